Background: an optimization exercise with open tools, aiming at a short achievable clock period and few clock cycles. Do not read the settings as production practice.
Only simulation tests tie the RTL to the original design; equivalence was not proved.
The runs stand in the order in which they began. Some may have run side by side, so a run need not build on the results above it, and the first need not be the original design.
The series may have gaps, and a smaller design here may also do less where the tests do not look.

### design.v
`timescale 10 ns / 1 ns
module alu(
	input  [32 - 1:0]  A,
	input  [32 - 1:0]  B,
	input  [              2:0]  ALUop,
	output                      Overflow,
	output                      CarryOut,
	output                      Zero,
	output [32 - 1:0]  Result
);
	localparam AND = 3'b111, OR = 3'b110, ADD = 3'b000, SUB = 3'b001, SLT = 3'b010, XOR = 3'b100, NOR = 3'b101, SLTU = 3'b011;
	wire [32 - 1:0] A_switched, B_switched, res_sum, res_and, res_or, res_xor, res_nor;
	wire cin, cout;
	wire A_sign, B_sign, sum_sign;   
	wire opAND, opOR, opADD, opSUB, opSLT, opXOR, opNOR, opSLTU;
	assign { cout,res_sum } = A_switched + B_switched + cin;
	assign { opAND,opOR,opADD,opSUB,opSLT,opXOR,opNOR,opSLTU } = { ALUop == AND,ALUop == OR,ALUop == ADD,ALUop == SUB,ALUop == SLT,ALUop == XOR,ALUop == NOR,ALUop == SLTU };
	assign Zero = ~|Result;
	assign A_switched = (opSLT ? { ~A_sign,A[32 - 2:0] } : A);   
	assign B_switched = (opSUB || opSLTU ? ~B : (opSLT ? ~{ ~B_sign,B[32 - 2:0] } : B));
	assign cin = (opSUB || opSLT || opSLTU ? 1'b1 : 1'b0);
	assign res_and = A & B;
	assign res_or = A | B;
	assign res_xor = A ^ B;
	assign res_nor = ~res_or;
	assign A_sign = A[32 - 1];
	assign B_sign = B[32 - 1];
	assign sum_sign = res_sum[32 - 1];
	assign Overflow = (A_sign == B_switched[32 - 1] && A_sign != sum_sign);
	assign CarryOut = (opADD && cout) || (opSUB && ~cout);
	assign Result = (
		{32{opAND}} & res_and |
		{32{opOR}} & res_or |
		{32{opXOR}} & res_xor |
		{32{opNOR}} & res_nor |
		{32{opADD || opSUB}} & res_sum |
		{32{opSLT || opSLTU}} & { 31'd0,~cout }
	);
endmodule
`timescale 10 ns / 1 ns
module shifter (
	input  signed [32 - 1:0] A,
	input  [              4:0] B,
	input  [              1:0] Shiftop,
	output [32 - 1:0] Result
);
	parameter LL = 2'b00, RL = 2'b10, RA = 2'b11;
	assign Result = (
		$signed({32{Shiftop == LL}}) & (A << B) |
		$signed({32{Shiftop == RL}}) & (A >> B) |
		$signed({32{Shiftop == RA}}) & (A >>> B)
	);
endmodule
`timescale 10 ns / 1 ns
module reg_file(
	input                       clk,
	input  [5 - 1:0]  waddr,
	input  [5 - 1:0]  raddr1,
	input  [5 - 1:0]  raddr2,
	input                       wen,
	input  [32 - 1:0]  wdata,
	output [32 - 1:0]  rdata1,
	output [32 - 1:0]  rdata2
);
	reg [32 - 1:0] rf [31:0];
	always @ (posedge clk) begin
		if (wen != 0 && waddr != 0)
			rf[waddr] <= wdata;
	end
	assign rdata1 = (raddr1 == 0 ? 32'd0 : rf[raddr1]);
	assign rdata2 = (raddr2 == 0 ? 32'd0 : rf[raddr2]);
endmodule
module multiplier(
	input [31:0] A,
	input [31:0] B,
	output [2 * 31 + 1:0] P,
	input clk,
	input rst,
	output done
);
	localparam s_ADD = 3'b001,
		s_SFT = 3'b010,
		s_DNE = 3'b100;
	localparam DW = 5'd31,    
		ZEROy = 5'd0,
		ZEROd = 33'd0;
	reg [4:0] ymr;
	reg [31 + 1:0] ACC, AX, Q;
	reg [2:0] current_state, next_state;
	always @ (posedge clk) begin
		if (rst)
			if (B[0] == 1'b0)
				current_state <= s_SFT;
			else
				current_state <= s_ADD;
		else
			current_state <= next_state;
	end
	always @ (*) begin
		case (current_state)
		s_ADD:
			if (ymr == ZEROy)
				next_state = s_DNE;
			else
				next_state = s_SFT;
		s_SFT:
			if (ymr == ZEROy)
				next_state = s_DNE;
			else if (Q[2] == Q[1])
				next_state = s_SFT;
			else	 
				next_state = s_ADD;
		default:	 
			next_state = s_DNE;
		endcase
	end
	always @ (posedge clk) begin
		if (rst)
			ymr <= DW;
		else if (current_state == s_SFT)  
			ymr <= ymr - 1;
	end
	always @ (posedge clk) begin
		if (rst)
			AX <= { A[31],A };
	end
	always @ (posedge clk) begin
		if (rst)
			ACC <= ZEROd;
		else if (current_state == s_ADD)
			ACC <= ACC + (Q[1] ? ~AX : AX) + Q[1];
		else if (current_state == s_SFT && ymr != ZEROy)
			ACC <= { ACC[31 + 1],ACC[31 + 1:1] };
	end
	always @ (posedge clk) begin
		if (rst)
			Q <= { B,1'd0 };
		else if (current_state == s_SFT && ymr != ZEROy)
			Q <= { ACC[0],Q[31 + 1:1] };
	end
	assign done = !rst && (current_state == s_DNE);
	assign P = { ACC,Q[31 + 1:2] };
endmodule
`timescale 10ns / 1ns
module custom_cpu(
	input         clk,
	input         rst,
	output reg [31:0] PC,
	output        Inst_Req_Valid,
	input         Inst_Req_Ready,
	input  [31:0] Instruction,
	input         Inst_Valid,
	output        Inst_Ready,
	output [31:0] Address,
	output        MemWrite,
	output [31:0] Write_data,
	output [ 3:0] Write_strb,
	output        MemRead,
	input         Mem_Req_Ready,
	input  [31:0] Read_data,
	input         Read_data_Valid,
	output        Read_data_Ready
);
	wire RF_wen;
	wire [31:0] RF_rdata1, RF_rdata2, RF_wdata;
	wire [4:0] RF_raddr1, RF_raddr2, RF_waddr;
	reg [31:0] RR1, RR2;
	reg [31:0] IR, PCs4;
	wire Rtype, Itype_CS, Itype_L, Itype_J, Stype, Utype, Btype, Jtype, Itype, MUL;
	wire SFTtype;	 
	wire [31:0] Imm;
	wire [6:0] Opcode, Funct7;
	wire [2:0] Funct3;
	wire [31:0] ALU_A, ALU_B, ALU_res;
	wire [2:0] ALUop;
	wire ALU_ZF, ALU_CF, ALU_OF;
	wire [31:0] SFT_A, SFT_B, SFT_res;
	wire [1:0] SFTop;
	wire [31:0] MULT_A, MULT_B;
	wire [63:0] MULT_res;
	wire MULT_rst, MULT_done;
	reg [31:0] ASR;	 
	reg [8:0] current_state, next_state;
	reg [31:0] MDR;	 
	wire [7:0] LoadB;
	wire [15:0] LoadH;
	localparam s_INIT = 9'h1, s_IF = 9'h2, s_IW = 9'h4,
		s_ID = 9'h8, s_EX = 9'h10, s_LD = 9'h20, s_RDW = 9'h40,
		s_ST = 9'h80, s_WB = 9'h100;
	localparam OC_auipc = 7'b0010111,
		OC_jal = 7'b1101111, OC_jalr = 7'b1100111;
	localparam ALU_ADD = 3'b000, ALU_SLT = 3'b010,
		ALU_SLTU = 3'b011, ALU_SUB = 3'b001;
	assign Rtype = (Opcode == 7'b0110011),
		Itype_CS = (Opcode == 7'b0010011),
		Itype_L = (Opcode == 7'b0000011),
		Itype_J = (Opcode == OC_jalr),
		Stype = (Opcode == 7'b0100011),
		Utype = ({ Opcode[6],Opcode[4:0] } == 6'b010111),
		Btype = (Opcode == 7'b1100011),
		Jtype = (Opcode == OC_jal);
	assign MUL = (Rtype && Funct3 == 3'd0 && Funct7 == 7'd1);
	assign Itype = Itype_CS || Itype_J || Itype_L;
	assign SFTtype = (Itype_CS || Rtype) && (Funct3[1:0] == 2'b01);
	assign Imm = {
 	IR[31],
 	(Utype ? IR[30:20] : {11{IR[31]}}),
 	(Utype || Jtype ? IR[19:12] : {8{IR[31]}}),
 	(Itype || Stype) & IR[31] |
			Btype & IR[7] |	Jtype & IR[20],
 	~{6{Utype}} & IR[30:25],
 	{4{Itype  || Jtype}} & IR[24:21] |
			{4{Stype || Btype}} & IR[11:8],
 		Itype & IR[20] | Stype & IR[7]
	};
	assign Opcode = IR[6:0];
	assign Funct3 = IR[14:12], Funct7 = IR[31:25];
	reg_file RF (
		.clk(clk), .waddr(RF_waddr), .wen(RF_wen), .wdata(RF_wdata),
		.raddr1(RF_raddr1), .raddr2(RF_raddr2), .rdata1(RF_rdata1), .rdata2(RF_rdata2)
	);
	alu ALU (
		.A(ALU_A), .B(ALU_B), .ALUop(ALUop), .Overflow(ALU_OF),
		.CarryOut(ALU_CF), .Zero(ALU_ZF), .Result(ALU_res)
	);
	shifter SFT (
		.A(SFT_A), .B(SFT_B), .Shiftop(SFTop), .Result(SFT_res)
	);
	multiplier MULT(
		.A(MULT_A), .B(MULT_B), .P(MULT_res),
		.clk(clk), .rst(MULT_rst), .done(MULT_done)
	);
	always @ (posedge clk)
		if (rst)
			current_state <= s_INIT;
		else
			current_state <= next_state;
	always @ (*) begin
		case (current_state)
		s_INIT:	 
			if (rst == 0)
				next_state = s_IF;
			else
				next_state = s_INIT;
		s_IF:	 
			if (Inst_Req_Ready)
				next_state = s_IW;
			else
				next_state = s_IF;
		s_IW:	 
			if (Inst_Valid)
				next_state = s_ID;
			else
				next_state = s_IW;
		s_ID:	 
			next_state = s_EX;
		s_EX:	 
			if (MUL && !MULT_done)
				next_state = s_EX;
			else if (Btype)
				next_state = s_IF;
			else if (Rtype || Itype_CS || Utype || Jtype || Itype_J)
				next_state = s_WB;
			else if (Itype_L)
				next_state = s_LD;
			else	 
				next_state = s_ST;
		s_ST:	 
			if (Mem_Req_Ready)
				next_state = s_IF;
			else
				next_state = s_ST;
		s_LD:	 
			if (Mem_Req_Ready)
				next_state = s_RDW;
			else
				next_state = s_LD;
		s_RDW:	 
			if (Read_data_Valid)
				next_state = s_WB;
			else
				next_state = s_RDW;
		s_WB:	 
			next_state = s_IF;
		default:
			next_state = s_INIT;
		endcase
	end
	always @ (posedge clk) begin
		if (rst)
			PC <= 32'd0;
		else if (current_state == s_IF && Inst_Req_Ready)
			PC <= ALU_res;	 
		else if (current_state == s_EX) begin
			if (Btype && (Funct3[2] ^ Funct3[0] ^ ALU_ZF)
				|| Jtype || Itype_J)
				PC <= { ASR[31:1],1'd0 };
		end
	end
	always @ (posedge clk) begin
		if (current_state == s_IF && Inst_Req_Ready)
			PCs4 <= PC;
	end
	always @ (posedge clk) begin
		if (current_state == s_IW && Inst_Valid)
			IR <= Instruction;
	end
	always @ (posedge clk) begin
		if (current_state == s_ID)
			RR1 <= RF_rdata1;
	end
	always @ (posedge clk) begin
		if (current_state == s_ID)
			RR2 <= RF_rdata2;
	end
	always @ (posedge clk) begin
		if (current_state == s_EX && SFTtype)
			ASR <= SFT_res;
		else if (current_state == s_EX && Utype)
			ASR <= (Opcode == OC_auipc ?
				ALU_res : Imm
			);	 
		else if (current_state == s_EX && MUL && MULT_done)
			ASR <= MULT_res[31:0];	 
		else if (current_state == s_EX ||
			current_state == s_ID && (Btype || Jtype || Itype_J))
			ASR <= ALU_res;
	end
	always @ (posedge clk) begin
		if (current_state == s_RDW && Read_data_Valid)
			MDR <= Read_data;
		else if (current_state == s_EX && Stype)
			MDR <= (
				{32{Funct3[1:0] == 2'b00}} & (RR2 << { ALU_res[1:0],3'd0 }) |
				{32{Funct3[1:0] == 2'b01}} & (RR2 << { ALU_res[1],4'd0 }) |
				{32{Funct3[1:0] == 2'b10}} & RR2
			);
	end
	assign ALU_A = (
		{32{current_state == s_IF}} & PC |
		{32{current_state == s_ID}} &
			(Itype_J ? RF_rdata1 : PCs4) |
		{32{current_state == s_EX}} & (Jtype || Itype_J || Utype ? PCs4 : RR1)
	);
	assign ALU_B = (
		{32{current_state == s_IF}} & 32'd4 |
		{32{current_state == s_ID}} & Imm |
		{32{current_state == s_EX}} & (
			{32{Rtype || Btype}} & RR2 |
			{32{Itype_CS || Itype_L || Stype || Utype}} & Imm |
			{32{Jtype || Itype_J}} & 32'd4
		)
	);
	assign ALUop = (
		{3{current_state == s_IF || current_state == s_ID}} & ALU_ADD |
		{3{current_state == s_EX}} & (
			{3{Rtype}} & (Funct3 | { 2'd0,Funct7[5] }) |
			{3{Itype_CS}} & Funct3 |
			{3{Itype_L || Stype || Utype || Jtype || Itype_J}} & ALU_ADD |
			{3{Btype}} & { 1'd0,Funct3[2],~(Funct3[2] ^ Funct3[1]) }
		)
	);
	assign SFT_A = {32{current_state == s_EX}} & RR1,
		SFT_B = {5{current_state == s_EX}} & (
		{5{Rtype}} & RR2[4:0] |
		{5{Itype_CS}} & Imm[4:0]
	);
	assign SFTop = { Funct3[2],Funct7[5] };
	assign MULT_A = {32{current_state == s_ID}} & RF_rdata1,
		MULT_B = {32{current_state == s_ID}} & RF_rdata2;
	assign MULT_rst = (current_state == s_ID && MUL);
	assign RF_raddr1 = IR[19:15],
		RF_raddr2 = IR[24:20],
		RF_waddr = IR[11:7];
	assign RF_wen = (
		current_state == s_WB && 
			(Rtype || Itype || Utype || Jtype)
	);
	assign RF_wdata = (
		{32{Rtype || Itype_CS || Utype || Jtype || Itype_J}} & ASR |
		{32{Itype_L}} & (
			{32{Funct3[1:0] == 2'b00}} &
				{ (Funct3[2] ? 24'd0 : {24{LoadB[7]}}),LoadB } |
			{32{Funct3[1:0] == 2'b01}} &
				{ (Funct3[2] ? 16'd0 : {24{LoadH[15]}}),LoadH } |
			{32{Funct3[1:0] == 2'b10}} & MDR
		)
	);
	assign LoadB = MDR[{ ASR[1:0],3'd0 } +: 8],
		LoadH = MDR[{ ASR[1],4'd0 } +: 16];
	assign MemRead = (current_state == s_LD),
		MemWrite = (current_state == s_ST);
	assign Inst_Req_Valid = (current_state == s_IF),
		Inst_Ready = (current_state == s_IW || current_state == s_INIT),
		Read_data_Ready = (current_state == s_RDW || current_state == s_INIT);
	assign Address = { ASR[31:2],2'd0 };
	assign Write_data = MDR,
		Write_strb = (
			{4{Funct3[1:0] == 2'b00}} & (4'd1 << ASR[1:0]) |
			{4{Funct3[1:0] == 2'b01}} & (4'd3 << { ASR[1],1'd0 }) |
			{4{Funct3[1:0] == 2'b10}} & 4'd15
		);
endmodule
### run.sh
#!/bin/bash
# synth_recipe.tcl (not shown) runs the flow's synth.tcl, then flattens the netlist and writes it again
# the make line also repeats each setting of config.mk as NAME=value (left out here)
make -C /OpenROAD-flow-scripts/flow DESIGN_CONFIG=/design/flow/config.mk WORK_HOME=/design/flow/orfs CLKGATE_MAP_FILE= SYNTH_SCRIPT=/design/flow/synth_recipe.tcl finish
### config.mk
export PLATFORM = sky130hd
export DESIGN_NAME = custom_cpu
export DESIGN_NICKNAME = custom_cpu
export VERILOG_FILES = /design/flow/design.v
export SDC_FILE = /design/flow/constraint.sdc
export NUM_CORES = 4
export LEC_CHECK = 0
export CAP_MARGIN = 20
export CORE_MARGIN = 2
export CORE_UTILIZATION = 30
export PLACE_DENSITY = 0.5
export SLEW_MARGIN = 20
### constraint.sdc
create_clock -name core_clock -period 10.0 [get_ports {clk}]
set_input_delay 2.0000 -clock core_clock [delete_from_list [all_inputs] [get_ports {clk}]]
set_output_delay 2.0000 -clock core_clock [all_outputs]
set_load 0.01 [all_outputs]
==> out/results.env, run 1 <==
FP.DIEAREA_SQ_UM=255000
FLOORPLAN.CORE_AREA_SQ_UM=249000
GRT-OVFL-TOTAL=0
CTS.REPAIR.RESIZED=0
SYNTH_ENABLE_FLOP_CELLS=1280
ASYNC_FLOP_SHARE=0
BUFFER_PORTS.INSERTED=172
CLOCK-SINKS=1372
WORST-PATH-MAX-FANOUT=49
SYNTH.CELL_AREA_SQ_UM=75200
YOSYS-TOP-CELLS-COUNT='1280 x edfxtp_1, 659 x mux4_2, 392 x nor2_1'
POST_SYNTH_MAIN_AREA_CONTRIBUTORS='edfxtp_1 51%, mux4_2 20%, dfxtp_1 2.4%'
SYNTH-SEQ-CELLS=1372
TIMING_WORST_SLEW_PIN_VALUE_NS=1.38
NUM-NETS-FINAL=5662
STATUS='finished clean'
PERIOD_MINUS_SLACK_NS=9.03
CLK_TRANSITION_REPORTED_PATHS_NS=0.06
WORST_EP_REQUIRED_TIME_NS=10.64
PIN_COUNT=175
HOLDBUFCOUNTCTS=0
TIMING.CRITICAL_PATH.FROM_TYPE='flip-flop'
YOSYS.CELL_COUNT.TOP_TYPE='edfxtp_1'
NETLIST.TOP_CELL.BY_AREA='edfxtp_1'
CRITICAL_PATH.ENDPOINT='PC[1]'
HOLD_PATH_DEPTH=2
SETUP_TOTAL_NEGATIVE_SLACK_NS=0
LARGEST_NET_DEGREE_AT_THE_START_OF_GLOBAL_ROUTING=87
DP_HPWL_MM=209
MAXSLEWVIOLCOUNT=0
CTS-BUFFERS-INSERTED=154
INSERTION_DELAY_NS=0.85
MOST_COMMON_FLOP_CELL_MAPPED_BY_YOSYS='edfxtp_1'
DRT_WL_TOTAL_MM=315
SYNTH_WARNINGS=4
R2R-END='PC[1]'
CTSHTREEMAXLEVEL=4
FMAX_MHz=111
CAP_VIOL_MAX_COUNT=0
SLOWEST_DELAY_NS=0.82
WORSTHOLDPATHTYPE='reg -> reg'
CTS_MAX_PATH_BUFFERS=3
SETUP_VIOL=0
CRIT_CELLS=24
DIE-HEIGHT_MICRONS=505
PART_OF_THE_YOSYS_AREA_USED_FOR_SEQUENTIAL_ELEMENTS=0.536
FINAL_WORST_PATH_CYCLE_SHARE=0.903
SYNTH.DISTINCT_CELLS=95
DRIVE_GT1_FRAC=0.234
ROUTED_VIA_DENSITY=6.00
DIE_W_MICRONS=505
CP_CELL_SEQUENCE='buf_12 -> buf_4 -> buf_4 -> mux4_2 -> mux4_2 -> mux2i_1 -> nor2_1 -> mux2_2 -> a221o_1 -> ha_1 -> and2_1 -> nand3_1 -> o211ai_1 -> nor2_1 -> a21oi_1 -> a311oi_1 -> nor3_1 -> nand3_1 -> or4_1 -> or3_1 -> o211ai_4 -> buf_12 -> nor3b_1 -> nor4_2'
CLOCKROOTBUFFER='clkbuf_16'
HOLD_VIOL=0
TIMING.REG2REG.SETUP_SLACK_NS=0.97
WIRE_LENGTH_OF_THE_FIRST_GLOBAL_ROUTING_PASS_MM=431
POST_CTS_BUFFERS=0
VIA_COUNT=53500
CRITICAL_PATH.ENDPOINT_TYPE='flip-flop'
DRT-PASS1-ITER-COUNT=9
DRT_FIRST_ITER_VIOLATIONS=7767
POST_DRT_WL_PER_CELL_MICRONS=35.3
RSZ0062_AT_GRT='false'
CRIT_FAMILY='simple AND/OR/NAND/NOR gates'
POST_SYNTH_INST_COUNT=5342
CRITICAL_PATH_SLOWEST_STAGE_CELL='nor3_1'
FLOORPLAN.INITIALDENSITY=0.302
GLOBALROUTETOTALUTIL=0.241
FINALCLOCKSKEW_NS=0.0660
REMAINING_DRC_ERRORS=0
SYN-MEAN-INSTANCE-AREA_SQ_UM=14.1
TIMING.SLEW.HEADROOM=0.0793
SYNTH_LARGEST_TYPE_AREA_FRACTION=0.511
FP-ROW-COUNT=183
RR_WORST_DEPTH=24
FINAL_ANTENNA_NET_COUNT=0
ARRIVAL_NS=9.67
GRT_PASS1_VIAS=51600
CP.BUFFERS_INVERTERS=4
TIMING.SETUP.CRITICAL_PATH_CLASS='reg -> reg'
CTS_TREE='done'
PLACE.GP.CONGESTION=0.997
GRT_ANTENNA_BEFORE_REPAIR=21
AREA_GROWTH_SYN_TO_LAYOUT_PCT=15.5
-- per-stage QoR --
stage | cells | utilization | hold WS (ns) | cell area, sq um | setup WS, ns
3_5_place_dp | 8630 | 0.328 | 0.479 | 81600 | 1.30
3_3_place_gp | 8630 | 0.328 | 0.475 | 81600 | 1.21
6_report | 8921 | 0.349 | 0.487 | 86900 | 0.973
4_1_cts | 8909 | 0.349 | 0.488 | 86700 | 1.22
5_1_grt | 8915 | 0.349 | 0.508 | 86800 | 0.647
2_1_floorplan | 5375 | - | 0.457 | 75300 | 2.59
-- cells in the final DEF, fill, tap and decap left out, types with 127 or more instances in the layout --
master	count
edfxtp_1	1280
mux4_2	659
nand2_1	356
nor2_1	352
a21oi_1	270
buf_4	195
o21ai_0	172
clkdlybuf4s50_1	171
clkbuf_16	156
ha_1	127
-- worst min-delay path by stage --
stage / from / endpoint / slack (ns)
after floorplan: MULT.ymr[3] / MULT.ymr[3] / 0.46
after global placement: MULT.ymr[3] / MULT.ymr[3] / 0.47
after detailed placement: MULT.ACC[32] / MULT.ACC[32] / 0.48
after CTS: MULT.ACC[32] / MULT.ACC[32] / 0.49
after global routing: MULT.ACC[32] / MULT.ACC[32] / 0.51
final: MULT.ACC[32] / MULT.ACC[32] / 0.49
-- cell type report --
class	instances	area, sq um
Multi-Input combinational cell	3447	33400
Clock inverter	93	1080
Clock buffer	186	4060
Sequential cell	1372	40300
Antenna cell	6	15.0
Tap cell	3330	4170
Timing Repair Buffer	382	3440
Fill cell	23900	162000
Inverter	105	398
-- cells by family (layout without fill, tap and decap cells) --
| family | after synthesis | count (layout) | synth area share |
|---|---|---|---|
| muxes | 829 | 829 | 0.221 |
| adders and majority gates | 130 | 130 | 0.0219 |
| AOI/OAI and AO/OA | 1094 | 1094 | 0.0994 |
| buffers and inverters | 556 | 766 | 0.0306 |
| xor gates and xnor gates | 113 | 113 | 0.0133 |
| other | 1 | 40 | 0.0000499 |
| DFF | 1372 | 1372 | 0.536 |
| and+or+nand+nor | 1247 | 1247 | 0.0783 |
-- registers in the layout, indices dropped and copies added (netlist names), named ones only --
signal	cells
MULT.ymr	5
RR1	32
PCs4	32
MULT.ACC	33
PC	32
MDR	32
MULT.AX	32
ASR	32
MULT.Q	32
RF.rf	1024
current_state	9
MULT.current_state	3
RR2	32
IR	32
-- routing by layer --
| metal | wire length, microns | GRT usage |
|---|---|---|
| met1 | 119000 | 0.300 |
| met2 | 148000 | 0.389 |
| met3 | 26200 | 0.0498 |
| met4 | 21400 | 0.138 |
| met5 | 91 | 0 |
-- tightest hold or removal path, cell delays in order, from the launching register on --
cell and delay [ns]:
dfxtp_1 0.32, nand3_1 0.06, a21oi_1 0.06
Testbench counts, summed over its fixed seeds: cycles 505,439.
Power of run 1 is not shown: the default activity estimate is doubtful for this run.
==> inputs of run 2 (changes only) <==
==> design.v (replaced) <==
`timescale 10 ns / 1 ns
module alu(
	input  [31:0] A,
	input  [31:0] B,         
	input  [31:0] Imm,
	input         use_imm,
	input         op_add,    
	input         op_sub,
	input         op_slt,
	input         op_sltu,
	input         op_xor,
	input         op_or,
	input         op_and,
	input         op_sll,
	input         op_srl,
	input         op_sra,
	input         op_pre,    
	input  [31:0] Pre,
	input  [2:0]  br_f3,
	output [31:0] Sum,
	output        Cond,
	output [31:0] Result
);
	wire [31:0] ob = use_imm ? Imm : B;
	assign Sum = A + (op_sub ? ~ob : ob) + {31'd0, op_sub};
	wire eq  = (A == ob);
	wire lts = ($signed(A) < $signed(ob));
	wire ltu = (A < ob);
	assign Cond = (br_f3[2] ? (br_f3[1] ? ltu : lts) : eq) ^ br_f3[0];
	wire [31:0] sft;
	shifter SFT (.A(A), .B(ob[4:0]), .op_sll(op_sll), .op_srl(op_srl), .op_sra(op_sra), .Result(sft));
	assign Result = ({32{op_add | op_sub}} & Sum) |
		{31'd0, op_slt & lts} | {31'd0, op_sltu & ltu} |
		({32{op_xor}} & (A ^ ob)) |
		({32{op_or}} & (A | ob)) |
		({32{op_and}} & (A & ob)) |
		sft |
		({32{op_pre}} & Pre);
endmodule
`timescale 10 ns / 1 ns
module shifter (
	input  [31:0] A,
	input  [4:0]  B,
	input         op_sll,
	input         op_srl,
	input         op_sra,
	output [31:0] Result
);
	wire [31:0] sll = A << B;
	wire [31:0] srl = A >> B;
	wire [31:0] sra = $signed(A) >>> B;
	assign Result = ({32{op_sll}} & sll) | ({32{op_srl}} & srl) | ({32{op_sra}} & sra);
endmodule
`timescale 10 ns / 1 ns
module reg_file(
	input         clk,
	input  [4:0]  waddr,
	input  [4:0]  raddr1,
	input  [4:0]  raddr2,
	input         wen,
	input  [31:0] wdata,
	output [31:0] rdata1,
	output [31:0] rdata2
);
	reg [31:0] rf [31:1];
	always @ (posedge clk) begin
		if (wen && waddr != 5'd0)
			rf[waddr] <= wdata;
	end
	assign rdata1 = (raddr1 == 5'd0) ? 32'd0 : rf[raddr1];
	assign rdata2 = (raddr2 == 5'd0) ? 32'd0 : rf[raddr2];
endmodule
module mul_pipe(
	input         clk,
	input         en,
	input  [31:0] a,
	input  [31:0] b,
	output [31:0] p
);
	wire [32:0] bx = {b, 1'b0};
	wire neg0 = bx[2] & ~(bx[1] & bx[0]);
	wire one0 = bx[1] ^ bx[0];
	wire two0 = (bx[2] & ~bx[1] & ~bx[0]) | (~bx[2] & bx[1] & bx[0]);
	wire pp0_0 = ((one0 & a[0]) | (two0 & 1'b0)) ^ neg0;
	wire pp0_1 = ((one0 & a[1]) | (two0 & a[0])) ^ neg0;
	wire pp0_2 = ((one0 & a[2]) | (two0 & a[1])) ^ neg0;
	wire pp0_3 = ((one0 & a[3]) | (two0 & a[2])) ^ neg0;
	wire pp0_4 = ((one0 & a[4]) | (two0 & a[3])) ^ neg0;
	wire pp0_5 = ((one0 & a[5]) | (two0 & a[4])) ^ neg0;
	wire pp0_6 = ((one0 & a[6]) | (two0 & a[5])) ^ neg0;
	wire pp0_7 = ((one0 & a[7]) | (two0 & a[6])) ^ neg0;
	wire pp0_8 = ((one0 & a[8]) | (two0 & a[7])) ^ neg0;
	wire pp0_9 = ((one0 & a[9]) | (two0 & a[8])) ^ neg0;
	wire pp0_10 = ((one0 & a[10]) | (two0 & a[9])) ^ neg0;
	wire pp0_11 = ((one0 & a[11]) | (two0 & a[10])) ^ neg0;
	wire pp0_12 = ((one0 & a[12]) | (two0 & a[11])) ^ neg0;
	wire pp0_13 = ((one0 & a[13]) | (two0 & a[12])) ^ neg0;
	wire pp0_14 = ((one0 & a[14]) | (two0 & a[13])) ^ neg0;
	wire pp0_15 = ((one0 & a[15]) | (two0 & a[14])) ^ neg0;
	wire pp0_16 = ((one0 & a[16]) | (two0 & a[15])) ^ neg0;
	wire pp0_17 = ((one0 & a[17]) | (two0 & a[16])) ^ neg0;
	wire pp0_18 = ((one0 & a[18]) | (two0 & a[17])) ^ neg0;
	wire pp0_19 = ((one0 & a[19]) | (two0 & a[18])) ^ neg0;
	wire pp0_20 = ((one0 & a[20]) | (two0 & a[19])) ^ neg0;
	wire pp0_21 = ((one0 & a[21]) | (two0 & a[20])) ^ neg0;
	wire pp0_22 = ((one0 & a[22]) | (two0 & a[21])) ^ neg0;
	wire pp0_23 = ((one0 & a[23]) | (two0 & a[22])) ^ neg0;
	wire pp0_24 = ((one0 & a[24]) | (two0 & a[23])) ^ neg0;
	wire pp0_25 = ((one0 & a[25]) | (two0 & a[24])) ^ neg0;
	wire pp0_26 = ((one0 & a[26]) | (two0 & a[25])) ^ neg0;
	wire pp0_27 = ((one0 & a[27]) | (two0 & a[26])) ^ neg0;
	wire pp0_28 = ((one0 & a[28]) | (two0 & a[27])) ^ neg0;
	wire pp0_29 = ((one0 & a[29]) | (two0 & a[28])) ^ neg0;
	wire pp0_30 = ((one0 & a[30]) | (two0 & a[29])) ^ neg0;
	wire pp0_31 = ((one0 & a[31]) | (two0 & a[30])) ^ neg0;
	wire neg1 = bx[4] & ~(bx[3] & bx[2]);
	wire one1 = bx[3] ^ bx[2];
	wire two1 = (bx[4] & ~bx[3] & ~bx[2]) | (~bx[4] & bx[3] & bx[2]);
	wire pp1_0 = ((one1 & a[0]) | (two1 & 1'b0)) ^ neg1;
	wire pp1_1 = ((one1 & a[1]) | (two1 & a[0])) ^ neg1;
	wire pp1_2 = ((one1 & a[2]) | (two1 & a[1])) ^ neg1;
	wire pp1_3 = ((one1 & a[3]) | (two1 & a[2])) ^ neg1;
	wire pp1_4 = ((one1 & a[4]) | (two1 & a[3])) ^ neg1;
	wire pp1_5 = ((one1 & a[5]) | (two1 & a[4])) ^ neg1;
	wire pp1_6 = ((one1 & a[6]) | (two1 & a[5])) ^ neg1;
	wire pp1_7 = ((one1 & a[7]) | (two1 & a[6])) ^ neg1;
	wire pp1_8 = ((one1 & a[8]) | (two1 & a[7])) ^ neg1;
	wire pp1_9 = ((one1 & a[9]) | (two1 & a[8])) ^ neg1;
	wire pp1_10 = ((one1 & a[10]) | (two1 & a[9])) ^ neg1;
	wire pp1_11 = ((one1 & a[11]) | (two1 & a[10])) ^ neg1;
	wire pp1_12 = ((one1 & a[12]) | (two1 & a[11])) ^ neg1;
	wire pp1_13 = ((one1 & a[13]) | (two1 & a[12])) ^ neg1;
	wire pp1_14 = ((one1 & a[14]) | (two1 & a[13])) ^ neg1;
	wire pp1_15 = ((one1 & a[15]) | (two1 & a[14])) ^ neg1;
	wire pp1_16 = ((one1 & a[16]) | (two1 & a[15])) ^ neg1;
	wire pp1_17 = ((one1 & a[17]) | (two1 & a[16])) ^ neg1;
	wire pp1_18 = ((one1 & a[18]) | (two1 & a[17])) ^ neg1;
	wire pp1_19 = ((one1 & a[19]) | (two1 & a[18])) ^ neg1;
	wire pp1_20 = ((one1 & a[20]) | (two1 & a[19])) ^ neg1;
	wire pp1_21 = ((one1 & a[21]) | (two1 & a[20])) ^ neg1;
	wire pp1_22 = ((one1 & a[22]) | (two1 & a[21])) ^ neg1;
	wire pp1_23 = ((one1 & a[23]) | (two1 & a[22])) ^ neg1;
	wire pp1_24 = ((one1 & a[24]) | (two1 & a[23])) ^ neg1;
	wire pp1_25 = ((one1 & a[25]) | (two1 & a[24])) ^ neg1;
	wire pp1_26 = ((one1 & a[26]) | (two1 & a[25])) ^ neg1;
	wire pp1_27 = ((one1 & a[27]) | (two1 & a[26])) ^ neg1;
	wire pp1_28 = ((one1 & a[28]) | (two1 & a[27])) ^ neg1;
	wire pp1_29 = ((one1 & a[29]) | (two1 & a[28])) ^ neg1;
	wire neg2 = bx[6] & ~(bx[5] & bx[4]);
	wire one2 = bx[5] ^ bx[4];
	wire two2 = (bx[6] & ~bx[5] & ~bx[4]) | (~bx[6] & bx[5] & bx[4]);
	wire pp2_0 = ((one2 & a[0]) | (two2 & 1'b0)) ^ neg2;
	wire pp2_1 = ((one2 & a[1]) | (two2 & a[0])) ^ neg2;
	wire pp2_2 = ((one2 & a[2]) | (two2 & a[1])) ^ neg2;
	wire pp2_3 = ((one2 & a[3]) | (two2 & a[2])) ^ neg2;
	wire pp2_4 = ((one2 & a[4]) | (two2 & a[3])) ^ neg2;
	wire pp2_5 = ((one2 & a[5]) | (two2 & a[4])) ^ neg2;
	wire pp2_6 = ((one2 & a[6]) | (two2 & a[5])) ^ neg2;
	wire pp2_7 = ((one2 & a[7]) | (two2 & a[6])) ^ neg2;
	wire pp2_8 = ((one2 & a[8]) | (two2 & a[7])) ^ neg2;
	wire pp2_9 = ((one2 & a[9]) | (two2 & a[8])) ^ neg2;
	wire pp2_10 = ((one2 & a[10]) | (two2 & a[9])) ^ neg2;
	wire pp2_11 = ((one2 & a[11]) | (two2 & a[10])) ^ neg2;
	wire pp2_12 = ((one2 & a[12]) | (two2 & a[11])) ^ neg2;
	wire pp2_13 = ((one2 & a[13]) | (two2 & a[12])) ^ neg2;
	wire pp2_14 = ((one2 & a[14]) | (two2 & a[13])) ^ neg2;
	wire pp2_15 = ((one2 & a[15]) | (two2 & a[14])) ^ neg2;
	wire pp2_16 = ((one2 & a[16]) | (two2 & a[15])) ^ neg2;
	wire pp2_17 = ((one2 & a[17]) | (two2 & a[16])) ^ neg2;
	wire pp2_18 = ((one2 & a[18]) | (two2 & a[17])) ^ neg2;
	wire pp2_19 = ((one2 & a[19]) | (two2 & a[18])) ^ neg2;
	wire pp2_20 = ((one2 & a[20]) | (two2 & a[19])) ^ neg2;
	wire pp2_21 = ((one2 & a[21]) | (two2 & a[20])) ^ neg2;
	wire pp2_22 = ((one2 & a[22]) | (two2 & a[21])) ^ neg2;
	wire pp2_23 = ((one2 & a[23]) | (two2 & a[22])) ^ neg2;
	wire pp2_24 = ((one2 & a[24]) | (two2 & a[23])) ^ neg2;
	wire pp2_25 = ((one2 & a[25]) | (two2 & a[24])) ^ neg2;
	wire pp2_26 = ((one2 & a[26]) | (two2 & a[25])) ^ neg2;
	wire pp2_27 = ((one2 & a[27]) | (two2 & a[26])) ^ neg2;
	wire neg3 = bx[8] & ~(bx[7] & bx[6]);
	wire one3 = bx[7] ^ bx[6];
	wire two3 = (bx[8] & ~bx[7] & ~bx[6]) | (~bx[8] & bx[7] & bx[6]);
	wire pp3_0 = ((one3 & a[0]) | (two3 & 1'b0)) ^ neg3;
	wire pp3_1 = ((one3 & a[1]) | (two3 & a[0])) ^ neg3;
	wire pp3_2 = ((one3 & a[2]) | (two3 & a[1])) ^ neg3;
	wire pp3_3 = ((one3 & a[3]) | (two3 & a[2])) ^ neg3;
	wire pp3_4 = ((one3 & a[4]) | (two3 & a[3])) ^ neg3;
	wire pp3_5 = ((one3 & a[5]) | (two3 & a[4])) ^ neg3;
	wire pp3_6 = ((one3 & a[6]) | (two3 & a[5])) ^ neg3;
	wire pp3_7 = ((one3 & a[7]) | (two3 & a[6])) ^ neg3;
	wire pp3_8 = ((one3 & a[8]) | (two3 & a[7])) ^ neg3;
	wire pp3_9 = ((one3 & a[9]) | (two3 & a[8])) ^ neg3;
	wire pp3_10 = ((one3 & a[10]) | (two3 & a[9])) ^ neg3;
	wire pp3_11 = ((one3 & a[11]) | (two3 & a[10])) ^ neg3;
	wire pp3_12 = ((one3 & a[12]) | (two3 & a[11])) ^ neg3;
	wire pp3_13 = ((one3 & a[13]) | (two3 & a[12])) ^ neg3;
	wire pp3_14 = ((one3 & a[14]) | (two3 & a[13])) ^ neg3;
	wire pp3_15 = ((one3 & a[15]) | (two3 & a[14])) ^ neg3;
	wire pp3_16 = ((one3 & a[16]) | (two3 & a[15])) ^ neg3;
	wire pp3_17 = ((one3 & a[17]) | (two3 & a[16])) ^ neg3;
	wire pp3_18 = ((one3 & a[18]) | (two3 & a[17])) ^ neg3;
	wire pp3_19 = ((one3 & a[19]) | (two3 & a[18])) ^ neg3;
	wire pp3_20 = ((one3 & a[20]) | (two3 & a[19])) ^ neg3;
	wire pp3_21 = ((one3 & a[21]) | (two3 & a[20])) ^ neg3;
	wire pp3_22 = ((one3 & a[22]) | (two3 & a[21])) ^ neg3;
	wire pp3_23 = ((one3 & a[23]) | (two3 & a[22])) ^ neg3;
	wire pp3_24 = ((one3 & a[24]) | (two3 & a[23])) ^ neg3;
	wire pp3_25 = ((one3 & a[25]) | (two3 & a[24])) ^ neg3;
	wire neg4 = bx[10] & ~(bx[9] & bx[8]);
	wire one4 = bx[9] ^ bx[8];
	wire two4 = (bx[10] & ~bx[9] & ~bx[8]) | (~bx[10] & bx[9] & bx[8]);
	wire pp4_0 = ((one4 & a[0]) | (two4 & 1'b0)) ^ neg4;
	wire pp4_1 = ((one4 & a[1]) | (two4 & a[0])) ^ neg4;
	wire pp4_2 = ((one4 & a[2]) | (two4 & a[1])) ^ neg4;
	wire pp4_3 = ((one4 & a[3]) | (two4 & a[2])) ^ neg4;
	wire pp4_4 = ((one4 & a[4]) | (two4 & a[3])) ^ neg4;
	wire pp4_5 = ((one4 & a[5]) | (two4 & a[4])) ^ neg4;
	wire pp4_6 = ((one4 & a[6]) | (two4 & a[5])) ^ neg4;
	wire pp4_7 = ((one4 & a[7]) | (two4 & a[6])) ^ neg4;
	wire pp4_8 = ((one4 & a[8]) | (two4 & a[7])) ^ neg4;
	wire pp4_9 = ((one4 & a[9]) | (two4 & a[8])) ^ neg4;
	wire pp4_10 = ((one4 & a[10]) | (two4 & a[9])) ^ neg4;
	wire pp4_11 = ((one4 & a[11]) | (two4 & a[10])) ^ neg4;
	wire pp4_12 = ((one4 & a[12]) | (two4 & a[11])) ^ neg4;
	wire pp4_13 = ((one4 & a[13]) | (two4 & a[12])) ^ neg4;
	wire pp4_14 = ((one4 & a[14]) | (two4 & a[13])) ^ neg4;
	wire pp4_15 = ((one4 & a[15]) | (two4 & a[14])) ^ neg4;
	wire pp4_16 = ((one4 & a[16]) | (two4 & a[15])) ^ neg4;
	wire pp4_17 = ((one4 & a[17]) | (two4 & a[16])) ^ neg4;
	wire pp4_18 = ((one4 & a[18]) | (two4 & a[17])) ^ neg4;
	wire pp4_19 = ((one4 & a[19]) | (two4 & a[18])) ^ neg4;
	wire pp4_20 = ((one4 & a[20]) | (two4 & a[19])) ^ neg4;
	wire pp4_21 = ((one4 & a[21]) | (two4 & a[20])) ^ neg4;
	wire pp4_22 = ((one4 & a[22]) | (two4 & a[21])) ^ neg4;
	wire pp4_23 = ((one4 & a[23]) | (two4 & a[22])) ^ neg4;
	wire neg5 = bx[12] & ~(bx[11] & bx[10]);
	wire one5 = bx[11] ^ bx[10];
	wire two5 = (bx[12] & ~bx[11] & ~bx[10]) | (~bx[12] & bx[11] & bx[10]);
	wire pp5_0 = ((one5 & a[0]) | (two5 & 1'b0)) ^ neg5;
	wire pp5_1 = ((one5 & a[1]) | (two5 & a[0])) ^ neg5;
	wire pp5_2 = ((one5 & a[2]) | (two5 & a[1])) ^ neg5;
	wire pp5_3 = ((one5 & a[3]) | (two5 & a[2])) ^ neg5;
	wire pp5_4 = ((one5 & a[4]) | (two5 & a[3])) ^ neg5;
	wire pp5_5 = ((one5 & a[5]) | (two5 & a[4])) ^ neg5;
	wire pp5_6 = ((one5 & a[6]) | (two5 & a[5])) ^ neg5;
	wire pp5_7 = ((one5 & a[7]) | (two5 & a[6])) ^ neg5;
	wire pp5_8 = ((one5 & a[8]) | (two5 & a[7])) ^ neg5;
	wire pp5_9 = ((one5 & a[9]) | (two5 & a[8])) ^ neg5;
	wire pp5_10 = ((one5 & a[10]) | (two5 & a[9])) ^ neg5;
	wire pp5_11 = ((one5 & a[11]) | (two5 & a[10])) ^ neg5;
	wire pp5_12 = ((one5 & a[12]) | (two5 & a[11])) ^ neg5;
	wire pp5_13 = ((one5 & a[13]) | (two5 & a[12])) ^ neg5;
	wire pp5_14 = ((one5 & a[14]) | (two5 & a[13])) ^ neg5;
	wire pp5_15 = ((one5 & a[15]) | (two5 & a[14])) ^ neg5;
	wire pp5_16 = ((one5 & a[16]) | (two5 & a[15])) ^ neg5;
	wire pp5_17 = ((one5 & a[17]) | (two5 & a[16])) ^ neg5;
	wire pp5_18 = ((one5 & a[18]) | (two5 & a[17])) ^ neg5;
	wire pp5_19 = ((one5 & a[19]) | (two5 & a[18])) ^ neg5;
	wire pp5_20 = ((one5 & a[20]) | (two5 & a[19])) ^ neg5;
	wire pp5_21 = ((one5 & a[21]) | (two5 & a[20])) ^ neg5;
	wire neg6 = bx[14] & ~(bx[13] & bx[12]);
	wire one6 = bx[13] ^ bx[12];
	wire two6 = (bx[14] & ~bx[13] & ~bx[12]) | (~bx[14] & bx[13] & bx[12]);
	wire pp6_0 = ((one6 & a[0]) | (two6 & 1'b0)) ^ neg6;
	wire pp6_1 = ((one6 & a[1]) | (two6 & a[0])) ^ neg6;
	wire pp6_2 = ((one6 & a[2]) | (two6 & a[1])) ^ neg6;
	wire pp6_3 = ((one6 & a[3]) | (two6 & a[2])) ^ neg6;
	wire pp6_4 = ((one6 & a[4]) | (two6 & a[3])) ^ neg6;
	wire pp6_5 = ((one6 & a[5]) | (two6 & a[4])) ^ neg6;
	wire pp6_6 = ((one6 & a[6]) | (two6 & a[5])) ^ neg6;
	wire pp6_7 = ((one6 & a[7]) | (two6 & a[6])) ^ neg6;
	wire pp6_8 = ((one6 & a[8]) | (two6 & a[7])) ^ neg6;
	wire pp6_9 = ((one6 & a[9]) | (two6 & a[8])) ^ neg6;
	wire pp6_10 = ((one6 & a[10]) | (two6 & a[9])) ^ neg6;
	wire pp6_11 = ((one6 & a[11]) | (two6 & a[10])) ^ neg6;
	wire pp6_12 = ((one6 & a[12]) | (two6 & a[11])) ^ neg6;
	wire pp6_13 = ((one6 & a[13]) | (two6 & a[12])) ^ neg6;
	wire pp6_14 = ((one6 & a[14]) | (two6 & a[13])) ^ neg6;
	wire pp6_15 = ((one6 & a[15]) | (two6 & a[14])) ^ neg6;
	wire pp6_16 = ((one6 & a[16]) | (two6 & a[15])) ^ neg6;
	wire pp6_17 = ((one6 & a[17]) | (two6 & a[16])) ^ neg6;
	wire pp6_18 = ((one6 & a[18]) | (two6 & a[17])) ^ neg6;
	wire pp6_19 = ((one6 & a[19]) | (two6 & a[18])) ^ neg6;
	wire neg7 = bx[16] & ~(bx[15] & bx[14]);
	wire one7 = bx[15] ^ bx[14];
	wire two7 = (bx[16] & ~bx[15] & ~bx[14]) | (~bx[16] & bx[15] & bx[14]);
	wire pp7_0 = ((one7 & a[0]) | (two7 & 1'b0)) ^ neg7;
	wire pp7_1 = ((one7 & a[1]) | (two7 & a[0])) ^ neg7;
	wire pp7_2 = ((one7 & a[2]) | (two7 & a[1])) ^ neg7;
	wire pp7_3 = ((one7 & a[3]) | (two7 & a[2])) ^ neg7;
	wire pp7_4 = ((one7 & a[4]) | (two7 & a[3])) ^ neg7;
	wire pp7_5 = ((one7 & a[5]) | (two7 & a[4])) ^ neg7;
	wire pp7_6 = ((one7 & a[6]) | (two7 & a[5])) ^ neg7;
	wire pp7_7 = ((one7 & a[7]) | (two7 & a[6])) ^ neg7;
	wire pp7_8 = ((one7 & a[8]) | (two7 & a[7])) ^ neg7;
	wire pp7_9 = ((one7 & a[9]) | (two7 & a[8])) ^ neg7;
	wire pp7_10 = ((one7 & a[10]) | (two7 & a[9])) ^ neg7;
	wire pp7_11 = ((one7 & a[11]) | (two7 & a[10])) ^ neg7;
	wire pp7_12 = ((one7 & a[12]) | (two7 & a[11])) ^ neg7;
	wire pp7_13 = ((one7 & a[13]) | (two7 & a[12])) ^ neg7;
	wire pp7_14 = ((one7 & a[14]) | (two7 & a[13])) ^ neg7;
	wire pp7_15 = ((one7 & a[15]) | (two7 & a[14])) ^ neg7;
	wire pp7_16 = ((one7 & a[16]) | (two7 & a[15])) ^ neg7;
	wire pp7_17 = ((one7 & a[17]) | (two7 & a[16])) ^ neg7;
	wire neg8 = bx[18] & ~(bx[17] & bx[16]);
	wire one8 = bx[17] ^ bx[16];
	wire two8 = (bx[18] & ~bx[17] & ~bx[16]) | (~bx[18] & bx[17] & bx[16]);
	wire pp8_0 = ((one8 & a[0]) | (two8 & 1'b0)) ^ neg8;
	wire pp8_1 = ((one8 & a[1]) | (two8 & a[0])) ^ neg8;
	wire pp8_2 = ((one8 & a[2]) | (two8 & a[1])) ^ neg8;
	wire pp8_3 = ((one8 & a[3]) | (two8 & a[2])) ^ neg8;
	wire pp8_4 = ((one8 & a[4]) | (two8 & a[3])) ^ neg8;
	wire pp8_5 = ((one8 & a[5]) | (two8 & a[4])) ^ neg8;
	wire pp8_6 = ((one8 & a[6]) | (two8 & a[5])) ^ neg8;
	wire pp8_7 = ((one8 & a[7]) | (two8 & a[6])) ^ neg8;
	wire pp8_8 = ((one8 & a[8]) | (two8 & a[7])) ^ neg8;
	wire pp8_9 = ((one8 & a[9]) | (two8 & a[8])) ^ neg8;
	wire pp8_10 = ((one8 & a[10]) | (two8 & a[9])) ^ neg8;
	wire pp8_11 = ((one8 & a[11]) | (two8 & a[10])) ^ neg8;
	wire pp8_12 = ((one8 & a[12]) | (two8 & a[11])) ^ neg8;
	wire pp8_13 = ((one8 & a[13]) | (two8 & a[12])) ^ neg8;
	wire pp8_14 = ((one8 & a[14]) | (two8 & a[13])) ^ neg8;
	wire pp8_15 = ((one8 & a[15]) | (two8 & a[14])) ^ neg8;
	wire neg9 = bx[20] & ~(bx[19] & bx[18]);
	wire one9 = bx[19] ^ bx[18];
	wire two9 = (bx[20] & ~bx[19] & ~bx[18]) | (~bx[20] & bx[19] & bx[18]);
	wire pp9_0 = ((one9 & a[0]) | (two9 & 1'b0)) ^ neg9;
	wire pp9_1 = ((one9 & a[1]) | (two9 & a[0])) ^ neg9;
	wire pp9_2 = ((one9 & a[2]) | (two9 & a[1])) ^ neg9;
	wire pp9_3 = ((one9 & a[3]) | (two9 & a[2])) ^ neg9;
	wire pp9_4 = ((one9 & a[4]) | (two9 & a[3])) ^ neg9;
	wire pp9_5 = ((one9 & a[5]) | (two9 & a[4])) ^ neg9;
	wire pp9_6 = ((one9 & a[6]) | (two9 & a[5])) ^ neg9;
	wire pp9_7 = ((one9 & a[7]) | (two9 & a[6])) ^ neg9;
	wire pp9_8 = ((one9 & a[8]) | (two9 & a[7])) ^ neg9;
	wire pp9_9 = ((one9 & a[9]) | (two9 & a[8])) ^ neg9;
	wire pp9_10 = ((one9 & a[10]) | (two9 & a[9])) ^ neg9;
	wire pp9_11 = ((one9 & a[11]) | (two9 & a[10])) ^ neg9;
	wire pp9_12 = ((one9 & a[12]) | (two9 & a[11])) ^ neg9;
	wire pp9_13 = ((one9 & a[13]) | (two9 & a[12])) ^ neg9;
	wire neg10 = bx[22] & ~(bx[21] & bx[20]);
	wire one10 = bx[21] ^ bx[20];
	wire two10 = (bx[22] & ~bx[21] & ~bx[20]) | (~bx[22] & bx[21] & bx[20]);
	wire pp10_0 = ((one10 & a[0]) | (two10 & 1'b0)) ^ neg10;
	wire pp10_1 = ((one10 & a[1]) | (two10 & a[0])) ^ neg10;
	wire pp10_2 = ((one10 & a[2]) | (two10 & a[1])) ^ neg10;
	wire pp10_3 = ((one10 & a[3]) | (two10 & a[2])) ^ neg10;
	wire pp10_4 = ((one10 & a[4]) | (two10 & a[3])) ^ neg10;
	wire pp10_5 = ((one10 & a[5]) | (two10 & a[4])) ^ neg10;
	wire pp10_6 = ((one10 & a[6]) | (two10 & a[5])) ^ neg10;
	wire pp10_7 = ((one10 & a[7]) | (two10 & a[6])) ^ neg10;
	wire pp10_8 = ((one10 & a[8]) | (two10 & a[7])) ^ neg10;
	wire pp10_9 = ((one10 & a[9]) | (two10 & a[8])) ^ neg10;
	wire pp10_10 = ((one10 & a[10]) | (two10 & a[9])) ^ neg10;
	wire pp10_11 = ((one10 & a[11]) | (two10 & a[10])) ^ neg10;
	wire neg11 = bx[24] & ~(bx[23] & bx[22]);
	wire one11 = bx[23] ^ bx[22];
	wire two11 = (bx[24] & ~bx[23] & ~bx[22]) | (~bx[24] & bx[23] & bx[22]);
	wire pp11_0 = ((one11 & a[0]) | (two11 & 1'b0)) ^ neg11;
	wire pp11_1 = ((one11 & a[1]) | (two11 & a[0])) ^ neg11;
	wire pp11_2 = ((one11 & a[2]) | (two11 & a[1])) ^ neg11;
	wire pp11_3 = ((one11 & a[3]) | (two11 & a[2])) ^ neg11;
	wire pp11_4 = ((one11 & a[4]) | (two11 & a[3])) ^ neg11;
	wire pp11_5 = ((one11 & a[5]) | (two11 & a[4])) ^ neg11;
	wire pp11_6 = ((one11 & a[6]) | (two11 & a[5])) ^ neg11;
	wire pp11_7 = ((one11 & a[7]) | (two11 & a[6])) ^ neg11;
	wire pp11_8 = ((one11 & a[8]) | (two11 & a[7])) ^ neg11;
	wire pp11_9 = ((one11 & a[9]) | (two11 & a[8])) ^ neg11;
	wire neg12 = bx[26] & ~(bx[25] & bx[24]);
	wire one12 = bx[25] ^ bx[24];
	wire two12 = (bx[26] & ~bx[25] & ~bx[24]) | (~bx[26] & bx[25] & bx[24]);
	wire pp12_0 = ((one12 & a[0]) | (two12 & 1'b0)) ^ neg12;
	wire pp12_1 = ((one12 & a[1]) | (two12 & a[0])) ^ neg12;
	wire pp12_2 = ((one12 & a[2]) | (two12 & a[1])) ^ neg12;
	wire pp12_3 = ((one12 & a[3]) | (two12 & a[2])) ^ neg12;
	wire pp12_4 = ((one12 & a[4]) | (two12 & a[3])) ^ neg12;
	wire pp12_5 = ((one12 & a[5]) | (two12 & a[4])) ^ neg12;
	wire pp12_6 = ((one12 & a[6]) | (two12 & a[5])) ^ neg12;
	wire pp12_7 = ((one12 & a[7]) | (two12 & a[6])) ^ neg12;
	wire neg13 = bx[28] & ~(bx[27] & bx[26]);
	wire one13 = bx[27] ^ bx[26];
	wire two13 = (bx[28] & ~bx[27] & ~bx[26]) | (~bx[28] & bx[27] & bx[26]);
	wire pp13_0 = ((one13 & a[0]) | (two13 & 1'b0)) ^ neg13;
	wire pp13_1 = ((one13 & a[1]) | (two13 & a[0])) ^ neg13;
	wire pp13_2 = ((one13 & a[2]) | (two13 & a[1])) ^ neg13;
	wire pp13_3 = ((one13 & a[3]) | (two13 & a[2])) ^ neg13;
	wire pp13_4 = ((one13 & a[4]) | (two13 & a[3])) ^ neg13;
	wire pp13_5 = ((one13 & a[5]) | (two13 & a[4])) ^ neg13;
	wire neg14 = bx[30] & ~(bx[29] & bx[28]);
	wire one14 = bx[29] ^ bx[28];
	wire two14 = (bx[30] & ~bx[29] & ~bx[28]) | (~bx[30] & bx[29] & bx[28]);
	wire pp14_0 = ((one14 & a[0]) | (two14 & 1'b0)) ^ neg14;
	wire pp14_1 = ((one14 & a[1]) | (two14 & a[0])) ^ neg14;
	wire pp14_2 = ((one14 & a[2]) | (two14 & a[1])) ^ neg14;
	wire pp14_3 = ((one14 & a[3]) | (two14 & a[2])) ^ neg14;
	wire neg15 = bx[32] & ~(bx[31] & bx[30]);
	wire one15 = bx[31] ^ bx[30];
	wire two15 = (bx[32] & ~bx[31] & ~bx[30]) | (~bx[32] & bx[31] & bx[30]);
	wire pp15_0 = ((one15 & a[0]) | (two15 & 1'b0)) ^ neg15;
	wire pp15_1 = ((one15 & a[1]) | (two15 & a[0])) ^ neg15;
	wire s1 = pp0_24 ^ pp1_22;
	wire c2 = pp0_24 & pp1_22;
	wire s3 = pp0_25 ^ pp1_23;
	wire c4 = pp0_25 & pp1_23;
	wire s5 = pp0_26 ^ pp1_24 ^ pp2_22;
	wire c6 = (pp0_26 & pp1_24) | (pp0_26 & pp2_22) | (pp1_24 & pp2_22);
	wire s7 = pp3_20 ^ pp4_18;
	wire c8 = pp3_20 & pp4_18;
	wire s9 = pp0_27 ^ pp1_25 ^ pp2_23;
	wire c10 = (pp0_27 & pp1_25) | (pp0_27 & pp2_23) | (pp1_25 & pp2_23);
	wire s11 = pp3_21 ^ pp4_19;
	wire c12 = pp3_21 & pp4_19;
	wire s13 = pp0_28 ^ pp1_26 ^ pp2_24;
	wire c14 = (pp0_28 & pp1_26) | (pp0_28 & pp2_24) | (pp1_26 & pp2_24);
	wire s15 = pp3_22 ^ pp4_20 ^ pp5_18;
	wire c16 = (pp3_22 & pp4_20) | (pp3_22 & pp5_18) | (pp4_20 & pp5_18);
	wire s17 = pp6_16 ^ pp7_14;
	wire c18 = pp6_16 & pp7_14;
	wire s19 = pp0_29 ^ pp1_27 ^ pp2_25;
	wire c20 = (pp0_29 & pp1_27) | (pp0_29 & pp2_25) | (pp1_27 & pp2_25);
	wire s21 = pp3_23 ^ pp4_21 ^ pp5_19;
	wire c22 = (pp3_23 & pp4_21) | (pp3_23 & pp5_19) | (pp4_21 & pp5_19);
	wire s23 = pp6_17 ^ pp7_15;
	wire c24 = pp6_17 & pp7_15;
	wire s25 = pp0_30 ^ pp1_28 ^ pp2_26;
	wire c26 = (pp0_30 & pp1_28) | (pp0_30 & pp2_26) | (pp1_28 & pp2_26);
	wire s27 = pp3_24 ^ pp4_22 ^ pp5_20;
	wire c28 = (pp3_24 & pp4_22) | (pp3_24 & pp5_20) | (pp4_22 & pp5_20);
	wire s29 = pp6_18 ^ pp7_16 ^ pp8_14;
	wire c30 = (pp6_18 & pp7_16) | (pp6_18 & pp8_14) | (pp7_16 & pp8_14);
	wire s31 = pp9_12 ^ pp10_10;
	wire c32 = pp9_12 & pp10_10;
	wire s33 = pp0_31 ^ pp1_29 ^ pp2_27;
	wire s35 = pp3_25 ^ pp4_23 ^ pp5_21;
	wire s37 = pp6_19 ^ pp7_17 ^ pp8_15;
	wire s39 = pp9_13 ^ pp10_11;
	wire s41 = pp0_16 ^ pp1_14;
	wire c42 = pp0_16 & pp1_14;
	wire s43 = pp0_17 ^ pp1_15;
	wire c44 = pp0_17 & pp1_15;
	wire s45 = pp0_18 ^ pp1_16 ^ pp2_14;
	wire c46 = (pp0_18 & pp1_16) | (pp0_18 & pp2_14) | (pp1_16 & pp2_14);
	wire s47 = pp3_12 ^ pp4_10;
	wire c48 = pp3_12 & pp4_10;
	wire s49 = pp0_19 ^ pp1_17 ^ pp2_15;
	wire c50 = (pp0_19 & pp1_17) | (pp0_19 & pp2_15) | (pp1_17 & pp2_15);
	wire s51 = pp3_13 ^ pp4_11;
	wire c52 = pp3_13 & pp4_11;
	wire s53 = pp0_20 ^ pp1_18 ^ pp2_16;
	wire c54 = (pp0_20 & pp1_18) | (pp0_20 & pp2_16) | (pp1_18 & pp2_16);
	wire s55 = pp3_14 ^ pp4_12 ^ pp5_10;
	wire c56 = (pp3_14 & pp4_12) | (pp3_14 & pp5_10) | (pp4_12 & pp5_10);
	wire s57 = pp6_8 ^ pp7_6;
	wire c58 = pp6_8 & pp7_6;
	wire s59 = pp0_21 ^ pp1_19 ^ pp2_17;
	wire c60 = (pp0_21 & pp1_19) | (pp0_21 & pp2_17) | (pp1_19 & pp2_17);
	wire s61 = pp3_15 ^ pp4_13 ^ pp5_11;
	wire c62 = (pp3_15 & pp4_13) | (pp3_15 & pp5_11) | (pp4_13 & pp5_11);
	wire s63 = pp6_9 ^ pp7_7;
	wire c64 = pp6_9 & pp7_7;
	wire s65 = pp0_22 ^ pp1_20 ^ pp2_18;
	wire c66 = (pp0_22 & pp1_20) | (pp0_22 & pp2_18) | (pp1_20 & pp2_18);
	wire s67 = pp3_16 ^ pp4_14 ^ pp5_12;
	wire c68 = (pp3_16 & pp4_14) | (pp3_16 & pp5_12) | (pp4_14 & pp5_12);
	wire s69 = pp6_10 ^ pp7_8 ^ pp8_6;
	wire c70 = (pp6_10 & pp7_8) | (pp6_10 & pp8_6) | (pp7_8 & pp8_6);
	wire s71 = pp9_4 ^ pp10_2;
	wire c72 = pp9_4 & pp10_2;
	wire s73 = pp0_23 ^ pp1_21 ^ pp2_19;
	wire c74 = (pp0_23 & pp1_21) | (pp0_23 & pp2_19) | (pp1_21 & pp2_19);
	wire s75 = pp3_17 ^ pp4_15 ^ pp5_13;
	wire c76 = (pp3_17 & pp4_15) | (pp3_17 & pp5_13) | (pp4_15 & pp5_13);
	wire s77 = pp6_11 ^ pp7_9 ^ pp8_7;
	wire c78 = (pp6_11 & pp7_9) | (pp6_11 & pp8_7) | (pp7_9 & pp8_7);
	wire s79 = pp9_5 ^ pp10_3;
	wire c80 = pp9_5 & pp10_3;
	wire s81 = s1 ^ pp2_20 ^ pp3_18;
	wire c82 = (s1 & pp2_20) | (s1 & pp3_18) | (pp2_20 & pp3_18);
	wire s83 = pp4_16 ^ pp5_14 ^ pp6_12;
	wire c84 = (pp4_16 & pp5_14) | (pp4_16 & pp6_12) | (pp5_14 & pp6_12);
	wire s85 = pp7_10 ^ pp8_8 ^ pp9_6;
	wire c86 = (pp7_10 & pp8_8) | (pp7_10 & pp9_6) | (pp8_8 & pp9_6);
	wire s87 = pp10_4 ^ pp11_2 ^ pp12_0;
	wire c88 = (pp10_4 & pp11_2) | (pp10_4 & pp12_0) | (pp11_2 & pp12_0);
	wire s89 = c2 ^ s3 ^ pp2_21;
	wire c90 = (c2 & s3) | (c2 & pp2_21) | (s3 & pp2_21);
	wire s91 = pp3_19 ^ pp4_17 ^ pp5_15;
	wire c92 = (pp3_19 & pp4_17) | (pp3_19 & pp5_15) | (pp4_17 & pp5_15);
	wire s93 = pp6_13 ^ pp7_11 ^ pp8_9;
	wire c94 = (pp6_13 & pp7_11) | (pp6_13 & pp8_9) | (pp7_11 & pp8_9);
	wire s95 = pp9_7 ^ pp10_5 ^ pp11_3;
	wire c96 = (pp9_7 & pp10_5) | (pp9_7 & pp11_3) | (pp10_5 & pp11_3);
	wire s97 = c4 ^ s5 ^ s7;
	wire c98 = (c4 & s5) | (c4 & s7) | (s5 & s7);
	wire s99 = pp5_16 ^ pp6_14 ^ pp7_12;
	wire c100 = (pp5_16 & pp6_14) | (pp5_16 & pp7_12) | (pp6_14 & pp7_12);
	wire s101 = pp8_10 ^ pp9_8 ^ pp10_6;
	wire c102 = (pp8_10 & pp9_8) | (pp8_10 & pp10_6) | (pp9_8 & pp10_6);
	wire s103 = pp11_4 ^ pp12_2 ^ pp13_0;
	wire c104 = (pp11_4 & pp12_2) | (pp11_4 & pp13_0) | (pp12_2 & pp13_0);
	wire s105 = c6 ^ c8 ^ s9;
	wire c106 = (c6 & c8) | (c6 & s9) | (c8 & s9);
	wire s107 = s11 ^ pp5_17 ^ pp6_15;
	wire c108 = (s11 & pp5_17) | (s11 & pp6_15) | (pp5_17 & pp6_15);
	wire s109 = pp7_13 ^ pp8_11 ^ pp9_9;
	wire c110 = (pp7_13 & pp8_11) | (pp7_13 & pp9_9) | (pp8_11 & pp9_9);
	wire s111 = pp10_7 ^ pp11_5 ^ pp12_3;
	wire c112 = (pp10_7 & pp11_5) | (pp10_7 & pp12_3) | (pp11_5 & pp12_3);
	wire s113 = c10 ^ c12 ^ s13;
	wire c114 = (c10 & c12) | (c10 & s13) | (c12 & s13);
	wire s115 = s15 ^ s17 ^ pp8_12;
	wire c116 = (s15 & s17) | (s15 & pp8_12) | (s17 & pp8_12);
	wire s117 = pp9_10 ^ pp10_8 ^ pp11_6;
	wire c118 = (pp9_10 & pp10_8) | (pp9_10 & pp11_6) | (pp10_8 & pp11_6);
	wire s119 = pp12_4 ^ pp13_2 ^ pp14_0;
	wire c120 = (pp12_4 & pp13_2) | (pp12_4 & pp14_0) | (pp13_2 & pp14_0);
	wire s121 = c14 ^ c16 ^ c18;
	wire c122 = (c14 & c16) | (c14 & c18) | (c16 & c18);
	wire s123 = s19 ^ s21 ^ s23;
	wire c124 = (s19 & s21) | (s19 & s23) | (s21 & s23);
	wire s125 = pp8_13 ^ pp9_11 ^ pp10_9;
	wire c126 = (pp8_13 & pp9_11) | (pp8_13 & pp10_9) | (pp9_11 & pp10_9);
	wire s127 = pp11_7 ^ pp12_5 ^ pp13_3;
	wire c128 = (pp11_7 & pp12_5) | (pp11_7 & pp13_3) | (pp12_5 & pp13_3);
	wire s129 = c20 ^ c22 ^ c24;
	wire c130 = (c20 & c22) | (c20 & c24) | (c22 & c24);
	wire s131 = s25 ^ s27 ^ s29;
	wire c132 = (s25 & s27) | (s25 & s29) | (s27 & s29);
	wire s133 = s31 ^ pp11_8 ^ pp12_6;
	wire c134 = (s31 & pp11_8) | (s31 & pp12_6) | (pp11_8 & pp12_6);
	wire s135 = pp13_4 ^ pp14_2 ^ pp15_0;
	wire c136 = (pp13_4 & pp14_2) | (pp13_4 & pp15_0) | (pp14_2 & pp15_0);
	wire s137 = c26 ^ c28 ^ c30;
	wire s139 = c32 ^ s33 ^ s35;
	wire s141 = s37 ^ s39 ^ pp11_9;
	wire s143 = pp12_7 ^ pp13_5 ^ pp14_3;
	wire s145 = pp0_10 ^ pp1_8;
	wire c146 = pp0_10 & pp1_8;
	wire s147 = pp0_11 ^ pp1_9;
	wire c148 = pp0_11 & pp1_9;
	wire s149 = pp0_12 ^ pp1_10 ^ pp2_8;
	wire c150 = (pp0_12 & pp1_10) | (pp0_12 & pp2_8) | (pp1_10 & pp2_8);
	wire s151 = pp3_6 ^ pp4_4;
	wire c152 = pp3_6 & pp4_4;
	wire s153 = pp0_13 ^ pp1_11 ^ pp2_9;
	wire c154 = (pp0_13 & pp1_11) | (pp0_13 & pp2_9) | (pp1_11 & pp2_9);
	wire s155 = pp3_7 ^ pp4_5;
	wire c156 = pp3_7 & pp4_5;
	wire s157 = pp0_14 ^ pp1_12 ^ pp2_10;
	wire c158 = (pp0_14 & pp1_12) | (pp0_14 & pp2_10) | (pp1_12 & pp2_10);
	wire s159 = pp3_8 ^ pp4_6 ^ pp5_4;
	wire c160 = (pp3_8 & pp4_6) | (pp3_8 & pp5_4) | (pp4_6 & pp5_4);
	wire s161 = pp6_2 ^ pp7_0;
	wire c162 = pp6_2 & pp7_0;
	wire s163 = pp0_15 ^ pp1_13 ^ pp2_11;
	wire c164 = (pp0_15 & pp1_13) | (pp0_15 & pp2_11) | (pp1_13 & pp2_11);
	wire s165 = pp3_9 ^ pp4_7 ^ pp5_5;
	wire c166 = (pp3_9 & pp4_7) | (pp3_9 & pp5_5) | (pp4_7 & pp5_5);
	wire s167 = pp6_3 ^ pp7_1;
	wire c168 = pp6_3 & pp7_1;
	wire s169 = s41 ^ pp2_12 ^ pp3_10;
	wire c170 = (s41 & pp2_12) | (s41 & pp3_10) | (pp2_12 & pp3_10);
	wire s171 = pp4_8 ^ pp5_6 ^ pp6_4;
	wire c172 = (pp4_8 & pp5_6) | (pp4_8 & pp6_4) | (pp5_6 & pp6_4);
	wire s173 = pp7_2 ^ pp8_0 ^ neg8;
	wire c174 = (pp7_2 & pp8_0) | (pp7_2 & neg8) | (pp8_0 & neg8);
	wire s175 = c42 ^ s43 ^ pp2_13;
	wire c176 = (c42 & s43) | (c42 & pp2_13) | (s43 & pp2_13);
	wire s177 = pp3_11 ^ pp4_9 ^ pp5_7;
	wire c178 = (pp3_11 & pp4_9) | (pp3_11 & pp5_7) | (pp4_9 & pp5_7);
	wire s179 = pp6_5 ^ pp7_3 ^ pp8_1;
	wire c180 = (pp6_5 & pp7_3) | (pp6_5 & pp8_1) | (pp7_3 & pp8_1);
	wire s181 = c44 ^ s45 ^ s47;
	wire c182 = (c44 & s45) | (c44 & s47) | (s45 & s47);
	wire s183 = pp5_8 ^ pp6_6 ^ pp7_4;
	wire c184 = (pp5_8 & pp6_6) | (pp5_8 & pp7_4) | (pp6_6 & pp7_4);
	wire s185 = pp8_2 ^ pp9_0 ^ neg9;
	wire c186 = (pp8_2 & pp9_0) | (pp8_2 & neg9) | (pp9_0 & neg9);
	wire s187 = c46 ^ c48 ^ s49;
	wire c188 = (c46 & c48) | (c46 & s49) | (c48 & s49);
	wire s189 = s51 ^ pp5_9 ^ pp6_7;
	wire c190 = (s51 & pp5_9) | (s51 & pp6_7) | (pp5_9 & pp6_7);
	wire s191 = pp7_5 ^ pp8_3 ^ pp9_1;
	wire c192 = (pp7_5 & pp8_3) | (pp7_5 & pp9_1) | (pp8_3 & pp9_1);
	wire s193 = c50 ^ c52 ^ s53;
	wire c194 = (c50 & c52) | (c50 & s53) | (c52 & s53);
	wire s195 = s55 ^ s57 ^ pp8_4;
	wire c196 = (s55 & s57) | (s55 & pp8_4) | (s57 & pp8_4);
	wire s197 = pp9_2 ^ pp10_0 ^ neg10;
	wire c198 = (pp9_2 & pp10_0) | (pp9_2 & neg10) | (pp10_0 & neg10);
	wire s199 = c54 ^ c56 ^ c58;
	wire c200 = (c54 & c56) | (c54 & c58) | (c56 & c58);
	wire s201 = s59 ^ s61 ^ s63;
	wire c202 = (s59 & s61) | (s59 & s63) | (s61 & s63);
	wire s203 = pp8_5 ^ pp9_3 ^ pp10_1;
	wire c204 = (pp8_5 & pp9_3) | (pp8_5 & pp10_1) | (pp9_3 & pp10_1);
	wire s205 = c60 ^ c62 ^ c64;
	wire c206 = (c60 & c62) | (c60 & c64) | (c62 & c64);
	wire s207 = s65 ^ s67 ^ s69;
	wire c208 = (s65 & s67) | (s65 & s69) | (s67 & s69);
	wire s209 = s71 ^ pp11_0 ^ neg11;
	wire c210 = (s71 & pp11_0) | (s71 & neg11) | (pp11_0 & neg11);
	wire s211 = c66 ^ c68 ^ c70;
	wire c212 = (c66 & c68) | (c66 & c70) | (c68 & c70);
	wire s213 = c72 ^ s73 ^ s75;
	wire c214 = (c72 & s73) | (c72 & s75) | (s73 & s75);
	wire s215 = s77 ^ s79 ^ pp11_1;
	wire c216 = (s77 & s79) | (s77 & pp11_1) | (s79 & pp11_1);
	wire s217 = c74 ^ c76 ^ c78;
	wire c218 = (c74 & c76) | (c74 & c78) | (c76 & c78);
	wire s219 = c80 ^ s81 ^ s83;
	wire c220 = (c80 & s81) | (c80 & s83) | (s81 & s83);
	wire s221 = s85 ^ s87 ^ neg12;
	wire c222 = (s85 & s87) | (s85 & neg12) | (s87 & neg12);
	wire s223 = c82 ^ c84 ^ c86;
	wire c224 = (c82 & c84) | (c82 & c86) | (c84 & c86);
	wire s225 = c88 ^ s89 ^ s91;
	wire c226 = (c88 & s89) | (c88 & s91) | (s89 & s91);
	wire s227 = s93 ^ s95 ^ pp12_1;
	wire c228 = (s93 & s95) | (s93 & pp12_1) | (s95 & pp12_1);
	wire s229 = c90 ^ c92 ^ c94;
	wire c230 = (c90 & c92) | (c90 & c94) | (c92 & c94);
	wire s231 = c96 ^ s97 ^ s99;
	wire c232 = (c96 & s97) | (c96 & s99) | (s97 & s99);
	wire s233 = s101 ^ s103 ^ neg13;
	wire c234 = (s101 & s103) | (s101 & neg13) | (s103 & neg13);
	wire s235 = c98 ^ c100 ^ c102;
	wire c236 = (c98 & c100) | (c98 & c102) | (c100 & c102);
	wire s237 = c104 ^ s105 ^ s107;
	wire c238 = (c104 & s105) | (c104 & s107) | (s105 & s107);
	wire s239 = s109 ^ s111 ^ pp13_1;
	wire c240 = (s109 & s111) | (s109 & pp13_1) | (s111 & pp13_1);
	wire s241 = c106 ^ c108 ^ c110;
	wire c242 = (c106 & c108) | (c106 & c110) | (c108 & c110);
	wire s243 = c112 ^ s113 ^ s115;
	wire c244 = (c112 & s113) | (c112 & s115) | (s113 & s115);
	wire s245 = s117 ^ s119 ^ neg14;
	wire c246 = (s117 & s119) | (s117 & neg14) | (s119 & neg14);
	wire s247 = c114 ^ c116 ^ c118;
	wire c248 = (c114 & c116) | (c114 & c118) | (c116 & c118);
	wire s249 = c120 ^ s121 ^ s123;
	wire c250 = (c120 & s121) | (c120 & s123) | (s121 & s123);
	wire s251 = s125 ^ s127 ^ pp14_1;
	wire c252 = (s125 & s127) | (s125 & pp14_1) | (s127 & pp14_1);
	wire s253 = c122 ^ c124 ^ c126;
	wire c254 = (c122 & c124) | (c122 & c126) | (c124 & c126);
	wire s255 = c128 ^ s129 ^ s131;
	wire c256 = (c128 & s129) | (c128 & s131) | (s129 & s131);
	wire s257 = s133 ^ s135 ^ neg15;
	wire c258 = (s133 & s135) | (s133 & neg15) | (s135 & neg15);
	wire s259 = c130 ^ c132 ^ c134;
	wire s261 = c136 ^ s137 ^ s139;
	wire s263 = s141 ^ s143 ^ pp15_1;
	reg r265;
	reg r266;
	reg r267;
	reg r268;
	reg r269;
	reg r270;
	reg r271;
	reg r272;
	reg r273;
	reg r274;
	reg r275;
	reg r276;
	reg r277;
	reg r278;
	reg r279;
	reg r280;
	reg r281;
	reg r282;
	reg r283;
	reg r284;
	reg r285;
	reg r286;
	reg r287;
	reg r288;
	reg r289;
	reg r290;
	reg r291;
	reg r292;
	reg r293;
	reg r294;
	reg r295;
	reg r296;
	reg r297;
	reg r298;
	reg r299;
	reg r300;
	reg r301;
	reg r302;
	reg r303;
	reg r304;
	reg r305;
	reg r306;
	reg r307;
	reg r308;
	reg r309;
	reg r310;
	reg r311;
	reg r312;
	reg r313;
	reg r314;
	reg r315;
	reg r316;
	reg r317;
	reg r318;
	reg r319;
	reg r320;
	reg r321;
	reg r322;
	reg r323;
	reg r324;
	reg r325;
	reg r326;
	reg r327;
	reg r328;
	reg r329;
	reg r330;
	reg r331;
	reg r332;
	reg r333;
	reg r334;
	reg r335;
	reg r336;
	reg r337;
	reg r338;
	reg r339;
	reg r340;
	reg r341;
	reg r342;
	reg r343;
	reg r344;
	reg r345;
	reg r346;
	reg r347;
	reg r348;
	reg r349;
	reg r350;
	reg r351;
	reg r352;
	reg r353;
	reg r354;
	reg r355;
	reg r356;
	reg r357;
	reg r358;
	reg r359;
	reg r360;
	reg r361;
	reg r362;
	reg r363;
	reg r364;
	reg r365;
	reg r366;
	reg r367;
	reg r368;
	reg r369;
	reg r370;
	reg r371;
	reg r372;
	reg r373;
	reg r374;
	reg r375;
	reg r376;
	reg r377;
	reg r378;
	reg r379;
	reg r380;
	reg r381;
	reg r382;
	reg r383;
	reg r384;
	reg r385;
	reg r386;
	reg r387;
	reg r388;
	reg r389;
	reg r390;
	reg r391;
	reg r392;
	reg r393;
	reg r394;
	reg r395;
	reg r396;
	reg r397;
	reg r398;
	reg r399;
	reg r400;
	reg r401;
	reg r402;
	reg r403;
	reg r404;
	reg r405;
	reg r406;
	reg r407;
	reg r408;
	reg r409;
	reg r410;
	reg r411;
	reg r412;
	reg r413;
	reg r414;
	reg r415;
	reg r416;
	reg r417;
	reg r418;
	reg r419;
	reg r420;
	reg r421;
	reg r422;
	reg r423;
	reg r424;
	reg r425;
	reg r426;
	reg r427;
	reg r428;
	reg r429;
	reg r430;
	reg r431;
	always @(posedge clk) if (en) begin
		r265 <= pp0_0;
		r266 <= neg0;
		r267 <= pp0_1;
		r268 <= pp0_2;
		r269 <= pp1_0;
		r270 <= neg1;
		r271 <= pp0_3;
		r272 <= pp1_1;
		r273 <= pp0_4;
		r274 <= pp1_2;
		r275 <= pp2_0;
		r276 <= neg2;
		r277 <= pp0_5;
		r278 <= pp1_3;
		r279 <= pp2_1;
		r280 <= pp0_6;
		r281 <= pp1_4;
		r282 <= pp2_2;
		r283 <= pp3_0;
		r284 <= neg3;
		r285 <= pp0_7;
		r286 <= pp1_5;
		r287 <= pp2_3;
		r288 <= pp3_1;
		r289 <= pp0_8;
		r290 <= pp1_6;
		r291 <= pp2_4;
		r292 <= pp3_2;
		r293 <= pp4_0;
		r294 <= neg4;
		r295 <= pp0_9;
		r296 <= pp1_7;
		r297 <= pp2_5;
		r298 <= pp3_3;
		r299 <= pp4_1;
		r300 <= s145;
		r301 <= pp2_6;
		r302 <= pp3_4;
		r303 <= pp4_2;
		r304 <= pp5_0;
		r305 <= neg5;
		r306 <= c146;
		r307 <= s147;
		r308 <= pp2_7;
		r309 <= pp3_5;
		r310 <= pp4_3;
		r311 <= pp5_1;
		r312 <= c148;
		r313 <= s149;
		r314 <= s151;
		r315 <= pp5_2;
		r316 <= pp6_0;
		r317 <= neg6;
		r318 <= c150;
		r319 <= c152;
		r320 <= s153;
		r321 <= s155;
		r322 <= pp5_3;
		r323 <= pp6_1;
		r324 <= c154;
		r325 <= c156;
		r326 <= s157;
		r327 <= s159;
		r328 <= s161;
		r329 <= neg7;
		r330 <= c158;
		r331 <= c160;
		r332 <= c162;
		r333 <= s163;
		r334 <= s165;
		r335 <= s167;
		r336 <= c164;
		r337 <= c166;
		r338 <= c168;
		r339 <= s169;
		r340 <= s171;
		r341 <= s173;
		r342 <= c170;
		r343 <= c172;
		r344 <= c174;
		r345 <= s175;
		r346 <= s177;
		r347 <= s179;
		r348 <= c176;
		r349 <= c178;
		r350 <= c180;
		r351 <= s181;
		r352 <= s183;
		r353 <= s185;
		r354 <= c182;
		r355 <= c184;
		r356 <= c186;
		r357 <= s187;
		r358 <= s189;
		r359 <= s191;
		r360 <= c188;
		r361 <= c190;
		r362 <= c192;
		r363 <= s193;
		r364 <= s195;
		r365 <= s197;
		r366 <= c194;
		r367 <= c196;
		r368 <= c198;
		r369 <= s199;
		r370 <= s201;
		r371 <= s203;
		r372 <= c200;
		r373 <= c202;
		r374 <= c204;
		r375 <= s205;
		r376 <= s207;
		r377 <= s209;
		r378 <= c206;
		r379 <= c208;
		r380 <= c210;
		r381 <= s211;
		r382 <= s213;
		r383 <= s215;
		r384 <= c212;
		r385 <= c214;
		r386 <= c216;
		r387 <= s217;
		r388 <= s219;
		r389 <= s221;
		r390 <= c218;
		r391 <= c220;
		r392 <= c222;
		r393 <= s223;
		r394 <= s225;
		r395 <= s227;
		r396 <= c224;
		r397 <= c226;
		r398 <= c228;
		r399 <= s229;
		r400 <= s231;
		r401 <= s233;
		r402 <= c230;
		r403 <= c232;
		r404 <= c234;
		r405 <= s235;
		r406 <= s237;
		r407 <= s239;
		r408 <= c236;
		r409 <= c238;
		r410 <= c240;
		r411 <= s241;
		r412 <= s243;
		r413 <= s245;
		r414 <= c242;
		r415 <= c244;
		r416 <= c246;
		r417 <= s247;
		r418 <= s249;
		r419 <= s251;
		r420 <= c248;
		r421 <= c250;
		r422 <= c252;
		r423 <= s253;
		r424 <= s255;
		r425 <= s257;
		r426 <= c254;
		r427 <= c256;
		r428 <= c258;
		r429 <= s259;
		r430 <= s261;
		r431 <= s263;
	end
	wire s432 = r280 ^ r281;
	wire c433 = r280 & r281;
	wire s434 = r285 ^ r286;
	wire c435 = r285 & r286;
	wire s436 = r289 ^ r290 ^ r291;
	wire c437 = (r289 & r290) | (r289 & r291) | (r290 & r291);
	wire s438 = r292 ^ r293;
	wire c439 = r292 & r293;
	wire s440 = r295 ^ r296 ^ r297;
	wire c441 = (r295 & r296) | (r295 & r297) | (r296 & r297);
	wire s442 = r298 ^ r299;
	wire c443 = r298 & r299;
	wire s444 = r300 ^ r301 ^ r302;
	wire c445 = (r300 & r301) | (r300 & r302) | (r301 & r302);
	wire s446 = r303 ^ r304 ^ r305;
	wire c447 = (r303 & r304) | (r303 & r305) | (r304 & r305);
	wire s448 = r306 ^ r307 ^ r308;
	wire c449 = (r306 & r307) | (r306 & r308) | (r307 & r308);
	wire s450 = r309 ^ r310 ^ r311;
	wire c451 = (r309 & r310) | (r309 & r311) | (r310 & r311);
	wire s452 = r312 ^ r313 ^ r314;
	wire c453 = (r312 & r313) | (r312 & r314) | (r313 & r314);
	wire s454 = r315 ^ r316 ^ r317;
	wire c455 = (r315 & r316) | (r315 & r317) | (r316 & r317);
	wire s456 = r318 ^ r319 ^ r320;
	wire c457 = (r318 & r319) | (r318 & r320) | (r319 & r320);
	wire s458 = r321 ^ r322 ^ r323;
	wire c459 = (r321 & r322) | (r321 & r323) | (r322 & r323);
	wire s460 = r324 ^ r325 ^ r326;
	wire c461 = (r324 & r325) | (r324 & r326) | (r325 & r326);
	wire s462 = r327 ^ r328 ^ r329;
	wire c463 = (r327 & r328) | (r327 & r329) | (r328 & r329);
	wire s464 = r330 ^ r331 ^ r332;
	wire c465 = (r330 & r331) | (r330 & r332) | (r331 & r332);
	wire s466 = r333 ^ r334 ^ r335;
	wire c467 = (r333 & r334) | (r333 & r335) | (r334 & r335);
	wire s468 = r336 ^ r337 ^ r338;
	wire c469 = (r336 & r337) | (r336 & r338) | (r337 & r338);
	wire s470 = r339 ^ r340 ^ r341;
	wire c471 = (r339 & r340) | (r339 & r341) | (r340 & r341);
	wire s472 = r342 ^ r343 ^ r344;
	wire c473 = (r342 & r343) | (r342 & r344) | (r343 & r344);
	wire s474 = r345 ^ r346 ^ r347;
	wire c475 = (r345 & r346) | (r345 & r347) | (r346 & r347);
	wire s476 = r348 ^ r349 ^ r350;
	wire c477 = (r348 & r349) | (r348 & r350) | (r349 & r350);
	wire s478 = r351 ^ r352 ^ r353;
	wire c479 = (r351 & r352) | (r351 & r353) | (r352 & r353);
	wire s480 = r354 ^ r355 ^ r356;
	wire c481 = (r354 & r355) | (r354 & r356) | (r355 & r356);
	wire s482 = r357 ^ r358 ^ r359;
	wire c483 = (r357 & r358) | (r357 & r359) | (r358 & r359);
	wire s484 = r360 ^ r361 ^ r362;
	wire c485 = (r360 & r361) | (r360 & r362) | (r361 & r362);
	wire s486 = r363 ^ r364 ^ r365;
	wire c487 = (r363 & r364) | (r363 & r365) | (r364 & r365);
	wire s488 = r366 ^ r367 ^ r368;
	wire c489 = (r366 & r367) | (r366 & r368) | (r367 & r368);
	wire s490 = r369 ^ r370 ^ r371;
	wire c491 = (r369 & r370) | (r369 & r371) | (r370 & r371);
	wire s492 = r372 ^ r373 ^ r374;
	wire c493 = (r372 & r373) | (r372 & r374) | (r373 & r374);
	wire s494 = r375 ^ r376 ^ r377;
	wire c495 = (r375 & r376) | (r375 & r377) | (r376 & r377);
	wire s496 = r378 ^ r379 ^ r380;
	wire c497 = (r378 & r379) | (r378 & r380) | (r379 & r380);
	wire s498 = r381 ^ r382 ^ r383;
	wire c499 = (r381 & r382) | (r381 & r383) | (r382 & r383);
	wire s500 = r384 ^ r385 ^ r386;
	wire c501 = (r384 & r385) | (r384 & r386) | (r385 & r386);
	wire s502 = r387 ^ r388 ^ r389;
	wire c503 = (r387 & r388) | (r387 & r389) | (r388 & r389);
	wire s504 = r390 ^ r391 ^ r392;
	wire c505 = (r390 & r391) | (r390 & r392) | (r391 & r392);
	wire s506 = r393 ^ r394 ^ r395;
	wire c507 = (r393 & r394) | (r393 & r395) | (r394 & r395);
	wire s508 = r396 ^ r397 ^ r398;
	wire c509 = (r396 & r397) | (r396 & r398) | (r397 & r398);
	wire s510 = r399 ^ r400 ^ r401;
	wire c511 = (r399 & r400) | (r399 & r401) | (r400 & r401);
	wire s512 = r402 ^ r403 ^ r404;
	wire c513 = (r402 & r403) | (r402 & r404) | (r403 & r404);
	wire s514 = r405 ^ r406 ^ r407;
	wire c515 = (r405 & r406) | (r405 & r407) | (r406 & r407);
	wire s516 = r408 ^ r409 ^ r410;
	wire c517 = (r408 & r409) | (r408 & r410) | (r409 & r410);
	wire s518 = r411 ^ r412 ^ r413;
	wire c519 = (r411 & r412) | (r411 & r413) | (r412 & r413);
	wire s520 = r414 ^ r415 ^ r416;
	wire c521 = (r414 & r415) | (r414 & r416) | (r415 & r416);
	wire s522 = r417 ^ r418 ^ r419;
	wire c523 = (r417 & r418) | (r417 & r419) | (r418 & r419);
	wire s524 = r420 ^ r421 ^ r422;
	wire c525 = (r420 & r421) | (r420 & r422) | (r421 & r422);
	wire s526 = r423 ^ r424 ^ r425;
	wire c527 = (r423 & r424) | (r423 & r425) | (r424 & r425);
	wire s528 = r426 ^ r427 ^ r428;
	wire s530 = r429 ^ r430 ^ r431;
	wire s532 = r273 ^ r274;
	wire c533 = r273 & r274;
	wire s534 = r277 ^ r278;
	wire c535 = r277 & r278;
	wire s536 = s432 ^ r282 ^ r283;
	wire c537 = (s432 & r282) | (s432 & r283) | (r282 & r283);
	wire s538 = c433 ^ s434 ^ r287;
	wire c539 = (c433 & s434) | (c433 & r287) | (s434 & r287);
	wire s540 = c435 ^ s436 ^ s438;
	wire c541 = (c435 & s436) | (c435 & s438) | (s436 & s438);
	wire s542 = c437 ^ c439 ^ s440;
	wire c543 = (c437 & c439) | (c437 & s440) | (c439 & s440);
	wire s544 = c441 ^ c443 ^ s444;
	wire c545 = (c441 & c443) | (c441 & s444) | (c443 & s444);
	wire s546 = c445 ^ c447 ^ s448;
	wire c547 = (c445 & c447) | (c445 & s448) | (c447 & s448);
	wire s548 = c449 ^ c451 ^ s452;
	wire c549 = (c449 & c451) | (c449 & s452) | (c451 & s452);
	wire s550 = c453 ^ c455 ^ s456;
	wire c551 = (c453 & c455) | (c453 & s456) | (c455 & s456);
	wire s552 = c457 ^ c459 ^ s460;
	wire c553 = (c457 & c459) | (c457 & s460) | (c459 & s460);
	wire s554 = c461 ^ c463 ^ s464;
	wire c555 = (c461 & c463) | (c461 & s464) | (c463 & s464);
	wire s556 = c465 ^ c467 ^ s468;
	wire c557 = (c465 & c467) | (c465 & s468) | (c467 & s468);
	wire s558 = c469 ^ c471 ^ s472;
	wire c559 = (c469 & c471) | (c469 & s472) | (c471 & s472);
	wire s560 = c473 ^ c475 ^ s476;
	wire c561 = (c473 & c475) | (c473 & s476) | (c475 & s476);
	wire s562 = c477 ^ c479 ^ s480;
	wire c563 = (c477 & c479) | (c477 & s480) | (c479 & s480);
	wire s564 = c481 ^ c483 ^ s484;
	wire c565 = (c481 & c483) | (c481 & s484) | (c483 & s484);
	wire s566 = c485 ^ c487 ^ s488;
	wire c567 = (c485 & c487) | (c485 & s488) | (c487 & s488);
	wire s568 = c489 ^ c491 ^ s492;
	wire c569 = (c489 & c491) | (c489 & s492) | (c491 & s492);
	wire s570 = c493 ^ c495 ^ s496;
	wire c571 = (c493 & c495) | (c493 & s496) | (c495 & s496);
	wire s572 = c497 ^ c499 ^ s500;
	wire c573 = (c497 & c499) | (c497 & s500) | (c499 & s500);
	wire s574 = c501 ^ c503 ^ s504;
	wire c575 = (c501 & c503) | (c501 & s504) | (c503 & s504);
	wire s576 = c505 ^ c507 ^ s508;
	wire c577 = (c505 & c507) | (c505 & s508) | (c507 & s508);
	wire s578 = c509 ^ c511 ^ s512;
	wire c579 = (c509 & c511) | (c509 & s512) | (c511 & s512);
	wire s580 = c513 ^ c515 ^ s516;
	wire c581 = (c513 & c515) | (c513 & s516) | (c515 & s516);
	wire s582 = c517 ^ c519 ^ s520;
	wire c583 = (c517 & c519) | (c517 & s520) | (c519 & s520);
	wire s584 = c521 ^ c523 ^ s524;
	wire c585 = (c521 & c523) | (c521 & s524) | (c523 & s524);
	wire s586 = c525 ^ c527 ^ s528;
	wire s588 = r268 ^ r269;
	wire c589 = r268 & r269;
	wire s590 = r271 ^ r272;
	wire c591 = r271 & r272;
	wire s592 = s532 ^ r275 ^ r276;
	wire c593 = (s532 & r275) | (s532 & r276) | (r275 & r276);
	wire s594 = c533 ^ s534 ^ r279;
	wire c595 = (c533 & s534) | (c533 & r279) | (s534 & r279);
	wire s596 = c535 ^ s536 ^ r284;
	wire c597 = (c535 & s536) | (c535 & r284) | (s536 & r284);
	wire s598 = c537 ^ s538 ^ r288;
	wire c599 = (c537 & s538) | (c537 & r288) | (s538 & r288);
	wire s600 = c539 ^ s540 ^ r294;
	wire c601 = (c539 & s540) | (c539 & r294) | (s540 & r294);
	wire s602 = c541 ^ s542 ^ s442;
	wire c603 = (c541 & s542) | (c541 & s442) | (s542 & s442);
	wire s604 = c543 ^ s544 ^ s446;
	wire c605 = (c543 & s544) | (c543 & s446) | (s544 & s446);
	wire s606 = c545 ^ s546 ^ s450;
	wire c607 = (c545 & s546) | (c545 & s450) | (s546 & s450);
	wire s608 = c547 ^ s548 ^ s454;
	wire c609 = (c547 & s548) | (c547 & s454) | (s548 & s454);
	wire s610 = c549 ^ s550 ^ s458;
	wire c611 = (c549 & s550) | (c549 & s458) | (s550 & s458);
	wire s612 = c551 ^ s552 ^ s462;
	wire c613 = (c551 & s552) | (c551 & s462) | (s552 & s462);
	wire s614 = c553 ^ s554 ^ s466;
	wire c615 = (c553 & s554) | (c553 & s466) | (s554 & s466);
	wire s616 = c555 ^ s556 ^ s470;
	wire c617 = (c555 & s556) | (c555 & s470) | (s556 & s470);
	wire s618 = c557 ^ s558 ^ s474;
	wire c619 = (c557 & s558) | (c557 & s474) | (s558 & s474);
	wire s620 = c559 ^ s560 ^ s478;
	wire c621 = (c559 & s560) | (c559 & s478) | (s560 & s478);
	wire s622 = c561 ^ s562 ^ s482;
	wire c623 = (c561 & s562) | (c561 & s482) | (s562 & s482);
	wire s624 = c563 ^ s564 ^ s486;
	wire c625 = (c563 & s564) | (c563 & s486) | (s564 & s486);
	wire s626 = c565 ^ s566 ^ s490;
	wire c627 = (c565 & s566) | (c565 & s490) | (s566 & s490);
	wire s628 = c567 ^ s568 ^ s494;
	wire c629 = (c567 & s568) | (c567 & s494) | (s568 & s494);
	wire s630 = c569 ^ s570 ^ s498;
	wire c631 = (c569 & s570) | (c569 & s498) | (s570 & s498);
	wire s632 = c571 ^ s572 ^ s502;
	wire c633 = (c571 & s572) | (c571 & s502) | (s572 & s502);
	wire s634 = c573 ^ s574 ^ s506;
	wire c635 = (c573 & s574) | (c573 & s506) | (s574 & s506);
	wire s636 = c575 ^ s576 ^ s510;
	wire c637 = (c575 & s576) | (c575 & s510) | (s576 & s510);
	wire s638 = c577 ^ s578 ^ s514;
	wire c639 = (c577 & s578) | (c577 & s514) | (s578 & s514);
	wire s640 = c579 ^ s580 ^ s518;
	wire c641 = (c579 & s580) | (c579 & s518) | (s580 & s518);
	wire s642 = c581 ^ s582 ^ s522;
	wire c643 = (c581 & s582) | (c581 & s522) | (s582 & s522);
	wire s644 = c583 ^ s584 ^ s526;
	wire c645 = (c583 & s584) | (c583 & s526) | (s584 & s526);
	wire s646 = c585 ^ s586 ^ s530;
	wire [31:0] x0 = {c645, c643, c641, c639, c637, c635, c633, c631, c629, c627, c625, c623, c621, c619, c617, c615, c613, c611, c609, c607, c605, c603, c601, c599, c597, c595, c593, c591, c589, s588, r267, r265};
	wire [31:0] x1 = {s646, s644, s642, s640, s638, s636, s634, s632, s630, s628, s626, s624, s622, s620, s618, s616, s614, s612, s610, s608, s606, s604, s602, s600, s598, s596, s594, s592, s590, r270, 1'b0, r266};
	assign p = x0 + x1;
endmodule
`timescale 10ns / 1ns
module custom_cpu(
	input         clk,
	input         rst,
	output reg [31:0] PC,
	output        Inst_Req_Valid,
	input         Inst_Req_Ready,
	input  [31:0] Instruction,
	input         Inst_Valid,
	output        Inst_Ready,
	output [31:0] Address,
	output        MemWrite,
	output [31:0] Write_data,
	output [ 3:0] Write_strb,
	output        MemRead,
	input         Mem_Req_Ready,
	input  [31:0] Read_data,
	input         Read_data_Valid,
	output        Read_data_Ready
);
	reg         run_r, ird_r, rdr_r;
	reg         pend, pend_kill;
	reg  [31:0] pend_pc, pend_ptgt;
	reg         pend_pt;
	reg         sk_v, sk_pt;
	reg  [31:0] sk_inst, sk_pc, sk_ptgt;
	reg         d_v, d_pt;
	reg  [31:0] d_inst, d_pc, d_ptgt;
	reg         e_v, e_pt, e_tok;
	reg  [31:0] e_pc4, e_tgt, e_rv1, e_rv2, e_imm, e_pre;
	reg  [3:0]  e_s1, e_s2;      
	reg         e_useimm;
	reg         e_add, e_sub, e_slt, e_sltu, e_xor, e_or, e_and, e_sll, e_srl, e_sra, e_pres;
	reg         e_ld, e_st, e_mul, e_br, e_jal, e_jalr, e_wen;
	reg  [2:0]  e_f3;
	reg  [4:0]  e_rd;
	reg  [31:0] e_pc;
	reg         m_v, m_ld, m_mul, m_wen, mrd_q, mwr_q;
	reg  [31:0] m_res, m_sdata;
	reg  [3:0]  m_strb;
	reg  [2:0]  m_f3;
	reg  [4:0]  m_rd;
	reg         w_v, w_ld, w_wen;
	reg  [31:0] w_res;
	reg  [2:0]  w_f3;
	reg  [4:0]  w_rd;
	reg         x_v, x_wen;
	reg  [31:0] x_res;
	reg  [4:0]  x_rd;
	wire stall_ldw = w_v & w_ld & ~Read_data_Valid;      
	wire stall_mem = (mrd_q | mwr_q) & ~Mem_Req_Ready;   
	wire frz_W = stall_ldw;
	wire frz_M = stall_ldw | stall_mem;                  
	reg  [15:0] btb_v;
	reg  [7:0]  btb_tag [0:15];
	reg  [31:0] btb_tgt [0:15];
	reg  [1:0]  btb_cnt [0:15];
	wire [3:0]  f_idx = PC[5:2];
	wire        f_hit = btb_v[f_idx] && (btb_tag[f_idx] == PC[13:6]);
	wire        f_pt = f_hit && btb_cnt[f_idx][1];
	wire [31:0] f_pnext = f_pt ? btb_tgt[f_idx] : PC + 32'd4;
	wire [6:0] d_op = d_inst[6:0];
	wire [2:0] d_f3 = d_inst[14:12];
	wire [4:0] d_rs1 = d_inst[19:15], d_rs2 = d_inst[24:20], d_rdn = d_inst[11:7];
	wire d_lui   = (d_op[6:2] == 5'b01101);
	wire d_auipc = (d_op[6:2] == 5'b00101);
	wire d_jal   = (d_op[6:2] == 5'b11011);
	wire d_jalr  = (d_op[6:2] == 5'b11001);
	wire d_br    = (d_op[6:2] == 5'b11000);
	wire d_ld    = (d_op[6:2] == 5'b00000);
	wire d_st    = (d_op[6:2] == 5'b01000);
	wire d_opi   = (d_op[6:2] == 5'b00100);
	wire d_opr   = (d_op[6:2] == 5'b01100);
	wire d_mul   = d_opr & d_inst[25];
	wire d_alu   = d_opi | (d_opr & ~d_inst[25]);
	wire [31:0] immI = {{20{d_inst[31]}}, d_inst[31:20]};
	wire [31:0] immS = {{20{d_inst[31]}}, d_inst[31:25], d_inst[11:7]};
	wire [31:0] immB = {{19{d_inst[31]}}, d_inst[31], d_inst[7], d_inst[30:25], d_inst[11:8], 1'b0};
	wire [31:0] immU = {d_inst[31:12], 12'd0};
	wire [31:0] immJ = {{11{d_inst[31]}}, d_inst[31], d_inst[19:12], d_inst[20], d_inst[30:21], 1'b0};
	wire [31:0] d_padd = d_pc + (d_jal ? immJ : (d_auipc ? immU : immB));
	wire [31:0] d_pc4 = d_pc + 32'd4;
	wire [31:0] d_pre = d_lui ? immU : (d_auipc ? d_padd : d_pc4);
	wire        d_use1 = ~(d_lui | d_auipc | d_jal);
	wire        d_use2 = d_opr | d_st | d_br;
	wire        d_wen = (d_lui | d_auipc | d_jal | d_jalr | d_ld | d_opi | d_opr) & (d_rdn != 5'd0);
	wire d_sttaken = d_jal | (d_br & (d_inst[31] | (d_f3 == 3'b001)));
	wire [31:0] rf_r1, rf_r2;
	reg_file RF (
		.clk(clk), .waddr(x_rd), .wen(x_v & x_wen), .wdata(x_res),
		.raddr1(d_rs1), .raddr2(d_rs2), .rdata1(rf_r1), .rdata2(rf_r2)
	);
	wire [31:0] d_rv1 = (x_v & x_wen & (x_rd == d_rs1)) ? x_res : rf_r1;
	wire [31:0] d_rv2 = (x_v & x_wen & (x_rd == d_rs2)) ? x_res : rf_r2;
	wire d1M = e_v & e_wen & (e_rd == d_rs1);
	wire d1W = m_v & m_wen & (m_rd == d_rs1);
	wire d1X = w_v & w_wen & (w_rd == d_rs1);
	wire d2M = e_v & e_wen & (e_rd == d_rs2);
	wire d2W = m_v & m_wen & (m_rd == d_rs2);
	wire d2X = w_v & w_wen & (w_rd == d_rs2);
	wire [3:0] d_s1 = d1M ? 4'b0001 : d1W ? 4'b0010 : d1X ? 4'b0100 : 4'b1000;
	wire [3:0] d_s2 = d2M ? 4'b0001 : d2W ? 4'b0010 : d2X ? 4'b0100 : 4'b1000;
	wire hz = d_v & (
		((e_ld | e_mul) & ((d_use1 & d1M) | (d_use2 & d2M))) |
		(m_ld & ((d_use1 & d1W) | (d_use2 & d2W))));
	wire [31:0] fa = ({32{e_s1[0]}} & m_res) | ({32{e_s1[1]}} & w_res) |
		({32{e_s1[2]}} & x_res) | ({32{e_s1[3]}} & e_rv1);
	wire [31:0] fb = ({32{e_s2[0]}} & m_res) | ({32{e_s2[1]}} & w_res) |
		({32{e_s2[2]}} & x_res) | ({32{e_s2[3]}} & e_rv2);
	wire [31:0] e_sum, e_res;
	wire        e_cond;
	alu ALU (
		.A(fa), .B(fb), .Imm(e_imm), .use_imm(e_useimm),
		.op_add(e_add), .op_sub(e_sub), .op_slt(e_slt), .op_sltu(e_sltu),
		.op_xor(e_xor), .op_or(e_or), .op_and(e_and),
		.op_sll(e_sll), .op_srl(e_srl), .op_sra(e_sra),
		.op_pre(e_pres), .Pre(e_pre), .br_f3(e_f3),
		.Sum(e_sum), .Cond(e_cond), .Result(e_res)
	);
	wire        e_taken = e_jal | (e_br & e_cond);
	wire        e_mis = e_v & (e_jalr |
		((e_br | e_jal) ? ((e_taken ^ e_pt) | (e_taken & ~e_tok)) : e_pt));
	wire [31:0] e_npc = e_jalr ? {e_sum[31:1], 1'b0} : (e_taken ? e_tgt : e_pc4);
	wire [31:0] mul_p;
	mul_pipe MULT (.clk(clk), .en(~frz_M), .a(fa), .b(fb), .p(mul_p));
	wire d_redir = d_v & ~d_pt & d_sttaken & ~e_mis;
	wire redir = e_mis | d_redir;
	wire [31:0] redir_pc = e_mis ? e_npc : d_padd;
	wire req_fire  = run_r & Inst_Req_Ready;
	wire resp_fire = pend & Inst_Valid & ird_r;
	wire resp_ok   = resp_fire & ~pend_kill & ~redir;
	wire d_adv  = ~frz_M & ~hz;           
	wire d_take = ~d_v | d_adv;           
	wire sk_v_n = rst ? 1'b0 :
		redir ? 1'b0 :
		sk_v ? ~d_take :
		(resp_ok & ~d_take);
	always @ (posedge clk) begin
		if (rst) begin
			run_r <= 1'b0;
			rdr_r <= 1'b0;
			ird_r <= 1'b0;
			pend <= 1'b0;
			pend_kill <= 1'b0;
			PC <= 32'd0;
		end else begin
			run_r <= 1'b1;
			rdr_r <= 1'b1;
			ird_r <= ~sk_v_n;
			if (redir)
				PC <= redir_pc;
			else if (req_fire)
				PC <= f_pnext;
			if (req_fire) begin
				pend <= 1'b1;
				pend_kill <= redir;
			end else if (resp_fire)
				pend <= 1'b0;
			else if (redir)
				pend_kill <= 1'b1;
		end
		if (req_fire) begin
			pend_pc <= PC;
			pend_pt <= f_pt;
			pend_ptgt <= f_pnext;
		end
	end
	always @ (posedge clk) begin
		sk_v <= sk_v_n;
		if (~sk_v) begin
			sk_inst <= Instruction;
			sk_pc <= pend_pc;
			sk_pt <= pend_pt;
			sk_ptgt <= pend_ptgt;
		end
	end
	always @ (posedge clk) begin
		if (rst)
			d_v <= 1'b0;
		else if (e_mis)
			d_v <= 1'b0;
		else if (d_take)
			d_v <= ~d_redir & (sk_v | resp_ok);
		if (d_take) begin
			d_inst <= sk_v ? sk_inst : Instruction;
			d_pc <= sk_v ? sk_pc : pend_pc;
			d_pt <= sk_v ? sk_pt : pend_pt;
			d_ptgt <= sk_v ? sk_ptgt : pend_ptgt;
		end else if (d_redir) begin
			d_pt <= 1'b1;
			d_ptgt <= d_padd;
		end
	end
	always @ (posedge clk) begin
		if (rst)
			e_v <= 1'b0;
		else if (~frz_M)
			e_v <= d_v & ~hz & ~e_mis;
		if (frz_M) begin
			e_rv1 <= fa;
			e_rv2 <= fb;
			e_s1 <= 4'b1000;
			e_s2 <= 4'b1000;
		end else begin
			e_rv1 <= d_rv1;
			e_rv2 <= d_rv2;
			e_s1 <= d_s1;
			e_s2 <= d_s2;
			e_pc <= d_pc;
			e_pc4 <= d_pc4;
			e_tgt <= d_padd;
			e_pt <= d_pt | d_redir;
			e_tok <= d_redir | (d_ptgt == d_padd);
			e_imm <= d_st ? immS : immI;
			e_useimm <= ~d_opr & ~d_br;
			e_pre <= d_pre;
			e_add <= (d_alu & (d_f3 == 3'b000) & ~(d_opr & d_inst[30])) | d_ld | d_st;
			e_sub <= d_opr & ~d_inst[25] & (d_f3 == 3'b000) & d_inst[30];
			e_slt <= d_alu & (d_f3 == 3'b010);
			e_sltu <= d_alu & (d_f3 == 3'b011);
			e_xor <= d_alu & (d_f3 == 3'b100);
			e_or <= d_alu & (d_f3 == 3'b110);
			e_and <= d_alu & (d_f3 == 3'b111);
			e_sll <= d_alu & (d_f3 == 3'b001);
			e_srl <= d_alu & (d_f3 == 3'b101) & ~d_inst[30];
			e_sra <= d_alu & (d_f3 == 3'b101) & d_inst[30];
			e_pres <= d_lui | d_auipc | d_jal | d_jalr;
			e_ld <= d_ld;
			e_st <= d_st;
			e_mul <= d_mul;
			e_br <= d_br;
			e_jal <= d_jal;
			e_jalr <= d_jalr;
			e_wen <= d_wen;
			e_f3 <= d_f3;
			e_rd <= d_rdn;
		end
	end
	wire [3:0] u_idx = e_pc[5:2];
	wire       u_hit = btb_v[u_idx] && (btb_tag[u_idx] == e_pc[13:6]);
	wire [1:0] u_cnt = btb_cnt[u_idx];
	always @ (posedge clk) begin
		if (rst)
			btb_v <= 16'd0;
		else if (e_v & (e_br | e_jal) & ~frz_M & e_taken)
			btb_v[u_idx] <= 1'b1;
		if (e_v & (e_br | e_jal) & ~frz_M) begin
			if (e_taken) begin
				btb_tag[u_idx] <= e_pc[13:6];
				btb_tgt[u_idx] <= e_tgt;
				btb_cnt[u_idx] <= ~u_hit ? 2'b10 : (u_cnt == 2'b11 ? 2'b11 : u_cnt + 2'b01);
			end else if (u_hit)
				btb_cnt[u_idx] <= (u_cnt == 2'b00) ? 2'b00 : u_cnt - 2'b01;
		end
	end
	always @ (posedge clk) begin
		if (rst) begin
			m_v <= 1'b0;
			mrd_q <= 1'b0;
			mwr_q <= 1'b0;
		end else if (~frz_M) begin
			m_v <= e_v;
			mrd_q <= e_v & e_ld;
			mwr_q <= e_v & e_st;
		end
		if (~frz_M) begin
			m_res <= e_res;
			m_ld <= e_ld;
			m_mul <= e_mul;
			m_wen <= e_wen;
			m_rd <= e_rd;
			m_f3 <= e_f3;
			m_sdata <= e_f3[1] ? fb : (e_f3[0] ? {2{fb[15:0]}} : {4{fb[7:0]}});
			m_strb <= e_f3[1] ? 4'b1111 :
				(e_f3[0] ? (e_sum[1] ? 4'b1100 : 4'b0011) : (4'b0001 << e_sum[1:0]));
		end
	end
	assign MemRead = mrd_q;
	assign MemWrite = mwr_q;
	assign Address = m_res;
	assign Write_data = m_sdata;
	assign Write_strb = m_strb;
	always @ (posedge clk) begin
		if (rst)
			w_v <= 1'b0;
		else if (~frz_W)
			w_v <= m_v & ~frz_M;
		if (~frz_W) begin
			w_res <= m_mul ? mul_p : m_res;
			w_ld <= m_ld;
			w_wen <= m_wen;
			w_rd <= m_rd;
			w_f3 <= m_f3;
		end
	end
	wire [31:0] ld_sh = Read_data >> {w_res[1:0], 3'b000};
	wire [31:0] ld_al = w_f3[1] ? Read_data :
		(w_f3[0] ? {{16{ld_sh[15] & ~w_f3[2]}}, ld_sh[15:0]} :
		           {{24{ld_sh[7] & ~w_f3[2]}}, ld_sh[7:0]});
	always @ (posedge clk) begin
		if (rst)
			x_v <= 1'b0;
		else
			x_v <= w_v & ~frz_W;
		x_res <= w_ld ? ld_al : w_res;
		x_wen <= w_wen;
		x_rd <= w_rd;
	end
	assign Inst_Req_Valid = run_r;
	assign Inst_Ready = ird_r;
	assign Read_data_Ready = rdr_r;
endmodule
--- a/config.mk
+++ b/config.mk
@@ -9,4 +9,5 @@
 export CORE_MARGIN = 2
 export CORE_UTILIZATION = 30
 export PLACE_DENSITY = 0.5
+export SETUP_SLACK_MARGIN = 5
 export SLEW_MARGIN = 20
==> run 2 against run 1 <==
  * Final cell count is 71% higher
  * Final area is 79% higher
  * Synthesized cell count is 68% higher
  * Worst setup slack better by 3.9 ns
  * Via count is 61% higher
  * Utilization is 1.1 points higher
  * Sequential share of layout area is 1.0 points higher
  * Largest cell class unchanged
  * Highest routed layer unchanged
==> out/results.env, run 2 <==
DRT_FIRST_ITER_VIOLATIONS=10700  # +38%
CTS_TREE='done'
PIN_COUNT=175  # unchanged
TIMING.CRITICAL_PATH.FROM='e_s1[1]'
GRT.MET2_USAGE=0.347  # -0.0427
NUM-NETS-FINAL=9832  # +74%
ROUTED_VIA_DENSITY=5.64  # -5.9%
FMAX_MHz=195  # +76%
FLOORPLAN.CORE_AREA_SQ_UM=431000  # +73%
TIMING.CRITICAL_PATH.FROM_TYPE='flip-flop'
WORST-PATH-MAX-FANOUT=32  # -35%
LAYOUT.CELLS.MOST_COMMON='edfxtp_1'
DRIVE_GT1_FRAC=0.255  # +0.0210
ARRIVAL_NS=5.74  # -3.93 ns
MULTI_INPUT_COMB_AREA_SQ_UM=55100  # +65%
SYNTH_WARNINGS=3  # -1
LARGEST_NET_DEGREE_AT_THE_START_OF_GLOBAL_ROUTING=139  # +60%
CTSHTREEMAXLEVEL=5  # +1
FINALCLOCKSKEW_NS=0.119  # +0.0535 ns
CAP_VIOL_MAX_COUNT=0  # unchanged
WORSTHOLDPATHTYPE='reg -> reg'
WIRE_LENGTH_OF_THE_FIRST_GLOBAL_ROUTING_PASS_MM=676  # +57%
PLACE.GP.CONGESTION=0.929  # -6.9%
GRT-OVFL-TOTAL=0  # unchanged
INSERTION_DELAY_NS=0.95  # +0.10 ns
YOSYS-TOP-CELLS-COUNT='2259 x edfxtp_1, 805 x mux4_2, 485 x clkbuf_1'
MAXSLEWVIOLCOUNT=0  # unchanged
SETUP_VIOL=0  # unchanged
CTS_MAX_PATH_BUFFERS=4  # +1
STATUS='finished clean'
DIE-HEIGHT_MICRONS=662  # +31%
POST_SYNTH_MAIN_AREA_CONTRIBUTORS='edfxtp_1 52%, mux4_2 14%, dfxtp_1 4.4%'
GROUTE.LAYER.MET1.USAGE=0.291  # -0.00979
REGAREA_SQ_UM=73600  # +83%
RR_STARTPOINT='e_s1[1]'
NUMPLACEDINSTANCES=14500  # +68%
SLOWEST_DELAY_NS=0.59  # -0.23 ns
REG.LARGEST.LIST='RF.rf: 992 flops, btb_tgt: 512 flops, btb_tag: 128 flops'
FP.DIEAREA_SQ_UM=439000  # +72%
CLOCKROOTBUFFER='clkbuf_16'
TIMING.SLEW.HEADROOM=0.134  # +0.0544
GLOBALROUTETOTALUTIL=0.217  # -0.0247
FINAL_ANTENNA_NET_COUNT=0  # unchanged
BUFFER_PORTS.INSERTED=172  # unchanged
CRITICAL_PATH.ENDPOINT_TYPE='flip-flop'
MOST_COMMON_FLOP_CELL_MAPPED_BY_YOSYS='edfxtp_1'
HOLDBUFCOUNTCTS=0  # unchanged
REMAINING_DRC_ERRORS=0  # unchanged
HOLD_VIOL=0  # unchanged
VIA_COUNT=86200  # +61%
SYNTH.DISTINCT_CELLS=94  # -1.1%
HOLD_PATH_STARTPOINT='w_rd[0]'
CP_CELL_SEQUENCE='buf_4 -> a22o_1 -> a221oi_2 -> buf_6 -> clkinvlp_4 -> ha_4 -> or4_4 -> a31oi_4 -> o31ai_4 -> a21boi_2 -> a32oi_2 -> buf_4 -> mux2_4 -> nor2_4 -> nor2_4 -> nand2_4 -> buf_6 -> nor2_4 -> buf_12 -> clkbuf_16'
SYNTH-SEQ-CELLS=2542  # +85%
SETUP_TOTAL_NEGATIVE_SLACK_NS=0  # unchanged
FILLERINSTANCES=40900  # +71%
FINISH.CELL_COUNT_WITHOUT_FILLERS=15300  # +71%
REGISTER_RANKED_FIRST_BY_FLIP_FLOP_COUNT='RF.rf'
POST_SYNTH_INST_COUNT=8958  # +68%
SYNTH_ENABLE_FLOP_CELLS=2259  # +76%
DRT_WL_TOTAL_MM=497  # +58%
WORST_EP_REQUIRED_TIME_NS=10.60  # -0.04 ns
GLOBAL_ROUTE.USAGE.MET3=0.0405  # -0.00922
CLOCK-SINKS=2542  # +85%
SYNTH_LARGEST_TYPE_AREA_FRACTION=0.522  # +0.0108
FLOORPLAN.INITIALDENSITY=0.301  # -0.000703
AREA_GROWTH_SYN_TO_LAYOUT_PCT=19.4
CLK_TRANSITION_REPORTED_PATHS_NS=0.06  # about the same
DRT-PASS1-ITER-COUNT=6  # -3
TIMING.CRITICAL_PATH.MODE_CELL='nor2_4'
BUSIEST_LAYER='met2'
TIMING_WORST_SLEW_PIN_VALUE_NS=1.30  # -0.0816 ns
GRT_PASS1_VIAS=85600  # +66%
MOST_USED_CELLS_IN_THE_LAYOUT_EXCLUDING_FILL_AND_TAP_CELLS='2259 x edfxtp_1, 805 x mux4_2, 435 x inv_1, 428 x nand2_1, 406 x a21oi_1'
SYNTH.CELL_AREA_SQ_UM=130000  # +73%
CRITICAL_PATH_SLOWEST_STAGE_CELL='or4_4'
SYN-MEAN-INSTANCE-AREA_SQ_UM=14.5  # +3.1%
PART_OF_THE_YOSYS_AREA_USED_FOR_SEQUENTIAL_ELEMENTS=0.565  # +0.0298
FP-ROW-COUNT=241  # +32%
CTS-BUFFERS-INSERTED=296  # +92%
ASYNC_FLOP_SHARE=0  # unchanged
RSZ0062_AT_GRT='true'
DIE_W_MICRONS=662  # +31%
DP_HPWL_MM=311  # +49%
GRT_ANTENNA_BEFORE_REPAIR=41  # +95%
POST_DRT_WL_PER_CELL_MICRONS=32.5  # -7.8%
FINAL_WORST_PATH_CYCLE_SHARE=0.514  # -0.389
PERIOD_MINUS_SLACK_NS=5.14  # -3.89 ns
LARGEST_REG_FLOPS=992  # -3.1%
TIMING.SETUP.CRITICAL_PATH_CLASS='reg -> reg'
YOSYS.CELL_COUNT.TOP_TYPE='edfxtp_1'
NETLIST.TOP_CELL.BY_AREA='edfxtp_1'
run 2: critical path, delay by kind of cell, from the launching register on:
family / cells / cell delay (ns)
flip-flops: 1 / 0.30
AO/OA/AOI/OAI: 6 / 1.18
multiplexers: 1 / 0.26
adder cells (fa/ha/maj): 1 / 0.29
AND/OR/NAND/NOR: 5 / 1.38
buffers and inverters: 7 / 1.37
run 2: per-stage QoR:
step           hold slack [ns]  setup slack, ns   util  cell area (sq um)
3_3_place_gp             0.361             2.27  0.323             139000
2_1_floorplan            0.348             4.82      -             130000
4_1_cts                  0.370             4.71  0.351             151000
5_1_grt                  0.390             4.74  0.360             155000
6_report                 0.379             4.86  0.360             155000
3_5_place_dp             0.356             2.34  0.323             139000
run 2: final cells by class:
type,instances,area share
Sequential cell,2542,0.474
Multi-Input combinational cell,5311,0.355
Timing Repair Buffer,708,0.0525
Clock buffer,377,0.0508
Tap cell,5710,0.0460
Inverter,470,0.0117
Clock inverter,159,0.00968
Antenna cell,15,0.000242
run 2: layer usage:
| metal | wire length, microns | share of wire |
|---|---|---|
| met1 | 202000 | 0.41 |
| met2 | 231000 | 0.46 |
| met3 | 41200 | 0.083 |
| met4 | 22900 | 0.046 |
| met5 | 31 | 0.000062 |
run 2: cells by family after synthesis:
kind of cell / Yosys count / share of synthesized area
DFF: 2542 / 0.565
AOI/OAI and AO/OA: 1745 / 0.0901
and+or+nand+nor: 1352 / 0.0468
muxes: 1217 / 0.174
buffers and inverters: 1112 / 0.0328
xor gates and xnor gates: 556 / 0.0383
adders and majority gates: 434 / 0.0530
run 2: worst paths after layout:
kind	to	slack (ns)	depth (start not counted)
hold reg to reg	x_rd[0]	0.38	0
setup / recovery	btb_tgt[13][15]	4.86	20
hold / removal	x_rd[0]	0.38	0
setup reg to reg	btb_tgt[13][15]	4.86	20
run 2: timing repair:
action,4_1_cts,5_1_grt
gates cloned,15,57
buffers inserted,103,100
hold endpoints to repair,0,0
pin swaps,63,123
endpoints found under the setup margin,1103,870
gates resized for setup,363,351
Testbench counts for the RTL of run 2, summed over its fixed seeds: cycles 81,442.
Power of run 2 is not shown: the default activity estimate is doubtful for this run.
==> inputs of run 3 (changes only) <==
==> design.v (replaced) <==
`timescale 10 ns / 1 ns
module alu(
	input  [31:0] A,
	input  [31:0] B,         
	input  [31:0] Imm,
	input         use_imm,
	input         op_add,    
	input         op_sub,
	input         op_slt,
	input         op_sltu,
	input         op_xor,
	input         op_or,
	input         op_and,
	input         op_sll,
	input         op_srl,
	input         op_sra,
	input         op_pre,    
	input  [31:0] Pre,
	input  [2:0]  br_f3,
	output [31:0] Sum,
	output        Cond,
	output [31:0] Result
);
	wire [31:0] ob = use_imm ? Imm : B;
	wire [31:0] add_rr = A + B;
	wire [31:0] add_ri = A + Imm;
	wire [31:0] sub_rr = A - B;
	assign Sum = use_imm ? add_ri : add_rr;
	wire eq    = (A == B);
	wire lts_r = ($signed(A) < $signed(B));
	wire ltu_r = (A < B);
	wire lts_i = ($signed(A) < $signed(Imm));
	wire ltu_i = (A < Imm);
	wire lts = use_imm ? lts_i : lts_r;
	wire ltu = use_imm ? ltu_i : ltu_r;
	assign Cond = (br_f3[2] ? (br_f3[1] ? ltu_r : lts_r) : eq) ^ br_f3[0];
	wire [31:0] sft;
	shifter SFT (.A(A), .B(ob[4:0]), .op_sll(op_sll), .op_srl(op_srl), .op_sra(op_sra), .Result(sft));
	assign Result = ({32{op_add & use_imm}} & add_ri) |
		({32{op_add & ~use_imm}} & add_rr) |
		({32{op_sub}} & sub_rr) |
		{31'd0, op_slt & lts} | {31'd0, op_sltu & ltu} |
		({32{op_xor}} & (A ^ ob)) |
		({32{op_or}} & (A | ob)) |
		({32{op_and}} & (A & ob)) |
		sft |
		({32{op_pre}} & Pre);
endmodule
`timescale 10 ns / 1 ns
module shifter (
	input  [31:0] A,
	input  [4:0]  B,
	input         op_sll,
	input         op_srl,
	input         op_sra,
	output [31:0] Result
);
	wire [31:0] sll = A << B;
	wire [31:0] srl = A >> B;
	wire [31:0] sra = $signed(A) >>> B;
	assign Result = ({32{op_sll}} & sll) | ({32{op_srl}} & srl) | ({32{op_sra}} & sra);
endmodule
`timescale 10 ns / 1 ns
module reg_file(
	input         clk,
	input  [4:0]  waddr,
	input  [4:0]  raddr1,
	input  [4:0]  raddr2,
	input         wen,
	input  [31:0] wdata,
	output [31:0] rdata1,
	output [31:0] rdata2
);
	reg [31:0] rf [31:1];
	always @ (posedge clk) begin
		if (wen && waddr != 5'd0)
			rf[waddr] <= wdata;
	end
	assign rdata1 = (raddr1 == 5'd0) ? 32'd0 : rf[raddr1];
	assign rdata2 = (raddr2 == 5'd0) ? 32'd0 : rf[raddr2];
endmodule
module mul_pipe(
	input         clk,
	input         en,
	input  [31:0] a,
	input  [31:0] b,
	output [31:0] p
);
	wire [32:0] bx = {b, 1'b0};
	reg [31:0] ar;
	reg [15:0] nr, or_, tr;
	wire eneg0 = bx[2] & ~(bx[1] & bx[0]);
	wire eone0 = bx[1] ^ bx[0];
	wire etwo0 = (bx[2] & ~bx[1] & ~bx[0]) | (~bx[2] & bx[1] & bx[0]);
	wire eneg1 = bx[4] & ~(bx[3] & bx[2]);
	wire eone1 = bx[3] ^ bx[2];
	wire etwo1 = (bx[4] & ~bx[3] & ~bx[2]) | (~bx[4] & bx[3] & bx[2]);
	wire eneg2 = bx[6] & ~(bx[5] & bx[4]);
	wire eone2 = bx[5] ^ bx[4];
	wire etwo2 = (bx[6] & ~bx[5] & ~bx[4]) | (~bx[6] & bx[5] & bx[4]);
	wire eneg3 = bx[8] & ~(bx[7] & bx[6]);
	wire eone3 = bx[7] ^ bx[6];
	wire etwo3 = (bx[8] & ~bx[7] & ~bx[6]) | (~bx[8] & bx[7] & bx[6]);
	wire eneg4 = bx[10] & ~(bx[9] & bx[8]);
	wire eone4 = bx[9] ^ bx[8];
	wire etwo4 = (bx[10] & ~bx[9] & ~bx[8]) | (~bx[10] & bx[9] & bx[8]);
	wire eneg5 = bx[12] & ~(bx[11] & bx[10]);
	wire eone5 = bx[11] ^ bx[10];
	wire etwo5 = (bx[12] & ~bx[11] & ~bx[10]) | (~bx[12] & bx[11] & bx[10]);
	wire eneg6 = bx[14] & ~(bx[13] & bx[12]);
	wire eone6 = bx[13] ^ bx[12];
	wire etwo6 = (bx[14] & ~bx[13] & ~bx[12]) | (~bx[14] & bx[13] & bx[12]);
	wire eneg7 = bx[16] & ~(bx[15] & bx[14]);
	wire eone7 = bx[15] ^ bx[14];
	wire etwo7 = (bx[16] & ~bx[15] & ~bx[14]) | (~bx[16] & bx[15] & bx[14]);
	wire eneg8 = bx[18] & ~(bx[17] & bx[16]);
	wire eone8 = bx[17] ^ bx[16];
	wire etwo8 = (bx[18] & ~bx[17] & ~bx[16]) | (~bx[18] & bx[17] & bx[16]);
	wire eneg9 = bx[20] & ~(bx[19] & bx[18]);
	wire eone9 = bx[19] ^ bx[18];
	wire etwo9 = (bx[20] & ~bx[19] & ~bx[18]) | (~bx[20] & bx[19] & bx[18]);
	wire eneg10 = bx[22] & ~(bx[21] & bx[20]);
	wire eone10 = bx[21] ^ bx[20];
	wire etwo10 = (bx[22] & ~bx[21] & ~bx[20]) | (~bx[22] & bx[21] & bx[20]);
	wire eneg11 = bx[24] & ~(bx[23] & bx[22]);
	wire eone11 = bx[23] ^ bx[22];
	wire etwo11 = (bx[24] & ~bx[23] & ~bx[22]) | (~bx[24] & bx[23] & bx[22]);
	wire eneg12 = bx[26] & ~(bx[25] & bx[24]);
	wire eone12 = bx[25] ^ bx[24];
	wire etwo12 = (bx[26] & ~bx[25] & ~bx[24]) | (~bx[26] & bx[25] & bx[24]);
	wire eneg13 = bx[28] & ~(bx[27] & bx[26]);
	wire eone13 = bx[27] ^ bx[26];
	wire etwo13 = (bx[28] & ~bx[27] & ~bx[26]) | (~bx[28] & bx[27] & bx[26]);
	wire eneg14 = bx[30] & ~(bx[29] & bx[28]);
	wire eone14 = bx[29] ^ bx[28];
	wire etwo14 = (bx[30] & ~bx[29] & ~bx[28]) | (~bx[30] & bx[29] & bx[28]);
	wire eneg15 = bx[32] & ~(bx[31] & bx[30]);
	wire eone15 = bx[31] ^ bx[30];
	wire etwo15 = (bx[32] & ~bx[31] & ~bx[30]) | (~bx[32] & bx[31] & bx[30]);
	always @(posedge clk) if (en) begin
		ar <= a;
		nr <= {eneg15, eneg14, eneg13, eneg12, eneg11, eneg10, eneg9, eneg8, eneg7, eneg6, eneg5, eneg4, eneg3, eneg2, eneg1, eneg0};
		or_ <= {eone15, eone14, eone13, eone12, eone11, eone10, eone9, eone8, eone7, eone6, eone5, eone4, eone3, eone2, eone1, eone0};
		tr <= {etwo15, etwo14, etwo13, etwo12, etwo11, etwo10, etwo9, etwo8, etwo7, etwo6, etwo5, etwo4, etwo3, etwo2, etwo1, etwo0};
	end
	wire neg0 = nr[0], one0 = or_[0], two0 = tr[0];
	wire pp0_0 = ((one0 & ar[0]) | (two0 & 1'b0)) ^ neg0;
	wire pp0_1 = ((one0 & ar[1]) | (two0 & ar[0])) ^ neg0;
	wire pp0_2 = ((one0 & ar[2]) | (two0 & ar[1])) ^ neg0;
	wire pp0_3 = ((one0 & ar[3]) | (two0 & ar[2])) ^ neg0;
	wire pp0_4 = ((one0 & ar[4]) | (two0 & ar[3])) ^ neg0;
	wire pp0_5 = ((one0 & ar[5]) | (two0 & ar[4])) ^ neg0;
	wire pp0_6 = ((one0 & ar[6]) | (two0 & ar[5])) ^ neg0;
	wire pp0_7 = ((one0 & ar[7]) | (two0 & ar[6])) ^ neg0;
	wire pp0_8 = ((one0 & ar[8]) | (two0 & ar[7])) ^ neg0;
	wire pp0_9 = ((one0 & ar[9]) | (two0 & ar[8])) ^ neg0;
	wire pp0_10 = ((one0 & ar[10]) | (two0 & ar[9])) ^ neg0;
	wire pp0_11 = ((one0 & ar[11]) | (two0 & ar[10])) ^ neg0;
	wire pp0_12 = ((one0 & ar[12]) | (two0 & ar[11])) ^ neg0;
	wire pp0_13 = ((one0 & ar[13]) | (two0 & ar[12])) ^ neg0;
	wire pp0_14 = ((one0 & ar[14]) | (two0 & ar[13])) ^ neg0;
	wire pp0_15 = ((one0 & ar[15]) | (two0 & ar[14])) ^ neg0;
	wire pp0_16 = ((one0 & ar[16]) | (two0 & ar[15])) ^ neg0;
	wire pp0_17 = ((one0 & ar[17]) | (two0 & ar[16])) ^ neg0;
	wire pp0_18 = ((one0 & ar[18]) | (two0 & ar[17])) ^ neg0;
	wire pp0_19 = ((one0 & ar[19]) | (two0 & ar[18])) ^ neg0;
	wire pp0_20 = ((one0 & ar[20]) | (two0 & ar[19])) ^ neg0;
	wire pp0_21 = ((one0 & ar[21]) | (two0 & ar[20])) ^ neg0;
	wire pp0_22 = ((one0 & ar[22]) | (two0 & ar[21])) ^ neg0;
	wire pp0_23 = ((one0 & ar[23]) | (two0 & ar[22])) ^ neg0;
	wire pp0_24 = ((one0 & ar[24]) | (two0 & ar[23])) ^ neg0;
	wire pp0_25 = ((one0 & ar[25]) | (two0 & ar[24])) ^ neg0;
	wire pp0_26 = ((one0 & ar[26]) | (two0 & ar[25])) ^ neg0;
	wire pp0_27 = ((one0 & ar[27]) | (two0 & ar[26])) ^ neg0;
	wire pp0_28 = ((one0 & ar[28]) | (two0 & ar[27])) ^ neg0;
	wire pp0_29 = ((one0 & ar[29]) | (two0 & ar[28])) ^ neg0;
	wire pp0_30 = ((one0 & ar[30]) | (two0 & ar[29])) ^ neg0;
	wire pp0_31 = ((one0 & ar[31]) | (two0 & ar[30])) ^ neg0;
	wire neg1 = nr[1], one1 = or_[1], two1 = tr[1];
	wire pp1_0 = ((one1 & ar[0]) | (two1 & 1'b0)) ^ neg1;
	wire pp1_1 = ((one1 & ar[1]) | (two1 & ar[0])) ^ neg1;
	wire pp1_2 = ((one1 & ar[2]) | (two1 & ar[1])) ^ neg1;
	wire pp1_3 = ((one1 & ar[3]) | (two1 & ar[2])) ^ neg1;
	wire pp1_4 = ((one1 & ar[4]) | (two1 & ar[3])) ^ neg1;
	wire pp1_5 = ((one1 & ar[5]) | (two1 & ar[4])) ^ neg1;
	wire pp1_6 = ((one1 & ar[6]) | (two1 & ar[5])) ^ neg1;
	wire pp1_7 = ((one1 & ar[7]) | (two1 & ar[6])) ^ neg1;
	wire pp1_8 = ((one1 & ar[8]) | (two1 & ar[7])) ^ neg1;
	wire pp1_9 = ((one1 & ar[9]) | (two1 & ar[8])) ^ neg1;
	wire pp1_10 = ((one1 & ar[10]) | (two1 & ar[9])) ^ neg1;
	wire pp1_11 = ((one1 & ar[11]) | (two1 & ar[10])) ^ neg1;
	wire pp1_12 = ((one1 & ar[12]) | (two1 & ar[11])) ^ neg1;
	wire pp1_13 = ((one1 & ar[13]) | (two1 & ar[12])) ^ neg1;
	wire pp1_14 = ((one1 & ar[14]) | (two1 & ar[13])) ^ neg1;
	wire pp1_15 = ((one1 & ar[15]) | (two1 & ar[14])) ^ neg1;
	wire pp1_16 = ((one1 & ar[16]) | (two1 & ar[15])) ^ neg1;
	wire pp1_17 = ((one1 & ar[17]) | (two1 & ar[16])) ^ neg1;
	wire pp1_18 = ((one1 & ar[18]) | (two1 & ar[17])) ^ neg1;
	wire pp1_19 = ((one1 & ar[19]) | (two1 & ar[18])) ^ neg1;
	wire pp1_20 = ((one1 & ar[20]) | (two1 & ar[19])) ^ neg1;
	wire pp1_21 = ((one1 & ar[21]) | (two1 & ar[20])) ^ neg1;
	wire pp1_22 = ((one1 & ar[22]) | (two1 & ar[21])) ^ neg1;
	wire pp1_23 = ((one1 & ar[23]) | (two1 & ar[22])) ^ neg1;
	wire pp1_24 = ((one1 & ar[24]) | (two1 & ar[23])) ^ neg1;
	wire pp1_25 = ((one1 & ar[25]) | (two1 & ar[24])) ^ neg1;
	wire pp1_26 = ((one1 & ar[26]) | (two1 & ar[25])) ^ neg1;
	wire pp1_27 = ((one1 & ar[27]) | (two1 & ar[26])) ^ neg1;
	wire pp1_28 = ((one1 & ar[28]) | (two1 & ar[27])) ^ neg1;
	wire pp1_29 = ((one1 & ar[29]) | (two1 & ar[28])) ^ neg1;
	wire neg2 = nr[2], one2 = or_[2], two2 = tr[2];
	wire pp2_0 = ((one2 & ar[0]) | (two2 & 1'b0)) ^ neg2;
	wire pp2_1 = ((one2 & ar[1]) | (two2 & ar[0])) ^ neg2;
	wire pp2_2 = ((one2 & ar[2]) | (two2 & ar[1])) ^ neg2;
	wire pp2_3 = ((one2 & ar[3]) | (two2 & ar[2])) ^ neg2;
	wire pp2_4 = ((one2 & ar[4]) | (two2 & ar[3])) ^ neg2;
	wire pp2_5 = ((one2 & ar[5]) | (two2 & ar[4])) ^ neg2;
	wire pp2_6 = ((one2 & ar[6]) | (two2 & ar[5])) ^ neg2;
	wire pp2_7 = ((one2 & ar[7]) | (two2 & ar[6])) ^ neg2;
	wire pp2_8 = ((one2 & ar[8]) | (two2 & ar[7])) ^ neg2;
	wire pp2_9 = ((one2 & ar[9]) | (two2 & ar[8])) ^ neg2;
	wire pp2_10 = ((one2 & ar[10]) | (two2 & ar[9])) ^ neg2;
	wire pp2_11 = ((one2 & ar[11]) | (two2 & ar[10])) ^ neg2;
	wire pp2_12 = ((one2 & ar[12]) | (two2 & ar[11])) ^ neg2;
	wire pp2_13 = ((one2 & ar[13]) | (two2 & ar[12])) ^ neg2;
	wire pp2_14 = ((one2 & ar[14]) | (two2 & ar[13])) ^ neg2;
	wire pp2_15 = ((one2 & ar[15]) | (two2 & ar[14])) ^ neg2;
	wire pp2_16 = ((one2 & ar[16]) | (two2 & ar[15])) ^ neg2;
	wire pp2_17 = ((one2 & ar[17]) | (two2 & ar[16])) ^ neg2;
	wire pp2_18 = ((one2 & ar[18]) | (two2 & ar[17])) ^ neg2;
	wire pp2_19 = ((one2 & ar[19]) | (two2 & ar[18])) ^ neg2;
	wire pp2_20 = ((one2 & ar[20]) | (two2 & ar[19])) ^ neg2;
	wire pp2_21 = ((one2 & ar[21]) | (two2 & ar[20])) ^ neg2;
	wire pp2_22 = ((one2 & ar[22]) | (two2 & ar[21])) ^ neg2;
	wire pp2_23 = ((one2 & ar[23]) | (two2 & ar[22])) ^ neg2;
	wire pp2_24 = ((one2 & ar[24]) | (two2 & ar[23])) ^ neg2;
	wire pp2_25 = ((one2 & ar[25]) | (two2 & ar[24])) ^ neg2;
	wire pp2_26 = ((one2 & ar[26]) | (two2 & ar[25])) ^ neg2;
	wire pp2_27 = ((one2 & ar[27]) | (two2 & ar[26])) ^ neg2;
	wire neg3 = nr[3], one3 = or_[3], two3 = tr[3];
	wire pp3_0 = ((one3 & ar[0]) | (two3 & 1'b0)) ^ neg3;
	wire pp3_1 = ((one3 & ar[1]) | (two3 & ar[0])) ^ neg3;
	wire pp3_2 = ((one3 & ar[2]) | (two3 & ar[1])) ^ neg3;
	wire pp3_3 = ((one3 & ar[3]) | (two3 & ar[2])) ^ neg3;
	wire pp3_4 = ((one3 & ar[4]) | (two3 & ar[3])) ^ neg3;
	wire pp3_5 = ((one3 & ar[5]) | (two3 & ar[4])) ^ neg3;
	wire pp3_6 = ((one3 & ar[6]) | (two3 & ar[5])) ^ neg3;
	wire pp3_7 = ((one3 & ar[7]) | (two3 & ar[6])) ^ neg3;
	wire pp3_8 = ((one3 & ar[8]) | (two3 & ar[7])) ^ neg3;
	wire pp3_9 = ((one3 & ar[9]) | (two3 & ar[8])) ^ neg3;
	wire pp3_10 = ((one3 & ar[10]) | (two3 & ar[9])) ^ neg3;
	wire pp3_11 = ((one3 & ar[11]) | (two3 & ar[10])) ^ neg3;
	wire pp3_12 = ((one3 & ar[12]) | (two3 & ar[11])) ^ neg3;
	wire pp3_13 = ((one3 & ar[13]) | (two3 & ar[12])) ^ neg3;
	wire pp3_14 = ((one3 & ar[14]) | (two3 & ar[13])) ^ neg3;
	wire pp3_15 = ((one3 & ar[15]) | (two3 & ar[14])) ^ neg3;
	wire pp3_16 = ((one3 & ar[16]) | (two3 & ar[15])) ^ neg3;
	wire pp3_17 = ((one3 & ar[17]) | (two3 & ar[16])) ^ neg3;
	wire pp3_18 = ((one3 & ar[18]) | (two3 & ar[17])) ^ neg3;
	wire pp3_19 = ((one3 & ar[19]) | (two3 & ar[18])) ^ neg3;
	wire pp3_20 = ((one3 & ar[20]) | (two3 & ar[19])) ^ neg3;
	wire pp3_21 = ((one3 & ar[21]) | (two3 & ar[20])) ^ neg3;
	wire pp3_22 = ((one3 & ar[22]) | (two3 & ar[21])) ^ neg3;
	wire pp3_23 = ((one3 & ar[23]) | (two3 & ar[22])) ^ neg3;
	wire pp3_24 = ((one3 & ar[24]) | (two3 & ar[23])) ^ neg3;
	wire pp3_25 = ((one3 & ar[25]) | (two3 & ar[24])) ^ neg3;
	wire neg4 = nr[4], one4 = or_[4], two4 = tr[4];
	wire pp4_0 = ((one4 & ar[0]) | (two4 & 1'b0)) ^ neg4;
	wire pp4_1 = ((one4 & ar[1]) | (two4 & ar[0])) ^ neg4;
	wire pp4_2 = ((one4 & ar[2]) | (two4 & ar[1])) ^ neg4;
	wire pp4_3 = ((one4 & ar[3]) | (two4 & ar[2])) ^ neg4;
	wire pp4_4 = ((one4 & ar[4]) | (two4 & ar[3])) ^ neg4;
	wire pp4_5 = ((one4 & ar[5]) | (two4 & ar[4])) ^ neg4;
	wire pp4_6 = ((one4 & ar[6]) | (two4 & ar[5])) ^ neg4;
	wire pp4_7 = ((one4 & ar[7]) | (two4 & ar[6])) ^ neg4;
	wire pp4_8 = ((one4 & ar[8]) | (two4 & ar[7])) ^ neg4;
	wire pp4_9 = ((one4 & ar[9]) | (two4 & ar[8])) ^ neg4;
	wire pp4_10 = ((one4 & ar[10]) | (two4 & ar[9])) ^ neg4;
	wire pp4_11 = ((one4 & ar[11]) | (two4 & ar[10])) ^ neg4;
	wire pp4_12 = ((one4 & ar[12]) | (two4 & ar[11])) ^ neg4;
	wire pp4_13 = ((one4 & ar[13]) | (two4 & ar[12])) ^ neg4;
	wire pp4_14 = ((one4 & ar[14]) | (two4 & ar[13])) ^ neg4;
	wire pp4_15 = ((one4 & ar[15]) | (two4 & ar[14])) ^ neg4;
	wire pp4_16 = ((one4 & ar[16]) | (two4 & ar[15])) ^ neg4;
	wire pp4_17 = ((one4 & ar[17]) | (two4 & ar[16])) ^ neg4;
	wire pp4_18 = ((one4 & ar[18]) | (two4 & ar[17])) ^ neg4;
	wire pp4_19 = ((one4 & ar[19]) | (two4 & ar[18])) ^ neg4;
	wire pp4_20 = ((one4 & ar[20]) | (two4 & ar[19])) ^ neg4;
	wire pp4_21 = ((one4 & ar[21]) | (two4 & ar[20])) ^ neg4;
	wire pp4_22 = ((one4 & ar[22]) | (two4 & ar[21])) ^ neg4;
	wire pp4_23 = ((one4 & ar[23]) | (two4 & ar[22])) ^ neg4;
	wire neg5 = nr[5], one5 = or_[5], two5 = tr[5];
	wire pp5_0 = ((one5 & ar[0]) | (two5 & 1'b0)) ^ neg5;
	wire pp5_1 = ((one5 & ar[1]) | (two5 & ar[0])) ^ neg5;
	wire pp5_2 = ((one5 & ar[2]) | (two5 & ar[1])) ^ neg5;
	wire pp5_3 = ((one5 & ar[3]) | (two5 & ar[2])) ^ neg5;
	wire pp5_4 = ((one5 & ar[4]) | (two5 & ar[3])) ^ neg5;
	wire pp5_5 = ((one5 & ar[5]) | (two5 & ar[4])) ^ neg5;
	wire pp5_6 = ((one5 & ar[6]) | (two5 & ar[5])) ^ neg5;
	wire pp5_7 = ((one5 & ar[7]) | (two5 & ar[6])) ^ neg5;
	wire pp5_8 = ((one5 & ar[8]) | (two5 & ar[7])) ^ neg5;
	wire pp5_9 = ((one5 & ar[9]) | (two5 & ar[8])) ^ neg5;
	wire pp5_10 = ((one5 & ar[10]) | (two5 & ar[9])) ^ neg5;
	wire pp5_11 = ((one5 & ar[11]) | (two5 & ar[10])) ^ neg5;
	wire pp5_12 = ((one5 & ar[12]) | (two5 & ar[11])) ^ neg5;
	wire pp5_13 = ((one5 & ar[13]) | (two5 & ar[12])) ^ neg5;
	wire pp5_14 = ((one5 & ar[14]) | (two5 & ar[13])) ^ neg5;
	wire pp5_15 = ((one5 & ar[15]) | (two5 & ar[14])) ^ neg5;
	wire pp5_16 = ((one5 & ar[16]) | (two5 & ar[15])) ^ neg5;
	wire pp5_17 = ((one5 & ar[17]) | (two5 & ar[16])) ^ neg5;
	wire pp5_18 = ((one5 & ar[18]) | (two5 & ar[17])) ^ neg5;
	wire pp5_19 = ((one5 & ar[19]) | (two5 & ar[18])) ^ neg5;
	wire pp5_20 = ((one5 & ar[20]) | (two5 & ar[19])) ^ neg5;
	wire pp5_21 = ((one5 & ar[21]) | (two5 & ar[20])) ^ neg5;
	wire neg6 = nr[6], one6 = or_[6], two6 = tr[6];
	wire pp6_0 = ((one6 & ar[0]) | (two6 & 1'b0)) ^ neg6;
	wire pp6_1 = ((one6 & ar[1]) | (two6 & ar[0])) ^ neg6;
	wire pp6_2 = ((one6 & ar[2]) | (two6 & ar[1])) ^ neg6;
	wire pp6_3 = ((one6 & ar[3]) | (two6 & ar[2])) ^ neg6;
	wire pp6_4 = ((one6 & ar[4]) | (two6 & ar[3])) ^ neg6;
	wire pp6_5 = ((one6 & ar[5]) | (two6 & ar[4])) ^ neg6;
	wire pp6_6 = ((one6 & ar[6]) | (two6 & ar[5])) ^ neg6;
	wire pp6_7 = ((one6 & ar[7]) | (two6 & ar[6])) ^ neg6;
	wire pp6_8 = ((one6 & ar[8]) | (two6 & ar[7])) ^ neg6;
	wire pp6_9 = ((one6 & ar[9]) | (two6 & ar[8])) ^ neg6;
	wire pp6_10 = ((one6 & ar[10]) | (two6 & ar[9])) ^ neg6;
	wire pp6_11 = ((one6 & ar[11]) | (two6 & ar[10])) ^ neg6;
	wire pp6_12 = ((one6 & ar[12]) | (two6 & ar[11])) ^ neg6;
	wire pp6_13 = ((one6 & ar[13]) | (two6 & ar[12])) ^ neg6;
	wire pp6_14 = ((one6 & ar[14]) | (two6 & ar[13])) ^ neg6;
	wire pp6_15 = ((one6 & ar[15]) | (two6 & ar[14])) ^ neg6;
	wire pp6_16 = ((one6 & ar[16]) | (two6 & ar[15])) ^ neg6;
	wire pp6_17 = ((one6 & ar[17]) | (two6 & ar[16])) ^ neg6;
	wire pp6_18 = ((one6 & ar[18]) | (two6 & ar[17])) ^ neg6;
	wire pp6_19 = ((one6 & ar[19]) | (two6 & ar[18])) ^ neg6;
	wire neg7 = nr[7], one7 = or_[7], two7 = tr[7];
	wire pp7_0 = ((one7 & ar[0]) | (two7 & 1'b0)) ^ neg7;
	wire pp7_1 = ((one7 & ar[1]) | (two7 & ar[0])) ^ neg7;
	wire pp7_2 = ((one7 & ar[2]) | (two7 & ar[1])) ^ neg7;
	wire pp7_3 = ((one7 & ar[3]) | (two7 & ar[2])) ^ neg7;
	wire pp7_4 = ((one7 & ar[4]) | (two7 & ar[3])) ^ neg7;
	wire pp7_5 = ((one7 & ar[5]) | (two7 & ar[4])) ^ neg7;
	wire pp7_6 = ((one7 & ar[6]) | (two7 & ar[5])) ^ neg7;
	wire pp7_7 = ((one7 & ar[7]) | (two7 & ar[6])) ^ neg7;
	wire pp7_8 = ((one7 & ar[8]) | (two7 & ar[7])) ^ neg7;
	wire pp7_9 = ((one7 & ar[9]) | (two7 & ar[8])) ^ neg7;
	wire pp7_10 = ((one7 & ar[10]) | (two7 & ar[9])) ^ neg7;
	wire pp7_11 = ((one7 & ar[11]) | (two7 & ar[10])) ^ neg7;
	wire pp7_12 = ((one7 & ar[12]) | (two7 & ar[11])) ^ neg7;
	wire pp7_13 = ((one7 & ar[13]) | (two7 & ar[12])) ^ neg7;
	wire pp7_14 = ((one7 & ar[14]) | (two7 & ar[13])) ^ neg7;
	wire pp7_15 = ((one7 & ar[15]) | (two7 & ar[14])) ^ neg7;
	wire pp7_16 = ((one7 & ar[16]) | (two7 & ar[15])) ^ neg7;
	wire pp7_17 = ((one7 & ar[17]) | (two7 & ar[16])) ^ neg7;
	wire neg8 = nr[8], one8 = or_[8], two8 = tr[8];
	wire pp8_0 = ((one8 & ar[0]) | (two8 & 1'b0)) ^ neg8;
	wire pp8_1 = ((one8 & ar[1]) | (two8 & ar[0])) ^ neg8;
	wire pp8_2 = ((one8 & ar[2]) | (two8 & ar[1])) ^ neg8;
	wire pp8_3 = ((one8 & ar[3]) | (two8 & ar[2])) ^ neg8;
	wire pp8_4 = ((one8 & ar[4]) | (two8 & ar[3])) ^ neg8;
	wire pp8_5 = ((one8 & ar[5]) | (two8 & ar[4])) ^ neg8;
	wire pp8_6 = ((one8 & ar[6]) | (two8 & ar[5])) ^ neg8;
	wire pp8_7 = ((one8 & ar[7]) | (two8 & ar[6])) ^ neg8;
	wire pp8_8 = ((one8 & ar[8]) | (two8 & ar[7])) ^ neg8;
	wire pp8_9 = ((one8 & ar[9]) | (two8 & ar[8])) ^ neg8;
	wire pp8_10 = ((one8 & ar[10]) | (two8 & ar[9])) ^ neg8;
	wire pp8_11 = ((one8 & ar[11]) | (two8 & ar[10])) ^ neg8;
	wire pp8_12 = ((one8 & ar[12]) | (two8 & ar[11])) ^ neg8;
	wire pp8_13 = ((one8 & ar[13]) | (two8 & ar[12])) ^ neg8;
	wire pp8_14 = ((one8 & ar[14]) | (two8 & ar[13])) ^ neg8;
	wire pp8_15 = ((one8 & ar[15]) | (two8 & ar[14])) ^ neg8;
	wire neg9 = nr[9], one9 = or_[9], two9 = tr[9];
	wire pp9_0 = ((one9 & ar[0]) | (two9 & 1'b0)) ^ neg9;
	wire pp9_1 = ((one9 & ar[1]) | (two9 & ar[0])) ^ neg9;
	wire pp9_2 = ((one9 & ar[2]) | (two9 & ar[1])) ^ neg9;
	wire pp9_3 = ((one9 & ar[3]) | (two9 & ar[2])) ^ neg9;
	wire pp9_4 = ((one9 & ar[4]) | (two9 & ar[3])) ^ neg9;
	wire pp9_5 = ((one9 & ar[5]) | (two9 & ar[4])) ^ neg9;
	wire pp9_6 = ((one9 & ar[6]) | (two9 & ar[5])) ^ neg9;
	wire pp9_7 = ((one9 & ar[7]) | (two9 & ar[6])) ^ neg9;
	wire pp9_8 = ((one9 & ar[8]) | (two9 & ar[7])) ^ neg9;
	wire pp9_9 = ((one9 & ar[9]) | (two9 & ar[8])) ^ neg9;
	wire pp9_10 = ((one9 & ar[10]) | (two9 & ar[9])) ^ neg9;
	wire pp9_11 = ((one9 & ar[11]) | (two9 & ar[10])) ^ neg9;
	wire pp9_12 = ((one9 & ar[12]) | (two9 & ar[11])) ^ neg9;
	wire pp9_13 = ((one9 & ar[13]) | (two9 & ar[12])) ^ neg9;
	wire neg10 = nr[10], one10 = or_[10], two10 = tr[10];
	wire pp10_0 = ((one10 & ar[0]) | (two10 & 1'b0)) ^ neg10;
	wire pp10_1 = ((one10 & ar[1]) | (two10 & ar[0])) ^ neg10;
	wire pp10_2 = ((one10 & ar[2]) | (two10 & ar[1])) ^ neg10;
	wire pp10_3 = ((one10 & ar[3]) | (two10 & ar[2])) ^ neg10;
	wire pp10_4 = ((one10 & ar[4]) | (two10 & ar[3])) ^ neg10;
	wire pp10_5 = ((one10 & ar[5]) | (two10 & ar[4])) ^ neg10;
	wire pp10_6 = ((one10 & ar[6]) | (two10 & ar[5])) ^ neg10;
	wire pp10_7 = ((one10 & ar[7]) | (two10 & ar[6])) ^ neg10;
	wire pp10_8 = ((one10 & ar[8]) | (two10 & ar[7])) ^ neg10;
	wire pp10_9 = ((one10 & ar[9]) | (two10 & ar[8])) ^ neg10;
	wire pp10_10 = ((one10 & ar[10]) | (two10 & ar[9])) ^ neg10;
	wire pp10_11 = ((one10 & ar[11]) | (two10 & ar[10])) ^ neg10;
	wire neg11 = nr[11], one11 = or_[11], two11 = tr[11];
	wire pp11_0 = ((one11 & ar[0]) | (two11 & 1'b0)) ^ neg11;
	wire pp11_1 = ((one11 & ar[1]) | (two11 & ar[0])) ^ neg11;
	wire pp11_2 = ((one11 & ar[2]) | (two11 & ar[1])) ^ neg11;
	wire pp11_3 = ((one11 & ar[3]) | (two11 & ar[2])) ^ neg11;
	wire pp11_4 = ((one11 & ar[4]) | (two11 & ar[3])) ^ neg11;
	wire pp11_5 = ((one11 & ar[5]) | (two11 & ar[4])) ^ neg11;
	wire pp11_6 = ((one11 & ar[6]) | (two11 & ar[5])) ^ neg11;
	wire pp11_7 = ((one11 & ar[7]) | (two11 & ar[6])) ^ neg11;
	wire pp11_8 = ((one11 & ar[8]) | (two11 & ar[7])) ^ neg11;
	wire pp11_9 = ((one11 & ar[9]) | (two11 & ar[8])) ^ neg11;
	wire neg12 = nr[12], one12 = or_[12], two12 = tr[12];
	wire pp12_0 = ((one12 & ar[0]) | (two12 & 1'b0)) ^ neg12;
	wire pp12_1 = ((one12 & ar[1]) | (two12 & ar[0])) ^ neg12;
	wire pp12_2 = ((one12 & ar[2]) | (two12 & ar[1])) ^ neg12;
	wire pp12_3 = ((one12 & ar[3]) | (two12 & ar[2])) ^ neg12;
	wire pp12_4 = ((one12 & ar[4]) | (two12 & ar[3])) ^ neg12;
	wire pp12_5 = ((one12 & ar[5]) | (two12 & ar[4])) ^ neg12;
	wire pp12_6 = ((one12 & ar[6]) | (two12 & ar[5])) ^ neg12;
	wire pp12_7 = ((one12 & ar[7]) | (two12 & ar[6])) ^ neg12;
	wire neg13 = nr[13], one13 = or_[13], two13 = tr[13];
	wire pp13_0 = ((one13 & ar[0]) | (two13 & 1'b0)) ^ neg13;
	wire pp13_1 = ((one13 & ar[1]) | (two13 & ar[0])) ^ neg13;
	wire pp13_2 = ((one13 & ar[2]) | (two13 & ar[1])) ^ neg13;
	wire pp13_3 = ((one13 & ar[3]) | (two13 & ar[2])) ^ neg13;
	wire pp13_4 = ((one13 & ar[4]) | (two13 & ar[3])) ^ neg13;
	wire pp13_5 = ((one13 & ar[5]) | (two13 & ar[4])) ^ neg13;
	wire neg14 = nr[14], one14 = or_[14], two14 = tr[14];
	wire pp14_0 = ((one14 & ar[0]) | (two14 & 1'b0)) ^ neg14;
	wire pp14_1 = ((one14 & ar[1]) | (two14 & ar[0])) ^ neg14;
	wire pp14_2 = ((one14 & ar[2]) | (two14 & ar[1])) ^ neg14;
	wire pp14_3 = ((one14 & ar[3]) | (two14 & ar[2])) ^ neg14;
	wire neg15 = nr[15], one15 = or_[15], two15 = tr[15];
	wire pp15_0 = ((one15 & ar[0]) | (two15 & 1'b0)) ^ neg15;
	wire pp15_1 = ((one15 & ar[1]) | (two15 & ar[0])) ^ neg15;
	wire s1 = pp0_24 ^ pp1_22;
	wire c2 = pp0_24 & pp1_22;
	wire s3 = pp0_25 ^ pp1_23;
	wire c4 = pp0_25 & pp1_23;
	wire s5 = pp0_26 ^ pp1_24 ^ pp2_22;
	wire c6 = (pp0_26 & pp1_24) | (pp0_26 & pp2_22) | (pp1_24 & pp2_22);
	wire s7 = pp3_20 ^ pp4_18;
	wire c8 = pp3_20 & pp4_18;
	wire s9 = pp0_27 ^ pp1_25 ^ pp2_23;
	wire c10 = (pp0_27 & pp1_25) | (pp0_27 & pp2_23) | (pp1_25 & pp2_23);
	wire s11 = pp3_21 ^ pp4_19;
	wire c12 = pp3_21 & pp4_19;
	wire s13 = pp0_28 ^ pp1_26 ^ pp2_24;
	wire c14 = (pp0_28 & pp1_26) | (pp0_28 & pp2_24) | (pp1_26 & pp2_24);
	wire s15 = pp3_22 ^ pp4_20 ^ pp5_18;
	wire c16 = (pp3_22 & pp4_20) | (pp3_22 & pp5_18) | (pp4_20 & pp5_18);
	wire s17 = pp6_16 ^ pp7_14;
	wire c18 = pp6_16 & pp7_14;
	wire s19 = pp0_29 ^ pp1_27 ^ pp2_25;
	wire c20 = (pp0_29 & pp1_27) | (pp0_29 & pp2_25) | (pp1_27 & pp2_25);
	wire s21 = pp3_23 ^ pp4_21 ^ pp5_19;
	wire c22 = (pp3_23 & pp4_21) | (pp3_23 & pp5_19) | (pp4_21 & pp5_19);
	wire s23 = pp6_17 ^ pp7_15;
	wire c24 = pp6_17 & pp7_15;
	wire s25 = pp0_30 ^ pp1_28 ^ pp2_26;
	wire c26 = (pp0_30 & pp1_28) | (pp0_30 & pp2_26) | (pp1_28 & pp2_26);
	wire s27 = pp3_24 ^ pp4_22 ^ pp5_20;
	wire c28 = (pp3_24 & pp4_22) | (pp3_24 & pp5_20) | (pp4_22 & pp5_20);
	wire s29 = pp6_18 ^ pp7_16 ^ pp8_14;
	wire c30 = (pp6_18 & pp7_16) | (pp6_18 & pp8_14) | (pp7_16 & pp8_14);
	wire s31 = pp9_12 ^ pp10_10;
	wire c32 = pp9_12 & pp10_10;
	wire s33 = pp0_31 ^ pp1_29 ^ pp2_27;
	wire s35 = pp3_25 ^ pp4_23 ^ pp5_21;
	wire s37 = pp6_19 ^ pp7_17 ^ pp8_15;
	wire s39 = pp9_13 ^ pp10_11;
	wire s41 = pp0_16 ^ pp1_14;
	wire c42 = pp0_16 & pp1_14;
	wire s43 = pp0_17 ^ pp1_15;
	wire c44 = pp0_17 & pp1_15;
	wire s45 = pp0_18 ^ pp1_16 ^ pp2_14;
	wire c46 = (pp0_18 & pp1_16) | (pp0_18 & pp2_14) | (pp1_16 & pp2_14);
	wire s47 = pp3_12 ^ pp4_10;
	wire c48 = pp3_12 & pp4_10;
	wire s49 = pp0_19 ^ pp1_17 ^ pp2_15;
	wire c50 = (pp0_19 & pp1_17) | (pp0_19 & pp2_15) | (pp1_17 & pp2_15);
	wire s51 = pp3_13 ^ pp4_11;
	wire c52 = pp3_13 & pp4_11;
	wire s53 = pp0_20 ^ pp1_18 ^ pp2_16;
	wire c54 = (pp0_20 & pp1_18) | (pp0_20 & pp2_16) | (pp1_18 & pp2_16);
	wire s55 = pp3_14 ^ pp4_12 ^ pp5_10;
	wire c56 = (pp3_14 & pp4_12) | (pp3_14 & pp5_10) | (pp4_12 & pp5_10);
	wire s57 = pp6_8 ^ pp7_6;
	wire c58 = pp6_8 & pp7_6;
	wire s59 = pp0_21 ^ pp1_19 ^ pp2_17;
	wire c60 = (pp0_21 & pp1_19) | (pp0_21 & pp2_17) | (pp1_19 & pp2_17);
	wire s61 = pp3_15 ^ pp4_13 ^ pp5_11;
	wire c62 = (pp3_15 & pp4_13) | (pp3_15 & pp5_11) | (pp4_13 & pp5_11);
	wire s63 = pp6_9 ^ pp7_7;
	wire c64 = pp6_9 & pp7_7;
	wire s65 = pp0_22 ^ pp1_20 ^ pp2_18;
	wire c66 = (pp0_22 & pp1_20) | (pp0_22 & pp2_18) | (pp1_20 & pp2_18);
	wire s67 = pp3_16 ^ pp4_14 ^ pp5_12;
	wire c68 = (pp3_16 & pp4_14) | (pp3_16 & pp5_12) | (pp4_14 & pp5_12);
	wire s69 = pp6_10 ^ pp7_8 ^ pp8_6;
	wire c70 = (pp6_10 & pp7_8) | (pp6_10 & pp8_6) | (pp7_8 & pp8_6);
	wire s71 = pp9_4 ^ pp10_2;
	wire c72 = pp9_4 & pp10_2;
	wire s73 = pp0_23 ^ pp1_21 ^ pp2_19;
	wire c74 = (pp0_23 & pp1_21) | (pp0_23 & pp2_19) | (pp1_21 & pp2_19);
	wire s75 = pp3_17 ^ pp4_15 ^ pp5_13;
	wire c76 = (pp3_17 & pp4_15) | (pp3_17 & pp5_13) | (pp4_15 & pp5_13);
	wire s77 = pp6_11 ^ pp7_9 ^ pp8_7;
	wire c78 = (pp6_11 & pp7_9) | (pp6_11 & pp8_7) | (pp7_9 & pp8_7);
	wire s79 = pp9_5 ^ pp10_3;
	wire c80 = pp9_5 & pp10_3;
	wire s81 = s1 ^ pp2_20 ^ pp3_18;
	wire c82 = (s1 & pp2_20) | (s1 & pp3_18) | (pp2_20 & pp3_18);
	wire s83 = pp4_16 ^ pp5_14 ^ pp6_12;
	wire c84 = (pp4_16 & pp5_14) | (pp4_16 & pp6_12) | (pp5_14 & pp6_12);
	wire s85 = pp7_10 ^ pp8_8 ^ pp9_6;
	wire c86 = (pp7_10 & pp8_8) | (pp7_10 & pp9_6) | (pp8_8 & pp9_6);
	wire s87 = pp10_4 ^ pp11_2 ^ pp12_0;
	wire c88 = (pp10_4 & pp11_2) | (pp10_4 & pp12_0) | (pp11_2 & pp12_0);
	wire s89 = c2 ^ s3 ^ pp2_21;
	wire c90 = (c2 & s3) | (c2 & pp2_21) | (s3 & pp2_21);
	wire s91 = pp3_19 ^ pp4_17 ^ pp5_15;
	wire c92 = (pp3_19 & pp4_17) | (pp3_19 & pp5_15) | (pp4_17 & pp5_15);
	wire s93 = pp6_13 ^ pp7_11 ^ pp8_9;
	wire c94 = (pp6_13 & pp7_11) | (pp6_13 & pp8_9) | (pp7_11 & pp8_9);
	wire s95 = pp9_7 ^ pp10_5 ^ pp11_3;
	wire c96 = (pp9_7 & pp10_5) | (pp9_7 & pp11_3) | (pp10_5 & pp11_3);
	wire s97 = c4 ^ s5 ^ s7;
	wire c98 = (c4 & s5) | (c4 & s7) | (s5 & s7);
	wire s99 = pp5_16 ^ pp6_14 ^ pp7_12;
	wire c100 = (pp5_16 & pp6_14) | (pp5_16 & pp7_12) | (pp6_14 & pp7_12);
	wire s101 = pp8_10 ^ pp9_8 ^ pp10_6;
	wire c102 = (pp8_10 & pp9_8) | (pp8_10 & pp10_6) | (pp9_8 & pp10_6);
	wire s103 = pp11_4 ^ pp12_2 ^ pp13_0;
	wire c104 = (pp11_4 & pp12_2) | (pp11_4 & pp13_0) | (pp12_2 & pp13_0);
	wire s105 = c6 ^ c8 ^ s9;
	wire c106 = (c6 & c8) | (c6 & s9) | (c8 & s9);
	wire s107 = s11 ^ pp5_17 ^ pp6_15;
	wire c108 = (s11 & pp5_17) | (s11 & pp6_15) | (pp5_17 & pp6_15);
	wire s109 = pp7_13 ^ pp8_11 ^ pp9_9;
	wire c110 = (pp7_13 & pp8_11) | (pp7_13 & pp9_9) | (pp8_11 & pp9_9);
	wire s111 = pp10_7 ^ pp11_5 ^ pp12_3;
	wire c112 = (pp10_7 & pp11_5) | (pp10_7 & pp12_3) | (pp11_5 & pp12_3);
	wire s113 = c10 ^ c12 ^ s13;
	wire c114 = (c10 & c12) | (c10 & s13) | (c12 & s13);
	wire s115 = s15 ^ s17 ^ pp8_12;
	wire c116 = (s15 & s17) | (s15 & pp8_12) | (s17 & pp8_12);
	wire s117 = pp9_10 ^ pp10_8 ^ pp11_6;
	wire c118 = (pp9_10 & pp10_8) | (pp9_10 & pp11_6) | (pp10_8 & pp11_6);
	wire s119 = pp12_4 ^ pp13_2 ^ pp14_0;
	wire c120 = (pp12_4 & pp13_2) | (pp12_4 & pp14_0) | (pp13_2 & pp14_0);
	wire s121 = c14 ^ c16 ^ c18;
	wire c122 = (c14 & c16) | (c14 & c18) | (c16 & c18);
	wire s123 = s19 ^ s21 ^ s23;
	wire c124 = (s19 & s21) | (s19 & s23) | (s21 & s23);
	wire s125 = pp8_13 ^ pp9_11 ^ pp10_9;
	wire c126 = (pp8_13 & pp9_11) | (pp8_13 & pp10_9) | (pp9_11 & pp10_9);
	wire s127 = pp11_7 ^ pp12_5 ^ pp13_3;
	wire c128 = (pp11_7 & pp12_5) | (pp11_7 & pp13_3) | (pp12_5 & pp13_3);
	wire s129 = c20 ^ c22 ^ c24;
	wire c130 = (c20 & c22) | (c20 & c24) | (c22 & c24);
	wire s131 = s25 ^ s27 ^ s29;
	wire c132 = (s25 & s27) | (s25 & s29) | (s27 & s29);
	wire s133 = s31 ^ pp11_8 ^ pp12_6;
	wire c134 = (s31 & pp11_8) | (s31 & pp12_6) | (pp11_8 & pp12_6);
	wire s135 = pp13_4 ^ pp14_2 ^ pp15_0;
	wire c136 = (pp13_4 & pp14_2) | (pp13_4 & pp15_0) | (pp14_2 & pp15_0);
	wire s137 = c26 ^ c28 ^ c30;
	wire s139 = c32 ^ s33 ^ s35;
	wire s141 = s37 ^ s39 ^ pp11_9;
	wire s143 = pp12_7 ^ pp13_5 ^ pp14_3;
	wire s145 = pp0_10 ^ pp1_8;
	wire c146 = pp0_10 & pp1_8;
	wire s147 = pp0_11 ^ pp1_9;
	wire c148 = pp0_11 & pp1_9;
	wire s149 = pp0_12 ^ pp1_10 ^ pp2_8;
	wire c150 = (pp0_12 & pp1_10) | (pp0_12 & pp2_8) | (pp1_10 & pp2_8);
	wire s151 = pp3_6 ^ pp4_4;
	wire c152 = pp3_6 & pp4_4;
	wire s153 = pp0_13 ^ pp1_11 ^ pp2_9;
	wire c154 = (pp0_13 & pp1_11) | (pp0_13 & pp2_9) | (pp1_11 & pp2_9);
	wire s155 = pp3_7 ^ pp4_5;
	wire c156 = pp3_7 & pp4_5;
	wire s157 = pp0_14 ^ pp1_12 ^ pp2_10;
	wire c158 = (pp0_14 & pp1_12) | (pp0_14 & pp2_10) | (pp1_12 & pp2_10);
	wire s159 = pp3_8 ^ pp4_6 ^ pp5_4;
	wire c160 = (pp3_8 & pp4_6) | (pp3_8 & pp5_4) | (pp4_6 & pp5_4);
	wire s161 = pp6_2 ^ pp7_0;
	wire c162 = pp6_2 & pp7_0;
	wire s163 = pp0_15 ^ pp1_13 ^ pp2_11;
	wire c164 = (pp0_15 & pp1_13) | (pp0_15 & pp2_11) | (pp1_13 & pp2_11);
	wire s165 = pp3_9 ^ pp4_7 ^ pp5_5;
	wire c166 = (pp3_9 & pp4_7) | (pp3_9 & pp5_5) | (pp4_7 & pp5_5);
	wire s167 = pp6_3 ^ pp7_1;
	wire c168 = pp6_3 & pp7_1;
	wire s169 = s41 ^ pp2_12 ^ pp3_10;
	wire c170 = (s41 & pp2_12) | (s41 & pp3_10) | (pp2_12 & pp3_10);
	wire s171 = pp4_8 ^ pp5_6 ^ pp6_4;
	wire c172 = (pp4_8 & pp5_6) | (pp4_8 & pp6_4) | (pp5_6 & pp6_4);
	wire s173 = pp7_2 ^ pp8_0 ^ neg8;
	wire c174 = (pp7_2 & pp8_0) | (pp7_2 & neg8) | (pp8_0 & neg8);
	wire s175 = c42 ^ s43 ^ pp2_13;
	wire c176 = (c42 & s43) | (c42 & pp2_13) | (s43 & pp2_13);
	wire s177 = pp3_11 ^ pp4_9 ^ pp5_7;
	wire c178 = (pp3_11 & pp4_9) | (pp3_11 & pp5_7) | (pp4_9 & pp5_7);
	wire s179 = pp6_5 ^ pp7_3 ^ pp8_1;
	wire c180 = (pp6_5 & pp7_3) | (pp6_5 & pp8_1) | (pp7_3 & pp8_1);
	wire s181 = c44 ^ s45 ^ s47;
	wire c182 = (c44 & s45) | (c44 & s47) | (s45 & s47);
	wire s183 = pp5_8 ^ pp6_6 ^ pp7_4;
	wire c184 = (pp5_8 & pp6_6) | (pp5_8 & pp7_4) | (pp6_6 & pp7_4);
	wire s185 = pp8_2 ^ pp9_0 ^ neg9;
	wire c186 = (pp8_2 & pp9_0) | (pp8_2 & neg9) | (pp9_0 & neg9);
	wire s187 = c46 ^ c48 ^ s49;
	wire c188 = (c46 & c48) | (c46 & s49) | (c48 & s49);
	wire s189 = s51 ^ pp5_9 ^ pp6_7;
	wire c190 = (s51 & pp5_9) | (s51 & pp6_7) | (pp5_9 & pp6_7);
	wire s191 = pp7_5 ^ pp8_3 ^ pp9_1;
	wire c192 = (pp7_5 & pp8_3) | (pp7_5 & pp9_1) | (pp8_3 & pp9_1);
	wire s193 = c50 ^ c52 ^ s53;
	wire c194 = (c50 & c52) | (c50 & s53) | (c52 & s53);
	wire s195 = s55 ^ s57 ^ pp8_4;
	wire c196 = (s55 & s57) | (s55 & pp8_4) | (s57 & pp8_4);
	wire s197 = pp9_2 ^ pp10_0 ^ neg10;
	wire c198 = (pp9_2 & pp10_0) | (pp9_2 & neg10) | (pp10_0 & neg10);
	wire s199 = c54 ^ c56 ^ c58;
	wire c200 = (c54 & c56) | (c54 & c58) | (c56 & c58);
	wire s201 = s59 ^ s61 ^ s63;
	wire c202 = (s59 & s61) | (s59 & s63) | (s61 & s63);
	wire s203 = pp8_5 ^ pp9_3 ^ pp10_1;
	wire c204 = (pp8_5 & pp9_3) | (pp8_5 & pp10_1) | (pp9_3 & pp10_1);
	wire s205 = c60 ^ c62 ^ c64;
	wire c206 = (c60 & c62) | (c60 & c64) | (c62 & c64);
	wire s207 = s65 ^ s67 ^ s69;
	wire c208 = (s65 & s67) | (s65 & s69) | (s67 & s69);
	wire s209 = s71 ^ pp11_0 ^ neg11;
	wire c210 = (s71 & pp11_0) | (s71 & neg11) | (pp11_0 & neg11);
	wire s211 = c66 ^ c68 ^ c70;
	wire c212 = (c66 & c68) | (c66 & c70) | (c68 & c70);
	wire s213 = c72 ^ s73 ^ s75;
	wire c214 = (c72 & s73) | (c72 & s75) | (s73 & s75);
	wire s215 = s77 ^ s79 ^ pp11_1;
	wire c216 = (s77 & s79) | (s77 & pp11_1) | (s79 & pp11_1);
	wire s217 = c74 ^ c76 ^ c78;
	wire c218 = (c74 & c76) | (c74 & c78) | (c76 & c78);
	wire s219 = c80 ^ s81 ^ s83;
	wire c220 = (c80 & s81) | (c80 & s83) | (s81 & s83);
	wire s221 = s85 ^ s87 ^ neg12;
	wire c222 = (s85 & s87) | (s85 & neg12) | (s87 & neg12);
	wire s223 = c82 ^ c84 ^ c86;
	wire c224 = (c82 & c84) | (c82 & c86) | (c84 & c86);
	wire s225 = c88 ^ s89 ^ s91;
	wire c226 = (c88 & s89) | (c88 & s91) | (s89 & s91);
	wire s227 = s93 ^ s95 ^ pp12_1;
	wire c228 = (s93 & s95) | (s93 & pp12_1) | (s95 & pp12_1);
	wire s229 = c90 ^ c92 ^ c94;
	wire c230 = (c90 & c92) | (c90 & c94) | (c92 & c94);
	wire s231 = c96 ^ s97 ^ s99;
	wire c232 = (c96 & s97) | (c96 & s99) | (s97 & s99);
	wire s233 = s101 ^ s103 ^ neg13;
	wire c234 = (s101 & s103) | (s101 & neg13) | (s103 & neg13);
	wire s235 = c98 ^ c100 ^ c102;
	wire c236 = (c98 & c100) | (c98 & c102) | (c100 & c102);
	wire s237 = c104 ^ s105 ^ s107;
	wire c238 = (c104 & s105) | (c104 & s107) | (s105 & s107);
	wire s239 = s109 ^ s111 ^ pp13_1;
	wire c240 = (s109 & s111) | (s109 & pp13_1) | (s111 & pp13_1);
	wire s241 = c106 ^ c108 ^ c110;
	wire c242 = (c106 & c108) | (c106 & c110) | (c108 & c110);
	wire s243 = c112 ^ s113 ^ s115;
	wire c244 = (c112 & s113) | (c112 & s115) | (s113 & s115);
	wire s245 = s117 ^ s119 ^ neg14;
	wire c246 = (s117 & s119) | (s117 & neg14) | (s119 & neg14);
	wire s247 = c114 ^ c116 ^ c118;
	wire c248 = (c114 & c116) | (c114 & c118) | (c116 & c118);
	wire s249 = c120 ^ s121 ^ s123;
	wire c250 = (c120 & s121) | (c120 & s123) | (s121 & s123);
	wire s251 = s125 ^ s127 ^ pp14_1;
	wire c252 = (s125 & s127) | (s125 & pp14_1) | (s127 & pp14_1);
	wire s253 = c122 ^ c124 ^ c126;
	wire c254 = (c122 & c124) | (c122 & c126) | (c124 & c126);
	wire s255 = c128 ^ s129 ^ s131;
	wire c256 = (c128 & s129) | (c128 & s131) | (s129 & s131);
	wire s257 = s133 ^ s135 ^ neg15;
	wire c258 = (s133 & s135) | (s133 & neg15) | (s135 & neg15);
	wire s259 = c130 ^ c132 ^ c134;
	wire s261 = c136 ^ s137 ^ s139;
	wire s263 = s141 ^ s143 ^ pp15_1;
	wire s265 = pp0_6 ^ pp1_4;
	wire c266 = pp0_6 & pp1_4;
	wire s267 = pp0_7 ^ pp1_5;
	wire c268 = pp0_7 & pp1_5;
	wire s269 = pp0_8 ^ pp1_6 ^ pp2_4;
	wire c270 = (pp0_8 & pp1_6) | (pp0_8 & pp2_4) | (pp1_6 & pp2_4);
	wire s271 = pp3_2 ^ pp4_0;
	wire c272 = pp3_2 & pp4_0;
	wire s273 = pp0_9 ^ pp1_7 ^ pp2_5;
	wire c274 = (pp0_9 & pp1_7) | (pp0_9 & pp2_5) | (pp1_7 & pp2_5);
	wire s275 = pp3_3 ^ pp4_1;
	wire c276 = pp3_3 & pp4_1;
	wire s277 = s145 ^ pp2_6 ^ pp3_4;
	wire c278 = (s145 & pp2_6) | (s145 & pp3_4) | (pp2_6 & pp3_4);
	wire s279 = pp4_2 ^ pp5_0 ^ neg5;
	wire c280 = (pp4_2 & pp5_0) | (pp4_2 & neg5) | (pp5_0 & neg5);
	wire s281 = c146 ^ s147 ^ pp2_7;
	wire c282 = (c146 & s147) | (c146 & pp2_7) | (s147 & pp2_7);
	wire s283 = pp3_5 ^ pp4_3 ^ pp5_1;
	wire c284 = (pp3_5 & pp4_3) | (pp3_5 & pp5_1) | (pp4_3 & pp5_1);
	wire s285 = c148 ^ s149 ^ s151;
	wire c286 = (c148 & s149) | (c148 & s151) | (s149 & s151);
	wire s287 = pp5_2 ^ pp6_0 ^ neg6;
	wire c288 = (pp5_2 & pp6_0) | (pp5_2 & neg6) | (pp6_0 & neg6);
	wire s289 = c150 ^ c152 ^ s153;
	wire c290 = (c150 & c152) | (c150 & s153) | (c152 & s153);
	wire s291 = s155 ^ pp5_3 ^ pp6_1;
	wire c292 = (s155 & pp5_3) | (s155 & pp6_1) | (pp5_3 & pp6_1);
	wire s293 = c154 ^ c156 ^ s157;
	wire c294 = (c154 & c156) | (c154 & s157) | (c156 & s157);
	wire s295 = s159 ^ s161 ^ neg7;
	wire c296 = (s159 & s161) | (s159 & neg7) | (s161 & neg7);
	wire s297 = c158 ^ c160 ^ c162;
	wire c298 = (c158 & c160) | (c158 & c162) | (c160 & c162);
	wire s299 = s163 ^ s165 ^ s167;
	wire c300 = (s163 & s165) | (s163 & s167) | (s165 & s167);
	wire s301 = c164 ^ c166 ^ c168;
	wire c302 = (c164 & c166) | (c164 & c168) | (c166 & c168);
	wire s303 = s169 ^ s171 ^ s173;
	wire c304 = (s169 & s171) | (s169 & s173) | (s171 & s173);
	wire s305 = c170 ^ c172 ^ c174;
	wire c306 = (c170 & c172) | (c170 & c174) | (c172 & c174);
	wire s307 = s175 ^ s177 ^ s179;
	wire c308 = (s175 & s177) | (s175 & s179) | (s177 & s179);
	wire s309 = c176 ^ c178 ^ c180;
	wire c310 = (c176 & c178) | (c176 & c180) | (c178 & c180);
	wire s311 = s181 ^ s183 ^ s185;
	wire c312 = (s181 & s183) | (s181 & s185) | (s183 & s185);
	wire s313 = c182 ^ c184 ^ c186;
	wire c314 = (c182 & c184) | (c182 & c186) | (c184 & c186);
	wire s315 = s187 ^ s189 ^ s191;
	wire c316 = (s187 & s189) | (s187 & s191) | (s189 & s191);
	wire s317 = c188 ^ c190 ^ c192;
	wire c318 = (c188 & c190) | (c188 & c192) | (c190 & c192);
	wire s319 = s193 ^ s195 ^ s197;
	wire c320 = (s193 & s195) | (s193 & s197) | (s195 & s197);
	wire s321 = c194 ^ c196 ^ c198;
	wire c322 = (c194 & c196) | (c194 & c198) | (c196 & c198);
	wire s323 = s199 ^ s201 ^ s203;
	wire c324 = (s199 & s201) | (s199 & s203) | (s201 & s203);
	wire s325 = c200 ^ c202 ^ c204;
	wire c326 = (c200 & c202) | (c200 & c204) | (c202 & c204);
	wire s327 = s205 ^ s207 ^ s209;
	wire c328 = (s205 & s207) | (s205 & s209) | (s207 & s209);
	wire s329 = c206 ^ c208 ^ c210;
	wire c330 = (c206 & c208) | (c206 & c210) | (c208 & c210);
	wire s331 = s211 ^ s213 ^ s215;
	wire c332 = (s211 & s213) | (s211 & s215) | (s213 & s215);
	wire s333 = c212 ^ c214 ^ c216;
	wire c334 = (c212 & c214) | (c212 & c216) | (c214 & c216);
	wire s335 = s217 ^ s219 ^ s221;
	wire c336 = (s217 & s219) | (s217 & s221) | (s219 & s221);
	wire s337 = c218 ^ c220 ^ c222;
	wire c338 = (c218 & c220) | (c218 & c222) | (c220 & c222);
	wire s339 = s223 ^ s225 ^ s227;
	wire c340 = (s223 & s225) | (s223 & s227) | (s225 & s227);
	wire s341 = c224 ^ c226 ^ c228;
	wire c342 = (c224 & c226) | (c224 & c228) | (c226 & c228);
	wire s343 = s229 ^ s231 ^ s233;
	wire c344 = (s229 & s231) | (s229 & s233) | (s231 & s233);
	wire s345 = c230 ^ c232 ^ c234;
	wire c346 = (c230 & c232) | (c230 & c234) | (c232 & c234);
	wire s347 = s235 ^ s237 ^ s239;
	wire c348 = (s235 & s237) | (s235 & s239) | (s237 & s239);
	wire s349 = c236 ^ c238 ^ c240;
	wire c350 = (c236 & c238) | (c236 & c240) | (c238 & c240);
	wire s351 = s241 ^ s243 ^ s245;
	wire c352 = (s241 & s243) | (s241 & s245) | (s243 & s245);
	wire s353 = c242 ^ c244 ^ c246;
	wire c354 = (c242 & c244) | (c242 & c246) | (c244 & c246);
	wire s355 = s247 ^ s249 ^ s251;
	wire c356 = (s247 & s249) | (s247 & s251) | (s249 & s251);
	wire s357 = c248 ^ c250 ^ c252;
	wire c358 = (c248 & c250) | (c248 & c252) | (c250 & c252);
	wire s359 = s253 ^ s255 ^ s257;
	wire c360 = (s253 & s255) | (s253 & s257) | (s255 & s257);
	wire s361 = c254 ^ c256 ^ c258;
	wire s363 = s259 ^ s261 ^ s263;
	wire s365 = pp0_4 ^ pp1_2;
	wire c366 = pp0_4 & pp1_2;
	wire s367 = pp0_5 ^ pp1_3;
	wire c368 = pp0_5 & pp1_3;
	wire s369 = s265 ^ pp2_2 ^ pp3_0;
	wire c370 = (s265 & pp2_2) | (s265 & pp3_0) | (pp2_2 & pp3_0);
	wire s371 = c266 ^ s267 ^ pp2_3;
	wire c372 = (c266 & s267) | (c266 & pp2_3) | (s267 & pp2_3);
	wire s373 = c268 ^ s269 ^ s271;
	wire c374 = (c268 & s269) | (c268 & s271) | (s269 & s271);
	wire s375 = c270 ^ c272 ^ s273;
	wire c376 = (c270 & c272) | (c270 & s273) | (c272 & s273);
	wire s377 = c274 ^ c276 ^ s277;
	wire c378 = (c274 & c276) | (c274 & s277) | (c276 & s277);
	wire s379 = c278 ^ c280 ^ s281;
	wire c380 = (c278 & c280) | (c278 & s281) | (c280 & s281);
	wire s381 = c282 ^ c284 ^ s285;
	wire c382 = (c282 & c284) | (c282 & s285) | (c284 & s285);
	wire s383 = c286 ^ c288 ^ s289;
	wire c384 = (c286 & c288) | (c286 & s289) | (c288 & s289);
	wire s385 = c290 ^ c292 ^ s293;
	wire c386 = (c290 & c292) | (c290 & s293) | (c292 & s293);
	wire s387 = c294 ^ c296 ^ s297;
	wire c388 = (c294 & c296) | (c294 & s297) | (c296 & s297);
	wire s389 = c298 ^ c300 ^ s301;
	wire c390 = (c298 & c300) | (c298 & s301) | (c300 & s301);
	wire s391 = c302 ^ c304 ^ s305;
	wire c392 = (c302 & c304) | (c302 & s305) | (c304 & s305);
	wire s393 = c306 ^ c308 ^ s309;
	wire c394 = (c306 & c308) | (c306 & s309) | (c308 & s309);
	wire s395 = c310 ^ c312 ^ s313;
	wire c396 = (c310 & c312) | (c310 & s313) | (c312 & s313);
	wire s397 = c314 ^ c316 ^ s317;
	wire c398 = (c314 & c316) | (c314 & s317) | (c316 & s317);
	wire s399 = c318 ^ c320 ^ s321;
	wire c400 = (c318 & c320) | (c318 & s321) | (c320 & s321);
	wire s401 = c322 ^ c324 ^ s325;
	wire c402 = (c322 & c324) | (c322 & s325) | (c324 & s325);
	wire s403 = c326 ^ c328 ^ s329;
	wire c404 = (c326 & c328) | (c326 & s329) | (c328 & s329);
	wire s405 = c330 ^ c332 ^ s333;
	wire c406 = (c330 & c332) | (c330 & s333) | (c332 & s333);
	wire s407 = c334 ^ c336 ^ s337;
	wire c408 = (c334 & c336) | (c334 & s337) | (c336 & s337);
	wire s409 = c338 ^ c340 ^ s341;
	wire c410 = (c338 & c340) | (c338 & s341) | (c340 & s341);
	wire s411 = c342 ^ c344 ^ s345;
	wire c412 = (c342 & c344) | (c342 & s345) | (c344 & s345);
	wire s413 = c346 ^ c348 ^ s349;
	wire c414 = (c346 & c348) | (c346 & s349) | (c348 & s349);
	wire s415 = c350 ^ c352 ^ s353;
	wire c416 = (c350 & c352) | (c350 & s353) | (c352 & s353);
	wire s417 = c354 ^ c356 ^ s357;
	wire c418 = (c354 & c356) | (c354 & s357) | (c356 & s357);
	wire s419 = c358 ^ c360 ^ s361;
	reg r421;
	reg r422;
	reg r423;
	reg r424;
	reg r425;
	reg r426;
	reg r427;
	reg r428;
	reg r429;
	reg r430;
	reg r431;
	reg r432;
	reg r433;
	reg r434;
	reg r435;
	reg r436;
	reg r437;
	reg r438;
	reg r439;
	reg r440;
	reg r441;
	reg r442;
	reg r443;
	reg r444;
	reg r445;
	reg r446;
	reg r447;
	reg r448;
	reg r449;
	reg r450;
	reg r451;
	reg r452;
	reg r453;
	reg r454;
	reg r455;
	reg r456;
	reg r457;
	reg r458;
	reg r459;
	reg r460;
	reg r461;
	reg r462;
	reg r463;
	reg r464;
	reg r465;
	reg r466;
	reg r467;
	reg r468;
	reg r469;
	reg r470;
	reg r471;
	reg r472;
	reg r473;
	reg r474;
	reg r475;
	reg r476;
	reg r477;
	reg r478;
	reg r479;
	reg r480;
	reg r481;
	reg r482;
	reg r483;
	reg r484;
	reg r485;
	reg r486;
	reg r487;
	reg r488;
	reg r489;
	reg r490;
	reg r491;
	reg r492;
	reg r493;
	reg r494;
	reg r495;
	reg r496;
	reg r497;
	reg r498;
	reg r499;
	reg r500;
	reg r501;
	reg r502;
	reg r503;
	reg r504;
	reg r505;
	reg r506;
	reg r507;
	reg r508;
	reg r509;
	reg r510;
	reg r511;
	reg r512;
	always @(posedge clk) begin
		r421 <= pp0_0;
		r422 <= neg0;
		r423 <= pp0_1;
		r424 <= pp0_2;
		r425 <= pp1_0;
		r426 <= neg1;
		r427 <= pp0_3;
		r428 <= pp1_1;
		r429 <= s365;
		r430 <= pp2_0;
		r431 <= neg2;
		r432 <= c366;
		r433 <= s367;
		r434 <= pp2_1;
		r435 <= c368;
		r436 <= s369;
		r437 <= neg3;
		r438 <= c370;
		r439 <= s371;
		r440 <= pp3_1;
		r441 <= c372;
		r442 <= s373;
		r443 <= neg4;
		r444 <= c374;
		r445 <= s375;
		r446 <= s275;
		r447 <= c376;
		r448 <= s377;
		r449 <= s279;
		r450 <= c378;
		r451 <= s379;
		r452 <= s283;
		r453 <= c380;
		r454 <= s381;
		r455 <= s287;
		r456 <= c382;
		r457 <= s383;
		r458 <= s291;
		r459 <= c384;
		r460 <= s385;
		r461 <= s295;
		r462 <= c386;
		r463 <= s387;
		r464 <= s299;
		r465 <= c388;
		r466 <= s389;
		r467 <= s303;
		r468 <= c390;
		r469 <= s391;
		r470 <= s307;
		r471 <= c392;
		r472 <= s393;
		r473 <= s311;
		r474 <= c394;
		r475 <= s395;
		r476 <= s315;
		r477 <= c396;
		r478 <= s397;
		r479 <= s319;
		r480 <= c398;
		r481 <= s399;
		r482 <= s323;
		r483 <= c400;
		r484 <= s401;
		r485 <= s327;
		r486 <= c402;
		r487 <= s403;
		r488 <= s331;
		r489 <= c404;
		r490 <= s405;
		r491 <= s335;
		r492 <= c406;
		r493 <= s407;
		r494 <= s339;
		r495 <= c408;
		r496 <= s409;
		r497 <= s343;
		r498 <= c410;
		r499 <= s411;
		r500 <= s347;
		r501 <= c412;
		r502 <= s413;
		r503 <= s351;
		r504 <= c414;
		r505 <= s415;
		r506 <= s355;
		r507 <= c416;
		r508 <= s417;
		r509 <= s359;
		r510 <= c418;
		r511 <= s419;
		r512 <= s363;
	end
	wire s513 = r424 ^ r425;
	wire c514 = r424 & r425;
	wire s515 = r427 ^ r428;
	wire c516 = r427 & r428;
	wire s517 = r429 ^ r430 ^ r431;
	wire c518 = (r429 & r430) | (r429 & r431) | (r430 & r431);
	wire s519 = r432 ^ r433 ^ r434;
	wire c520 = (r432 & r433) | (r432 & r434) | (r433 & r434);
	wire s521 = r435 ^ r436 ^ r437;
	wire c522 = (r435 & r436) | (r435 & r437) | (r436 & r437);
	wire s523 = r438 ^ r439 ^ r440;
	wire c524 = (r438 & r439) | (r438 & r440) | (r439 & r440);
	wire s525 = r441 ^ r442 ^ r443;
	wire c526 = (r441 & r442) | (r441 & r443) | (r442 & r443);
	wire s527 = r444 ^ r445 ^ r446;
	wire c528 = (r444 & r445) | (r444 & r446) | (r445 & r446);
	wire s529 = r447 ^ r448 ^ r449;
	wire c530 = (r447 & r448) | (r447 & r449) | (r448 & r449);
	wire s531 = r450 ^ r451 ^ r452;
	wire c532 = (r450 & r451) | (r450 & r452) | (r451 & r452);
	wire s533 = r453 ^ r454 ^ r455;
	wire c534 = (r453 & r454) | (r453 & r455) | (r454 & r455);
	wire s535 = r456 ^ r457 ^ r458;
	wire c536 = (r456 & r457) | (r456 & r458) | (r457 & r458);
	wire s537 = r459 ^ r460 ^ r461;
	wire c538 = (r459 & r460) | (r459 & r461) | (r460 & r461);
	wire s539 = r462 ^ r463 ^ r464;
	wire c540 = (r462 & r463) | (r462 & r464) | (r463 & r464);
	wire s541 = r465 ^ r466 ^ r467;
	wire c542 = (r465 & r466) | (r465 & r467) | (r466 & r467);
	wire s543 = r468 ^ r469 ^ r470;
	wire c544 = (r468 & r469) | (r468 & r470) | (r469 & r470);
	wire s545 = r471 ^ r472 ^ r473;
	wire c546 = (r471 & r472) | (r471 & r473) | (r472 & r473);
	wire s547 = r474 ^ r475 ^ r476;
	wire c548 = (r474 & r475) | (r474 & r476) | (r475 & r476);
	wire s549 = r477 ^ r478 ^ r479;
	wire c550 = (r477 & r478) | (r477 & r479) | (r478 & r479);
	wire s551 = r480 ^ r481 ^ r482;
	wire c552 = (r480 & r481) | (r480 & r482) | (r481 & r482);
	wire s553 = r483 ^ r484 ^ r485;
	wire c554 = (r483 & r484) | (r483 & r485) | (r484 & r485);
	wire s555 = r486 ^ r487 ^ r488;
	wire c556 = (r486 & r487) | (r486 & r488) | (r487 & r488);
	wire s557 = r489 ^ r490 ^ r491;
	wire c558 = (r489 & r490) | (r489 & r491) | (r490 & r491);
	wire s559 = r492 ^ r493 ^ r494;
	wire c560 = (r492 & r493) | (r492 & r494) | (r493 & r494);
	wire s561 = r495 ^ r496 ^ r497;
	wire c562 = (r495 & r496) | (r495 & r497) | (r496 & r497);
	wire s563 = r498 ^ r499 ^ r500;
	wire c564 = (r498 & r499) | (r498 & r500) | (r499 & r500);
	wire s565 = r501 ^ r502 ^ r503;
	wire c566 = (r501 & r502) | (r501 & r503) | (r502 & r503);
	wire s567 = r504 ^ r505 ^ r506;
	wire c568 = (r504 & r505) | (r504 & r506) | (r505 & r506);
	wire s569 = r507 ^ r508 ^ r509;
	wire c570 = (r507 & r508) | (r507 & r509) | (r508 & r509);
	wire s571 = r510 ^ r511 ^ r512;
	wire [31:0] x0 = {c570, c568, c566, c564, c562, c560, c558, c556, c554, c552, c550, c548, c546, c544, c542, c540, c538, c536, c534, c532, c530, c528, c526, c524, c522, c520, c518, c516, c514, s513, r423, r421};
	wire [31:0] x1 = {s571, s569, s567, s565, s563, s561, s559, s557, s555, s553, s551, s549, s547, s545, s543, s541, s539, s537, s535, s533, s531, s529, s527, s525, s523, s521, s519, s517, s515, r426, 1'b0, r422};
	assign p = x0 + x1;
endmodule
`timescale 10ns / 1ns
module custom_cpu(
	input         clk,
	input         rst,
	output reg [31:0] PC,
	output        Inst_Req_Valid,
	input         Inst_Req_Ready,
	input  [31:0] Instruction,
	input         Inst_Valid,
	output        Inst_Ready,
	output [31:0] Address,
	output        MemWrite,
	output [31:0] Write_data,
	output [ 3:0] Write_strb,
	output        MemRead,
	input         Mem_Req_Ready,
	input  [31:0] Read_data,
	input         Read_data_Valid,
	output        Read_data_Ready
);
	reg         run_r, ird_r, rdr_r;
	reg         pend, pend_kill;
	reg  [31:0] pend_pc, pend_ptgt;
	reg         pend_pt;
	reg         sk_v, sk_pt;
	reg  [31:0] sk_inst, sk_pc, sk_ptgt;
	reg         d_v, d_pt;
	reg  [31:0] d_inst, d_pc, d_ptgt;
	reg         e_v, e_pt, e_tokf;
	reg  [31:0] e_ptgt;
	reg  [31:0] e_pc4, e_tgt, e_rv1, e_rv2, e_imm, e_pre;
	reg  [3:0]  e_s1, e_s2;      
	reg         e_useimm;
	reg         e_add, e_sub, e_slt, e_sltu, e_xor, e_or, e_and, e_sll, e_srl, e_sra, e_pres;
	reg         e_ld, e_st, e_mul, e_br, e_jal, e_jalr, e_wen;
	reg  [2:0]  e_f3;
	reg  [4:0]  e_rd;
	reg  [31:0] e_pc;
	reg         m_v, m_ld, m_mul, m_wen, mrd_q, mwr_q;
	reg  [31:0] m_res, m_sdata;
	reg  [3:0]  m_strb;
	reg  [2:0]  m_f3;
	reg  [4:0]  m_rd;
	reg         w_v, w_ld, w_mul, w_wen;
	reg  [31:0] w_res;
	reg  [2:0]  w_f3;
	reg  [4:0]  w_rd;
	reg         x_v, x_wen;
	reg  [31:0] x_res;
	reg  [4:0]  x_rd;
	wire stall_ldw = w_v & w_ld & ~Read_data_Valid;      
	wire stall_mem = (mrd_q | mwr_q) & ~Mem_Req_Ready;   
	wire frz_W = stall_ldw;
	wire frz_M = stall_ldw | stall_mem;                  
	reg  [15:0] btb_v;
	reg  [7:0]  btb_tag [0:15];
	reg  [31:0] btb_tgt [0:15];
	reg  [1:0]  btb_cnt [0:15];
	wire [3:0]  f_idx = PC[5:2];
	wire        f_hit = btb_v[f_idx] && (btb_tag[f_idx] == PC[13:6]);
	wire        f_pt = f_hit && btb_cnt[f_idx][1];
	wire [31:0] f_pnext = f_pt ? btb_tgt[f_idx] : PC + 32'd4;
	wire [6:0] d_op = d_inst[6:0];
	wire [2:0] d_f3 = d_inst[14:12];
	wire [4:0] d_rs1 = d_inst[19:15], d_rs2 = d_inst[24:20], d_rdn = d_inst[11:7];
	wire d_lui   = (d_op[6:2] == 5'b01101);
	wire d_auipc = (d_op[6:2] == 5'b00101);
	wire d_jal   = (d_op[6:2] == 5'b11011);
	wire d_jalr  = (d_op[6:2] == 5'b11001);
	wire d_br    = (d_op[6:2] == 5'b11000);
	wire d_ld    = (d_op[6:2] == 5'b00000);
	wire d_st    = (d_op[6:2] == 5'b01000);
	wire d_opi   = (d_op[6:2] == 5'b00100);
	wire d_opr   = (d_op[6:2] == 5'b01100);
	wire d_mul   = d_opr & d_inst[25];
	wire d_alu   = d_opi | (d_opr & ~d_inst[25]);
	wire [31:0] immI = {{20{d_inst[31]}}, d_inst[31:20]};
	wire [31:0] immS = {{20{d_inst[31]}}, d_inst[31:25], d_inst[11:7]};
	wire [31:0] immB = {{19{d_inst[31]}}, d_inst[31], d_inst[7], d_inst[30:25], d_inst[11:8], 1'b0};
	wire [31:0] immU = {d_inst[31:12], 12'd0};
	wire [31:0] immJ = {{11{d_inst[31]}}, d_inst[31], d_inst[19:12], d_inst[20], d_inst[30:21], 1'b0};
	wire [31:0] d_tgtB = d_pc + immB;
	wire [31:0] d_tgtJ = d_pc + immJ;
	wire [31:0] d_padd = d_jal ? d_tgtJ : d_tgtB;      
	wire [31:0] d_pc4 = d_pc + 32'd4;
	wire [31:0] d_pre = d_lui ? immU : (d_auipc ? (d_pc + immU) : d_pc4);
	wire        d_use1 = ~(d_lui | d_auipc | d_jal);
	wire        d_use2 = d_opr | d_st | d_br;
	wire        d_wen = (d_lui | d_auipc | d_jal | d_jalr | d_ld | d_opi | d_opr) & (d_rdn != 5'd0);
	wire d_sttaken = d_jal | (d_br & (d_inst[31] | (d_f3 == 3'b001)));
	wire [31:0] rf_r1, rf_r2;
	reg_file RF (
		.clk(clk), .waddr(x_rd), .wen(x_v & x_wen), .wdata(x_res),
		.raddr1(d_rs1), .raddr2(d_rs2), .rdata1(rf_r1), .rdata2(rf_r2)
	);
	wire [31:0] d_rv1 = (x_v & x_wen & (x_rd == d_rs1)) ? x_res : rf_r1;
	wire [31:0] d_rv2 = (x_v & x_wen & (x_rd == d_rs2)) ? x_res : rf_r2;
	wire d1M = e_v & e_wen & (e_rd == d_rs1);
	wire d1W = m_v & m_wen & (m_rd == d_rs1);
	wire d1X = w_v & w_wen & (w_rd == d_rs1);
	wire d2M = e_v & e_wen & (e_rd == d_rs2);
	wire d2W = m_v & m_wen & (m_rd == d_rs2);
	wire d2X = w_v & w_wen & (w_rd == d_rs2);
	wire [3:0] d_s1 = d1M ? 4'b0001 : d1W ? 4'b0010 : d1X ? 4'b0100 : 4'b1000;
	wire [3:0] d_s2 = d2M ? 4'b0001 : d2W ? 4'b0010 : d2X ? 4'b0100 : 4'b1000;
	wire hz = d_v & (
		((e_ld | e_mul) & ((d_use1 & d1M) | (d_use2 & d2M))) |
		((m_ld | m_mul) & ((d_use1 & d1W) | (d_use2 & d2W))));
	wire [31:0] fa = ({32{e_s1[0]}} & m_res) | ({32{e_s1[1]}} & w_res) |
		({32{e_s1[2]}} & x_res) | ({32{e_s1[3]}} & e_rv1);
	wire [31:0] fb = ({32{e_s2[0]}} & m_res) | ({32{e_s2[1]}} & w_res) |
		({32{e_s2[2]}} & x_res) | ({32{e_s2[3]}} & e_rv2);
	wire [31:0] e_sum, e_res;
	wire        e_cond;
	alu ALU (
		.A(fa), .B(fb), .Imm(e_imm), .use_imm(e_useimm),
		.op_add(e_add), .op_sub(e_sub), .op_slt(e_slt), .op_sltu(e_sltu),
		.op_xor(e_xor), .op_or(e_or), .op_and(e_and),
		.op_sll(e_sll), .op_srl(e_srl), .op_sra(e_sra),
		.op_pre(e_pres), .Pre(e_pre), .br_f3(e_f3),
		.Sum(e_sum), .Cond(e_cond), .Result(e_res)
	);
	wire        e_tok = e_tokf | (e_ptgt == e_tgt);
	wire        e_taken = e_jal | (e_br & e_cond);
	wire        e_mis = e_v & (e_jalr |
		((e_br | e_jal) ? ((e_taken ^ e_pt) | (e_taken & ~e_tok)) : e_pt));
	wire [31:0] e_npc = e_jalr ? {e_sum[31:1], 1'b0} : (e_taken ? e_tgt : e_pc4);
	wire [31:0] mul_p;
	mul_pipe MULT (.clk(clk), .en(~frz_M), .a(fa), .b(fb), .p(mul_p));
	wire d_redir_raw = d_v & ~d_pt & d_sttaken;
	wire d_redir = d_redir_raw & ~e_mis;
	wire redir = e_mis | d_redir;
	wire [31:0] redir_pc = e_mis ? e_npc : d_padd;
	wire req_fire  = run_r & Inst_Req_Ready;
	wire resp_fire = pend & Inst_Valid & ird_r;
	wire resp_ok   = resp_fire & ~pend_kill & ~redir;
	wire d_adv  = ~frz_M & ~hz;           
	wire d_take = ~d_v | d_adv;           
	wire sk_v_n = rst ? 1'b0 :
		redir ? 1'b0 :
		sk_v ? ~d_take :
		(resp_ok & ~d_take);
	always @ (posedge clk) begin
		if (rst) begin
			run_r <= 1'b0;
			rdr_r <= 1'b0;
			ird_r <= 1'b0;
			pend <= 1'b0;
			pend_kill <= 1'b0;
			PC <= 32'd0;
		end else begin
			run_r <= 1'b1;
			rdr_r <= 1'b1;
			ird_r <= ~sk_v_n;
			if (redir)
				PC <= redir_pc;
			else if (req_fire)
				PC <= f_pnext;
			if (req_fire) begin
				pend <= 1'b1;
				pend_kill <= redir;
			end else if (resp_fire)
				pend <= 1'b0;
			else if (redir)
				pend_kill <= 1'b1;
		end
		if (req_fire) begin
			pend_pc <= PC;
			pend_pt <= f_pt;
			pend_ptgt <= f_pnext;
		end
	end
	always @ (posedge clk) begin
		sk_v <= sk_v_n;
		if (~sk_v) begin
			sk_inst <= Instruction;
			sk_pc <= pend_pc;
			sk_pt <= pend_pt;
			sk_ptgt <= pend_ptgt;
		end
	end
	always @ (posedge clk) begin
		if (rst)
			d_v <= 1'b0;
		else if (e_mis)
			d_v <= 1'b0;
		else if (d_take)
			d_v <= ~d_redir & (sk_v | resp_ok);
		if (d_take) begin
			d_inst <= sk_v ? sk_inst : Instruction;
			d_pc <= sk_v ? sk_pc : pend_pc;
			d_pt <= sk_v ? sk_pt : pend_pt;
			d_ptgt <= sk_v ? sk_ptgt : pend_ptgt;
		end else if (d_redir_raw) begin
			d_pt <= 1'b1;
			d_ptgt <= d_padd;
		end
	end
	always @ (posedge clk) begin
		if (rst)
			e_v <= 1'b0;
		else if (~frz_M)
			e_v <= d_v & ~hz & ~e_mis;
		if (frz_M) begin
			e_rv1 <= fa;
			e_rv2 <= fb;
			e_s1 <= 4'b1000;
			e_s2 <= 4'b1000;
		end else begin
			e_rv1 <= d_rv1;
			e_rv2 <= d_rv2;
			e_s1 <= d_s1;
			e_s2 <= d_s2;
			e_pc <= d_pc;
			e_pc4 <= d_pc4;
			e_tgt <= d_padd;
			e_pt <= d_pt | d_redir_raw;
			e_tokf <= d_redir_raw;
			e_ptgt <= d_ptgt;
			e_imm <= d_st ? immS : immI;
			e_useimm <= ~d_opr & ~d_br;
			e_pre <= d_pre;
			e_add <= (d_alu & (d_f3 == 3'b000) & ~(d_opr & d_inst[30])) | d_ld | d_st;
			e_sub <= d_opr & ~d_inst[25] & (d_f3 == 3'b000) & d_inst[30];
			e_slt <= d_alu & (d_f3 == 3'b010);
			e_sltu <= d_alu & (d_f3 == 3'b011);
			e_xor <= d_alu & (d_f3 == 3'b100);
			e_or <= d_alu & (d_f3 == 3'b110);
			e_and <= d_alu & (d_f3 == 3'b111);
			e_sll <= d_alu & (d_f3 == 3'b001);
			e_srl <= d_alu & (d_f3 == 3'b101) & ~d_inst[30];
			e_sra <= d_alu & (d_f3 == 3'b101) & d_inst[30];
			e_pres <= d_lui | d_auipc | d_jal | d_jalr;
			e_ld <= d_ld;
			e_st <= d_st;
			e_mul <= d_mul;
			e_br <= d_br;
			e_jal <= d_jal;
			e_jalr <= d_jalr;
			e_wen <= d_wen;
			e_f3 <= d_f3;
			e_rd <= d_rdn;
		end
	end
	reg        u_v, u_taken;
	reg [31:0] u_pc, u_tgt;
	always @ (posedge clk) begin
		if (rst)
			u_v <= 1'b0;
		else
			u_v <= e_v & (e_br | e_jal) & ~frz_M;
		u_taken <= e_taken;
		u_pc <= e_pc;
		u_tgt <= e_tgt;
	end
	wire [3:0] u_idx = u_pc[5:2];
	wire       u_hit = btb_v[u_idx] && (btb_tag[u_idx] == u_pc[13:6]);
	wire [1:0] u_cnt = btb_cnt[u_idx];
	always @ (posedge clk) begin
		if (rst)
			btb_v <= 16'd0;
		else if (u_v & u_taken)
			btb_v[u_idx] <= 1'b1;
		if (u_v) begin
			if (u_taken) begin
				btb_tag[u_idx] <= u_pc[13:6];
				btb_tgt[u_idx] <= u_tgt;
				btb_cnt[u_idx] <= ~u_hit ? 2'b10 : (u_cnt == 2'b11 ? 2'b11 : u_cnt + 2'b01);
			end else if (u_hit)
				btb_cnt[u_idx] <= (u_cnt == 2'b00) ? 2'b00 : u_cnt - 2'b01;
		end
	end
	always @ (posedge clk) begin
		if (rst) begin
			m_v <= 1'b0;
			mrd_q <= 1'b0;
			mwr_q <= 1'b0;
		end else if (~frz_M) begin
			m_v <= e_v;
			mrd_q <= e_v & e_ld;
			mwr_q <= e_v & e_st;
		end
		if (~frz_M) begin
			m_res <= e_res;
			m_ld <= e_ld;
			m_mul <= e_mul;
			m_wen <= e_wen;
			m_rd <= e_rd;
			m_f3 <= e_f3;
			m_sdata <= e_f3[1] ? fb : (e_f3[0] ? {2{fb[15:0]}} : {4{fb[7:0]}});
			m_strb <= e_f3[1] ? 4'b1111 :
				(e_f3[0] ? (e_sum[1] ? 4'b1100 : 4'b0011) : (4'b0001 << e_sum[1:0]));
		end
	end
	assign MemRead = mrd_q;
	assign MemWrite = mwr_q;
	assign Address = m_res;
	assign Write_data = m_sdata;
	assign Write_strb = m_strb;
	always @ (posedge clk) begin
		if (rst)
			w_v <= 1'b0;
		else if (~frz_W)
			w_v <= m_v & ~frz_M;
		if (~frz_W) begin
			w_res <= m_res;
			w_ld <= m_ld;
			w_mul <= m_mul;
			w_wen <= m_wen;
			w_rd <= m_rd;
			w_f3 <= m_f3;
		end
	end
	wire [31:0] ld_sh = Read_data >> {w_res[1:0], 3'b000};
	wire [31:0] ld_al = w_f3[1] ? Read_data :
		(w_f3[0] ? {{16{ld_sh[15] & ~w_f3[2]}}, ld_sh[15:0]} :
		           {{24{ld_sh[7] & ~w_f3[2]}}, ld_sh[7:0]});
	always @ (posedge clk) begin
		if (rst)
			x_v <= 1'b0;
		else
			x_v <= w_v & ~frz_W;
		x_res <= w_ld ? ld_al : (w_mul ? mul_p : w_res);
		x_wen <= w_wen;
		x_rd <= w_rd;
	end
	assign Inst_Req_Valid = run_r;
	assign Inst_Ready = ird_r;
	assign Read_data_Ready = rdr_r;
endmodule
==> flow/run.sh (new file) <==
#!/bin/bash
set -euo pipefail
MARGIN=6.5
bash standard.sh SETUP_SLACK_MARGIN=$MARGIN finish > standard_make.log 2>&1
==> standard.sh (new file) <==
#!/bin/bash
# synth_recipe.tcl (not shown) runs the flow's synth.tcl, then flattens the netlist and writes it again
# the make line also repeats each setting of config.mk as NAME=value (left out here)
make -C /OpenROAD-flow-scripts/flow DESIGN_CONFIG=/design/flow/config.mk WORK_HOME=/design/flow/orfs CLKGATE_MAP_FILE= SYNTH_SCRIPT=/design/flow/synth_recipe.tcl "${@:-finish}"
--- a/config.mk
+++ b/config.mk
@@ -9,5 +9,4 @@
 export CORE_MARGIN = 2
 export CORE_UTILIZATION = 30
 export PLACE_DENSITY = 0.5
-export SETUP_SLACK_MARGIN = 5
 export SLEW_MARGIN = 20
removed: run.sh
==> run 3 against run 2 <==
  * Non-clock buffer count rose by 364
  * Utilization rose by 1.6 points
  * Global-route usage grew 0.65 points
  * Synthesized cell count grew 6.1%
  * Critical endpoint is now PC[13]
  * Highest routed layer unchanged
==> out/results.env, run 3 <==
VIA_COUNT=91900  # +6.5%
PIN_COUNT=175  # unchanged
FLOORPLAN.CORE_AREA_SQ_UM=446000  # +3.4%
REGAREA_SQ_UM=74800  # +1.6%
BUFFER_PORTS.INSERTED=172  # unchanged
WORST-PATH-MAX-FANOUT=7  # -78%
DRT_FIRST_ITER_VIOLATIONS=10500  # -1.8%
DIE_W_MICRONS=674  # +1.7%
GLOBALROUTETOTALUTIL=0.223  # +0.00652
GRT_PASS1_VIAS=91000  # +6.4%
PLACE.GP.CONGESTION=0.917  # -1.3%
SYNTH_MUX_AREA_FRAC=0.171  # -0.00235
CP_CELL_SEQUENCE='buf_12 -> a22o_4 -> a221oi_4 -> buf_6 -> clkinv_8 -> ha_4 -> or3_4 -> or3_4 -> a311oi_4 -> nor3_2 -> o31ai_4 -> nor3_4 -> buf_12 -> or3_4 -> a311oi_4 -> nor2_4 -> buf_12 -> buf_16 -> or3_1 -> o2111a_1'
WORST_EP_REQUIRED_TIME_NS=10.76  # +0.16 ns
CRITICAL_PATH_SLOWEST_STAGE_CELL='dfxtp_4'
WIRE_LENGTH_OF_THE_FIRST_GLOBAL_ROUTING_PASS_MM=720  # +6.5%
CTS_TREE='done'
ROUTED_VIA_DENSITY=5.61  # -0.49%
NUM-NETS-FINAL=10800  # +9.7%
FP-ROW-COUNT=245  # +1.7%
SYNTH-COMPOUND-AREA-SHARE=0.0940  # +0.00394
SYNTH_WARNINGS=3  # unchanged
NUMPLACEDINSTANCES=15200  # +4.9%
MULTI_INPUT_COMB_AREA_SQ_UM=62400  # +13%
SYNTH-SEQ-CELLS=2621  # +3.1%
MOST_COMMON_FLOP_CELL_MAPPED_BY_YOSYS='edfxtp_1'
DRIVE_GT1_FRAC=0.331  # +0.0756
GRT_ANTENNA_BEFORE_REPAIR=48  # +17%
TIMING.CRITICAL_PATH.FROM_TYPE='flip-flop'
LARGEST_REG_FLOPS=992  # unchanged
DRT-PASS1-ITER-COUNT=6  # unchanged
FINALCLOCKSKEW_NS=0.0961  # -0.0234 ns
POST_SYNTH_INST_COUNT=9503  # +6.1%
LAYOUT.CELLS.MOST_COMMON='edfxtp_1'
HOLD_VIOL=0  # unchanged
YOSYS-TOP-CELLS-COUNT='2204 x edfxtp_1, 806 x mux4_2, 602 x nor2_1'
NETLIST.TOP_CELL.BY_AREA='edfxtp_1'
POST_SYNTH_MAIN_AREA_CONTRIBUTORS='edfxtp_1 49%, mux4_2 13%, dfxtp_1 6.2%'
SETUP_VIOL=0  # unchanged
MAXSLEWVIOLCOUNT=0  # unchanged
LARGEST_NET_DEGREE_AT_THE_START_OF_GLOBAL_ROUTING=88  # -37%
POST_SYNTHESIS_SIMPLE_GATE_AREA_FRACTION=0.0527  # +0.00582
RSZ0062_AT_GRT='true'
SYNTH_ENABLE_FLOP_CELLS=2204  # -2.4%
WORSTHOLDPATHTYPE='reg -> reg'
DRT_WL_TOTAL_MM=524  # +5.4%
TIMING_WORST_SLEW_PIN_VALUE_NS=1.20  # -0.103 ns
REMAINING_DRC_ERRORS=0  # unchanged
ASYNC_FLOP_SHARE=0  # unchanged
CAP_VIOL_MAX_COUNT=0  # unchanged
FILLERINSTANCES=41800  # +2.2%
STATUS='finished clean'
FLOORPLAN.INITIALDENSITY=0.302  # about the same
SYNTH_TOP_FAMILY_BY_AREA='multiplexers'
REGISTER_RANKED_FIRST_BY_FLIP_FLOP_COUNT='RF.rf'
TIMING.SETUP.CRITICAL_PATH_CLASS='reg -> reg'
SETUP_TOTAL_NEGATIVE_SLACK_NS=0  # unchanged
SYN-MEAN-INSTANCE-AREA_SQ_UM=14.2  # -2.5%
MOST_USED_CELLS_IN_THE_LAYOUT_EXCLUDING_FILL_AND_TAP_CELLS='2204 x edfxtp_1, 806 x mux4_2, 599 x buf_4, 516 x nor2_1, 438 x nand2_1'
DP_HPWL_MM=325  # +4.4%
FINAL_ANTENNA_NET_COUNT=0  # unchanged
SLOWEST_DELAY_NS=0.41  # -0.18 ns
CLOCKROOTBUFFER='clkbuf_16'
INSERTION_DELAY_NS=0.95  # about the same
FINISH.CELL_COUNT_WITHOUT_FILLERS=16400  # +7.1%
PERIOD_MINUS_SLACK_NS=4.84  # -0.293 ns
FP.DIEAREA_SQ_UM=454000  # +3.4%
POST_DRT_WL_PER_CELL_MICRONS=32.0  # -1.6%
CRITICAL_PATH.ENDPOINT_TYPE='flip-flop'
HOLDBUFCOUNTCTS=0  # unchanged
DIE-HEIGHT_MICRONS=674  # +1.7%
TIMING.SLEW.HEADROOM=0.191  # +0.0576
CTS-BUFFERS-INSERTED=300  # +1.4%
FINAL_WORST_PATH_CYCLE_SHARE=0.484  # -0.0293
YOSYS.CELL_COUNT.TOP_TYPE='edfxtp_1'
REG.LARGEST.LIST='RF.rf: 992 flops, btb_tgt: 512 flops, btb_tag: 128 flops'
SYNTH_LARGEST_TYPE_AREA_FRACTION=0.492  # -0.0298
GRT-OVFL-TOTAL=0  # unchanged
FMAX_MHz=206  # +6.0%
SYNTH.CELL_AREA_SQ_UM=134000  # +3.5%
CLK_TRANSITION_REPORTED_PATHS_NS=0.06  # about the same
YOSYS.AREA_SHARE.ADDER=0.0591  # +0.00619
AREA_GROWTH_SYN_TO_LAYOUT_PCT=24.4
CLOCK-SINKS=2621  # +3.1%
ARRIVAL_NS=5.61  # -0.13 ns
SYNTH.DISTINCT_CELLS=101  # +7.4%
PART_OF_THE_YOSYS_AREA_USED_FOR_SEQUENTIAL_ELEMENTS=0.554  # -0.0113
CTSHTREEMAXLEVEL=5  # unchanged
CTS_MAX_PATH_BUFFERS=4  # unchanged
SYNTH-XOR-AREA-SHARE=0.0381  # -0.000223
-- run 3: changes by cell type in the layout (fill, tap and decap cells not counted), moves of 79 or more --
| cell | previous run | this run |
|---|---|---|
| buf_4 | 326 | 599 |
| buf_6 | 56 | 183 |
| clkdlybuf4s50_1 | 171 | 65 |
| dfxtp_1 | 255 | 344 |
| inv_1 | 435 | 298 |
| nor2_1 | 402 | 516 |
| xnor2_1 | 390 | 310 |
| xor2_1 | 132 | 211 |
-- run 3: cell type report --
type | count | share of cell area
diodes | 5 | 0.0000748
repair buffers | 1072 | 0.0684
multi-input cells | 5834 | 0.373
repair inverters | 2 | 0.0000822
flip-flops and latches | 2621 | 0.447
clock buffers | 400 | 0.0501
clock inverters | 146 | 0.00831
well taps | 5928 | 0.0443
inverters | 365 | 0.00917
-- run 3: through the flow --
stage               setup WS (ns)  area [sq um]  utilization  hold slack, ns
floorplan                    4.98        136000            -           0.323
global placement             3.32        144000        0.324           0.334
detailed placement           3.25        144000        0.324           0.337
CTS                          4.95        163000        0.366           0.344
global route                 5.10        167000        0.375           0.352
finish                       5.16        167000        0.376           0.337
-- run 3: kinds of logic after synthesis --
kind of cell / count (synthesis)
compound gates: 1876
xor+xnor: 585
mux: 1268
buf+inv: 1054
simple gates: 1580
fa+ha+maj: 519
flops: 2621
-- run 3: routing by layer --
layer  GRT usage  vias to the layer above  share of wire
li1            -                    38300              -
met1       0.299                    48200           0.41
met2       0.359                     4367           0.46
met3      0.0403                      935          0.082
met4      0.0853                       16          0.048
met5           0                        -        0.00023
-- run 3: worst max-delay path: cells and delay by family (launching register included) --
family	cells	cell delay [ns]
DFF	1	0.41
buffers and inverters	6	0.85
adders and majority gates	1	0.25
and+or+nand+nor	7	1.66
AOI/OAI and AO/OA	6	1.50
-- run 3: final timing paths --
kind	to	slack, ns	cells past startpoint	start
worst max-delay path	PC[13]	5.16	20	e_s1[0]
worst min-delay path	u_pc[3]	0.34	0	e_pc[3]
worst max register to register	PC[13]	5.16	20	e_s1[0]
worst min register to register	u_pc[3]	0.34	0	e_pc[3]
-- run 3: repair_timing --
item / in CTS / in global routing
pin swaps: 221 / 312
gates cloned: 41 / 12
resized for setup: 1582 / 484
setup endpoints to repair: 908 / 376
buffers inserted: 382 / 207
Testbench counts for the RTL of run 3, summed over its fixed seeds: cycles 82,065.
Power of run 3 is not shown: the default activity estimate is doubtful for this run.
==> inputs of run 4 (changes only) <==
--- a/design.v
+++ b/design.v
@@ -1117,7 +1117,7 @@
 	reg         e_v, e_pt, e_tokf;
 	reg  [31:0] e_ptgt;
 	reg  [31:0] e_pc4, e_tgt, e_rv1, e_rv2, e_imm, e_pre;
-	reg  [3:0]  e_s1, e_s2;      
+	reg         e_s1, e_s2;      
 	reg         e_useimm;
 	reg         e_add, e_sub, e_slt, e_sltu, e_xor, e_or, e_and, e_sll, e_srl, e_sra, e_pres;
 	reg         e_ld, e_st, e_mul, e_br, e_jal, e_jalr, e_wen;
@@ -1176,6 +1176,12 @@
 	wire        d_use2 = d_opr | d_st | d_br;
 	wire        d_wen = (d_lui | d_auipc | d_jal | d_jalr | d_ld | d_opi | d_opr) & (d_rdn != 5'd0);
 	wire d_sttaken = d_jal | (d_br & (d_inst[31] | (d_f3 == 3'b001)));
+	wire [31:0] ld_sh = Read_data >> {w_res[1:0], 3'b000};
+	wire [31:0] ld_al = w_f3[1] ? Read_data :
+		(w_f3[0] ? {{16{ld_sh[15] & ~w_f3[2]}}, ld_sh[15:0]} :
+		           {{24{ld_sh[7] & ~w_f3[2]}}, ld_sh[7:0]});
+	wire [31:0] mul_p;
+	wire [31:0] x_next = w_ld ? ld_al : (w_mul ? mul_p : w_res);
 	wire [31:0] rf_r1, rf_r2;
 	reg_file RF (
 		.clk(clk), .waddr(x_rd), .wen(x_v & x_wen), .wdata(x_res),
@@ -1189,15 +1195,13 @@
 	wire d2M = e_v & e_wen & (e_rd == d_rs2);
 	wire d2W = m_v & m_wen & (m_rd == d_rs2);
 	wire d2X = w_v & w_wen & (w_rd == d_rs2);
-	wire [3:0] d_s1 = d1M ? 4'b0001 : d1W ? 4'b0010 : d1X ? 4'b0100 : 4'b1000;
-	wire [3:0] d_s2 = d2M ? 4'b0001 : d2W ? 4'b0010 : d2X ? 4'b0100 : 4'b1000;
+	wire [31:0] d_op1 = d1W ? m_res : (d1X ? x_next : d_rv1);
+	wire [31:0] d_op2 = d2W ? m_res : (d2X ? x_next : d_rv2);
 	wire hz = d_v & (
 		((e_ld | e_mul) & ((d_use1 & d1M) | (d_use2 & d2M))) |
 		((m_ld | m_mul) & ((d_use1 & d1W) | (d_use2 & d2W))));
-	wire [31:0] fa = ({32{e_s1[0]}} & m_res) | ({32{e_s1[1]}} & w_res) |
-		({32{e_s1[2]}} & x_res) | ({32{e_s1[3]}} & e_rv1);
-	wire [31:0] fb = ({32{e_s2[0]}} & m_res) | ({32{e_s2[1]}} & w_res) |
-		({32{e_s2[2]}} & x_res) | ({32{e_s2[3]}} & e_rv2);
+	wire [31:0] fa = e_s1 ? m_res : e_rv1;
+	wire [31:0] fb = e_s2 ? m_res : e_rv2;
 	wire [31:0] e_sum, e_res;
 	wire        e_cond;
 	alu ALU (
@@ -1213,7 +1217,6 @@
 	wire        e_mis = e_v & (e_jalr |
 		((e_br | e_jal) ? ((e_taken ^ e_pt) | (e_taken & ~e_tok)) : e_pt));
 	wire [31:0] e_npc = e_jalr ? {e_sum[31:1], 1'b0} : (e_taken ? e_tgt : e_pc4);
-	wire [31:0] mul_p;
 	mul_pipe MULT (.clk(clk), .en(~frz_M), .a(fa), .b(fb), .p(mul_p));
 	wire d_redir_raw = d_v & ~d_pt & d_sttaken;
 	wire d_redir = d_redir_raw & ~e_mis;
@@ -1292,13 +1295,13 @@
 		if (frz_M) begin
 			e_rv1 <= fa;
 			e_rv2 <= fb;
-			e_s1 <= 4'b1000;
-			e_s2 <= 4'b1000;
+			e_s1 <= 1'b0;
+			e_s2 <= 1'b0;
 		end else begin
-			e_rv1 <= d_rv1;
-			e_rv2 <= d_rv2;
-			e_s1 <= d_s1;
-			e_s2 <= d_s2;
+			e_rv1 <= d_op1;
+			e_rv2 <= d_op2;
+			e_s1 <= d1M;
+			e_s2 <= d2M;
 			e_pc <= d_pc;
 			e_pc4 <= d_pc4;
 			e_tgt <= d_padd;
@@ -1399,16 +1402,12 @@
 			w_f3 <= m_f3;
 		end
 	end
-	wire [31:0] ld_sh = Read_data >> {w_res[1:0], 3'b000};
-	wire [31:0] ld_al = w_f3[1] ? Read_data :
-		(w_f3[0] ? {{16{ld_sh[15] & ~w_f3[2]}}, ld_sh[15:0]} :
-		           {{24{ld_sh[7] & ~w_f3[2]}}, ld_sh[7:0]});
 	always @ (posedge clk) begin
 		if (rst)
 			x_v <= 1'b0;
 		else
 			x_v <= w_v & ~frz_W;
-		x_res <= w_ld ? ld_al : (w_mul ? mul_p : w_res);
+		x_res <= x_next;
 		x_wen <= w_wen;
 		x_rd <= w_rd;
 	end
==> run 4 against run 3 <==
  * Register-to-register slack better by 0.30 ns
  * Critical path depth increased by 7
  * Clock skew increased by 0.014 ns
  * Wire length rose by 1.3%
  * Global-route usage up 0.20 points
  * Utilization grew 0.20 points
  * Die area is essentially flat
  * Count of clock-buffer cells in the layout is 18 higher
  * Final cell count grew 0.89%
  * Synthesized area is essentially flat
  * Flip-flop and latch count is 6 lower
  * Hold slack better by 0.011 ns
  * Highest routed layer unchanged
==> out/results.env, run 4 <==
FMAX_MHz=220  # +6.7%
FINAL.HOLD.WORST_SLACK_NS=0.349  # +0.0114 ns
WORSTHOLDPATHTYPE='reg -> reg'
GLOBAL_ROUTE.USAGE.MET3=0.0410  # +0.000747
CRITICAL_PATH.ENDPOINT='m_res[6]'
R2R-END='m_res[6]'
GLOBALROUTETOTALUTIL=0.225  # +0.00201
POST_DRT_WL_PER_CELL_MICRONS=32.1  # +0.38%
CTS-BUFFERS-INSERTED=303  # +1.0%
INSERTION_DELAY_NS=0.97  # +0.02 ns
RR_STARTPOINT='e_s2'
FINAL_WORST_PATH_CYCLE_SHARE=0.454  # -0.0302
SYNTH_WARNINGS=3  # unchanged
SYN-MEAN-INSTANCE-AREA_SQ_UM=14.1  # -0.12%
BUFFER_PORTS.INSERTED=172  # unchanged
RR_WORST_DEPTH=27  # +35%
DIE_W_MICRONS=674  # about the same
LARGEST_REG_FLOPS=992  # unchanged
DRT_FIRST_ITER_VIOLATIONS=11000  # +5.0%
REGISTER_RANKED_FIRST_BY_FLIP_FLOP_COUNT='RF.rf'
NUM-NETS-FINAL=10900  # +1.2%
PERIOD_MINUS_SLACK_NS=4.54  # -0.302 ns
GRT_PASS1_VIAS=92500  # +1.6%
DRT_WL_TOTAL_MM=531  # +1.3%
AREA_GROWTH_SYN_TO_LAYOUT_PCT=25.2
BUSIEST_LAYER='met2'
POST_SYNTHESIS_SIMPLE_GATE_AREA_FRACTION=0.0527  # +0.0000651
TIMING.CRITICAL_PATH.FROM='e_s2'
RSZ0062_AT_GRT='true'
DIE-HEIGHT_MICRONS=674  # about the same
GRT-OVFL-TOTAL=0  # unchanged
MOST_COMMON_FLOP_CELL_MAPPED_BY_YOSYS='edfxtp_1'
FINALCLOCKSKEW_NS=0.110  # +0.0139 ns
VIA_COUNT=93400  # +1.7%
CTS_TREE='done'
SYNTH-XOR-AREA-SHARE=0.0381  # +0.0000516
PIN_COUNT=175  # unchanged
TIMING.SETUP.CRITICAL_PATH_CLASS='reg -> reg'
WORST_EP_REQUIRED_TIME_NS=10.61  # -0.15 ns
REMAINING_DRC_ERRORS=0  # unchanged
TIMING_WORST_SLEW_PIN_VALUE_NS=1.23  # +0.0322 ns
ROUTED_VIA_DENSITY=5.66  # +0.78%
MAXSLEWVIOLCOUNT=0  # unchanged
FLOORPLAN.CORE_AREA_SQ_UM=446000  # about the same
HOLD_VIOL=0  # unchanged
GRT.MET2_USAGE=0.349  # -0.0103
SYNTH_TOP_FAMILY_BY_AREA='multiplexers'
SETUP_VIOL=0  # unchanged
NETLIST.TOP_CELL.BY_AREA='edfxtp_1'
POST_SYNTH_INST_COUNT=9518  # +0.16%
SYNTH_LARGEST_TYPE_AREA_FRACTION=0.492  # about the same
MOST_USED_CELLS_IN_THE_LAYOUT_EXCLUDING_FILL_AND_TAP_CELLS='2204 x edfxtp_1, 800 x mux4_2, 645 x buf_4, 510 x nor2_1, 404 x nand2_1'
FP.DIEAREA_SQ_UM=454000  # about the same
CRITICAL_PATH.ENDPOINT_TYPE='flip-flop'
GRT_ANTENNA_BEFORE_REPAIR=44  # -8.3%
TIMING.REG2REG.SETUP_SLACK_NS=5.46  # +0.30 ns
FINAL_ANTENNA_NET_COUNT=0  # unchanged
YOSYS-TOP-CELLS-COUNT='2204 x edfxtp_1, 800 x mux4_2, 619 x nor2_1'
WIRE_LENGTH_OF_THE_FIRST_GLOBAL_ROUTING_PASS_MM=729  # +1.2%
SYNTH_ENABLE_FLOP_CELLS=2204  # unchanged
YOSYS.CELL_COUNT.TOP_TYPE='edfxtp_1'
REG.LARGEST.LIST='RF.rf: 992 flops, btb_tgt: 512 flops, btb_tag: 128 flops'
STATUS='finished clean'
SYNTH-SEQ-CELLS=2615  # -0.23%
CTS_MAX_PATH_BUFFERS=4  # unchanged
SETUP_TOTAL_NEGATIVE_SLACK_NS=0  # unchanged
CTSHTREEMAXLEVEL=5  # unchanged
ARRIVAL_NS=5.15  # -0.46 ns
FP-ROW-COUNT=245  # unchanged
TIMING.CRITICAL_PATH.FROM_TYPE='flip-flop'
YOSYS.AREA_SHARE.ADDER=0.0591  # about the same
PLACE.GP.CONGESTION=0.962  # +4.9%
HOLDBUFCOUNTCTS=0  # unchanged
PART_OF_THE_YOSYS_AREA_USED_FOR_SEQUENTIAL_ELEMENTS=0.553  # -0.00109
SYNTH-COMPOUND-AREA-SHARE=0.0906  # -0.00347
FLOORPLAN.INITIALDENSITY=0.302  # about the same
DRT-PASS1-ITER-COUNT=6  # unchanged
CLK_TRANSITION_REPORTED_PATHS_NS=0.06  # about the same
LARGEST_NET_DEGREE_AT_THE_START_OF_GLOBAL_ROUTING=162  # +84%
SYNTH.CELL_AREA_SQ_UM=135000  # about the same
POST_SYNTH_MAIN_AREA_CONTRIBUTORS='edfxtp_1 49%, mux4_2 13%, dfxtp_1 6.1%'
TIMING.SLEW.HEADROOM=0.181  # -0.0102
DP_HPWL_MM=322  # -0.70%
DRIVE_GT1_FRAC=0.338  # +0.00697
LAYOUT.CELLS.MOST_COMMON='edfxtp_1'
CAP_VIOL_MAX_COUNT=0  # unchanged
CLOCKROOTBUFFER='clkbuf_16'
SYNTH_MUX_AREA_FRAC=0.176  # +0.00472
WORST-PATH-MAX-FANOUT=6  # -1
SYNTH.DISTINCT_CELLS=99  # -2.0%
GROUTE.LAYER.MET1.USAGE=0.313  # +0.0136
CLOCK-SINKS=2615  # -0.23%
ASYNC_FLOP_SHARE=0  # unchanged
[run 4: cell count changes in the layout (fill, tap and decap cells not counted), sizes merged, moves of 28 or more]
cell,change
nand2,-30
mux2,+36
inv,+28
mux2i,+33
o21ai,+82
a22oi,-86
buf,+88
[run 4: area by class of cell]
type,count,area (sq um)
multi-input combinational,5858,62300
sequential,2615,74600
tap,5928,7420
antenna,17,42.5
inverter,383,1550
clock buffer,418,8340
fill,41700,278000
clock inverter,134,1290
timing repair buffer,1164,12800
timing repair inverter,2,13.8
[run 4: worst min path at each step]
stage	from	endpoint	slack [ns]	cells past startpoint
finish	e_pc[3]	u_pc[3]	0.35	0
global route	e_pc[12]	u_pc[12]	0.36	0
CTS	e_pc[3]	u_pc[3]	0.35	0
detailed placement	e_pc[10]	u_pc[10]	0.33	0
global placement	e_pc[3]	u_pc[3]	0.33	0
floorplan	e_pc[10]	u_pc[10]	0.32	0
[run 4: worst max-delay path, stage by stage, from the launching register on]
cell and delay, ns:
dfxtp_4 0.38, buf_12 0.16, buf_16 0.15, mux2_4 0.33, buf_6 0.13, ha_4 0.15, inv_2 0.05, fa_2 0.23
nand3_4 0.08, buf_4 0.14, buf_6 0.10, buf_4 0.12, buf_4 0.12, buf_4 0.12, buf_4 0.13, buf_6 0.11
buf_4 0.12, buf_4 0.12, buf_4 0.12, buf_4 0.12, buf_4 0.13, nand2_4 0.07, a21o_1 0.14, a21oi_2 0.07
xnor2_2 0.18, nand2_1 0.10, o2111ai_2 0.10, a221o_1 0.40
[run 4: kinds of logic (layout without fill, tap and decap cells)]
kind of cell,after synthesis,in the layout
AOI/OAI and AO/OA,1839,1839
muxes,1332,1332
DFF,2615,2615
buffers and inverters,1050,2101
xor gates and xnor gates,586,586
adders and majority gates,519,519
other,0,17
and+or+nand+nor,1577,1582
[run 4: metal layers]
| metal | vias to the layer above | wire [microns] |
|---|---|---|
| li1 | 38500 | - |
| met3 | 895 | 45000 |
| met2 | 4541 | 239000 |
| met5 | - | 57 |
| met1 | 49500 | 223000 |
| met4 | 10 | 24200 |
[run 4: what timing repair did]
action | in CTS | in global routing
setup buffers | 497 | 185
pin swaps | 247 | 275
resized for setup | 1586 | 528
endpoints found under the setup margin | 1036 | 521
cloned | 48 | 15
[run 4: metrics by stage]
stage / instances / utilization / area (sq um) / setup WS, ns
2_1_floorplan: 9518 / - / 135000 / 4.87
3_5_place_dp: 15200 / 0.323 / 144000 / 3.33
6_report: 16500 / 0.378 / 168000 / 5.46
4_1_cts: 16300 / 0.367 / 164000 / 5.51
5_1_grt: 16500 / 0.378 / 168000 / 5.40
3_3_place_gp: 15200 / 0.322 / 144000 / 3.38
Testbench counts for the RTL of run 4, summed over its fixed seeds: cycles 82,065.
Power of run 4 is not shown: the default activity estimate is doubtful for this run.
==> inputs of run 5 (changes only) <==
--- a/design.v
+++ b/design.v
@@ -1108,15 +1108,12 @@
 );
 	reg         run_r, ird_r, rdr_r;
 	reg         pend, pend_kill;
-	reg  [31:0] pend_pc, pend_ptgt;
+	reg  [31:0] pend_pc;
 	reg         pend_pt;
-	reg         sk_v, sk_pt;
-	reg  [31:0] sk_inst, sk_pc, sk_ptgt;
-	reg         d_v, d_pt;
-	reg  [31:0] d_inst, d_pc, d_ptgt;
-	reg         e_v, e_pt, e_tokf;
-	reg  [31:0] e_ptgt;
-	reg  [31:0] e_pc4, e_tgt, e_rv1, e_rv2, e_imm, e_pre;
+	reg         dq_v, dq_pt;
+	reg  [31:0] dq_inst, dq_pc;
+	reg         e_v, e_pt, e_auipc;
+	reg  [31:0] e_pc4, e_timm, e_rv1, e_rv2, e_imm, e_pre;
 	reg         e_s1, e_s2;      
 	reg         e_useimm;
 	reg         e_add, e_sub, e_slt, e_sltu, e_xor, e_or, e_and, e_sll, e_srl, e_sra, e_pres;
@@ -1141,13 +1138,18 @@
 	wire frz_W = stall_ldw;
 	wire frz_M = stall_ldw | stall_mem;                  
 	reg  [15:0] btb_v;
-	reg  [7:0]  btb_tag [0:15];
+	reg  [25:0] btb_tag [0:15];
 	reg  [31:0] btb_tgt [0:15];
 	reg  [1:0]  btb_cnt [0:15];
 	wire [3:0]  f_idx = PC[5:2];
-	wire        f_hit = btb_v[f_idx] && (btb_tag[f_idx] == PC[13:6]);
+	wire        f_hit = btb_v[f_idx] && (btb_tag[f_idx] == PC[31:6]);
 	wire        f_pt = f_hit && btb_cnt[f_idx][1];
 	wire [31:0] f_pnext = f_pt ? btb_tgt[f_idx] : PC + 32'd4;
+	wire        resp_fire = pend & Inst_Valid & ird_r;
+	wire        d_v = dq_v | (resp_fire & ~pend_kill);
+	wire [31:0] d_inst = dq_v ? dq_inst : Instruction;
+	wire [31:0] d_pc = dq_v ? dq_pc : pend_pc;
+	wire        d_pt = dq_v ? dq_pt : pend_pt;
 	wire [6:0] d_op = d_inst[6:0];
 	wire [2:0] d_f3 = d_inst[14:12];
 	wire [4:0] d_rs1 = d_inst[19:15], d_rs2 = d_inst[24:20], d_rdn = d_inst[11:7];
@@ -1167,15 +1169,12 @@
 	wire [31:0] immB = {{19{d_inst[31]}}, d_inst[31], d_inst[7], d_inst[30:25], d_inst[11:8], 1'b0};
 	wire [31:0] immU = {d_inst[31:12], 12'd0};
 	wire [31:0] immJ = {{11{d_inst[31]}}, d_inst[31], d_inst[19:12], d_inst[20], d_inst[30:21], 1'b0};
-	wire [31:0] d_tgtB = d_pc + immB;
-	wire [31:0] d_tgtJ = d_pc + immJ;
-	wire [31:0] d_padd = d_jal ? d_tgtJ : d_tgtB;      
 	wire [31:0] d_pc4 = d_pc + 32'd4;
-	wire [31:0] d_pre = d_lui ? immU : (d_auipc ? (d_pc + immU) : d_pc4);
+	wire [31:0] d_pre = d_lui ? immU : d_pc4;
+	wire [31:0] d_timm = d_jal ? immJ : (d_auipc ? immU : immB);
 	wire        d_use1 = ~(d_lui | d_auipc | d_jal);
 	wire        d_use2 = d_opr | d_st | d_br;
 	wire        d_wen = (d_lui | d_auipc | d_jal | d_jalr | d_ld | d_opi | d_opr) & (d_rdn != 5'd0);
-	wire d_sttaken = d_jal | (d_br & (d_inst[31] | (d_f3 == 3'b001)));
 	wire [31:0] ld_sh = Read_data >> {w_res[1:0], 3'b000};
 	wire [31:0] ld_al = w_f3[1] ? Read_data :
 		(w_f3[0] ? {{16{ld_sh[15] & ~w_f3[2]}}, ld_sh[15:0]} :
@@ -1202,6 +1201,7 @@
 		((m_ld | m_mul) & ((d_use1 & d1W) | (d_use2 & d2W))));
 	wire [31:0] fa = e_s1 ? m_res : e_rv1;
 	wire [31:0] fb = e_s2 ? m_res : e_rv2;
+	wire [31:0] e_tgt = e_pc + e_timm;
 	wire [31:0] e_sum, e_res;
 	wire        e_cond;
 	alu ALU (
@@ -1209,28 +1209,22 @@
 		.op_add(e_add), .op_sub(e_sub), .op_slt(e_slt), .op_sltu(e_sltu),
 		.op_xor(e_xor), .op_or(e_or), .op_and(e_and),
 		.op_sll(e_sll), .op_srl(e_srl), .op_sra(e_sra),
-		.op_pre(e_pres), .Pre(e_pre), .br_f3(e_f3),
+		.op_pre(e_pres), .Pre(e_auipc ? e_tgt : e_pre), .br_f3(e_f3),
 		.Sum(e_sum), .Cond(e_cond), .Result(e_res)
 	);
-	wire        e_tok = e_tokf | (e_ptgt == e_tgt);
 	wire        e_taken = e_jal | (e_br & e_cond);
-	wire        e_mis = e_v & (e_jalr |
-		((e_br | e_jal) ? ((e_taken ^ e_pt) | (e_taken & ~e_tok)) : e_pt));
+	wire        e_mis = e_v & (e_jalr | ((e_br | e_jal) ? (e_taken ^ e_pt) : e_pt));
 	wire [31:0] e_npc = e_jalr ? {e_sum[31:1], 1'b0} : (e_taken ? e_tgt : e_pc4);
 	mul_pipe MULT (.clk(clk), .en(~frz_M), .a(fa), .b(fb), .p(mul_p));
-	wire d_redir_raw = d_v & ~d_pt & d_sttaken;
-	wire d_redir = d_redir_raw & ~e_mis;
-	wire redir = e_mis | d_redir;
-	wire [31:0] redir_pc = e_mis ? e_npc : d_padd;
+	wire redir = e_mis;
+	wire [31:0] redir_pc = e_npc;
 	wire req_fire  = run_r & Inst_Req_Ready;
-	wire resp_fire = pend & Inst_Valid & ird_r;
 	wire resp_ok   = resp_fire & ~pend_kill & ~redir;
 	wire d_adv  = ~frz_M & ~hz;           
-	wire d_take = ~d_v | d_adv;           
-	wire sk_v_n = rst ? 1'b0 :
+	wire dq_v_n = rst ? 1'b0 :
 		redir ? 1'b0 :
-		sk_v ? ~d_take :
-		(resp_ok & ~d_take);
+		dq_v ? ~d_adv :
+		(resp_ok & ~d_adv);
 	always @ (posedge clk) begin
 		if (rst) begin
 			run_r <= 1'b0;
@@ -1242,7 +1236,7 @@
 		end else begin
 			run_r <= 1'b1;
 			rdr_r <= 1'b1;
-			ird_r <= ~sk_v_n;
+			ird_r <= ~dq_v_n;
 			if (redir)
 				PC <= redir_pc;
 			else if (req_fire)
@@ -1258,33 +1252,14 @@
 		if (req_fire) begin
 			pend_pc <= PC;
 			pend_pt <= f_pt;
-			pend_ptgt <= f_pnext;
 		end
 	end
 	always @ (posedge clk) begin
-		sk_v <= sk_v_n;
-		if (~sk_v) begin
-			sk_inst <= Instruction;
-			sk_pc <= pend_pc;
-			sk_pt <= pend_pt;
-			sk_ptgt <= pend_ptgt;
-		end
-	end
-	always @ (posedge clk) begin
-		if (rst)
-			d_v <= 1'b0;
-		else if (e_mis)
-			d_v <= 1'b0;
-		else if (d_take)
-			d_v <= ~d_redir & (sk_v | resp_ok);
-		if (d_take) begin
-			d_inst <= sk_v ? sk_inst : Instruction;
-			d_pc <= sk_v ? sk_pc : pend_pc;
-			d_pt <= sk_v ? sk_pt : pend_pt;
-			d_ptgt <= sk_v ? sk_ptgt : pend_ptgt;
-		end else if (d_redir_raw) begin
-			d_pt <= 1'b1;
-			d_ptgt <= d_padd;
+		dq_v <= dq_v_n;
+		if (~dq_v) begin
+			dq_inst <= Instruction;
+			dq_pc <= pend_pc;
+			dq_pt <= pend_pt;
 		end
 	end
 	always @ (posedge clk) begin
@@ -1304,10 +1279,9 @@
 			e_s2 <= d2M;
 			e_pc <= d_pc;
 			e_pc4 <= d_pc4;
-			e_tgt <= d_padd;
-			e_pt <= d_pt | d_redir_raw;
-			e_tokf <= d_redir_raw;
-			e_ptgt <= d_ptgt;
+			e_timm <= d_timm;
+			e_auipc <= d_auipc;
+			e_pt <= d_pt;
 			e_imm <= d_st ? immS : immI;
 			e_useimm <= ~d_opr & ~d_br;
 			e_pre <= d_pre;
@@ -1345,7 +1319,7 @@
 		u_tgt <= e_tgt;
 	end
 	wire [3:0] u_idx = u_pc[5:2];
-	wire       u_hit = btb_v[u_idx] && (btb_tag[u_idx] == u_pc[13:6]);
+	wire       u_hit = btb_v[u_idx] && (btb_tag[u_idx] == u_pc[31:6]);
 	wire [1:0] u_cnt = btb_cnt[u_idx];
 	always @ (posedge clk) begin
 		if (rst)
@@ -1354,7 +1328,7 @@
 			btb_v[u_idx] <= 1'b1;
 		if (u_v) begin
 			if (u_taken) begin
-				btb_tag[u_idx] <= u_pc[13:6];
+				btb_tag[u_idx] <= u_pc[31:6];
 				btb_tgt[u_idx] <= u_tgt;
 				btb_cnt[u_idx] <= ~u_hit ? 2'b10 : (u_cnt == 2'b11 ? 2'b11 : u_cnt + 2'b01);
 			end else if (u_hit)
==> run 5 against run 4 <==
  * Via count grew 29%
  * Utilization grew 2.7 points
  * Flip-flop and latch count grew 121
  * Critical path depth is 7 lower
  * Fmax increased by 2.5%
  * Sequential share of layout area decreased by 3.7 points
==> out/results.env, run 5 <==
STATUS='finished clean'
HOLDBUFCOUNTCTS=0  # unchanged
TIMING.SLEW.HEADROOM=0.200  # +0.0187
SYNTH_LARGEST_TYPE_AREA_FRACTION=0.491  # -0.000642
GLOBALROUTETOTALUTIL=0.271  # +0.0458
GRT_ANTENNA_BEFORE_REPAIR=47  # +6.8%
POST_SYNTH_MAIN_AREA_CONTRIBUTORS='edfxtp_1 49%, mux4_2 6.3%, nand2_1 6.2%'
TIMING.CRITICAL_PATH.MODE_CELL='buf_12'
ARRIVAL_NS=5.20  # +0.05 ns
CTS-BUFFERS-INSERTED=315  # +4.0%
FINAL_WORST_PATH_CYCLE_SHARE=0.443  # -0.0111
DIE-HEIGHT_MICRONS=696  # +3.3%
TOP_LAYER_USED='met5'
REGISTER_RANKED_FIRST_BY_FLIP_FLOP_COUNT='RF.rf'
BUFFER_PORTS.INSERTED=172  # unchanged
ROUTEDLENGTHMET1_MM=256  # +15%
TIMING.CRITICAL_PATH.FROM='e_s1'
RSZ0062_AT_GRT='true'
NETLIST.TOP_CELL.BY_AREA='edfxtp_1'
SLOWEST_DELAY_NS=0.41  # about the same
PLACE.GP.CONGESTION=0.977  # +1.6%
MOST_USED_CELLS_IN_THE_LAYOUT_EXCLUDING_FILL_AND_TAP_CELLS='2350 x edfxtp_1, 2307 x nand2_1, 890 x nand3_1, 857 x buf_4, 404 x nor2_1'
ASYNC_FLOP_SHARE=0  # unchanged
CP.BUFFERS_INVERTERS=7  # -9
HOLD_VIOL=0  # unchanged
NUMPLACEDINSTANCES=18500  # +22%
GRT_PASS1_VIAS=113000  # +22%
FLOORPLAN.CORE_AREA_SQ_UM=478000  # +7.1%
SYNTH_ENABLE_FLOP_CELLS=2350  # +6.6%
CLOCKROOTBUFFER='clkbuf_16'
CRITICAL_PATH.ENDPOINT_TYPE='flip-flop'
TIMING.REG2REG.SETUP_SLACK_NS=5.57  # +0.11 ns
WIRE_LENGTH_OF_THE_FIRST_GLOBAL_ROUTING_PASS_MM=925  # +27%
NUM-NETS-FINAL=14400  # +32%
VIA_COUNT=120000  # +29%
CAP_VIOL_MAX_COUNT=0  # unchanged
HOLD_PATH_DEPTH=0  # unchanged
TIMING_WORST_SLEW_PIN_VALUE_NS=1.20  # -0.0280 ns
CTSHTREEMAXLEVEL=5  # unchanged
ROUTED_VIA_DENSITY=5.87  # +3.9%
GRT-OVFL-TOTAL=0  # unchanged
FINALCLOCKSKEW_NS=0.128  # +0.0178 ns
SYNTH-SEQ-CELLS=2736  # +4.6%
DRIVE_GT1_FRAC=0.305  # -0.0328
FINAL_ANTENNA_NET_COUNT=0  # unchanged
RR_STARTPOINT='e_s1'
CLK_TRANSITION_REPORTED_PATHS_NS=0.06  # about the same
DP_HPWL_MM=362  # +12%
ROUTED_WL_MET3_MM=80.2  # +78%
CP_CELL_SEQUENCE='buf_12 -> mux2i_4 -> buf_6 -> clkinvlp_4 -> buf_6 -> ha_4 -> nand4_1 -> buf_4 -> a21oi_4 -> o31ai_4 -> nand2_2 -> a21bo_4 -> a21o_1 -> a31oi_4 -> buf_12 -> buf_12 -> mux2i_1 -> nor2_1 -> a21oi_2 -> o32ai_2'
INSERTION_DELAY_NS=1.02  # +0.05 ns
PIN_COUNT=175  # unchanged
FP.DIEAREA_SQ_UM=484000  # +6.7%
TIMING.SETUP.CRITICAL_PATH_CLASS='reg -> reg'
WORSTHOLDPATHTYPE='reg -> reg'
SETUP_VIOL=0  # unchanged
PART_OF_THE_YOSYS_AREA_USED_FOR_SEQUENTIAL_ELEMENTS=0.545  # -0.00800
PERIOD_MINUS_SLACK_NS=4.43  # -0.111 ns
DRT_WL_TOTAL_MM=690  # +30%
POST_DRT_WL_PER_CELL_MICRONS=33.7  # +4.9%
FMAX_MHz=226  # +2.5%
MAXSLEWVIOLCOUNT=0  # unchanged
DRT_FIRST_ITER_VIOLATIONS=17600  # +60%
CRIT_CELLS=20  # -26%
SYNTH.CELL_AREA_SQ_UM=144000  # +6.8%
POST_SYNTH_INST_COUNT=12600  # +32%
WORST_EP_REQUIRED_TIME_NS=10.77  # +0.16 ns
LAYOUT.CELLS.MOST_COMMON='edfxtp_1'
SYNTH.DISTINCT_CELLS=90  # -9.1%
AREA_GROWTH_SYN_TO_LAYOUT_PCT=34.5
YOSYS-TOP-CELLS-COUNT='2371 x nand2_1, 2350 x edfxtp_1, 939 x nand3_1'
RR_WORST_DEPTH=20  # -26%
CLOCK-SINKS=2736  # +4.6%
SYN-MEAN-INSTANCE-AREA_SQ_UM=11.4  # -19%
LARGEST_NET_DEGREE_AT_THE_START_OF_GLOBAL_ROUTING=90  # -44%
TIMING.CRITICAL_PATH.FROM_TYPE='flip-flop'
LARGEST_REG_FLOPS=992  # unchanged
FINISH.CELL_COUNT_WITHOUT_FILLERS=20500  # +24%
WORST-PATH-MAX-FANOUT=7  # +1
CTS_MAX_PATH_BUFFERS=4  # unchanged
FLOORPLAN.INITIALDENSITY=0.301  # -0.000930
CTS_TREE='done'
SYNTH_WARNINGS=3  # unchanged
MET2_WIRE_LEN_MM=297  # +24%
REMAINING_DRC_ERRORS=0  # unchanged
FP-ROW-COUNT=254  # +3.7%
MOST_COMMON_FLOP_CELL_MAPPED_BY_YOSYS='edfxtp_1'
REG.LARGEST.LIST='RF.rf: 992 flops, btb_tgt: 512 flops, btb_tag: 416 flops'
CRIT_FAMILY='compound AO/OA/AOI/OAI gates'
YOSYS.CELL_COUNT.TOP_TYPE='nand2_1'
CRITICAL_PATH_SLOWEST_STAGE_CELL='dfxtp_4'
DIE_W_MICRONS=696  # +3.3%
HOLD_PATH_STARTPOINT='m_ld'
DRT-PASS1-ITER-COUNT=6  # unchanged
SETUP_TOTAL_NEGATIVE_SLACK_NS=0  # unchanged
==> run 5: cell count changes after synthesis, sizes merged, moves of 127 or more <==
cell    before   now
nand2      448  2372
edfxtp    2204  2350
a311oi       4   397
nand3      119   939
mux4       801   403
and3        36   163
clkbuf     464   673
==> run 5: area by class of cell <==
cell class              instances  area (sq um)
inverters                     400          1810
repair buffers               1836         24200
diodes                         16          40.0
repair inverters               21           246
multi-input cells            8484         70100
well taps                    6400          8010
clock inverters               182          1800
fillers                     44400        285000
clock buffers                 403          8500
flip-flops and latches       2736         78500
==> run 5: path summary, 6_finish.rpt <==
path | end
min reg2reg | w_ld
max | PC[17]
max reg2reg | PC[17]
min | w_ld
==> run 5: logic make-up (layout without fill, tap and decap cells) <==
kind of cell | count (synthesis) | after routing | share of synthesized area
buf+inv | 1352 | 2842 | 0.0365
simple gates | 4375 | 4383 | 0.133
flops | 2736 | 2736 | 0.545
fa+ha+maj | 499 | 499 | 0.0536
compound gates | 2273 | 2274 | 0.108
xor+xnor | 558 | 558 | 0.0340
mux | 770 | 770 | 0.0898
other cells | 0 | 16 | 0
==> run 5: layer usage <==
| layer | vias up | global-route usage |
|---|---|---|
| met5 | - | 0 |
| met4 | 22 | 0.176 |
| li1 | 49300 | - |
| met2 | 8236 | 0.407 |
| met1 | 60700 | 0.348 |
| met3 | 2082 | 0.0654 |
==> run 5: worst reg2reg max path: stages (launching register included) <==
cell and delay [ns]:
dfxtp_4 0.41, buf_12 0.18, mux2i_4 0.26, buf_6 0.16, clkinvlp_4 0.23, buf_6 0.20
ha_4 0.22, nand4_1 0.14, buf_4 0.15, a21oi_4 0.04, o31ai_4 0.36, nand2_2 0.15
a21bo_4 0.29, a21o_1 0.21, a31oi_4 0.20, buf_12 0.17, buf_12 0.17, mux2i_1 0.19
nor2_1 0.07, a21oi_2 0.31, o32ai_2 0.13
==> run 5: timing repair <==
| item | CTS | global route |
|---|---|---|
| buffers inserted | 813 | 299 |
| gates cloned | 204 | 31 |
| pin swaps | 544 | 503 |
| resized for setup | 2679 | 779 |
| endpoints found under the setup margin | 1145 | 656 |
==> run 5: stage by stage <==
step / area [sq um] / hold slack (ns) / setup WS (ns) / utilization
6_report: 193000 / 0.461 / 5.57 / 0.404
5_1_grt: 193000 / 0.457 / 5.54 / 0.404
4_1_cts: 186000 / 0.458 / 5.66 / 0.390
3_5_place_dp: 154000 / 0.436 / 3.46 / 0.322
3_3_place_gp: 154000 / 0.442 / 3.40 / 0.321
2_1_floorplan: 144000 / 0.346 / 5.05 / -
Testbench counts for the RTL of run 5, summed over its fixed seeds: cycles 79,314.
Power of run 5 is not shown: the default activity estimate is doubtful for this run.
==> inputs of run 6 (changes only) <==
--- a/design.v
+++ b/design.v
@@ -1115,6 +1115,7 @@
 	reg         e_v, e_pt, e_auipc;
 	reg  [31:0] e_pc4, e_timm, e_rv1, e_rv2, e_imm, e_pre;
 	reg         e_s1, e_s2;      
+	reg         e_s1n, e_s2n;    
 	reg         e_useimm;
 	reg         e_add, e_sub, e_slt, e_sltu, e_xor, e_or, e_and, e_sll, e_srl, e_sra, e_pres;
 	reg         e_ld, e_st, e_mul, e_br, e_jal, e_jalr, e_wen;
@@ -1199,8 +1200,8 @@
 	wire hz = d_v & (
 		((e_ld | e_mul) & ((d_use1 & d1M) | (d_use2 & d2M))) |
 		((m_ld | m_mul) & ((d_use1 & d1W) | (d_use2 & d2W))));
-	wire [31:0] fa = e_s1 ? m_res : e_rv1;
-	wire [31:0] fb = e_s2 ? m_res : e_rv2;
+	wire [31:0] fa = {e_s1n ? e_rv1[31:16] : m_res[31:16], e_s1 ? m_res[15:0] : e_rv1[15:0]};
+	wire [31:0] fb = {e_s2n ? e_rv2[31:16] : m_res[31:16], e_s2 ? m_res[15:0] : e_rv2[15:0]};
 	wire [31:0] e_tgt = e_pc + e_timm;
 	wire [31:0] e_sum, e_res;
 	wire        e_cond;
@@ -1214,7 +1215,7 @@
 	);
 	wire        e_taken = e_jal | (e_br & e_cond);
 	wire        e_mis = e_v & (e_jalr | ((e_br | e_jal) ? (e_taken ^ e_pt) : e_pt));
-	wire [31:0] e_npc = e_jalr ? {e_sum[31:1], 1'b0} : (e_taken ? e_tgt : e_pc4);
+	wire [31:0] e_npc = e_jalr ? {e_sum[31:1], 1'b0} : (e_pt ? e_pc4 : e_tgt);
 	mul_pipe MULT (.clk(clk), .en(~frz_M), .a(fa), .b(fb), .p(mul_p));
 	wire redir = e_mis;
 	wire [31:0] redir_pc = e_npc;
@@ -1272,11 +1273,15 @@
 			e_rv2 <= fb;
 			e_s1 <= 1'b0;
 			e_s2 <= 1'b0;
+			e_s1n <= 1'b1;
+			e_s2n <= 1'b1;
 		end else begin
 			e_rv1 <= d_op1;
 			e_rv2 <= d_op2;
 			e_s1 <= d1M;
 			e_s2 <= d2M;
+			e_s1n <= ~d1M;
+			e_s2n <= ~d2M;
 			e_pc <= d_pc;
 			e_pc4 <= d_pc4;
 			e_timm <= d_timm;
==> run 6 against run 5 <==
  * Flip-flop and latch count up 2
  * Non-clock buffer count is 56 lower
  * Critical path depth fell by 1
  * Still clean
  * Final area fell by 1.1%
  * Synthesized cell count fell by 0.25%
  * Global-route usage down 0.80 points
  * Synthesized area barely moved
  * Highest routed layer unchanged
  * Via count shrank 1.6%
  * First-iteration DRC count fell by 7.9%
  * Sequential share of layout area rose by 0.48 points
==> out/results.env, run 6 <==
MAXSLEWVIOLCOUNT=0  # unchanged
MOST_COMMON_FLOP_CELL_MAPPED_BY_YOSYS='edfxtp_1'
ROUTED_VIA_DENSITY=5.81  # -1.1%
SYNTH_ENABLE_FLOP_CELLS=2350  # unchanged
SYNTH.CELL_AREA_SQ_UM=144000  # about the same
ARRIVAL_NS=4.92  # -0.28 ns
PIN_COUNT=175  # unchanged
STATUS='finished clean'
WORST_EP_REQUIRED_TIME_NS=10.70  # -0.07 ns
CTSHTREEMAXLEVEL=5  # unchanged
REG.LARGEST.LIST='RF.rf: 992 flops, btb_tgt: 512 flops, btb_tag: 416 flops'
RSZ0062_AT_GRT='true'
GRT_ANTENNA_BEFORE_REPAIR=27  # -43%
FLOORPLAN.INITIALDENSITY=0.301  # about the same
TIMING.REG2REG.SETUP_SLACK_NS=5.78  # +0.21 ns
PERIOD_MINUS_SLACK_NS=4.22  # -0.214 ns
DIE-HEIGHT_MICRONS=696  # about the same
FINAL_WORST_PATH_CYCLE_SHARE=0.422  # -0.0214
CLOCK-SINKS=2738  # +0.073%
FP.DIEAREA_SQ_UM=484000  # about the same
DRT_FIRST_ITER_VIOLATIONS=16200  # -7.9%
WORSTHOLDPATHTYPE='reg -> reg'
BUFFER_PORTS.INSERTED=172  # unchanged
R2R-END='m_res[21]'
POST_SYNTH_MAIN_AREA_CONTRIBUTORS='edfxtp_1 49%, mux4_2 6.5%, nand2_1 6.2%'
CTS-BUFFERS-INSERTED=303  # -3.8%
HOLD_PATH_STARTPOINT='m_f3[2]'
LAYOUT.CELLS.MOST_COMMON='edfxtp_1'
GLOBALROUTETOTALUTIL=0.263  # -0.00799
REGAREA_SQ_UM=78500  # about the same
MULTI_INPUT_COMB_AREA_SQ_UM=69600  # -0.76%
TIMING.CRITICAL_PATH.FROM_TYPE='flip-flop'
FINALCLOCKSKEW_NS=0.116  # -0.0113 ns
SYNTH_LARGEST_TYPE_AREA_FRACTION=0.491  # about the same
RR_STARTPOINT='e_s1'
WIRE_LENGTH_OF_THE_FIRST_GLOBAL_ROUTING_PASS_MM=902  # -2.5%
YOSYS.CELL_COUNT.TOP_TYPE='nand2_1'
FILLERINSTANCES=44400  # -0.16%
GRT-OVFL-TOTAL=0  # unchanged
FP-ROW-COUNT=254  # unchanged
TIMING_WORST_SLEW_PIN_VALUE_NS=1.22  # +0.0236 ns
SYNTH_WARNINGS=3  # unchanged
FLOORPLAN.CORE_AREA_SQ_UM=478000  # unchanged
DRT_WL_TOTAL_MM=670  # -2.9%
DIE_W_MICRONS=696  # about the same
RR_WORST_DEPTH=19  # -5.0%
WORST-PATH-MAX-FANOUT=7  # unchanged
SYN-MEAN-INSTANCE-AREA_SQ_UM=11.5  # +0.25%
ASYNC_FLOP_SHARE=0  # unchanged
DRIVE_GT1_FRAC=0.297  # -0.00810
AREA_GROWTH_SYN_TO_LAYOUT_PCT=33.0
INSERTION_DELAY_NS=0.99  # -0.03 ns
CRITICAL_PATH.ENDPOINT='m_res[21]'
FMAX_MHz=237  # +5.1%
CLK_TRANSITION_REPORTED_PATHS_NS=0.07  # about the same
PLACE.GP.CONGESTION=0.963  # -1.4%
PART_OF_THE_YOSYS_AREA_USED_FOR_SEQUENTIAL_ELEMENTS=0.545  # about the same
SYNTH.DISTINCT_CELLS=84  # -6.7%
CAP_VIOL_MAX_COUNT=0  # unchanged
CTS_TREE='done'
GRT_PASS1_VIAS=111000  # -1.2%
SETUP_TOTAL_NEGATIVE_SLACK_NS=0  # unchanged
POST-ROUTE-UTIL=0.400  # -0.00450
POST_SYNTH_INST_COUNT=12500  # -0.25%
CRITICAL_PATH.ENDPOINT_TYPE='flip-flop'
VIA_COUNT=118000  # -1.6%
DRT-PASS1-ITER-COUNT=8  # +2
POST_DRT_WL_PER_CELL_MICRONS=32.9  # -2.4%
MOST_USED_CELLS_IN_THE_LAYOUT_EXCLUDING_FILL_AND_TAP_CELLS='2350 x edfxtp_1, 2307 x nand2_1, 902 x nand3_1, 879 x buf_4, 413 x mux4_2'
FINAL_ANTENNA_NET_COUNT=0  # unchanged
TIMING.SETUP.CRITICAL_PATH_CLASS='reg -> reg'
LARGEST_NET_DEGREE_AT_THE_START_OF_GLOBAL_ROUTING=81  # -10%
YOSYS-TOP-CELLS-COUNT='2378 x nand2_1, 2350 x edfxtp_1, 946 x nand3_1'
TIMING.SLEW.HEADROOM=0.183  # -0.0166
CLOCKROOTBUFFER='clkbuf_16'
REGISTER_RANKED_FIRST_BY_FLIP_FLOP_COUNT='RF.rf'
NETLIST.TOP_CELL.BY_AREA='edfxtp_1'
DP_HPWL_MM=353  # -2.6%
REMAINING_DRC_ERRORS=0  # unchanged
SYNTH-SEQ-CELLS=2738  # +0.073%
LARGEST_REG_FLOPS=992  # unchanged
HOLD_VIOL=0  # unchanged
CTS_MAX_PATH_BUFFERS=4  # unchanged
NUM-NETS-FINAL=14300  # -0.61%
TIMING.CRITICAL_PATH.FROM='e_s1'
SETUP_VIOL=0  # unchanged
==> run 6: cell count changes in the layout (fill, tap and decap cells not counted), sizes merged, moves of 15 or more <==
| cell | previous run | this run |
|---|---|---|
| nor2 | 521 | 490 |
| buf | 1668 | 1617 |
| nor2b | 58 | 43 |
| o211ai | 78 | 115 |
| a21oi | 465 | 481 |
| mux2i | 244 | 267 |
| clkinv | 143 | 121 |
| a31oi | 78 | 95 |
| a211oi | 100 | 117 |
| o21ai | 398 | 365 |
| xnor2 | 385 | 400 |
==> run 6: through the flow <==
| stage | instance area, sq um | hold WS [ns] | setup WS, ns | cells |
|---|---|---|---|---|
| 2_1_floorplan | 144000 | 0.346 | 4.87 | 12500 |
| 6_report | 191000 | 0.412 | 5.78 | 20400 |
| 3_3_place_gp | 153000 | 0.414 | 3.48 | 18500 |
| 5_1_grt | 191000 | 0.431 | 5.73 | 20400 |
| 3_5_place_dp | 153000 | 0.402 | 3.48 | 18500 |
| 4_1_cts | 185000 | 0.426 | 5.83 | 20000 |
==> run 6: cells by family after synthesis <==
kind of cell | share of synthesized area
xor+xnor | 0.0343
compound gates | 0.108
buf+inv | 0.0360
mux | 0.0923
fa+ha+maj | 0.0536
flops | 0.545
simple gates | 0.130
==> run 6: worst min-delay path by stage <==
stage,end,slack (ns),cells after the start
6_report,w_f3[2],0.41,0
3_3_place_gp,x_wen,0.41,0
2_1_floorplan,MULT.r426,0.35,0
4_1_cts,w_f3[2],0.43,0
3_5_place_dp,x_wen,0.40,0
5_1_grt,w_f3[2],0.43,0
==> run 6: critical path, stage by stage, from the launching register on <==
cell and delay (ns):
dfxtp_4 0.37, buf_12 0.15, buf_4 0.14, mux2i_2 0.21, buf_4 0.18, clkinvlp_4 0.16
ha_4 0.28, buf_4 0.14, a21oi_2 0.12, o21ai_1 0.08, a21o_1 0.21, a221oi_4 0.40
o41ai_4 0.14, buf_4 0.15, nand3_1 0.07, nand2_1 0.07, a211oi_2 0.27, a2bb2oi_1 0.19
nand4_1 0.31, a221o_1 0.36
==> run 6: cell type report <==
cell class	instances	share of cell area
clock inverters	151	0.00742
repair inverters	18	0.000930
clock buffers	402	0.0436
flip-flops and latches	2738	0.411
diodes	14	0.000183
multi-input cells	8464	0.364
repair buffers	1780	0.121
well taps	6400	0.0419
inverters	401	0.00938
==> run 6: repair_timing <==
action	4_1_cts	5_1_grt
hold endpoints to repair	0	0
gates resized for setup	2611	620
endpoints found under the setup margin	1666	560
hold buffers	0	0
gates cloned	198	36
pin swaps	628	446
buffers inserted	784	289
==> run 6: routing by layer <==
layer / global-route usage / part of all wire / vias up
li1: - / - / 49100
met1: 0.333 / 0.37 / 59700
met2: 0.409 / 0.44 / 7548
met3: 0.0584 / 0.10 / 1990
met4: 0.161 / 0.080 / 2
met5: 0 / 0.000028 / -
Testbench counts for the RTL of run 6, summed over its fixed seeds: cycles 79,314.
Power of run 6 is not shown: the default activity estimate is doubtful for this run.
==> inputs of run 7 (changes only) <==
--- a/design.v
+++ b/design.v
@@ -1139,13 +1139,13 @@
 	wire frz_W = stall_ldw;
 	wire frz_M = stall_ldw | stall_mem;                  
 	reg  [15:0] btb_v;
-	reg  [25:0] btb_tag [0:15];
-	reg  [31:0] btb_tgt [0:15];
-	reg  [1:0]  btb_cnt [0:15];
+	reg  [16*26-1:0] btb_tag;
+	reg  [16*32-1:0] btb_tgt;
+	reg  [16*2-1:0]  btb_cnt;
 	wire [3:0]  f_idx = PC[5:2];
-	wire        f_hit = btb_v[f_idx] && (btb_tag[f_idx] == PC[31:6]);
-	wire        f_pt = f_hit && btb_cnt[f_idx][1];
-	wire [31:0] f_pnext = f_pt ? btb_tgt[f_idx] : PC + 32'd4;
+	wire        f_hit = btb_v[f_idx] && (btb_tag[f_idx*26 +: 26] == PC[31:6]);
+	wire        f_pt = f_hit && btb_cnt[f_idx*2 + 1];
+	wire [31:0] f_pnext = f_pt ? btb_tgt[f_idx*32 +: 32] : PC + 32'd4;
 	wire        resp_fire = pend & Inst_Valid & ird_r;
 	wire        d_v = dq_v | (resp_fire & ~pend_kill);
 	wire [31:0] d_inst = dq_v ? dq_inst : Instruction;
@@ -1171,6 +1171,14 @@
 	wire [31:0] immU = {d_inst[31:12], 12'd0};
 	wire [31:0] immJ = {{11{d_inst[31]}}, d_inst[31], d_inst[19:12], d_inst[20], d_inst[30:21], 1'b0};
 	wire [31:0] d_pc4 = d_pc + 32'd4;
+	wire [13:0] tb_lo = {1'b0, d_pc[12:0]} + {1'b0, immB[12:0]};
+	wire [18:0] tb_hi = tb_lo[13] ? (d_inst[31] ? d_pc[31:13] : d_pc[31:13] + 19'd1)
+	                              : (d_inst[31] ? d_pc[31:13] - 19'd1 : d_pc[31:13]);
+	wire [21:0] tj_lo = {1'b0, d_pc[20:0]} + {1'b0, immJ[20:0]};
+	wire [10:0] tj_hi = tj_lo[21] ? (d_inst[31] ? d_pc[31:21] : d_pc[31:21] + 11'd1)
+	                              : (d_inst[31] ? d_pc[31:21] - 11'd1 : d_pc[31:21]);
+	wire [31:0] d_stgt = d_jal ? {tj_hi, tj_lo[20:0]} : {tb_hi, tb_lo[12:0]};
+	wire d_redir = d_v & ~d_pt & (d_jal | (d_br & (d_inst[31] | (d_f3 == 3'b001))));
 	wire [31:0] d_pre = d_lui ? immU : d_pc4;
 	wire [31:0] d_timm = d_jal ? immJ : (d_auipc ? immU : immB);
 	wire        d_use1 = ~(d_lui | d_auipc | d_jal);
@@ -1217,13 +1225,12 @@
 	wire        e_mis = e_v & (e_jalr | ((e_br | e_jal) ? (e_taken ^ e_pt) : e_pt));
 	wire [31:0] e_npc = e_jalr ? {e_sum[31:1], 1'b0} : (e_pt ? e_pc4 : e_tgt);
 	mul_pipe MULT (.clk(clk), .en(~frz_M), .a(fa), .b(fb), .p(mul_p));
-	wire redir = e_mis;
-	wire [31:0] redir_pc = e_npc;
+	wire redir = e_mis | d_redir;
 	wire req_fire  = run_r & Inst_Req_Ready;
-	wire resp_ok   = resp_fire & ~pend_kill & ~redir;
+	wire resp_ok   = resp_fire & ~pend_kill & ~e_mis;
 	wire d_adv  = ~frz_M & ~hz;           
 	wire dq_v_n = rst ? 1'b0 :
-		redir ? 1'b0 :
+		e_mis ? 1'b0 :
 		dq_v ? ~d_adv :
 		(resp_ok & ~d_adv);
 	always @ (posedge clk) begin
@@ -1238,8 +1245,10 @@
 			run_r <= 1'b1;
 			rdr_r <= 1'b1;
 			ird_r <= ~dq_v_n;
-			if (redir)
-				PC <= redir_pc;
+			if (e_mis)
+				PC <= e_npc;
+			else if (d_redir)
+				PC <= d_stgt;
 			else if (req_fire)
 				PC <= f_pnext;
 			if (req_fire) begin
@@ -1257,10 +1266,12 @@
 	end
 	always @ (posedge clk) begin
 		dq_v <= dq_v_n;
+		if (dq_v & d_redir)
+			dq_pt <= 1'b1;
 		if (~dq_v) begin
 			dq_inst <= Instruction;
 			dq_pc <= pend_pc;
-			dq_pt <= pend_pt;
+			dq_pt <= pend_pt | d_redir;
 		end
 	end
 	always @ (posedge clk) begin
@@ -1286,7 +1297,7 @@
 			e_pc4 <= d_pc4;
 			e_timm <= d_timm;
 			e_auipc <= d_auipc;
-			e_pt <= d_pt;
+			e_pt <= d_pt | d_redir;
 			e_imm <= d_st ? immS : immI;
 			e_useimm <= ~d_opr & ~d_br;
 			e_pre <= d_pre;
@@ -1324,8 +1335,9 @@
 		u_tgt <= e_tgt;
 	end
 	wire [3:0] u_idx = u_pc[5:2];
-	wire       u_hit = btb_v[u_idx] && (btb_tag[u_idx] == u_pc[31:6]);
-	wire [1:0] u_cnt = btb_cnt[u_idx];
+	wire       u_hit = btb_v[u_idx] && (btb_tag[u_idx*26 +: 26] == u_pc[31:6]);
+	wire [1:0] u_cnt = btb_cnt[u_idx*2 +: 2];
+	integer bi;
 	always @ (posedge clk) begin
 		if (rst)
 			btb_v <= 16'd0;
@@ -1333,11 +1345,16 @@
 			btb_v[u_idx] <= 1'b1;
 		if (u_v) begin
 			if (u_taken) begin
-				btb_tag[u_idx] <= u_pc[31:6];
-				btb_tgt[u_idx] <= u_tgt;
-				btb_cnt[u_idx] <= ~u_hit ? 2'b10 : (u_cnt == 2'b11 ? 2'b11 : u_cnt + 2'b01);
+				for (bi = 0; bi < 16; bi = bi + 1)
+					if (u_idx == bi) begin
+						btb_tag[bi*26 +: 26] <= u_pc[31:6];
+						btb_tgt[bi*32 +: 32] <= u_tgt;
+						btb_cnt[bi*2 +: 2] <= ~u_hit ? 2'b10 : (u_cnt == 2'b11 ? 2'b11 : u_cnt + 2'b01);
+					end
 			end else if (u_hit)
-				btb_cnt[u_idx] <= (u_cnt == 2'b00) ? 2'b00 : u_cnt - 2'b01;
+				for (bi = 0; bi < 16; bi = bi + 1)
+					if (u_idx == bi)
+						btb_cnt[bi*2 +: 2] <= (u_cnt == 2'b00) ? 2'b00 : u_cnt - 2'b01;
 		end
 	end
 	always @ (posedge clk) begin
==> run 7 against run 6 <==
  * Flip-flop and latch count decreased by 4
  * Critical path type unchanged
  * Clock skew increased by 0.011 ns
  * Final area increased by 1.3%
  * Still clean on timing, DRC and antenna
  * Synthesized cell count increased by 3.6%
  * Synthesized area increased by 1.9%
  * Count of clock-buffer cells in the layout increased by 21
  * Largest cell class unchanged
==> out/results.env, run 7 <==
SYNTH.DISTINCT_CELLS=96  # +14%
SYNTH.CELL_AREA_SQ_UM=146000  # +1.9%
FLOORPLAN.CORE_AREA_SQ_UM=486000  # +1.7%
NUM-NETS-FINAL=14700  # +2.9%
FP.DIEAREA_SQ_UM=494000  # +1.9%
DRT_FIRST_ITER_VIOLATIONS=18200  # +13%
BUFFER_PORTS.INSERTED=172  # unchanged
FINISH.CELL_COUNT_WITHOUT_FILLERS=20800  # +2.1%
CTS_TREE='done'
INSERTION_DELAY_NS=1.07  # +0.08 ns
NETLIST.TOP_CELL.BY_AREA='edfxtp_1'
WORST-PATH-MAX-FANOUT=7  # unchanged
REGAREA_SQ_UM=78400  # -0.11%
RR_WORST_DEPTH=17  # -2
TIMING_WORST_SLEW_PIN_VALUE_NS=1.22  # -0.00105 ns
WIRE_LENGTH_OF_THE_FIRST_GLOBAL_ROUTING_PASS_MM=926  # +2.7%
LARGEST_REG_FLOPS=992  # unchanged
HOLD_PATH_STARTPOINT='w_wen'
ARRIVAL_NS=5.11  # +0.19 ns
NUMPLACEDINSTANCES=19000  # +2.8%
FLOORPLAN.INITIALDENSITY=0.301  # +0.000567
GRT_PASS1_VIAS=114000  # +2.6%
GRT_ANTENNA_BEFORE_REPAIR=45  # +67%
CLK_TRANSITION_REPORTED_PATHS_NS=0.06  # about the same
FILLERINSTANCES=45500  # +2.5%
ROUTED_VIA_DENSITY=5.87  # +1.1%
TIMING.REG2REG.SETUP_SLACK_NS=5.42  # -0.37 ns
POST_DRT_WL_PER_CELL_MICRONS=33.0  # +0.19%
LAYOUT.CELLS.MOST_COMMON='nand2_1'
SETUP_VIOL=0  # unchanged
REMAINING_DRC_ERRORS=0  # unchanged
TIMING.HOLD.WORST_ENDPOINT='x_wen'
SYNTH_LARGEST_TYPE_AREA_FRACTION=0.482  # -0.00904
CLOCK-SINKS=2734  # -0.15%
TIMING.SETUP.CRITICAL_PATH_CLASS='reg -> reg'
FINAL_ANTENNA_NET_COUNT=0  # unchanged
ASYNC_FLOP_SHARE=0  # unchanged
SYNTH-SEQ-CELLS=2734  # -0.15%
MULTI_INPUT_COMB_AREA_SQ_UM=73000  # +5.0%
WORSTHOLDPATHTYPE='reg -> reg'
YOSYS-TOP-CELLS-COUNT='2418 x nand2_1, 2351 x edfxtp_1, 923 x nand3_1'
CTSHTREEMAXLEVEL=5  # unchanged
PLACE.GP.CONGESTION=0.994  # +3.2%
LARGEST_NET_DEGREE_AT_THE_START_OF_GLOBAL_ROUTING=87  # +7.4%
CTS_MAX_PATH_BUFFERS=4  # unchanged
SETUP_TOTAL_NEGATIVE_SLACK_NS=0  # unchanged
DRIVE_GT1_FRAC=0.294  # -0.00305
CTS-BUFFERS-INSERTED=310  # +2.3%
POST_SYNTH_MAIN_AREA_CONTRIBUTORS='edfxtp_1 48%, mux4_2 6.2%, nand2_1 6.2%'
DIE-HEIGHT_MICRONS=703  # +0.95%
WORST_EP_REQUIRED_TIME_NS=10.53  # -0.17 ns
CRITICAL_PATH.ENDPOINT_TYPE='flip-flop'
POST_SYNTH_INST_COUNT=13000  # +3.6%
MOST_USED_CELLS_IN_THE_LAYOUT_EXCLUDING_FILL_AND_TAP_CELLS='2360 x nand2_1, 2351 x edfxtp_1, 878 x nand3_1, 834 x buf_4, 479 x nor2_1'
SYNTH_ENABLE_FLOP_CELLS=2351  # +0.043%
YOSYS.CELL_COUNT.TOP_TYPE='nand2_1'
HOLD_VIOL=0  # unchanged
FP-ROW-COUNT=256  # +0.79%
FINAL_WORST_PATH_CYCLE_SHARE=0.458  # +0.0367
RSZ0062_AT_GRT='true'
TIMING.SLEW.HEADROOM=0.176  # -0.00704
SYN-MEAN-INSTANCE-AREA_SQ_UM=11.3  # -1.6%
GRT-OVFL-TOTAL=0  # unchanged
SYNTH_WARNINGS=3  # unchanged
STATUS='finished clean'
MAXSLEWVIOLCOUNT=0  # unchanged
RR_STARTPOINT='e_s1'
PART_OF_THE_YOSYS_AREA_USED_FOR_SEQUENTIAL_ELEMENTS=0.535  # -0.0107
DIE_W_MICRONS=703  # +0.95%
CLOCKROOTBUFFER='clkbuf_16'
DRT-PASS1-ITER-COUNT=6  # -2
DRT_WL_TOTAL_MM=686  # +2.3%
TIMING.CRITICAL_PATH.FROM_TYPE='flip-flop'
VIA_COUNT=122000  # +3.2%
AREA_GROWTH_SYN_TO_LAYOUT_PCT=32.2
PIN_COUNT=175  # unchanged
HOLD_PATH_DEPTH=0  # unchanged
MOST_COMMON_FLOP_CELL_MAPPED_BY_YOSYS='edfxtp_1'
GLOBALROUTETOTALUTIL=0.265  # +0.00242
CAP_VIOL_MAX_COUNT=0  # unchanged
R2R-END='m_res[30]'
REGISTER_RANKED_FIRST_BY_FLIP_FLOP_COUNT='RF.rf'
FINALCLOCKSKEW_NS=0.127  # +0.0107 ns
FMAX_MHz=218  # -8.0%
DP_HPWL_MM=376  # +6.6%
PERIOD_MINUS_SLACK_NS=4.58  # +0.367 ns
REG.LARGEST.LIST='RF.rf: 992 flops, btb_tgt: 512 flops, btb_tag: 416 flops'
[run 7: changes by cell type in the layout (fill, tap and decap cells not counted), moves of 45 or more]
| cell | previous run | this run |
|---|---|---|
| nand2_1 | 2307 | 2360 |
| buf_16 | 176 | 131 |
| buf_4 | 879 | 834 |
| nor2_1 | 409 | 479 |
| buf_6 | 236 | 326 |
| a311oi_1 | 129 | 184 |
[run 7: timing repair]
item | 4_1_cts | 5_1_grt
pin swaps | 615 | 534
gates cloned | 175 | 25
setup endpoints to repair | 1310 | 637
resized for setup | 2765 | 765
setup buffers | 758 | 256
hold buffers | 0 | 0
[run 7: metal layers]
layer,vias to the layer above,wire length [microns],global-route usage
met2,8024,289000,0.388
met4,16,48300,0.153
met3,1720,82400,0.0654
met1,61800,265000,0.357
met5,-,113,0
li1,50600,-,-
[run 7: through the flow]
stage	area, sq um	util	setup WS, ns	hold WS [ns]
global route	193000	0.398	5.38	0.396
CTS	187000	0.386	5.58	0.383
detailed placement	157000	0.322	2.64	0.364
floorplan	147000	-	4.86	0.346
finish	194000	0.398	5.42	0.383
global placement	157000	0.322	2.69	0.367
[run 7: cells by family (layout without fill, tap and decap cells)]
group                    after synthesis  in the layout  share of synthesized area
flip-flops                          2734           2734                      0.535
multiplexers                         783            783                     0.0888
adder cells (fa/ha/maj)              532            532                     0.0555
AND/OR/NAND/NOR                     4498           4507                      0.133
other                                  0             19                          0
buffers and inverters               1408           2747                     0.0374
XOR/XNOR                             614            614                     0.0367
AO/OA/AOI/OAI                       2413           2413                      0.114
[run 7: worst max-delay path by stage]
stage                         start         to  slack (ns)  cells past startpoint
floorplan           Instruction[17]     PC[30]        4.86                     19
global placement    Instruction[23]   e_rv2[4]        2.69                     14
detailed placement  Instruction[23]   e_rv2[4]        2.64                     14
CTS                            e_s1  m_res[30]        5.58                     17
global route                   e_s1  m_res[30]        5.38                     17
finish                         e_s1  m_res[30]        5.42                     17
[run 7: final cells by class]
type	instances	area share
well taps	6450	0.0417
diodes	19	0.000246
inverters	436	0.0100
clock inverters	138	0.00683
clock buffers	423	0.0445
multi-input cells	8849	0.377
flip-flops and latches	2734	0.405
repair buffers	1727	0.112
repair inverters	23	0.00204
[run 7: worst max-delay path, stage by stage, from the launching register on]
cell        delay (ns)
dfxtp_4           0.37
buf_12            0.13
buf_16            0.14
mux2i_4           0.32
clkinvlp_4        0.25
ha_4              0.28
or4_4             0.43
nand2b_4          0.16
a211oi_4          0.21
buf_6             0.16
o311ai_4          0.09
o211ai_1          0.27
a211oi_2          0.14
o21bai_1          0.17
xor2_1            0.26
mux2i_4           0.14
a211oi_2          0.19
nand4_1           0.43
Testbench counts for the RTL of run 7, summed over its fixed seeds: cycles 77,672.
Power of run 7 is not shown: the default activity estimate is doubtful for this run.
==> inputs of run 8 (changes only) <==
--- a/design.v
+++ b/design.v
@@ -1116,6 +1116,7 @@
 	reg  [31:0] e_pc4, e_timm, e_rv1, e_rv2, e_imm, e_pre;
 	reg         e_s1, e_s2;      
 	reg         e_s1n, e_s2n;    
+	reg         e_s1m, e_s2m;    
 	reg         e_useimm;
 	reg         e_add, e_sub, e_slt, e_sltu, e_xor, e_or, e_and, e_sll, e_srl, e_sra, e_pres;
 	reg         e_ld, e_st, e_mul, e_br, e_jal, e_jalr, e_wen;
@@ -1224,7 +1225,9 @@
 	wire        e_taken = e_jal | (e_br & e_cond);
 	wire        e_mis = e_v & (e_jalr | ((e_br | e_jal) ? (e_taken ^ e_pt) : e_pt));
 	wire [31:0] e_npc = e_jalr ? {e_sum[31:1], 1'b0} : (e_pt ? e_pc4 : e_tgt);
-	mul_pipe MULT (.clk(clk), .en(~frz_M), .a(fa), .b(fb), .p(mul_p));
+	wire [31:0] ma = e_s1m ? m_res : e_rv1;
+	wire [31:0] mb = e_s2m ? m_res : e_rv2;
+	mul_pipe MULT (.clk(clk), .en(~frz_M), .a(ma), .b(mb), .p(mul_p));
 	wire redir = e_mis | d_redir;
 	wire req_fire  = run_r & Inst_Req_Ready;
 	wire resp_ok   = resp_fire & ~pend_kill & ~e_mis;
@@ -1286,6 +1289,8 @@
 			e_s2 <= 1'b0;
 			e_s1n <= 1'b1;
 			e_s2n <= 1'b1;
+			e_s1m <= 1'b0;
+			e_s2m <= 1'b0;
 		end else begin
 			e_rv1 <= d_op1;
 			e_rv2 <= d_op2;
@@ -1293,6 +1298,8 @@
 			e_s2 <= d2M;
 			e_s1n <= ~d1M;
 			e_s2n <= ~d2M;
+			e_s1m <= d1M & d_mul;
+			e_s2m <= d2M & d_mul;
 			e_pc <= d_pc;
 			e_pc4 <= d_pc4;
 			e_timm <= d_timm;
==> run 8 against run 7 <==
  * Largest cell class unchanged
  * Synthesized area is 0.85% higher
  * Global-route usage is 0.43 points higher
  * Critical path type unchanged
  * Critical endpoint unchanged
  * Fmax up 0.67%
  * Flip-flop and latch count increased by 4
  * Final area up 2.0%
==> out/results.env, run 8 <==
STATUS='finished clean'
INSERTION_DELAY_NS=1.00  # -0.07 ns
FINAL_ANTENNA_NET_COUNT=0  # unchanged
LAYOUT.CELLS.MOST_COMMON='nand2_1'
TIMING.CRITICAL_PATH.FROM='e_s1'
FMAX_MHz=220  # +0.67%
SYNTH.DISTINCT_CELLS=99  # +3.1%
POST-ROUTE-UTIL=0.403  # +0.00464
CRIT_FAMILY='compound AO/OA/AOI/OAI gates'
ROUTED_VIA_DENSITY=5.90  # +0.45%
TIMING.CRITICAL_PATH.FROM_TYPE='flip-flop'
DRT-PASS1-ITER-COUNT=8  # +2
SYNTH.CELL_AREA_SQ_UM=148000  # +0.85%
REGAREA_SQ_UM=78500  # +0.11%
SETUP_VIOL=0  # unchanged
LARGEST_REG_FLOPS=992  # unchanged
REGISTER_RANKED_FIRST_BY_FLIP_FLOP_COUNT='RF.rf'
FP.DIEAREA_SQ_UM=498000  # +0.84%
HOLD_PATH_STARTPOINT='w_wen'
CAP_VIOL_MAX_COUNT=0  # unchanged
REMAINING_DRC_ERRORS=0  # unchanged
CTS-BUFFERS-INSERTED=305  # -1.6%
DRIVE_GT1_FRAC=0.297  # +0.00332
POST_SYNTH_INST_COUNT=13200  # +1.8%
DIE_W_MICRONS=706  # +0.42%
PLACE.GP.CONGESTION=0.951  # -4.3%
LARGEST_NET_DEGREE_AT_THE_START_OF_GLOBAL_ROUTING=65  # -25%
SETUP_TOTAL_NEGATIVE_SLACK_NS=0  # unchanged
WORST_EP_REQUIRED_TIME_NS=10.52  # about the same
DPL_WORST_SLACK_NS=2.42  # -0.218 ns
TIMING.SETUP.CRITICAL_PATH_CLASS='reg -> reg'
DETAILED_PLACE.AREA_SQ_UM=158000  # +0.84%
HOLDBUFCOUNTCTS=0  # unchanged
GLOBALROUTETOTALUTIL=0.270  # +0.00431
TIMING_WORST_SLEW_PIN_VALUE_NS=1.30  # +0.0753 ns
WIRE_LENGTH_OF_THE_FIRST_GLOBAL_ROUTING_PASS_MM=954  # +3.0%
WORST-PATH-MAX-FANOUT=8  # +1
CRITICAL_PATH.ENDPOINT_TYPE='flip-flop'
CLOCKROOTBUFFER='clkbuf_16'
POST_DRT_WL_PER_CELL_MICRONS=33.4  # +1.3%
YOSYS.CELL_COUNT.TOP_TYPE='nand2_1'
CELL_AREA_AFTER_LAYOUT_SQ_UM=197000  # +2.0%
NETLIST.TOP_CELL.BY_AREA='edfxtp_1'
SYNTH-SEQ-CELLS=2738  # +0.15%
MOST_USED_CELLS_IN_THE_LAYOUT_EXCLUDING_FILL_AND_TAP_CELLS='2398 x nand2_1, 2353 x edfxtp_1, 917 x nand3_1, 900 x buf_4, 417 x nor2_1'
PIN_COUNT=175  # unchanged
FINAL_WORST_PATH_CYCLE_SHARE=0.455  # -0.00306
SYNTH_LARGEST_TYPE_AREA_FRACTION=0.479  # -0.00366
CLK_TRANSITION_REPORTED_PATHS_NS=0.08  # +0.02 ns
ARRIVAL_NS=5.07  # -0.04 ns
ASYNC_FLOP_SHARE=0  # unchanged
DRT_FIRST_ITER_VIOLATIONS=18400  # +0.76%
CP.BUFFERS_INVERTERS=5  # +1
SLOWEST_DELAY_NS=0.38  # -0.05 ns
CTS_TREE='done'
CTS_MAX_PATH_BUFFERS=4  # unchanged
FINALCLOCKSKEW_NS=0.0871  # -0.0400 ns
SYN-MEAN-INSTANCE-AREA_SQ_UM=11.2  # -0.94%
DP_HPWL_MM=384  # +2.3%
FLOORPLAN.INITIALDENSITY=0.301  # about the same
SYNTH_ENABLE_FLOP_CELLS=2353  # +0.085%
YOSYS-TOP-CELLS-COUNT='2486 x nand2_1, 2353 x edfxtp_1, 962 x nand3_1'
CLOCK-SINKS=2738  # +0.15%
BUFFER_PORTS.INSERTED=172  # unchanged
CP_CELL_SEQUENCE='buf_12 -> buf_12 -> mux2i_4 -> clkinvlp_4 -> buf_6 -> ha_4 -> or2_0 -> a221oi_2 -> nor3b_2 -> o41ai_4 -> buf_6 -> a311o_1 -> nand3_1 -> a221oi_2 -> xnor2_1 -> a21o_1 -> o211ai_1'
SYNTH_WARNINGS=3  # unchanged
MOST_COMMON_FLOP_CELL_MAPPED_BY_YOSYS='edfxtp_1'
AREA_GROWTH_SYN_TO_LAYOUT_PCT=33.7
FILLERINSTANCES=46000  # +1.1%
TIMING.SLEW.HEADROOM=0.128  # -0.0478
PART_OF_THE_YOSYS_AREA_USED_FOR_SEQUENTIAL_ELEMENTS=0.531  # -0.00383
VIA_COUNT=125000  # +2.3%
REG.LARGEST.LIST='RF.rf: 992 flops, btb_tgt: 512 flops, btb_tag: 416 flops'
WORSTHOLDPATHTYPE='reg -> reg'
CTSHTREEMAXLEVEL=5  # unchanged
POST_SYNTH_MAIN_AREA_CONTRIBUTORS='edfxtp_1 48%, nand2_1 6.3%, mux4_2 5.8%'
FP-ROW-COUNT=257  # +0.39%
FLOORPLAN.CORE_AREA_SQ_UM=490000  # +0.85%
DRT_WL_TOTAL_MM=707  # +3.1%
PERIOD_MINUS_SLACK_NS=4.55  # -0.0306 ns
MULTI_INPUT_COMB_AREA_SQ_UM=74100  # +1.4%
NUM-NETS-FINAL=15000  # +2.3%
RSZ0062_AT_GRT='true'
DIE-HEIGHT_MICRONS=706  # +0.42%
GRT-OVFL-TOTAL=0  # unchanged
CRITICAL_PATH_SLOWEST_STAGE_CELL='dfxtp_4'
MAXSLEWVIOLCOUNT=0  # unchanged
GRT_PASS1_VIAS=116000  # +1.6%
RR_STARTPOINT='e_s1'
GRT_ANTENNA_BEFORE_REPAIR=48  # +6.7%
FINAL_CRITICAL_PATH_SETUP_SLACK_NS=5.45  # +0.0306 ns
HOLD_VIOL=0  # unchanged
[run 8: worst paths after layout]
kind	to	slack [ns]	depth (start not counted)
max reg2reg	m_res[30]	5.45	17
max	m_res[30]	5.45	17
min reg2reg	x_wen	0.42	0
min	x_wen	0.42	0
[run 8: worst reg2reg max path, stage by stage (launching register included)]
cell and delay (ns):
dfxtp_4 0.38, buf_12 0.17, buf_12 0.14, mux2i_4 0.30, clkinvlp_4 0.13, buf_6 0.16
ha_4 0.28, or2_0 0.24, a221oi_2 0.35, nor3b_2 0.13, o41ai_4 0.32, buf_6 0.17
a311o_1 0.24, nand3_1 0.13, a221oi_2 0.26, xnor2_1 0.17, a21o_1 0.18, o211ai_1 0.36
[run 8: area by class of cell]
class | count | area share
clock buffers | 403 | 0.0430
multi-input cells | 9046 | 0.375
flip-flops and latches | 2738 | 0.398
clock inverters | 159 | 0.00988
repair inverters | 26 | 0.00168
diodes | 23 | 0.000291
repair buffers | 1844 | 0.121
inverters | 462 | 0.0106
well taps | 6475 | 0.0410
[run 8: cell families after synthesis]
family | after synthesis | synth area share
mux | 810 | 0.0887
xor+xnor | 583 | 0.0346
flops | 2738 | 0.531
compound gates | 2518 | 0.117
buf+inv | 1442 | 0.0383
fa+ha+maj | 532 | 0.0550
simple gates | 4594 | 0.135
[run 8: layer usage]
layer / share of wire / track usage / vias to the layer above
li1: - / - / 51700
met1: 0.38 / 0.356 / 63000
met2: 0.43 / 0.403 / 8305
met3: 0.12 / 0.0683 / 1997
met4: 0.071 / 0.149 / 36
met5: 0.00036 / 0 / -
[run 8: what timing repair did]
item                                    4_1_cts  5_1_grt
cloned                                      195       33
endpoints found under the setup margin     1361      590
pin swaps                                   642      504
gates resized for setup                    2841      648
setup buffers                               843      270
[run 8: stage by stage]
| step | std cells | hold WS, ns |
|---|---|---|
| global route | 21200 | 0.436 |
| CTS | 20900 | 0.421 |
| finish | 21200 | 0.421 |
| global placement | 19200 | 0.394 |
| floorplan | 13200 | 0.346 |
| detailed placement | 19300 | 0.399 |
Testbench counts for the RTL of run 8, summed over its fixed seeds: cycles 77,672.
Power of run 8 is not shown: the default activity estimate is doubtful for this run.
==> inputs of run 9 (changes only) <==
--- a/design.v
+++ b/design.v
@@ -1125,6 +1125,7 @@
 	reg  [31:0] e_pc;
 	reg         m_v, m_ld, m_mul, m_wen, mrd_q, mwr_q;
 	reg  [31:0] m_res, m_sdata;
+	reg  [31:0] m_fwd;
 	reg  [3:0]  m_strb;
 	reg  [2:0]  m_f3;
 	reg  [4:0]  m_rd;
@@ -1209,8 +1210,8 @@
 	wire hz = d_v & (
 		((e_ld | e_mul) & ((d_use1 & d1M) | (d_use2 & d2M))) |
 		((m_ld | m_mul) & ((d_use1 & d1W) | (d_use2 & d2W))));
-	wire [31:0] fa = {e_s1n ? e_rv1[31:16] : m_res[31:16], e_s1 ? m_res[15:0] : e_rv1[15:0]};
-	wire [31:0] fb = {e_s2n ? e_rv2[31:16] : m_res[31:16], e_s2 ? m_res[15:0] : e_rv2[15:0]};
+	wire [31:0] fa = {e_s1n ? e_rv1[31:16] : m_fwd[31:16], e_s1 ? m_fwd[15:0] : e_rv1[15:0]};
+	wire [31:0] fb = {e_s2n ? e_rv2[31:16] : m_fwd[31:16], e_s2 ? m_fwd[15:0] : e_rv2[15:0]};
 	wire [31:0] e_tgt = e_pc + e_timm;
 	wire [31:0] e_sum, e_res;
 	wire        e_cond;
@@ -1225,8 +1226,8 @@
 	wire        e_taken = e_jal | (e_br & e_cond);
 	wire        e_mis = e_v & (e_jalr | ((e_br | e_jal) ? (e_taken ^ e_pt) : e_pt));
 	wire [31:0] e_npc = e_jalr ? {e_sum[31:1], 1'b0} : (e_pt ? e_pc4 : e_tgt);
-	wire [31:0] ma = e_s1m ? m_res : e_rv1;
-	wire [31:0] mb = e_s2m ? m_res : e_rv2;
+	wire [31:0] ma = e_s1m ? m_fwd : e_rv1;
+	wire [31:0] mb = e_s2m ? m_fwd : e_rv2;
 	mul_pipe MULT (.clk(clk), .en(~frz_M), .a(ma), .b(mb), .p(mul_p));
 	wire redir = e_mis | d_redir;
 	wire req_fire  = run_r & Inst_Req_Ready;
@@ -1374,6 +1375,7 @@
 			mrd_q <= e_v & e_ld;
 			mwr_q <= e_v & e_st;
 		end
+		m_fwd <= e_res;
 		if (~frz_M) begin
 			m_res <= e_res;
 			m_ld <= e_ld;
==> run 9 against run 8 <==
  * Still clean on timing, DRC and antenna
  * Synthesized cell count rose by 0.39%
  * Hold slack lost 0.011 ns
  * Sequential share of layout area increased by 0.78 points
  * Register-to-register slack lost 0.05 ns
  * Global-route usage grew 0.10 points
  * Via count is 0.70% lower
==> out/results.env, run 9 <==
SYNTH_ENABLE_FLOP_CELLS=2353  # unchanged
HOLD_VIOL=0  # unchanged
CRIT_FAMILY='compound AO/OA/AOI/OAI gates'
CLOCKROOTBUFFER='clkbuf_16'
TIMING.SLEW.HEADROOM=0.138  # +0.00981
SETUP_VIOL=0  # unchanged
CTS_MAX_PATH_BUFFERS=4  # unchanged
SYN-MEAN-INSTANCE-AREA_SQ_UM=11.2  # +0.14%
SYNTH_WARNINGS=3  # unchanged
ARRIVAL_NS=5.45  # +0.38 ns
LAYOUT.CELLS.MOST_COMMON='nand2_1'
DRT-PASS1-ITER-COUNT=6  # -2
SYNTH-SEQ-CELLS=2770  # +1.2%
CRITICAL_PATH.ENDPOINT_TYPE='flip-flop'
YOSYS.CELL_COUNT.TOP_TYPE='nand2_1'
DRT_WL_TOTAL_MM=708  # +0.17%
NUM-NETS-FINAL=14900  # -0.76%
FLOORPLAN.CORE_AREA_SQ_UM=493000  # +0.65%
WORST_EP_REQUIRED_TIME_NS=10.84  # +0.32 ns
WIRE_LENGTH_OF_THE_FIRST_GLOBAL_ROUTING_PASS_MM=956  # +0.30%
YOSYS-TOP-CELLS-COUNT='2484 x nand2_1, 2353 x edfxtp_1, 996 x nand3_1'
PLACE.GP.CONGESTION=0.981  # +3.2%
MOST_COMMON_FLOP_CELL_MAPPED_BY_YOSYS='edfxtp_1'
SYNTH_LARGEST_TYPE_AREA_FRACTION=0.476  # -0.00252
FINAL_ANTENNA_NET_COUNT=0  # unchanged
SYNTH.DISTINCT_CELLS=96  # -3.0%
TIMING_WORST_SLEW_PIN_VALUE_NS=1.26  # -0.0413 ns
SYNTH.CELL_AREA_SQ_UM=148000  # +0.53%
FINALCLOCKSKEW_NS=0.0915  # +0.00434 ns
FP.DIEAREA_SQ_UM=500000  # +0.53%
GRT-OVFL-TOTAL=0  # unchanged
GRT_PASS1_VIAS=116000  # +0.24%
FP-ROW-COUNT=258  # +0.39%
CP_CELL_SEQUENCE='buf_16 -> mux2i_4 -> clkinvlp_4 -> buf_12 -> ha_4 -> buf_6 -> nor2b_4 -> o21ai_4 -> buf_6 -> a31oi_4 -> o31a_1 -> buf_6 -> o211ai_1 -> nand2_1 -> a311o_1 -> xnor2_2 -> buf_4 -> a32oi_1 -> a21o_1 -> o221ai_1'
SLOWEST_DELAY_NS=0.43  # +0.05 ns
CTSHTREEMAXLEVEL=5  # unchanged
TIMING.CRITICAL_PATH.MODE_CELL='buf_6'
DRIVE_GT1_FRAC=0.283  # -0.0141
CP.BUFFERS_INVERTERS=7  # +2
WORSTHOLDPATHTYPE='reg -> reg'
MAXSLEWVIOLCOUNT=0  # unchanged
POST_SYNTH_MAIN_AREA_CONTRIBUTORS='edfxtp_1 48%, nand2_1 6.3%, mux4_2 5.6%'
DP_HPWL_MM=405  # +5.4%
FLOORPLAN.INITIALDENSITY=0.301  # -0.000368
ASYNC_FLOP_SHARE=0  # unchanged
NUMPLACEDINSTANCES=19300  # +0.50%
CRITICAL_PATH_SLOWEST_STAGE_CELL='dfxtp_4'
FILLERINSTANCES=46600  # +1.4%
REGISTER_RANKED_FIRST_BY_FLIP_FLOP_COUNT='RF.rf'
SETUP_TOTAL_NEGATIVE_SLACK_NS=0  # unchanged
TIMING.SETUP.CRITICAL_PATH_CLASS='reg -> reg'
DRT_FIRST_ITER_VIOLATIONS=17400  # -5.2%
STATUS='finished clean'
POST_SYNTH_INST_COUNT=13300  # +0.39%
REG.LARGEST.LIST='RF.rf: 992 flops, btb_tgt: 512 flops, btb_tag: 416 flops'
MOST_USED_CELLS_IN_THE_LAYOUT_EXCLUDING_FILL_AND_TAP_CELLS='2420 x nand2_1, 2353 x edfxtp_1, 950 x nand3_1, 835 x buf_4, 445 x nor2_1'
PIN_COUNT=175  # unchanged
CTS-BUFFERS-INSERTED=317  # +3.9%
CLK_TRANSITION_REPORTED_PATHS_NS=0.06  # -0.02 ns
NETLIST.TOP_CELL.BY_AREA='edfxtp_1'
LARGEST_REG_FLOPS=992  # unchanged
LARGEST_NET_DEGREE_AT_THE_START_OF_GLOBAL_ROUTING=77  # +18%
DIE_W_MICRONS=707  # +0.26%
CLOCK-SINKS=2770  # +1.2%
POST_DRT_WL_PER_CELL_MICRONS=33.6  # +0.55%
REMAINING_DRC_ERRORS=0  # unchanged
FINISH.CELL_COUNT_WITHOUT_FILLERS=21100  # -0.38%
CTS_TREE='done'
INSERTION_DELAY_NS=0.97  # -0.03 ns
RSZ0062_AT_GRT='true'
WORST-PATH-MAX-FANOUT=7  # -1
BUFFER_PORTS.INSERTED=172  # unchanged
DIE-HEIGHT_MICRONS=707  # +0.26%
VIA_COUNT=124000  # -0.70%
GRT_ANTENNA_BEFORE_REPAIR=62  # +29%
AREA_GROWTH_SYN_TO_LAYOUT_PCT=31.6
GLOBALROUTETOTALUTIL=0.271  # +0.00102
PERIOD_MINUS_SLACK_NS=4.61  # +0.0533 ns
HOLDBUFCOUNTCTS=0  # unchanged
ROUTED_VIA_DENSITY=5.88  # -0.32%
TIMING.CRITICAL_PATH.FROM_TYPE='flip-flop'
FMAX_MHz=217  # -1.2%
PART_OF_THE_YOSYS_AREA_USED_FOR_SEQUENTIAL_ELEMENTS=0.532  # +0.00152
FINAL_WORST_PATH_CYCLE_SHARE=0.461  # +0.00533
CAP_VIOL_MAX_COUNT=0  # unchanged
-- run 9: cell type report --
cell class / count / area [sq um] / share of cell area
multi-input combinational: 9064 / 74100 / 0.379
clock buffer: 430 / 8720 / 0.0447
antenna: 29 / 72.6 / 0.000372
sequential: 2770 / 79200 / 0.405
timing repair inverter: 12 / 114 / 0.000583
tap: 6500 / 8130 / 0.0416
clock inverter: 147 / 1450 / 0.00744
inverter: 453 / 2020 / 0.0104
timing repair buffer: 1691 / 21500 / 0.110
-- run 9: worst paths after layout --
| path | startpoint | endpoint | slack [ns] | cells after the start |
|---|---|---|---|---|
| min reg2reg | e_pc[30] | u_pc[30] | 0.41 | 0 |
| max reg2reg | e_s1 | PC[31] | 5.39 | 20 |
| max | e_s1 | PC[31] | 5.39 | 20 |
| min | e_pc[30] | u_pc[30] | 0.41 | 0 |
-- run 9: timing repair --
item                                    in CTS  in global routing
gates resized for setup                   2806                657
pin swaps                                  602                494
setup buffers                              727                232
cloned                                     167                 18
endpoints found under the setup margin    1361                534
-- run 9: layer usage --
layer | global-route usage | vias up | share of wire
met1 | 0.361 | 62700 | 0.39
met4 | 0.153 | 34 | 0.072
met2 | 0.394 | 8044 | 0.42
met5 | 0 | - | 0.00067
li1 | - | 51500 | -
met3 | 0.0746 | 1824 | 0.12
-- run 9: kinds of logic after synthesis --
group	share of synthesized area
fa+ha+maj	0.0548
flops	0.532
simple gates	0.136
buf+inv	0.0380
xor+xnor	0.0348
compound gates	0.113
mux	0.0910
-- run 9: worst register-to-register path: stages (launching register included) --
cell,delay (ns)
dfxtp_4,0.43
buf_16,0.19
mux2i_4,0.35
clkinvlp_4,0.23
buf_12,0.17
ha_4,0.31
buf_6,0.13
nor2b_4,0.05
o21ai_4,0.23
buf_6,0.14
a31oi_4,0.09
o31a_1,0.39
buf_6,0.16
o211ai_1,0.28
nand2_1,0.15
a311o_1,0.33
xnor2_2,0.16
buf_4,0.16
a32oi_1,0.21
a21o_1,0.23
o221ai_1,0.13
-- run 9: metrics by stage --
step | utilization | cell area, sq um | setup slack, ns | hold WS (ns)
2_1_floorplan | - | 149000 | 4.49 | 0.346
3_3_place_gp | 0.322 | 159000 | 2.13 | 0.388
3_5_place_dp | 0.322 | 159000 | 2.11 | 0.393
4_1_cts | 0.385 | 190000 | 5.40 | 0.407
5_1_grt | 0.396 | 195000 | 5.40 | 0.419
6_report | 0.396 | 195000 | 5.39 | 0.410
Testbench counts for the RTL of run 9, summed over its fixed seeds: cycles 77,672.
Power of run 9 is not shown: the default activity estimate is doubtful for this run.
==> inputs of run 10 (changes only) <==
--- a/design.v
+++ b/design.v
@@ -1173,14 +1173,6 @@
 	wire [31:0] immU = {d_inst[31:12], 12'd0};
 	wire [31:0] immJ = {{11{d_inst[31]}}, d_inst[31], d_inst[19:12], d_inst[20], d_inst[30:21], 1'b0};
 	wire [31:0] d_pc4 = d_pc + 32'd4;
-	wire [13:0] tb_lo = {1'b0, d_pc[12:0]} + {1'b0, immB[12:0]};
-	wire [18:0] tb_hi = tb_lo[13] ? (d_inst[31] ? d_pc[31:13] : d_pc[31:13] + 19'd1)
-	                              : (d_inst[31] ? d_pc[31:13] - 19'd1 : d_pc[31:13]);
-	wire [21:0] tj_lo = {1'b0, d_pc[20:0]} + {1'b0, immJ[20:0]};
-	wire [10:0] tj_hi = tj_lo[21] ? (d_inst[31] ? d_pc[31:21] : d_pc[31:21] + 11'd1)
-	                              : (d_inst[31] ? d_pc[31:21] - 11'd1 : d_pc[31:21]);
-	wire [31:0] d_stgt = d_jal ? {tj_hi, tj_lo[20:0]} : {tb_hi, tb_lo[12:0]};
-	wire d_redir = d_v & ~d_pt & (d_jal | (d_br & (d_inst[31] | (d_f3 == 3'b001))));
 	wire [31:0] d_pre = d_lui ? immU : d_pc4;
 	wire [31:0] d_timm = d_jal ? immJ : (d_auipc ? immU : immB);
 	wire        d_use1 = ~(d_lui | d_auipc | d_jal);
@@ -1229,7 +1221,7 @@
 	wire [31:0] ma = e_s1m ? m_fwd : e_rv1;
 	wire [31:0] mb = e_s2m ? m_fwd : e_rv2;
 	mul_pipe MULT (.clk(clk), .en(~frz_M), .a(ma), .b(mb), .p(mul_p));
-	wire redir = e_mis | d_redir;
+	wire redir = e_mis;
 	wire req_fire  = run_r & Inst_Req_Ready;
 	wire resp_ok   = resp_fire & ~pend_kill & ~e_mis;
 	wire d_adv  = ~frz_M & ~hz;           
@@ -1251,8 +1243,6 @@
 			ird_r <= ~dq_v_n;
 			if (e_mis)
 				PC <= e_npc;
-			else if (d_redir)
-				PC <= d_stgt;
 			else if (req_fire)
 				PC <= f_pnext;
 			if (req_fire) begin
@@ -1270,12 +1260,10 @@
 	end
 	always @ (posedge clk) begin
 		dq_v <= dq_v_n;
-		if (dq_v & d_redir)
-			dq_pt <= 1'b1;
 		if (~dq_v) begin
 			dq_inst <= Instruction;
 			dq_pc <= pend_pc;
-			dq_pt <= pend_pt | d_redir;
+			dq_pt <= pend_pt;
 		end
 	end
 	always @ (posedge clk) begin
@@ -1305,7 +1293,7 @@
 			e_pc4 <= d_pc4;
 			e_timm <= d_timm;
 			e_auipc <= d_auipc;
-			e_pt <= d_pt | d_redir;
+			e_pt <= d_pt;
 			e_imm <= d_st ? immS : immI;
 			e_useimm <= ~d_opr & ~d_br;
 			e_pre <= d_pre;
==> run 10 against run 9 <==
  * Still clean
  * Synthesized area decreased by 2.3%
  * Register-to-register slack gained 0.30 ns
  * Hold slack gained 0.0061 ns
  * Final cell count fell by 2.9%
==> out/results.env, run 10 <==
SYNTH_ENABLE_FLOP_CELLS=2352  # -0.042%
FMAX_MHz=232  # +6.9%
TIMING.SETUP.CRITICAL_PATH_CLASS='reg -> reg'
NETLIST.TOP_CELL.BY_AREA='edfxtp_1'
LAYOUT.CELLS.MOST_COMMON='edfxtp_1'
DRT_FIRST_ITER_VIOLATIONS=17900  # +2.5%
POST_DRT_WL_PER_CELL_MICRONS=33.7  # +0.29%
GRT-OVFL-TOTAL=0  # unchanged
PIN_COUNT=175  # unchanged
MAXSLEWVIOLCOUNT=0  # unchanged
PLACE.GP.CONGESTION=0.976  # -0.56%
YOSYS-TOP-CELLS-COUNT='2401 x nand2_1, 2352 x edfxtp_1, 958 x nand3_1'
ARRIVAL_NS=5.15  # -0.30 ns
SYNTH_LARGEST_TYPE_AREA_FRACTION=0.487  # +0.0110
HOLDBUFCOUNTCTS=0  # unchanged
SYNTH.CELL_AREA_SQ_UM=145000  # -2.3%
CP_CELL_SEQUENCE='buf_12 -> buf_4 -> mux2_4 -> ha_4 -> buf_4 -> nand2_1 -> o21ai_0 -> a31oi_2 -> a21o_1 -> nand3_2 -> a2111o_1 -> nand4_1 -> nand3_4 -> buf_12 -> nand2_8 -> buf_12 -> inv_8 -> a32o_1'
CTS_MAX_PATH_BUFFERS=4  # unchanged
DRIVE_GT1_FRAC=0.293  # +0.0100
FINAL_ANTENNA_NET_COUNT=0  # unchanged
DIE_W_MICRONS=699  # -1.2%
REGISTER_RANKED_FIRST_BY_FLIP_FLOP_COUNT='RF.rf'
GLOBALROUTETOTALUTIL=0.270  # -0.00104
POST_SYNTH_INST_COUNT=12700  # -4.1%
LARGEST_REG_FLOPS=992  # unchanged
RSZ0062_AT_GRT='true'
TIMING.SLEW.HEADROOM=0.182  # +0.0443
POST_SYNTH_MAIN_AREA_CONTRIBUTORS='edfxtp_1 49%, mux4_2 6.3%, nand2_1 6.2%'
FP-ROW-COUNT=255  # -1.2%
MOST_COMMON_FLOP_CELL_MAPPED_BY_YOSYS='edfxtp_1'
SYN-MEAN-INSTANCE-AREA_SQ_UM=11.4  # +1.9%
ASYNC_FLOP_SHARE=0  # unchanged
PART_OF_THE_YOSYS_AREA_USED_FOR_SEQUENTIAL_ELEMENTS=0.545  # +0.0125
WORST-PATH-MAX-FANOUT=10  # +3
DIE-HEIGHT_MICRONS=699  # -1.2%
LARGEST_NET_DEGREE_AT_THE_START_OF_GLOBAL_ROUTING=69  # -10%
CLOCKROOTBUFFER='clkbuf_16'
REMAINING_DRC_ERRORS=0  # unchanged
FLOORPLAN.CORE_AREA_SQ_UM=482000  # -2.3%
CTS-BUFFERS-INSERTED=313  # -1.3%
DRT-PASS1-ITER-COUNT=9  # +3
SYNTH_WARNINGS=3  # unchanged
CTS_TREE='done'
HOLD_VIOL=0  # unchanged
AREA_GROWTH_SYN_TO_LAYOUT_PCT=33.1
CRITICAL_PATH.ENDPOINT_TYPE='flip-flop'
CLOCK-SINKS=2770  # unchanged
TIMING_WORST_SLEW_PIN_VALUE_NS=1.22  # -0.0334 ns
CAP_VIOL_MAX_COUNT=0  # unchanged
MOST_USED_CELLS_IN_THE_LAYOUT_EXCLUDING_FILL_AND_TAP_CELLS='2352 x edfxtp_1, 2313 x nand2_1, 902 x nand3_1, 781 x buf_4, 412 x nor2_1'
PERIOD_MINUS_SLACK_NS=4.31  # -0.299 ns
GRT_PASS1_VIAS=113000  # -3.0%
ROUTED_VIA_DENSITY=5.88  # about the same
CELL_AREA_AFTER_LAYOUT_SQ_UM=193000  # -1.2%
CTSHTREEMAXLEVEL=5  # unchanged
DPL_WORST_SLACK_NS=3.20  # +1.09 ns
WORSTHOLDPATHTYPE='reg -> reg'
BUFFER_PORTS.INSERTED=172  # unchanged
FINALCLOCKSKEW_NS=0.134  # +0.0422 ns
CLK_TRANSITION_REPORTED_PATHS_NS=0.07  # about the same
TIMING.CRITICAL_PATH.FROM_TYPE='flip-flop'
FLOORPLAN.INITIALDENSITY=0.301  # about the same
SLOWEST_DELAY_NS=0.59  # +0.16 ns
DRT_WL_TOTAL_MM=690  # -2.6%
TIMING.REG2REG.SETUP_SLACK_NS=5.69  # +0.30 ns
SYNTH-SEQ-CELLS=2770  # unchanged
POST-ROUTE-UTIL=0.400  # +0.00454
SETUP_TOTAL_NEGATIVE_SLACK_NS=0  # unchanged
NUM-NETS-FINAL=14400  # -3.6%
TIMING.CRITICAL_PATH.MODE_CELL='buf_12'
FINAL_WORST_PATH_CYCLE_SHARE=0.431  # -0.0299
DETAILED_PLACE.AREA_SQ_UM=154000  # -2.7%
GRT_ANTENNA_BEFORE_REPAIR=44  # -29%
STATUS='finished clean'
YOSYS.CELL_COUNT.TOP_TYPE='nand2_1'
FINAL_CRITICAL_PATH_SETUP_SLACK_NS=5.69  # +0.299 ns
SYNTH.DISTINCT_CELLS=81  # -16%
FP.DIEAREA_SQ_UM=489000  # -2.3%
WIRE_LENGTH_OF_THE_FIRST_GLOBAL_ROUTING_PASS_MM=931  # -2.6%
SETUP_VIOL=0  # unchanged
REG.LARGEST.LIST='RF.rf: 992 flops, btb_tgt: 512 flops, btb_tag: 416 flops'
VIA_COUNT=120000  # -2.9%
DP_HPWL_MM=356  # -12%
INSERTION_DELAY_NS=1.03  # +0.06 ns
WORST_EP_REQUIRED_TIME_NS=10.84  # about the same
CRITICAL_PATH_SLOWEST_STAGE_CELL='a2111o_1'
FILLERINSTANCES=45000  # -3.4%
[run 10: worst paths after layout]
kind / from / endpoint / cells past startpoint
hold reg to reg: w_rd[4] / x_rd[4] / 0
hold / removal: w_rd[4] / x_rd[4] / 0
setup / recovery: e_s1 / PC[22] / 18
setup reg to reg: e_s1 / PC[22] / 18
[run 10: stage by stage]
| step | hold slack (ns) | instances |
|---|---|---|
| after floorplan | 0.346 | 12700 |
| after global placement | 0.408 | 18700 |
| after detailed placement | 0.412 | 18700 |
| after CTS | 0.390 | 20200 |
| after global routing | 0.428 | 20500 |
| final | 0.416 | 20500 |
[run 10: cell families after synthesis]
logic type	after synthesis	share of synthesized area
buf+inv	1423	0.0379
fa+ha+maj	498	0.0530
xor+xnor	545	0.0329
flops	2770	0.545
compound gates	2266	0.107
mux	834	0.0935
simple gates	4384	0.131
[run 10: layout make-up]
class / count / area, sq um / share of cell area
antenna: 20 / 50.0 / 0.000259
tap: 6425 / 8040 / 0.0417
clock buffer: 421 / 8720 / 0.0452
clock inverter: 139 / 1500 / 0.00776
sequential: 2770 / 79100 / 0.410
inverter: 461 / 2060 / 0.0107
timing repair inverter: 24 / 340 / 0.00176
multi-input combinational: 8537 / 70400 / 0.365
timing repair buffer: 1694 / 22700 / 0.118
[run 10: routing by layer]
| layer | share of wire | track usage | vias up |
|---|---|---|---|
| met5 | 0.00021 | 0 | - |
| met4 | 0.085 | 0.180 | 24 |
| met3 | 0.11 | 0.0613 | 2097 |
| met2 | 0.43 | 0.400 | 8310 |
| met1 | 0.38 | 0.352 | 60500 |
| li1 | - | - | 49500 |
[run 10: timing repair]
item | 4_1_cts | 5_1_grt
endpoints found under the setup margin | 1450 | 576
gates cloned | 228 | 22
setup buffers | 754 | 233
resized for setup | 2682 | 710
pin swaps | 637 | 532
[run 10: worst max-delay path, delay by kind of cell, from the launching register on]
| kind | cells | cell delay, ns |
|---|---|---|
| DFF | 1 | 0.37 |
| and+or+nand+nor | 5 | 0.70 |
| AOI/OAI and AO/OA | 5 | 1.50 |
| muxes | 1 | 0.42 |
| adders and majority gates | 1 | 0.30 |
| buffers and inverters | 6 | 0.85 |
Testbench counts for the RTL of run 10, summed over its fixed seeds: cycles 79,314.
Power of run 10 is not shown: the default activity estimate is doubtful for this run.
==> inputs of run 11 (changes only) <==
--- a/design.v
+++ b/design.v
@@ -1173,6 +1173,11 @@
 	wire [31:0] immU = {d_inst[31:12], 12'd0};
 	wire [31:0] immJ = {{11{d_inst[31]}}, d_inst[31], d_inst[19:12], d_inst[20], d_inst[30:21], 1'b0};
 	wire [31:0] d_pc4 = d_pc + 32'd4;
+	wire [13:0] tb_lo = {1'b0, d_pc[12:0]} + {1'b0, immB[12:0]};
+	wire [18:0] tb_hi = tb_lo[13] ? (d_inst[31] ? d_pc[31:13] : d_pc[31:13] + 19'd1)
+	                              : (d_inst[31] ? d_pc[31:13] - 19'd1 : d_pc[31:13]);
+	wire [31:0] d_stgt = {tb_hi, tb_lo[12:0]};
+	wire d_redir = d_v & ~d_pt & d_br & (d_inst[31] | (d_f3 == 3'b001));
 	wire [31:0] d_pre = d_lui ? immU : d_pc4;
 	wire [31:0] d_timm = d_jal ? immJ : (d_auipc ? immU : immB);
 	wire        d_use1 = ~(d_lui | d_auipc | d_jal);
@@ -1221,7 +1226,7 @@
 	wire [31:0] ma = e_s1m ? m_fwd : e_rv1;
 	wire [31:0] mb = e_s2m ? m_fwd : e_rv2;
 	mul_pipe MULT (.clk(clk), .en(~frz_M), .a(ma), .b(mb), .p(mul_p));
-	wire redir = e_mis;
+	wire redir = e_mis | d_redir;
 	wire req_fire  = run_r & Inst_Req_Ready;
 	wire resp_ok   = resp_fire & ~pend_kill & ~e_mis;
 	wire d_adv  = ~frz_M & ~hz;           
@@ -1243,6 +1248,8 @@
 			ird_r <= ~dq_v_n;
 			if (e_mis)
 				PC <= e_npc;
+			else if (d_redir)
+				PC <= d_stgt;
 			else if (req_fire)
 				PC <= f_pnext;
 			if (req_fire) begin
@@ -1260,10 +1267,12 @@
 	end
 	always @ (posedge clk) begin
 		dq_v <= dq_v_n;
+		if (dq_v & d_redir)
+			dq_pt <= 1'b1;
 		if (~dq_v) begin
 			dq_inst <= Instruction;
 			dq_pc <= pend_pc;
-			dq_pt <= pend_pt;
+			dq_pt <= pend_pt | d_redir;
 		end
 	end
 	always @ (posedge clk) begin
@@ -1293,7 +1302,7 @@
 			e_pc4 <= d_pc4;
 			e_timm <= d_timm;
 			e_auipc <= d_auipc;
-			e_pt <= d_pt;
+			e_pt <= d_pt | d_redir;
 			e_imm <= d_st ? immS : immI;
 			e_useimm <= ~d_opr & ~d_br;
 			e_pre <= d_pre;
==> run 11 against run 10 <==
  * Fmax decreased by 5.3%
  * Synthesized area rose by 1.6%
  * Worst setup slack worse by 0.24 ns
  * Synthesized cell count rose by 3.0%
  * Clock skew is 0.0044 ns higher
  * Flip-flop and latch count unchanged
  * Critical path depth grew 3
  * Via count rose by 2.5%
  * Hold slack worse by 0.019 ns
  * Non-clock buffer count decreased by 63
==> out/results.env, run 11 <==
WIRE_LENGTH_OF_THE_FIRST_GLOBAL_ROUTING_PASS_MM=947  # +1.6%
YOSYS.CELL_COUNT.TOP_TYPE='nand2_1'
RR_STARTPOINT='e_s1'
MAXSLEWVIOLCOUNT=0  # unchanged
SYNTH.CELL_AREA_SQ_UM=147000  # +1.6%
WORST-PATH-MAX-FANOUT=7  # -3
CRITICAL_PATH_SLOWEST_STAGE_CELL='or4_4'
FP.DIEAREA_SQ_UM=497000  # +1.6%
PIN_COUNT=175  # unchanged
MULTI_INPUT_COMB_AREA_SQ_UM=72200  # +2.7%
NUM-NETS-FINAL=14700  # +2.2%
HOLDBUFCOUNTCTS=0  # unchanged
DRT_WL_TOTAL_MM=701  # +1.6%
TIMING_WORST_SLEW_PIN_VALUE_NS=1.21  # -0.0154 ns
FINAL_ANTENNA_NET_COUNT=0  # unchanged
CLOCK-SINKS=2770  # unchanged
TIMING.SETUP.CRITICAL_PATH_CLASS='reg -> reg'
DRT_FIRST_ITER_VIOLATIONS=18500  # +3.8%
TIMING.REG2REG.SETUP_SLACK_NS=5.45  # -0.24 ns
DRIVE_GT1_FRAC=0.280  # -0.0131
ASYNC_FLOP_SHARE=0  # unchanged
RR_WORST_DEPTH=21  # +3
REG.LARGEST.LIST='RF.rf: 992 flops, btb_tgt: 512 flops, btb_tag: 416 flops'
FLOORPLAN.INITIALDENSITY=0.301  # about the same
R2R-END='PC[7]'
GRT_ANTENNA_BEFORE_REPAIR=76  # +73%
POST_SYNTH_MAIN_AREA_CONTRIBUTORS='edfxtp_1 48%, nand2_1 6.3%, mux4_2 5.7%'
INSERTION_DELAY_NS=1.03  # about the same
PERIOD_MINUS_SLACK_NS=4.55  # +0.239 ns
DIE-HEIGHT_MICRONS=705  # +0.81%
REGAREA_SQ_UM=79200  # about the same
BUFFER_PORTS.INSERTED=172  # unchanged
LAYOUT.CELLS.MOST_COMMON='nand2_1'
FINAL_CRITICAL_PATH_SETUP_SLACK_NS=5.45  # -0.239 ns
TIMING.CRITICAL_PATH.FROM_TYPE='flip-flop'
POST_DRT_WL_PER_CELL_MICRONS=33.6  # -0.20%
FILLERINSTANCES=46000  # +2.1%
ARRIVAL_NS=5.44  # +0.29 ns
SYN-MEAN-INSTANCE-AREA_SQ_UM=11.3  # -1.3%
POST_SYNTH_INST_COUNT=13100  # +3.0%
CRIT_FAMILY='simple AND/OR/NAND/NOR gates'
SYNTH_LARGEST_TYPE_AREA_FRACTION=0.479  # -0.00768
MOST_COMMON_FLOP_CELL_MAPPED_BY_YOSYS='edfxtp_1'
SETUP_VIOL=0  # unchanged
CAP_VIOL_MAX_COUNT=0  # unchanged
HOLD_PATH_STARTPOINT='m_mul'
MOST_USED_CELLS_IN_THE_LAYOUT_EXCLUDING_FILL_AND_TAP_CELLS='2389 x nand2_1, 2353 x edfxtp_1, 869 x nand3_1, 747 x buf_4, 457 x nor2_1'
SYNTH_ENABLE_FLOP_CELLS=2353  # +0.043%
AREA_GROWTH_SYN_TO_LAYOUT_PCT=31.6
REMAINING_DRC_ERRORS=0  # unchanged
REGISTER_RANKED_FIRST_BY_FLIP_FLOP_COUNT='RF.rf'
CTSHTREEMAXLEVEL=5  # unchanged
SYNTH-SEQ-CELLS=2770  # unchanged
WORST_EP_REQUIRED_TIME_NS=10.89  # +0.05 ns
SYNTH.DISTINCT_CELLS=99  # +22%
YOSYS-TOP-CELLS-COUNT='2491 x nand2_1, 2353 x edfxtp_1, 941 x nand3_1'
GRT-OVFL-TOTAL=0  # unchanged
PART_OF_THE_YOSYS_AREA_USED_FOR_SEQUENTIAL_ELEMENTS=0.536  # -0.00875
HOLD_PATH_DEPTH=0  # unchanged
HOLD_VIOL=0  # unchanged
VIA_COUNT=123000  # +2.5%
TIMING.SLEW.HEADROOM=0.195  # +0.0122
CP_CELL_SEQUENCE='buf_12 -> buf_4 -> mux2i_4 -> buf_12 -> inv_4 -> ha_4 -> nand4_1 -> nor3_4 -> o311ai_4 -> a21oi_4 -> o22ai_4 -> mux2i_4 -> or4_4 -> and3_4 -> buf_12 -> nor3_4 -> buf_6 -> buf_12 -> buf_16 -> a211oi_1 -> nor3_1'
DPL_WORST_SLACK_NS=2.72  # -0.476 ns
FLOORPLAN.CORE_AREA_SQ_UM=490000  # +1.7%
CLOCKROOTBUFFER='clkbuf_16'
CLK_TRANSITION_REPORTED_PATHS_NS=0.06  # about the same
CTS_TREE='done'
DP_HPWL_MM=391  # +9.9%
GRT_PASS1_VIAS=116000  # +2.5%
FINAL_WORST_PATH_CYCLE_SHARE=0.455  # +0.0239
FINALCLOCKSKEW_NS=0.138  # +0.00438 ns
NETLIST.TOP_CELL.BY_AREA='edfxtp_1'
WORSTHOLDPATHTYPE='reg -> reg'
DIE_W_MICRONS=705  # +0.81%
DRT-PASS1-ITER-COUNT=7  # -2
SLOWEST_DELAY_NS=0.55  # -0.04 ns
LARGEST_NET_DEGREE_AT_THE_START_OF_GLOBAL_ROUTING=69  # unchanged
SETUP_TOTAL_NEGATIVE_SLACK_NS=0  # unchanged
GLOBALROUTETOTALUTIL=0.269  # -0.000998
RSZ0062_AT_GRT='true'
ROUTED_VIA_DENSITY=5.92  # +0.71%
LARGEST_REG_FLOPS=992  # unchanged
STATUS='finished clean'
CTS_MAX_PATH_BUFFERS=4  # unchanged
TIMING.HOLD.WORST_ENDPOINT='w_mul'
CRITICAL_PATH.ENDPOINT_TYPE='flip-flop'
CP.BUFFERS_INVERTERS=8  # +2
SYNTH_WARNINGS=3  # unchanged
FMAX_MHz=220  # -5.3%
CTS-BUFFERS-INSERTED=315  # +0.64%
PLACE.GP.CONGESTION=0.973  # -0.26%
FP-ROW-COUNT=257  # +0.78%
TIMING.CRITICAL_PATH.MODE_CELL='buf_12'
## run 11: cell count changes after synthesis, sizes merged, moves of 17 or more
| cell | previous run | this run |
|---|---|---|
| o22ai | 59 | 31 |
| nor2 | 495 | 545 |
| a21oi | 439 | 481 |
| o211ai | 93 | 125 |
| mux2i | 303 | 321 |
| a21boi | 5 | 22 |
| mux4 | 404 | 381 |
| nand3 | 958 | 941 |
| xnor2 | 385 | 423 |
| nand2 | 2401 | 2491 |
| a31oi | 116 | 136 |
| inv | 447 | 427 |
## run 11: cells by family after synthesis
group / share of synthesized area
and+or+nand+nor: 0.135
DFF: 0.536
AOI/OAI and AO/OA: 0.112
buffers and inverters: 0.0377
muxes: 0.0911
xor gates and xnor gates: 0.0349
adders and majority gates: 0.0535
## run 11: how the worst max path moves through the flow
stage	slack (ns)	start	cells after the start	to
finish	5.45	e_s1	21	PC[7]
global route	5.38	e_s1	21	PC[8]
CTS	5.56	e_s1	19	m_res[27]
detailed placement	2.72	Instruction[18]	13	e_rv1[11]
global placement	2.57	Instruction[18]	13	e_rv1[8]
floorplan	5.03	Read_data_Valid	5	MULT.ar[0]
## run 11: layout make-up
cell class              count  area share
clock inverters           149     0.00912
repair inverters           16    0.000806
repair buffers           1631       0.112
well taps                6475      0.0418
clock buffers             431      0.0455
diodes                     27    0.000348
flip-flops and latches   2770       0.408
multi-input cells        8921       0.372
inverters                 442      0.0102
## run 11: through the flow
| step | hold slack, ns | utilization | instance area (sq um) | std cells |
|---|---|---|---|---|
| finish | 0.396 | 0.396 | 194000 | 20900 |
| global route | 0.406 | 0.396 | 194000 | 20800 |
| CTS | 0.394 | 0.386 | 189000 | 20600 |
| detailed placement | 0.389 | 0.322 | 158000 | 19100 |
| global placement | 0.380 | 0.322 | 157000 | 19100 |
| floorplan | 0.346 | - | 148000 | 13100 |
## run 11: routing by layer
metal / up-vias / share of wire / GRT usage
met1: 62400 / 0.38 / 0.354
li1: 50800 / - / -
met4: 52 / 0.070 / 0.151
met2: 8274 / 0.43 / 0.401
met3: 1937 / 0.12 / 0.0688
met5: - / 0.0013 / 0.00260
## run 11: repair_timing
item / 4_1_cts / 5_1_grt
buffers inserted: 719 / 199
gates cloned: 192 / 23
resized for setup: 2646 / 597
setup endpoints to repair: 1723 / 630
pin swaps: 570 / 422
Testbench counts for the RTL of run 11, summed over its fixed seeds: cycles 78,073.
Power of run 11 is not shown: the default activity estimate is doubtful for this run.

afterwards: timing with drivers on the ports:
The results above use ideal ports. As a check the final layouts listed here were re-extracted and re-timed, cells and wires unchanged.
Step 1 (the two cells are an assumption about what drives the block):
set clk [get_ports {clk}]
set_driving_cell -lib_cell sky130_fd_sc_hd__clkbuf_16 $clk
set_driving_cell -lib_cell sky130_fd_sc_hd__buf_2 [delete_from_list [all_inputs] $clk]
Step 2 also shifts input and output timing later by t, the mid clock arrival at the registers, as if the neighbouring blocks saw the same clock.
Three values: ideal, step 1, step 2; two values: the first two.
| run | shift t [ns] | setup slack, ns | worst hold slack (ns) | worst register clock-pin slew, ns | pins driven straight from the clock port |
|---|---|---|---|---|---|
| run 1 | 0.901 | 0.973 / 0.973 / 0.973 | 0.487 / 0.487 / 0.487 | 0.07 / 0.07 | 1 |
| run 2 | 1.003 | 4.862 / 4.862 / 4.215 | 0.379 / 0.379 / 0.379 | 0.07 / 0.07 | 1 |
| run 3 | 1.011 | 5.155 / 5.155 / 5.155 | 0.337 / 0.337 / 0.337 | 0.07 / 0.07 | 1 |
| run 4 | 1.024 | 5.458 / 5.458 / 5.411 | 0.349 / 0.349 / 0.349 | 0.08 / 0.08 | 1 |
| run 5 | 1.089 | 5.569 / 5.569 / 5.043 | 0.461 / 0.461 / 0.461 | 0.07 / 0.07 | 1 |
| run 6 | 1.038 | 5.783 / 5.783 / 5.049 | 0.412 / 0.412 / 0.412 | 0.07 / 0.07 | 1 |
| run 7 | 1.081 | 5.416 / 5.416 / 4.652 | 0.383 / 0.383 / 0.383 | 0.08 / 0.08 | 1 |
| run 8 | 1.078 | 5.446 / 5.446 / 4.477 | 0.421 / 0.421 / 0.421 | 0.08 / 0.08 | 1 |
| run 9 | 1.066 | 5.393 / 5.393 / 4.443 | 0.410 / 0.410 / 0.410 | 0.07 / 0.07 | 1 |
| run 10 | 1.084 | 5.692 / 5.692 / 5.036 | 0.416 / 0.416 / 0.416 | 0.07 / 0.07 | 1 |
| run 11 | 1.060 | 5.453 / 5.453 / 4.672 | 0.396 / 0.396 / 0.396 | 0.06 / 0.06 | 1 |
After both steps every run listed still meets setup and hold. For run 8, which loses most, drivers alone change the setup slack by 0.000 ns; drivers and shift together by -0.969 ns.
